This is an optimization exercise on Yosys and OpenROAD, whose aim is small area, a short achievable clock period and few clock cycles per item, not a production implementation. Only simulation tests tie the RTL to the original design; equivalence was not proved. The runs stand in the order in which they began. Some may have run side by side, so a run need not build on the results above it, and the first need not be the original design. Some runs may be left out. An edit can pass the tests and still lose a function that they never use.

<file path="flow/design.v">
`timescale 1ns / 1ps
module fix_point_multiplier
    #(
        parameter FRACTIONAL_BITS = 13,    
        parameter N = 16 
    )
    (
        input   [N-1:0] a,
        input   [N-1:0] b,
        input          clk, 
        input          rstn,
        input          poke,
        output  [N-1:0] prod,
        output reg peek   
    );
reg [2*N-1:0] r_full_product;
reg r_sign;
always @ (posedge clk or negedge rstn) begin : Multiplication
    if(!rstn) begin 
    r_full_product <= 'b0;
    r_sign <= 1'b0;
    peek <= 1'b0;
    end
    else begin 
    peek <= poke;
    if(poke) begin 
    r_full_product <= a[N-2:0] * b[N-2:0];
    r_sign <= a[N-1] ^ b[N-1];  
    end
    end
end
assign prod[N-2:0] = r_full_product[N-2+FRACTIONAL_BITS:FRACTIONAL_BITS];
assign prod[N-1] = r_sign;
endmodule
`timescale 1ns / 1ps
module fix_point_adder
    #(
        parameter Q = 13,    
        parameter N = 16 
    )
    (
        input                clk,
        input                rstn,
        input        [N-1:0] a,
        input        [N-1:0] b,
        input                poke, 
        output       [N-1:0] sum, 
        output reg           peek
    );
reg [N-1:0] r_sum;
always @(posedge clk or negedge rstn) begin
    if(!rstn) begin 
        r_sum <= 'b0;
        peek  <= 'b0;
    end
    else begin
        peek <= poke;
        if(poke) begin 
            if(a[N-1] == b[N-1]) begin 
                r_sum[N-2:0] <= a[N-2:0] + b[N-2:0];  
                r_sum[N-1] <= a[N-1];
            end
            else if(a[N-1] == 0 && b[N-1] == 1) begin   
                if(a[N-2:0] > b[N-2:0]) begin 
                    r_sum[N-2:0] <= a[N-2:0] - b[N-2:0]; 
                    r_sum[N-1] <= 0;  
                end
                else begin  
                    r_sum[N-2:0] <= b[N-2:0] - a[N-2:0]; 
                    if(b[N-2:0] == a[N-2:0]) 
                        r_sum[N-1] <= 0;  
                    else
                        r_sum[N-1] <= 1;  
                end
            end
            else begin   
                if(b[N-2:0] > a[N-2:0]) begin 
                    r_sum[N-2:0] <= b[N-2:0] - a[N-2:0]; 
                    r_sum[N-1] <= 0;  
                end
                else begin  
                    r_sum[N-2:0] <= a[N-2:0] - b[N-2:0]; 
                    if(a[N-2:0] == b[N-2:0]) 
                        r_sum[N-1] <= 0;  
                    else
                        r_sum[N-1] <= 1;  
                end
            end
        end
    end   
end
assign sum = r_sum;
endmodule
`timescale 1ns / 1ps
module sigmoid
#(
    parameter Q = 13,    
    parameter N = 16, 
    parameter MEM_SIZE = 10 
)
(
    input                 clk,
    input                 rstn,
    input         [N-1:0] sigmoid_in,
    input                 poke,
    output reg    [N-1:0] sigmoid_out,
    output reg            peek
);
wire [MEM_SIZE-1:0] x_trunc; 
assign x_trunc = sigmoid_in[N-1:N-MEM_SIZE];
reg [MEM_SIZE-1:0] y;
always @(posedge clk or negedge rstn)
begin
    if(!rstn) begin 
        y <= 0; 
        peek <= 1'b0;
    end
    else begin 
        peek <= poke;
        if(poke) begin 
            if($signed(x_trunc) >= 0) begin 
                    y <= x_trunc+(2**(MEM_SIZE-1));
                end
            else begin 
                    y <= x_trunc-(2**(MEM_SIZE-1));
                end
        end
    end
end
always @(*) begin
    case (y)
        10'd0: sigmoid_out = 16'b0000000010010100;
        10'd1: sigmoid_out = 16'b0000000010010101;
        10'd2: sigmoid_out = 16'b0000000010010110;
        10'd3: sigmoid_out = 16'b0000000010010111;
        10'd4: sigmoid_out = 16'b0000000010011001;
        10'd5: sigmoid_out = 16'b0000000010011010;
        10'd6: sigmoid_out = 16'b0000000010011011;
        10'd7: sigmoid_out = 16'b0000000010011100;
        10'd8: sigmoid_out = 16'b0000000010011101;
        10'd9: sigmoid_out = 16'b0000000010011111;
        10'd10: sigmoid_out = 16'b0000000010100000;
        10'd11: sigmoid_out = 16'b0000000010100001;
        10'd12: sigmoid_out = 16'b0000000010100010;
        10'd13: sigmoid_out = 16'b0000000010100100;
        10'd14: sigmoid_out = 16'b0000000010100101;
        10'd15: sigmoid_out = 16'b0000000010100110;
        10'd16: sigmoid_out = 16'b0000000010100111;
        10'd17: sigmoid_out = 16'b0000000010101001;
        10'd18: sigmoid_out = 16'b0000000010101010;
        10'd19: sigmoid_out = 16'b0000000010101011;
        10'd20: sigmoid_out = 16'b0000000010101101;
        10'd21: sigmoid_out = 16'b0000000010101110;
        10'd22: sigmoid_out = 16'b0000000010101111;
        10'd23: sigmoid_out = 16'b0000000010110001;
        10'd24: sigmoid_out = 16'b0000000010110010;
        10'd25: sigmoid_out = 16'b0000000010110011;
        10'd26: sigmoid_out = 16'b0000000010110101;
        10'd27: sigmoid_out = 16'b0000000010110110;
        10'd28: sigmoid_out = 16'b0000000010110111;
        10'd29: sigmoid_out = 16'b0000000010111001;
        10'd30: sigmoid_out = 16'b0000000010111010;
        10'd31: sigmoid_out = 16'b0000000010111100;
        10'd32: sigmoid_out = 16'b0000000010111101;
        10'd33: sigmoid_out = 16'b0000000010111111;
        10'd34: sigmoid_out = 16'b0000000011000000;
        10'd35: sigmoid_out = 16'b0000000011000010;
        10'd36: sigmoid_out = 16'b0000000011000011;
        10'd37: sigmoid_out = 16'b0000000011000101;
        10'd38: sigmoid_out = 16'b0000000011000110;
        10'd39: sigmoid_out = 16'b0000000011001000;
        10'd40: sigmoid_out = 16'b0000000011001001;
        10'd41: sigmoid_out = 16'b0000000011001011;
        10'd42: sigmoid_out = 16'b0000000011001100;
        10'd43: sigmoid_out = 16'b0000000011001110;
        10'd44: sigmoid_out = 16'b0000000011001111;
        10'd45: sigmoid_out = 16'b0000000011010001;
        10'd46: sigmoid_out = 16'b0000000011010011;
        10'd47: sigmoid_out = 16'b0000000011010100;
        10'd48: sigmoid_out = 16'b0000000011010110;
        10'd49: sigmoid_out = 16'b0000000011010111;
        10'd50: sigmoid_out = 16'b0000000011011001;
        10'd51: sigmoid_out = 16'b0000000011011011;
        10'd52: sigmoid_out = 16'b0000000011011100;
        10'd53: sigmoid_out = 16'b0000000011011110;
        10'd54: sigmoid_out = 16'b0000000011100000;
        10'd55: sigmoid_out = 16'b0000000011100001;
        10'd56: sigmoid_out = 16'b0000000011100011;
        10'd57: sigmoid_out = 16'b0000000011100101;
        10'd58: sigmoid_out = 16'b0000000011100111;
        10'd59: sigmoid_out = 16'b0000000011101000;
        10'd60: sigmoid_out = 16'b0000000011101010;
        10'd61: sigmoid_out = 16'b0000000011101100;
        10'd62: sigmoid_out = 16'b0000000011101110;
        10'd63: sigmoid_out = 16'b0000000011110000;
        10'd64: sigmoid_out = 16'b0000000011110001;
        10'd65: sigmoid_out = 16'b0000000011110011;
        10'd66: sigmoid_out = 16'b0000000011110101;
        10'd67: sigmoid_out = 16'b0000000011110111;
        10'd68: sigmoid_out = 16'b0000000011111001;
        10'd69: sigmoid_out = 16'b0000000011111011;
        10'd70: sigmoid_out = 16'b0000000011111101;
        10'd71: sigmoid_out = 16'b0000000011111111;
        10'd72: sigmoid_out = 16'b0000000100000001;
        10'd73: sigmoid_out = 16'b0000000100000011;
        10'd74: sigmoid_out = 16'b0000000100000100;
        10'd75: sigmoid_out = 16'b0000000100000110;
        10'd76: sigmoid_out = 16'b0000000100001000;
        10'd77: sigmoid_out = 16'b0000000100001010;
        10'd78: sigmoid_out = 16'b0000000100001101;
        10'd79: sigmoid_out = 16'b0000000100001111;
        10'd80: sigmoid_out = 16'b0000000100010001;
        10'd81: sigmoid_out = 16'b0000000100010011;
        10'd82: sigmoid_out = 16'b0000000100010101;
        10'd83: sigmoid_out = 16'b0000000100010111;
        10'd84: sigmoid_out = 16'b0000000100011001;
        10'd85: sigmoid_out = 16'b0000000100011011;
        10'd86: sigmoid_out = 16'b0000000100011101;
        10'd87: sigmoid_out = 16'b0000000100011111;
        10'd88: sigmoid_out = 16'b0000000100100010;
        10'd89: sigmoid_out = 16'b0000000100100100;
        10'd90: sigmoid_out = 16'b0000000100100110;
        10'd91: sigmoid_out = 16'b0000000100101000;
        10'd92: sigmoid_out = 16'b0000000100101010;
        10'd93: sigmoid_out = 16'b0000000100101101;
        10'd94: sigmoid_out = 16'b0000000100101111;
        10'd95: sigmoid_out = 16'b0000000100110001;
        10'd96: sigmoid_out = 16'b0000000100110100;
        10'd97: sigmoid_out = 16'b0000000100110110;
        10'd98: sigmoid_out = 16'b0000000100111000;
        10'd99: sigmoid_out = 16'b0000000100111011;
        10'd100: sigmoid_out = 16'b0000000100111101;
        10'd101: sigmoid_out = 16'b0000000100111111;
        10'd102: sigmoid_out = 16'b0000000101000010;
        10'd103: sigmoid_out = 16'b0000000101000100;
        10'd104: sigmoid_out = 16'b0000000101000111;
        10'd105: sigmoid_out = 16'b0000000101001001;
        10'd106: sigmoid_out = 16'b0000000101001100;
        10'd107: sigmoid_out = 16'b0000000101001110;
        10'd108: sigmoid_out = 16'b0000000101010001;
        10'd109: sigmoid_out = 16'b0000000101010011;
        10'd110: sigmoid_out = 16'b0000000101010110;
        10'd111: sigmoid_out = 16'b0000000101011000;
        10'd112: sigmoid_out = 16'b0000000101011011;
        10'd113: sigmoid_out = 16'b0000000101011101;
        10'd114: sigmoid_out = 16'b0000000101100000;
        10'd115: sigmoid_out = 16'b0000000101100011;
        10'd116: sigmoid_out = 16'b0000000101100101;
        10'd117: sigmoid_out = 16'b0000000101101000;
        10'd118: sigmoid_out = 16'b0000000101101011;
        10'd119: sigmoid_out = 16'b0000000101101110;
        10'd120: sigmoid_out = 16'b0000000101110000;
        10'd121: sigmoid_out = 16'b0000000101110011;
        10'd122: sigmoid_out = 16'b0000000101110110;
        10'd123: sigmoid_out = 16'b0000000101111001;
        10'd124: sigmoid_out = 16'b0000000101111011;
        10'd125: sigmoid_out = 16'b0000000101111110;
        10'd126: sigmoid_out = 16'b0000000110000001;
        10'd127: sigmoid_out = 16'b0000000110000100;
        10'd128: sigmoid_out = 16'b0000000110000111;
        10'd129: sigmoid_out = 16'b0000000110001010;
        10'd130: sigmoid_out = 16'b0000000110001101;
        10'd131: sigmoid_out = 16'b0000000110010000;
        10'd132: sigmoid_out = 16'b0000000110010011;
        10'd133: sigmoid_out = 16'b0000000110010110;
        10'd134: sigmoid_out = 16'b0000000110011001;
        10'd135: sigmoid_out = 16'b0000000110011100;
        10'd136: sigmoid_out = 16'b0000000110011111;
        10'd137: sigmoid_out = 16'b0000000110100010;
        10'd138: sigmoid_out = 16'b0000000110100101;
        10'd139: sigmoid_out = 16'b0000000110101000;
        10'd140: sigmoid_out = 16'b0000000110101011;
        10'd141: sigmoid_out = 16'b0000000110101111;
        10'd142: sigmoid_out = 16'b0000000110110010;
        10'd143: sigmoid_out = 16'b0000000110110101;
        10'd144: sigmoid_out = 16'b0000000110111000;
        10'd145: sigmoid_out = 16'b0000000110111011;
        10'd146: sigmoid_out = 16'b0000000110111111;
        10'd147: sigmoid_out = 16'b0000000111000010;
        10'd148: sigmoid_out = 16'b0000000111000101;
        10'd149: sigmoid_out = 16'b0000000111001001;
        10'd150: sigmoid_out = 16'b0000000111001100;
        10'd151: sigmoid_out = 16'b0000000111010000;
        10'd152: sigmoid_out = 16'b0000000111010011;
        10'd153: sigmoid_out = 16'b0000000111010110;
        10'd154: sigmoid_out = 16'b0000000111011010;
        10'd155: sigmoid_out = 16'b0000000111011101;
        10'd156: sigmoid_out = 16'b0000000111100001;
        10'd157: sigmoid_out = 16'b0000000111100101;
        10'd158: sigmoid_out = 16'b0000000111101000;
        10'd159: sigmoid_out = 16'b0000000111101100;
        10'd160: sigmoid_out = 16'b0000000111101111;
        10'd161: sigmoid_out = 16'b0000000111110011;
        10'd162: sigmoid_out = 16'b0000000111110111;
        10'd163: sigmoid_out = 16'b0000000111111010;
        10'd164: sigmoid_out = 16'b0000000111111110;
        10'd165: sigmoid_out = 16'b0000001000000010;
        10'd166: sigmoid_out = 16'b0000001000000110;
        10'd167: sigmoid_out = 16'b0000001000001001;
        10'd168: sigmoid_out = 16'b0000001000001101;
        10'd169: sigmoid_out = 16'b0000001000010001;
        10'd170: sigmoid_out = 16'b0000001000010101;
        10'd171: sigmoid_out = 16'b0000001000011001;
        10'd172: sigmoid_out = 16'b0000001000011101;
        10'd173: sigmoid_out = 16'b0000001000100001;
        10'd174: sigmoid_out = 16'b0000001000100101;
        10'd175: sigmoid_out = 16'b0000001000101001;
        10'd176: sigmoid_out = 16'b0000001000101101;
        10'd177: sigmoid_out = 16'b0000001000110001;
        10'd178: sigmoid_out = 16'b0000001000110101;
        10'd179: sigmoid_out = 16'b0000001000111001;
        10'd180: sigmoid_out = 16'b0000001000111101;
        10'd181: sigmoid_out = 16'b0000001001000010;
        10'd182: sigmoid_out = 16'b0000001001000110;
        10'd183: sigmoid_out = 16'b0000001001001010;
        10'd184: sigmoid_out = 16'b0000001001001110;
        10'd185: sigmoid_out = 16'b0000001001010011;
        10'd186: sigmoid_out = 16'b0000001001010111;
        10'd187: sigmoid_out = 16'b0000001001011011;
        10'd188: sigmoid_out = 16'b0000001001100000;
        10'd189: sigmoid_out = 16'b0000001001100100;
        10'd190: sigmoid_out = 16'b0000001001101000;
        10'd191: sigmoid_out = 16'b0000001001101101;
        10'd192: sigmoid_out = 16'b0000001001110001;
        10'd193: sigmoid_out = 16'b0000001001110110;
        10'd194: sigmoid_out = 16'b0000001001111011;
        10'd195: sigmoid_out = 16'b0000001001111111;
        10'd196: sigmoid_out = 16'b0000001010000100;
        10'd197: sigmoid_out = 16'b0000001010001000;
        10'd198: sigmoid_out = 16'b0000001010001101;
        10'd199: sigmoid_out = 16'b0000001010010010;
        10'd200: sigmoid_out = 16'b0000001010010111;
        10'd201: sigmoid_out = 16'b0000001010011011;
        10'd202: sigmoid_out = 16'b0000001010100000;
        10'd203: sigmoid_out = 16'b0000001010100101;
        10'd204: sigmoid_out = 16'b0000001010101010;
        10'd205: sigmoid_out = 16'b0000001010101111;
        10'd206: sigmoid_out = 16'b0000001010110100;
        10'd207: sigmoid_out = 16'b0000001010111001;
        10'd208: sigmoid_out = 16'b0000001010111110;
        10'd209: sigmoid_out = 16'b0000001011000011;
        10'd210: sigmoid_out = 16'b0000001011001000;
        10'd211: sigmoid_out = 16'b0000001011001101;
        10'd212: sigmoid_out = 16'b0000001011010010;
        10'd213: sigmoid_out = 16'b0000001011010111;
        10'd214: sigmoid_out = 16'b0000001011011100;
        10'd215: sigmoid_out = 16'b0000001011100010;
        10'd216: sigmoid_out = 16'b0000001011100111;
        10'd217: sigmoid_out = 16'b0000001011101100;
        10'd218: sigmoid_out = 16'b0000001011110001;
        10'd219: sigmoid_out = 16'b0000001011110111;
        10'd220: sigmoid_out = 16'b0000001011111100;
        10'd221: sigmoid_out = 16'b0000001100000010;
        10'd222: sigmoid_out = 16'b0000001100000111;
        10'd223: sigmoid_out = 16'b0000001100001101;
        10'd224: sigmoid_out = 16'b0000001100010010;
        10'd225: sigmoid_out = 16'b0000001100011000;
        10'd226: sigmoid_out = 16'b0000001100011101;
        10'd227: sigmoid_out = 16'b0000001100100011;
        10'd228: sigmoid_out = 16'b0000001100101001;
        10'd229: sigmoid_out = 16'b0000001100101110;
        10'd230: sigmoid_out = 16'b0000001100110100;
        10'd231: sigmoid_out = 16'b0000001100111010;
        10'd232: sigmoid_out = 16'b0000001101000000;
        10'd233: sigmoid_out = 16'b0000001101000110;
        10'd234: sigmoid_out = 16'b0000001101001011;
        10'd235: sigmoid_out = 16'b0000001101010001;
        10'd236: sigmoid_out = 16'b0000001101010111;
        10'd237: sigmoid_out = 16'b0000001101011101;
        10'd238: sigmoid_out = 16'b0000001101100011;
        10'd239: sigmoid_out = 16'b0000001101101010;
        10'd240: sigmoid_out = 16'b0000001101110000;
        10'd241: sigmoid_out = 16'b0000001101110110;
        10'd242: sigmoid_out = 16'b0000001101111100;
        10'd243: sigmoid_out = 16'b0000001110000010;
        10'd244: sigmoid_out = 16'b0000001110001000;
        10'd245: sigmoid_out = 16'b0000001110001111;
        10'd246: sigmoid_out = 16'b0000001110010101;
        10'd247: sigmoid_out = 16'b0000001110011100;
        10'd248: sigmoid_out = 16'b0000001110100010;
        10'd249: sigmoid_out = 16'b0000001110101000;
        10'd250: sigmoid_out = 16'b0000001110101111;
        10'd251: sigmoid_out = 16'b0000001110110101;
        10'd252: sigmoid_out = 16'b0000001110111100;
        10'd253: sigmoid_out = 16'b0000001111000011;
        10'd254: sigmoid_out = 16'b0000001111001001;
        10'd255: sigmoid_out = 16'b0000001111010000;
        10'd256: sigmoid_out = 16'b0000001111010111;
        10'd257: sigmoid_out = 16'b0000001111011110;
        10'd258: sigmoid_out = 16'b0000001111100100;
        10'd259: sigmoid_out = 16'b0000001111101011;
        10'd260: sigmoid_out = 16'b0000001111110010;
        10'd261: sigmoid_out = 16'b0000001111111001;
        10'd262: sigmoid_out = 16'b0000010000000000;
        10'd263: sigmoid_out = 16'b0000010000000111;
        10'd264: sigmoid_out = 16'b0000010000001110;
        10'd265: sigmoid_out = 16'b0000010000010101;
        10'd266: sigmoid_out = 16'b0000010000011100;
        10'd267: sigmoid_out = 16'b0000010000100100;
        10'd268: sigmoid_out = 16'b0000010000101011;
        10'd269: sigmoid_out = 16'b0000010000110010;
        10'd270: sigmoid_out = 16'b0000010000111001;
        10'd271: sigmoid_out = 16'b0000010001000001;
        10'd272: sigmoid_out = 16'b0000010001001000;
        10'd273: sigmoid_out = 16'b0000010001010000;
        10'd274: sigmoid_out = 16'b0000010001010111;
        10'd275: sigmoid_out = 16'b0000010001011111;
        10'd276: sigmoid_out = 16'b0000010001100110;
        10'd277: sigmoid_out = 16'b0000010001101110;
        10'd278: sigmoid_out = 16'b0000010001110101;
        10'd279: sigmoid_out = 16'b0000010001111101;
        10'd280: sigmoid_out = 16'b0000010010000101;
        10'd281: sigmoid_out = 16'b0000010010001101;
        10'd282: sigmoid_out = 16'b0000010010010100;
        10'd283: sigmoid_out = 16'b0000010010011100;
        10'd284: sigmoid_out = 16'b0000010010100100;
        10'd285: sigmoid_out = 16'b0000010010101100;
        10'd286: sigmoid_out = 16'b0000010010110100;
        10'd287: sigmoid_out = 16'b0000010010111100;
        10'd288: sigmoid_out = 16'b0000010011000100;
        10'd289: sigmoid_out = 16'b0000010011001101;
        10'd290: sigmoid_out = 16'b0000010011010101;
        10'd291: sigmoid_out = 16'b0000010011011101;
        10'd292: sigmoid_out = 16'b0000010011100101;
        10'd293: sigmoid_out = 16'b0000010011101110;
        10'd294: sigmoid_out = 16'b0000010011110110;
        10'd295: sigmoid_out = 16'b0000010011111110;
        10'd296: sigmoid_out = 16'b0000010100000111;
        10'd297: sigmoid_out = 16'b0000010100001111;
        10'd298: sigmoid_out = 16'b0000010100011000;
        10'd299: sigmoid_out = 16'b0000010100100000;
        10'd300: sigmoid_out = 16'b0000010100101001;
        10'd301: sigmoid_out = 16'b0000010100110010;
        10'd302: sigmoid_out = 16'b0000010100111010;
        10'd303: sigmoid_out = 16'b0000010101000011;
        10'd304: sigmoid_out = 16'b0000010101001100;
        10'd305: sigmoid_out = 16'b0000010101010101;
        10'd306: sigmoid_out = 16'b0000010101011110;
        10'd307: sigmoid_out = 16'b0000010101100111;
        10'd308: sigmoid_out = 16'b0000010101110000;
        10'd309: sigmoid_out = 16'b0000010101111001;
        10'd310: sigmoid_out = 16'b0000010110000010;
        10'd311: sigmoid_out = 16'b0000010110001011;
        10'd312: sigmoid_out = 16'b0000010110010100;
        10'd313: sigmoid_out = 16'b0000010110011110;
        10'd314: sigmoid_out = 16'b0000010110100111;
        10'd315: sigmoid_out = 16'b0000010110110000;
        10'd316: sigmoid_out = 16'b0000010110111010;
        10'd317: sigmoid_out = 16'b0000010111000011;
        10'd318: sigmoid_out = 16'b0000010111001100;
        10'd319: sigmoid_out = 16'b0000010111010110;
        10'd320: sigmoid_out = 16'b0000010111011111;
        10'd321: sigmoid_out = 16'b0000010111101001;
        10'd322: sigmoid_out = 16'b0000010111110011;
        10'd323: sigmoid_out = 16'b0000010111111100;
        10'd324: sigmoid_out = 16'b0000011000000110;
        10'd325: sigmoid_out = 16'b0000011000010000;
        10'd326: sigmoid_out = 16'b0000011000011010;
        10'd327: sigmoid_out = 16'b0000011000100100;
        10'd328: sigmoid_out = 16'b0000011000101110;
        10'd329: sigmoid_out = 16'b0000011000111000;
        10'd330: sigmoid_out = 16'b0000011001000010;
        10'd331: sigmoid_out = 16'b0000011001001100;
        10'd332: sigmoid_out = 16'b0000011001010110;
        10'd333: sigmoid_out = 16'b0000011001100000;
        10'd334: sigmoid_out = 16'b0000011001101010;
        10'd335: sigmoid_out = 16'b0000011001110101;
        10'd336: sigmoid_out = 16'b0000011001111111;
        10'd337: sigmoid_out = 16'b0000011010001001;
        10'd338: sigmoid_out = 16'b0000011010010100;
        10'd339: sigmoid_out = 16'b0000011010011110;
        10'd340: sigmoid_out = 16'b0000011010101001;
        10'd341: sigmoid_out = 16'b0000011010110011;
        10'd342: sigmoid_out = 16'b0000011010111110;
        10'd343: sigmoid_out = 16'b0000011011001001;
        10'd344: sigmoid_out = 16'b0000011011010011;
        10'd345: sigmoid_out = 16'b0000011011011110;
        10'd346: sigmoid_out = 16'b0000011011101001;
        10'd347: sigmoid_out = 16'b0000011011110100;
        10'd348: sigmoid_out = 16'b0000011011111111;
        10'd349: sigmoid_out = 16'b0000011100001010;
        10'd350: sigmoid_out = 16'b0000011100010101;
        10'd351: sigmoid_out = 16'b0000011100100000;
        10'd352: sigmoid_out = 16'b0000011100101011;
        10'd353: sigmoid_out = 16'b0000011100110110;
        10'd354: sigmoid_out = 16'b0000011101000001;
        10'd355: sigmoid_out = 16'b0000011101001101;
        10'd356: sigmoid_out = 16'b0000011101011000;
        10'd357: sigmoid_out = 16'b0000011101100011;
        10'd358: sigmoid_out = 16'b0000011101101111;
        10'd359: sigmoid_out = 16'b0000011101111010;
        10'd360: sigmoid_out = 16'b0000011110000110;
        10'd361: sigmoid_out = 16'b0000011110010001;
        10'd362: sigmoid_out = 16'b0000011110011101;
        10'd363: sigmoid_out = 16'b0000011110101000;
        10'd364: sigmoid_out = 16'b0000011110110100;
        10'd365: sigmoid_out = 16'b0000011111000000;
        10'd366: sigmoid_out = 16'b0000011111001011;
        10'd367: sigmoid_out = 16'b0000011111010111;
        10'd368: sigmoid_out = 16'b0000011111100011;
        10'd369: sigmoid_out = 16'b0000011111101111;
        10'd370: sigmoid_out = 16'b0000011111111011;
        10'd371: sigmoid_out = 16'b0000100000000111;
        10'd372: sigmoid_out = 16'b0000100000010011;
        10'd373: sigmoid_out = 16'b0000100000011111;
        10'd374: sigmoid_out = 16'b0000100000101011;
        10'd375: sigmoid_out = 16'b0000100000110111;
        10'd376: sigmoid_out = 16'b0000100001000100;
        10'd377: sigmoid_out = 16'b0000100001010000;
        10'd378: sigmoid_out = 16'b0000100001011100;
        10'd379: sigmoid_out = 16'b0000100001101001;
        10'd380: sigmoid_out = 16'b0000100001110101;
        10'd381: sigmoid_out = 16'b0000100010000010;
        10'd382: sigmoid_out = 16'b0000100010001110;
        10'd383: sigmoid_out = 16'b0000100010011011;
        10'd384: sigmoid_out = 16'b0000100010100111;
        10'd385: sigmoid_out = 16'b0000100010110100;
        10'd386: sigmoid_out = 16'b0000100011000001;
        10'd387: sigmoid_out = 16'b0000100011001101;
        10'd388: sigmoid_out = 16'b0000100011011010;
        10'd389: sigmoid_out = 16'b0000100011100111;
        10'd390: sigmoid_out = 16'b0000100011110100;
        10'd391: sigmoid_out = 16'b0000100100000001;
        10'd392: sigmoid_out = 16'b0000100100001110;
        10'd393: sigmoid_out = 16'b0000100100011011;
        10'd394: sigmoid_out = 16'b0000100100101000;
        10'd395: sigmoid_out = 16'b0000100100110101;
        10'd396: sigmoid_out = 16'b0000100101000010;
        10'd397: sigmoid_out = 16'b0000100101001111;
        10'd398: sigmoid_out = 16'b0000100101011100;
        10'd399: sigmoid_out = 16'b0000100101101010;
        10'd400: sigmoid_out = 16'b0000100101110111;
        10'd401: sigmoid_out = 16'b0000100110000100;
        10'd402: sigmoid_out = 16'b0000100110010010;
        10'd403: sigmoid_out = 16'b0000100110011111;
        10'd404: sigmoid_out = 16'b0000100110101101;
        10'd405: sigmoid_out = 16'b0000100110111010;
        10'd406: sigmoid_out = 16'b0000100111001000;
        10'd407: sigmoid_out = 16'b0000100111010101;
        10'd408: sigmoid_out = 16'b0000100111100011;
        10'd409: sigmoid_out = 16'b0000100111110001;
        10'd410: sigmoid_out = 16'b0000100111111110;
        10'd411: sigmoid_out = 16'b0000101000001100;
        10'd412: sigmoid_out = 16'b0000101000011010;
        10'd413: sigmoid_out = 16'b0000101000101000;
        10'd414: sigmoid_out = 16'b0000101000110110;
        10'd415: sigmoid_out = 16'b0000101001000100;
        10'd416: sigmoid_out = 16'b0000101001010010;
        10'd417: sigmoid_out = 16'b0000101001100000;
        10'd418: sigmoid_out = 16'b0000101001101110;
        10'd419: sigmoid_out = 16'b0000101001111100;
        10'd420: sigmoid_out = 16'b0000101010001010;
        10'd421: sigmoid_out = 16'b0000101010011000;
        10'd422: sigmoid_out = 16'b0000101010100110;
        10'd423: sigmoid_out = 16'b0000101010110100;
        10'd424: sigmoid_out = 16'b0000101011000011;
        10'd425: sigmoid_out = 16'b0000101011010001;
        10'd426: sigmoid_out = 16'b0000101011011111;
        10'd427: sigmoid_out = 16'b0000101011101110;
        10'd428: sigmoid_out = 16'b0000101011111100;
        10'd429: sigmoid_out = 16'b0000101100001011;
        10'd430: sigmoid_out = 16'b0000101100011001;
        10'd431: sigmoid_out = 16'b0000101100101000;
        10'd432: sigmoid_out = 16'b0000101100110110;
        10'd433: sigmoid_out = 16'b0000101101000101;
        10'd434: sigmoid_out = 16'b0000101101010011;
        10'd435: sigmoid_out = 16'b0000101101100010;
        10'd436: sigmoid_out = 16'b0000101101110001;
        10'd437: sigmoid_out = 16'b0000101101111111;
        10'd438: sigmoid_out = 16'b0000101110001110;
        10'd439: sigmoid_out = 16'b0000101110011101;
        10'd440: sigmoid_out = 16'b0000101110101100;
        10'd441: sigmoid_out = 16'b0000101110111011;
        10'd442: sigmoid_out = 16'b0000101111001001;
        10'd443: sigmoid_out = 16'b0000101111011000;
        10'd444: sigmoid_out = 16'b0000101111100111;
        10'd445: sigmoid_out = 16'b0000101111110110;
        10'd446: sigmoid_out = 16'b0000110000000101;
        10'd447: sigmoid_out = 16'b0000110000010100;
        10'd448: sigmoid_out = 16'b0000110000100011;
        10'd449: sigmoid_out = 16'b0000110000110010;
        10'd450: sigmoid_out = 16'b0000110001000010;
        10'd451: sigmoid_out = 16'b0000110001010001;
        10'd452: sigmoid_out = 16'b0000110001100000;
        10'd453: sigmoid_out = 16'b0000110001101111;
        10'd454: sigmoid_out = 16'b0000110001111110;
        10'd455: sigmoid_out = 16'b0000110010001110;
        10'd456: sigmoid_out = 16'b0000110010011101;
        10'd457: sigmoid_out = 16'b0000110010101100;
        10'd458: sigmoid_out = 16'b0000110010111011;
        10'd459: sigmoid_out = 16'b0000110011001011;
        10'd460: sigmoid_out = 16'b0000110011011010;
        10'd461: sigmoid_out = 16'b0000110011101010;
        10'd462: sigmoid_out = 16'b0000110011111001;
        10'd463: sigmoid_out = 16'b0000110100001000;
        10'd464: sigmoid_out = 16'b0000110100011000;
        10'd465: sigmoid_out = 16'b0000110100100111;
        10'd466: sigmoid_out = 16'b0000110100110111;
        10'd467: sigmoid_out = 16'b0000110101000110;
        10'd468: sigmoid_out = 16'b0000110101010110;
        10'd469: sigmoid_out = 16'b0000110101100101;
        10'd470: sigmoid_out = 16'b0000110101110101;
        10'd471: sigmoid_out = 16'b0000110110000101;
        10'd472: sigmoid_out = 16'b0000110110010100;
        10'd473: sigmoid_out = 16'b0000110110100100;
        10'd474: sigmoid_out = 16'b0000110110110100;
        10'd475: sigmoid_out = 16'b0000110111000011;
        10'd476: sigmoid_out = 16'b0000110111010011;
        10'd477: sigmoid_out = 16'b0000110111100011;
        10'd478: sigmoid_out = 16'b0000110111110010;
        10'd479: sigmoid_out = 16'b0000111000000010;
        10'd480: sigmoid_out = 16'b0000111000010010;
        10'd481: sigmoid_out = 16'b0000111000100010;
        10'd482: sigmoid_out = 16'b0000111000110001;
        10'd483: sigmoid_out = 16'b0000111001000001;
        10'd484: sigmoid_out = 16'b0000111001010001;
        10'd485: sigmoid_out = 16'b0000111001100001;
        10'd486: sigmoid_out = 16'b0000111001110001;
        10'd487: sigmoid_out = 16'b0000111010000001;
        10'd488: sigmoid_out = 16'b0000111010010000;
        10'd489: sigmoid_out = 16'b0000111010100000;
        10'd490: sigmoid_out = 16'b0000111010110000;
        10'd491: sigmoid_out = 16'b0000111011000000;
        10'd492: sigmoid_out = 16'b0000111011010000;
        10'd493: sigmoid_out = 16'b0000111011100000;
        10'd494: sigmoid_out = 16'b0000111011110000;
        10'd495: sigmoid_out = 16'b0000111100000000;
        10'd496: sigmoid_out = 16'b0000111100010000;
        10'd497: sigmoid_out = 16'b0000111100100000;
        10'd498: sigmoid_out = 16'b0000111100110000;
        10'd499: sigmoid_out = 16'b0000111101000000;
        10'd500: sigmoid_out = 16'b0000111101010000;
        10'd501: sigmoid_out = 16'b0000111101100000;
        10'd502: sigmoid_out = 16'b0000111101110000;
        10'd503: sigmoid_out = 16'b0000111110000000;
        10'd504: sigmoid_out = 16'b0000111110010000;
        10'd505: sigmoid_out = 16'b0000111110100000;
        10'd506: sigmoid_out = 16'b0000111110110000;
        10'd507: sigmoid_out = 16'b0000111111000000;
        10'd508: sigmoid_out = 16'b0000111111010000;
        10'd509: sigmoid_out = 16'b0000111111100000;
        10'd510: sigmoid_out = 16'b0000111111110000;
        10'd511: sigmoid_out = 16'b0001000000000000;
        10'd512: sigmoid_out = 16'b0001000000001111;
        10'd513: sigmoid_out = 16'b0001000000011111;
        10'd514: sigmoid_out = 16'b0001000000101111;
        10'd515: sigmoid_out = 16'b0001000000111111;
        10'd516: sigmoid_out = 16'b0001000001001111;
        10'd517: sigmoid_out = 16'b0001000001011111;
        10'd518: sigmoid_out = 16'b0001000001101111;
        10'd519: sigmoid_out = 16'b0001000001111111;
        10'd520: sigmoid_out = 16'b0001000010001111;
        10'd521: sigmoid_out = 16'b0001000010011111;
        10'd522: sigmoid_out = 16'b0001000010101111;
        10'd523: sigmoid_out = 16'b0001000010111111;
        10'd524: sigmoid_out = 16'b0001000011001111;
        10'd525: sigmoid_out = 16'b0001000011011111;
        10'd526: sigmoid_out = 16'b0001000011101111;
        10'd527: sigmoid_out = 16'b0001000011111111;
        10'd528: sigmoid_out = 16'b0001000100001111;
        10'd529: sigmoid_out = 16'b0001000100011111;
        10'd530: sigmoid_out = 16'b0001000100101111;
        10'd531: sigmoid_out = 16'b0001000100111111;
        10'd532: sigmoid_out = 16'b0001000101001111;
        10'd533: sigmoid_out = 16'b0001000101011111;
        10'd534: sigmoid_out = 16'b0001000101101111;
        10'd535: sigmoid_out = 16'b0001000101111110;
        10'd536: sigmoid_out = 16'b0001000110001110;
        10'd537: sigmoid_out = 16'b0001000110011110;
        10'd538: sigmoid_out = 16'b0001000110101110;
        10'd539: sigmoid_out = 16'b0001000110111110;
        10'd540: sigmoid_out = 16'b0001000111001110;
        10'd541: sigmoid_out = 16'b0001000111011101;
        10'd542: sigmoid_out = 16'b0001000111101101;
        10'd543: sigmoid_out = 16'b0001000111111101;
        10'd544: sigmoid_out = 16'b0001001000001101;
        10'd545: sigmoid_out = 16'b0001001000011100;
        10'd546: sigmoid_out = 16'b0001001000101100;
        10'd547: sigmoid_out = 16'b0001001000111100;
        10'd548: sigmoid_out = 16'b0001001001001011;
        10'd549: sigmoid_out = 16'b0001001001011011;
        10'd550: sigmoid_out = 16'b0001001001101011;
        10'd551: sigmoid_out = 16'b0001001001111010;
        10'd552: sigmoid_out = 16'b0001001010001010;
        10'd553: sigmoid_out = 16'b0001001010011010;
        10'd554: sigmoid_out = 16'b0001001010101001;
        10'd555: sigmoid_out = 16'b0001001010111001;
        10'd556: sigmoid_out = 16'b0001001011001000;
        10'd557: sigmoid_out = 16'b0001001011011000;
        10'd558: sigmoid_out = 16'b0001001011100111;
        10'd559: sigmoid_out = 16'b0001001011110111;
        10'd560: sigmoid_out = 16'b0001001100000110;
        10'd561: sigmoid_out = 16'b0001001100010101;
        10'd562: sigmoid_out = 16'b0001001100100101;
        10'd563: sigmoid_out = 16'b0001001100110100;
        10'd564: sigmoid_out = 16'b0001001101000100;
        10'd565: sigmoid_out = 16'b0001001101010011;
        10'd566: sigmoid_out = 16'b0001001101100010;
        10'd567: sigmoid_out = 16'b0001001101110001;
        10'd568: sigmoid_out = 16'b0001001110000001;
        10'd569: sigmoid_out = 16'b0001001110010000;
        10'd570: sigmoid_out = 16'b0001001110011111;
        10'd571: sigmoid_out = 16'b0001001110101110;
        10'd572: sigmoid_out = 16'b0001001110111101;
        10'd573: sigmoid_out = 16'b0001001111001101;
        10'd574: sigmoid_out = 16'b0001001111011100;
        10'd575: sigmoid_out = 16'b0001001111101011;
        10'd576: sigmoid_out = 16'b0001001111111010;
        10'd577: sigmoid_out = 16'b0001010000001001;
        10'd578: sigmoid_out = 16'b0001010000011000;
        10'd579: sigmoid_out = 16'b0001010000100111;
        10'd580: sigmoid_out = 16'b0001010000110110;
        10'd581: sigmoid_out = 16'b0001010001000100;
        10'd582: sigmoid_out = 16'b0001010001010011;
        10'd583: sigmoid_out = 16'b0001010001100010;
        10'd584: sigmoid_out = 16'b0001010001110001;
        10'd585: sigmoid_out = 16'b0001010010000000;
        10'd586: sigmoid_out = 16'b0001010010001110;
        10'd587: sigmoid_out = 16'b0001010010011101;
        10'd588: sigmoid_out = 16'b0001010010101100;
        10'd589: sigmoid_out = 16'b0001010010111010;
        10'd590: sigmoid_out = 16'b0001010011001001;
        10'd591: sigmoid_out = 16'b0001010011010111;
        10'd592: sigmoid_out = 16'b0001010011100110;
        10'd593: sigmoid_out = 16'b0001010011110100;
        10'd594: sigmoid_out = 16'b0001010100000011;
        10'd595: sigmoid_out = 16'b0001010100010001;
        10'd596: sigmoid_out = 16'b0001010100100000;
        10'd597: sigmoid_out = 16'b0001010100101110;
        10'd598: sigmoid_out = 16'b0001010100111100;
        10'd599: sigmoid_out = 16'b0001010101001011;
        10'd600: sigmoid_out = 16'b0001010101011001;
        10'd601: sigmoid_out = 16'b0001010101100111;
        10'd602: sigmoid_out = 16'b0001010101110101;
        10'd603: sigmoid_out = 16'b0001010110000011;
        10'd604: sigmoid_out = 16'b0001010110010001;
        10'd605: sigmoid_out = 16'b0001010110011111;
        10'd606: sigmoid_out = 16'b0001010110101101;
        10'd607: sigmoid_out = 16'b0001010110111011;
        10'd608: sigmoid_out = 16'b0001010111001001;
        10'd609: sigmoid_out = 16'b0001010111010111;
        10'd610: sigmoid_out = 16'b0001010111100101;
        10'd611: sigmoid_out = 16'b0001010111110011;
        10'd612: sigmoid_out = 16'b0001011000000001;
        10'd613: sigmoid_out = 16'b0001011000001110;
        10'd614: sigmoid_out = 16'b0001011000011100;
        10'd615: sigmoid_out = 16'b0001011000101010;
        10'd616: sigmoid_out = 16'b0001011000110111;
        10'd617: sigmoid_out = 16'b0001011001000101;
        10'd618: sigmoid_out = 16'b0001011001010010;
        10'd619: sigmoid_out = 16'b0001011001100000;
        10'd620: sigmoid_out = 16'b0001011001101101;
        10'd621: sigmoid_out = 16'b0001011001111011;
        10'd622: sigmoid_out = 16'b0001011010001000;
        10'd623: sigmoid_out = 16'b0001011010010101;
        10'd624: sigmoid_out = 16'b0001011010100011;
        10'd625: sigmoid_out = 16'b0001011010110000;
        10'd626: sigmoid_out = 16'b0001011010111101;
        10'd627: sigmoid_out = 16'b0001011011001010;
        10'd628: sigmoid_out = 16'b0001011011010111;
        10'd629: sigmoid_out = 16'b0001011011100100;
        10'd630: sigmoid_out = 16'b0001011011110001;
        10'd631: sigmoid_out = 16'b0001011011111110;
        10'd632: sigmoid_out = 16'b0001011100001011;
        10'd633: sigmoid_out = 16'b0001011100011000;
        10'd634: sigmoid_out = 16'b0001011100100101;
        10'd635: sigmoid_out = 16'b0001011100110010;
        10'd636: sigmoid_out = 16'b0001011100111110;
        10'd637: sigmoid_out = 16'b0001011101001011;
        10'd638: sigmoid_out = 16'b0001011101011000;
        10'd639: sigmoid_out = 16'b0001011101100100;
        10'd640: sigmoid_out = 16'b0001011101110001;
        10'd641: sigmoid_out = 16'b0001011101111101;
        10'd642: sigmoid_out = 16'b0001011110001010;
        10'd643: sigmoid_out = 16'b0001011110010110;
        10'd644: sigmoid_out = 16'b0001011110100011;
        10'd645: sigmoid_out = 16'b0001011110101111;
        10'd646: sigmoid_out = 16'b0001011110111011;
        10'd647: sigmoid_out = 16'b0001011111001000;
        10'd648: sigmoid_out = 16'b0001011111010100;
        10'd649: sigmoid_out = 16'b0001011111100000;
        10'd650: sigmoid_out = 16'b0001011111101100;
        10'd651: sigmoid_out = 16'b0001011111111000;
        10'd652: sigmoid_out = 16'b0001100000000100;
        10'd653: sigmoid_out = 16'b0001100000010000;
        10'd654: sigmoid_out = 16'b0001100000011100;
        10'd655: sigmoid_out = 16'b0001100000101000;
        10'd656: sigmoid_out = 16'b0001100000110100;
        10'd657: sigmoid_out = 16'b0001100000111111;
        10'd658: sigmoid_out = 16'b0001100001001011;
        10'd659: sigmoid_out = 16'b0001100001010111;
        10'd660: sigmoid_out = 16'b0001100001100010;
        10'd661: sigmoid_out = 16'b0001100001101110;
        10'd662: sigmoid_out = 16'b0001100001111001;
        10'd663: sigmoid_out = 16'b0001100010000101;
        10'd664: sigmoid_out = 16'b0001100010010000;
        10'd665: sigmoid_out = 16'b0001100010011100;
        10'd666: sigmoid_out = 16'b0001100010100111;
        10'd667: sigmoid_out = 16'b0001100010110010;
        10'd668: sigmoid_out = 16'b0001100010111110;
        10'd669: sigmoid_out = 16'b0001100011001001;
        10'd670: sigmoid_out = 16'b0001100011010100;
        10'd671: sigmoid_out = 16'b0001100011011111;
        10'd672: sigmoid_out = 16'b0001100011101010;
        10'd673: sigmoid_out = 16'b0001100011110101;
        10'd674: sigmoid_out = 16'b0001100100000000;
        10'd675: sigmoid_out = 16'b0001100100001011;
        10'd676: sigmoid_out = 16'b0001100100010110;
        10'd677: sigmoid_out = 16'b0001100100100001;
        10'd678: sigmoid_out = 16'b0001100100101100;
        10'd679: sigmoid_out = 16'b0001100100110110;
        10'd680: sigmoid_out = 16'b0001100101000001;
        10'd681: sigmoid_out = 16'b0001100101001100;
        10'd682: sigmoid_out = 16'b0001100101010110;
        10'd683: sigmoid_out = 16'b0001100101100001;
        10'd684: sigmoid_out = 16'b0001100101101011;
        10'd685: sigmoid_out = 16'b0001100101110110;
        10'd686: sigmoid_out = 16'b0001100110000000;
        10'd687: sigmoid_out = 16'b0001100110001010;
        10'd688: sigmoid_out = 16'b0001100110010101;
        10'd689: sigmoid_out = 16'b0001100110011111;
        10'd690: sigmoid_out = 16'b0001100110101001;
        10'd691: sigmoid_out = 16'b0001100110110011;
        10'd692: sigmoid_out = 16'b0001100110111101;
        10'd693: sigmoid_out = 16'b0001100111000111;
        10'd694: sigmoid_out = 16'b0001100111010001;
        10'd695: sigmoid_out = 16'b0001100111011011;
        10'd696: sigmoid_out = 16'b0001100111100101;
        10'd697: sigmoid_out = 16'b0001100111101111;
        10'd698: sigmoid_out = 16'b0001100111111001;
        10'd699: sigmoid_out = 16'b0001101000000011;
        10'd700: sigmoid_out = 16'b0001101000001100;
        10'd701: sigmoid_out = 16'b0001101000010110;
        10'd702: sigmoid_out = 16'b0001101000100000;
        10'd703: sigmoid_out = 16'b0001101000101001;
        10'd704: sigmoid_out = 16'b0001101000110011;
        10'd705: sigmoid_out = 16'b0001101000111100;
        10'd706: sigmoid_out = 16'b0001101001000101;
        10'd707: sigmoid_out = 16'b0001101001001111;
        10'd708: sigmoid_out = 16'b0001101001011000;
        10'd709: sigmoid_out = 16'b0001101001100001;
        10'd710: sigmoid_out = 16'b0001101001101011;
        10'd711: sigmoid_out = 16'b0001101001110100;
        10'd712: sigmoid_out = 16'b0001101001111101;
        10'd713: sigmoid_out = 16'b0001101010000110;
        10'd714: sigmoid_out = 16'b0001101010001111;
        10'd715: sigmoid_out = 16'b0001101010011000;
        10'd716: sigmoid_out = 16'b0001101010100001;
        10'd717: sigmoid_out = 16'b0001101010101010;
        10'd718: sigmoid_out = 16'b0001101010110011;
        10'd719: sigmoid_out = 16'b0001101010111100;
        10'd720: sigmoid_out = 16'b0001101011000101;
        10'd721: sigmoid_out = 16'b0001101011001101;
        10'd722: sigmoid_out = 16'b0001101011010110;
        10'd723: sigmoid_out = 16'b0001101011011111;
        10'd724: sigmoid_out = 16'b0001101011100111;
        10'd725: sigmoid_out = 16'b0001101011110000;
        10'd726: sigmoid_out = 16'b0001101011111000;
        10'd727: sigmoid_out = 16'b0001101100000001;
        10'd728: sigmoid_out = 16'b0001101100001001;
        10'd729: sigmoid_out = 16'b0001101100010001;
        10'd730: sigmoid_out = 16'b0001101100011010;
        10'd731: sigmoid_out = 16'b0001101100100010;
        10'd732: sigmoid_out = 16'b0001101100101010;
        10'd733: sigmoid_out = 16'b0001101100110010;
        10'd734: sigmoid_out = 16'b0001101100111011;
        10'd735: sigmoid_out = 16'b0001101101000011;
        10'd736: sigmoid_out = 16'b0001101101001011;
        10'd737: sigmoid_out = 16'b0001101101010011;
        10'd738: sigmoid_out = 16'b0001101101011011;
        10'd739: sigmoid_out = 16'b0001101101100011;
        10'd740: sigmoid_out = 16'b0001101101101011;
        10'd741: sigmoid_out = 16'b0001101101110010;
        10'd742: sigmoid_out = 16'b0001101101111010;
        10'd743: sigmoid_out = 16'b0001101110000010;
        10'd744: sigmoid_out = 16'b0001101110001010;
        10'd745: sigmoid_out = 16'b0001101110010001;
        10'd746: sigmoid_out = 16'b0001101110011001;
        10'd747: sigmoid_out = 16'b0001101110100000;
        10'd748: sigmoid_out = 16'b0001101110101000;
        10'd749: sigmoid_out = 16'b0001101110101111;
        10'd750: sigmoid_out = 16'b0001101110110111;
        10'd751: sigmoid_out = 16'b0001101110111110;
        10'd752: sigmoid_out = 16'b0001101111000110;
        10'd753: sigmoid_out = 16'b0001101111001101;
        10'd754: sigmoid_out = 16'b0001101111010100;
        10'd755: sigmoid_out = 16'b0001101111011011;
        10'd756: sigmoid_out = 16'b0001101111100011;
        10'd757: sigmoid_out = 16'b0001101111101010;
        10'd758: sigmoid_out = 16'b0001101111110001;
        10'd759: sigmoid_out = 16'b0001101111111000;
        10'd760: sigmoid_out = 16'b0001101111111111;
        10'd761: sigmoid_out = 16'b0001110000000110;
        10'd762: sigmoid_out = 16'b0001110000001101;
        10'd763: sigmoid_out = 16'b0001110000010100;
        10'd764: sigmoid_out = 16'b0001110000011011;
        10'd765: sigmoid_out = 16'b0001110000100001;
        10'd766: sigmoid_out = 16'b0001110000101000;
        10'd767: sigmoid_out = 16'b0001110000101111;
        10'd768: sigmoid_out = 16'b0001110000110110;
        10'd769: sigmoid_out = 16'b0001110000111100;
        10'd770: sigmoid_out = 16'b0001110001000011;
        10'd771: sigmoid_out = 16'b0001110001001010;
        10'd772: sigmoid_out = 16'b0001110001010000;
        10'd773: sigmoid_out = 16'b0001110001010111;
        10'd774: sigmoid_out = 16'b0001110001011101;
        10'd775: sigmoid_out = 16'b0001110001100011;
        10'd776: sigmoid_out = 16'b0001110001101010;
        10'd777: sigmoid_out = 16'b0001110001110000;
        10'd778: sigmoid_out = 16'b0001110001110111;
        10'd779: sigmoid_out = 16'b0001110001111101;
        10'd780: sigmoid_out = 16'b0001110010000011;
        10'd781: sigmoid_out = 16'b0001110010001001;
        10'd782: sigmoid_out = 16'b0001110010001111;
        10'd783: sigmoid_out = 16'b0001110010010101;
        10'd784: sigmoid_out = 16'b0001110010011100;
        10'd785: sigmoid_out = 16'b0001110010100010;
        10'd786: sigmoid_out = 16'b0001110010101000;
        10'd787: sigmoid_out = 16'b0001110010101110;
        10'd788: sigmoid_out = 16'b0001110010110100;
        10'd789: sigmoid_out = 16'b0001110010111001;
        10'd790: sigmoid_out = 16'b0001110010111111;
        10'd791: sigmoid_out = 16'b0001110011000101;
        10'd792: sigmoid_out = 16'b0001110011001011;
        10'd793: sigmoid_out = 16'b0001110011010001;
        10'd794: sigmoid_out = 16'b0001110011010110;
        10'd795: sigmoid_out = 16'b0001110011011100;
        10'd796: sigmoid_out = 16'b0001110011100010;
        10'd797: sigmoid_out = 16'b0001110011100111;
        10'd798: sigmoid_out = 16'b0001110011101101;
        10'd799: sigmoid_out = 16'b0001110011110010;
        10'd800: sigmoid_out = 16'b0001110011111000;
        10'd801: sigmoid_out = 16'b0001110011111101;
        10'd802: sigmoid_out = 16'b0001110100000011;
        10'd803: sigmoid_out = 16'b0001110100001000;
        10'd804: sigmoid_out = 16'b0001110100001110;
        10'd805: sigmoid_out = 16'b0001110100010011;
        10'd806: sigmoid_out = 16'b0001110100011000;
        10'd807: sigmoid_out = 16'b0001110100011101;
        10'd808: sigmoid_out = 16'b0001110100100011;
        10'd809: sigmoid_out = 16'b0001110100101000;
        10'd810: sigmoid_out = 16'b0001110100101101;
        10'd811: sigmoid_out = 16'b0001110100110010;
        10'd812: sigmoid_out = 16'b0001110100110111;
        10'd813: sigmoid_out = 16'b0001110100111100;
        10'd814: sigmoid_out = 16'b0001110101000001;
        10'd815: sigmoid_out = 16'b0001110101000110;
        10'd816: sigmoid_out = 16'b0001110101001011;
        10'd817: sigmoid_out = 16'b0001110101010000;
        10'd818: sigmoid_out = 16'b0001110101010101;
        10'd819: sigmoid_out = 16'b0001110101011010;
        10'd820: sigmoid_out = 16'b0001110101011111;
        10'd821: sigmoid_out = 16'b0001110101100100;
        10'd822: sigmoid_out = 16'b0001110101101000;
        10'd823: sigmoid_out = 16'b0001110101101101;
        10'd824: sigmoid_out = 16'b0001110101110010;
        10'd825: sigmoid_out = 16'b0001110101110111;
        10'd826: sigmoid_out = 16'b0001110101111011;
        10'd827: sigmoid_out = 16'b0001110110000000;
        10'd828: sigmoid_out = 16'b0001110110000100;
        10'd829: sigmoid_out = 16'b0001110110001001;
        10'd830: sigmoid_out = 16'b0001110110001110;
        10'd831: sigmoid_out = 16'b0001110110010010;
        10'd832: sigmoid_out = 16'b0001110110010111;
        10'd833: sigmoid_out = 16'b0001110110011011;
        10'd834: sigmoid_out = 16'b0001110110011111;
        10'd835: sigmoid_out = 16'b0001110110100100;
        10'd836: sigmoid_out = 16'b0001110110101000;
        10'd837: sigmoid_out = 16'b0001110110101100;
        10'd838: sigmoid_out = 16'b0001110110110001;
        10'd839: sigmoid_out = 16'b0001110110110101;
        10'd840: sigmoid_out = 16'b0001110110111001;
        10'd841: sigmoid_out = 16'b0001110110111101;
        10'd842: sigmoid_out = 16'b0001110111000010;
        10'd843: sigmoid_out = 16'b0001110111000110;
        10'd844: sigmoid_out = 16'b0001110111001010;
        10'd845: sigmoid_out = 16'b0001110111001110;
        10'd846: sigmoid_out = 16'b0001110111010010;
        10'd847: sigmoid_out = 16'b0001110111010110;
        10'd848: sigmoid_out = 16'b0001110111011010;
        10'd849: sigmoid_out = 16'b0001110111011110;
        10'd850: sigmoid_out = 16'b0001110111100010;
        10'd851: sigmoid_out = 16'b0001110111100110;
        10'd852: sigmoid_out = 16'b0001110111101010;
        10'd853: sigmoid_out = 16'b0001110111101110;
        10'd854: sigmoid_out = 16'b0001110111110010;
        10'd855: sigmoid_out = 16'b0001110111110110;
        10'd856: sigmoid_out = 16'b0001110111111001;
        10'd857: sigmoid_out = 16'b0001110111111101;
        10'd858: sigmoid_out = 16'b0001111000000001;
        10'd859: sigmoid_out = 16'b0001111000000101;
        10'd860: sigmoid_out = 16'b0001111000001000;
        10'd861: sigmoid_out = 16'b0001111000001100;
        10'd862: sigmoid_out = 16'b0001111000010000;
        10'd863: sigmoid_out = 16'b0001111000010011;
        10'd864: sigmoid_out = 16'b0001111000010111;
        10'd865: sigmoid_out = 16'b0001111000011010;
        10'd866: sigmoid_out = 16'b0001111000011110;
        10'd867: sigmoid_out = 16'b0001111000100010;
        10'd868: sigmoid_out = 16'b0001111000100101;
        10'd869: sigmoid_out = 16'b0001111000101001;
        10'd870: sigmoid_out = 16'b0001111000101100;
        10'd871: sigmoid_out = 16'b0001111000101111;
        10'd872: sigmoid_out = 16'b0001111000110011;
        10'd873: sigmoid_out = 16'b0001111000110110;
        10'd874: sigmoid_out = 16'b0001111000111010;
        10'd875: sigmoid_out = 16'b0001111000111101;
        10'd876: sigmoid_out = 16'b0001111001000000;
        10'd877: sigmoid_out = 16'b0001111001000100;
        10'd878: sigmoid_out = 16'b0001111001000111;
        10'd879: sigmoid_out = 16'b0001111001001010;
        10'd880: sigmoid_out = 16'b0001111001001101;
        10'd881: sigmoid_out = 16'b0001111001010000;
        10'd882: sigmoid_out = 16'b0001111001010100;
        10'd883: sigmoid_out = 16'b0001111001010111;
        10'd884: sigmoid_out = 16'b0001111001011010;
        10'd885: sigmoid_out = 16'b0001111001011101;
        10'd886: sigmoid_out = 16'b0001111001100000;
        10'd887: sigmoid_out = 16'b0001111001100011;
        10'd888: sigmoid_out = 16'b0001111001100110;
        10'd889: sigmoid_out = 16'b0001111001101001;
        10'd890: sigmoid_out = 16'b0001111001101100;
        10'd891: sigmoid_out = 16'b0001111001101111;
        10'd892: sigmoid_out = 16'b0001111001110010;
        10'd893: sigmoid_out = 16'b0001111001110101;
        10'd894: sigmoid_out = 16'b0001111001111000;
        10'd895: sigmoid_out = 16'b0001111001111011;
        10'd896: sigmoid_out = 16'b0001111001111110;
        10'd897: sigmoid_out = 16'b0001111010000001;
        10'd898: sigmoid_out = 16'b0001111010000100;
        10'd899: sigmoid_out = 16'b0001111010000110;
        10'd900: sigmoid_out = 16'b0001111010001001;
        10'd901: sigmoid_out = 16'b0001111010001100;
        10'd902: sigmoid_out = 16'b0001111010001111;
        10'd903: sigmoid_out = 16'b0001111010010001;
        10'd904: sigmoid_out = 16'b0001111010010100;
        10'd905: sigmoid_out = 16'b0001111010010111;
        10'd906: sigmoid_out = 16'b0001111010011010;
        10'd907: sigmoid_out = 16'b0001111010011100;
        10'd908: sigmoid_out = 16'b0001111010011111;
        10'd909: sigmoid_out = 16'b0001111010100010;
        10'd910: sigmoid_out = 16'b0001111010100100;
        10'd911: sigmoid_out = 16'b0001111010100111;
        10'd912: sigmoid_out = 16'b0001111010101001;
        10'd913: sigmoid_out = 16'b0001111010101100;
        10'd914: sigmoid_out = 16'b0001111010101110;
        10'd915: sigmoid_out = 16'b0001111010110001;
        10'd916: sigmoid_out = 16'b0001111010110011;
        10'd917: sigmoid_out = 16'b0001111010110110;
        10'd918: sigmoid_out = 16'b0001111010111000;
        10'd919: sigmoid_out = 16'b0001111010111011;
        10'd920: sigmoid_out = 16'b0001111010111101;
        10'd921: sigmoid_out = 16'b0001111011000000;
        10'd922: sigmoid_out = 16'b0001111011000010;
        10'd923: sigmoid_out = 16'b0001111011000100;
        10'd924: sigmoid_out = 16'b0001111011000111;
        10'd925: sigmoid_out = 16'b0001111011001001;
        10'd926: sigmoid_out = 16'b0001111011001011;
        10'd927: sigmoid_out = 16'b0001111011001110;
        10'd928: sigmoid_out = 16'b0001111011010000;
        10'd929: sigmoid_out = 16'b0001111011010010;
        10'd930: sigmoid_out = 16'b0001111011010101;
        10'd931: sigmoid_out = 16'b0001111011010111;
        10'd932: sigmoid_out = 16'b0001111011011001;
        10'd933: sigmoid_out = 16'b0001111011011011;
        10'd934: sigmoid_out = 16'b0001111011011101;
        10'd935: sigmoid_out = 16'b0001111011100000;
        10'd936: sigmoid_out = 16'b0001111011100010;
        10'd937: sigmoid_out = 16'b0001111011100100;
        10'd938: sigmoid_out = 16'b0001111011100110;
        10'd939: sigmoid_out = 16'b0001111011101000;
        10'd940: sigmoid_out = 16'b0001111011101010;
        10'd941: sigmoid_out = 16'b0001111011101100;
        10'd942: sigmoid_out = 16'b0001111011101110;
        10'd943: sigmoid_out = 16'b0001111011110000;
        10'd944: sigmoid_out = 16'b0001111011110010;
        10'd945: sigmoid_out = 16'b0001111011110101;
        10'd946: sigmoid_out = 16'b0001111011110111;
        10'd947: sigmoid_out = 16'b0001111011111001;
        10'd948: sigmoid_out = 16'b0001111011111011;
        10'd949: sigmoid_out = 16'b0001111011111100;
        10'd950: sigmoid_out = 16'b0001111011111110;
        10'd951: sigmoid_out = 16'b0001111100000000;
        10'd952: sigmoid_out = 16'b0001111100000010;
        10'd953: sigmoid_out = 16'b0001111100000100;
        10'd954: sigmoid_out = 16'b0001111100000110;
        10'd955: sigmoid_out = 16'b0001111100001000;
        10'd956: sigmoid_out = 16'b0001111100001010;
        10'd957: sigmoid_out = 16'b0001111100001100;
        10'd958: sigmoid_out = 16'b0001111100001110;
        10'd959: sigmoid_out = 16'b0001111100001111;
        10'd960: sigmoid_out = 16'b0001111100010001;
        10'd961: sigmoid_out = 16'b0001111100010011;
        10'd962: sigmoid_out = 16'b0001111100010101;
        10'd963: sigmoid_out = 16'b0001111100010111;
        10'd964: sigmoid_out = 16'b0001111100011000;
        10'd965: sigmoid_out = 16'b0001111100011010;
        10'd966: sigmoid_out = 16'b0001111100011100;
        10'd967: sigmoid_out = 16'b0001111100011110;
        10'd968: sigmoid_out = 16'b0001111100011111;
        10'd969: sigmoid_out = 16'b0001111100100001;
        10'd970: sigmoid_out = 16'b0001111100100011;
        10'd971: sigmoid_out = 16'b0001111100100100;
        10'd972: sigmoid_out = 16'b0001111100100110;
        10'd973: sigmoid_out = 16'b0001111100101000;
        10'd974: sigmoid_out = 16'b0001111100101001;
        10'd975: sigmoid_out = 16'b0001111100101011;
        10'd976: sigmoid_out = 16'b0001111100101100;
        10'd977: sigmoid_out = 16'b0001111100101110;
        10'd978: sigmoid_out = 16'b0001111100110000;
        10'd979: sigmoid_out = 16'b0001111100110001;
        10'd980: sigmoid_out = 16'b0001111100110011;
        10'd981: sigmoid_out = 16'b0001111100110100;
        10'd982: sigmoid_out = 16'b0001111100110110;
        10'd983: sigmoid_out = 16'b0001111100110111;
        10'd984: sigmoid_out = 16'b0001111100111001;
        10'd985: sigmoid_out = 16'b0001111100111010;
        10'd986: sigmoid_out = 16'b0001111100111100;
        10'd987: sigmoid_out = 16'b0001111100111101;
        10'd988: sigmoid_out = 16'b0001111100111111;
        10'd989: sigmoid_out = 16'b0001111101000000;
        10'd990: sigmoid_out = 16'b0001111101000010;
        10'd991: sigmoid_out = 16'b0001111101000011;
        10'd992: sigmoid_out = 16'b0001111101000101;
        10'd993: sigmoid_out = 16'b0001111101000110;
        10'd994: sigmoid_out = 16'b0001111101001000;
        10'd995: sigmoid_out = 16'b0001111101001001;
        10'd996: sigmoid_out = 16'b0001111101001010;
        10'd997: sigmoid_out = 16'b0001111101001100;
        10'd998: sigmoid_out = 16'b0001111101001101;
        10'd999: sigmoid_out = 16'b0001111101001110;
        10'd1000: sigmoid_out = 16'b0001111101010000;
        10'd1001: sigmoid_out = 16'b0001111101010001;
        10'd1002: sigmoid_out = 16'b0001111101010010;
        10'd1003: sigmoid_out = 16'b0001111101010100;
        10'd1004: sigmoid_out = 16'b0001111101010101;
        10'd1005: sigmoid_out = 16'b0001111101010110;
        10'd1006: sigmoid_out = 16'b0001111101011000;
        10'd1007: sigmoid_out = 16'b0001111101011001;
        10'd1008: sigmoid_out = 16'b0001111101011010;
        10'd1009: sigmoid_out = 16'b0001111101011011;
        10'd1010: sigmoid_out = 16'b0001111101011101;
        10'd1011: sigmoid_out = 16'b0001111101011110;
        10'd1012: sigmoid_out = 16'b0001111101011111;
        10'd1013: sigmoid_out = 16'b0001111101100000;
        10'd1014: sigmoid_out = 16'b0001111101100010;
        10'd1015: sigmoid_out = 16'b0001111101100011;
        10'd1016: sigmoid_out = 16'b0001111101100100;
        10'd1017: sigmoid_out = 16'b0001111101100101;
        10'd1018: sigmoid_out = 16'b0001111101100110;
        10'd1019: sigmoid_out = 16'b0001111101101000;
        10'd1020: sigmoid_out = 16'b0001111101101001;
        10'd1021: sigmoid_out = 16'b0001111101101010;
        10'd1022: sigmoid_out = 16'b0001111101101011;
        10'd1023: sigmoid_out = 16'b0000000000000001;
        default: sigmoid_out = 16'b0;
    endcase
end
endmodule
module input_hidden_layer
#(
    parameter Q = 13,    
    parameter N = 16, 
    parameter NUM_OF_INPUTS = 4,
    parameter NUM_OF_OUTPUTS = 2 
)
(
    input          clk,
    input          rstn,
    input    [NUM_OF_INPUTS*N-1:0] data_in,    
    input           fire,
    output   [NUM_OF_OUTPUTS*N-1:0] data_out,  
    output              done
);
wire done_int [0:NUM_OF_OUTPUTS-1];
wire [N-1:0] data_out_int [0:NUM_OF_OUTPUTS-1];
wire [N-1:0] WeightMem [0:NUM_OF_INPUTS-1][0:NUM_OF_OUTPUTS-1];
wire [N-1:0] BiasMem [0:NUM_OF_OUTPUTS-1];
assign WeightMem[0][0] = 16'b1110010000111100; 
assign WeightMem[1][0] = 16'b0111100010001000; 
assign WeightMem[2][0] = 16'b0111100010001000; 
assign WeightMem[3][0] = 16'b0111100010001000; 
assign WeightMem[0][1] = 16'b1111011011000010; 
assign WeightMem[1][1] = 16'b0110111001100111; 
assign WeightMem[2][1] = 16'b0110111001100111; 
assign WeightMem[3][1] = 16'b0110111001100111; 
assign BiasMem[0] = 16'b1111011110010110;
assign BiasMem[1] = 16'b1111010010111110; 
wire mult_done [0:NUM_OF_INPUTS-1][0:NUM_OF_OUTPUTS-1];
wire [N-1:0] prod_result [0:NUM_OF_INPUTS-1][0:NUM_OF_OUTPUTS-1];
genvar i; 
generate 
    for(i = 0; i < NUM_OF_INPUTS ; i = i + 1) begin : g_n1
        fix_point_multiplier fp_mult_n1
        (
            .a(data_in[i*N +: N]),
            .b(WeightMem[i][0]),
            .clk(clk), 
            .rstn(rstn),
            .poke(fire),
            .prod(prod_result[i][0]),
            .peek(mult_done[i][0])   
        );
    end
endgenerate
wire [N-1:0] adder1_l1_n1, adder2_l1_n1;
wire adder1_l1_n1_done, adder2_l1_n1_done;
fix_point_adder layer1_add1_n1
    (
    .clk(clk),
    .rstn(rstn),
    .a(prod_result[0][0]),
    .b(prod_result[1][0]),
    .poke(mult_done[0][0]), 
    .sum(adder1_l1_n1), 
    .peek(adder1_l1_n1_done)
    );
fix_point_adder layer1_add2_n1
    (
    .clk(clk),
    .rstn(rstn),
    .a(prod_result[2][0]),
    .b(prod_result[3][0]),
    .poke(mult_done[2][0]), 
    .sum(adder2_l1_n1), 
    .peek(adder2_l1_n1_done)
    );
wire [N-1:0] adder3_l2_n1;
wire adder3_l2_n1_done;
fix_point_adder layer2_add3_n1 
    (
    .clk(clk),
    .rstn(rstn),
    .a(adder1_l1_n1),
    .b(adder2_l1_n1),
    .poke(adder1_l1_n1_done), 
    .sum(adder3_l2_n1), 
    .peek(adder3_l2_n1_done)
    );
fix_point_adder layer3_add4_n1 
    (
    .clk(clk),
    .rstn(rstn),
    .a(adder3_l2_n1),
    .b(BiasMem[0]),
    .poke(adder3_l2_n1_done), 
    .sum(data_out_int[0]), 
    .peek(done_int[0])
    );
genvar j; 
generate 
    for(j = 0; j < NUM_OF_INPUTS ; j = j + 1) begin : g_n2
        fix_point_multiplier fp_mult_n2
        (
            .a(data_in[j*N +: N]),
            .b(WeightMem[j][1]),
            .clk(clk), 
            .rstn(rstn),
            .poke(fire),
            .prod(prod_result[j][1]),
            .peek(mult_done[j][1])   
        );
    end
endgenerate
wire [N-1:0] adder1_l1_n2, adder2_l1_n2;
wire adder1_l1_n2_done, adder2_l1_n2_done;
fix_point_adder layer1_add1_n2
    (
    .clk(clk),
    .rstn(rstn),
    .a(prod_result[0][1]),
    .b(prod_result[1][1]),
    .poke(mult_done[0][1]), 
    .sum(adder1_l1_n2), 
    .peek(adder1_l1_n2_done)
    );
fix_point_adder layer1_add2_n2
    (
    .clk(clk),
    .rstn(rstn),
    .a(prod_result[2][1]),
    .b(prod_result[3][1]),
    .poke(mult_done[2][1]), 
    .sum(adder2_l1_n2), 
    .peek(adder2_l1_n2_done)
    );
wire [N-1:0] adder3_l2_n2;
wire adder3_l2_n2_done;
fix_point_adder layer2_add3_n2 
    (
    .clk(clk),
    .rstn(rstn),
    .a(adder1_l1_n2),
    .b(adder2_l1_n2),
    .poke(adder1_l1_n2_done), 
    .sum(adder3_l2_n2), 
    .peek(adder3_l2_n2_done)
    );
fix_point_adder layer3_add4_n2 
    (
    .clk(clk),
    .rstn(rstn),
    .a(adder3_l2_n2),
    .b(BiasMem[0]),
    .poke(adder3_l2_n2_done), 
    .sum(data_out_int[1]), 
    .peek(done_int[1])
    );
wire sigmoid_done [0:NUM_OF_OUTPUTS-1];
sigmoid n1
    (
      .clk(clk),
      .rstn(rstn),
      .sigmoid_in(data_out_int[0]),
      .poke(done_int[0]),
      .sigmoid_out(data_out[0 +: N]),
      .peek(sigmoid_done[0])
    );
sigmoid n2
    (
      .clk(clk),
      .rstn(rstn),
      .sigmoid_in(data_out_int[1]),
      .poke(done_int[1]),
      .sigmoid_out(data_out[N +: N]),
      .peek(sigmoid_done[1])
    );
assign done = sigmoid_done[0] & sigmoid_done[1];
endmodule
module hidden_output_layer
#(
    parameter Q = 13,    
    parameter N = 16, 
    parameter NUM_OF_INPUTS = 2,
    parameter NUM_OF_OUTPUTS = 1 
)
(
    input          clk,
    input          rstn,
    input    [NUM_OF_INPUTS*N-1:0] data_in,    
    input           fire,
    output   [N-1:0] data_out,
    output              done
);
wire done_int;
wire [N-1:0] data_out_int;
wire [N-1:0] WeightMem [0:NUM_OF_INPUTS-1];
wire [N-1:0] BiasMem;
assign WeightMem[0] = 16'b1111100011101110; 
assign WeightMem[1] = 16'b0111100011101100; 
assign BiasMem = 16'b1010110001100011;
wire mult_done [0:NUM_OF_INPUTS-1];
wire [N-1:0] prod_result [0:NUM_OF_INPUTS-1];
genvar i; 
generate 
    for(i = 0; i < NUM_OF_INPUTS ; i = i + 1) begin : g_n1
        fix_point_multiplier fp_mult_n1
        (
            .a(data_in[i*N +: N]),
            .b(WeightMem[i]),
            .clk(clk), 
            .rstn(rstn),
            .poke(fire),
            .prod(prod_result[i]),
            .peek(mult_done[i])   
        );
    end
endgenerate
wire [N-1:0] adder1_l1_n1;
wire adder1_l1_n1_done;
fix_point_adder layer1_add1_n1
    (
    .clk(clk),
    .rstn(rstn),
    .a(prod_result[0]),
    .b(prod_result[1]),
    .poke(mult_done[0]), 
    .sum(adder1_l1_n1), 
    .peek(adder1_l1_n1_done)
    );
fix_point_adder layer2_add3_n1 
    (
    .clk(clk),
    .rstn(rstn),
    .a(adder1_l1_n1),
    .b(BiasMem),
    .poke(adder1_l1_n1_done), 
    .sum(data_out_int), 
    .peek(done_int)
    );
wire sigmoid_done;
sigmoid n1
    (
      .clk(clk),
      .rstn(rstn),
      .sigmoid_in(data_out_int),
      .poke(done_int),
      .sigmoid_out(data_out),
      .peek(sigmoid_done)
    );
assign done = sigmoid_done;
endmodule
module neural_network 
#(
    parameter Q = 13,    
    parameter N = 16, 
    parameter NUM_OF_INPUTS = 4,
    parameter NUM_OF_OUTPUTS = 1 
)
(
    input          clk_i,
    input          rstn_i,
    input    [NUM_OF_INPUTS*N-1:0] data_in_i,    
    input           fire_i,
    output    [N-1:0]   prediction_o,
    output              done_o
);
wire layer_12_done, layer_23_done;
wire [2*N-1:0] hidden_layer_out;
input_hidden_layer layer_12
( 
.clk(clk_i),
.rstn(rstn_i),
.data_in(data_in_i),
.fire(fire_i),
.data_out(hidden_layer_out),
.done(layer_12_done)
);
wire [N-1:0] output_layer_out;
hidden_output_layer layer_23
(
.clk(clk_i),
.rstn(rstn_i),
.data_in(hidden_layer_out),
.fire(layer_12_done),
.data_out(output_layer_out),
.done(layer_23_done)
);
assign prediction_o = output_layer_out; 
assign done_o = layer_23_done;
endmodule
</file>
<file path="flow/run.sh">
#!/bin/bash
# synth_recipe.tcl (not shown) runs the flow's synth.tcl, then flattens the netlist and writes it again
# the make line also repeats each setting of config.mk as NAME=value (left out here)
make -C /OpenROAD-flow-scripts/flow DESIGN_CONFIG=/design/flow/config.mk WORK_HOME=/design/flow/orfs CLKGATE_MAP_FILE= SYNTH_SCRIPT=/design/flow/synth_recipe.tcl finish
</file>
<file path="flow/config.mk">
export PLATFORM = sky130hd
export DESIGN_NAME = neural_network
export DESIGN_NICKNAME = neural_network
export VERILOG_FILES = /design/flow/design.v
export SDC_FILE = /design/flow/constraint.sdc
export NUM_CORES = 4
export LEC_CHECK = 0
export CAP_MARGIN = 20
export CORE_MARGIN = 2
export CORE_UTILIZATION = 35
export SLEW_MARGIN = 20
export SYNTH_MEMORY_MAX_BITS = 65536
</file>
<file path="flow/constraint.sdc">
create_clock -name core_clock -period 10.0 [get_ports {clk_i}]
set_input_delay 2.0000 -clock core_clock [delete_from_list [all_inputs] [get_ports {clk_i}]]
set_output_delay 2.0000 -clock core_clock [all_outputs]
set_load 0.01 [all_outputs]
</file>
==> impl_results.md, run 1 <==
* Status: timing/DRC/antenna clean
* Resize count post-CTS at 0
* Clock latency (worst-skew pair) at 0.62 ns
* Maximum clock rate at ~110 MHz
* Largest net degree at the start of global routing at 138
* Starting density of the core at 0.3529
* DRC at 0
* Worst EP required at 10.47 ns
* Commonest cells in the netlist: ha_1, inv_1, a21oi_1
* Post-Syn Instances at 10180
* Area grow syn2layout at 7.597%
* Post-CTS Hold Buffers at 0
* Ratio of cells with drive above 1 in the final layout at 0.06083
* CP Data Arrival Time at 9.84 ns
* Via/cell ratio at 6.062
* # nets final at 11830
* Netlist cell types at 112
* Endpoints failing setup at 0
* Synth Flop Type: dfrtp_1
* H-Tree Level Count at 2
* Routed WL at between 300000 and 400000 um
* Synthesized area at 0.07943 mm^2
* GRT Residual Overflow at 0
* Slowest cell on the critical path: dfrtp_4
* Top-count cell post-synth: ha_1
* Setup TNS at 0 ns
* Worst Path Buf+Inv at 6
* Vias in the first global route at 77670
* Detailed placement HPWL at roughly 250000 um
* Main area contributors after synthesis: ha_1, fa_1, dfrtp_1, a21oi_1, inv_1
* Hold slack at about 0.45 ns
* Number of port buffers at 80
* Startpoint Class: register
* Yosys reg bits at 336
* Clock sink count at 336
* Syn avg cell area at 7.806 um^2
* Period utilisation layout at 0.9372
* Worst Skew at slightly above 0.03 ns
* Ports at 84
* Cell taking the most area after synthesis: ha_1
* Initial antenna violation count at 28
* Core box area at 0.2251 mm^2
* Hold path cells at 1
* Max-cap violation count at 0
* Hold Path Class: reg2reg
* Max-slew violations at 0
* Vias at just under 80000
* CP top delay family: compound AO/OA/AOI/OAI gates
* CTS tree: yes
* Min Tclk post-route at 9.372 ns
* Die width at 480.4 um
* Gpl congestion at 1.051
* Drt initial violations at 9586
* Synth top area share at 0.1950
* Synth async-reset ratio at 1.000
* Filler instances at 23580
* Die footprint at 0.2308 mm^2
* Root Buffer: clkbuf_16
* Detail Route Antenna Nets at 0
* Global-route wire length before repair at 495600 um
* CTS max path bufs at 3
* Postcts setup bufs at 0
* Worst r2r path cells at 32
* Crit-path most repeated cell: fa_1
* Crit path capture type: register
* Final Hold Viols at 0
* Row count at 174
* Critical path's largest stage delay at between 0.6 and 0.7 ns
* Clk slew on worst S/H paths at 0.06 ns
* Number of buffers created by CTS at 44
* Actual slew at the worst max-slew pin at 1.233 ns
* Levels on crit path at 32
* RSZ-0062 raised after global routing: false
* Crit path kind: reg2reg
* EDFF count, synth at 0
* Die Ht at 480.4 um
* WL/cell at 25.28 um
* Post-synthesis sequential area ratio at 0.1059
* Drt pass-1 iters at 7
* Yosys synthesis warning count at 5
* Rel. slew slack at 0.1772
* Crit-path max FO at 26
* Total GRT Usage at 0.2760
## cells by family (layout without fill, tap and decap cells)
logic type,Yosys count,in the layout,synth area share
AOI/OAI and AO/OA,3210,3210,0.2565
and+or+nand+nor,2429,2429,0.1354
adders and majority gates,1822,1822,0.3422
buffers and inverters,1819,1620,0.08758
DFF,336,336,0.1059
xor gates and xnor gates,289,289,0.03187
muxes,270,270,0.04053
other,1,18,0.00004721
## stage by stage
stage	area, um^2	setup slack [ns]	utilization	std cells
floorplan	79440	1.586	-	10180
detailed placement	83910	0.7967	0.3728	12890
global route	85460	0.1476	0.3796	12980
global placement	83900	0.7274	0.3727	12890
finish	85470	0.6282	0.3797	12990
CTS	85430	0.7407	0.3795	12970
## cells in the final DEF, fill, tap and decap left out, types with 81 or more instances in the layout
master,instances
ha_1,1238
inv_1,1131
a21oi_1,903
a31oi_1,137
fa_1,584
nand2b_1,81
o21ai_0,818
nor3_1,153
xnor2_1,204
buf_4,291
nor2_1,777
nor2b_1,95
a211oi_1,177
mux2i_1,163
xor2_1,85
dfrtp_1,315
nand3_1,183
a21o_1,117
o211ai_1,170
nand2_1,878
## worst paths after layout
| path | to | slack, ns | from |
|---|---|---|---|
| max reg2reg | layer_23.g_n1[1].fp_mult_n1.r_full_product[27] | 0.63 | layer_12.n2.y[2] |
| min in group asynchronous | layer_12.g_n1[2].fp_mult_n1.r_full_product[19] | 1.41 | rstn_i |
| max | layer_23.g_n1[1].fp_mult_n1.r_full_product[27] | 0.63 | layer_12.n2.y[2] |
| min reg2reg | layer_23.n1.y[9] | 0.45 | layer_23.layer2_add3_n1.r_sum[15] |
| max in group asynchronous | layer_23.n1.y[2] | 7.07 | rstn_i |
| min | layer_23.n1.y[9] | 0.45 | layer_23.layer2_add3_n1.r_sum[15] |
## flip-flops by register name, summed over array words and instances, names as in the netlist, 4 cells and up
name and cells:
layer_12.g_n1.fp_mult_n1.r_full_product 60, layer_12.g_n1.fp_mult_n1.r_sign 4, layer_12.g_n2.fp_mult_n2.r_full_product 60, layer_12.layer1_add1_n1.r_sum 16, layer_12.layer1_add1_n2.r_sum 16, layer_12.layer1_add2_n1.r_sum 16, layer_12.layer1_add2_n2.r_sum 16, layer_12.layer2_add3_n1.r_sum 16
layer_12.layer2_add3_n2.r_sum 16, layer_12.layer3_add4_n1.r_sum 10, layer_12.layer3_add4_n2.r_sum 10, layer_12.n1.y 10, layer_12.n2.y 10, layer_23.g_n1.fp_mult_n1.r_full_product 30, layer_23.layer1_add1_n1.r_sum 16, layer_23.layer2_add3_n1.r_sum 10
layer_23.n1.y 10
## layout make-up
type / count / area, um^2 / share of cell area
flip-flops and latches: 336 / 8467 / 0.09907
clock inverters: 19 / 252.7 / 0.002957
multi-input cells: 8023 / 64090 / 0.7499
repair buffers: 385 / 3272 / 0.03828
diodes: 15 / 37.54 / 0.0004392
well taps: 2992 / 3744 / 0.04380
clock buffers: 61 / 1265 / 0.01480
inverters: 1155 / 4335 / 0.05073
## routing by layer
layer | part of all wire | GRT usage
met5 | 0.00012 | 0
met4 | 0.054 | 0.1263
met3 | 0.094 | 0.04917
met2 | 0.43 | 0.4196
met1 | 0.42 | 0.3790
Testbench counts, summed over its fixed seeds: cycles 18,432, items 2,048.
Power of run 1 is not shown: default switching activity piles up to over one toggle a cycle in this logic, so the estimate is an artifact.
## Run 2: large edit since run 1, in outline
flow/design.v: 1441 -> 3190 lines; modules unchanged: 0
  neural_network: edited, 39 -> 3190 lines, shown in part
  removed: fix_point_multiplier, fix_point_adder, sigmoid, input_hidden_layer, hidden_output_layer
  code outside the modules changed too, not shown
==> module neural_network, changes in run 2, first 71 of 3225 lines <==
@@ -1,39 +1,3190 @@
-module neural_network 
-#(
-    parameter Q = 13,    
-    parameter N = 16, 
-    parameter NUM_OF_INPUTS = 4,
-    parameter NUM_OF_OUTPUTS = 1 
-)
+module neural_network
 (
     input          clk_i,
     input          rstn_i,
-    input    [NUM_OF_INPUTS*N-1:0] data_in_i,    
-    input           fire_i,
-    output    [N-1:0]   prediction_o,
-    output              done_o
+    input   [63:0] data_in_i,
+    input          fire_i,
+    output  [15:0] prediction_o,
+    output         done_o
 );
-wire layer_12_done, layer_23_done;
-wire [2*N-1:0] hidden_layer_out;
-input_hidden_layer layer_12
-( 
-.clk(clk_i),
-.rstn(rstn_i),
-.data_in(data_in_i),
-.fire(fire_i),
-.data_out(hidden_layer_out),
-.done(layer_12_done)
-);
-wire [N-1:0] output_layer_out;
-hidden_output_layer layer_23
-(
-.clk(clk_i),
-.rstn(rstn_i),
-.data_in(hidden_layer_out),
-.fire(layer_12_done),
-.data_out(output_layer_out),
-.done(layer_23_done)
-);
-assign prediction_o = output_layer_out; 
-assign done_o = layer_23_done;
+function automatic [14:0] m643c(input [14:0] a);
+    reg [27:0] x, p;
+    begin
+        x = {13'd0, a};
+        p = (x << 15) - (x << 13) + (x << 10) + (x << 6) - (x << 2);
+        m643c = p[27:13];
+    end
+endfunction
+function automatic [14:0] m7888(input [14:0] a);
+    reg [27:0] x, p;
+    begin
+        x = {13'd0, a};
+        p = (x << 15) - (x << 11) + (x << 7) + (x << 3);
+        m7888 = p[27:13];
+    end
+endfunction
+function automatic [14:0] m76c2(input [14:0] a);
+    reg [27:0] x, p;
+    begin
+        x = {13'd0, a};
+        p = (x << 15) - (x << 11) - (x << 8) - (x << 6) + (x << 1);
+        m76c2 = p[27:13];
+    end
+endfunction
+function automatic [14:0] m6e67(input [14:0] a);
+    reg [27:0] x, p;
+    begin
==> run 2 against run 1 <==
  * Final cell count down 32%
  * Worst setup slack got worse by 0.11 ns
  * Final area is 36% lower
  * Global-route usage rose by 4.5 points
  * Maximum frequency fell by 1.2%
  * Count of clock-buffer cells in the layout shrank 52
  * Sequential cell count fell by 239
  * Clock skew shrank 0.017 ns
  * Synthesized cell count decreased by 32%
  * Still clean
==> impl_results.md, run 2 <==
* Root Buffer: clkbuf_16
* WL/cell at 27.94 um (+11%)
* Netlist cell types at 112 (unchanged)
* Commonest non-fill, non-tap cells in the layout: ha_1, inv_1, a21oi_1
* Postcts setup bufs at 0 (unchanged)
* Clock sink count at 97 (-71%)
* Compound-Gate Fraction of Synth Area at 0.3251 (+0.06865)
* Crit-path max FO at 9 (-65%)
* Number of port buffers at 80 (unchanged)
* Period utilisation layout at 0.9485 (+0.01131)
* Main area contributors after synthesis: ha_1, fa_1, a21oi_1, o21ai_0, inv_1
* Setup ws final at 0.5151 ns (-0.1131 ns)
* Top-count cell post-synth: ha_1
* Post-Syn Instances at 6964 (-32%)
* Routed WL at 245200 um (-25%)
* Synth Area in Adders at 0.3024 (-0.03981)
* Crit path kind: in2reg
* Actual slew at the worst max-slew pin at 1.285 ns (+0.05190 ns)
* Die Ht at 383.2 um (-20%)
* Maximum clock rate at 105.4 MHz (-1.2%)
* Commonest cells in the netlist: ha_1, inv_1, a21oi_1
* Startpoint Class: input port
* Drt pass-1 iters at 10 (+3)
* Mux share of post-synthesis cell area at 0.01355 (-0.02698)
* Ports at 84 (unchanged)
* Final Hold Viols at 0 (unchanged)
* Post-DP Area at 0.05394 mm^2 (-36%)
* Worst Path Buf+Inv at 4 (-2)
* Crit path capture type: register
* Status: timing/DRC/antenna clean
* Detail Route Antenna Nets at 0 (unchanged)
* Cell taking the most area after synthesis: ha_1
* Area grow syn2layout at 7.825%
* Global-route wire length before repair at 362500 um (-27%)
* Syn avg cell area at 7.228 um^2 (-7.4%)
* Endpoints failing setup at 0 (unchanged)
* Hold Path Class: reg2reg
* GRT Residual Overflow at 0 (unchanged)
* Max-slew violations at 0 (unchanged)
* Row count at 139 (-20%)
* Clk slew on worst S/H paths at 0.07 ns (about the same)
* Critical path's largest stage delay at 0.68 ns (+0.02 ns)
* Max-cap violation count at 0 (unchanged)
* Synth Area in Simple Gates at 0.1594 (+0.02398)
* Synth top area share at 0.1974 (+0.002368)
* Ratio of cells with drive above 1 in the final layout at 0.06314 (+0.002309)
* Worst EP required at 10.25 ns (-0.22 ns)
* Die width at 383.2 um (-20%)
* Total GRT Usage at 0.3209 (+0.04485)
* Synth Flop Type: dfxtp_1
* CP top delay family: compound AO/OA/AOI/OAI gates
* Number of buffers created by CTS at 9 (-80%)
* Pre-CTS setup slack at 0.2073 ns (-0.5894 ns)
* Synthesized area at 0.05033 mm^2 (-37%)
* Via/cell ratio at 6.581 (+8.6%)
* Vias at 57780 (-27%)
* CTS max path bufs at 2 (-1)
* Synth async-reset ratio at 0.02062 (-0.9794)
* Slowest cell on the critical path: clkdlybuf4s50_1
* Initial antenna violation count at 13 (-54%)
* EDFF count, synth at 31 (+31)
* CTS tree: yes
* H-Tree Level Count at 3 (+1)
* Min Tclk post-route at 9.485 ns (+0.1131 ns)
* Yosys synthesis warning count at 1 (-4)
* Drt initial violations at 8830 (-7.9%)
* Detailed placement HPWL at 178200 um (-29%)
* RSZ-0062 raised after global routing: false
* Leading cell type in the layout, fill and taps excluded: ha_1
* Gpl congestion at 1.086 (+3.3%)
* # nets final at 7994 (-32%)
* Rel. slew slack at 0.1408 (-0.03637)
* Post-Place Cells at 8759 (-32%)
* Setup TNS at 0 ns (unchanged)
* Filler instances at 15150 (-36%)
* Die footprint at 0.1469 mm^2 (-36%)
* XOR/XNOR share of the synthesized area at 0.06279 (+0.03093)
* Final Cell Area at 0.05427 mm^2 (-36%)
* CP Data Arrival Time at 9.73 ns (-0.11 ns)
* Combinational family with the most area after synthesis: compound AO/OA/AOI/OAI gates
* Post-Layout Cell Count at 8779 (-32%)
* DRC at 0 (unchanged)
* Starting density of the core at 0.3517 (-0.001207)
* Clock latency (worst-skew pair) at 0.38 ns (-0.24 ns)
* Worst Skew at 0.01448 ns (-0.01665 ns)
* Vias in the first global route at 55420 (-29%)
* Core box area at 0.1431 mm^2 (-36%)
* Largest net degree at the start of global routing at 113 (-18%)
* Post-synthesis sequential area ratio at 0.04494 (-0.06091)
* Yosys reg bits at 97 (-71%)
-- run 2: layout make-up --
class                           count  area [um^2]  share of cell area
Sequential cell                    97         2262             0.04168
Clock buffer                        9        225.2            0.004150
Clock inverter                      7        77.57            0.001429
Tap cell                         1903         2381             0.04387
Timing Repair Buffer              371         3117             0.05743
Multi-Input combinational cell   5723        43690              0.8051
Antenna cell                        2        5.005          0.00009222
Inverter                          667         2512             0.04629
-- run 2: per-layer routing --
layer  wire [um]  GRT usage  part of all wire  up-vias
li1            -          -                 -    25210
met1       93690     0.3984              0.38    27220
met2      104600     0.4913              0.43     4133
met5         128          0           0.00052        -
met4       18880     0.1988             0.077       18
met3       27990    0.08671              0.11     1197
-- run 2: worst reg2reg max path: stages, from the launching register on --
cell and delay, ns:
dfxtp_1 0.31, ha_1 0.23, fa_1 0.44, a211oi_1 0.34, o31ai_1 0.16, a211oi_1 0.55, a21o_1 0.23, mux2i_1 0.40
o221a_2 0.82, o21ai_1 0.18, buf_4 0.23, inv_1 0.57, ha_1 0.27, buf_4 0.38, nor2_1 0.15, buf_4 0.20
a211oi_1 0.23, a21oi_1 0.08, o21ai_0 0.29, nand2_1 0.18, a22oi_1 0.20, a221oi_1 0.18, nor3_1 0.22, nor3_1 0.09
nor3_1 0.90
-- run 2: timing repair --
item                                    in CTS  in global routing
resized for setup                            0                  2
hold buffers                                 0                  0
endpoints found under the setup margin       0                  1
-- run 2: through the flow --
stage                       util  hold slack (ns)
after floorplan                -           0.9278
after global placement    0.3768           0.3691
after detailed placement  0.3768           0.3800
after CTS                 0.3789           0.3966
after global routing      0.3791           0.4055
final                     0.3792           0.3962
-- run 2: final timing paths --
kind / start / to / slack (ns) / cells past startpoint
min in group asynchronous: rstn_i / done_q / 1.78 / 1
hold reg to reg: v1_q / done_q / 0.40 / 0
hold / removal: v1_q / done_q / 0.40 / 0
setup reg to reg: pa0_q[0] / a0[4] / 1.86 / 24
setup / recovery: data_in_i[38] / pb1_q[15] / 0.52 / 29
max in group asynchronous: rstn_i / v1_q / 8.10 / 1
-- run 2: logic make-up (layout without fill, tap and decap cells) --
kind of cell	Yosys count	in the layout
flops	97	97
mux	61	61
other cells	1	6
simple gates	1758	1758
fa+ha+maj	1058	1058
buf+inv	1147	1054
compound gates	2482	2482
xor+xnor	360	360
Testbench counts for the RTL of run 2, summed over its fixed seeds: cycles 4,096, items 2,048.
Power of run 2 is left out for the same reason.
==> run 3: changes to the inputs <==
--- a/flow/config.mk
+++ b/flow/config.mk
@@ -5,6 +5,7 @@
 export SDC_FILE = /design/flow/constraint.sdc
 export NUM_CORES = 4
 export LEC_CHECK = 0
+export ABC_AREA = 1
 export CAP_MARGIN = 20
 export CORE_MARGIN = 2
 export CORE_UTILIZATION = 35
==> run 3 against run 2 <==
  * Still clean on timing, DRC and antenna
  * Non-clock buffer count down 170
  * Register-to-register slack better by 1.6 ns
  * Global-route usage down 1.9 points
  * Sequential cell count unchanged
  * Routed wire length down 11%
  * Critical path depth up 8
  * Maximum frequency up 8.1%
  * First-iteration DRC count down 21%
  * Final area down 6.0%
  * Final cell count up 6.8%
  * Clock skew up 0.0027 ns
  * Synthesized cell count up 9.5%
==> impl_results.md, run 3 <==
* Final Hold Viols at 0 (unchanged)
* Post-Syn Instances at 7626 (+9.5%)
* Cell taking the most area after synthesis: ha_1
* Crit-path max FO at 9 (unchanged)
* Period utilisation layout at 0.8770 (-0.07146)
* Routed WL at 219100 um (-11%)
* Leading cell type in the layout, fill and taps excluded: nand2_1
* Area grow syn2layout at 5.997%
* Resize count post-CTS at 0 (unchanged)
* Clock sink count at 97 (unchanged)
* Yosys synthesis warning count at 1 (unchanged)
* Min Tclk post-route at 8.770 ns (-0.7146 ns)
* Top-count cell post-synth: nand2_1
* Vias at 54150 (-6.3%)
* Hold Path Class: reg2reg
* Yosys reg bits at 97 (unchanged)
* Initial antenna violation count at 4 (-9)
* Setup TNS at 0 ns (unchanged)
* Startpoint Class: input port
* Actual slew at the worst max-slew pin at 1.116 ns (-0.1691 ns)
* Starting density of the core at 0.3512 (-0.0004195)
* WL/cell at 23.36 um (-16%)
* Total GRT Usage at 0.3018 (-0.01907)
* # nets final at 8703 (+8.9%)
* Synth top area share at 0.2065 (+0.009111)
* Number of buffers created by CTS at 9 (unchanged)
* Post-CTS Hold Buffers at 0 (unchanged)
* Vias in the first global route at 52890 (-4.6%)
* Clock latency (worst-skew pair) at 0.37 ns (about the same)
* Drt initial violations at 7005 (-21%)
* Synthesized area at 0.04811 mm^2 (-4.4%)
* Crit path capture type: register
* Ports at 84 (unchanged)
* Status: timing/DRC/antenna clean
* Critical path's largest stage delay at 0.74 ns (+0.06 ns)
* Maximum clock rate at 114.0 MHz (+8.1%)
* Detailed placement HPWL at 170000 um (-4.6%)
* Crit-path most repeated cell: inv_1
* Main area contributors after synthesis: ha_1, nand2_1, fa_1, inv_1, nand3_1
* Max-cap violation count at 0 (unchanged)
* Synth Flop Type: dfxtp_1
* Largest net degree at the start of global routing at 93 (-18%)
* CTS tree: yes
* Die footprint at 0.1404 mm^2 (-4.4%)
* DRC at 0 (unchanged)
* Commonest cells in the netlist: nand2_1, inv_1, ha_1
* Slowest cell on the critical path: clkdlybuf4s50_1
* Clk slew on worst S/H paths at 0.08 ns (about the same)
* Die width at 374.8 um (-2.2%)
* Detail Route Antenna Nets at 0 (unchanged)
* Crit path kind: in2reg
* Worst Skew at 0.01720 ns (+0.002724 ns)
* Post-synthesis sequential area ratio at 0.04702 (+0.002075)
* Netlist cell types at 69 (-38%)
* Synth async-reset ratio at 0.02062 (unchanged)
* GRT Residual Overflow at 0 (unchanged)
* Endpoints failing setup at 0 (unchanged)
* Root Buffer: clkbuf_16
* Commonest non-fill, non-tap cells in the layout: nand2_1, inv_1, ha_1
* RSZ-0062 raised after global routing: false
* Postcts setup bufs at 0 (unchanged)
* Global-route wire length before repair at 328200 um (-9.5%)
* Ratio of cells with drive above 1 in the final layout at 0.04049 (-0.02265)
* Max-slew violations at 0 (unchanged)
* Filler instances at 15070 (-0.51%)
* Rel. slew slack at 0.2540 (+0.1132)
* EDFF count, synth at 31 (unchanged)
* Via/cell ratio at 5.773 (-12%)
* Number of port buffers at 80 (unchanged)
* Syn avg cell area at 6.309 um^2 (-13%)
* Gpl congestion at 1.059 (-2.5%)
* CTS max path bufs at 2 (unchanged)
* Worst EP required at 10.28 ns (+0.03 ns)
* Die Ht at 374.8 um (-2.2%)
* Core box area at 0.1370 mm^2 (-4.3%)
* H-Tree Level Count at 3 (unchanged)
* Drt pass-1 iters at 7 (-3)
* CP Data Arrival Time at 9.05 ns (-0.68 ns)
* Row count at 136 (-2.2%)
-- run 3: cell type report --
| cell class | count | area, um^2 | share of cell area |
|---|---|---|---|
| Tap cell | 1794 | 2245 | 0.04401 |
| Clock buffer | 9 | 225.2 | 0.004416 |
| Timing Repair Buffer | 201 | 1727 | 0.03386 |
| Clock inverter | 7 | 91.34 | 0.001791 |
| Multi-Input combinational cell | 6216 | 40480 | 0.7938 |
| Inverter | 1053 | 3960 | 0.07765 |
| Antenna cell | 2 | 5.005 | 0.00009814 |
| Sequential cell | 97 | 2262 | 0.04436 |
-- run 3: critical path: cells and delay by family --
family	cells	cell delay (ns)
buf+inv	7	1.31
simple gates	10	0.86
xor+xnor	2	0.30
compound gates	11	1.95
fa+ha+maj	7	2.62
-- run 3: through the flow --
stage | setup slack [ns] | utilization | cell area, um^2 | hold WS, ns | std cells
2_1_floorplan | 2.194 | - | 48120 | 0.9278 | 7629
3_3_place_gp | 0.9238 | 0.3699 | 50680 | 0.7247 | 9361
3_5_place_dp | 0.9116 | 0.3699 | 50680 | 0.7275 | 9361
4_1_cts | 1.269 | 0.3723 | 50990 | 0.7399 | 9377
5_1_grt | 0.6993 | 0.3723 | 50990 | 0.7493 | 9377
6_report | 1.230 | 0.3723 | 51000 | 0.7101 | 9379
-- run 3: cells by family (layout without fill, tap and decap cells) --
family,count (synthesis),count (layout),share of synthesized area
AO/OA/AOI/OAI,1286,1286,0.1499
XOR/XNOR,356,356,0.06481
buffers and inverters,1316,1270,0.1126
flip-flops,97,97,0.04702
other,1,6,0.00007794
adder cells (fa/ha/maj),1058,1058,0.3163
AND/OR/NAND/NOR,3512,3512,0.3092
-- run 3: worst paths after layout --
kind                          startpoint   endpoint  slack [ns]  cells past startpoint
max in group asynchronous         rstn_i     done_q        8.10                      1
setup / recovery           data_in_i[49]  pb1_q[15]        1.23                     37
min in group asynchronous         rstn_i       v1_q        1.78                      1
setup reg to reg                pb1_q[0]      t1[0]        3.49                     30
hold reg to reg                     v1_q     done_q        0.71                      1
hold / removal                      v1_q     done_q        0.71                      1
-- run 3: routing by layer --
layer  wire [um]  track usage  vias to the layer above
li1            -            -                    24910
met5          47            0                        -
met2       95960       0.4820                     3394
met4       13750       0.1575                        6
met3       21800      0.05512                      812
met1       87560       0.3866                    25020
Power of run 3 is left out for the same reason.
==> run 4: changes to the inputs <==
--- a/flow/config.mk
+++ b/flow/config.mk
@@ -9,5 +9,6 @@
 export CAP_MARGIN = 20
 export CORE_MARGIN = 2
 export CORE_UTILIZATION = 35
+export SETUP_SLACK_MARGIN = 1.5
 export SLEW_MARGIN = 20
 export SYNTH_MEMORY_MAX_BITS = 65536
==> run 4 against run 3 <==
  * Still clean
  * First-iteration DRC count rose by 4.0%
  * Non-clock buffer count rose by 78
  * Register-to-register slack improved by 0.10 ns
  * Routed wire length rose by 0.47%
  * Hold slack improved by 0.0022 ns
  * Global-route usage barely moved
  * Critical path depth fell by 10
  * Critical endpoint is now prediction_o[2]
==> impl_results.md, run 4 <==
* Drt pass-1 iters at 7 (unchanged)
* Syn avg cell area at 6.309 um^2 (unchanged)
* Cell taking the most area after synthesis: ha_1
* Core box area at 0.1370 mm^2 (unchanged)
* Multi-input gate area at 0.04066 mm^2 (+0.45%)
* Netlist cell types at 69 (unchanged)
* Final Hold Viols at 0 (unchanged)
* DRC at 0 (unchanged)
* Ports at 84 (unchanged)
* Commonest non-fill, non-tap cells in the layout: nand2_1, inv_1, ha_1
* GRT Residual Overflow at 0 (unchanged)
* Global-route wire length before repair at 328700 um (+0.14%)
* Storage cell area at 0.002262 mm^2 (unchanged)
* Post-CTS Hold Buffers at 0 (unchanged)
* Number of diodes at 0 (-2)
* Root Buffer: clkbuf_16
* Number of buffers created by CTS at 9 (unchanged)
* Die width at 374.8 um (unchanged)
* Detail Route Antenna Nets at 0 (unchanged)
* EDFF count, synth at 31 (unchanged)
* Starting density of the core at 0.3512 (unchanged)
* Synth top area share at 0.2065 (unchanged)
* Yosys reg bits at 97 (unchanged)
* Filler instances at 15000 (-0.45%)
* Endpoints failing setup at 0 (unchanged)
* Drt initial violations at 7284 (+4.0%)
* Total GRT Usage at 0.3022 (+0.0003927)
* Leading cell type in the layout, fill and taps excluded: nand2_1
* Clock sink count at 97 (unchanged)
* Crit path kind: reg2out
* Number of port buffers at 80 (unchanged)
* Actual slew at the worst max-slew pin at 1.125 ns (+0.009442 ns)
* Via/cell ratio at 5.784 (+0.18%)
* # nets final at 8781 (+0.90%)
* Synth Flop Type: dfxtp_1
* Period utilisation layout at 0.8312 (-0.04583)
* Worst Skew at 0.01830 ns (+0.001093 ns)
* Area grow syn2layout at 7.872%
* Top-count cell post-synth: nand2_1
* Yosys synthesis warning count at 1 (unchanged)
* Crit path capture type: output pin
* Die footprint at 0.1404 mm^2 (unchanged)
* Commonest cells in the netlist: nand2_1, inv_1, ha_1
* Vias at 54690 (+1.0%)
* Status: timing/DRC/antenna clean
* Clk slew on worst S/H paths at 0.08 ns (about the same)
* Ratio of cells with drive above 1 in the final layout at 0.05861 (+0.01812)
* Initial antenna violation count at 5 (+1)
* WL/cell at 23.28 um (-0.34%)
* Row count at 136 (unchanged)
* Crit-path max FO at 23 (+14)
* Rel. slew slack at 0.2476 (-0.006313)
* Maximum clock rate at 120.3 MHz (+5.5%)
* Max-cap violation count at 0 (unchanged)
* Detailed placement HPWL at 170000 um (unchanged)
* CP Data Arrival Time at 6.31 ns (-2.74 ns)
* Post-Syn Instances at 7626 (unchanged)
* Main area contributors after synthesis: ha_1, nand2_1, fa_1, inv_1, nand3_1
* Clock latency (worst-skew pair) at 0.37 ns (about the same)
* H-Tree Level Count at 3 (unchanged)
* Gpl congestion at 1.059 (unchanged)
* Routed WL at 220100 um (+0.47%)
* Vias in the first global route at 52990 (+0.19%)
* Synthesized area at 0.04811 mm^2 (unchanged)
* CTS tree: yes
* Synth async-reset ratio at 0.02062 (unchanged)
* Worst EP required at 8.00 ns (-2.28 ns)
* Startpoint Class: register
* RSZ-0062 raised after global routing: true
* Hold Path Class: reg2reg
* Largest net degree at the start of global routing at 93 (unchanged)
* Min Tclk post-route at 8.312 ns (-0.4583 ns)
* Max-slew violations at 0 (unchanged)
* CTS max path bufs at 2 (unchanged)
* Post-synthesis sequential area ratio at 0.04702 (unchanged)
* Setup TNS at 0 ns (unchanged)
* Die Ht at 374.8 um (unchanged)
==> run 4: cell types whose count changed in the layout (fill, tap and decap cells not counted), moves of 10 or more <==
cell / previous run / this run
buf_4: 118 / 192
clkdlybuf4s50_1: 76 / 43
inv_1: 1014 / 988
dlymetal6s2s_1: 0 / 25
clkinvlp_4: 0 / 22
o21ai_0: 369 / 351
a21oi_1: 555 / 544
a21oi_2: 4 / 15
o21ai_1: 54 / 64
==> run 4: per-stage QoR <==
stage	hold WS [ns]	area, um^2	std cells	utilization	setup WS (ns)
2_1_floorplan	0.9278	48120	7629	-	2.194
6_report	0.7123	51900	9455	0.3789	1.688
3_3_place_gp	0.7247	50680	9361	0.3699	0.9238
5_1_grt	0.7493	51900	9455	0.3789	1.381
4_1_cts	0.7399	51080	9387	0.3729	1.506
3_5_place_dp	0.7275	50680	9361	0.3699	0.9116
==> run 4: cell type report <==
type                            instances  share of cell area
Multi-Input combinational cell       6216              0.7835
Inverter                             1053             0.07789
Timing Repair Buffer                  279             0.04566
Sequential cell                        97             0.04359
Tap cell                             1794             0.04325
Clock buffer                            9            0.004339
Clock inverter                          7            0.001760
==> run 4: final timing paths <==
path | from | cells after the start | endpoint | slack (ns)
worst max register to register | pb1_q[0] | 30 | t1[0] | 3.59
worst max-delay path | t1[2] | 27 | prediction_o[2] | 1.69
worst min register to register | v1_q | 1 | done_q | 0.71
worst min-delay path | v1_q | 1 | done_q | 0.71
max in group asynchronous | rstn_i | 1 | done_q | 8.10
min in group asynchronous | rstn_i | 1 | v1_q | 1.78
==> run 4: logic make-up after synthesis <==
family	share of synthesized area
other cells	0.00007794
xor+xnor	0.06481
flops	0.04702
buf+inv	0.1126
simple gates	0.3092
fa+ha+maj	0.3163
compound gates	0.1499
==> run 4: critical path: stages, from the launching register on <==
cell and delay, ns:
edfxtp_1 0.46, ha_1 0.36, a21oi_1 0.18, nand2_1 0.11, a21oi_1 0.22, o21ai_1 0.17
nand3_1 0.10, nand2_1 0.15, inv_2 0.18, buf_4 0.28, nand2_1 0.10, nand2_2 0.06
buf_4 0.31, inv_2 0.10, buf_4 0.29, nor2_1 0.15, buf_4 0.33, inv_1 0.40
nor2_2 0.39, nand2_1 0.09, nor2_1 0.21, a21oi_1 0.08, nand3_1 0.17, o21bai_1 0.10
nand2_1 0.06, inv_1 0.04, nand2_1 0.20, clkdlybuf4s50_1 0.60
==> run 4: layer usage <==
layer	wire length, um	GRT usage	vias up
met4	14210	0.1588	8
met1	87460	0.3870	25370
met2	96090	0.4821	3389
met5	57	0	-
li1	-	-	25080
met3	22330	0.05531	836
==> run 4: timing repair <==
| action | 4_1_cts | 5_1_grt |
|---|---|---|
| resized for setup | 17 | 107 |
| setup buffers | 10 | 68 |
| setup endpoints to repair | 2 | 15 |
| pin swaps | 0 | 12 |
Power of run 4 is left out for the same reason.
==> run 5: changes to the inputs <==
==> flow/design.v (replaced) <==
module neural_network
(
    input          clk_i,
    input          rstn_i,
    input   [63:0] data_in_i,
    input          fire_i,
    output  [15:0] prediction_o,
    output         done_o
);
wire [15:0] x0 = data_in_i[15:0];
wire [15:0] x1 = data_in_i[31:16];
wire [15:0] x2 = data_in_i[47:32];
wire [15:0] x3 = data_in_i[63:48];
wire [14:0] m00, m10, m20, m30, m01, m11, m21, m31;
nn_m643c u_m00 (.a(x0[14:0]), .p(m00));
nn_m7888 u_m10 (.a(x1[14:0]), .p(m10));
nn_m7888 u_m20 (.a(x2[14:0]), .p(m20));
nn_m7888 u_m30 (.a(x3[14:0]), .p(m30));
nn_m76c2 u_m01 (.a(x0[14:0]), .p(m01));
nn_m6e67 u_m11 (.a(x1[14:0]), .p(m11));
nn_m6e67 u_m21 (.a(x2[14:0]), .p(m21));
nn_m6e67 u_m31 (.a(x3[14:0]), .p(m31));
reg [14:0] m00_q, m10_q, m20_q, m30_q, m01_q, m11_q, m21_q, m31_q;
reg [3:0]  xs_q;
reg        v1_q, done_q;
always @(posedge clk_i) begin
    m00_q <= m00;
    m10_q <= m10;
    m20_q <= m20;
    m30_q <= m30;
    m01_q <= m01;
    m11_q <= m11;
    m21_q <= m21;
    m31_q <= m31;
    xs_q  <= {x3[15], x2[15], x1[15], x0[15]};
end
always @(posedge clk_i or negedge rstn_i) begin
    if (!rstn_i) begin
        v1_q   <= 1'b0;
        done_q <= 1'b0;
    end else begin
        v1_q   <= fire_i;
        done_q <= v1_q;
    end
end
wire [15:0] pa0, pb0, pa1, pb1;
nn_pair u_pa0 (.sa(~xs_q[0]), .ma(m00_q), .sb(xs_q[1]), .mb(m10_q), .s(pa0));
nn_pair u_pb0 (.sa( xs_q[2]), .ma(m20_q), .sb(xs_q[3]), .mb(m30_q), .s(pb0));
nn_pair u_pa1 (.sa(~xs_q[0]), .ma(m01_q), .sb(xs_q[1]), .mb(m11_q), .s(pa1));
nn_pair u_pb1 (.sa( xs_q[2]), .ma(m21_q), .sb(xs_q[3]), .mb(m31_q), .s(pb1));
wire       h0_pos, h1_pos;
wire [5:0] h0_p, h1_p;
wire [8:0] h0_n, h1_n;
nn_hidx u_h0 (.a(pa0), .b(pb0), .pos(h0_pos), .p(h0_p), .n(h0_n));
nn_hidx u_h1 (.a(pa1), .b(pb1), .pos(h1_pos), .p(h1_p), .n(h1_n));
wire [15:0] a0p, a0n;
wire [14:0] t1p, t1n;
nn_tab_a0p u_a0p (.i(h0_p), .o(a0p));
nn_tab_a0n u_a0n (.i(h0_n), .o(a0n));
nn_tab_t1p u_t1p (.i(h1_p), .o(t1p));
nn_tab_t1n u_t1n (.i(h1_n), .o(t1n));
wire [15:0] a0 = h0_pos ? a0p : a0n;
wire [14:0] t1 = h1_pos ? t1p : t1n;
reg [15:0] a0_q;
reg [14:0] t1_q;
always @(posedge clk_i) begin
    if (v1_q) begin
        a0_q <= a0;
        t1_q <= t1;
    end
end
wire       o_pos;
wire [8:0] o_p, o_n;
wire [15:0] sigp, sign;
nn_oidx u_o (.a0(a0_q), .t1(t1_q), .pos(o_pos), .p(o_p), .n(o_n));
nn_tab_sigp u_sigp (.i(o_p), .o(sigp));
nn_tab_sign u_sign (.i(o_n), .o(sign));
assign prediction_o = o_pos ? sigp : sign;
assign done_o = done_q;
endmodule
module nn_m643c (input [14:0] a, output [14:0] p);
wire [27:0] x = {13'd0, a};
wire [27:0] s = (x << 15) - (x << 13) + (x << 10) + (x << 6) - (x << 2);
assign p = s[27:13];
endmodule
module nn_m7888 (input [14:0] a, output [14:0] p);
wire [27:0] x = {13'd0, a};
wire [27:0] s = (x << 15) - (x << 11) + (x << 7) + (x << 3);
assign p = s[27:13];
endmodule
module nn_m76c2 (input [14:0] a, output [14:0] p);
wire [27:0] x = {13'd0, a};
wire [27:0] s = (x << 15) - (x << 11) - (x << 8) - (x << 6) + (x << 1);
assign p = s[27:13];
endmodule
module nn_m6e67 (input [14:0] a, output [14:0] p);
wire [27:0] x = {13'd0, a};
wire [27:0] s = (x << 15) - (x << 12) - (x << 9) + (x << 7) - (x << 5) + (x << 3) - x;
assign p = s[27:13];
endmodule
module nn_pair (input sa, input [14:0] ma, input sb, input [14:0] mb, output [15:0] s);
wire [16:0] v = ({17{sa}} ^ {2'b0, ma}) + ({17{sb}} ^ {2'b0, mb}) + {16'd0, sa} + {16'd0, sb};
assign s = {v[16] & (|v[14:0]), v[14:0]};
endmodule
module nn_hidx (input [15:0] a, input [15:0] b, output pos, output [5:0] p, output [8:0] n);
wire [16:0] t = {a[15], a} + {b[15], b};
wire [16:0] u = {a[15], a} + {b[15], b} - 17'h07796;
wire [16:0] m = 17'h07796 - {a[15], a} - {b[15], b};
wire neg_s = t[16] & (|t[14:0]);
wire ge = (u[14:0] < 15'h086A);         
assign pos = ~neg_s & ge;               
assign p = u[11:6];
assign n = m[14:6];
endmodule
module nn_oidx (input [15:0] a0, input [14:0] t1, output pos, output [8:0] p, output [8:0] n);
wire [16:0] d = {2'b0, t1} - {1'b0, a0};
wire [16:0] e = {1'b0, a0} - {2'b0, t1};
assign pos = ~d[16];
assign p = d[14:6];
assign n = e[14:6];
endmodule
module nn_tab_a0n
(
    input      [8:0] i,
    output reg [15:0] o
);
always @(*) begin
    case (i)
        9'd0: o = 16'd11922;
        9'd1: o = 16'd11926;
        9'd2: o = 16'd11929;
        9'd3: o = 16'd11933;
        9'd4: o = 16'd11941;
        9'd5: o = 16'd11944;
        9'd6: o = 16'd11948;
        9'd7: o = 16'd11952;
        9'd8: o = 16'd11956;
        9'd9: o = 16'd11963;
        9'd10: o = 16'd11967;
        9'd11: o = 16'd11971;
        9'd12: o = 16'd11975;
        9'd13: o = 16'd11982;
        9'd14: o = 16'd11986;
        9'd15: o = 16'd11990;
        9'd16: o = 16'd11994;
        9'd17: o = 16'd12001;
        9'd18: o = 16'd12005;
        9'd19: o = 16'd12009;
        9'd20: o = 16'd12016;
        9'd21: o = 16'd12020;
        9'd22: o = 16'd12024;
        9'd23: o = 16'd12031;
        9'd24: o = 16'd12035;
        9'd25: o = 16'd12039;
        9'd26: o = 16'd12047;
        9'd27: o = 16'd12050;
        9'd28: o = 16'd12054;
        9'd29: o = 16'd12062;
        9'd30: o = 16'd12065;
        9'd31: o = 16'd12073;
        9'd32: o = 16'd12077;
        9'd33: o = 16'd12084;
        9'd34: o = 16'd12088;
        9'd35: o = 16'd12096;
        9'd36: o = 16'd12099;
        9'd37: o = 16'd12107;
        9'd38: o = 16'd12111;
        9'd39: o = 16'd12118;
        9'd40: o = 16'd12122;
        9'd41: o = 16'd12130;
        9'd42: o = 16'd12133;
        9'd43: o = 16'd12141;
        9'd44: o = 16'd12145;
        9'd45: o = 16'd12152;
        9'd46: o = 16'd12160;
        9'd47: o = 16'd12164;
        9'd48: o = 16'd12171;
        9'd49: o = 16'd12175;
        9'd50: o = 16'd12183;
        9'd51: o = 16'd12190;
        9'd52: o = 16'd12194;
        9'd53: o = 16'd12201;
        9'd54: o = 16'd12209;
        9'd55: o = 16'd12213;
        9'd56: o = 16'd12220;
        9'd57: o = 16'd12228;
        9'd58: o = 16'd12235;
        9'd59: o = 16'd12239;
        9'd60: o = 16'd12247;
        9'd61: o = 16'd12254;
        9'd62: o = 16'd12262;
        9'd63: o = 16'd12269;
        9'd64: o = 16'd12273;
        9'd65: o = 16'd12281;
        9'd66: o = 16'd12288;
        9'd67: o = 16'd12296;
        9'd68: o = 16'd12303;
        9'd69: o = 16'd12311;
        9'd70: o = 16'd12319;
        9'd71: o = 16'd12326;
        9'd72: o = 16'd12334;
        9'd73: o = 16'd12341;
        9'd74: o = 16'd12345;
        9'd75: o = 16'd12353;
        9'd76: o = 16'd12360;
        9'd77: o = 16'd12368;
        9'd78: o = 16'd12379;
        9'd79: o = 16'd12387;
        9'd80: o = 16'd12394;
        9'd81: o = 16'd12402;
        9'd82: o = 16'd12409;
        9'd83: o = 16'd12417;
        9'd84: o = 16'd12424;
        9'd85: o = 16'd12432;
        9'd86: o = 16'd12440;
        9'd87: o = 16'd12447;
        9'd88: o = 16'd12458;
        9'd89: o = 16'd12466;
        9'd90: o = 16'd12474;
        9'd91: o = 16'd12481;
        9'd92: o = 16'd12489;
        9'd93: o = 16'd12500;
        9'd94: o = 16'd12508;
        9'd95: o = 16'd12515;
        9'd96: o = 16'd12526;
        9'd97: o = 16'd12534;
        9'd98: o = 16'd12542;
        9'd99: o = 16'd12553;
        9'd100: o = 16'd12560;
        9'd101: o = 16'd12568;
        9'd102: o = 16'd12579;
        9'd103: o = 16'd12587;
        9'd104: o = 16'd12598;
        9'd105: o = 16'd12606;
        9'd106: o = 16'd12617;
        9'd107: o = 16'd12625;
        9'd108: o = 16'd12636;
        9'd109: o = 16'd12644;
        9'd110: o = 16'd12655;
        9'd111: o = 16'd12662;
        9'd112: o = 16'd12674;
        9'd113: o = 16'd12681;
        9'd114: o = 16'd12693;
        9'd115: o = 16'd12704;
        9'd116: o = 16'd12712;
        9'd117: o = 16'd12723;
        9'd118: o = 16'd12734;
        9'd119: o = 16'd12746;
        9'd120: o = 16'd12753;
        9'd121: o = 16'd12765;
        9'd122: o = 16'd12776;
        9'd123: o = 16'd12787;
        9'd124: o = 16'd12795;
        9'd125: o = 16'd12806;
        9'd126: o = 16'd12817;
        9'd127: o = 16'd12829;
        9'd128: o = 16'd12840;
        9'd129: o = 16'd12851;
        9'd130: o = 16'd12863;
        9'd131: o = 16'd12874;
        9'd132: o = 16'd12885;
        9'd133: o = 16'd12897;
        9'd134: o = 16'd12908;
        9'd135: o = 16'd12919;
        9'd136: o = 16'd12931;
        9'd137: o = 16'd12942;
        9'd138: o = 16'd12953;
        9'd139: o = 16'd12965;
        9'd140: o = 16'd12976;
        9'd141: o = 16'd12991;
        9'd142: o = 16'd13003;
        9'd143: o = 16'd13014;
        9'd144: o = 16'd13025;
        9'd145: o = 16'd13037;
        9'd146: o = 16'd13052;
        9'd147: o = 16'd13063;
        9'd148: o = 16'd13074;
        9'd149: o = 16'd13090;
        9'd150: o = 16'd13101;
        9'd151: o = 16'd13116;
        9'd152: o = 16'd13127;
        9'd153: o = 16'd13139;
        9'd154: o = 16'd13154;
        9'd155: o = 16'd13165;
        9'd156: o = 16'd13180;
        9'd157: o = 16'd13195;
        9'd158: o = 16'd13207;
        9'd159: o = 16'd13222;
        9'd160: o = 16'd13233;
        9'd161: o = 16'd13248;
        9'd162: o = 16'd13263;
        9'd163: o = 16'd13275;
        9'd164: o = 16'd13290;
        9'd165: o = 16'd13305;
        9'd166: o = 16'd13320;
        9'd167: o = 16'd13331;
        9'd168: o = 16'd13347;
        9'd169: o = 16'd13362;
        9'd170: o = 16'd13377;
        9'd171: o = 16'd13392;
        9'd172: o = 16'd13407;
        9'd173: o = 16'd13422;
        9'd174: o = 16'd13437;
        9'd175: o = 16'd13452;
        9'd176: o = 16'd13467;
        9'd177: o = 16'd13483;
        9'd178: o = 16'd13498;
        9'd179: o = 16'd13513;
        9'd180: o = 16'd13528;
        9'd181: o = 16'd13547;
        9'd182: o = 16'd13562;
        9'd183: o = 16'd13577;
        9'd184: o = 16'd13592;
        9'd185: o = 16'd13611;
        9'd186: o = 16'd13626;
        9'd187: o = 16'd13641;
        9'd188: o = 16'd13660;
        9'd189: o = 16'd13675;
        9'd190: o = 16'd13690;
        9'd191: o = 16'd13709;
        9'd192: o = 16'd13724;
        9'd193: o = 16'd13743;
        9'd194: o = 16'd13762;
        9'd195: o = 16'd13777;
        9'd196: o = 16'd13796;
        9'd197: o = 16'd13811;
        9'd198: o = 16'd13830;
        9'd199: o = 16'd13849;
        9'd200: o = 16'd13868;
        9'd201: o = 16'd13883;
        9'd202: o = 16'd13902;
        9'd203: o = 16'd13921;
        9'd204: o = 16'd13940;
        9'd205: o = 16'd13959;
        9'd206: o = 16'd13978;
        9'd207: o = 16'd13996;
        9'd208: o = 16'd14015;
        9'd209: o = 16'd14034;
        9'd210: o = 16'd14053;
        9'd211: o = 16'd14072;
        9'd212: o = 16'd14091;
        9'd213: o = 16'd14110;
        9'd214: o = 16'd14129;
        9'd215: o = 16'd14151;
        9'd216: o = 16'd14170;
        9'd217: o = 16'd14189;
        9'd218: o = 16'd14208;
        9'd219: o = 16'd14231;
        9'd220: o = 16'd14250;
        9'd221: o = 16'd14272;
        9'd222: o = 16'd14291;
        9'd223: o = 16'd14314;
        9'd224: o = 16'd14333;
        9'd225: o = 16'd14356;
        9'd226: o = 16'd14374;
        9'd227: o = 16'd14397;
        9'd228: o = 16'd14420;
        9'd229: o = 16'd14439;
        9'd230: o = 16'd14461;
        9'd231: o = 16'd14484;
        9'd232: o = 16'd14507;
        9'd233: o = 16'd14529;
        9'd234: o = 16'd14548;
        9'd235: o = 16'd14571;
        9'd236: o = 16'd14594;
        9'd237: o = 16'd14616;
        9'd238: o = 16'd14639;
        9'd239: o = 16'd14665;
        9'd240: o = 16'd14688;
        9'd241: o = 16'd14711;
        9'd242: o = 16'd14733;
        9'd243: o = 16'd14756;
        9'd244: o = 16'd14779;
        9'd245: o = 16'd14805;
        9'd246: o = 16'd14828;
        9'd247: o = 16'd14854;
        9'd248: o = 16'd14877;
        9'd249: o = 16'd14900;
        9'd250: o = 16'd14926;
        9'd251: o = 16'd14949;
        9'd252: o = 16'd14975;
        9'd253: o = 16'd15002;
        9'd254: o = 16'd15024;
        9'd255: o = 16'd15051;
        9'd256: o = 16'd15077;
        9'd257: o = 16'd15104;
        9'd258: o = 16'd15126;
        9'd259: o = 16'd15153;
        9'd260: o = 16'd15179;
        9'd261: o = 16'd15206;
        9'd262: o = 16'd15232;
        9'd263: o = 16'd15259;
        9'd264: o = 16'd15285;
        9'd265: o = 16'd15312;
        9'd266: o = 16'd15338;
        9'd267: o = 16'd15368;
        9'd268: o = 16'd15395;
        9'd269: o = 16'd15421;
        9'd270: o = 16'd15448;
        9'd271: o = 16'd15478;
        9'd272: o = 16'd15504;
        9'd273: o = 16'd15535;
        9'd274: o = 16'd15561;
        9'd275: o = 16'd15591;
        9'd276: o = 16'd15618;
        9'd277: o = 16'd15648;
        9'd278: o = 16'd15674;
        9'd279: o = 16'd15705;
        9'd280: o = 16'd15735;
        9'd281: o = 16'd15765;
        9'd282: o = 16'd15792;
        9'd283: o = 16'd15822;
        9'd284: o = 16'd15852;
        9'd285: o = 16'd15882;
        9'd286: o = 16'd15912;
        9'd287: o = 16'd15943;
        9'd288: o = 16'd15973;
        9'd289: o = 16'd16007;
        9'd290: o = 16'd16037;
        9'd291: o = 16'd16067;
        9'd292: o = 16'd16098;
        9'd293: o = 16'd16132;
        9'd294: o = 16'd16162;
        9'd295: o = 16'd16192;
        9'd296: o = 16'd16226;
        9'd297: o = 16'd16256;
        9'd298: o = 16'd16290;
        9'd299: o = 16'd16321;
        9'd300: o = 16'd16355;
        9'd301: o = 16'd16389;
        9'd302: o = 16'd16419;
        9'd303: o = 16'd16453;
        9'd304: o = 16'd16487;
        9'd305: o = 16'd16521;
        9'd306: o = 16'd16555;
        9'd307: o = 16'd16589;
        9'd308: o = 16'd16623;
        9'd309: o = 16'd16657;
        9'd310: o = 16'd16691;
        9'd311: o = 16'd16725;
        9'd312: o = 16'd16759;
        9'd313: o = 16'd16797;
        9'd314: o = 16'd16831;
        9'd315: o = 16'd16865;
        9'd316: o = 16'd16903;
        9'd317: o = 16'd16937;
        9'd318: o = 16'd16971;
        9'd319: o = 16'd17008;
        9'd320: o = 16'd17042;
        9'd321: o = 16'd17080;
        9'd322: o = 16'd17118;
        9'd323: o = 16'd17152;
        9'd324: o = 16'd17190;
        9'd325: o = 16'd17228;
        9'd326: o = 16'd17265;
        9'd327: o = 16'd17303;
        9'd328: o = 16'd17341;
        9'd329: o = 16'd17379;
        9'd330: o = 16'd17417;
        9'd331: o = 16'd17454;
        9'd332: o = 16'd17492;
        9'd333: o = 16'd17530;
        9'd334: o = 16'd17568;
        9'd335: o = 16'd17609;
        9'd336: o = 16'd17647;
        9'd337: o = 16'd17685;
        9'd338: o = 16'd17726;
        9'd339: o = 16'd17764;
        9'd340: o = 16'd17806;
        9'd341: o = 16'd17844;
        9'd342: o = 16'd17885;
        9'd343: o = 16'd17927;
        9'd344: o = 16'd17965;
        9'd345: o = 16'd18006;
        9'd346: o = 16'd18048;
        9'd347: o = 16'd18089;
        9'd348: o = 16'd18131;
        9'd349: o = 16'd18172;
        9'd350: o = 16'd18214;
        9'd351: o = 16'd18255;
        9'd352: o = 16'd18297;
        9'd353: o = 16'd18339;
        9'd354: o = 16'd18380;
        9'd355: o = 16'd18426;
        9'd356: o = 16'd18467;
        9'd357: o = 16'd18509;
        9'd358: o = 16'd18554;
        9'd359: o = 16'd18596;
        9'd360: o = 16'd18641;
        9'd361: o = 16'd18683;
        9'd362: o = 16'd18728;
        9'd363: o = 16'd18769;
        9'd364: o = 16'd18815;
        9'd365: o = 16'd18860;
        9'd366: o = 16'd18902;
        9'd367: o = 16'd18947;
        9'd368: o = 16'd18992;
        9'd369: o = 16'd19038;
        9'd370: o = 16'd19083;
        9'd371: o = 16'd19128;
        9'd372: o = 16'd19174;
        9'd373: o = 16'd19219;
        9'd374: o = 16'd19264;
        9'd375: o = 16'd19310;
        9'd376: o = 16'd19359;
        9'd377: o = 16'd19404;
        9'd378: o = 16'd19450;
        9'd379: o = 16'd19499;
        9'd380: o = 16'd19544;
        9'd381: o = 16'd19593;
        9'd382: o = 16'd19639;
        9'd383: o = 16'd19688;
        9'd384: o = 16'd19733;
        9'd385: o = 16'd19782;
        9'd386: o = 16'd19831;
        9'd387: o = 16'd19877;
        9'd388: o = 16'd19926;
        9'd389: o = 16'd19975;
        9'd390: o = 16'd20024;
        9'd391: o = 16'd20073;
        9'd392: o = 16'd20122;
        9'd393: o = 16'd20171;
        9'd394: o = 16'd20221;
        9'd395: o = 16'd20270;
        9'd396: o = 16'd20319;
        9'd397: o = 16'd20368;
        9'd398: o = 16'd20417;
        9'd399: o = 16'd20470;
        9'd400: o = 16'd20519;
        9'd401: o = 16'd20568;
        9'd402: o = 16'd20621;
        9'd403: o = 16'd20670;
        9'd404: o = 16'd20723;
        9'd405: o = 16'd20772;
        9'd406: o = 16'd20825;
        9'd407: o = 16'd20874;
        9'd408: o = 16'd20927;
        9'd409: o = 16'd20980;
        9'd410: o = 16'd21029;
        9'd411: o = 16'd21082;
        9'd412: o = 16'd21135;
        9'd413: o = 16'd21188;
        9'd414: o = 16'd21241;
        9'd415: o = 16'd21294;
        9'd416: o = 16'd21347;
        9'd417: o = 16'd21400;
        9'd418: o = 16'd21453;
        9'd419: o = 16'd21505;
        9'd420: o = 16'd21558;
        9'd421: o = 16'd21611;
        9'd422: o = 16'd21664;
        9'd423: o = 16'd21717;
        9'd424: o = 16'd21774;
        9'd425: o = 16'd21827;
        9'd426: o = 16'd21880;
        9'd427: o = 16'd21936;
        9'd428: o = 16'd21989;
        9'd429: o = 16'd22046;
        9'd430: o = 16'd22099;
        9'd431: o = 16'd22155;
        9'd432: o = 16'd22208;
        9'd433: o = 16'd22265;
        9'd434: o = 16'd22318;
        9'd435: o = 16'd22375;
        9'd436: o = 16'd22431;
        9'd437: o = 16'd22484;
        9'd438: o = 16'd22541;
        9'd439: o = 16'd22598;
        9'd440: o = 16'd22654;
        9'd441: o = 16'd22711;
        9'd442: o = 16'd22764;
        9'd443: o = 16'd22821;
        9'd444: o = 16'd22877;
        9'd445: o = 16'd22934;
        9'd446: o = 16'd22991;
        9'd447: o = 16'd23047;
        9'd448: o = 16'd23104;
        9'd449: o = 16'd23161;
        9'd450: o = 16'd23221;
        9'd451: o = 16'd23278;
        9'd452: o = 16'd23335;
        9'd453: o = 16'd23391;
        9'd454: o = 16'd23448;
        9'd455: o = 16'd23508;
        9'd456: o = 16'd23565;
        9'd457: o = 16'd23622;
        9'd458: o = 16'd23678;
        9'd459: o = 16'd23739;
        9'd460: o = 16'd23796;
        9'd461: o = 16'd23856;
        9'd462: o = 16'd23913;
        9'd463: o = 16'd23969;
        9'd464: o = 16'd24030;
        9'd465: o = 16'd24087;
        9'd466: o = 16'd24147;
        9'd467: o = 16'd24204;
        9'd468: o = 16'd24264;
        9'd469: o = 16'd24321;
        9'd470: o = 16'd24381;
        9'd471: o = 16'd24442;
        9'd472: o = 16'd24498;
        9'd473: o = 16'd24559;
        9'd474: o = 16'd24619;
        9'd475: o = 16'd24676;
        9'd476: o = 16'd24737;
        9'd477: o = 16'd24797;
        9'd478: o = 16'd24854;
        9'd479: o = 16'd24914;
        9'd480: o = 16'd24975;
        9'd481: o = 16'd25035;
        9'd482: o = 16'd25092;
        9'd483: o = 16'd25152;
        9'd484: o = 16'd25213;
        9'd485: o = 16'd25273;
        9'd486: o = 16'd25334;
        9'd487: o = 16'd25394;
        9'd488: o = 16'd25451;
        9'd489: o = 16'd25511;
        9'd490: o = 16'd25572;
        9'd491: o = 16'd25632;
        9'd492: o = 16'd25693;
        9'd493: o = 16'd25753;
        9'd494: o = 16'd25814;
        9'd495: o = 16'd25874;
        9'd496: o = 16'd25935;
        9'd497: o = 16'd25995;
        9'd498: o = 16'd26055;
        9'd499: o = 16'd26116;
        9'd500: o = 16'd26176;
        9'd501: o = 16'd26237;
        9'd502: o = 16'd26297;
        9'd503: o = 16'd26358;
        9'd504: o = 16'd26418;
        9'd505: o = 16'd26479;
        9'd506: o = 16'd26539;
        9'd507: o = 16'd26600;
        9'd508: o = 16'd26660;
        9'd509: o = 16'd26721;
        9'd510: o = 16'd26781;
        9'd511: o = 16'd26842;
        default: o = 16'd0;
    endcase
end
endmodule
module nn_tab_a0p
(
    input      [5:0] i,
    output reg [15:0] o
);
always @(*) begin
    case (i)
        6'd0: o = 16'd26898;
        6'd1: o = 16'd26959;
        6'd2: o = 16'd27019;
        6'd3: o = 16'd27080;
        6'd4: o = 16'd27140;
        6'd5: o = 16'd27201;
        6'd6: o = 16'd27261;
        6'd7: o = 16'd27321;
        6'd8: o = 16'd27382;
        6'd9: o = 16'd27442;
        6'd10: o = 16'd27503;
        6'd11: o = 16'd27563;
        6'd12: o = 16'd27624;
        6'd13: o = 16'd27684;
        6'd14: o = 16'd27745;
        6'd15: o = 16'd27805;
        6'd16: o = 16'd27866;
        6'd17: o = 16'd27926;
        6'd18: o = 16'd27987;
        6'd19: o = 16'd28047;
        6'd20: o = 16'd28107;
        6'd21: o = 16'd28168;
        6'd22: o = 16'd28228;
        6'd23: o = 16'd28285;
        6'd24: o = 16'd28346;
        6'd25: o = 16'd28406;
        6'd26: o = 16'd28466;
        6'd27: o = 16'd28527;
        6'd28: o = 16'd28587;
        6'd29: o = 16'd28644;
        6'd30: o = 16'd28705;
        6'd31: o = 16'd28765;
        6'd32: o = 16'd28826;
        6'd33: o = 16'd28882;
        6'd34: o = 16'd28882;
        6'd35: o = 16'd28882;
        6'd36: o = 16'd28882;
        6'd37: o = 16'd28882;
        6'd38: o = 16'd28882;
        6'd39: o = 16'd28882;
        6'd40: o = 16'd28882;
        6'd41: o = 16'd28882;
        6'd42: o = 16'd28882;
        6'd43: o = 16'd28882;
        6'd44: o = 16'd28882;
        6'd45: o = 16'd28882;
        6'd46: o = 16'd28882;
        6'd47: o = 16'd28882;
        6'd48: o = 16'd28882;
        6'd49: o = 16'd28882;
        6'd50: o = 16'd28882;
        6'd51: o = 16'd28882;
        6'd52: o = 16'd28882;
        6'd53: o = 16'd28882;
        6'd54: o = 16'd28882;
        6'd55: o = 16'd28882;
        6'd56: o = 16'd28882;
        6'd57: o = 16'd28882;
        6'd58: o = 16'd28882;
        6'd59: o = 16'd28882;
        6'd60: o = 16'd28882;
        6'd61: o = 16'd28882;
        6'd62: o = 16'd28882;
        6'd63: o = 16'd28882;
        default: o = 16'd0;
    endcase
end
endmodule
module nn_tab_t1n
(
    input      [8:0] i,
    output reg [14:0] o
);
always @(*) begin
    case (i)
        9'd0: o = 15'd559;
        9'd1: o = 15'd563;
        9'd2: o = 15'd566;
        9'd3: o = 15'd570;
        9'd4: o = 15'd578;
        9'd5: o = 15'd581;
        9'd6: o = 15'd585;
        9'd7: o = 15'd589;
        9'd8: o = 15'd593;
        9'd9: o = 15'd600;
        9'd10: o = 15'd604;
        9'd11: o = 15'd608;
        9'd12: o = 15'd612;
        9'd13: o = 15'd619;
        9'd14: o = 15'd623;
        9'd15: o = 15'd627;
        9'd16: o = 15'd631;
        9'd17: o = 15'd638;
        9'd18: o = 15'd642;
        9'd19: o = 15'd646;
        9'd20: o = 15'd653;
        9'd21: o = 15'd657;
        9'd22: o = 15'd661;
        9'd23: o = 15'd668;
        9'd24: o = 15'd672;
        9'd25: o = 15'd676;
        9'd26: o = 15'd683;
        9'd27: o = 15'd687;
        9'd28: o = 15'd691;
        9'd29: o = 15'd699;
        9'd30: o = 15'd702;
        9'd31: o = 15'd710;
        9'd32: o = 15'd714;
        9'd33: o = 15'd721;
        9'd34: o = 15'd725;
        9'd35: o = 15'd733;
        9'd36: o = 15'd736;
        9'd37: o = 15'd744;
        9'd38: o = 15'd748;
        9'd39: o = 15'd755;
        9'd40: o = 15'd759;
        9'd41: o = 15'd767;
        9'd42: o = 15'd770;
        9'd43: o = 15'd778;
        9'd44: o = 15'd782;
        9'd45: o = 15'd789;
        9'd46: o = 15'd797;
        9'd47: o = 15'd801;
        9'd48: o = 15'd808;
        9'd49: o = 15'd812;
        9'd50: o = 15'd820;
        9'd51: o = 15'd827;
        9'd52: o = 15'd831;
        9'd53: o = 15'd838;
        9'd54: o = 15'd846;
        9'd55: o = 15'd850;
        9'd56: o = 15'd857;
        9'd57: o = 15'd865;
        9'd58: o = 15'd872;
        9'd59: o = 15'd876;
        9'd60: o = 15'd884;
        9'd61: o = 15'd891;
        9'd62: o = 15'd899;
        9'd63: o = 15'd906;
        9'd64: o = 15'd910;
        9'd65: o = 15'd918;
        9'd66: o = 15'd925;
        9'd67: o = 15'd933;
        9'd68: o = 15'd940;
        9'd69: o = 15'd948;
        9'd70: o = 15'd956;
        9'd71: o = 15'd963;
        9'd72: o = 15'd971;
        9'd73: o = 15'd978;
        9'd74: o = 15'd982;
        9'd75: o = 15'd990;
        9'd76: o = 15'd997;
        9'd77: o = 15'd1005;
        9'd78: o = 15'd1016;
        9'd79: o = 15'd1024;
        9'd80: o = 15'd1031;
        9'd81: o = 15'd1039;
        9'd82: o = 15'd1046;
        9'd83: o = 15'd1054;
        9'd84: o = 15'd1061;
        9'd85: o = 15'd1069;
        9'd86: o = 15'd1076;
        9'd87: o = 15'd1084;
        9'd88: o = 15'd1095;
        9'd89: o = 15'd1103;
        9'd90: o = 15'd1110;
        9'd91: o = 15'd1118;
        9'd92: o = 15'd1126;
        9'd93: o = 15'd1137;
        9'd94: o = 15'd1144;
        9'd95: o = 15'd1152;
        9'd96: o = 15'd1163;
        9'd97: o = 15'd1171;
        9'd98: o = 15'd1178;
        9'd99: o = 15'd1190;
        9'd100: o = 15'd1197;
        9'd101: o = 15'd1205;
        9'd102: o = 15'd1216;
        9'd103: o = 15'd1224;
        9'd104: o = 15'd1235;
        9'd105: o = 15'd1243;
        9'd106: o = 15'd1254;
        9'd107: o = 15'd1262;
        9'd108: o = 15'd1273;
        9'd109: o = 15'd1281;
        9'd110: o = 15'd1292;
        9'd111: o = 15'd1299;
        9'd112: o = 15'd1311;
        9'd113: o = 15'd1318;
        9'd114: o = 15'd1330;
        9'd115: o = 15'd1341;
        9'd116: o = 15'd1349;
        9'd117: o = 15'd1360;
        9'd118: o = 15'd1371;
        9'd119: o = 15'd1383;
        9'd120: o = 15'd1390;
        9'd121: o = 15'd1401;
        9'd122: o = 15'd1413;
        9'd123: o = 15'd1424;
        9'd124: o = 15'd1432;
        9'd125: o = 15'd1443;
        9'd126: o = 15'd1454;
        9'd127: o = 15'd1466;
        9'd128: o = 15'd1477;
        9'd129: o = 15'd1488;
        9'd130: o = 15'd1500;
        9'd131: o = 15'd1511;
        9'd132: o = 15'd1522;
        9'd133: o = 15'd1534;
        9'd134: o = 15'd1545;
        9'd135: o = 15'd1556;
        9'd136: o = 15'd1568;
        9'd137: o = 15'd1579;
        9'd138: o = 15'd1590;
        9'd139: o = 15'd1602;
        9'd140: o = 15'd1613;
        9'd141: o = 15'd1628;
        9'd142: o = 15'd1640;
        9'd143: o = 15'd1651;
        9'd144: o = 15'd1662;
        9'd145: o = 15'd1674;
        9'd146: o = 15'd1689;
        9'd147: o = 15'd1700;
        9'd148: o = 15'd1711;
        9'd149: o = 15'd1726;
        9'd150: o = 15'd1738;
        9'd151: o = 15'd1753;
        9'd152: o = 15'd1764;
        9'd153: o = 15'd1776;
        9'd154: o = 15'd1791;
        9'd155: o = 15'd1802;
        9'd156: o = 15'd1817;
        9'd157: o = 15'd1832;
        9'd158: o = 15'd1844;
        9'd159: o = 15'd1859;
        9'd160: o = 15'd1870;
        9'd161: o = 15'd1885;
        9'd162: o = 15'd1900;
        9'd163: o = 15'd1912;
        9'd164: o = 15'd1927;
        9'd165: o = 15'd1942;
        9'd166: o = 15'd1957;
        9'd167: o = 15'd1968;
        9'd168: o = 15'd1983;
        9'd169: o = 15'd1998;
        9'd170: o = 15'd2014;
        9'd171: o = 15'd2029;
        9'd172: o = 15'd2044;
        9'd173: o = 15'd2059;
        9'd174: o = 15'd2074;
        9'd175: o = 15'd2089;
        9'd176: o = 15'd2104;
        9'd177: o = 15'd2119;
        9'd178: o = 15'd2135;
        9'd179: o = 15'd2150;
        9'd180: o = 15'd2165;
        9'd181: o = 15'd2184;
        9'd182: o = 15'd2199;
        9'd183: o = 15'd2214;
        9'd184: o = 15'd2229;
        9'd185: o = 15'd2248;
        9'd186: o = 15'd2263;
        9'd187: o = 15'd2278;
        9'd188: o = 15'd2297;
        9'd189: o = 15'd2312;
        9'd190: o = 15'd2327;
        9'd191: o = 15'd2346;
        9'd192: o = 15'd2361;
        9'd193: o = 15'd2380;
        9'd194: o = 15'd2399;
        9'd195: o = 15'd2414;
        9'd196: o = 15'd2433;
        9'd197: o = 15'd2448;
        9'd198: o = 15'd2467;
        9'd199: o = 15'd2486;
        9'd200: o = 15'd2505;
        9'd201: o = 15'd2520;
        9'd202: o = 15'd2539;
        9'd203: o = 15'd2558;
        9'd204: o = 15'd2577;
        9'd205: o = 15'd2596;
        9'd206: o = 15'd2614;
        9'd207: o = 15'd2633;
        9'd208: o = 15'd2652;
        9'd209: o = 15'd2671;
        9'd210: o = 15'd2690;
        9'd211: o = 15'd2709;
        9'd212: o = 15'd2728;
        9'd213: o = 15'd2747;
        9'd214: o = 15'd2766;
        9'd215: o = 15'd2788;
        9'd216: o = 15'd2807;
        9'd217: o = 15'd2826;
        9'd218: o = 15'd2845;
        9'd219: o = 15'd2868;
        9'd220: o = 15'd2887;
        9'd221: o = 15'd2909;
        9'd222: o = 15'd2928;
        9'd223: o = 15'd2951;
        9'd224: o = 15'd2970;
        9'd225: o = 15'd2992;
        9'd226: o = 15'd3011;
        9'd227: o = 15'd3034;
        9'd228: o = 15'd3057;
        9'd229: o = 15'd3075;
        9'd230: o = 15'd3098;
        9'd231: o = 15'd3121;
        9'd232: o = 15'd3143;
        9'd233: o = 15'd3166;
        9'd234: o = 15'd3185;
        9'd235: o = 15'd3208;
        9'd236: o = 15'd3230;
        9'd237: o = 15'd3253;
        9'd238: o = 15'd3276;
        9'd239: o = 15'd3302;
        9'd240: o = 15'd3325;
        9'd241: o = 15'd3348;
        9'd242: o = 15'd3370;
        9'd243: o = 15'd3393;
        9'd244: o = 15'd3416;
        9'd245: o = 15'd3442;
        9'd246: o = 15'd3465;
        9'd247: o = 15'd3491;
        9'd248: o = 15'd3514;
        9'd249: o = 15'd3536;
        9'd250: o = 15'd3563;
        9'd251: o = 15'd3586;
        9'd252: o = 15'd3612;
        9'd253: o = 15'd3638;
        9'd254: o = 15'd3661;
        9'd255: o = 15'd3688;
        9'd256: o = 15'd3714;
        9'd257: o = 15'd3741;
        9'd258: o = 15'd3763;
        9'd259: o = 15'd3790;
        9'd260: o = 15'd3816;
        9'd261: o = 15'd3843;
        9'd262: o = 15'd3869;
        9'd263: o = 15'd3895;
        9'd264: o = 15'd3922;
        9'd265: o = 15'd3948;
        9'd266: o = 15'd3975;
        9'd267: o = 15'd4005;
        9'd268: o = 15'd4031;
        9'd269: o = 15'd4058;
        9'd270: o = 15'd4084;
        9'd271: o = 15'd4115;
        9'd272: o = 15'd4141;
        9'd273: o = 15'd4171;
        9'd274: o = 15'd4198;
        9'd275: o = 15'd4228;
        9'd276: o = 15'd4254;
        9'd277: o = 15'd4285;
        9'd278: o = 15'd4311;
        9'd279: o = 15'd4341;
        9'd280: o = 15'd4372;
        9'd281: o = 15'd4402;
        9'd282: o = 15'd4428;
        9'd283: o = 15'd4458;
        9'd284: o = 15'd4489;
        9'd285: o = 15'd4519;
        9'd286: o = 15'd4549;
        9'd287: o = 15'd4579;
        9'd288: o = 15'd4610;
        9'd289: o = 15'd4644;
        9'd290: o = 15'd4674;
        9'd291: o = 15'd4704;
        9'd292: o = 15'd4734;
        9'd293: o = 15'd4768;
        9'd294: o = 15'd4799;
        9'd295: o = 15'd4829;
        9'd296: o = 15'd4863;
        9'd297: o = 15'd4893;
        9'd298: o = 15'd4927;
        9'd299: o = 15'd4957;
        9'd300: o = 15'd4991;
        9'd301: o = 15'd5025;
        9'd302: o = 15'd5056;
        9'd303: o = 15'd5090;
        9'd304: o = 15'd5124;
        9'd305: o = 15'd5158;
        9'd306: o = 15'd5192;
        9'd307: o = 15'd5226;
        9'd308: o = 15'd5260;
        9'd309: o = 15'd5294;
        9'd310: o = 15'd5328;
        9'd311: o = 15'd5362;
        9'd312: o = 15'd5396;
        9'd313: o = 15'd5433;
        9'd314: o = 15'd5467;
        9'd315: o = 15'd5501;
        9'd316: o = 15'd5539;
        9'd317: o = 15'd5573;
        9'd318: o = 15'd5607;
        9'd319: o = 15'd5645;
        9'd320: o = 15'd5679;
        9'd321: o = 15'd5717;
        9'd322: o = 15'd5755;
        9'd323: o = 15'd5789;
        9'd324: o = 15'd5826;
        9'd325: o = 15'd5864;
        9'd326: o = 15'd5902;
        9'd327: o = 15'd5940;
        9'd328: o = 15'd5978;
        9'd329: o = 15'd6015;
        9'd330: o = 15'd6053;
        9'd331: o = 15'd6091;
        9'd332: o = 15'd6129;
        9'd333: o = 15'd6167;
        9'd334: o = 15'd6204;
        9'd335: o = 15'd6246;
        9'd336: o = 15'd6284;
        9'd337: o = 15'd6321;
        9'd338: o = 15'd6363;
        9'd339: o = 15'd6401;
        9'd340: o = 15'd6442;
        9'd341: o = 15'd6480;
        9'd342: o = 15'd6522;
        9'd343: o = 15'd6563;
        9'd344: o = 15'd6601;
        9'd345: o = 15'd6643;
        9'd346: o = 15'd6684;
        9'd347: o = 15'd6726;
        9'd348: o = 15'd6767;
        9'd349: o = 15'd6809;
        9'd350: o = 15'd6850;
        9'd351: o = 15'd6892;
        9'd352: o = 15'd6934;
        9'd353: o = 15'd6975;
        9'd354: o = 15'd7017;
        9'd355: o = 15'd7062;
        9'd356: o = 15'd7104;
        9'd357: o = 15'd7145;
        9'd358: o = 15'd7191;
        9'd359: o = 15'd7232;
        9'd360: o = 15'd7277;
        9'd361: o = 15'd7319;
        9'd362: o = 15'd7364;
        9'd363: o = 15'd7406;
        9'd364: o = 15'd7451;
        9'd365: o = 15'd7497;
        9'd366: o = 15'd7538;
        9'd367: o = 15'd7584;
        9'd368: o = 15'd7629;
        9'd369: o = 15'd7674;
        9'd370: o = 15'd7720;
        9'd371: o = 15'd7765;
        9'd372: o = 15'd7810;
        9'd373: o = 15'd7856;
        9'd374: o = 15'd7901;
        9'd375: o = 15'd7946;
        9'd376: o = 15'd7995;
        9'd377: o = 15'd8041;
        9'd378: o = 15'd8086;
        9'd379: o = 15'd8135;
        9'd380: o = 15'd8181;
        9'd381: o = 15'd8230;
        9'd382: o = 15'd8275;
        9'd383: o = 15'd8324;
        9'd384: o = 15'd8370;
        9'd385: o = 15'd8419;
        9'd386: o = 15'd8468;
        9'd387: o = 15'd8513;
        9'd388: o = 15'd8562;
        9'd389: o = 15'd8611;
        9'd390: o = 15'd8661;
        9'd391: o = 15'd8710;
        9'd392: o = 15'd8759;
        9'd393: o = 15'd8808;
        9'd394: o = 15'd8857;
        9'd395: o = 15'd8906;
        9'd396: o = 15'd8955;
        9'd397: o = 15'd9004;
        9'd398: o = 15'd9054;
        9'd399: o = 15'd9106;
        9'd400: o = 15'd9156;
        9'd401: o = 15'd9205;
        9'd402: o = 15'd9258;
        9'd403: o = 15'd9307;
        9'd404: o = 15'd9360;
        9'd405: o = 15'd9409;
        9'd406: o = 15'd9462;
        9'd407: o = 15'd9511;
        9'd408: o = 15'd9564;
        9'd409: o = 15'd9617;
        9'd410: o = 15'd9666;
        9'd411: o = 15'd9719;
        9'd412: o = 15'd9771;
        9'd413: o = 15'd9824;
        9'd414: o = 15'd9877;
        9'd415: o = 15'd9930;
        9'd416: o = 15'd9983;
        9'd417: o = 15'd10036;
        9'd418: o = 15'd10089;
        9'd419: o = 15'd10142;
        9'd420: o = 15'd10195;
        9'd421: o = 15'd10248;
        9'd422: o = 15'd10301;
        9'd423: o = 15'd10353;
        9'd424: o = 15'd10410;
        9'd425: o = 15'd10463;
        9'd426: o = 15'd10516;
        9'd427: o = 15'd10573;
        9'd428: o = 15'd10626;
        9'd429: o = 15'd10682;
        9'd430: o = 15'd10735;
        9'd431: o = 15'd10792;
        9'd432: o = 15'd10845;
        9'd433: o = 15'd10901;
        9'd434: o = 15'd10954;
        9'd435: o = 15'd11011;
        9'd436: o = 15'd11068;
        9'd437: o = 15'd11121;
        9'd438: o = 15'd11177;
        9'd439: o = 15'd11234;
        9'd440: o = 15'd11291;
        9'd441: o = 15'd11347;
        9'd442: o = 15'd11400;
        9'd443: o = 15'd11457;
        9'd444: o = 15'd11514;
        9'd445: o = 15'd11570;
        9'd446: o = 15'd11627;
        9'd447: o = 15'd11684;
        9'd448: o = 15'd11740;
        9'd449: o = 15'd11797;
        9'd450: o = 15'd11857;
        9'd451: o = 15'd11914;
        9'd452: o = 15'd11971;
        9'd453: o = 15'd12027;
        9'd454: o = 15'd12084;
        9'd455: o = 15'd12145;
        9'd456: o = 15'd12201;
        9'd457: o = 15'd12258;
        9'd458: o = 15'd12315;
        9'd459: o = 15'd12375;
        9'd460: o = 15'd12432;
        9'd461: o = 15'd12492;
        9'd462: o = 15'd12549;
        9'd463: o = 15'd12606;
        9'd464: o = 15'd12666;
        9'd465: o = 15'd12723;
        9'd466: o = 15'd12783;
        9'd467: o = 15'd12840;
        9'd468: o = 15'd12900;
        9'd469: o = 15'd12957;
        9'd470: o = 15'd13017;
        9'd471: o = 15'd13078;
        9'd472: o = 15'd13135;
        9'd473: o = 15'd13195;
        9'd474: o = 15'd13256;
        9'd475: o = 15'd13312;
        9'd476: o = 15'd13373;
        9'd477: o = 15'd13433;
        9'd478: o = 15'd13490;
        9'd479: o = 15'd13550;
        9'd480: o = 15'd13611;
        9'd481: o = 15'd13671;
        9'd482: o = 15'd13728;
        9'd483: o = 15'd13788;
        9'd484: o = 15'd13849;
        9'd485: o = 15'd13909;
        9'd486: o = 15'd13970;
        9'd487: o = 15'd14030;
        9'd488: o = 15'd14087;
        9'd489: o = 15'd14147;
        9'd490: o = 15'd14208;
        9'd491: o = 15'd14268;
        9'd492: o = 15'd14329;
        9'd493: o = 15'd14389;
        9'd494: o = 15'd14450;
        9'd495: o = 15'd14510;
        9'd496: o = 15'd14571;
        9'd497: o = 15'd14631;
        9'd498: o = 15'd14692;
        9'd499: o = 15'd14752;
        9'd500: o = 15'd14812;
        9'd501: o = 15'd14873;
        9'd502: o = 15'd14933;
        9'd503: o = 15'd14994;
        9'd504: o = 15'd15054;
        9'd505: o = 15'd15115;
        9'd506: o = 15'd15175;
        9'd507: o = 15'd15236;
        9'd508: o = 15'd15296;
        9'd509: o = 15'd15357;
        9'd510: o = 15'd15417;
        9'd511: o = 15'd15478;
        default: o = 15'd0;
    endcase
end
endmodule
module nn_tab_t1p
(
    input      [5:0] i,
    output reg [14:0] o
);
always @(*) begin
    case (i)
        6'd0: o = 15'd15534;
        6'd1: o = 15'd15595;
        6'd2: o = 15'd15655;
        6'd3: o = 15'd15716;
        6'd4: o = 15'd15776;
        6'd5: o = 15'd15836;
        6'd6: o = 15'd15897;
        6'd7: o = 15'd15957;
        6'd8: o = 15'd16018;
        6'd9: o = 15'd16078;
        6'd10: o = 15'd16139;
        6'd11: o = 15'd16199;
        6'd12: o = 15'd16260;
        6'd13: o = 15'd16320;
        6'd14: o = 15'd16381;
        6'd15: o = 15'd16441;
        6'd16: o = 15'd16502;
        6'd17: o = 15'd16562;
        6'd18: o = 15'd16622;
        6'd19: o = 15'd16683;
        6'd20: o = 15'd16743;
        6'd21: o = 15'd16804;
        6'd22: o = 15'd16864;
        6'd23: o = 15'd16921;
        6'd24: o = 15'd16981;
        6'd25: o = 15'd17042;
        6'd26: o = 15'd17102;
        6'd27: o = 15'd17163;
        6'd28: o = 15'd17223;
        6'd29: o = 15'd17280;
        6'd30: o = 15'd17340;
        6'd31: o = 15'd17401;
        6'd32: o = 15'd17461;
        6'd33: o = 15'd17518;
        6'd34: o = 15'd17518;
        6'd35: o = 15'd17518;
        6'd36: o = 15'd17518;
        6'd37: o = 15'd17518;
        6'd38: o = 15'd17518;
        6'd39: o = 15'd17518;
        6'd40: o = 15'd17518;
        6'd41: o = 15'd17518;
        6'd42: o = 15'd17518;
        6'd43: o = 15'd17518;
        6'd44: o = 15'd17518;
        6'd45: o = 15'd17518;
        6'd46: o = 15'd17518;
        6'd47: o = 15'd17518;
        6'd48: o = 15'd17518;
        6'd49: o = 15'd17518;
        6'd50: o = 15'd17518;
        6'd51: o = 15'd17518;
        6'd52: o = 15'd17518;
        6'd53: o = 15'd17518;
        6'd54: o = 15'd17518;
        6'd55: o = 15'd17518;
        6'd56: o = 15'd17518;
        6'd57: o = 15'd17518;
        6'd58: o = 15'd17518;
        6'd59: o = 15'd17518;
        6'd60: o = 15'd17518;
        6'd61: o = 15'd17518;
        6'd62: o = 15'd17518;
        6'd63: o = 15'd17518;
        default: o = 15'd0;
    endcase
end
endmodule
module nn_tab_sign
(
    input      [8:0] i,
    output reg [15:0] o
);
always @(*) begin
    case (i)
        9'd0: o = 16'd148;
        9'd1: o = 16'd149;
        9'd2: o = 16'd150;
        9'd3: o = 16'd151;
        9'd4: o = 16'd153;
        9'd5: o = 16'd154;
        9'd6: o = 16'd155;
        9'd7: o = 16'd156;
        9'd8: o = 16'd157;
        9'd9: o = 16'd159;
        9'd10: o = 16'd160;
        9'd11: o = 16'd161;
        9'd12: o = 16'd162;
        9'd13: o = 16'd164;
        9'd14: o = 16'd165;
        9'd15: o = 16'd166;
        9'd16: o = 16'd167;
        9'd17: o = 16'd169;
        9'd18: o = 16'd170;
        9'd19: o = 16'd171;
        9'd20: o = 16'd173;
        9'd21: o = 16'd174;
        9'd22: o = 16'd175;
        9'd23: o = 16'd177;
        9'd24: o = 16'd178;
        9'd25: o = 16'd179;
        9'd26: o = 16'd181;
        9'd27: o = 16'd182;
        9'd28: o = 16'd183;
        9'd29: o = 16'd185;
        9'd30: o = 16'd186;
        9'd31: o = 16'd188;
        9'd32: o = 16'd189;
        9'd33: o = 16'd191;
        9'd34: o = 16'd192;
        9'd35: o = 16'd194;
        9'd36: o = 16'd195;
        9'd37: o = 16'd197;
        9'd38: o = 16'd198;
        9'd39: o = 16'd200;
        9'd40: o = 16'd201;
        9'd41: o = 16'd203;
        9'd42: o = 16'd204;
        9'd43: o = 16'd206;
        9'd44: o = 16'd207;
        9'd45: o = 16'd209;
        9'd46: o = 16'd211;
        9'd47: o = 16'd212;
        9'd48: o = 16'd214;
        9'd49: o = 16'd215;
        9'd50: o = 16'd217;
        9'd51: o = 16'd219;
        9'd52: o = 16'd220;
        9'd53: o = 16'd222;
        9'd54: o = 16'd224;
        9'd55: o = 16'd225;
        9'd56: o = 16'd227;
        9'd57: o = 16'd229;
        9'd58: o = 16'd231;
        9'd59: o = 16'd232;
        9'd60: o = 16'd234;
        9'd61: o = 16'd236;
        9'd62: o = 16'd238;
        9'd63: o = 16'd240;
        9'd64: o = 16'd241;
        9'd65: o = 16'd243;
        9'd66: o = 16'd245;
        9'd67: o = 16'd247;
        9'd68: o = 16'd249;
        9'd69: o = 16'd251;
        9'd70: o = 16'd253;
        9'd71: o = 16'd255;
        9'd72: o = 16'd257;
        9'd73: o = 16'd259;
        9'd74: o = 16'd260;
        9'd75: o = 16'd262;
        9'd76: o = 16'd264;
        9'd77: o = 16'd266;
        9'd78: o = 16'd269;
        9'd79: o = 16'd271;
        9'd80: o = 16'd273;
        9'd81: o = 16'd275;
        9'd82: o = 16'd277;
        9'd83: o = 16'd279;
        9'd84: o = 16'd281;
        9'd85: o = 16'd283;
        9'd86: o = 16'd285;
        9'd87: o = 16'd287;
        9'd88: o = 16'd290;
        9'd89: o = 16'd292;
        9'd90: o = 16'd294;
        9'd91: o = 16'd296;
        9'd92: o = 16'd298;
        9'd93: o = 16'd301;
        9'd94: o = 16'd303;
        9'd95: o = 16'd305;
        9'd96: o = 16'd308;
        9'd97: o = 16'd310;
        9'd98: o = 16'd312;
        9'd99: o = 16'd315;
        9'd100: o = 16'd317;
        9'd101: o = 16'd319;
        9'd102: o = 16'd322;
        9'd103: o = 16'd324;
        9'd104: o = 16'd327;
        9'd105: o = 16'd329;
        9'd106: o = 16'd332;
        9'd107: o = 16'd334;
        9'd108: o = 16'd337;
        9'd109: o = 16'd339;
        9'd110: o = 16'd342;
        9'd111: o = 16'd344;
        9'd112: o = 16'd347;
        9'd113: o = 16'd349;
        9'd114: o = 16'd352;
        9'd115: o = 16'd355;
        9'd116: o = 16'd357;
        9'd117: o = 16'd360;
        9'd118: o = 16'd363;
        9'd119: o = 16'd366;
        9'd120: o = 16'd368;
        9'd121: o = 16'd371;
        9'd122: o = 16'd374;
        9'd123: o = 16'd377;
        9'd124: o = 16'd379;
        9'd125: o = 16'd382;
        9'd126: o = 16'd385;
        9'd127: o = 16'd388;
        9'd128: o = 16'd391;
        9'd129: o = 16'd394;
        9'd130: o = 16'd397;
        9'd131: o = 16'd400;
        9'd132: o = 16'd403;
        9'd133: o = 16'd406;
        9'd134: o = 16'd409;
        9'd135: o = 16'd412;
        9'd136: o = 16'd415;
        9'd137: o = 16'd418;
        9'd138: o = 16'd421;
        9'd139: o = 16'd424;
        9'd140: o = 16'd427;
        9'd141: o = 16'd431;
        9'd142: o = 16'd434;
        9'd143: o = 16'd437;
        9'd144: o = 16'd440;
        9'd145: o = 16'd443;
        9'd146: o = 16'd447;
        9'd147: o = 16'd450;
        9'd148: o = 16'd453;
        9'd149: o = 16'd457;
        9'd150: o = 16'd460;
        9'd151: o = 16'd464;
        9'd152: o = 16'd467;
        9'd153: o = 16'd470;
        9'd154: o = 16'd474;
        9'd155: o = 16'd477;
        9'd156: o = 16'd481;
        9'd157: o = 16'd485;
        9'd158: o = 16'd488;
        9'd159: o = 16'd492;
        9'd160: o = 16'd495;
        9'd161: o = 16'd499;
        9'd162: o = 16'd503;
        9'd163: o = 16'd506;
        9'd164: o = 16'd510;
        9'd165: o = 16'd514;
        9'd166: o = 16'd518;
        9'd167: o = 16'd521;
        9'd168: o = 16'd525;
        9'd169: o = 16'd529;
        9'd170: o = 16'd533;
        9'd171: o = 16'd537;
        9'd172: o = 16'd541;
        9'd173: o = 16'd545;
        9'd174: o = 16'd549;
        9'd175: o = 16'd553;
        9'd176: o = 16'd557;
        9'd177: o = 16'd561;
        9'd178: o = 16'd565;
        9'd179: o = 16'd569;
        9'd180: o = 16'd573;
        9'd181: o = 16'd578;
        9'd182: o = 16'd582;
        9'd183: o = 16'd586;
        9'd184: o = 16'd590;
        9'd185: o = 16'd595;
        9'd186: o = 16'd599;
        9'd187: o = 16'd603;
        9'd188: o = 16'd608;
        9'd189: o = 16'd612;
        9'd190: o = 16'd616;
        9'd191: o = 16'd621;
        9'd192: o = 16'd625;
        9'd193: o = 16'd630;
        9'd194: o = 16'd635;
        9'd195: o = 16'd639;
        9'd196: o = 16'd644;
        9'd197: o = 16'd648;
        9'd198: o = 16'd653;
        9'd199: o = 16'd658;
        9'd200: o = 16'd663;
        9'd201: o = 16'd667;
        9'd202: o = 16'd672;
        9'd203: o = 16'd677;
        9'd204: o = 16'd682;
        9'd205: o = 16'd687;
        9'd206: o = 16'd692;
        9'd207: o = 16'd697;
        9'd208: o = 16'd702;
        9'd209: o = 16'd707;
        9'd210: o = 16'd712;
        9'd211: o = 16'd717;
        9'd212: o = 16'd722;
        9'd213: o = 16'd727;
        9'd214: o = 16'd732;
        9'd215: o = 16'd738;
        9'd216: o = 16'd743;
        9'd217: o = 16'd748;
        9'd218: o = 16'd753;
        9'd219: o = 16'd759;
        9'd220: o = 16'd764;
        9'd221: o = 16'd770;
        9'd222: o = 16'd775;
        9'd223: o = 16'd781;
        9'd224: o = 16'd786;
        9'd225: o = 16'd792;
        9'd226: o = 16'd797;
        9'd227: o = 16'd803;
        9'd228: o = 16'd809;
        9'd229: o = 16'd814;
        9'd230: o = 16'd820;
        9'd231: o = 16'd826;
        9'd232: o = 16'd832;
        9'd233: o = 16'd838;
        9'd234: o = 16'd843;
        9'd235: o = 16'd849;
        9'd236: o = 16'd855;
        9'd237: o = 16'd861;
        9'd238: o = 16'd867;
        9'd239: o = 16'd874;
        9'd240: o = 16'd880;
        9'd241: o = 16'd886;
        9'd242: o = 16'd892;
        9'd243: o = 16'd898;
        9'd244: o = 16'd904;
        9'd245: o = 16'd911;
        9'd246: o = 16'd917;
        9'd247: o = 16'd924;
        9'd248: o = 16'd930;
        9'd249: o = 16'd936;
        9'd250: o = 16'd943;
        9'd251: o = 16'd949;
        9'd252: o = 16'd956;
        9'd253: o = 16'd963;
        9'd254: o = 16'd969;
        9'd255: o = 16'd976;
        9'd256: o = 16'd983;
        9'd257: o = 16'd990;
        9'd258: o = 16'd996;
        9'd259: o = 16'd1003;
        9'd260: o = 16'd1010;
        9'd261: o = 16'd1017;
        9'd262: o = 16'd1024;
        9'd263: o = 16'd1031;
        9'd264: o = 16'd1038;
        9'd265: o = 16'd1045;
        9'd266: o = 16'd1052;
        9'd267: o = 16'd1060;
        9'd268: o = 16'd1067;
        9'd269: o = 16'd1074;
        9'd270: o = 16'd1081;
        9'd271: o = 16'd1089;
        9'd272: o = 16'd1096;
        9'd273: o = 16'd1104;
        9'd274: o = 16'd1111;
        9'd275: o = 16'd1119;
        9'd276: o = 16'd1126;
        9'd277: o = 16'd1134;
        9'd278: o = 16'd1141;
        9'd279: o = 16'd1149;
        9'd280: o = 16'd1157;
        9'd281: o = 16'd1165;
        9'd282: o = 16'd1172;
        9'd283: o = 16'd1180;
        9'd284: o = 16'd1188;
        9'd285: o = 16'd1196;
        9'd286: o = 16'd1204;
        9'd287: o = 16'd1212;
        9'd288: o = 16'd1220;
        9'd289: o = 16'd1229;
        9'd290: o = 16'd1237;
        9'd291: o = 16'd1245;
        9'd292: o = 16'd1253;
        9'd293: o = 16'd1262;
        9'd294: o = 16'd1270;
        9'd295: o = 16'd1278;
        9'd296: o = 16'd1287;
        9'd297: o = 16'd1295;
        9'd298: o = 16'd1304;
        9'd299: o = 16'd1312;
        9'd300: o = 16'd1321;
        9'd301: o = 16'd1330;
        9'd302: o = 16'd1338;
        9'd303: o = 16'd1347;
        9'd304: o = 16'd1356;
        9'd305: o = 16'd1365;
        9'd306: o = 16'd1374;
        9'd307: o = 16'd1383;
        9'd308: o = 16'd1392;
        9'd309: o = 16'd1401;
        9'd310: o = 16'd1410;
        9'd311: o = 16'd1419;
        9'd312: o = 16'd1428;
        9'd313: o = 16'd1438;
        9'd314: o = 16'd1447;
        9'd315: o = 16'd1456;
        9'd316: o = 16'd1466;
        9'd317: o = 16'd1475;
        9'd318: o = 16'd1484;
        9'd319: o = 16'd1494;
        9'd320: o = 16'd1503;
        9'd321: o = 16'd1513;
        9'd322: o = 16'd1523;
        9'd323: o = 16'd1532;
        9'd324: o = 16'd1542;
        9'd325: o = 16'd1552;
        9'd326: o = 16'd1562;
        9'd327: o = 16'd1572;
        9'd328: o = 16'd1582;
        9'd329: o = 16'd1592;
        9'd330: o = 16'd1602;
        9'd331: o = 16'd1612;
        9'd332: o = 16'd1622;
        9'd333: o = 16'd1632;
        9'd334: o = 16'd1642;
        9'd335: o = 16'd1653;
        9'd336: o = 16'd1663;
        9'd337: o = 16'd1673;
        9'd338: o = 16'd1684;
        9'd339: o = 16'd1694;
        9'd340: o = 16'd1705;
        9'd341: o = 16'd1715;
        9'd342: o = 16'd1726;
        9'd343: o = 16'd1737;
        9'd344: o = 16'd1747;
        9'd345: o = 16'd1758;
        9'd346: o = 16'd1769;
        9'd347: o = 16'd1780;
        9'd348: o = 16'd1791;
        9'd349: o = 16'd1802;
        9'd350: o = 16'd1813;
        9'd351: o = 16'd1824;
        9'd352: o = 16'd1835;
        9'd353: o = 16'd1846;
        9'd354: o = 16'd1857;
        9'd355: o = 16'd1869;
        9'd356: o = 16'd1880;
        9'd357: o = 16'd1891;
        9'd358: o = 16'd1903;
        9'd359: o = 16'd1914;
        9'd360: o = 16'd1926;
        9'd361: o = 16'd1937;
        9'd362: o = 16'd1949;
        9'd363: o = 16'd1960;
        9'd364: o = 16'd1972;
        9'd365: o = 16'd1984;
        9'd366: o = 16'd1995;
        9'd367: o = 16'd2007;
        9'd368: o = 16'd2019;
        9'd369: o = 16'd2031;
        9'd370: o = 16'd2043;
        9'd371: o = 16'd2055;
        9'd372: o = 16'd2067;
        9'd373: o = 16'd2079;
        9'd374: o = 16'd2091;
        9'd375: o = 16'd2103;
        9'd376: o = 16'd2116;
        9'd377: o = 16'd2128;
        9'd378: o = 16'd2140;
        9'd379: o = 16'd2153;
        9'd380: o = 16'd2165;
        9'd381: o = 16'd2178;
        9'd382: o = 16'd2190;
        9'd383: o = 16'd2203;
        9'd384: o = 16'd2215;
        9'd385: o = 16'd2228;
        9'd386: o = 16'd2241;
        9'd387: o = 16'd2253;
        9'd388: o = 16'd2266;
        9'd389: o = 16'd2279;
        9'd390: o = 16'd2292;
        9'd391: o = 16'd2305;
        9'd392: o = 16'd2318;
        9'd393: o = 16'd2331;
        9'd394: o = 16'd2344;
        9'd395: o = 16'd2357;
        9'd396: o = 16'd2370;
        9'd397: o = 16'd2383;
        9'd398: o = 16'd2396;
        9'd399: o = 16'd2410;
        9'd400: o = 16'd2423;
        9'd401: o = 16'd2436;
        9'd402: o = 16'd2450;
        9'd403: o = 16'd2463;
        9'd404: o = 16'd2477;
        9'd405: o = 16'd2490;
        9'd406: o = 16'd2504;
        9'd407: o = 16'd2517;
        9'd408: o = 16'd2531;
        9'd409: o = 16'd2545;
        9'd410: o = 16'd2558;
        9'd411: o = 16'd2572;
        9'd412: o = 16'd2586;
        9'd413: o = 16'd2600;
        9'd414: o = 16'd2614;
        9'd415: o = 16'd2628;
        9'd416: o = 16'd2642;
        9'd417: o = 16'd2656;
        9'd418: o = 16'd2670;
        9'd419: o = 16'd2684;
        9'd420: o = 16'd2698;
        9'd421: o = 16'd2712;
        9'd422: o = 16'd2726;
        9'd423: o = 16'd2740;
        9'd424: o = 16'd2755;
        9'd425: o = 16'd2769;
        9'd426: o = 16'd2783;
        9'd427: o = 16'd2798;
        9'd428: o = 16'd2812;
        9'd429: o = 16'd2827;
        9'd430: o = 16'd2841;
        9'd431: o = 16'd2856;
        9'd432: o = 16'd2870;
        9'd433: o = 16'd2885;
        9'd434: o = 16'd2899;
        9'd435: o = 16'd2914;
        9'd436: o = 16'd2929;
        9'd437: o = 16'd2943;
        9'd438: o = 16'd2958;
        9'd439: o = 16'd2973;
        9'd440: o = 16'd2988;
        9'd441: o = 16'd3003;
        9'd442: o = 16'd3017;
        9'd443: o = 16'd3032;
        9'd444: o = 16'd3047;
        9'd445: o = 16'd3062;
        9'd446: o = 16'd3077;
        9'd447: o = 16'd3092;
        9'd448: o = 16'd3107;
        9'd449: o = 16'd3122;
        9'd450: o = 16'd3138;
        9'd451: o = 16'd3153;
        9'd452: o = 16'd3168;
        9'd453: o = 16'd3183;
        9'd454: o = 16'd3198;
        9'd455: o = 16'd3214;
        9'd456: o = 16'd3229;
        9'd457: o = 16'd3244;
        9'd458: o = 16'd3259;
        9'd459: o = 16'd3275;
        9'd460: o = 16'd3290;
        9'd461: o = 16'd3306;
        9'd462: o = 16'd3321;
        9'd463: o = 16'd3336;
        9'd464: o = 16'd3352;
        9'd465: o = 16'd3367;
        9'd466: o = 16'd3383;
        9'd467: o = 16'd3398;
        9'd468: o = 16'd3414;
        9'd469: o = 16'd3429;
        9'd470: o = 16'd3445;
        9'd471: o = 16'd3461;
        9'd472: o = 16'd3476;
        9'd473: o = 16'd3492;
        9'd474: o = 16'd3508;
        9'd475: o = 16'd3523;
        9'd476: o = 16'd3539;
        9'd477: o = 16'd3555;
        9'd478: o = 16'd3570;
        9'd479: o = 16'd3586;
        9'd480: o = 16'd3602;
        9'd481: o = 16'd3618;
        9'd482: o = 16'd3633;
        9'd483: o = 16'd3649;
        9'd484: o = 16'd3665;
        9'd485: o = 16'd3681;
        9'd486: o = 16'd3697;
        9'd487: o = 16'd3713;
        9'd488: o = 16'd3728;
        9'd489: o = 16'd3744;
        9'd490: o = 16'd3760;
        9'd491: o = 16'd3776;
        9'd492: o = 16'd3792;
        9'd493: o = 16'd3808;
        9'd494: o = 16'd3824;
        9'd495: o = 16'd3840;
        9'd496: o = 16'd3856;
        9'd497: o = 16'd3872;
        9'd498: o = 16'd3888;
        9'd499: o = 16'd3904;
        9'd500: o = 16'd3920;
        9'd501: o = 16'd3936;
        9'd502: o = 16'd3952;
        9'd503: o = 16'd3968;
        9'd504: o = 16'd3984;
        9'd505: o = 16'd4000;
        9'd506: o = 16'd4016;
        9'd507: o = 16'd4032;
        9'd508: o = 16'd4048;
        9'd509: o = 16'd4064;
        9'd510: o = 16'd4080;
        9'd511: o = 16'd4096;
        default: o = 16'd0;
    endcase
end
endmodule
module nn_tab_sigp
(
    input      [8:0] i,
    output reg [15:0] o
);
always @(*) begin
    case (i)
        9'd0: o = 16'd4111;
        9'd1: o = 16'd4127;
        9'd2: o = 16'd4143;
        9'd3: o = 16'd4159;
        9'd4: o = 16'd4175;
        9'd5: o = 16'd4191;
        9'd6: o = 16'd4207;
        9'd7: o = 16'd4223;
        9'd8: o = 16'd4239;
        9'd9: o = 16'd4255;
        9'd10: o = 16'd4271;
        9'd11: o = 16'd4287;
        9'd12: o = 16'd4303;
        9'd13: o = 16'd4319;
        9'd14: o = 16'd4335;
        9'd15: o = 16'd4351;
        9'd16: o = 16'd4367;
        9'd17: o = 16'd4383;
        9'd18: o = 16'd4399;
        9'd19: o = 16'd4415;
        9'd20: o = 16'd4431;
        9'd21: o = 16'd4447;
        9'd22: o = 16'd4463;
        9'd23: o = 16'd4478;
        9'd24: o = 16'd4494;
        9'd25: o = 16'd4510;
        9'd26: o = 16'd4526;
        9'd27: o = 16'd4542;
        9'd28: o = 16'd4558;
        9'd29: o = 16'd4573;
        9'd30: o = 16'd4589;
        9'd31: o = 16'd4605;
        9'd32: o = 16'd4621;
        9'd33: o = 16'd4636;
        9'd34: o = 16'd4652;
        9'd35: o = 16'd4668;
        9'd36: o = 16'd4683;
        9'd37: o = 16'd4699;
        9'd38: o = 16'd4715;
        9'd39: o = 16'd4730;
        9'd40: o = 16'd4746;
        9'd41: o = 16'd4762;
        9'd42: o = 16'd4777;
        9'd43: o = 16'd4793;
        9'd44: o = 16'd4808;
        9'd45: o = 16'd4824;
        9'd46: o = 16'd4839;
        9'd47: o = 16'd4855;
        9'd48: o = 16'd4870;
        9'd49: o = 16'd4885;
        9'd50: o = 16'd4901;
        9'd51: o = 16'd4916;
        9'd52: o = 16'd4932;
        9'd53: o = 16'd4947;
        9'd54: o = 16'd4962;
        9'd55: o = 16'd4977;
        9'd56: o = 16'd4993;
        9'd57: o = 16'd5008;
        9'd58: o = 16'd5023;
        9'd59: o = 16'd5038;
        9'd60: o = 16'd5053;
        9'd61: o = 16'd5069;
        9'd62: o = 16'd5084;
        9'd63: o = 16'd5099;
        9'd64: o = 16'd5114;
        9'd65: o = 16'd5129;
        9'd66: o = 16'd5144;
        9'd67: o = 16'd5159;
        9'd68: o = 16'd5174;
        9'd69: o = 16'd5188;
        9'd70: o = 16'd5203;
        9'd71: o = 16'd5218;
        9'd72: o = 16'd5233;
        9'd73: o = 16'd5248;
        9'd74: o = 16'd5262;
        9'd75: o = 16'd5277;
        9'd76: o = 16'd5292;
        9'd77: o = 16'd5306;
        9'd78: o = 16'd5321;
        9'd79: o = 16'd5335;
        9'd80: o = 16'd5350;
        9'd81: o = 16'd5364;
        9'd82: o = 16'd5379;
        9'd83: o = 16'd5393;
        9'd84: o = 16'd5408;
        9'd85: o = 16'd5422;
        9'd86: o = 16'd5436;
        9'd87: o = 16'd5451;
        9'd88: o = 16'd5465;
        9'd89: o = 16'd5479;
        9'd90: o = 16'd5493;
        9'd91: o = 16'd5507;
        9'd92: o = 16'd5521;
        9'd93: o = 16'd5535;
        9'd94: o = 16'd5549;
        9'd95: o = 16'd5563;
        9'd96: o = 16'd5577;
        9'd97: o = 16'd5591;
        9'd98: o = 16'd5605;
        9'd99: o = 16'd5619;
        9'd100: o = 16'd5633;
        9'd101: o = 16'd5646;
        9'd102: o = 16'd5660;
        9'd103: o = 16'd5674;
        9'd104: o = 16'd5687;
        9'd105: o = 16'd5701;
        9'd106: o = 16'd5714;
        9'd107: o = 16'd5728;
        9'd108: o = 16'd5741;
        9'd109: o = 16'd5755;
        9'd110: o = 16'd5768;
        9'd111: o = 16'd5781;
        9'd112: o = 16'd5795;
        9'd113: o = 16'd5808;
        9'd114: o = 16'd5821;
        9'd115: o = 16'd5834;
        9'd116: o = 16'd5847;
        9'd117: o = 16'd5860;
        9'd118: o = 16'd5873;
        9'd119: o = 16'd5886;
        9'd120: o = 16'd5899;
        9'd121: o = 16'd5912;
        9'd122: o = 16'd5925;
        9'd123: o = 16'd5938;
        9'd124: o = 16'd5950;
        9'd125: o = 16'd5963;
        9'd126: o = 16'd5976;
        9'd127: o = 16'd5988;
        9'd128: o = 16'd6001;
        9'd129: o = 16'd6013;
        9'd130: o = 16'd6026;
        9'd131: o = 16'd6038;
        9'd132: o = 16'd6051;
        9'd133: o = 16'd6063;
        9'd134: o = 16'd6075;
        9'd135: o = 16'd6088;
        9'd136: o = 16'd6100;
        9'd137: o = 16'd6112;
        9'd138: o = 16'd6124;
        9'd139: o = 16'd6136;
        9'd140: o = 16'd6148;
        9'd141: o = 16'd6160;
        9'd142: o = 16'd6172;
        9'd143: o = 16'd6184;
        9'd144: o = 16'd6196;
        9'd145: o = 16'd6207;
        9'd146: o = 16'd6219;
        9'd147: o = 16'd6231;
        9'd148: o = 16'd6242;
        9'd149: o = 16'd6254;
        9'd150: o = 16'd6265;
        9'd151: o = 16'd6277;
        9'd152: o = 16'd6288;
        9'd153: o = 16'd6300;
        9'd154: o = 16'd6311;
        9'd155: o = 16'd6322;
        9'd156: o = 16'd6334;
        9'd157: o = 16'd6345;
        9'd158: o = 16'd6356;
        9'd159: o = 16'd6367;
        9'd160: o = 16'd6378;
        9'd161: o = 16'd6389;
        9'd162: o = 16'd6400;
        9'd163: o = 16'd6411;
        9'd164: o = 16'd6422;
        9'd165: o = 16'd6433;
        9'd166: o = 16'd6444;
        9'd167: o = 16'd6454;
        9'd168: o = 16'd6465;
        9'd169: o = 16'd6476;
        9'd170: o = 16'd6486;
        9'd171: o = 16'd6497;
        9'd172: o = 16'd6507;
        9'd173: o = 16'd6518;
        9'd174: o = 16'd6528;
        9'd175: o = 16'd6538;
        9'd176: o = 16'd6549;
        9'd177: o = 16'd6559;
        9'd178: o = 16'd6569;
        9'd179: o = 16'd6579;
        9'd180: o = 16'd6589;
        9'd181: o = 16'd6599;
        9'd182: o = 16'd6609;
        9'd183: o = 16'd6619;
        9'd184: o = 16'd6629;
        9'd185: o = 16'd6639;
        9'd186: o = 16'd6649;
        9'd187: o = 16'd6659;
        9'd188: o = 16'd6668;
        9'd189: o = 16'd6678;
        9'd190: o = 16'd6688;
        9'd191: o = 16'd6697;
        9'd192: o = 16'd6707;
        9'd193: o = 16'd6716;
        9'd194: o = 16'd6725;
        9'd195: o = 16'd6735;
        9'd196: o = 16'd6744;
        9'd197: o = 16'd6753;
        9'd198: o = 16'd6763;
        9'd199: o = 16'd6772;
        9'd200: o = 16'd6781;
        9'd201: o = 16'd6790;
        9'd202: o = 16'd6799;
        9'd203: o = 16'd6808;
        9'd204: o = 16'd6817;
        9'd205: o = 16'd6826;
        9'd206: o = 16'd6835;
        9'd207: o = 16'd6844;
        9'd208: o = 16'd6853;
        9'd209: o = 16'd6861;
        9'd210: o = 16'd6870;
        9'd211: o = 16'd6879;
        9'd212: o = 16'd6887;
        9'd213: o = 16'd6896;
        9'd214: o = 16'd6904;
        9'd215: o = 16'd6913;
        9'd216: o = 16'd6921;
        9'd217: o = 16'd6929;
        9'd218: o = 16'd6938;
        9'd219: o = 16'd6946;
        9'd220: o = 16'd6954;
        9'd221: o = 16'd6962;
        9'd222: o = 16'd6971;
        9'd223: o = 16'd6979;
        9'd224: o = 16'd6987;
        9'd225: o = 16'd6995;
        9'd226: o = 16'd7003;
        9'd227: o = 16'd7011;
        9'd228: o = 16'd7019;
        9'd229: o = 16'd7026;
        9'd230: o = 16'd7034;
        9'd231: o = 16'd7042;
        9'd232: o = 16'd7050;
        9'd233: o = 16'd7057;
        9'd234: o = 16'd7065;
        9'd235: o = 16'd7072;
        9'd236: o = 16'd7080;
        9'd237: o = 16'd7087;
        9'd238: o = 16'd7095;
        9'd239: o = 16'd7102;
        9'd240: o = 16'd7110;
        9'd241: o = 16'd7117;
        9'd242: o = 16'd7124;
        9'd243: o = 16'd7131;
        9'd244: o = 16'd7139;
        9'd245: o = 16'd7146;
        9'd246: o = 16'd7153;
        9'd247: o = 16'd7160;
        9'd248: o = 16'd7167;
        9'd249: o = 16'd7174;
        9'd250: o = 16'd7181;
        9'd251: o = 16'd7188;
        9'd252: o = 16'd7195;
        9'd253: o = 16'd7201;
        9'd254: o = 16'd7208;
        9'd255: o = 16'd7215;
        9'd256: o = 16'd7222;
        9'd257: o = 16'd7228;
        9'd258: o = 16'd7235;
        9'd259: o = 16'd7242;
        9'd260: o = 16'd7248;
        9'd261: o = 16'd7255;
        9'd262: o = 16'd7261;
        9'd263: o = 16'd7267;
        9'd264: o = 16'd7274;
        9'd265: o = 16'd7280;
        9'd266: o = 16'd7287;
        9'd267: o = 16'd7293;
        9'd268: o = 16'd7299;
        9'd269: o = 16'd7305;
        9'd270: o = 16'd7311;
        9'd271: o = 16'd7317;
        9'd272: o = 16'd7324;
        9'd273: o = 16'd7330;
        9'd274: o = 16'd7336;
        9'd275: o = 16'd7342;
        9'd276: o = 16'd7348;
        9'd277: o = 16'd7353;
        9'd278: o = 16'd7359;
        9'd279: o = 16'd7365;
        9'd280: o = 16'd7371;
        9'd281: o = 16'd7377;
        9'd282: o = 16'd7382;
        9'd283: o = 16'd7388;
        9'd284: o = 16'd7394;
        9'd285: o = 16'd7399;
        9'd286: o = 16'd7405;
        9'd287: o = 16'd7410;
        9'd288: o = 16'd7416;
        9'd289: o = 16'd7421;
        9'd290: o = 16'd7427;
        9'd291: o = 16'd7432;
        9'd292: o = 16'd7438;
        9'd293: o = 16'd7443;
        9'd294: o = 16'd7448;
        9'd295: o = 16'd7453;
        9'd296: o = 16'd7459;
        9'd297: o = 16'd7464;
        9'd298: o = 16'd7464;
        9'd299: o = 16'd7464;
        9'd300: o = 16'd7464;
        9'd301: o = 16'd7464;
        9'd302: o = 16'd7464;
        9'd303: o = 16'd7464;
        9'd304: o = 16'd7464;
        9'd305: o = 16'd7464;
        9'd306: o = 16'd7464;
        9'd307: o = 16'd7464;
        9'd308: o = 16'd7464;
        9'd309: o = 16'd7464;
        9'd310: o = 16'd7464;
        9'd311: o = 16'd7464;
        9'd312: o = 16'd7464;
        9'd313: o = 16'd7464;
        9'd314: o = 16'd7464;
        9'd315: o = 16'd7464;
        9'd316: o = 16'd7464;
        9'd317: o = 16'd7464;
        9'd318: o = 16'd7464;
        9'd319: o = 16'd7464;
        9'd320: o = 16'd7464;
        9'd321: o = 16'd7464;
        9'd322: o = 16'd7464;
        9'd323: o = 16'd7464;
        9'd324: o = 16'd7464;
        9'd325: o = 16'd7464;
        9'd326: o = 16'd7464;
        9'd327: o = 16'd7464;
        9'd328: o = 16'd7464;
        9'd329: o = 16'd7464;
        9'd330: o = 16'd7464;
        9'd331: o = 16'd7464;
        9'd332: o = 16'd7464;
        9'd333: o = 16'd7464;
        9'd334: o = 16'd7464;
        9'd335: o = 16'd7464;
        9'd336: o = 16'd7464;
        9'd337: o = 16'd7464;
        9'd338: o = 16'd7464;
        9'd339: o = 16'd7464;
        9'd340: o = 16'd7464;
        9'd341: o = 16'd7464;
        9'd342: o = 16'd7464;
        9'd343: o = 16'd7464;
        9'd344: o = 16'd7464;
        9'd345: o = 16'd7464;
        9'd346: o = 16'd7464;
        9'd347: o = 16'd7464;
        9'd348: o = 16'd7464;
        9'd349: o = 16'd7464;
        9'd350: o = 16'd7464;
        9'd351: o = 16'd7464;
        9'd352: o = 16'd7464;
        9'd353: o = 16'd7464;
        9'd354: o = 16'd7464;
        9'd355: o = 16'd7464;
        9'd356: o = 16'd7464;
        9'd357: o = 16'd7464;
        9'd358: o = 16'd7464;
        9'd359: o = 16'd7464;
        9'd360: o = 16'd7464;
        9'd361: o = 16'd7464;
        9'd362: o = 16'd7464;
        9'd363: o = 16'd7464;
        9'd364: o = 16'd7464;
        9'd365: o = 16'd7464;
        9'd366: o = 16'd7464;
        9'd367: o = 16'd7464;
        9'd368: o = 16'd7464;
        9'd369: o = 16'd7464;
        9'd370: o = 16'd7464;
        9'd371: o = 16'd7464;
        9'd372: o = 16'd7464;
        9'd373: o = 16'd7464;
        9'd374: o = 16'd7464;
        9'd375: o = 16'd7464;
        9'd376: o = 16'd7464;
        9'd377: o = 16'd7464;
        9'd378: o = 16'd7464;
        9'd379: o = 16'd7464;
        9'd380: o = 16'd7464;
        9'd381: o = 16'd7464;
        9'd382: o = 16'd7464;
        9'd383: o = 16'd7464;
        9'd384: o = 16'd7464;
        9'd385: o = 16'd7464;
        9'd386: o = 16'd7464;
        9'd387: o = 16'd7464;
        9'd388: o = 16'd7464;
        9'd389: o = 16'd7464;
        9'd390: o = 16'd7464;
        9'd391: o = 16'd7464;
        9'd392: o = 16'd7464;
        9'd393: o = 16'd7464;
        9'd394: o = 16'd7464;
        9'd395: o = 16'd7464;
        9'd396: o = 16'd7464;
        9'd397: o = 16'd7464;
        9'd398: o = 16'd7464;
        9'd399: o = 16'd7464;
        9'd400: o = 16'd7464;
        9'd401: o = 16'd7464;
        9'd402: o = 16'd7464;
        9'd403: o = 16'd7464;
        9'd404: o = 16'd7464;
        9'd405: o = 16'd7464;
        9'd406: o = 16'd7464;
        9'd407: o = 16'd7464;
        9'd408: o = 16'd7464;
        9'd409: o = 16'd7464;
        9'd410: o = 16'd7464;
        9'd411: o = 16'd7464;
        9'd412: o = 16'd7464;
        9'd413: o = 16'd7464;
        9'd414: o = 16'd7464;
        9'd415: o = 16'd7464;
        9'd416: o = 16'd7464;
        9'd417: o = 16'd7464;
        9'd418: o = 16'd7464;
        9'd419: o = 16'd7464;
        9'd420: o = 16'd7464;
        9'd421: o = 16'd7464;
        9'd422: o = 16'd7464;
        9'd423: o = 16'd7464;
        9'd424: o = 16'd7464;
        9'd425: o = 16'd7464;
        9'd426: o = 16'd7464;
        9'd427: o = 16'd7464;
        9'd428: o = 16'd7464;
        9'd429: o = 16'd7464;
        9'd430: o = 16'd7464;
        9'd431: o = 16'd7464;
        9'd432: o = 16'd7464;
        9'd433: o = 16'd7464;
        9'd434: o = 16'd7464;
        9'd435: o = 16'd7464;
        9'd436: o = 16'd7464;
        9'd437: o = 16'd7464;
        9'd438: o = 16'd7464;
        9'd439: o = 16'd7464;
        9'd440: o = 16'd7464;
        9'd441: o = 16'd7464;
        9'd442: o = 16'd7464;
        9'd443: o = 16'd7464;
        9'd444: o = 16'd7464;
        9'd445: o = 16'd7464;
        9'd446: o = 16'd7464;
        9'd447: o = 16'd7464;
        9'd448: o = 16'd7464;
        9'd449: o = 16'd7464;
        9'd450: o = 16'd7464;
        9'd451: o = 16'd7464;
        9'd452: o = 16'd7464;
        9'd453: o = 16'd7464;
        9'd454: o = 16'd7464;
        9'd455: o = 16'd7464;
        9'd456: o = 16'd7464;
        9'd457: o = 16'd7464;
        9'd458: o = 16'd7464;
        9'd459: o = 16'd7464;
        9'd460: o = 16'd7464;
        9'd461: o = 16'd7464;
        9'd462: o = 16'd7464;
        9'd463: o = 16'd7464;
        9'd464: o = 16'd7464;
        9'd465: o = 16'd7464;
        9'd466: o = 16'd7464;
        9'd467: o = 16'd7464;
        9'd468: o = 16'd7464;
        9'd469: o = 16'd7464;
        9'd470: o = 16'd7464;
        9'd471: o = 16'd7464;
        9'd472: o = 16'd7464;
        9'd473: o = 16'd7464;
        9'd474: o = 16'd7464;
        9'd475: o = 16'd7464;
        9'd476: o = 16'd7464;
        9'd477: o = 16'd7464;
        9'd478: o = 16'd7464;
        9'd479: o = 16'd7464;
        9'd480: o = 16'd7464;
        9'd481: o = 16'd7464;
        9'd482: o = 16'd7464;
        9'd483: o = 16'd7464;
        9'd484: o = 16'd7464;
        9'd485: o = 16'd7464;
        9'd486: o = 16'd7464;
        9'd487: o = 16'd7464;
        9'd488: o = 16'd7464;
        9'd489: o = 16'd7464;
        9'd490: o = 16'd7464;
        9'd491: o = 16'd7464;
        9'd492: o = 16'd7464;
        9'd493: o = 16'd7464;
        9'd494: o = 16'd7464;
        9'd495: o = 16'd7464;
        9'd496: o = 16'd7464;
        9'd497: o = 16'd7464;
        9'd498: o = 16'd7464;
        9'd499: o = 16'd7464;
        9'd500: o = 16'd7464;
        9'd501: o = 16'd7464;
        9'd502: o = 16'd7464;
        9'd503: o = 16'd7464;
        9'd504: o = 16'd7464;
        9'd505: o = 16'd7464;
        9'd506: o = 16'd7464;
        9'd507: o = 16'd7464;
        9'd508: o = 16'd7464;
        9'd509: o = 16'd7464;
        9'd510: o = 16'd7464;
        9'd511: o = 16'd7464;
        default: o = 16'd0;
    endcase
end
endmodule
--- a/flow/config.mk
+++ b/flow/config.mk
@@ -8,7 +8,7 @@
 export ABC_AREA = 1
 export CAP_MARGIN = 20
 export CORE_MARGIN = 2
-export CORE_UTILIZATION = 35
-export SETUP_SLACK_MARGIN = 1.5
+export CORE_UTILIZATION = 45
+export SETUP_SLACK_MARGIN = 3
 export SLEW_MARGIN = 20
 export SYNTH_MEMORY_MAX_BITS = 65536
==> run 5 against run 4 <==
  * Sequential share of layout area grew 2.0 points
  * Critical path type unchanged
  * Count of clock-buffer cells in the layout grew 8
  * Synthesized area rose by 6.3%
  * Still clean on timing, DRC and antenna
==> impl_results.md, run 5 <==
* Clock sink count at 156 (+61%)
* Startpoint Class: register
* # nets final at 9221 (+5.0%)
* Netlist cell types at 69 (unchanged)
* Top-count cell post-synth: nand2_1
* Clock latency (worst-skew pair) at 0.48 ns (+0.11 ns)
* Largest net degree at the start of global routing at 84 (-9.7%)
* Post-synthesis sequential area ratio at 0.06712 (+0.02010)
* Synth Flop Type: dfxtp_1
* Initial antenna violation count at 1 (-4)
* Sink of the worst hold path: done_q
* CP Data Arrival Time at 4.84 ns (-1.47 ns)
* Number of diodes at 0 (unchanged)
* Max-slew violations at 0 (unchanged)
* Crit-path max FO at 14 (-39%)
* Leading cell type in the layout, fill and taps excluded: nand2_1
* H-Tree Level Count at 4 (+1)
* Final Hold Viols at 0 (unchanged)
* Setup slack, reg-to-reg at 3.27 ns (-0.32 ns)
* Hold Path Class: reg2reg
* Gpl congestion at 1.021 (-3.6%)
* Global-route wire length before repair at 301500 um (-8.3%)
* Drt pass-1 iters at 14 (+7)
* Area grow syn2layout at 6.654%
* Vias in the first global route at 53420 (+0.82%)
* Routed WL at 194400 um (-12%)
* Pre-CTS setup slack at 2.292 ns (+1.380 ns)
* Commonest non-fill, non-tap cells in the layout: nand2_1, inv_1, nand3_1
* R2r endpoint: a0_q[3]
* Min Tclk post-route at 6.839 ns (-1.473 ns)
* Worst EP required at 8.00 ns (about the same)
* Filler instances at 12080 (-19%)
* Cell taking the most area after synthesis: ha_1
* Setup ws final at 3.161 ns (+1.473 ns)
* Total GRT Usage at 0.3231 (+0.02090)
* Row count at 123 (-9.6%)
* CTS max path bufs at 2 (unchanged)
* Final Cell Area at 0.05455 mm^2 (+5.1%)
* Die Ht at 341.1 um (-9.0%)
* Post-DP Area at 0.05283 mm^2 (+4.3%)
* Min-delay src: v1_q
* DRC at 0 (unchanged)
* Ports at 84 (unchanged)
* Core box area at 0.1127 mm^2 (-18%)
* Setup TNS at 0 ns (unchanged)
* WL/cell at 20.29 um (-13%)
* Max-cap violation count at 0 (unchanged)
* Endpoints failing setup at 0 (unchanged)
* Detailed placement HPWL at 146900 um (-14%)
* Worst Skew at 0.01700 ns (-0.001300 ns)
* Syn avg cell area at 6.282 um^2 (-0.42%)
* Post-Syn Instances at 8142 (+6.8%)
* Crit path kind: reg2out
* CTS tree: yes
* Number of port buffers at 80 (unchanged)
* Actual slew at the worst max-slew pin at 0.8595 ns (-0.2657 ns)
* Hold path cells at 0 (-1)
* Root Buffer: clkbuf_16
* Period utilisation layout at 0.6839 (-0.1473)
* Drt initial violations at 6102 (-16%)
* Via/cell ratio at 5.798 (+0.23%)
* Hold slack at 0.8713 ns (+0.1590 ns)
* GRT Residual Overflow at 0 (unchanged)
* Yosys synthesis warning count at 7 (+6)
* Number of buffers created by CTS at 17 (+8)
* Clk slew on worst S/H paths at 0.08 ns (about the same)
* Vias at 55540 (+1.6%)
* Ratio of cells with drive above 1 in the final layout at 0.04790 (-0.01071)
* Worst reg2reg path startpoint: xs_q[0]
* Synth top area share at 0.2001 (-0.006393)
* Starting density of the core at 0.4541 (+0.1028)
* EDFF count, synth at 30 (-3.2%)
* Detail Route Antenna Nets at 0 (unchanged)
* Die width at 341.1 um (-9.0%)
* Rel. slew slack at 0.4249 (+0.1773)
* Commonest cells in the netlist: nand2_1, inv_1, nand3_1
* Main area contributors after synthesis: ha_1, nand2_1, fa_1, nand3_1, inv_1
* Yosys reg bits at 156 (+61%)
* Maximum clock rate at 146.2 MHz (+22%)
* Worst r2r path cells at 31 (+3.3%)
* Crit path capture type: output pin
* Die footprint at 0.1164 mm^2 (-17%)
* Post-CTS Hold Buffers at 0 (unchanged)
* Status: timing/DRC/antenna clean
* RSZ-0062 raised after global routing: true
* Synthesized area at 0.05115 mm^2 (+6.3%)
* Synth async-reset ratio at 0.01282 (-0.007798)
run 5: cell count changes after synthesis, sizes merged, moves of 18 or more:
cell	before	now
ha	794	818
nor3	35	53
a21oi	559	492
inv	1048	1021
dfxtp	64	124
nor2	398	424
nand2	2238	2621
nand3	696	977
o21ai	426	324
run 5: critical path, stage by stage, from the launching register on:
cell             delay (ns)
edfxtp_1               0.43
inv_1                  0.06
ha_1                   0.41
nand2_2                0.14
inv_1                  0.05
a21oi_1                0.25
nand2_1                0.09
nand2_1                0.16
nand2_8                0.16
inv_6                  0.17
ha_1                   0.20
inv_2                  0.11
nand2_2                0.24
nand2_1                0.17
inv_2                  0.17
nand2_1                0.09
a21oi_1                0.16
o21ai_0                0.12
nand2_1                0.09
nand2_1                0.08
nand3_1                0.22
nand2_1                0.11
nand2_1                0.11
clkdlybuf4s50_1        0.54
run 5: what timing repair did:
action	in CTS	in global routing
setup buffers	9	24
resized for setup	49	158
pin swaps	2	11
gates cloned	2	6
endpoints found under the setup margin	39	47
run 5: per-stage QoR:
stage / utilization / std cells
5_1_grt: 0.4843 / 9580
2_1_floorplan: - / 8144
6_report: 0.4843 / 9580
3_5_place_dp: 0.4690 / 9507
3_3_place_gp: 0.4690 / 9507
4_1_cts: 0.4766 / 9550
run 5: worst max path at each step:
stage / endpoint / cells past startpoint / slack, ns / start
after floorplan: t1_q[7] / 31 / 4.03 / xs_q[1]
after detailed placement: a0_q[6] / 30 / 2.29 / xs_q[0]
after CTS: prediction_o[3] / 23 / 2.93 / a0_q[6]
after global routing: a0_q[3] / 37 / 2.97 / xs_q[0]
after global placement: a0_q[6] / 34 / 2.45 / xs_q[0]
final: prediction_o[5] / 23 / 3.16 / a0_q[6]
run 5: cell families (layout without fill, tap and decap cells):
family                     count (synthesis)  in the layout  share of synthesized area
adders and majority gates               1087           1087                     0.3054
AOI/OAI and AO/OA                       1023           1023                     0.1107
and+or+nand+nor                         4257           4265                     0.3555
other                                      1              3                 0.00007331
xor gates and xnor gates                 333            333                    0.05900
buffers and inverters                   1285           1213                     0.1022
DFF                                      156            156                    0.06712
run 5: layout make-up:
class                      count  area, um^2  share of cell area
inverter                    1024        3933             0.07209
tap                         1500        1877             0.03440
sequential                   156        3447             0.06319
clock buffer                  17       425.4            0.007798
clock inverter                15       173.9            0.003188
timing repair buffer         157        1568             0.02874
multi-input combinational   6711       43130              0.7906
run 5: layer usage:
metal,routed length [um],global-route usage,vias up
met5,14,0,-
met4,9277,0.1357,2
met3,15830,0.04156,604
met2,87280,0.5277,2742
met1,82020,0.4285,25760
li1,-,-,26430
Testbench counts for the RTL of run 5, summed over its fixed seeds: cycles 4,096, items 2,048.
Power of run 5 is left out for the same reason.
==> run 6: changes to the inputs <==
==> flow/flow/run.sh (new file) <==
#!/bin/bash
# The standard layout with two changes after the standard synthesis:
#  - the platform's delay cells (clkdlybuf4s*, dlygate4sd*, dlymetal6s*) are
#    added to its don't-use list, so the port buffers that placement inserts
#    are plain buffers rather than delay cells;
#  - sizing may swap a cell for one of another footprint
#    (MATCH_CELL_FOOTPRINT=0; the platform sets 1).
# Each step's output goes to its own log.
set -e
bash standard.sh synth > synth.log 2>&1
DU=$(sed -n '/^export DONT_USE_CELLS/,/^$/p' "$FLOW_HOME/platforms/sky130hd/config.mk" \
     | tr -d '\\' | tr -s ' \n' ' ' | sed 's/export DONT_USE_CELLS += //; s/#.*//')
for c in clkdlybuf4s15_1 clkdlybuf4s15_2 clkdlybuf4s18_1 clkdlybuf4s18_2 \
         clkdlybuf4s25_1 clkdlybuf4s25_2 clkdlybuf4s50_1 clkdlybuf4s50_2 \
         dlygate4sd1_1 dlygate4sd2_1 dlygate4sd3_1 \
         dlymetal6s2s_1 dlymetal6s4s_1 dlymetal6s6s_1; do
    DU="$DU sky130_fd_sc_hd__$c"
done
echo "DONT_USE_CELLS=$DU" > dont_use.log
bash standard.sh "DONT_USE_CELLS=$DU" MATCH_CELL_FOOTPRINT=0 finish > layout.log 2>&1
==> flow/standard.sh (new file) <==
#!/bin/bash
# synth_recipe.tcl (not shown) runs the flow's synth.tcl, then flattens the netlist and writes it again
# the make line also repeats each setting of config.mk as NAME=value (left out here)
make -C /OpenROAD-flow-scripts/flow DESIGN_CONFIG=/design/flow/config.mk WORK_HOME=/design/flow/orfs CLKGATE_MAP_FILE= SYNTH_SCRIPT=/design/flow/synth_recipe.tcl "${@:-finish}"
removed: flow/run.sh
==> run 6 against run 5 <==
  * Non-clock buffer count rose by 22
  * Clock skew rose by 0.014 ns
  * Count of clock-buffer cells in the layout rose by 1
  * Worst setup slack lost 0.024 ns
  * Synthesized cell count did not move
==> impl_results.md, run 6 <==
* Status: timing/DRC/antenna clean
* Via/cell ratio at 5.815 (+0.30%)
* Final Hold Viols at 0 (unchanged)
* R2r endpoint: a0_q[3]
* Filler instances at 12130 (+0.42%)
* Worst Setup EP: prediction_o[1]
* Cell taking the most area after synthesis: ha_1
* Startpoint Class: register
* CTS tree: yes
* Die footprint at 0.1164 mm^2 (unchanged)
* Synth top area share at 0.2001 (unchanged)
* Yosys reg bits at 156 (unchanged)
* Core box area at 0.1127 mm^2 (unchanged)
* Row count at 123 (unchanged)
* Synth async-reset ratio at 0.01282 (unchanged)
* Worst reg2reg path startpoint: xs_q[0]
* Max-slew violations at 0 (unchanged)
* Die Ht at 341.1 um (unchanged)
* Syn avg cell area at 6.282 um^2 (unchanged)
* GRT Residual Overflow at 0 (unchanged)
* Actual slew at the worst max-slew pin at 0.9668 ns (+0.1073 ns)
* Max-cap violation count at 0 (unchanged)
* Top-count cell post-synth: nand2_1
* Die width at 341.1 um (unchanged)
* Leading cell type in the layout, fill and taps excluded: nand2_1
* Crit path capture type: output pin
* Netlist cell types at 69 (unchanged)
* Clock sink count at 156 (unchanged)
* # nets final at 9244 (+0.25%)
* CTS max path bufs at 2 (unchanged)
* CP Data Arrival Time at 4.86 ns (+0.02 ns)
* Post-CTS Hold Buffers at 0 (unchanged)
* Drt pass-1 iters at 12 (-2)
* Yosys synthesis warning count at 7 (unchanged)
* Crit-path max FO at 27 (+13)
* Setup slack, reg-to-reg at 3.34 ns (+0.07 ns)
* Worst EP required at 8.00 ns (about the same)
* Starting density of the core at 0.4541 (unchanged)
* Routed WL at 198100 um (+1.9%)
* Core Util, Final at 0.4765 (-0.007719)
* Vias at 55840 (+0.54%)
* Maximum clock rate at 145.7 MHz (-0.36%)
* Critical path launch point: a0_q[8]
* Initial antenna violation count at 0 (-1)
* H-Tree Level Count at 4 (unchanged)
* Area grow syn2layout at 4.953%
* Vias in the first global route at 53130 (-0.55%)
* RSZ-0062 raised after global routing: true
* Commonest cells in the netlist: nand2_1, inv_1, nand3_1
* Endpoints failing setup at 0 (unchanged)
* Total GRT Usage at 0.3290 (+0.005847)
* Period utilisation layout at 0.6863 (+0.002445)
* Global-route wire length before repair at 305300 um (+1.2%)
* WL/cell at 20.63 um (+1.7%)
* Post-Syn Instances at 8142 (unchanged)
* Worst r2r path cells at 34 (+9.7%)
* Rel. slew slack at 0.3555 (-0.06942)
* Largest net degree at the start of global routing at 71 (-15%)
* Ratio of cells with drive above 1 in the final layout at 0.04381 (-0.004085)
* Commonest non-fill, non-tap cells in the layout: nand2_1, inv_1, nand3_1
* Gpl congestion at 1.048 (+2.6%)
* Crit path kind: reg2out
* DRC at 0 (unchanged)
* Drt initial violations at 6338 (+3.9%)
* Synthesized area at 0.05115 mm^2 (unchanged)
* Post-synthesis sequential area ratio at 0.06712 (unchanged)
* Main area contributors after synthesis: ha_1, nand2_1, fa_1, nand3_1, inv_1
* Number of port buffers at 80 (unchanged)
* Setup TNS at 0 ns (unchanged)
* Detailed placement HPWL at 151000 um (+2.8%)
* Min Tclk post-route at 6.863 ns (+0.02445 ns)
* Ports at 84 (unchanged)
* Clk slew on worst S/H paths at 0.10 ns (+0.02 ns)
* Root Buffer: clkbuf_16
* Clock latency (worst-skew pair) at 0.51 ns (+0.03 ns)
* Hold Path Class: reg2reg
* Number of buffers created by CTS at 17 (unchanged)
* Synth Flop Type: dfxtp_1
* Worst Skew at 0.03144 ns (+0.01444 ns)
* Detail Route Antenna Nets at 0 (unchanged)
* EDFF count, synth at 30 (unchanged)
* Number of diodes at 0 (unchanged)
## run 6: worst min path at each step
stage                     from  endpoint  cells after the start
after floorplan           v1_q    done_q                      0
after global placement    v1_q    done_q                      0
after detailed placement  v1_q    done_q                      0
after CTS                 v1_q    done_q                      0
after global routing      v1_q    done_q                      0
final                     v1_q    done_q                      0
## run 6: layer usage
layer | up-vias | track usage | part of all wire
met5 | - | 0.002042 | 0.000025
met4 | 2 | 0.1401 | 0.047
met3 | 627 | 0.04083 | 0.082
met2 | 2924 | 0.5344 | 0.45
met1 | 25800 | 0.4386 | 0.42
li1 | 26490 | - | -
## run 6: what timing repair did
item | CTS | global route
pin swaps | 1 | 12
buffers inserted | 7 | 34
endpoints found under the setup margin | 33 | 40
gates resized for setup | 37 | 120
gates cloned | 1 | 8
## run 6: per-stage QoR
stage | cells | setup WS (ns) | hold WS (ns) | area (um^2)
2_1_floorplan | 8144 | 4.032 | 0.9110 | 51160
3_3_place_gp | 9521 | 1.878 | 0.9525 | 52260
3_5_place_dp | 9521 | 1.932 | 0.9471 | 52270
4_1_cts | 9561 | 2.946 | 0.9620 | 53010
5_1_grt | 9603 | 2.952 | 0.9737 | 53680
6_report | 9603 | 3.137 | 0.9620 | 53680
## run 6: layout make-up
type / count / area (um^2) / share of cell area
clock buffer: 18 / 439.2 / 0.008181
clock inverter: 14 / 148.9 / 0.002774
inverter: 1024 / 3908 / 0.07279
multi-input combinational: 6711 / 42970 / 0.8004
sequential: 156 / 3450 / 0.06426
tap: 1500 / 1877 / 0.03496
timing repair buffer: 179 / 890.9 / 0.01659
timing repair inverter: 1 / 5.005 / 0.00009323
## run 6: kinds of logic (layout without fill, tap and decap cells)
family | after synthesis | after routing | share of synthesized area
adders and majority gates | 1087 | 1087 | 0.3054
DFF | 156 | 156 | 0.06712
xor gates and xnor gates | 333 | 333 | 0.05900
AOI/OAI and AO/OA | 1023 | 1023 | 0.1107
and+or+nand+nor | 4257 | 4265 | 0.3555
other | 1 | 3 | 0.00007331
buffers and inverters | 1285 | 1236 | 0.1022
## run 6: worst max-delay path, stage by stage (launching register included)
cell        delay (ns)
edfxtp_1          0.40
inv_1             0.06
ha_1              0.51
inv_2             0.16
o21ai_1           0.27
nand2_1           0.08
nand2_1           0.07
nor2_1            0.05
nand2_1           0.05
nand2_1           0.08
nand2_4           0.27
inv_4             0.24
nand2_1           0.40
clkinvlp_4        0.48
a21oi_1           0.37
nand2_1           0.08
nor2_1            0.26
nor2_1            0.10
nor2_1            0.11
nor2_1            0.09
buf_1             0.16
Power of run 6 is left out for the same reason.
==> run 7: changes to the inputs <==
--- a/flow/design.v
+++ b/flow/design.v
@@ -20,39 +20,30 @@
 nn_m6e67 u_m11 (.a(x1[14:0]), .p(m11));
 nn_m6e67 u_m21 (.a(x2[14:0]), .p(m21));
 nn_m6e67 u_m31 (.a(x3[14:0]), .p(m31));
-reg [14:0] m00_q, m10_q, m20_q, m30_q, m01_q, m11_q, m21_q, m31_q;
-reg [3:0]  xs_q;
-reg        v1_q, done_q;
+wire [15:0] pa0, pb0, pa1, pb1;
+nn_pair u_pa0 (.sa(~x0[15]), .ma(m00), .sb(x1[15]), .mb(m10), .s(pa0));
+nn_pair u_pb0 (.sa( x2[15]), .ma(m20), .sb(x3[15]), .mb(m30), .s(pb0));
+nn_pair u_pa1 (.sa(~x0[15]), .ma(m01), .sb(x1[15]), .mb(m11), .s(pa1));
+nn_pair u_pb1 (.sa( x2[15]), .ma(m21), .sb(x3[15]), .mb(m31), .s(pb1));
+reg [15:0] pa0_q, pb0_q, pa1_q, pb1_q;
+reg        done_q;
 always @(posedge clk_i) begin
-    m00_q <= m00;
-    m10_q <= m10;
-    m20_q <= m20;
-    m30_q <= m30;
-    m01_q <= m01;
-    m11_q <= m11;
-    m21_q <= m21;
-    m31_q <= m31;
-    xs_q  <= {x3[15], x2[15], x1[15], x0[15]};
+    if (fire_i) begin
+        pa0_q <= pa0;
+        pb0_q <= pb0;
+        pa1_q <= pa1;
+        pb1_q <= pb1;
+    end
 end
 always @(posedge clk_i or negedge rstn_i) begin
-    if (!rstn_i) begin
-        v1_q   <= 1'b0;
-        done_q <= 1'b0;
-    end else begin
-        v1_q   <= fire_i;
-        done_q <= v1_q;
-    end
+    if (!rstn_i) done_q <= 1'b0;
+    else         done_q <= fire_i;
 end
-wire [15:0] pa0, pb0, pa1, pb1;
-nn_pair u_pa0 (.sa(~xs_q[0]), .ma(m00_q), .sb(xs_q[1]), .mb(m10_q), .s(pa0));
-nn_pair u_pb0 (.sa( xs_q[2]), .ma(m20_q), .sb(xs_q[3]), .mb(m30_q), .s(pb0));
-nn_pair u_pa1 (.sa(~xs_q[0]), .ma(m01_q), .sb(xs_q[1]), .mb(m11_q), .s(pa1));
-nn_pair u_pb1 (.sa( xs_q[2]), .ma(m21_q), .sb(xs_q[3]), .mb(m31_q), .s(pb1));
 wire       h0_pos, h1_pos;
 wire [5:0] h0_p, h1_p;
 wire [8:0] h0_n, h1_n;
-nn_hidx u_h0 (.a(pa0), .b(pb0), .pos(h0_pos), .p(h0_p), .n(h0_n));
-nn_hidx u_h1 (.a(pa1), .b(pb1), .pos(h1_pos), .p(h1_p), .n(h1_n));
+nn_hidx u_h0 (.a(pa0_q), .b(pb0_q), .pos(h0_pos), .p(h0_p), .n(h0_n));
+nn_hidx u_h1 (.a(pa1_q), .b(pb1_q), .pos(h1_pos), .p(h1_p), .n(h1_n));
 wire [15:0] a0p, a0n;
 wire [14:0] t1p, t1n;
 nn_tab_a0p u_a0p (.i(h0_p), .o(a0p));
@@ -61,18 +52,10 @@
 nn_tab_t1n u_t1n (.i(h1_n), .o(t1n));
 wire [15:0] a0 = h0_pos ? a0p : a0n;
 wire [14:0] t1 = h1_pos ? t1p : t1n;
-reg [15:0] a0_q;
-reg [14:0] t1_q;
-always @(posedge clk_i) begin
-    if (v1_q) begin
-        a0_q <= a0;
-        t1_q <= t1;
-    end
-end
 wire       o_pos;
 wire [8:0] o_p, o_n;
 wire [15:0] sigp, sign;
-nn_oidx u_o (.a0(a0_q), .t1(t1_q), .pos(o_pos), .p(o_p), .n(o_n));
+nn_oidx u_o (.a0(a0), .t1(t1), .pos(o_pos), .p(o_p), .n(o_n));
 nn_tab_sigp u_sigp (.i(o_p), .o(sigp));
 nn_tab_sign u_sign (.i(o_n), .o(sign));
 assign prediction_o = o_pos ? sigp : sign;
--- a/flow/config.mk
+++ b/flow/config.mk
@@ -9,6 +9,6 @@
 export CAP_MARGIN = 20
 export CORE_MARGIN = 2
 export CORE_UTILIZATION = 45
-export SETUP_SLACK_MARGIN = 3
+export SETUP_SLACK_MARGIN = 1
 export SLEW_MARGIN = 20
 export SYNTH_MEMORY_MAX_BITS = 65536
==> run 7 against run 6 <==
  * Synthesized cell count down 12%
  * Final area up 8.2%
  * Sequential share of layout area down 3.1 points
  * Sequential cell count down 91
  * Routed wire length up 2.3%
  * Core utilization up 8.4 points
  * Critical path type unchanged
  * Critical endpoint is now prediction_o[0]
==> impl_results.md, run 7 <==
* Number of port buffers at 80 (unchanged)
* EDFF count, synth at 64 (+110%)
* Root Buffer: clkbuf_16
* Leading cell type in the layout, fill and taps excluded: nand2_1
* Routed WL at 202800 um (+2.3%)
* Drt initial violations at 5389 (-15%)
* Drt pass-1 iters at 10 (-2)
* Vias at 55140 (-1.3%)
* Initial antenna violation count at 3 (+3)
* Crit-path most repeated cell: nand2_1
* Post-synthesis sequential area ratio at 0.04135 (-0.02577)
* Row count at 118 (-4.1%)
* Crit path kind: reg2out
* Number of buffers created by CTS at 9 (-8)
* Yosys synthesis warning count at 7 (unchanged)
* Storage cell area at 0.001947 mm^2 (-44%)
* Clock sink count at 65 (-58%)
* Ratio of cells with drive above 1 in the final layout at 0.1892 (+0.1454)
* CTS tree: yes
* Die footprint at 0.1072 mm^2 (-7.9%)
* Met2 WL at 91630 um (+3.3%)
* Critical path's largest stage delay at 0.62 ns (+0.11 ns)
* Final Hold Viols at 0 (unchanged)
* # nets final at 9405 (+1.7%)
* Total GRT Usage at 0.3670 (+0.03806)
* Die Ht at 327.5 um (-4.0%)
* Post-CTS Hold Buffers at 0 (unchanged)
* Multi-input gate area at 0.04260 mm^2 (-0.86%)
* DR top layer: met4
* Gpl congestion at 1.060 (+1.2%)
* Rel. slew slack at 0.2865 (-0.06903)
* Core box area at 0.1036 mm^2 (-8.0%)
* Endpoints failing setup at 0 (unchanged)
* Status: timing/DRC/antenna clean
* H-Tree Level Count at 3 (-1)
* Commonest cells in the netlist: nand2_1, inv_1, ha_1
* Commonest non-fill, non-tap cells in the layout: nand2_1, inv_1, ha_1
* Global-route wire length before repair at 309300 um (+1.3%)
* Detailed placement HPWL at 165100 um (+9.3%)
* Startpoint Class: register
* DR WL met3 at 16920 um (+3.9%)
* RSZ-0062 raised after global routing: true
* Number of diodes at 0 (unchanged)
* Synthesized area at 0.04708 mm^2 (-8.0%)
* Yosys reg bits at 65 (-58%)
* Crit path capture type: output pin
* Actual slew at the worst max-slew pin at 1.070 ns (+0.1035 ns)
* Slowest cell on the critical path: fa_2
* Clk slew on worst S/H paths at 0.11 ns (about the same)
* Min Tclk post-route at 9.327 ns (+2.464 ns)
* Critical path launch point: pa0_q[4]
* Syn avg cell area at 6.549 um^2 (+4.2%)
* Crit-path max FO at 5 (-81%)
* Netlist cell types at 76 (+10%)
* Max-cap violation count at 0 (unchanged)
* GRT Residual Overflow at 0 (unchanged)
* Post-Syn Instances at 7189 (-12%)
* CP Data Arrival Time at 7.33 ns (+2.47 ns)
* Main area contributors after synthesis: ha_1, nand2_1, fa_1, inv_1, nand3_1
* Synth Flop Type: edfxtp_1
* Met1 WL at 81620 um (-2.6%)
* Via/cell ratio at 5.737 (-1.3%)
* Synth top area share at 0.2222 (+0.02209)
* Ports at 84 (unchanged)
* Largest net degree at the start of global routing at 56 (-21%)
* Period utilisation layout at 0.9327 (+0.2464)
* CTS max path bufs at 2 (unchanged)
* Vias in the first global route at 53260 (+0.24%)
* Cell taking the most area after synthesis: ha_1
* DRC at 0 (unchanged)
* Die width at 327.5 um (-4.0%)
* Top-count cell post-synth: nand2_1
* Detail Route Antenna Nets at 0 (unchanged)
* Maximum clock rate at 107.2 MHz (-26%)
* Max-slew violations at 0 (unchanged)
* WL/cell at 21.10 um (+2.3%)
* Area grow syn2layout at 23.42%
* Starting density of the core at 0.4542 (about the same)
* Hold Path Class: in2async
* Filler instances at 10490 (-14%)
* Synth async-reset ratio at 0.01538 (+0.002564)
* Setup TNS at 0 ns (unchanged)
* Core Util, Final at 0.5606 (+0.08408)
* Worst EP required at 8.00 ns (about the same)
-- run 7: cell count changes after synthesis, sizes merged, moves of 61 or more --
cell	delta
buf	-61
nand2	-837
o21ai	+93
nand3	-329
inv	+63
dfxtp	-124
-- run 7: final cells by class --
class | count | share of cell area
Sequential cell | 65 | 0.03351
Timing Repair Buffer | 1273 | 0.1267
Tap cell | 1380 | 0.02972
Clock buffer | 9 | 0.003876
Multi-Input combinational cell | 5789 | 0.7331
Clock inverter | 7 | 0.001292
Inverter | 1087 | 0.07188
-- run 7: worst max path at each step --
stage	slack (ns)	depth (start not counted)	end
after floorplan	1.46	45	prediction_o[5]
after global placement	0.15	41	prediction_o[1]
after detailed placement	0.28	41	prediction_o[1]
after CTS	0.89	47	prediction_o[1]
after global routing	0.31	53	prediction_o[8]
final	0.67	46	prediction_o[0]
-- run 7: cell families after synthesis --
| logic type | synth area share |
|---|---|
| flip-flops | 0.04135 |
| other | 0.00007965 |
| AND/OR/NAND/NOR | 0.2720 |
| AO/OA/AOI/OAI | 0.1657 |
| adder cells (fa/ha/maj) | 0.3400 |
| XOR/XNOR | 0.06891 |
| buffers and inverters | 0.1120 |
-- run 7: layer usage --
layer	global-route usage	vias up
met2	0.6069	2880
met3	0.05589	772
met5	0	-
met4	0.1788	0
met1	0.4659	25560
li1	-	25930
-- run 7: through the flow --
step           hold slack [ns]  std cells  setup slack [ns]  cell area [um^2]
2_1_floorplan            1.704       7191             1.463             47090
3_3_place_gp             1.763       9402            0.1544             53360
3_5_place_dp             1.766       9402            0.2755             53360
4_1_cts                  1.332       9523            0.8912             56310
5_1_grt                  1.338       9610            0.3114             58110
6_report                 1.336       9610            0.6732             58110
-- run 7: what timing repair did --
action                     4_1_cts  5_1_grt
buffers inserted               102       86
pin swaps                      140      147
resized for setup              671      450
setup endpoints to repair       14       21
cloned                           3        1
-- run 7: worst max-delay path, delay by kind of cell, from the launching register on --
kind | cells | cell delay [ns]
flip-flops | 1 | 0.39
adder cells (fa/ha/maj) | 3 | 1.05
buffers and inverters | 10 | 1.31
AO/OA/AOI/OAI | 4 | 0.68
AND/OR/NAND/NOR | 29 | 3.48
Testbench counts for the RTL of run 7, summed over its fixed seeds: cycles 2,048, items 2,048.
Power of run 7 is left out for the same reason.
==> run 8: changes to the inputs <==
--- a/flow/config.mk
+++ b/flow/config.mk
@@ -8,7 +8,8 @@
 export ABC_AREA = 1
 export CAP_MARGIN = 20
 export CORE_MARGIN = 2
-export CORE_UTILIZATION = 45
+export CORE_UTILIZATION = 60
+export PLACE_DENSITY = 0.75
 export SETUP_SLACK_MARGIN = 1
 export SLEW_MARGIN = 20
 export SYNTH_MEMORY_MAX_BITS = 65536
==> run 8 against run 7 <==
  * The run now fails in global routing
  * Synthesized cell count unchanged
  * Synthesized area is the same
==> impl_results.md, run 8 <==
* Stage reached: global routing
* Starting density of the core at 0.6067 (+0.1525)
* Vias in the first global route at 67540
* Gpl congestion at 1.122 (+5.8%)
* Commonest cells in the netlist: nand2_1, inv_1, ha_1
* Status: stopped before the end
* Detailed placement HPWL at 169700 um (+2.8%)
* Row count at 102 (-14%)
* Global-route wire length before repair at about 420000 um
* EDFF count, synth at 64 (unchanged)
* Synth Flop Type: edfxtp_1
* Yosys synthesis warning count at 7 (unchanged)
* Number of buffers created by CTS at 9 (unchanged)
* Largest net degree at the start of global routing at 57
* Die Ht at 284.1 um (-13%)
* Total GRT Usage at 0.6727
* Pre-CTS setup slack at 0.08383 ns (-0.1916 ns)
* Die width at 284.1 um (-13%)
* Post-Syn Instances at 7189 (unchanged)
* Ports at 84 (unchanged)
* Post-DP Area at 0.05210 mm^2 (-2.4%)
* H-Tree Level Count at 3 (unchanged)
* Number of port buffers at 80 (unchanged)
* Main area contributors after synthesis: ha_1, nand2_1, fa_1, inv_1, nand3_1
* GRT Residual Overflow at 38
* Root Buffer: clkbuf_16
* Syn avg cell area at 6.549 um^2 (unchanged)
* Netlist cell types at 76 (unchanged)
* Top-count cell post-synth: nand2_1
* Synthesized area at 0.04708 mm^2 (unchanged)
* Post-synthesis sequential area ratio at 0.04135 (unchanged)
* First Err: [ERROR GRT-0116] Global routing finished with congestion. Check the congestion regions in the DRC Viewer.
* Synth async-reset ratio at 0.01538 (unchanged)
* CTS max path bufs at 2 (unchanged)
* Clock sink count at 65 (unchanged)
* Cell taking the most area after synthesis: ha_1
* Yosys reg bits at 65 (unchanged)
* Synth top area share at 0.2222 (unchanged)
[run 8: cell counts after synthesis]
No cell type changed its count.
[run 8: kinds of logic after synthesis]
| kind of cell | Yosys count | share of synthesized area |
|---|---|---|
| fa+ha+maj | 1113 | 0.3400 |
| simple gates | 2973 | 0.2720 |
| compound gates | 1348 | 0.1657 |
| flops | 65 | 0.04135 |
| xor+xnor | 352 | 0.06891 |
| buf+inv | 1337 | 0.1120 |
| other cells | 1 | 0.00007965 |
[run 8: metrics by stage]
stage	hold WS [ns]	cells
floorplan	1.704	7191
global placement	1.778	8907
detailed placement	1.767	8907
CTS	1.405	9017
[run 8: worst max path at each step]
| stage | from | end |
|---|---|---|
| 2_1_floorplan | pa1_q[6] | prediction_o[5] |
| 3_3_place_gp | pa1_q[6] | prediction_o[2] |
| 3_5_place_dp | data_in_i[36] | pb1_q[15] |
| 4_1_cts | pb0_q[3] | prediction_o[1] |
[run 8: per-layer routing]
| layer | track usage | overflow |
|---|---|---|
| met5 | 0.2524 | 0 |
| met4 | 0.6405 | 15 |
| met3 | 0.4800 | 0 |
| met2 | 0.8675 | 22 |
| met1 | 0.6810 | 1 |
[run 8: what timing repair did]
action,CTS
hold buffers,0
gates cloned,2
endpoints found under the setup margin,21
pin swaps,61
setup buffers,92
gates resized for setup,559
==> run 9: changes to the inputs <==
--- a/flow/config.mk
+++ b/flow/config.mk
@@ -10,6 +10,6 @@
 export CORE_MARGIN = 2
 export CORE_UTILIZATION = 60
 export PLACE_DENSITY = 0.75
-export SETUP_SLACK_MARGIN = 1
+export SETUP_SLACK_MARGIN = 0.5
 export SLEW_MARGIN = 20
 export SYNTH_MEMORY_MAX_BITS = 65536
==> run 9 against run 8 <==
  * The run again fails in global routing
  * Synthesized cell count stayed put
  * Synthesized area did not move
==> impl_results.md, run 9 <==
* Synth Flop Type: edfxtp_1
* Stage reached: global routing
* EDFF count, synth at 64 (unchanged)
* Gpl congestion at 1.122 (unchanged)
* Pre-CTS setup slack at 0.08383 ns (unchanged)
* Number of port buffers at 80 (unchanged)
* Commonest cells in the netlist: nand2_1, inv_1, ha_1
* Die width at 284.1 um (unchanged)
* Largest net degree at the start of global routing at 57
* Number of buffers created by CTS at 9 (unchanged)
* Die Ht at 284.1 um (unchanged)
* First Err: [ERROR GRT-0116] Global routing finished with congestion. Check the congestion regions in the DRC Viewer.
* Status: stopped before the end
* Post-Place Cells at 8907 (unchanged)
* Post-synthesis sequential area ratio at 0.04135 (unchanged)
* Synth top area share at 0.2222 (unchanged)
* Yosys synthesis warning count at 7 (unchanged)
* Clock sink count at 65 (unchanged)
* Synthesized area at 0.04708 mm^2 (unchanged)
* Top-count cell post-synth: nand2_1
* GRT Residual Overflow at 1
* Netlist cell types at 76 (unchanged)
* Vias in the first global route at ~65000
* Cell taking the most area after synthesis: ha_1
* Global-route wire length before repair at 382900 um
* Ports at 84 (unchanged)
* Yosys reg bits at 65 (unchanged)
* Row count at 102 (unchanged)
* Main area contributors after synthesis: ha_1, nand2_1, fa_1, inv_1, nand3_1
* Synth async-reset ratio at 0.01538 (unchanged)
* Syn avg cell area at 6.549 um^2 (unchanged)
* Total GRT Usage at 0.6179
* Starting density of the core at 0.6067 (unchanged)
* Detailed placement HPWL at 169700 um (unchanged)
* CTS max path bufs at 2 (unchanged)
* Post-Syn Instances at 7189 (unchanged)
* H-Tree Level Count at 3 (unchanged)
* Root Buffer: clkbuf_16
==> run 9: cell counts after synthesis <==
Identical to the previous run, type by type.
==> run 9: timing repair <==
| item | 4_1_cts |
|---|---|
| setup endpoints to repair | 15 |
| pin swaps | 4 |
| buffers inserted | 16 |
| hold buffers | 0 |
| resized for setup | 105 |
==> run 9: stage by stage <==
stage          area [um^2]  hold WS (ns)
2_1_floorplan        47090         1.704
3_3_place_gp         52100         1.778
3_5_place_dp         52100         1.767
4_1_cts              52760         1.405
==> run 9: metal layers <==
| layer | overflow | GRT usage |
|---|---|---|
| met5 | 0 | 0.1952 |
| met4 | 1 | 0.5805 |
| met3 | 0 | 0.3827 |
| met2 | 0 | 0.8322 |
| met1 | 0 | 0.6390 |
==> run 9: cells by family after synthesis <==
logic type	synth area share
other	0.00007965
AO/OA/AOI/OAI	0.1657
AND/OR/NAND/NOR	0.2720
XOR/XNOR	0.06891
adder cells (fa/ha/maj)	0.3400
flip-flops	0.04135
buffers and inverters	0.1120
==> run 9: worst max path at each step <==
stage	startpoint	endpoint	slack [ns]
after floorplan	pa1_q[6]	prediction_o[5]	1.46
after global placement	pa1_q[6]	prediction_o[2]	0.43
after detailed placement	data_in_i[36]	pb1_q[15]	0.08
after CTS	data_in_i[16]	pa1_q[15]	0.50
==> run 10: changes to the inputs <==
--- a/flow/config.mk
+++ b/flow/config.mk
@@ -8,8 +8,8 @@
 export ABC_AREA = 1
 export CAP_MARGIN = 20
 export CORE_MARGIN = 2
-export CORE_UTILIZATION = 60
-export PLACE_DENSITY = 0.75
-export SETUP_SLACK_MARGIN = 0.5
+export CORE_UTILIZATION = 50
+export PLACE_DENSITY = 0.68
+export SETUP_SLACK_MARGIN = 1
 export SLEW_MARGIN = 20
 export SYNTH_MEMORY_MAX_BITS = 65536
==> run 10 against run 9 <==
  * Synthesized area did not move
  * The run now finishes clean
  * Synthesized cell count did not move
==> impl_results.md, run 10 <==
* Die footprint at 0.09663 mm^2
* Status: timing/DRC/antenna clean
* Synth Flop Type: edfxtp_1
* Yosys reg bits at 65 (unchanged)
* Root Buffer: clkbuf_16
* Number of port buffers at 80 (unchanged)
* Commonest cells in the netlist: nand2_1, inv_1, ha_1
* Synthesized area at 0.04708 mm^2 (unchanged)
* Clk slew on worst S/H paths at roughly 0.060 ns
* Top-count cell post-synth: nand2_1
* Die Ht at 310.9 um (+9.4%)
* Initial antenna violation count at 3
* Routed WL at 201600 um
* Largest net degree at the start of global routing at 47
* Via/cell ratio at 5.946
* Detailed placement HPWL at 158600 um (-6.5%)
* CTS max path bufs at 2 (unchanged)
* Period utilisation layout at 0.9233
* Actual slew at the worst max-slew pin at 1.087 ns
* Maximum clock rate at 108.3 MHz
* Ratio of cells with drive above 1 in the final layout at 0.2088
* Main area contributors after synthesis: ha_1, nand2_1, fa_1, inv_1, nand3_1
* Final Hold Viols at 0
* Rel. slew slack at 0.2755
* Total GRT Usage at 0.3921
* EDFF count, synth at 64 (unchanged)
* Crit-path max FO at 13
* Gpl congestion at 1.083 (-3.5%)
* Row count at 112 (+9.8%)
* WL/cell at 21.19 um
* Global-route wire length before repair at 303000 um
* Commonest non-fill, non-tap cells in the layout: nand2_1, inv_1, ha_1
* Post-CTS Hold Buffers at 0 (unchanged)
* Worst EP required at ~8 ns
* Crit-path most repeated cell: buf_6
* Area grow syn2layout at 26.13%
* # nets final at 9431
* Post-synthesis sequential area ratio at 0.04135 (unchanged)
* Die width at 310.9 um (+9.4%)
* Drt pass-1 iters at 8
* Slowest cell on the critical path: fa_2
* Hold Path Class: in2async
* Vias at 56560
* Leading cell type in the layout, fill and taps excluded: nand2_1
* Post-Syn Instances at 7189 (unchanged)
* Synth async-reset ratio at 0.01538 (unchanged)
* Drt initial violations at 6946
* DRC at 0
* Max-cap violation count at 0
* Synth top area share at 0.2222 (unchanged)
* Critical path launch point: pb1_q[8]
* Vias in the first global route at 53630
* Netlist cell types at 76 (unchanged)
* Endpoints failing setup at 0
* Clock sink count at 65 (unchanged)
* Detail Route Antenna Nets at 0
* Yosys synthesis warning count at 7 (unchanged)
* Crit path kind: reg2out
* Max-slew violations at 0
* Starting density of the core at 0.5044 (-0.1023)
* CTS tree: yes
* Cell taking the most area after synthesis: ha_1
* Crit path capture type: output pin
* Ports at 84 (unchanged)
* Critical path's largest stage delay at approximately 0.65 ns
* Startpoint Class: register
* Number of buffers created by CTS at 9 (unchanged)
* GRT Residual Overflow at 0
* Setup TNS at 0 ns
* Syn avg cell area at 6.549 um^2 (unchanged)
* RSZ-0062 raised after global routing: true
* H-Tree Level Count at 3 (unchanged)
* CP Data Arrival Time at 7.23 ns
* Min Tclk post-route at 9.233 ns
* Core box area at between 0.09 and 0.1 mm^2
## run 10: area by class of cell
class / count / area, um^2
multi-input combinational: 5791 / 43570
fill: 8743 / 33950
timing repair buffer: 1296 / 7689
inverter: 1087 / 4252
sequential: 65 / 1947
tap: 1254 / 1569
clock buffer: 9 / 225.2
clock inverter: 7 / 117.6
timing repair inverter: 1 / 7.507
antenna: 1 / 2.502
## run 10: cells by family after synthesis
kind of cell             Yosys count  synth area share
AO/OA/AOI/OAI                   1348            0.1657
XOR/XNOR                         352           0.06891
AND/OR/NAND/NOR                 2973            0.2720
adder cells (fa/ha/maj)         1113            0.3400
other                              1        0.00007965
buffers and inverters           1337            0.1120
flip-flops                        65           0.04135
## run 10: stage by stage
step	cell area, um^2	hold WS, ns	instances	util	worst slack (ns)
after CTS	54940	1.401	9241	0.5886	0.9629
after global placement	52530	1.764	9156	0.5629	0.2385
after floorplan	47090	1.704	7191	-	1.463
final	59380	1.412	9511	0.6362	0.7674
after detailed placement	52530	1.770	9156	0.5629	0.3726
after global routing	59380	1.409	9510	0.6362	0.4769
## run 10: worst max-delay path, delay by kind of cell (launching register included)
kind                     cells  cell delay (ns)
AO/OA/AOI/OAI               10             1.84
XOR/XNOR                     1             0.17
adder cells (fa/ha/maj)      4             1.19
buffers and inverters       13             1.64
flip-flops                   1             0.33
AND/OR/NAND/NOR             14             1.71
## run 10: what timing repair did
action | CTS | global route
pin swaps | 58 | 224
setup endpoints to repair | 15 | 21
setup buffers | 66 | 263
gates cloned | 3 | 6
resized for setup | 531 | 936
## run 10: metal layers
| layer | vias to the layer above | global-route usage | part of all wire |
|---|---|---|---|
| met3 | 950 | 0.06178 | 0.094 |
| met1 | 26120 | 0.4819 | 0.38 |
| met4 | 2 | 0.2312 | 0.074 |
| met2 | 3484 | 0.6483 | 0.45 |
| met5 | - | 0 | 0.000060 |
| li1 | 26000 | - | - |
## run 10: how the worst max path moves through the flow
stage	end	slack [ns]	cells past startpoint
floorplan	prediction_o[5]	1.46	45
global placement	prediction_o[2]	0.24	45
detailed placement	prediction_o[2]	0.37	45
CTS	prediction_o[2]	0.96	49
global route	prediction_o[4]	0.48	49
finish	prediction_o[2]	0.77	42
Power of run 10 is left out for the same reason.
==> run 11: changes to the inputs <==
--- a/flow/config.mk
+++ b/flow/config.mk
@@ -8,8 +8,7 @@
 export ABC_AREA = 1
 export CAP_MARGIN = 20
 export CORE_MARGIN = 2
-export CORE_UTILIZATION = 50
-export PLACE_DENSITY = 0.68
-export SETUP_SLACK_MARGIN = 1
+export CORE_UTILIZATION = 45
+export SETUP_SLACK_MARGIN = 0.6
 export SLEW_MARGIN = 20
 export SYNTH_MEMORY_MAX_BITS = 65536
==> run 11 against run 10 <==
  * Core utilization is 8.7 points lower
  * Synthesized area unchanged
  * Sequential cell count unchanged
  * Count of clock-buffer cells in the layout did not move
  * Via count is 3.3% lower
  * Die area rose by 11%
  * Non-clock buffer count shrank 91
  * Final area down 4.1%
  * Hold slack got worse by 0.075 ns
  * Critical path depth up 7
  * Worst setup slack got worse by 0.084 ns
  * Highest routed layer is now met4
==> impl_results.md, run 11 <==
* Setup TNS at 0 ns (unchanged)
* Root Buffer: clkbuf_16
* Combinational family with the most area after synthesis: adder cells
* Synth Area in Adders at 0.3400 (unchanged)
* Period utilisation layout at 0.9317 (+0.008402)
* Startpoint Class: register
* CTS max path bufs at 2 (unchanged)
* Starting density of the core at 0.4542 (-0.05020)
* Initial antenna violation count at 3 (unchanged)
* Post-CTS Hold Buffers at 0 (unchanged)
* Routed WL at 200700 um (-0.41%)
* Status: timing/DRC/antenna clean
* CP Data Arrival Time at 7.32 ns (+0.09 ns)
* Number of buffers created by CTS at 9 (unchanged)
* Critical path's largest stage delay at 0.51 ns (-0.14 ns)
* CTS tree: yes
* Post-Syn Instances at 7189 (unchanged)
* Filler instances at 10570 (+21%)
* Hold Path Class: in2async
* Clk slew on worst S/H paths at 0.11 ns (+0.05 ns)
* Row count at 118 (+5.4%)
* Min Tclk post-route at 9.317 ns (+0.08402 ns)
* Detail Route Antenna Nets at 0 (unchanged)
* Die width at 327.5 um (+5.3%)
* Global-route wire length before repair at 304500 um (+0.49%)
* RSZ-0062 raised after global routing: true
* Synth Flop Type: edfxtp_1
* Number of port buffers at 80 (unchanged)
* Ports at 84 (unchanged)
* Synth top area share at 0.2222 (unchanged)
* Drt pass-1 iters at 10 (+2)
* Die Ht at 327.5 um (+5.3%)
* Crit-path max FO at 8 (-5)
* Netlist cell types at 76 (unchanged)
* GRT Residual Overflow at 0 (unchanged)
* Synth Area in Simple Gates at 0.2720 (unchanged)
* Cell taking the most area after synthesis: ha_1
* Drt initial violations at 5632 (-19%)
* Main area contributors after synthesis: ha_1, nand2_1, fa_1, inv_1, nand3_1
* Yosys reg bits at 65 (unchanged)
* Post-synthesis sequential area ratio at 0.04135 (unchanged)
* Via/cell ratio at 5.734 (-3.6%)
* Rel. slew slack at 0.2738 (-0.001670)
* Detailed placement HPWL at 165100 um (+4.1%)
* Yosys synthesis warning count at 7 (unchanged)
* Hold slack at 1.337 ns (-0.07506 ns)
* Top-count cell post-synth: nand2_1
* Max-slew violations at 0 (unchanged)
* Vias at 54720 (-3.3%)
* Area grow syn2layout at 20.98%
* Leading cell type in the layout, fill and taps excluded: nand2_1
* Endpoints failing setup at 0 (unchanged)
* H-Tree Level Count at 3 (unchanged)
* WL/cell at 21.03 um (-0.74%)
* Compound-Gate Fraction of Synth Area at 0.1657 (unchanged)
* Mux share of post-synthesis cell area at 0 (unchanged)
* Commonest non-fill, non-tap cells in the layout: nand2_1, inv_1, ha_1
* Final Hold Viols at 0 (unchanged)
* Ratio of cells with drive above 1 in the final layout at 0.1680 (-0.04084)
* Synth async-reset ratio at 0.01538 (unchanged)
* DRC at 0 (unchanged)
* Clock sink count at 65 (unchanged)
* Core box area at 0.1036 mm^2 (+11%)
* Slowest cell on the critical path: fa_2
* Die footprint at 0.1072 mm^2 (+11%)
* Maximum clock rate at 107.3 MHz (-0.90%)
* Crit path kind: reg2out
* Largest net degree at the start of global routing at 56 (+19%)
* Actual slew at the worst max-slew pin at 1.089 ns (+0.002505 ns)
* Gpl congestion at 1.060 (-2.1%)
* Max-cap violation count at 0 (unchanged)
* EDFF count, synth at 64 (unchanged)
* Crit-path most repeated cell: nand2_1
* Synthesized area at 0.04708 mm^2 (unchanged)
* Vias in the first global route at 52430 (-2.2%)
* Total GRT Usage at 0.3609 (-0.03113)
* Worst EP required at 8.00 ns (about the same)
* Commonest cells in the netlist: nand2_1, inv_1, ha_1
* Crit path capture type: output pin
* # nets final at 9337 (-1.0%)
* XOR/XNOR share of the synthesized area at 0.06891 (unchanged)
* Syn avg cell area at 6.549 um^2 (unchanged)
run 11: cell counts after synthesis:
Identical to the previous run, type by type.
run 11: kinds of logic after synthesis:
logic type | count (synthesis)
buffers and inverters | 1337
adders and majority gates | 1113
and+or+nand+nor | 2973
AOI/OAI and AO/OA | 1348
xor gates and xnor gates | 352
DFF | 65
other | 1
run 11: critical path: cells and delay by family (launching register included):
kind	cells	cell delay, ns
AO/OA/AOI/OAI	7	0.86
adder cells (fa/ha/maj)	3	1.00
buffers and inverters	16	2.06
flip-flops	1	0.46
AND/OR/NAND/NOR	23	2.55
run 11: final timing paths:
kind | to | slack [ns] | cells past startpoint | startpoint
max | prediction_o[0] | 0.68 | 49 | pb0_q[8]
min | done_q | 1.34 | 1 | rstn_i
max in group asynchronous | done_q | 8.57 | 1 | rstn_i
min in group core_clock | done_q | 2.12 | 1 | fire_i
run 11: cell type report:
cell class | instances | area, um^2 | area share
clock buffers | 9 | 225.2 | 0.003954
repair buffers | 1205 | 6809 | 0.1195
clock inverters | 7 | 75.07 | 0.001318
multi-input cells | 5789 | 42020 | 0.7376
inverters | 1087 | 4158 | 0.07300
well taps | 1380 | 1727 | 0.03031
flip-flops and latches | 65 | 1947 | 0.03418
diodes | 1 | 2.502 | 0.00004393
run 11: layer usage:
layer,global-route usage,share of wire
met1,0.4616,0.40
met2,0.5955,0.45
met3,0.05008,0.085
met4,0.1780,0.063
met5,0,0
run 11: metrics by stage:
| step | setup WS, ns | cell area, um^2 | utilization | instances |
|---|---|---|---|---|
| final | 0.6834 | 56960 | 0.5496 | 9543 |
| after global routing | 0.4076 | 56960 | 0.5495 | 9542 |
| after CTS | 0.5919 | 54340 | 0.5243 | 9443 |
| after detailed placement | 0.2755 | 53360 | 0.5148 | 9402 |
| after global placement | 0.1544 | 53360 | 0.5148 | 9402 |
| after floorplan | 1.463 | 47090 | - | 7191 |
run 11: what timing repair did:
| item | in CTS | in global routing |
|---|---|---|
| setup endpoints to repair | 13 | 15 |
| setup buffers | 25 | 99 |
| hold endpoints to repair | 0 | 0 |
| pin swaps | 18 | 139 |
| gates resized for setup | 173 | 685 |
Power of run 11 is left out for the same reason.
==> run 12: changes to the inputs <==
--- a/flow/design.v
+++ b/flow/design.v
@@ -62,24 +62,431 @@
 assign done_o = done_q;
 endmodule
 module nn_m643c (input [14:0] a, output [14:0] p);
-wire [27:0] x = {13'd0, a};
-wire [27:0] s = (x << 15) - (x << 13) + (x << 10) + (x << 6) - (x << 2);
-assign p = s[27:13];
+wire [14:0] na = ~a;
+wire w0 = a[3] ^ a[7];
+wire w1 = a[3] & a[7];
+wire w2 = a[4] ^ a[8];
+wire w3 = a[4] & a[8];
+wire w4 = a[0] ^ a[5] ^ a[9];
+wire w5 = (a[0] & a[5]) | (a[0] & a[9]) | (a[5] & a[9]);
+wire w6 = a[1] ^ a[6] ^ a[10];
+wire w7 = (a[1] & a[6]) | (a[1] & a[10]) | (a[6] & a[10]);
+wire w8 = a[2] ^ a[7] ^ a[11];
+wire w9 = (a[2] & a[7]) | (a[2] & a[11]) | (a[7] & a[11]);
+wire w10 = a[3] ^ a[8] ^ a[12];
+wire w11 = (a[3] & a[8]) | (a[3] & a[12]) | (a[8] & a[12]);
+wire w12 = a[4] ^ a[9] ^ a[13];
+wire w13 = (a[4] & a[9]) | (a[4] & a[13]) | (a[9] & a[13]);
+wire w14 = a[5] ^ a[10] ^ a[14];
+wire w15 = (a[5] & a[10]) | (a[5] & a[14]) | (a[10] & a[14]);
+wire w16 = a[6] ^ a[11];
+wire w17 = a[6] & a[11];
+wire w18 = a[7] ^ a[12];
+wire w19 = a[7] & a[12];
+wire w20 = a[8] ^ a[13];
+wire w21 = a[8] & a[13];
+wire w22 = a[9] ^ a[14];
+wire w23 = a[9] & a[14];
+wire w24 = na[0] ^ na[11];
+wire w25 = na[0] & na[11];
+wire w26 = na[1] ^ na[12] ^ w1;
+wire w27 = (na[1] & na[12]) | (na[1] & w1) | (na[12] & w1);
+wire w28 = na[2] ^ na[13] ^ w3;
+wire w29 = (na[2] & na[13]) | (na[2] & w3) | (na[13] & w3);
+wire w30 = na[3] ^ na[14] ^ w5;
+wire w31 = (na[3] & na[14]) | (na[3] & w5) | (na[14] & w5);
+wire w32 = na[4] ^ w7 ^ w8;
+wire w33 = (na[4] & w7) | (na[4] & w8) | (w7 & w8);
+wire w34 = na[5] ^ w9 ^ w10;
+wire w35 = (na[5] & w9) | (na[5] & w10) | (w9 & w10);
+wire w36 = na[6] ^ w11 ^ w12;
+wire w37 = (na[6] & w11) | (na[6] & w12) | (w11 & w12);
+wire w38 = na[7] ^ w13 ^ w14;
+wire w39 = (na[7] & w13) | (na[7] & w14) | (w13 & w14);
+wire w40 = na[8] ^ w16 ^ w15;
+wire w41 = (na[8] & w16) | (na[8] & w15) | (w16 & w15);
+wire w42 = na[9] ^ w17 ^ w18;
+wire w43 = (na[9] & w17) | (na[9] & w18) | (w17 & w18);
+wire w44 = na[10] ^ w19 ^ w20;
+wire w45 = (na[10] & w19) | (na[10] & w20) | (w19 & w20);
+wire w46 = na[11] ^ w21 ^ w22;
+wire w47 = (na[11] & w21) | (na[11] & w22) | (w21 & w22);
+wire w48 = a[10] ^ na[12] ^ w23;
+wire w49 = (a[10] & na[12]) | (a[10] & w23) | (na[12] & w23);
+wire w50 = a[11] ^ na[13];
+wire w51 = a[11] & na[13];
+wire w52 = a[12] ^ na[14];
+wire w53 = a[0] ^ a[4];
+wire w54 = a[0] & a[4];
+wire w55 = a[1] ^ a[5] ^ na[9];
+wire w56 = (a[1] & a[5]) | (a[1] & na[9]) | (a[5] & na[9]);
+wire w57 = a[2] ^ a[6] ^ na[10];
+wire w58 = (a[2] & a[6]) | (a[2] & na[10]) | (a[6] & na[10]);
+wire w59 = ~(w0 ^ w24);
+wire w60 = w0 | w24;
+wire w61 = w2 ^ w25 ^ w26;
+wire w62 = (w2 & w25) | (w2 & w26) | (w25 & w26);
+wire w63 = w4 ^ w27 ^ w28;
+wire w64 = (w4 & w27) | (w4 & w28) | (w27 & w28);
+wire w65 = w6 ^ w29 ^ w30;
+wire w66 = (w6 & w29) | (w6 & w30) | (w29 & w30);
+wire w67 = ~(w31 ^ w32);
+wire w68 = w31 | w32;
+wire w69 = ~(w33 ^ w34);
+wire w70 = w33 | w34;
+wire w71 = ~(w35 ^ w36);
+wire w72 = w35 | w36;
+wire w73 = ~(w37 ^ w38);
+wire w74 = w37 | w38;
+wire w75 = ~(w39 ^ w40);
+wire w76 = w39 | w40;
+wire w77 = ~(w42 ^ w41);
+wire w78 = w42 | w41;
+wire w79 = ~(w43 ^ w44);
+wire w80 = w43 | w44;
+wire w81 = ~(w45 ^ w46);
+wire w82 = w45 | w46;
+wire w83 = ~(w47 ^ w48);
+wire w84 = w47 | w48;
+wire w85 = ~(w50 ^ w49);
+wire w86 = w50 | w49;
+wire w87 = ~(w51 ^ w52);
+wire [27:0] ra = {w86, w84, w82, w80, w78, w76, w74, w72, w70, w68, w66, w64, w62, w60, w58, w56, w54, w53, a[3], a[2], a[1], a[0], na[3], na[2], na[1], na[0], 1'b0, 1'b0};
+wire [27:0] rb = {w87, w85, w83, w81, w79, w77, w75, w73, w71, w69, w67, w65, w63, w61, w59, w57, w55, na[8], na[7], na[6], na[5], na[4], 1'b0, 1'b0, 1'b0, 1'b1, 1'b0, 1'b0};
+wire [13:0] lo = {1'b0, ra[12:0]} + {1'b0, rb[12:0]};
+assign p = ra[27:13] + rb[27:13] + {14'd0, lo[13]};
 endmodule
 module nn_m7888 (input [14:0] a, output [14:0] p);
-wire [27:0] x = {13'd0, a};
-wire [27:0] s = (x << 15) - (x << 11) + (x << 7) + (x << 3);
-assign p = s[27:13];
+wire [14:0] na = ~a;
+wire w0 = a[4] ^ a[8];
+wire w1 = a[4] & a[8];
+wire w2 = a[5] ^ a[9];
+wire w3 = a[5] & a[9];
+wire w4 = a[6] ^ a[10];
+wire w5 = a[6] & a[10];
+wire w6 = a[7] ^ a[11];
+wire w7 = a[7] & a[11];
+wire w8 = a[0] ^ a[8] ^ a[12];
+wire w9 = (a[0] & a[8]) | (a[0] & a[12]) | (a[8] & a[12]);
+wire w10 = a[1] ^ a[9] ^ a[13];
+wire w11 = (a[1] & a[9]) | (a[1] & a[13]) | (a[9] & a[13]);
+wire w12 = a[2] ^ a[10] ^ a[14];
+wire w13 = (a[2] & a[10]) | (a[2] & a[14]) | (a[10] & a[14]);
+wire w14 = a[3] ^ a[11];
+wire w15 = a[3] & a[11];
+wire w16 = a[4] ^ a[12];
+wire w17 = a[4] & a[12];
+wire w18 = a[5] ^ a[13];
+wire w19 = a[5] & a[13];
+wire w20 = a[6] ^ a[14];
+wire w21 = a[6] & a[14];
+wire w22 = na[0] ^ w0;
+wire w23 = na[0] & w0;
+wire w24 = na[1] ^ w1 ^ w2;
+wire w25 = (na[1] & w1) | (na[1] & w2) | (w1 & w2);
+wire w26 = na[2] ^ w3 ^ w4;
+wire w27 = (na[2] & w3) | (na[2] & w4) | (w3 & w4);
+wire w28 = na[3] ^ w5 ^ w6;
+wire w29 = (na[3] & w5) | (na[3] & w6) | (w5 & w6);
+wire w30 = na[4] ^ w7 ^ w8;
+wire w31 = (na[4] & w7) | (na[4] & w8) | (w7 & w8);
+wire w32 = na[5] ^ w9 ^ w10;
+wire w33 = (na[5] & w9) | (na[5] & w10) | (w9 & w10);
+wire w34 = na[6] ^ w11 ^ w12;
+wire w35 = (na[6] & w11) | (na[6] & w12) | (w11 & w12);
+wire w36 = na[7] ^ w14 ^ w13;
+wire w37 = (na[7] & w14) | (na[7] & w13) | (w14 & w13);
+wire w38 = na[8] ^ w15 ^ w16;
+wire w39 = (na[8] & w15) | (na[8] & w16) | (w15 & w16);
+wire w40 = na[9] ^ w17 ^ w18;
+wire w41 = (na[9] & w17) | (na[9] & w18) | (w17 & w18);
+wire w42 = na[10] ^ w19 ^ w20;
+wire w43 = (na[10] & w19) | (na[10] & w20) | (w19 & w20);
+wire w44 = a[7] ^ na[11] ^ w21;
+wire w45 = (a[7] & na[11]) | (a[7] & w21) | (na[11] & w21);
+wire w46 = a[8] ^ na[12];
+wire w47 = a[8] & na[12];
+wire w48 = a[9] ^ na[13];
+wire w49 = a[9] & na[13];
+wire w50 = a[10] ^ na[14];
+wire w51 = a[10] & na[14];
+wire w52 = ~a[11];
+wire w53 = ~a[12];
+wire [27:0] ra = {a[11], w51, w49, w47, w45, w43, w41, w39, w37, w35, w33, w31, w29, w27, w25, w23, w22, a[3], a[2], a[1], a[0], a[3], a[2], a[1], a[0], 1'b0, 1'b0, 1'b0};
+wire [27:0] rb = {w53, w52, w50, w48, w46, w44, w42, w40, w38, w36, w34, w32, w30, w28, w26, w24, 1'b1, a[7], a[6], a[5], a[4], 1'b0, 1'b0, 1'b0, 1'b0, 1'b0, 1'b0, 1'b0};
+wire [13:0] lo = {1'b0, ra[12:0]} + {1'b0, rb[12:0]};
+assign p = ra[27:13] + rb[27:13] + {14'd0, lo[13]};
 endmodule
 module nn_m76c2 (input [14:0] a, output [14:0] p);
-wire [27:0] x = {13'd0, a};
-wire [27:0] s = (x << 15) - (x << 11) - (x << 8) - (x << 6) + (x << 1);
-assign p = s[27:13];
+wire [14:0] na = ~a;
+wire w0 = a[10] ^ na[0];
+wire w1 = a[10] & na[0];
+wire w2 = a[11] ^ na[1];
+wire w3 = a[11] & na[1];
+wire w4 = a[12] ^ na[2];
+wire w5 = a[12] & na[2];
+wire w6 = a[13] ^ na[3];
+wire w7 = a[13] & na[3];
+wire w8 = a[0] ^ a[14] ^ na[4];
+wire w9 = (a[0] & a[14]) | (a[0] & na[4]) | (a[14] & na[4]);
+wire w10 = a[1] ^ na[5];
+wire w11 = a[1] & na[5];
+wire w12 = a[2] ^ na[6];
+wire w13 = a[2] & na[6];
+wire w14 = a[3] ^ na[7];
+wire w15 = a[3] & na[7];
+wire w16 = a[4] ^ na[8];
+wire w17 = a[4] & na[8];
+wire w18 = a[5] ^ na[9];
+wire w19 = a[5] & na[9];
+wire w20 = a[6] ^ na[10];
+wire w21 = a[6] & na[10];
+wire w22 = a[7] ^ na[11];
+wire w23 = a[7] & na[11];
+wire w24 = a[7] ^ na[0];
+wire w25 = a[7] & na[0];
+wire w26 = a[8] ^ na[1];
+wire w27 = a[8] & na[1];
+wire w28 = a[9] ^ na[2];
+wire w29 = a[9] & na[2];
+wire w30 = na[3] ^ na[5] ^ w0;
+wire w31 = (na[3] & na[5]) | (na[3] & w0) | (na[5] & w0);
+wire w32 = na[4] ^ na[6] ^ w1;
+wire w33 = (na[4] & na[6]) | (na[4] & w1) | (na[6] & w1);
+wire w34 = na[5] ^ na[7] ^ w3;
+wire w35 = (na[5] & na[7]) | (na[5] & w3) | (na[7] & w3);
+wire w36 = na[6] ^ na[8] ^ w5;
+wire w37 = (na[6] & na[8]) | (na[6] & w5) | (na[8] & w5);
+wire w38 = na[7] ^ na[9] ^ w7;
+wire w39 = (na[7] & na[9]) | (na[7] & w7) | (na[9] & w7);
+wire w40 = na[8] ^ na[10] ^ w10;
+wire w41 = (na[8] & na[10]) | (na[8] & w10) | (na[10] & w10);
+wire w42 = na[9] ^ na[11] ^ w11;
+wire w43 = (na[9] & na[11]) | (na[9] & w11) | (na[11] & w11);
+wire w44 = na[10] ^ na[12] ^ w13;
+wire w45 = (na[10] & na[12]) | (na[10] & w13) | (na[12] & w13);
+wire w46 = na[11] ^ na[13] ^ w15;
+wire w47 = (na[11] & na[13]) | (na[11] & w15) | (na[13] & w15);
+wire w48 = na[12] ^ na[14] ^ w17;
+wire w49 = (na[12] & na[14]) | (na[12] & w17) | (na[14] & w17);
+wire w50 = na[13] ^ w19 ^ w20;
+wire w51 = (na[13] & w19) | (na[13] & w20) | (w19 & w20);
+wire w52 = na[14] ^ w21 ^ w22;
+wire w53 = (na[14] & w21) | (na[14] & w22) | (w21 & w22);
+wire w54 = a[8] ^ na[12];
+wire w55 = a[8] & na[12];
+wire w56 = a[9] ^ na[13];
+wire w57 = a[9] & na[13];
+wire w58 = a[10] ^ na[14];
+wire w59 = a[10] & na[14];
+wire w60 = a[5] ^ na[0];
+wire w61 = a[5] & na[0];
+wire w62 = a[6] ^ na[1];
+wire w63 = a[6] & na[1];
+wire w64 = ~(na[2] ^ w24);
+wire w65 = na[2] | w24;
+wire w66 = na[3] ^ w25 ^ w26;
+wire w67 = (na[3] & w25) | (na[3] & w26) | (w25 & w26);
+wire w68 = na[4] ^ w27 ^ w28;
+wire w69 = (na[4] & w27) | (na[4] & w28) | (w27 & w28);
+wire w70 = ~(w29 ^ w30);
+wire w71 = w29 | w30;
+wire w72 = w2 ^ w31 ^ w32;
+wire w73 = (w2 & w31) | (w2 & w32) | (w31 & w32);
+wire w74 = w4 ^ w33 ^ w34;
+wire w75 = (w4 & w33) | (w4 & w34) | (w33 & w34);
+wire w76 = w6 ^ w35 ^ w36;
+wire w77 = (w6 & w35) | (w6 & w36) | (w35 & w36);
+wire w78 = w8 ^ w37 ^ w38;
+wire w79 = (w8 & w37) | (w8 & w38) | (w37 & w38);
+wire w80 = w9 ^ w39 ^ w40;
+wire w81 = (w9 & w39) | (w9 & w40) | (w39 & w40);
+wire w82 = w12 ^ w41 ^ w42;
+wire w83 = (w12 & w41) | (w12 & w42) | (w41 & w42);
+wire w84 = w14 ^ w43 ^ w44;
+wire w85 = (w14 & w43) | (w14 & w44) | (w43 & w44);
+wire w86 = w16 ^ w45 ^ w46;
+wire w87 = (w16 & w45) | (w16 & w46) | (w45 & w46);
+wire w88 = w18 ^ w47 ^ w48;
+wire w89 = (w18 & w47) | (w18 & w48) | (w47 & w48);
+wire w90 = ~(w49 ^ w50);
+wire w91 = w49 | w50;
+wire w92 = ~(w51 ^ w52);
+wire w93 = w51 | w52;
+wire w94 = w54 ^ w23 ^ w53;
+wire w95 = (w54 & w23) | (w54 & w53) | (w23 & w53);
+wire w96 = ~(w55 ^ w56);
+wire w97 = w55 | w56;
+wire w98 = ~(w57 ^ w58);
+wire w99 = w57 | w58;
+wire w100 = a[11] ^ w59;
+wire w101 = a[11] & w59;
+wire w102 = ~a[12];
+wire [27:0] ra = {w101, w99, w97, w95, w93, w91, w89, w87, w85, w83, w81, w79, w77, w75, w73, w71, w69, w67, w65, w63, w61, w60, a[4], a[3], a[2], a[1], a[0], 1'b0};
+wire [27:0] rb = {w102, w100, w98, w96, w94, w92, w90, w88, w86, w84, w82, w80, w78, w76, w74, w72, w70, w68, w66, w64, w62, 1'b1, 1'b0, 1'b0, 1'b0, 1'b0, 1'b0, 1'b0};
+wire [13:0] lo = {1'b0, ra[12:0]} + {1'b0, rb[12:0]};
+assign p = ra[27:13] + rb[27:13] + {14'd0, lo[13]};
 endmodule
 module nn_m6e67 (input [14:0] a, output [14:0] p);
-wire [27:0] x = {13'd0, a};
-wire [27:0] s = (x << 15) - (x << 12) - (x << 9) + (x << 7) - (x << 5) + (x << 3) - x;
-assign p = s[27:13];
+wire [14:0] na = ~a;
+wire w0 = a[5] ^ a[9];
+wire w1 = a[5] & a[9];
+wire w2 = a[6] ^ a[10];
+wire w3 = a[6] & a[10];
+wire w4 = a[7] ^ a[11];
+wire w5 = a[7] & a[11];
+wire w6 = a[0] ^ a[8] ^ a[12];
+wire w7 = (a[0] & a[8]) | (a[0] & a[12]) | (a[8] & a[12]);
+wire w8 = a[1] ^ a[9] ^ a[13];
+wire w9 = (a[1] & a[9]) | (a[1] & a[13]) | (a[9] & a[13]);
+wire w10 = a[2] ^ a[10] ^ a[14];
+wire w11 = (a[2] & a[10]) | (a[2] & a[14]) | (a[10] & a[14]);
+wire w12 = a[3] ^ a[11];
+wire w13 = a[3] & a[11];
+wire w14 = a[4] ^ a[12];
+wire w15 = a[4] & a[12];
+wire w16 = a[2] ^ a[6] ^ na[0];
+wire w17 = (a[2] & a[6]) | (a[2] & na[0]) | (a[6] & na[0]);
+wire w18 = a[3] ^ a[7] ^ na[1];
+wire w19 = (a[3] & a[7]) | (a[3] & na[1]) | (a[7] & na[1]);
+wire w20 = a[4] ^ a[8] ^ na[2];
+wire w21 = (a[4] & a[8]) | (a[4] & na[2]) | (a[8] & na[2]);
+wire w22 = na[0] ^ na[3] ^ na[7];
+wire w23 = (na[0] & na[3]) | (na[0] & na[7]) | (na[3] & na[7]);
+wire w24 = na[12] ^ w0;
+wire w25 = na[12] & w0;
+wire w26 = na[1] ^ na[4] ^ na[8];
+wire w27 = (na[1] & na[4]) | (na[1] & na[8]) | (na[4] & na[8]);
+wire w28 = na[13] ^ w1 ^ w2;
+wire w29 = (na[13] & w1) | (na[13] & w2) | (w1 & w2);
+wire w30 = na[2] ^ na[5] ^ na[9];
+wire w31 = (na[2] & na[5]) | (na[2] & na[9]) | (na[5] & na[9]);
+wire w32 = na[14] ^ w3 ^ w4;
+wire w33 = (na[14] & w3) | (na[14] & w4) | (w3 & w4);
+wire w34 = na[3] ^ na[6] ^ na[10];
+wire w35 = (na[3] & na[6]) | (na[3] & na[10]) | (na[6] & na[10]);
+wire w36 = ~(w5 ^ w6);
+wire w37 = w5 | w6;
+wire w38 = na[4] ^ na[7] ^ na[11];
+wire w39 = (na[4] & na[7]) | (na[4] & na[11]) | (na[7] & na[11]);
+wire w40 = ~(w7 ^ w8);
+wire w41 = w7 | w8;
+wire w42 = na[5] ^ na[8] ^ na[12];
+wire w43 = (na[5] & na[8]) | (na[5] & na[12]) | (na[8] & na[12]);
+wire w44 = ~(w9 ^ w10);
+wire w45 = w9 | w10;
+wire w46 = na[6] ^ na[9] ^ na[13];
+wire w47 = (na[6] & na[9]) | (na[6] & na[13]) | (na[9] & na[13]);
+wire w48 = ~(w12 ^ w11);
+wire w49 = w12 | w11;
+wire w50 = na[7] ^ na[10] ^ na[14];
+wire w51 = (na[7] & na[10]) | (na[7] & na[14]) | (na[10] & na[14]);
+wire w52 = ~(w13 ^ w14);
+wire w53 = w13 | w14;
+wire w54 = a[5] ^ a[13] ^ na[8];
+wire w55 = (a[5] & a[13]) | (a[5] & na[8]) | (a[13] & na[8]);
+wire w56 = na[11] ^ w15;
+wire w57 = na[11] & w15;
+wire w58 = a[6] ^ a[14] ^ na[9];
+wire w59 = (a[6] & a[14]) | (a[6] & na[9]) | (a[14] & na[9]);
+wire w60 = ~na[12];
+wire w61 = a[7] ^ na[10] ^ na[13];
+wire w62 = (a[7] & na[10]) | (a[7] & na[13]) | (na[10] & na[13]);
+wire w63 = a[8] ^ na[11];
+wire w64 = a[8] & na[11];
+wire w65 = a[2] ^ na[0];
+wire w66 = a[2] & na[0];
+wire w67 = a[3] ^ na[1];
+wire w68 = a[3] & na[1];
+wire w69 = a[0] ^ a[4] ^ na[2];
+wire w70 = (a[0] & a[4]) | (a[0] & na[2]) | (a[4] & na[2]);
+wire w71 = a[1] ^ a[5] ^ na[3];
+wire w72 = (a[1] & a[5]) | (a[1] & na[3]) | (a[5] & na[3]);
+wire w73 = na[4] ^ na[9] ^ w16;
+wire w74 = (na[4] & na[9]) | (na[4] & w16) | (na[9] & w16);
+wire w75 = na[5] ^ na[10] ^ w17;
+wire w76 = (na[5] & na[10]) | (na[5] & w17) | (na[10] & w17);
+wire w77 = na[6] ^ na[11] ^ w19;
+wire w78 = (na[6] & na[11]) | (na[6] & w19) | (na[11] & w19);
+wire w79 = w21 ^ w22 ^ w24;
+wire w80 = (w21 & w22) | (w21 & w24) | (w22 & w24);
+wire w81 = w23 ^ w25 ^ w26;
+wire w82 = (w23 & w25) | (w23 & w26) | (w25 & w26);
+wire w83 = w27 ^ w30 ^ w29;
+wire w84 = (w27 & w30) | (w27 & w29) | (w30 & w29);
+wire w85 = w31 ^ w34 ^ w33;
+wire w86 = (w31 & w34) | (w31 & w33) | (w34 & w33);
+wire w87 = w35 ^ w38 ^ w37;
+wire w88 = (w35 & w38) | (w35 & w37) | (w38 & w37);
+wire w89 = w39 ^ w42 ^ w41;
+wire w90 = (w39 & w42) | (w39 & w41) | (w42 & w41);
+wire w91 = w43 ^ w46 ^ w45;
+wire w92 = (w43 & w46) | (w43 & w45) | (w46 & w45);
+wire w93 = w47 ^ w50 ^ w52;
+wire w94 = (w47 & w50) | (w47 & w52) | (w50 & w52);
+wire w95 = w51 ^ w53 ^ w54;
+wire w96 = (w51 & w53) | (w51 & w54) | (w53 & w54);
+wire w97 = w60 ^ w55 ^ w57;
+wire w98 = (w60 & w55) | (w60 & w57) | (w55 & w57);
+wire w99 = na[12] ^ w59 ^ w61;
+wire w100 = (na[12] & w59) | (na[12] & w61) | (w59 & w61);
+wire w101 = na[14] ^ w63 ^ w62;
+wire w102 = (na[14] & w63) | (na[14] & w62) | (w63 & w62);
+wire w103 = a[9] ^ na[12];
+wire w104 = a[9] & na[12];
+wire w105 = a[10] ^ na[13];
+wire w106 = a[10] & na[13];
+wire w107 = a[11] ^ na[14];
+wire w108 = a[11] & na[14];
+wire w109 = na[5] ^ w65;
+wire w110 = na[5] & w65;
+wire w111 = na[6] ^ w66 ^ w67;
+wire w112 = (na[6] & w66) | (na[6] & w67) | (w66 & w67);
+wire w113 = na[7] ^ w68 ^ w69;
+wire w114 = (na[7] & w68) | (na[7] & w69) | (w68 & w69);
+wire w115 = na[8] ^ w70 ^ w71;
+wire w116 = (na[8] & w70) | (na[8] & w71) | (w70 & w71);
+wire w117 = ~(w72 ^ w73);
+wire w118 = w72 | w73;
+wire w119 = w18 ^ w74 ^ w75;
+wire w120 = (w18 & w74) | (w18 & w75) | (w74 & w75);
+wire w121 = w20 ^ w76 ^ w77;
+wire w122 = (w20 & w76) | (w20 & w77) | (w76 & w77);
+wire w123 = ~(w78 ^ w79);
+wire w124 = w78 | w79;
+wire w125 = w28 ^ w80 ^ w81;
+wire w126 = (w28 & w80) | (w28 & w81) | (w80 & w81);
+wire w127 = w32 ^ w82 ^ w83;
+wire w128 = (w32 & w82) | (w32 & w83) | (w82 & w83);
+wire w129 = w36 ^ w84 ^ w85;
+wire w130 = (w36 & w84) | (w36 & w85) | (w84 & w85);
+wire w131 = w40 ^ w86 ^ w87;
+wire w132 = (w40 & w86) | (w40 & w87) | (w86 & w87);
+wire w133 = w44 ^ w88 ^ w89;
+wire w134 = (w44 & w88) | (w44 & w89) | (w88 & w89);
+wire w135 = w48 ^ w90 ^ w91;
+wire w136 = (w48 & w90) | (w48 & w91) | (w90 & w91);
+wire w137 = w49 ^ w93 ^ w92;
+wire w138 = (w49 & w93) | (w49 & w92) | (w93 & w92);
+wire w139 = w56 ^ w94 ^ w95;
+wire w140 = (w56 & w94) | (w56 & w95) | (w94 & w95);
+wire w141 = w58 ^ w96 ^ w97;
+wire w142 = (w58 & w96) | (w58 & w97) | (w96 & w97);
+wire w143 = ~(w98 ^ w99);
+wire w144 = w98 | w99;
+wire w145 = ~(w100 ^ w101);
+wire w146 = w100 | w101;
+wire w147 = w103 ^ w64 ^ w102;
+wire w148 = (w103 & w64) | (w103 & w102) | (w64 & w102);
+wire w149 = ~(w104 ^ w105);
+wire w150 = w104 | w105;
+wire w151 = ~(w106 ^ w107);
+wire w152 = w106 | w107;
+wire w153 = a[12] ^ w108;
+wire [27:0] ra = {w152, w150, w148, w146, w144, w142, w140, w138, w136, w134, w132, w130, w128, w126, w124, w122, w120, w118, w116, w114, w112, w110, w109, a[1], a[0], na[2], na[1], na[0]};
+wire [27:0] rb = {w153, w151, w149, w147, w145, w143, w141, w139, w137, w135, w133, w131, w129, w127, w125, w123, w121, w119, w117, w115, w113, w111, 1'b1, na[4], na[3], 1'b0, 1'b0, 1'b1};
+wire [13:0] lo = {1'b0, ra[12:0]} + {1'b0, rb[12:0]};
+assign p = ra[27:13] + rb[27:13] + {14'd0, lo[13]};
 endmodule
 module nn_pair (input sa, input [14:0] ma, input sb, input [14:0] mb, output [15:0] s);
 wire [16:0] v = ({17{sa}} ^ {2'b0, ma}) + ({17{sb}} ^ {2'b0, mb}) + {16'd0, sa} + {16'd0, sb};
==> run 12 against run 11 <==
  * Still clean on timing, DRC and antenna
  * Synthesized cell count down 4.1%
  * Synthesized area down 6.3%
  * Routed wire length shrank 2.8%
==> impl_results.md, run 12 <==
* Row count at 114 (-3.4%)
* Rel. slew slack at 0.3159 (+0.04211)
* Die width at 317.1 um (-3.2%)
* Initial antenna violation count at 4 (+1)
* Setup ws final at 0.7449 ns (+0.06152 ns)
* Gpl congestion at 1.074 (+1.3%)
* Synth Area in Adders at 0.3158 (-0.02415)
* Clock sink count at 65 (unchanged)
* Netlist cell types at 69 (-9.2%)
* H-Tree Level Count at 3 (unchanged)
* Final Hold Viols at 0 (unchanged)
* Startpoint Class: register
* Maximum clock rate at 108.0 MHz (+0.67%)
* Die footprint at 0.1005 mm^2 (-6.2%)
* Starting density of the core at 0.4554 (+0.001208)
* Synthesized area at 0.04411 mm^2 (-6.3%)
* Post-synthesis sequential area ratio at 0.04414 (+0.002784)
* Min Tclk post-route at 9.255 ns (-0.06152 ns)
* Cell taking the most area after synthesis: ha_1
* Vias in the first global route at 49810 (-5.0%)
* CP top delay family: simple AND/OR/NAND/NOR gates
* Compound-Gate Fraction of Synth Area at 0.1737 (+0.007977)
* Status: timing/DRC/antenna clean
* Hold slack at 1.400 ns (+0.06277 ns)
* Die Ht at 317.1 um (-3.2%)
* Total GRT Usage at 0.3744 (+0.01342)
* Worst Path Buf+Inv at 12 (-4)
* Worst EP required at 8.00 ns (about the same)
* Via/cell ratio at 5.760 (+0.47%)
* Endpoints failing setup at 0 (unchanged)
* Commonest non-fill, non-tap cells in the layout: nand2_1, inv_1, ha_1
* EDFF count, synth at 64 (unchanged)
* Pre-CTS setup slack at 0.3923 ns (+0.1169 ns)
* Crit-path most repeated cell: nand2_1
* Mux share of post-synthesis cell area at 0.0002553 (+0.0002553)
* GRT Max-Usage Layer: met2
* XOR/XNOR share of the synthesized area at 0.06918 (+0.0002704)
* Actual slew at the worst max-slew pin at 1.026 ns (-0.06316 ns)
* Met1 Use GR at 0.4616 (about the same)
* Number of buffers created by CTS at 9 (unchanged)
* Combinational family with the most area after synthesis: adder cells
* Synth async-reset ratio at 0.01538 (unchanged)
* Max-cap violation count at 0 (unchanged)
* Synth top area share at 0.1937 (-0.02844)
* Met3 track demand over resource at 0.06332 (+0.01324)
* Syn avg cell area at 6.397 um^2 (-2.3%)
* Crit path kind: reg2out
* Number of port buffers at 80 (unchanged)
* Routed WL at 195100 um (-2.8%)
* Synth Area in Simple Gates at 0.2747 (+0.002707)
* Ratio of cells with drive above 1 in the final layout at 0.1668 (-0.001221)
* CTS max path bufs at 2 (unchanged)
* Critical path's largest stage delay at 0.41 ns (-0.10 ns)
* Detail Route Antenna Nets at 0 (unchanged)
* Max-slew violations at 0 (unchanged)
* Ports at 84 (unchanged)
* Crit path capture type: output pin
* Commonest cells in the netlist: nand2_1, inv_1, ha_1
* CP Data Arrival Time at 7.26 ns (-0.06 ns)
* Crit-path max FO at 7 (-1)
* GRT Residual Overflow at 0 (unchanged)
* Slowest cell on the critical path: edfxtp_1
* # nets final at 8786 (-5.9%)
* Post-CTS Hold Buffers at 0 (unchanged)
* Met2 usage at 0.6186 (+0.02318)
* Clk slew on worst S/H paths at 0.06 ns (-0.05 ns)
* Hold Path Class: in2async
* Leading cell type in the layout, fill and taps excluded: nand2_1
* Largest net degree at the start of global routing at 44 (-21%)
* Core box area at 0.09685 mm^2 (-6.6%)
* WL/cell at 21.56 um (+2.5%)
* Levels on crit path at 44 (-10%)
* Setup TNS at 0 ns (unchanged)
* Main area contributors after synthesis: ha_1, nand2_1, fa_1, inv_1, nand3_1
* Yosys synthesis warning count at 7 (unchanged)
* Vias at 52120 (-4.7%)
* Root Buffer: clkbuf_16
* RSZ-0062 raised after global routing: true
* Detailed placement HPWL at 158700 um (-3.9%)
* CTS tree: yes
* Area grow syn2layout at 20.95% (about the same)
* Yosys reg bits at 65 (unchanged)
* Filler instances at 9952 (-5.8%)
* Top-count cell post-synth: nand2_1
* Post-Syn Instances at 6895 (-4.1%)
* Period utilisation layout at 0.9255 (-0.006152)
* Drt pass-1 iters at 9 (-1)
* Synth Flop Type: edfxtp_1
* DRC at 0 (unchanged)
* Drt initial violations at 6087 (+8.1%)
* Global-route wire length before repair at 291400 um (-4.3%)
[run 12: what timing repair did]
action | in CTS | in global routing
setup endpoints to repair | 13 | 15
pin swaps | 10 | 104
gates resized for setup | 178 | 626
setup buffers | 16 | 110
gates cloned | 1 | 6
[run 12: cell type report]
class	instances	area, um^2	share of cell area
Clock buffer	10	229.0	0.004292
Timing Repair Buffer	1092	6160	0.1155
Clock inverter	6	106.4	0.001994
Tap cell	1276	1597	0.02993
Multi-Input combinational cell	5459	38970	0.7305
Antenna cell	1	2.502	0.00004691
Sequential cell	65	1947	0.03649
Inverter	1140	4334	0.08124
[run 12: layer usage]
metal,vias up,part of all wire
met4,2,0.068
met2,2854,0.46
met3,792,0.084
met5,-,0.000067
met1,24150,0.39
li1,24330,-
[run 12: per-stage QoR]
stage,util,cell area (um^2),std cells
finish,0.5508,53350,9049
global route,0.5508,53350,9048
CTS,0.5237,50720,8932
detailed placement,0.5131,49700,8899
global placement,0.5131,49700,8899
floorplan,-,44120,6897
[run 12: worst paths after layout]
check | from | to | slack [ns]
max in group asynchronous | rstn_i | done_q | 8.50
min in group core_clock | fire_i | pb1_q[3] | 2.13
max | pb1_q[3] | prediction_o[1] | 0.74
min | rstn_i | done_q | 1.40
[run 12: kinds of logic (layout without fill, tap and decap cells)]
family,Yosys count,in the layout
and+or+nand+nor,2860,2862
buffers and inverters,1375,2248
AOI/OAI and AO/OA,1308,1308
adders and majority gates,952,952
xor gates and xnor gates,333,333
DFF,65,65
other,1,4
muxes,1,1
Testbench counts for the RTL of run 12, summed over its fixed seeds: cycles 2,048, items 2,048.
Power of run 12 is left out for the same reason.
==> run 13: changes to the inputs <==
--- a/flow/config.mk
+++ b/flow/config.mk
@@ -9,6 +9,6 @@
 export CAP_MARGIN = 20
 export CORE_MARGIN = 2
 export CORE_UTILIZATION = 45
-export SETUP_SLACK_MARGIN = 0.6
+export SETUP_SLACK_MARGIN = 0.3
 export SLEW_MARGIN = 20
 export SYNTH_MEMORY_MAX_BITS = 65536
==> run 13 against run 12 <==
  * Routed wire length fell by 1.3%
  * Non-clock buffer count is 81 lower
  * Die area stayed put
  * Global-route usage shrank 0.23 points
  * Final area is 3.0% lower
  * Maximum frequency is 1.6% lower
  * Sequential share of layout area grew 0.11 points
==> impl_results.md, run 13 <==
* Number of port buffers at 80 (unchanged)
* Total GRT Usage at 0.3721 (-0.002261)
* Die Ht at 317.1 um (unchanged)
* CP top delay family: simple AND/OR/NAND/NOR gates
* Filler instances at 10070 (+1.2%)
* Top-count cell post-synth: nand2_1
* Multi-input gate area at 0.03808 mm^2 (-2.3%)
* Largest net degree at the start of global routing at 77 (+75%)
* Root Buffer: clkbuf_16
* Drt pass-1 iters at 7 (-2)
* Drt initial violations at 5878 (-3.4%)
* Die footprint at 0.1005 mm^2 (unchanged)
* Syn avg cell area at 6.397 um^2 (unchanged)
* EDFF count, synth at 64 (unchanged)
* Die width at 317.1 um (unchanged)
* Max-cap violation count at 0 (unchanged)
* Clock sink count at 65 (unchanged)
* Worst Path Buf+Inv at 9 (-3)
* Post-synthesis sequential area ratio at 0.04414 (unchanged)
* CTS max path bufs at 2 (unchanged)
* Vias at 51540 (-1.1%)
* Initial antenna violation count at 3 (-1)
* Detailed placement HPWL at 158700 um (unchanged)
* Commonest non-fill, non-tap cells in the layout: nand2_1, inv_1, ha_1
* Max-slew violations at 0 (unchanged)
* Clk slew on worst S/H paths at 0.06 ns (about the same)
* Endpoints failing setup at 0 (unchanged)
* CTS tree: yes
* Critical path's largest stage delay at 0.38 ns (-0.03 ns)
* Status: timing/DRC/antenna clean
* Actual slew at the worst max-slew pin at 1.034 ns (+0.007596 ns)
* RSZ-0062 raised after global routing: true
* Met1 WL at 75760 um (-0.87%)
* Gpl congestion at 1.074 (unchanged)
* DRC at 0 (unchanged)
* Worst EP required at 8.00 ns (about the same)
* Synth async-reset ratio at 0.01538 (unchanged)
* Crit path kind: reg2out
* Synth Flop Type: edfxtp_1
* Met2 WL at 87060 um (-2.1%)
* Min Tclk post-route at 9.408 ns (+0.1530 ns)
* Storage cell area at 0.001947 mm^2 (unchanged)
* Rel. slew slack at 0.3109 (-0.005064)
* Synthesized area at 0.04411 mm^2 (unchanged)
* Ratio of cells with drive above 1 in the final layout at 0.1329 (-0.03385)
* Commonest cells in the netlist: nand2_1, inv_1, ha_1
* Row count at 114 (unchanged)
* Post-Syn Instances at 6895 (unchanged)
* Detail Route Antenna Nets at 0 (unchanged)
* CP Data Arrival Time at 7.41 ns (+0.15 ns)
* Main area contributors after synthesis: ha_1, nand2_1, fa_1, inv_1, nand3_1
* Crit-path max FO at 12 (+5)
* Synth top area share at 0.1937 (unchanged)
* Period utilisation layout at 0.9408 (+0.01530)
* Leading cell type in the layout, fill and taps excluded: nand2_1
* Maximum clock rate at 106.3 MHz (-1.6%)
* Yosys synthesis warning count at 7 (unchanged)
* Crit path capture type: output pin
* Final Hold Viols at 0 (unchanged)
* Hold Path Class: in2async
* Area grow syn2layout at 17.35%
* Routed WL at 192500 um (-1.3%)
* WL/cell at 21.47 um (-0.44%)
* H-Tree Level Count at 3 (unchanged)
* Setup TNS at 0 ns (unchanged)
* # nets final at 8704 (-0.93%)
* Cell taking the most area after synthesis: ha_1
* Global-route wire length before repair at 289500 um (-0.65%)
* Crit-path most repeated cell: nand2_1
* Slowest cell on the critical path: ha_2
* Ports at 84 (unchanged)
* Core box area at 0.09685 mm^2 (unchanged)
* Startpoint Class: register
* Netlist cell types at 69 (unchanged)
* GRT Residual Overflow at 0 (unchanged)
* Yosys reg bits at 65 (unchanged)
* Starting density of the core at 0.4554 (unchanged)
* Vias in the first global route at 49490 (-0.63%)
* DR WL met3 at 16150 um (-1.6%)
* DR top layer: met5
* Number of buffers created by CTS at 9 (unchanged)
* Via/cell ratio at 5.747 (-0.23%)
run 13: cell types whose count changed in the layout (fill, tap and decap cells not counted), moves of 13 or more:
cell | before | now
clkbuf_2 | 45 | 30
ha_4 | 39 | 21
inv_2 | 66 | 39
nand2_2 | 146 | 100
o21ai_1 | 80 | 65
buf_2 | 406 | 381
nor2_1 | 346 | 375
nand2_1 | 1540 | 1596
o21ai_0 | 311 | 338
buf_6 | 84 | 71
nor2_2 | 62 | 38
ha_1 | 624 | 644
inv_1 | 1055 | 1087
run 13: per-stage QoR:
stage / setup WS [ns] / hold WS, ns / utilization / instance area (um^2) / cells
after floorplan: 1.444 / 1.704 / - / 44120 / 6897
after global placement: 0.3113 / 1.765 / 0.5131 / 49700 / 8899
after detailed placement: 0.3923 / 1.770 / 0.5131 / 49700 / 8899
after CTS: 0.3019 / 1.389 / 0.5175 / 50120 / 8915
after global routing: 0.2323 / 1.391 / 0.5344 / 51760 / 8966
final: 0.5919 / 1.400 / 0.5344 / 51760 / 8968
run 13: area by class of cell:
cell class | instances | area share
multi-input cells | 5458 | 0.7356
repair buffers | 1011 | 0.1062
inverters | 1140 | 0.08315
flip-flops and latches | 65 | 0.03761
well taps | 1276 | 0.03084
clock buffers | 10 | 0.004424
clock inverters | 6 | 0.002055
diodes | 2 | 0.00009669
run 13: worst max-delay path by stage:
stage,to,startpoint,slack (ns),depth (start not counted)
floorplan,prediction_o[3],pa0_q[6],1.44,45
global placement,prediction_o[0],pa0_q[3],0.31,46
detailed placement,prediction_o[3],pb0_q[3],0.39,45
CTS,prediction_o[0],pa1_q[6],0.30,45
global route,prediction_o[4],pa1_q[3],0.23,51
finish,prediction_o[4],pb1_q[7],0.59,45
run 13: what timing repair did:
item | in CTS | in global routing
hold buffers | 0 | 0
resized for setup | 35 | 389
endpoints found under the setup margin | 12 | 13
setup buffers | 0 | 48
pin swaps | 0 | 36
cloned | 0 | 3
run 13: logic make-up after synthesis:
logic type / share of synthesized area
simple gates: 0.2747
buf+inv: 0.1221
compound gates: 0.1737
fa+ha+maj: 0.3158
xor+xnor: 0.06918
flops: 0.04414
other cells: 0.00008502
mux: 0.0002553
run 13: layer usage:
layer / vias to the layer above / track usage
li1: 24160 / -
met5: - / 0
met3: 803 / 0.05941
met1: 23750 / 0.4607
met4: 4 / 0.2130
met2: 2826 / 0.6136
Power of run 13 is left out for the same reason.
==> run 14: changes to the inputs <==
--- a/flow/config.mk
+++ b/flow/config.mk
@@ -12,3 +12,4 @@
 export SETUP_SLACK_MARGIN = 0.3
 export SLEW_MARGIN = 20
 export SYNTH_MEMORY_MAX_BITS = 65536
+export TNS_END_PERCENT = 5
==> run 14 against run 13 <==
  * Synthesized area is the same
  * Maximum frequency fell by 0.27%
  * Via count shrank 0.19%
  * Sequential share of layout area barely moved
  * Worst setup slack worse by 0.026 ns
  * Count of clock-buffer cells in the layout is the same
  * Critical path depth is 1 higher
  * First-iteration DRC count decreased by 1.8%
  * Still clean on timing, DRC and antenna
==> impl_results.md, run 14 <==
* Drt initial violations at 5773 (-1.8%)
* DRC at 0 (unchanged)
* Max-cap violation count at 0 (unchanged)
* Min Tclk post-route at 9.434 ns (+0.02584 ns)
* EDFF count, synth at 64 (unchanged)
* Yosys reg bits at 65 (unchanged)
* Netlist cell types at 69 (unchanged)
* GRT Residual Overflow at 0 (unchanged)
* Largest net degree at the start of global routing at 77 (unchanged)
* Final Hold Viols at 0 (unchanged)
* Actual slew at the worst max-slew pin at 1.029 ns (-0.004803 ns)
* Die Ht at 317.1 um (unchanged)
* Critical path launch point: pb0_q[7]
* Via/cell ratio at 5.736 (-0.19%)
* Period utilisation layout at 0.9434 (+0.002584)
* Levels on crit path at 46 (+2.2%)
* Commonest non-fill, non-tap cells in the layout: nand2_1, inv_1, ha_1
* Clock sink count at 65 (unchanged)
* Hold Path Class: in2async
* Detail Route Antenna Nets at 0 (unchanged)
* Vias in the first global route at 49490 (unchanged)
* Number of port buffers at 80 (unchanged)
* CP top delay family: compound AO/OA/AOI/OAI gates
* Commonest cells in the netlist: nand2_1, inv_1, ha_1
* Initial antenna violation count at 3 (unchanged)
* Crit-path max FO at 7 (-5)
* Synth async-reset ratio at 0.01538 (unchanged)
* WL/cell at 21.43 um (-0.17%)
* Ratio of cells with drive above 1 in the final layout at 0.1322 (-0.0006502)
* Global-route wire length before repair at 289500 um (unchanged)
* Drt pass-1 iters at 9 (+2)
* Worst Path Buf+Inv at 15 (+6)
* Endpoints failing setup at 0 (unchanged)
* Clk slew on worst S/H paths at 0.05 ns (about the same)
* Detailed placement HPWL at 158700 um (unchanged)
* Post-Syn Instances at 6895 (unchanged)
* Crit-path most repeated cell: nand2_1
* Yosys synthesis warning count at 7 (unchanged)
* RSZ-0062 raised after global routing: true
* Gpl congestion at 1.074 (unchanged)
* Startpoint Class: register
* Rel. slew slack at 0.3141 (+0.003202)
* Filler instances at 10070 (unchanged)
* CP Data Arrival Time at 7.43 ns (+0.02 ns)
* # nets final at 8704 (unchanged)
* Core box area at 0.09685 mm^2 (unchanged)
* Row count at 114 (unchanged)
* Worst Setup EP: prediction_o[1]
* Max-slew violations at 0 (unchanged)
* Post-CTS Hold Buffers at 0 (unchanged)
* Critical path's largest stage delay at 0.41 ns (+0.03 ns)
* Syn avg cell area at 6.397 um^2 (unchanged)
* Crit path kind: reg2out
* Starting density of the core at 0.4554 (unchanged)
* Area grow syn2layout at 17.31% (about the same)
* Setup TNS at 0 ns (unchanged)
* Leading cell type in the layout, fill and taps excluded: nand2_1
* CTS tree: yes
* Worst EP required at 8.00 ns (about the same)
* Number of buffers created by CTS at 9 (unchanged)
* Synth top area share at 0.1937 (unchanged)
* Total GRT Usage at 0.3721 (unchanged)
* Vias at 51440 (-0.19%)
* Synth Flop Type: edfxtp_1
* Top-count cell post-synth: nand2_1
* Cell taking the most area after synthesis: ha_1
* CTS max path bufs at 2 (unchanged)
* Status: timing/DRC/antenna clean
* Ports at 84 (unchanged)
* Crit path capture type: output pin
* Slowest cell on the critical path: edfxtp_1
* Post-synthesis sequential area ratio at 0.04414 (unchanged)
* Die width at 317.1 um (unchanged)
* Root Buffer: clkbuf_16
* Maximum clock rate at 106.0 MHz (-0.27%)
* Synthesized area at 0.04411 mm^2 (unchanged)
* Pre-CTS setup slack at 0.3923 ns (unchanged)
* Main area contributors after synthesis: ha_1, nand2_1, fa_1, inv_1, nand3_1
* Setup ws final at 0.5661 ns (-0.02584 ns)
* Die footprint at 0.1005 mm^2 (unchanged)
* Routed WL at 192200 um (-0.17%)
* H-Tree Level Count at 3 (unchanged)
[run 14: cell types whose count changed in the layout (fill, tap and decap cells not counted)]
cell      change
nor2_2        -1
a21oi_2       -1
a211oi_2      -1
nor2_1        +1
ha_1          +1
ha_2          -1
clkbuf_2      -1
a21oi_1       +1
a211oi_1      +1
buf_1         +1
[run 14: cell type report]
class | count | area, um^2 | area share
Multi-Input combinational cell | 5458 | 38060 | 0.7355
Timing Repair Buffer | 1011 | 5497 | 0.1062
Inverter | 1140 | 4304 | 0.08318
Sequential cell | 65 | 1947 | 0.03762
Tap cell | 1276 | 1597 | 0.03085
Clock buffer | 10 | 229.0 | 0.004425
Clock inverter | 6 | 106.4 | 0.002055
Antenna cell | 2 | 5.005 | 0.00009672
[run 14: cell families after synthesis]
family,synth area share
AOI/OAI and AO/OA,0.1737
muxes,0.0002553
xor gates and xnor gates,0.06918
other,0.00008502
adders and majority gates,0.3158
DFF,0.04414
and+or+nand+nor,0.2747
buffers and inverters,0.1221
[run 14: layer usage]
metal	part of all wire	global-route usage	vias to the layer above
met2	0.45	0.6136	2869
met1	0.39	0.4607	23630
met4	0.070	0.2130	4
met3	0.084	0.05941	776
met5	0.00014	0	-
li1	-	-	24160
[run 14: stage by stage]
step | hold slack (ns) | util | instances | area (um^2)
after floorplan | 1.704 | - | 6897 | 44120
after global placement | 1.765 | 0.5131 | 8899 | 49700
after detailed placement | 1.770 | 0.5131 | 8899 | 49700
after CTS | 1.389 | 0.5174 | 8915 | 50110
after global routing | 1.391 | 0.5342 | 8966 | 51740
final | 1.400 | 0.5343 | 8968 | 51750
[run 14: what timing repair did]
action | 4_1_cts | 5_1_grt
gates resized for setup | 34 | 385
pin swaps | 0 | 34
setup buffers | 0 | 48
cloned | 0 | 3
endpoints found under the setup margin | 12 | 13
[run 14: how the worst min path moves through the flow]
stage | start | endpoint | slack (ns) | cells after the start
after global routing | rstn_i | done_q | 1.39 | 1
final | rstn_i | done_q | 1.40 | 1
after floorplan | rstn_i | done_q | 1.70 | 0
after CTS | rstn_i | done_q | 1.39 | 1
after global placement | rstn_i | done_q | 1.77 | 1
after detailed placement | rstn_i | done_q | 1.77 | 1
Power of run 14 is left out for the same reason.
==> run 15: changes to the inputs <==
--- a/flow/config.mk
+++ b/flow/config.mk
@@ -9,7 +9,7 @@
 export CAP_MARGIN = 20
 export CORE_MARGIN = 2
 export CORE_UTILIZATION = 45
+export GPL_TIMING_DRIVEN = 0
 export SETUP_SLACK_MARGIN = 0.3
 export SLEW_MARGIN = 20
 export SYNTH_MEMORY_MAX_BITS = 65536
-export TNS_END_PERCENT = 5
==> run 15 against run 14 <==
  * Non-clock buffer count decreased by 407
  * Critical path type unchanged
  * Sequential share of layout area about the same
  * Core utilization increased by 0.27 points
  * Worst setup slack got worse by 0.32 ns
==> impl_results.md, run 15 <==
* Synthesized area at 0.04411 mm^2 (unchanged)
* Max-slew violations at 0 (unchanged)
* Commonest cells in the netlist: nand2_1, inv_1, ha_1
* Crit path capture type: output pin
* CTS max path bufs at 2 (unchanged)
* Largest net degree at the start of global routing at 57 (-26%)
* Commonest non-fill, non-tap cells in the layout: nand2_1, inv_1, ha_1
* Worst EP required at 8.00 ns (about the same)
* Min Tclk post-route at 9.756 ns (+0.3225 ns)
* Row count at 114 (unchanged)
* EDFF count, synth at 64 (unchanged)
* Pre-CTS setup slack at -2.597 ns (-2.989 ns)
* Filler instances at 9891 (-1.7%)
* Critical path launch point: pa0_q[7]
* Detailed placement HPWL at 165400 um (+4.2%)
* Total GRT Usage at 0.4206 (+0.04846)
* Via/cell ratio at 6.198 (+8.1%)
* Yosys reg bits at 65 (unchanged)
* GRT Residual Overflow at 0 (unchanged)
* # nets final at 8297 (-4.7%)
* Yosys synthesis warning count at 7 (unchanged)
* Slowest cell on the critical path: clkbuf_1
* Status: timing/DRC/antenna clean
* Crit-path max FO at 10 (+3)
* Multi-input gate area at 0.03977 mm^2 (+4.5%)
* Synth top area share at 0.1937 (unchanged)
* Hold Path Class: in2async
* Actual slew at the worst max-slew pin at 0.9371 ns (-0.09174 ns)
* Number of port buffers at 79 (-1.3%)
* Vias at 53070 (+3.2%)
* Post-CTS Hold Buffers at 0 (unchanged)
* Crit path kind: reg2out
* Post-DP Area at 0.04605 mm^2 (-7.3%)
* Setup TNS at 0 ns (unchanged)
* Final Cell Area at 0.05201 mm^2 (+0.50%)
* Leading cell type in the layout, fill and taps excluded: nand2_1
* Ports at 84 (unchanged)
* Crit-path most repeated cell: nand2_1
* Ratio of cells with drive above 1 in the final layout at 0.1525 (+0.02030)
* Maximum clock rate at 102.5 MHz (-3.3%)
* Post-Syn Instances at 6895 (unchanged)
* DRC at 0 (unchanged)
* Detail Route Antenna Nets at 0 (unchanged)
* Core box area at 0.09685 mm^2 (unchanged)
* Critical path's largest stage delay at 0.70 ns (+0.29 ns)
* Area grow syn2layout at 17.90%
* Routed WL at 219500 um (+14%)
* Worst Setup EP: prediction_o[4]
* Die width at 317.1 um (unchanged)
* Post-Layout Cell Count at 8562 (-4.5%)
* Drt initial violations at 7526 (+30%)
* Storage cell area at 0.001947 mm^2 (unchanged)
* Vias in the first global route at 49740 (+0.51%)
* Rel. slew slack at 0.3731 (+0.05904)
* Starting density of the core at 0.4554 (unchanged)
* CTS tree: yes
* Endpoints failing setup at 0 (unchanged)
* Clk slew on worst S/H paths at 0.07 ns (+0.02 ns)
* Synth Flop Type: edfxtp_1
* WL/cell at 25.63 um (+20%)
* Die Ht at 317.1 um (unchanged)
* Post-synthesis sequential area ratio at 0.04414 (unchanged)
* Drt pass-1 iters at 9 (unchanged)
* Final Hold Viols at 0 (unchanged)
* Root Buffer: clkbuf_16
* Synth async-reset ratio at 0.01538 (unchanged)
* Clock sink count at 65 (unchanged)
* RSZ-0062 raised after global routing: true
* Die footprint at 0.1005 mm^2 (unchanged)
* Post-Place Cells at 8253 (-7.3%)
* Period utilisation layout at 0.9756 (+0.03225)
* H-Tree Level Count at 3 (unchanged)
* Netlist cell types at 69 (unchanged)
* Gpl congestion at 1.126 (+4.8%)
* Setup ws final at 0.2436 ns (-0.3225 ns)
* Startpoint Class: register
* Global-route wire length before repair at 316900 um (+9.5%)
* Cell taking the most area after synthesis: ha_1
* Top-count cell post-synth: nand2_1
* Initial antenna violation count at 7 (+4)
* Number of buffers created by CTS at 9 (unchanged)
* CP Data Arrival Time at 7.76 ns (+0.33 ns)
* Max-cap violation count at 0 (unchanged)
* Syn avg cell area at 6.397 um^2 (unchanged)
* Main area contributors after synthesis: ha_1, nand2_1, fa_1, inv_1, nand3_1
## run 15: cell counts after synthesis
Identical to the previous run, type by type.
## run 15: per-stage QoR
| step | hold slack (ns) | utilization |
|---|---|---|
| final | 1.405 | 0.5370 |
| after global routing | 1.407 | 0.5369 |
| after CTS | 1.401 | 0.5012 |
| after detailed placement | 1.765 | 0.4754 |
| after global placement | 1.764 | 0.4751 |
| after floorplan | 1.704 | - |
## run 15: kinds of logic after synthesis
| logic type | synth area share |
|---|---|
| muxes | 0.0002553 |
| AOI/OAI and AO/OA | 0.1737 |
| xor gates and xnor gates | 0.06918 |
| and+or+nand+nor | 0.2747 |
| other | 0.00008502 |
| DFF | 0.04414 |
| buffers and inverters | 0.1221 |
| adders and majority gates | 0.3158 |
## run 15: worst min-delay path by stage
stage	start	slack (ns)	to	cells past startpoint
global route	rstn_i	1.41	done_q	1
global placement	rstn_i	1.76	done_q	1
finish	rstn_i	1.41	done_q	1
CTS	rstn_i	1.40	done_q	1
detailed placement	rstn_i	1.77	done_q	1
floorplan	rstn_i	1.70	done_q	0
## run 15: worst max-delay path: cells and delay by family, from the launching register on
family	cells	cell delay, ns
flip-flops	1	0.47
AND/OR/NAND/NOR	20	2.70
AO/OA/AOI/OAI	7	1.32
XOR/XNOR	1	0.21
buffers and inverters	7	1.47
adder cells (fa/ha/maj)	4	1.23
## run 15: cell type report
class / count / area share
Antenna cell: 3 / 0.0001444
Buffer: 235 / 0.03756
Clock buffer: 9 / 0.004331
Clock inverter: 7 / 0.001588
Inverter: 1140 / 0.08406
Multi-Input combinational cell: 5458 / 0.7647
Sequential cell: 65 / 0.03744
Tap cell: 1276 / 0.03070
Timing Repair Buffer: 369 / 0.03946
## run 15: layer usage
| layer | share of wire | track usage | up-vias |
|---|---|---|---|
| met5 | 0.00067 | 0 | - |
| met4 | 0.081 | 0.2503 | 10 |
| met3 | 0.12 | 0.1283 | 1192 |
| met2 | 0.42 | 0.6432 | 3895 |
| met1 | 0.38 | 0.5202 | 24600 |
| li1 | - | - | 23370 |
## run 15: what timing repair did
action                                  CTS  global route
gates cloned                              2             3
hold endpoints to repair                  0             0
resized for setup                       673           726
pin swaps                                35           131
endpoints found under the setup margin   13            16
buffers inserted                         77           208
Power of run 15 is left out for the same reason.
==> run 16: changes to the inputs <==
--- a/flow/config.mk
+++ b/flow/config.mk
@@ -8,8 +8,7 @@
 export ABC_AREA = 1
 export CAP_MARGIN = 20
 export CORE_MARGIN = 2
-export CORE_UTILIZATION = 45
-export GPL_TIMING_DRIVEN = 0
+export CORE_UTILIZATION = 40
 export SETUP_SLACK_MARGIN = 0.3
 export SLEW_MARGIN = 20
 export SYNTH_MEMORY_MAX_BITS = 65536
==> run 16 against run 15 <==
  * Still clean on timing, DRC and antenna
  * Synthesized cell count unchanged
  * Die area increased by 12%
  * Synthesized area unchanged
  * Count of clock-buffer cells in the layout unchanged
  * Sequential share of layout area barely moved
  * Non-clock buffer count increased by 364
  * Maximum frequency rose by 3.1%
  * Via count is 3.4% lower
  * Final area decreased by 0.51%
  * Sequential cell count unchanged
  * Worst setup slack improved by 0.29 ns
  * First-iteration DRC count fell by 19%
  * Critical endpoint is now prediction_o[2]
==> impl_results.md, run 16 <==
* Detailed placement HPWL at 154800 um (-6.4%)
* Post-Syn Instances at 6895 (unchanged)
* EDFF count, synth at 64 (unchanged)
* Vias in the first global route at 49440 (-0.62%)
* Die footprint at 0.1129 mm^2 (+12%)
* Global-route wire length before repair at 288300 um (-9.0%)
* Yosys synthesis warning count at 7 (unchanged)
* Area grow syn2layout at 17.30%
* Post-CTS Hold Buffers at 0 (unchanged)
* Drt pass-1 iters at 8 (-1)
* Total GRT Usage at 0.3254 (-0.09512)
* GRT Residual Overflow at 0 (unchanged)
* Gpl congestion at 1.064 (-5.5%)
* Yosys reg bits at 65 (unchanged)
* Initial antenna violation count at 3 (-4)
* Core box area at 0.1092 mm^2 (+13%)
* Setup ws final at 0.5375 ns (+0.2939 ns)
* Final Hold Viols at 0 (unchanged)
* Synth top area share at 0.1937 (unchanged)
* Filler instances at 11550 (+17%)
* Cell taking the most area after synthesis: ha_1
* Min Tclk post-route at 9.462 ns (-0.2939 ns)
* Synthesized area at 0.04411 mm^2 (unchanged)
* Hold Path Class: in2async
* Die width at 336.1 um (+6.0%)
* Drt initial violations at 6095 (-19%)
* Die Ht at 336.1 um (+6.0%)
* Post-DP Area at 0.04978 mm^2 (+8.1%)
* Via/cell ratio at 5.621 (-9.3%)
* Number of diodes at 0 (-3)
* # nets final at 8660 (+4.4%)
* CTS tree: yes
* Crit-path max FO at 19 (+9)
* Commonest non-fill, non-tap cells in the layout: nand2_1, inv_1, ha_1
* Netlist cell types at 69 (unchanged)
* Worst EP required at 8.00 ns (about the same)
* Number of buffers created by CTS at 9 (unchanged)
* Rel. slew slack at 0.3093 (-0.06385)
* CTS max path bufs at 2 (unchanged)
* Ports at 84 (unchanged)
* H-Tree Level Count at 3 (unchanged)
* Maximum clock rate at 105.7 MHz (+3.1%)
* Max-slew violations at 0 (unchanged)
* Leading cell type in the layout, fill and taps excluded: nand2_1
* Slowest cell on the critical path: fa_2
* Number of port buffers at 80 (+1.3%)
* Max-cap violation count at 0 (unchanged)
* Post-synthesis sequential area ratio at 0.04414 (unchanged)
* Final Cell Area at 0.05174 mm^2 (-0.51%)
* Status: timing/DRC/antenna clean
* Startpoint Class: register
* Clk slew on worst S/H paths at 0.06 ns (about the same)
* Syn avg cell area at 6.397 um^2 (unchanged)
* Critical path's largest stage delay at 0.50 ns (-0.20 ns)
* Post-Place Cells at 9060 (+9.8%)
* Period utilisation layout at 0.9462 (-0.02939)
* Synth Flop Type: edfxtp_1
* Top-count cell post-synth: nand2_1
* Detail Route Antenna Nets at 0 (unchanged)
* Pre-CTS setup slack at 0.2915 ns (+2.888 ns)
* Endpoints failing setup at 0 (unchanged)
* Vias at 51270 (-3.4%)
* Clock sink count at 65 (unchanged)
* Routed WL at 188300 um (-14%)
* Critical path launch point: pb0_q[7]
* Root Buffer: clkbuf_16
* DRC at 0 (unchanged)
* Ratio of cells with drive above 1 in the final layout at 0.1274 (-0.02516)
* Row count at 121 (+6.1%)
* Setup TNS at 0 ns (unchanged)
* Synth async-reset ratio at 0.01538 (unchanged)
* Crit path kind: reg2out
* Post-Layout Cell Count at 9122 (+6.5%)
* RSZ-0062 raised after global routing: true
* Crit path capture type: output pin
* WL/cell at 20.64 um (-19%)
* Actual slew at the worst max-slew pin at 1.029 ns (+0.09156 ns)
* Commonest cells in the netlist: nand2_1, inv_1, ha_1
* Starting density of the core at 0.4041 (-0.05134)
* Largest net degree at the start of global routing at 59 (+3.5%)
* CP Data Arrival Time at 7.46 ns (-0.30 ns)
* Storage cell area at 0.001947 mm^2 (unchanged)
* Main area contributors after synthesis: ha_1, nand2_1, fa_1, inv_1, nand3_1
* Multi-input gate area at 0.03807 mm^2 (-4.3%)
==> run 16: critical path, delay by kind of cell (launching register included) <==
family,cells,cell delay [ns]
simple gates,14,2.24
fa+ha+maj,4,1.30
xor+xnor,1,0.21
flops,1,0.46
buf+inv,11,1.70
compound gates,6,1.17
==> run 16: path summary, 6_finish.rpt <==
path                       slack [ns]         endpoint  cells after the start
setup / recovery                 0.54  prediction_o[2]                     36
max in group asynchronous        8.50           done_q                      1
hold / removal                   1.40           done_q                      1
min in group core_clock          2.28         pa1_q[1]                      1
==> run 16: layout make-up <==
| cell class | instances | share of cell area |
|---|---|---|
| Clock buffer | 9 | 0.004353 |
| Clock inverter | 7 | 0.001161 |
| Inverter | 1140 | 0.08343 |
| Multi-Input combinational cell | 5457 | 0.7357 |
| Sequential cell | 65 | 0.03763 |
| Tap cell | 1476 | 0.03569 |
| Timing Repair Buffer | 968 | 0.1020 |
==> run 16: metal layers <==
layer  vias up  track usage  share of wire
li1      24050            -              -
met1     23670       0.4218           0.40
met2      2881       0.5379           0.45
met3       669      0.03985          0.087
met4         4       0.1520          0.057
met5         -            0        0.00014
==> run 16: through the flow <==
| stage | hold WS [ns] | util |
|---|---|---|
| 3_3_place_gp | 1.763 | 0.4560 |
| 4_1_cts | 1.398 | 0.4604 |
| 6_report | 1.402 | 0.4740 |
| 2_1_floorplan | 1.704 | - |
| 3_5_place_dp | 1.765 | 0.4560 |
| 5_1_grt | 1.400 | 0.4740 |
==> run 16: repair_timing <==
item	CTS	global route
setup buffers	3	43
gates resized for setup	52	377
cloned	0	0
setup endpoints to repair	12	13
pin swaps	3	44
==> run 16: kinds of logic after synthesis <==
group / after synthesis / synth area share
buffers and inverters: 1375 / 0.1221
flip-flops: 65 / 0.04414
AO/OA/AOI/OAI: 1308 / 0.1737
adder cells (fa/ha/maj): 952 / 0.3158
XOR/XNOR: 333 / 0.06918
AND/OR/NAND/NOR: 2860 / 0.2747
multiplexers: 1 / 0.0002553
other: 1 / 0.00008502
Power of run 16 is left out for the same reason.
==> run 17: changes to the inputs <==
--- a/flow/config.mk
+++ b/flow/config.mk
@@ -8,7 +8,7 @@
 export ABC_AREA = 1
 export CAP_MARGIN = 20
 export CORE_MARGIN = 2
-export CORE_UTILIZATION = 40
-export SETUP_SLACK_MARGIN = 0.3
+export CORE_UTILIZATION = 45
+export SETUP_SLACK_MARGIN = 0.15
 export SLEW_MARGIN = 20
 export SYNTH_MEMORY_MAX_BITS = 65536
==> run 17 against run 16 <==
  * Still clean on timing, DRC and antenna
  * Sequential cell count did not move
  * First-iteration DRC count up 0.28%
  * Via count is 0.13% higher
  * Final area decreased by 1.2%
  * Largest cell class unchanged
==> impl_results.md, run 17 <==
* Synth top area share at 0.1937 (unchanged)
* Yosys synthesis warning count at 7 (unchanged)
* Max-cap violation count at 0 (unchanged)
* Crit path kind: reg2out
* CTS tree: yes
* Synth async-reset ratio at 0.01538 (unchanged)
* Crit path capture type: output pin
* Crit-path max FO at 8 (-11)
* Worst EP required at 8.00 ns (about the same)
* Gpl congestion at 1.074 (+0.94%)
* Commonest cells in the netlist: nand2_1, inv_1, ha_1
* Multi-input gate area at 0.03762 mm^2 (-1.2%)
* Routed WL at 191500 um (+1.7%)
* Actual slew at the worst max-slew pin at 1.024 ns (-0.004367 ns)
* Slowest cell on the critical path: ha_2
* Hold slack at 1.399 ns (-0.002300 ns)
* Number of port buffers at 80 (unchanged)
* Final Hold Viols at 0 (unchanged)
* Root Buffer: clkbuf_16
* H-Tree Level Count at 3 (unchanged)
* Period utilisation layout at 0.9560 (+0.009783)
* Total GRT Usage at 0.3722 (+0.04677)
* Cell taking the most area after synthesis: ha_1
* Worst Setup EP: prediction_o[3]
* Ports at 84 (unchanged)
* Max-slew violations at 0 (unchanged)
* Post-CTS Hold Buffers at 0 (unchanged)
* Syn avg cell area at 6.397 um^2 (unchanged)
* Yosys reg bits at 65 (unchanged)
* Crit-path most repeated cell: nand2_1
* Die footprint at 0.1005 mm^2 (-11%)
* # nets final at 8678 (+0.21%)
* Leading cell type in the layout, fill and taps excluded: nand2_1
* Initial antenna violation count at 4 (+1)
* Rel. slew slack at 0.3171 (+0.007839)
* Drt pass-1 iters at 10 (+2)
* Hold Path Class: in2async
* Status: timing/DRC/antenna clean
* Area grow syn2layout at 15.88%
* GRT Residual Overflow at 0 (unchanged)
* EDFF count, synth at 64 (unchanged)
* Core box area at 0.09685 mm^2 (-11%)
* Min Tclk post-route at 9.560 ns (+0.09783 ns)
* WL/cell at 21.41 um (+3.7%)
* Critical path launch point: pb1_q[7]
* Filler instances at 10120 (-12%)
* Startpoint Class: register
* CP Data Arrival Time at 7.56 ns (+0.10 ns)
* Detailed placement HPWL at 158700 um (+2.5%)
* Post-Syn Instances at 6895 (unchanged)
* RSZ-0062 raised after global routing: true
* Main area contributors after synthesis: ha_1, nand2_1, fa_1, inv_1, nand3_1
* Post-synthesis sequential area ratio at 0.04414 (unchanged)
* CTS max path bufs at 2 (unchanged)
* Starting density of the core at 0.4554 (+0.05134)
* Endpoints failing setup at 0 (unchanged)
* Global-route wire length before repair at 289600 um (+0.45%)
* Clk slew on worst S/H paths at 0.05 ns (about the same)
* Drt initial violations at 6112 (+0.28%)
* Critical path's largest stage delay at 0.38 ns (-0.12 ns)
* Largest net degree at the start of global routing at 77 (+31%)
* Via/cell ratio at 5.742 (+2.1%)
* Storage cell area at 0.001947 mm^2 (unchanged)
* Vias in the first global route at 49470 (+0.079%)
* Core Util, Final at 0.5278 (+0.05377)
* Commonest non-fill, non-tap cells in the layout: nand2_1, inv_1, ha_1
* Row count at 114 (-5.8%)
* Ratio of cells with drive above 1 in the final layout at 0.1210 (-0.006432)
* Detail Route Antenna Nets at 0 (unchanged)
* Die Ht at 317.1 um (-5.7%)
* Clock sink count at 65 (unchanged)
* Synthesized area at 0.04411 mm^2 (unchanged)
* Setup TNS at 0 ns (unchanged)
* Top-count cell post-synth: nand2_1
* Number of buffers created by CTS at 9 (unchanged)
* Netlist cell types at 69 (unchanged)
* Maximum clock rate at 104.6 MHz (-1.0%)
* Vias at 51340 (+0.13%)
* DRC at 0 (unchanged)
* Synth Flop Type: edfxtp_1
* Die width at 317.1 um (-5.7%)
-- run 17: cell counts after synthesis --
No cell type changed its count.
-- run 17: worst min path at each step --
stage	endpoint	cells after the start	from	slack, ns
after floorplan	done_q	0	rstn_i	1.70
after global placement	done_q	1	rstn_i	1.77
after detailed placement	done_q	1	rstn_i	1.77
after CTS	done_q	1	rstn_i	1.39
after global routing	done_q	1	rstn_i	1.39
final	done_q	1	rstn_i	1.40
-- run 17: timing repair --
item,CTS,global route
setup buffers,0,23
gates resized for setup,13,285
gates cloned,0,2
pin swaps,0,19
setup endpoints to repair,7,13
-- run 17: cell type report --
cell class | instances | area share
Clock buffer | 10 | 0.004479
Antenna cell | 2 | 0.00009791
Clock inverter | 6 | 0.002081
Inverter | 1140 | 0.08403
Sequential cell | 65 | 0.03809
Timing Repair Buffer | 986 | 0.1040
Multi-Input combinational cell | 5457 | 0.7360
Tap cell | 1276 | 0.03123
-- run 17: critical path: cells and delay by family, from the launching register on --
family / cells / cell delay [ns]
AO/OA/AOI/OAI: 8 / 1.78
XOR/XNOR: 1 / 0.19
adder cells (fa/ha/maj): 5 / 1.57
buffers and inverters: 9 / 1.34
flip-flops: 1 / 0.36
AND/OR/NAND/NOR: 17 / 1.93
-- run 17: per-layer routing --
metal,part of all wire,GRT usage,routed length (um),vias up
met3,0.083,0.05967,15800,755
met2,0.45,0.6128,86760,2769
met5,0.00012,0,23,-
met4,0.069,0.2154,13240,4
li1,-,-,-,24100
met1,0.40,0.4607,75650,23710
-- run 17: stage by stage --
stage	setup WS, ns	area, um^2	std cells
after floorplan	1.444	44120	6897
after global placement	0.3113	49700	8899
after detailed placement	0.3923	49700	8899
after CTS	0.1561	50070	8915
after global routing	0.06363	51110	8940
final	0.4397	51120	8942
-- run 17: kinds of logic (layout without fill, tap and decap cells) --
family,after synthesis,count (layout),share of synthesized area
buffers and inverters,1375,2142,0.1221
DFF,65,65,0.04414
xor gates and xnor gates,333,333,0.06918
muxes,1,1,0.0002553
other,1,5,0.00008502
adders and majority gates,952,952,0.3158
and+or+nand+nor,2860,2860,0.2747
AOI/OAI and AO/OA,1308,1308,0.1737
Power of run 17 is left out for the same reason.

static timing again, ports no longer ideal:
Ports are ideal in the flow. The routed layouts listed here were re-timed in OpenROAD. Step 1 assumes that a clkbuf_16 drives the clock port and a buf_2 every other input. Step 2 also shifts input and output timing later by t, the mid clock arrival at the registers, as if the neighbouring blocks saw the same clock. Three values: ideal ports, drivers, drivers and shift; two values: the first two.
run	t (ns)	setup WS [ns]	pins driven straight from the clock port
run 1	0.684	0.628 / 0.628 / 0.628	1
run 2	0.428	0.515 / 0.544 / 0.120	1
run 3	0.435	1.230 / 1.274 / 0.839	1
run 4	0.434	1.688 / 1.618 / 1.406	1
run 5	0.549	3.161 / 3.088 / 2.796	1
run 6	0.560	3.137 / 3.070 / 2.900	1
run 7	0.421	0.673 / 0.624 / 1.045	1
run 10	0.391	0.767 / 0.723 / 1.052	1
run 11	0.420	0.683 / 0.634 / 0.845	1
run 12	0.398	0.745 / 0.697 / 0.816	1
run 13	0.397	0.592 / 0.546 / 0.604	1
run 14	0.397	0.566 / 0.520 / 0.597	1
run 15	0.388	0.244 / 0.196 / 0.422	1
run 16	0.394	0.538 / 0.486 / 0.589	1
run 17	0.400	0.440 / 0.392 / 0.587	1
After both steps every run listed still meets setup and hold. For run 2, which loses most, drivers alone change the setup slack by +0.029 ns; drivers and shift together by -0.395 ns.
